This design comes from an exercise in tuning for small area, a short achievable clock period and few clock cycles per item on the open sky130 flow, not from production work. RTL that was checked went through simulation tests only; none was proved equivalent to the original. Runs are listed by start time; runs that overlapped did not see each other's results, and the first one shown may already differ from the original design. Not every run is shown, and edits may drop behaviour that the tests do not exercise. No functional check of the RTL was part of runs 4 to 7, 13, 18, 22, 26 and 29.

--- flow/config.mk ---
export PLATFORM = sky130hd
export DESIGN_NAME = multiplierIEEE754_verilog
export DESIGN_NICKNAME = multiplierIEEE754_verilog
export VERILOG_FILES = /design/flow/design.v
export SDC_FILE = /design/flow/constraint.sdc
export NUM_CORES = 4
export LEC_CHECK = 0
export CAP_MARGIN = 20
export CORE_MARGIN = 2
export CORE_UTILIZATION = 40
export SLEW_MARGIN = 20
--- flow/design.v ---
`timescale 1ns / 1ps
module multiplierIEEE754_verilog(
    op1,
    op2,
    in_rdy,
    res,
    res_rdy,
    clk,
    rst
    );
    input  wire [31:0] op1, op2;
    input  wire clk, in_rdy, rst;
    output reg  [31:0] res;
    output reg  res_rdy;
    wire [7:0]  e1 = op1[30:23];
    wire [7:0]  e2 = op2[30:23];
    wire [22:0] f1 = op1[22:0];
    wire [22:0] f2 = op2[22:0];
    wire        s1 = op1[31];
    wire        s2 = op2[31];
    wire        s  = s1 ^ s2;
    wire e1_max = &e1, e2_max = &e2;
    wire e1_0 = ~|e1, e2_0 = ~|e2;
    wire f1_0 = ~|f1, f2_0 = ~|f2;
    wire nan1 = e1_max & ~f1_0;
    wire nan2 = e2_max & ~f2_0;
    wire inf1 = e1_max & f1_0;
    wire inf2 = e2_max & f2_0;
    wire zer1 = e1_0 & f1_0;
    wire zer2 = e2_0 & f2_0;
    wire        swap = e2_0;
    wire [23:0] ma = swap ? {1'b0, f2} : {~e1_0, f1};
    wire [23:0] mb = swap ? {~e1_0, f1} : {1'b1, f2};
    reg  [4:0]  za;
    integer i;
    always @(*) begin
        za = 5'd0;
        for (i = 0; i < 24; i = i + 1)
            if (ma[i]) za = 5'd23 - i[4:0];
    end
    wire [23:0] man = ma << za;
    wire [47:0] p   = man * mb;
    wire        p47 = p[47];
    wire [10:0] x0 = {3'b0, e1} + {3'b0, e2} - 11'd127 - {6'b0, za};
    wire        xneg = x0[10];
    wire [10:0] nx0  = -x0;
    wire        big  = |nx0[10:5] | (nx0[4:0] > 5'd25);
    wire [25:0] v  = p[47:22];
    wire [25:0] q  = xneg ? (big ? 26'd0 : (v >> nx0[4:0])) : (p47 ? (v >> 1) : v);
    wire [24:0] mr = {1'b0, q[24:1]} + {24'd0, q[0]};
    wire [7:0]  t  = xneg ? 8'd0 : (x0[7:0] + {7'd0, p47});
    wire [7:0]  te = t + {7'd0, mr[24]};
    reg [31:0] r;
    always @(*) begin
        if (nan1)
            r = {s1, 8'hFF, 1'b1, f1[21:0]};
        else if (nan2)
            r = {s2, 8'hFF, 1'b1, f2[21:0]};
        else if ((inf1 & zer2) | (zer1 & inf2))
            r = 32'hFFC00000;
        else if (inf1 | inf2)
            r = {s, 8'hFF, 23'd0};
        else if (zer1 | zer2 | (e1_0 & e2_0))
            r = {s, 31'd0};
        else
            r = {s, te, mr[22:0]};
    end
    always @(posedge clk)
        res <= r;
    always @(posedge clk, posedge rst)
        if (rst)
            res_rdy <= 1'b0;
        else
            res_rdy <= in_rdy;
endmodule
--- flow/constraint.sdc ---
create_clock -name core_clock -period 12.0 [get_ports {clk}]
set_input_delay 2.4000 -clock core_clock [delete_from_list [all_inputs] [get_ports {clk}]]
set_output_delay 2.4000 -clock core_clock [all_outputs]
set_load 0.01 [all_outputs]
--- flow/run.sh ---
#!/bin/bash
# synth_recipe.tcl (not shown) runs the flow's synth.tcl, then flattens the netlist and writes it again
# the make line also repeats each setting of config.mk as NAME=value (left out here)
make -C /OpenROAD-flow-scripts/flow DESIGN_CONFIG=/design/flow/config.mk WORK_HOME=/design/flow/orfs CLKGATE_MAP_FILE= SYNTH_SCRIPT=/design/flow/synth_recipe.tcl finish
==> qor.yml, run 1 <==
status:
  status: "failed layout checks"
  check.faults: "negative setup slack"
drt:
  drtIter0Drc: 2679
  wire_per_inst_um: 22.0
  num_vias: 31169
  drc: 0
  dr.pass1.iters: 5
  wirelength_um: 123000
  via_per_inst: 5.56
  postRouteAntennaNets: 0
timing:
  setup_slack_ns: -2.53
  final-max-slew-violation-count: 0
  worst_pin_slew_ns: 1.11
  min_period_ns: 14.53
  min_period_over_period: 1.21
  setup_viol: 31
  hold_viol: 0
  rsz0062_at_grt: "yes"
  fmax_ghz: 0.0688
  slew_headroom: 0.258
yosys:
  async_reset_ff_frac: 0.0303
  synth_compound_area_frac: 0.156
  yosys.area_share.simple: 0.230
  yosysWarnings: 1
  synthXorXnorAreaFrac: 0.0201
  synthMuxAreaShare: 0.0299
  synth_edf_count: 0
  ys_ff_latch: 33
  synth_fa_ha_area_frac: 0.431
  synth_ff_type: "dfxtp_1"
  postSynthAreaPerCell_um2: 7.56
  yosysSeqAreaShare: 0.0236
  synth_top_family_by_area: "adder cells"
  ys_types: 113
  syn_area_mm2: 0.0282
  synth_cells: 3729
grt:
  gr-usage-all-layers: 0.330
  grt_max_degree: 49
  gr-total-overflow: 0
  grt_pass1_vias: 31158
  grt_pass1_wl_um: 187000
  antenna_found_initial: 1
clock_tree:
  clkSinkCount: 33
  cts_made_buffers: 5
  cts_root_buffer: "clkbuf_16"
  cts_tree: "built"
  hold_buffers: 0
  htree_levels: 2
  cts_buffer_depth: 2
  clk_pin_slew_worst_paths_ns: 0.06
final_layout:
  multi_input_area_mm2: 0.0270
  fill_cells: 6336
  seqCellArea_um2: 666
  final_common_cell: "buf_4"
  fin_util: 0.589
  nNetsFinal: 5410
  final_cell_area_mm2: 0.0412
  layout_common_cells: "buf_4, inv_1, nand2_1"
  syn_to_final_growth_pct: 46.1
  diodes: 0
  final_cells: 5602
  drive_gt1_frac: 0.335
placed_design:
  place_hpwl_um: 104000
  place_ws_ns: -3.46
  place_area_mm2: 0.0377
  portBuffers: 99
  dp_cells: 5461
  globalplace.congestion: 0.994
critical_path:
  critPathCaptureType: "flop"
  startpoint_type: "input port"
  cp_max_fo: 6
  required_ns: 12.17
  max_stage_delay_ns: 0.57
  cpLargestDelayFamily: "adder cells"
  critPathArrivalTime_ns: 14.71
  critical_path_buf_inv_count: 21
  path_class: "in2reg"
  crit_slowest_cell: "fa_1"
die:
  start_util: 0.403
  die_w_um: 270
  core_mm2: 0.0699
  die-area_mm2: 0.0726
  rows: 97
  ios: 100
  fp.dieH_um: 270
job:
  drv_cap: 0
hold_path:
  min_path_type: "in2async"
area by class of cell:
cell class	count	share of cell area
timing repair inverter	1	0.000152
inverter	594	0.0546
clock inverter	3	0.000425
timing repair buffer	1142	0.243
tap	940	0.0286
clock buffer	5	0.00304
sequential	33	0.0162
multi-input combinational	2884	0.654
metal layers:
metal	wire length, um	global-route usage
met5	10	0
met3	8760	0.0316
met1	51000	0.449
met4	7030	0.154
met2	56400	0.531
cell usage after synthesis (26+ instances only):
| library cell | n | share of area |
|---|---|---|
| a211oi_1 | 29 | 0.0077 |
| a21oi_1 | 127 | 0.023 |
| a31oi_1 | 36 | 0.0080 |
| and2_1 | 29 | 0.0064 |
| and3_1 | 40 | 0.0089 |
| clkbuf_1 | 186 | 0.025 |
| dfxtp_1 | 32 | 0.023 |
| fa_1 | 483 | 0.34 |
| ha_1 | 199 | 0.088 |
| inv_1 | 590 | 0.079 |
| mux2i_1 | 63 | 0.022 |
| nand2_1 | 586 | 0.078 |
| nand2b_1 | 27 | 0.0060 |
| nand3_1 | 49 | 0.0087 |
| nand4_1 | 55 | 0.012 |
| nor2_1 | 455 | 0.061 |
| nor3_1 | 72 | 0.013 |
| nor4_1 | 31 | 0.0069 |
| o21ai_0 | 95 | 0.017 |
| o21ai_1 | 26 | 0.0046 |
| xnor2_1 | 35 | 0.011 |
| xor2_1 | 28 | 0.0087 |
per-stage QoR:
step           hold slack [ns]  setup TNS (ns)
6_report                  2.25          -64.25
3_5_place_dp              2.55          -89.76
2_1_floorplan             2.13          -38.30
5_1_grt                   2.27          -76.09
4_1_cts                   2.25          -56.96
3_3_place_gp              2.54          -87.33
timing repair:
item,4_1_cts,5_1_grt
gates resized for setup,324,265
buffers inserted,76,63
cloned,4,1
hold endpoints to repair,0,0
pin swaps,123,128
endpoints found under the setup margin,31,31
cell families (layout without fill, tap and decap cells):
kind of cell,Yosys count,in the layout
simple gates,1438,1438
buf+inv,812,1745
fa+ha+maj,682,682
compound gates,621,621
mux,79,79
xor+xnor,64,64
flops,33,33
sequential cells by signal, summed over array words and instances, names as in the netlist:
name and cells:
res 32, res_rdy 1
worst max-delay path by stage:
stage | start | to | slack (ns) | cells past startpoint
finish | op2[15] | res[22] | -2.53 | 61
global route | op2[28] | res[29] | -2.95 | 62
CTS | op2[24] | res[30] | -2.29 | 63
detailed placement | op2[28] | res[30] | -3.46 | 56
global placement | op2[28] | res[30] | -3.39 | 57
floorplan | op2[28] | res[30] | -1.96 | 60
Testbench counts, summed over its fixed seeds: cycles 6,392, items 3,200.
Power of run 1 is not shown: default switching activity piles up to over one toggle a cycle in this logic, so the estimate is an artifact.
==> inputs of run 2 (changes only) <==
==> flow/design.v (replaced) <==
`timescale 1ns / 1ps
module multiplierIEEE754_verilog(
    op1,
    op2,
    in_rdy,
    res,
    res_rdy,
    clk,
    rst
    );
    input  wire [31:0] op1, op2;
    input  wire clk, in_rdy, rst;
    output reg  [31:0] res;
    output reg  res_rdy;
    wire [7:0]  e1 = op1[30:23];
    wire [7:0]  e2 = op2[30:23];
    wire [22:0] f1 = op1[22:0];
    wire [22:0] f2 = op2[22:0];
    wire        s1 = op1[31];
    wire        s2 = op2[31];
    wire        s  = s1 ^ s2;
    wire e1_max = &e1, e2_max = &e2;
    wire e1_0 = ~|e1, e2_0 = ~|e2;
    wire f1_0 = ~|f1, f2_0 = ~|f2;
    wire nan1 = e1_max & ~f1_0;
    wire nan2 = e2_max & ~f2_0;
    wire inf1 = e1_max & f1_0;
    wire inf2 = e2_max & f2_0;
    wire zer1 = e1_0 & f1_0;
    wire zer2 = e2_0 & f2_0;
    wire [47:0] p;
    mul24 u_mul(.a({~e1_0, f1}), .b({~e2_0, f2}), .p(p));
    wire p47 = p[47];
    wire [8:0]  sum   = {1'b0, e1} + {1'b0, e2};
    wire [8:0]  t0    = sum - 9'd127;              
    wire        under = (sum < 9'd127);
    wire [6:0]  d     = 7'd127 - sum[6:0];         
    wire        dn    = e1_0 | e2_0;               
    wire        rare  = under | dn;
    wire [22:0] fd = e1_0 ? f1 : f2;
    reg  [4:0]  lz;
    integer i;
    always @(*) begin
        lz = 5'd23;
        for (i = 0; i < 23; i = i + 1)
            if (fd[i]) lz = 5'd22 - i[4:0];
    end
    wire        extra = ({4'b0, lz} < t0);
    wire [4:0]  k1    = extra ? lz : t0[4:0];
    wire [5:0]  rsh   = under ? (6'd22 + {1'b0, d[4:0]}) : (6'd22 - {1'b0, k1});
    wire        flush = under & ((d[6:5] != 2'b00) | (d[4:0] >= 5'd26));
    wire [48:0] pv    = {p, 1'b0};
    wire [48:0] ysh   = pv >> rsh;
    wire [25:0] y     = flush ? 26'd0 : ysh[25:0];
    wire        late  = ~under & extra & ~y[25];
    wire [24:0] qr    = late ? y[24:0] : y[25:1];
    wire [7:0]  tr    = under ? 8'd0 : (t0[7:0] - {3'b0, k1} - {7'd0, late});
    wire [24:0] qn = p47 ? p[47:23] : p[46:22];
    wire [7:0]  tn = t0[7:0] + {7'd0, p47};
    wire [24:0] q  = rare ? qr : qn;
    wire [7:0]  t  = rare ? tr : tn;
    wire [24:0] mr = {1'b0, q[24:1]} + {24'd0, q[0]};
    wire [7:0]  te = t + {7'd0, mr[24]};
    reg [31:0] r;
    always @(*) begin
        if (nan1)
            r = {s1, 8'hFF, 1'b1, f1[21:0]};
        else if (nan2)
            r = {s2, 8'hFF, 1'b1, f2[21:0]};
        else if ((inf1 & zer2) | (zer1 & inf2))
            r = 32'hFFC00000;
        else if (inf1 | inf2)
            r = {s, 8'hFF, 23'd0};
        else if (zer1 | zer2 | (e1_0 & e2_0))
            r = {s, 31'd0};
        else
            r = {s, te, mr[22:0]};
    end
    always @(posedge clk)
        res <= r;
    always @(posedge clk, posedge rst)
        if (rst)
            res_rdy <= 1'b0;
        else
            res_rdy <= in_rdy;
endmodule
module mul24(a, b, p);
    input  wire [23:0] a;
    input  wire [23:0] b;
    output wire [47:0] p;
    wire pp0_0 = a[0] & b[0];
    wire pp0_1 = a[0] & b[1];
    wire pp0_2 = a[0] & b[2];
    wire pp0_3 = a[0] & b[3];
    wire pp0_4 = a[0] & b[4];
    wire pp0_5 = a[0] & b[5];
    wire pp0_6 = a[0] & b[6];
    wire pp0_7 = a[0] & b[7];
    wire pp0_8 = a[0] & b[8];
    wire pp0_9 = a[0] & b[9];
    wire pp0_10 = a[0] & b[10];
    wire pp0_11 = a[0] & b[11];
    wire pp0_12 = a[0] & b[12];
    wire pp0_13 = a[0] & b[13];
    wire pp0_14 = a[0] & b[14];
    wire pp0_15 = a[0] & b[15];
    wire pp0_16 = a[0] & b[16];
    wire pp0_17 = a[0] & b[17];
    wire pp0_18 = a[0] & b[18];
    wire pp0_19 = a[0] & b[19];
    wire pp0_20 = a[0] & b[20];
    wire pp0_21 = a[0] & b[21];
    wire pp0_22 = a[0] & b[22];
    wire pp0_23 = a[0] & b[23];
    wire pp1_0 = a[1] & b[0];
    wire pp1_1 = a[1] & b[1];
    wire pp1_2 = a[1] & b[2];
    wire pp1_3 = a[1] & b[3];
    wire pp1_4 = a[1] & b[4];
    wire pp1_5 = a[1] & b[5];
    wire pp1_6 = a[1] & b[6];
    wire pp1_7 = a[1] & b[7];
    wire pp1_8 = a[1] & b[8];
    wire pp1_9 = a[1] & b[9];
    wire pp1_10 = a[1] & b[10];
    wire pp1_11 = a[1] & b[11];
    wire pp1_12 = a[1] & b[12];
    wire pp1_13 = a[1] & b[13];
    wire pp1_14 = a[1] & b[14];
    wire pp1_15 = a[1] & b[15];
    wire pp1_16 = a[1] & b[16];
    wire pp1_17 = a[1] & b[17];
    wire pp1_18 = a[1] & b[18];
    wire pp1_19 = a[1] & b[19];
    wire pp1_20 = a[1] & b[20];
    wire pp1_21 = a[1] & b[21];
    wire pp1_22 = a[1] & b[22];
    wire pp1_23 = a[1] & b[23];
    wire pp2_0 = a[2] & b[0];
    wire pp2_1 = a[2] & b[1];
    wire pp2_2 = a[2] & b[2];
    wire pp2_3 = a[2] & b[3];
    wire pp2_4 = a[2] & b[4];
    wire pp2_5 = a[2] & b[5];
    wire pp2_6 = a[2] & b[6];
    wire pp2_7 = a[2] & b[7];
    wire pp2_8 = a[2] & b[8];
    wire pp2_9 = a[2] & b[9];
    wire pp2_10 = a[2] & b[10];
    wire pp2_11 = a[2] & b[11];
    wire pp2_12 = a[2] & b[12];
    wire pp2_13 = a[2] & b[13];
    wire pp2_14 = a[2] & b[14];
    wire pp2_15 = a[2] & b[15];
    wire pp2_16 = a[2] & b[16];
    wire pp2_17 = a[2] & b[17];
    wire pp2_18 = a[2] & b[18];
    wire pp2_19 = a[2] & b[19];
    wire pp2_20 = a[2] & b[20];
    wire pp2_21 = a[2] & b[21];
    wire pp2_22 = a[2] & b[22];
    wire pp2_23 = a[2] & b[23];
    wire pp3_0 = a[3] & b[0];
    wire pp3_1 = a[3] & b[1];
    wire pp3_2 = a[3] & b[2];
    wire pp3_3 = a[3] & b[3];
    wire pp3_4 = a[3] & b[4];
    wire pp3_5 = a[3] & b[5];
    wire pp3_6 = a[3] & b[6];
    wire pp3_7 = a[3] & b[7];
    wire pp3_8 = a[3] & b[8];
    wire pp3_9 = a[3] & b[9];
    wire pp3_10 = a[3] & b[10];
    wire pp3_11 = a[3] & b[11];
    wire pp3_12 = a[3] & b[12];
    wire pp3_13 = a[3] & b[13];
    wire pp3_14 = a[3] & b[14];
    wire pp3_15 = a[3] & b[15];
    wire pp3_16 = a[3] & b[16];
    wire pp3_17 = a[3] & b[17];
    wire pp3_18 = a[3] & b[18];
    wire pp3_19 = a[3] & b[19];
    wire pp3_20 = a[3] & b[20];
    wire pp3_21 = a[3] & b[21];
    wire pp3_22 = a[3] & b[22];
    wire pp3_23 = a[3] & b[23];
    wire pp4_0 = a[4] & b[0];
    wire pp4_1 = a[4] & b[1];
    wire pp4_2 = a[4] & b[2];
    wire pp4_3 = a[4] & b[3];
    wire pp4_4 = a[4] & b[4];
    wire pp4_5 = a[4] & b[5];
    wire pp4_6 = a[4] & b[6];
    wire pp4_7 = a[4] & b[7];
    wire pp4_8 = a[4] & b[8];
    wire pp4_9 = a[4] & b[9];
    wire pp4_10 = a[4] & b[10];
    wire pp4_11 = a[4] & b[11];
    wire pp4_12 = a[4] & b[12];
    wire pp4_13 = a[4] & b[13];
    wire pp4_14 = a[4] & b[14];
    wire pp4_15 = a[4] & b[15];
    wire pp4_16 = a[4] & b[16];
    wire pp4_17 = a[4] & b[17];
    wire pp4_18 = a[4] & b[18];
    wire pp4_19 = a[4] & b[19];
    wire pp4_20 = a[4] & b[20];
    wire pp4_21 = a[4] & b[21];
    wire pp4_22 = a[4] & b[22];
    wire pp4_23 = a[4] & b[23];
    wire pp5_0 = a[5] & b[0];
    wire pp5_1 = a[5] & b[1];
    wire pp5_2 = a[5] & b[2];
    wire pp5_3 = a[5] & b[3];
    wire pp5_4 = a[5] & b[4];
    wire pp5_5 = a[5] & b[5];
    wire pp5_6 = a[5] & b[6];
    wire pp5_7 = a[5] & b[7];
    wire pp5_8 = a[5] & b[8];
    wire pp5_9 = a[5] & b[9];
    wire pp5_10 = a[5] & b[10];
    wire pp5_11 = a[5] & b[11];
    wire pp5_12 = a[5] & b[12];
    wire pp5_13 = a[5] & b[13];
    wire pp5_14 = a[5] & b[14];
    wire pp5_15 = a[5] & b[15];
    wire pp5_16 = a[5] & b[16];
    wire pp5_17 = a[5] & b[17];
    wire pp5_18 = a[5] & b[18];
    wire pp5_19 = a[5] & b[19];
    wire pp5_20 = a[5] & b[20];
    wire pp5_21 = a[5] & b[21];
    wire pp5_22 = a[5] & b[22];
    wire pp5_23 = a[5] & b[23];
    wire pp6_0 = a[6] & b[0];
    wire pp6_1 = a[6] & b[1];
    wire pp6_2 = a[6] & b[2];
    wire pp6_3 = a[6] & b[3];
    wire pp6_4 = a[6] & b[4];
    wire pp6_5 = a[6] & b[5];
    wire pp6_6 = a[6] & b[6];
    wire pp6_7 = a[6] & b[7];
    wire pp6_8 = a[6] & b[8];
    wire pp6_9 = a[6] & b[9];
    wire pp6_10 = a[6] & b[10];
    wire pp6_11 = a[6] & b[11];
    wire pp6_12 = a[6] & b[12];
    wire pp6_13 = a[6] & b[13];
    wire pp6_14 = a[6] & b[14];
    wire pp6_15 = a[6] & b[15];
    wire pp6_16 = a[6] & b[16];
    wire pp6_17 = a[6] & b[17];
    wire pp6_18 = a[6] & b[18];
    wire pp6_19 = a[6] & b[19];
    wire pp6_20 = a[6] & b[20];
    wire pp6_21 = a[6] & b[21];
    wire pp6_22 = a[6] & b[22];
    wire pp6_23 = a[6] & b[23];
    wire pp7_0 = a[7] & b[0];
    wire pp7_1 = a[7] & b[1];
    wire pp7_2 = a[7] & b[2];
    wire pp7_3 = a[7] & b[3];
    wire pp7_4 = a[7] & b[4];
    wire pp7_5 = a[7] & b[5];
    wire pp7_6 = a[7] & b[6];
    wire pp7_7 = a[7] & b[7];
    wire pp7_8 = a[7] & b[8];
    wire pp7_9 = a[7] & b[9];
    wire pp7_10 = a[7] & b[10];
    wire pp7_11 = a[7] & b[11];
    wire pp7_12 = a[7] & b[12];
    wire pp7_13 = a[7] & b[13];
    wire pp7_14 = a[7] & b[14];
    wire pp7_15 = a[7] & b[15];
    wire pp7_16 = a[7] & b[16];
    wire pp7_17 = a[7] & b[17];
    wire pp7_18 = a[7] & b[18];
    wire pp7_19 = a[7] & b[19];
    wire pp7_20 = a[7] & b[20];
    wire pp7_21 = a[7] & b[21];
    wire pp7_22 = a[7] & b[22];
    wire pp7_23 = a[7] & b[23];
    wire pp8_0 = a[8] & b[0];
    wire pp8_1 = a[8] & b[1];
    wire pp8_2 = a[8] & b[2];
    wire pp8_3 = a[8] & b[3];
    wire pp8_4 = a[8] & b[4];
    wire pp8_5 = a[8] & b[5];
    wire pp8_6 = a[8] & b[6];
    wire pp8_7 = a[8] & b[7];
    wire pp8_8 = a[8] & b[8];
    wire pp8_9 = a[8] & b[9];
    wire pp8_10 = a[8] & b[10];
    wire pp8_11 = a[8] & b[11];
    wire pp8_12 = a[8] & b[12];
    wire pp8_13 = a[8] & b[13];
    wire pp8_14 = a[8] & b[14];
    wire pp8_15 = a[8] & b[15];
    wire pp8_16 = a[8] & b[16];
    wire pp8_17 = a[8] & b[17];
    wire pp8_18 = a[8] & b[18];
    wire pp8_19 = a[8] & b[19];
    wire pp8_20 = a[8] & b[20];
    wire pp8_21 = a[8] & b[21];
    wire pp8_22 = a[8] & b[22];
    wire pp8_23 = a[8] & b[23];
    wire pp9_0 = a[9] & b[0];
    wire pp9_1 = a[9] & b[1];
    wire pp9_2 = a[9] & b[2];
    wire pp9_3 = a[9] & b[3];
    wire pp9_4 = a[9] & b[4];
    wire pp9_5 = a[9] & b[5];
    wire pp9_6 = a[9] & b[6];
    wire pp9_7 = a[9] & b[7];
    wire pp9_8 = a[9] & b[8];
    wire pp9_9 = a[9] & b[9];
    wire pp9_10 = a[9] & b[10];
    wire pp9_11 = a[9] & b[11];
    wire pp9_12 = a[9] & b[12];
    wire pp9_13 = a[9] & b[13];
    wire pp9_14 = a[9] & b[14];
    wire pp9_15 = a[9] & b[15];
    wire pp9_16 = a[9] & b[16];
    wire pp9_17 = a[9] & b[17];
    wire pp9_18 = a[9] & b[18];
    wire pp9_19 = a[9] & b[19];
    wire pp9_20 = a[9] & b[20];
    wire pp9_21 = a[9] & b[21];
    wire pp9_22 = a[9] & b[22];
    wire pp9_23 = a[9] & b[23];
    wire pp10_0 = a[10] & b[0];
    wire pp10_1 = a[10] & b[1];
    wire pp10_2 = a[10] & b[2];
    wire pp10_3 = a[10] & b[3];
    wire pp10_4 = a[10] & b[4];
    wire pp10_5 = a[10] & b[5];
    wire pp10_6 = a[10] & b[6];
    wire pp10_7 = a[10] & b[7];
    wire pp10_8 = a[10] & b[8];
    wire pp10_9 = a[10] & b[9];
    wire pp10_10 = a[10] & b[10];
    wire pp10_11 = a[10] & b[11];
    wire pp10_12 = a[10] & b[12];
    wire pp10_13 = a[10] & b[13];
    wire pp10_14 = a[10] & b[14];
    wire pp10_15 = a[10] & b[15];
    wire pp10_16 = a[10] & b[16];
    wire pp10_17 = a[10] & b[17];
    wire pp10_18 = a[10] & b[18];
    wire pp10_19 = a[10] & b[19];
    wire pp10_20 = a[10] & b[20];
    wire pp10_21 = a[10] & b[21];
    wire pp10_22 = a[10] & b[22];
    wire pp10_23 = a[10] & b[23];
    wire pp11_0 = a[11] & b[0];
    wire pp11_1 = a[11] & b[1];
    wire pp11_2 = a[11] & b[2];
    wire pp11_3 = a[11] & b[3];
    wire pp11_4 = a[11] & b[4];
    wire pp11_5 = a[11] & b[5];
    wire pp11_6 = a[11] & b[6];
    wire pp11_7 = a[11] & b[7];
    wire pp11_8 = a[11] & b[8];
    wire pp11_9 = a[11] & b[9];
    wire pp11_10 = a[11] & b[10];
    wire pp11_11 = a[11] & b[11];
    wire pp11_12 = a[11] & b[12];
    wire pp11_13 = a[11] & b[13];
    wire pp11_14 = a[11] & b[14];
    wire pp11_15 = a[11] & b[15];
    wire pp11_16 = a[11] & b[16];
    wire pp11_17 = a[11] & b[17];
    wire pp11_18 = a[11] & b[18];
    wire pp11_19 = a[11] & b[19];
    wire pp11_20 = a[11] & b[20];
    wire pp11_21 = a[11] & b[21];
    wire pp11_22 = a[11] & b[22];
    wire pp11_23 = a[11] & b[23];
    wire pp12_0 = a[12] & b[0];
    wire pp12_1 = a[12] & b[1];
    wire pp12_2 = a[12] & b[2];
    wire pp12_3 = a[12] & b[3];
    wire pp12_4 = a[12] & b[4];
    wire pp12_5 = a[12] & b[5];
    wire pp12_6 = a[12] & b[6];
    wire pp12_7 = a[12] & b[7];
    wire pp12_8 = a[12] & b[8];
    wire pp12_9 = a[12] & b[9];
    wire pp12_10 = a[12] & b[10];
    wire pp12_11 = a[12] & b[11];
    wire pp12_12 = a[12] & b[12];
    wire pp12_13 = a[12] & b[13];
    wire pp12_14 = a[12] & b[14];
    wire pp12_15 = a[12] & b[15];
    wire pp12_16 = a[12] & b[16];
    wire pp12_17 = a[12] & b[17];
    wire pp12_18 = a[12] & b[18];
    wire pp12_19 = a[12] & b[19];
    wire pp12_20 = a[12] & b[20];
    wire pp12_21 = a[12] & b[21];
    wire pp12_22 = a[12] & b[22];
    wire pp12_23 = a[12] & b[23];
    wire pp13_0 = a[13] & b[0];
    wire pp13_1 = a[13] & b[1];
    wire pp13_2 = a[13] & b[2];
    wire pp13_3 = a[13] & b[3];
    wire pp13_4 = a[13] & b[4];
    wire pp13_5 = a[13] & b[5];
    wire pp13_6 = a[13] & b[6];
    wire pp13_7 = a[13] & b[7];
    wire pp13_8 = a[13] & b[8];
    wire pp13_9 = a[13] & b[9];
    wire pp13_10 = a[13] & b[10];
    wire pp13_11 = a[13] & b[11];
    wire pp13_12 = a[13] & b[12];
    wire pp13_13 = a[13] & b[13];
    wire pp13_14 = a[13] & b[14];
    wire pp13_15 = a[13] & b[15];
    wire pp13_16 = a[13] & b[16];
    wire pp13_17 = a[13] & b[17];
    wire pp13_18 = a[13] & b[18];
    wire pp13_19 = a[13] & b[19];
    wire pp13_20 = a[13] & b[20];
    wire pp13_21 = a[13] & b[21];
    wire pp13_22 = a[13] & b[22];
    wire pp13_23 = a[13] & b[23];
    wire pp14_0 = a[14] & b[0];
    wire pp14_1 = a[14] & b[1];
    wire pp14_2 = a[14] & b[2];
    wire pp14_3 = a[14] & b[3];
    wire pp14_4 = a[14] & b[4];
    wire pp14_5 = a[14] & b[5];
    wire pp14_6 = a[14] & b[6];
    wire pp14_7 = a[14] & b[7];
    wire pp14_8 = a[14] & b[8];
    wire pp14_9 = a[14] & b[9];
    wire pp14_10 = a[14] & b[10];
    wire pp14_11 = a[14] & b[11];
    wire pp14_12 = a[14] & b[12];
    wire pp14_13 = a[14] & b[13];
    wire pp14_14 = a[14] & b[14];
    wire pp14_15 = a[14] & b[15];
    wire pp14_16 = a[14] & b[16];
    wire pp14_17 = a[14] & b[17];
    wire pp14_18 = a[14] & b[18];
    wire pp14_19 = a[14] & b[19];
    wire pp14_20 = a[14] & b[20];
    wire pp14_21 = a[14] & b[21];
    wire pp14_22 = a[14] & b[22];
    wire pp14_23 = a[14] & b[23];
    wire pp15_0 = a[15] & b[0];
    wire pp15_1 = a[15] & b[1];
    wire pp15_2 = a[15] & b[2];
    wire pp15_3 = a[15] & b[3];
    wire pp15_4 = a[15] & b[4];
    wire pp15_5 = a[15] & b[5];
    wire pp15_6 = a[15] & b[6];
    wire pp15_7 = a[15] & b[7];
    wire pp15_8 = a[15] & b[8];
    wire pp15_9 = a[15] & b[9];
    wire pp15_10 = a[15] & b[10];
    wire pp15_11 = a[15] & b[11];
    wire pp15_12 = a[15] & b[12];
    wire pp15_13 = a[15] & b[13];
    wire pp15_14 = a[15] & b[14];
    wire pp15_15 = a[15] & b[15];
    wire pp15_16 = a[15] & b[16];
    wire pp15_17 = a[15] & b[17];
    wire pp15_18 = a[15] & b[18];
    wire pp15_19 = a[15] & b[19];
    wire pp15_20 = a[15] & b[20];
    wire pp15_21 = a[15] & b[21];
    wire pp15_22 = a[15] & b[22];
    wire pp15_23 = a[15] & b[23];
    wire pp16_0 = a[16] & b[0];
    wire pp16_1 = a[16] & b[1];
    wire pp16_2 = a[16] & b[2];
    wire pp16_3 = a[16] & b[3];
    wire pp16_4 = a[16] & b[4];
    wire pp16_5 = a[16] & b[5];
    wire pp16_6 = a[16] & b[6];
    wire pp16_7 = a[16] & b[7];
    wire pp16_8 = a[16] & b[8];
    wire pp16_9 = a[16] & b[9];
    wire pp16_10 = a[16] & b[10];
    wire pp16_11 = a[16] & b[11];
    wire pp16_12 = a[16] & b[12];
    wire pp16_13 = a[16] & b[13];
    wire pp16_14 = a[16] & b[14];
    wire pp16_15 = a[16] & b[15];
    wire pp16_16 = a[16] & b[16];
    wire pp16_17 = a[16] & b[17];
    wire pp16_18 = a[16] & b[18];
    wire pp16_19 = a[16] & b[19];
    wire pp16_20 = a[16] & b[20];
    wire pp16_21 = a[16] & b[21];
    wire pp16_22 = a[16] & b[22];
    wire pp16_23 = a[16] & b[23];
    wire pp17_0 = a[17] & b[0];
    wire pp17_1 = a[17] & b[1];
    wire pp17_2 = a[17] & b[2];
    wire pp17_3 = a[17] & b[3];
    wire pp17_4 = a[17] & b[4];
    wire pp17_5 = a[17] & b[5];
    wire pp17_6 = a[17] & b[6];
    wire pp17_7 = a[17] & b[7];
    wire pp17_8 = a[17] & b[8];
    wire pp17_9 = a[17] & b[9];
    wire pp17_10 = a[17] & b[10];
    wire pp17_11 = a[17] & b[11];
    wire pp17_12 = a[17] & b[12];
    wire pp17_13 = a[17] & b[13];
    wire pp17_14 = a[17] & b[14];
    wire pp17_15 = a[17] & b[15];
    wire pp17_16 = a[17] & b[16];
    wire pp17_17 = a[17] & b[17];
    wire pp17_18 = a[17] & b[18];
    wire pp17_19 = a[17] & b[19];
    wire pp17_20 = a[17] & b[20];
    wire pp17_21 = a[17] & b[21];
    wire pp17_22 = a[17] & b[22];
    wire pp17_23 = a[17] & b[23];
    wire pp18_0 = a[18] & b[0];
    wire pp18_1 = a[18] & b[1];
    wire pp18_2 = a[18] & b[2];
    wire pp18_3 = a[18] & b[3];
    wire pp18_4 = a[18] & b[4];
    wire pp18_5 = a[18] & b[5];
    wire pp18_6 = a[18] & b[6];
    wire pp18_7 = a[18] & b[7];
    wire pp18_8 = a[18] & b[8];
    wire pp18_9 = a[18] & b[9];
    wire pp18_10 = a[18] & b[10];
    wire pp18_11 = a[18] & b[11];
    wire pp18_12 = a[18] & b[12];
    wire pp18_13 = a[18] & b[13];
    wire pp18_14 = a[18] & b[14];
    wire pp18_15 = a[18] & b[15];
    wire pp18_16 = a[18] & b[16];
    wire pp18_17 = a[18] & b[17];
    wire pp18_18 = a[18] & b[18];
    wire pp18_19 = a[18] & b[19];
    wire pp18_20 = a[18] & b[20];
    wire pp18_21 = a[18] & b[21];
    wire pp18_22 = a[18] & b[22];
    wire pp18_23 = a[18] & b[23];
    wire pp19_0 = a[19] & b[0];
    wire pp19_1 = a[19] & b[1];
    wire pp19_2 = a[19] & b[2];
    wire pp19_3 = a[19] & b[3];
    wire pp19_4 = a[19] & b[4];
    wire pp19_5 = a[19] & b[5];
    wire pp19_6 = a[19] & b[6];
    wire pp19_7 = a[19] & b[7];
    wire pp19_8 = a[19] & b[8];
    wire pp19_9 = a[19] & b[9];
    wire pp19_10 = a[19] & b[10];
    wire pp19_11 = a[19] & b[11];
    wire pp19_12 = a[19] & b[12];
    wire pp19_13 = a[19] & b[13];
    wire pp19_14 = a[19] & b[14];
    wire pp19_15 = a[19] & b[15];
    wire pp19_16 = a[19] & b[16];
    wire pp19_17 = a[19] & b[17];
    wire pp19_18 = a[19] & b[18];
    wire pp19_19 = a[19] & b[19];
    wire pp19_20 = a[19] & b[20];
    wire pp19_21 = a[19] & b[21];
    wire pp19_22 = a[19] & b[22];
    wire pp19_23 = a[19] & b[23];
    wire pp20_0 = a[20] & b[0];
    wire pp20_1 = a[20] & b[1];
    wire pp20_2 = a[20] & b[2];
    wire pp20_3 = a[20] & b[3];
    wire pp20_4 = a[20] & b[4];
    wire pp20_5 = a[20] & b[5];
    wire pp20_6 = a[20] & b[6];
    wire pp20_7 = a[20] & b[7];
    wire pp20_8 = a[20] & b[8];
    wire pp20_9 = a[20] & b[9];
    wire pp20_10 = a[20] & b[10];
    wire pp20_11 = a[20] & b[11];
    wire pp20_12 = a[20] & b[12];
    wire pp20_13 = a[20] & b[13];
    wire pp20_14 = a[20] & b[14];
    wire pp20_15 = a[20] & b[15];
    wire pp20_16 = a[20] & b[16];
    wire pp20_17 = a[20] & b[17];
    wire pp20_18 = a[20] & b[18];
    wire pp20_19 = a[20] & b[19];
    wire pp20_20 = a[20] & b[20];
    wire pp20_21 = a[20] & b[21];
    wire pp20_22 = a[20] & b[22];
    wire pp20_23 = a[20] & b[23];
    wire pp21_0 = a[21] & b[0];
    wire pp21_1 = a[21] & b[1];
    wire pp21_2 = a[21] & b[2];
    wire pp21_3 = a[21] & b[3];
    wire pp21_4 = a[21] & b[4];
    wire pp21_5 = a[21] & b[5];
    wire pp21_6 = a[21] & b[6];
    wire pp21_7 = a[21] & b[7];
    wire pp21_8 = a[21] & b[8];
    wire pp21_9 = a[21] & b[9];
    wire pp21_10 = a[21] & b[10];
    wire pp21_11 = a[21] & b[11];
    wire pp21_12 = a[21] & b[12];
    wire pp21_13 = a[21] & b[13];
    wire pp21_14 = a[21] & b[14];
    wire pp21_15 = a[21] & b[15];
    wire pp21_16 = a[21] & b[16];
    wire pp21_17 = a[21] & b[17];
    wire pp21_18 = a[21] & b[18];
    wire pp21_19 = a[21] & b[19];
    wire pp21_20 = a[21] & b[20];
    wire pp21_21 = a[21] & b[21];
    wire pp21_22 = a[21] & b[22];
    wire pp21_23 = a[21] & b[23];
    wire pp22_0 = a[22] & b[0];
    wire pp22_1 = a[22] & b[1];
    wire pp22_2 = a[22] & b[2];
    wire pp22_3 = a[22] & b[3];
    wire pp22_4 = a[22] & b[4];
    wire pp22_5 = a[22] & b[5];
    wire pp22_6 = a[22] & b[6];
    wire pp22_7 = a[22] & b[7];
    wire pp22_8 = a[22] & b[8];
    wire pp22_9 = a[22] & b[9];
    wire pp22_10 = a[22] & b[10];
    wire pp22_11 = a[22] & b[11];
    wire pp22_12 = a[22] & b[12];
    wire pp22_13 = a[22] & b[13];
    wire pp22_14 = a[22] & b[14];
    wire pp22_15 = a[22] & b[15];
    wire pp22_16 = a[22] & b[16];
    wire pp22_17 = a[22] & b[17];
    wire pp22_18 = a[22] & b[18];
    wire pp22_19 = a[22] & b[19];
    wire pp22_20 = a[22] & b[20];
    wire pp22_21 = a[22] & b[21];
    wire pp22_22 = a[22] & b[22];
    wire pp22_23 = a[22] & b[23];
    wire pp23_0 = a[23] & b[0];
    wire pp23_1 = a[23] & b[1];
    wire pp23_2 = a[23] & b[2];
    wire pp23_3 = a[23] & b[3];
    wire pp23_4 = a[23] & b[4];
    wire pp23_5 = a[23] & b[5];
    wire pp23_6 = a[23] & b[6];
    wire pp23_7 = a[23] & b[7];
    wire pp23_8 = a[23] & b[8];
    wire pp23_9 = a[23] & b[9];
    wire pp23_10 = a[23] & b[10];
    wire pp23_11 = a[23] & b[11];
    wire pp23_12 = a[23] & b[12];
    wire pp23_13 = a[23] & b[13];
    wire pp23_14 = a[23] & b[14];
    wire pp23_15 = a[23] & b[15];
    wire pp23_16 = a[23] & b[16];
    wire pp23_17 = a[23] & b[17];
    wire pp23_18 = a[23] & b[18];
    wire pp23_19 = a[23] & b[19];
    wire pp23_20 = a[23] & b[20];
    wire pp23_21 = a[23] & b[21];
    wire pp23_22 = a[23] & b[22];
    wire pp23_23 = a[23] & b[23];
    wire t1, t2;
    ha u_t1 (.a(pp0_19), .b(pp1_18), .s(t1), .co(t2));
    wire t3, t4;
    fa u_t3 (.a(pp0_20), .b(pp1_19), .c(pp2_18), .s(t3), .co(t4));
    wire t5, t6;
    ha u_t5 (.a(pp3_17), .b(pp4_16), .s(t5), .co(t6));
    wire t7, t8;
    fa u_t7 (.a(pp0_21), .b(pp1_20), .c(pp2_19), .s(t7), .co(t8));
    wire t9, t10;
    fa u_t9 (.a(pp3_18), .b(pp4_17), .c(pp5_16), .s(t9), .co(t10));
    wire t11, t12;
    ha u_t11 (.a(pp6_15), .b(pp7_14), .s(t11), .co(t12));
    wire t13, t14;
    fa u_t13 (.a(pp0_22), .b(pp1_21), .c(pp2_20), .s(t13), .co(t14));
    wire t15, t16;
    fa u_t15 (.a(pp3_19), .b(pp4_18), .c(pp5_17), .s(t15), .co(t16));
    wire t17, t18;
    fa u_t17 (.a(pp6_16), .b(pp7_15), .c(pp8_14), .s(t17), .co(t18));
    wire t19, t20;
    ha u_t19 (.a(pp9_13), .b(pp10_12), .s(t19), .co(t20));
    wire t21, t22;
    fa u_t21 (.a(pp0_23), .b(pp1_22), .c(pp2_21), .s(t21), .co(t22));
    wire t23, t24;
    fa u_t23 (.a(pp3_20), .b(pp4_19), .c(pp5_18), .s(t23), .co(t24));
    wire t25, t26;
    fa u_t25 (.a(pp6_17), .b(pp7_16), .c(pp8_15), .s(t25), .co(t26));
    wire t27, t28;
    fa u_t27 (.a(pp9_14), .b(pp10_13), .c(pp11_12), .s(t27), .co(t28));
    wire t29, t30;
    ha u_t29 (.a(pp12_11), .b(pp13_10), .s(t29), .co(t30));
    wire t31, t32;
    fa u_t31 (.a(pp1_23), .b(pp2_22), .c(pp3_21), .s(t31), .co(t32));
    wire t33, t34;
    fa u_t33 (.a(pp4_20), .b(pp5_19), .c(pp6_18), .s(t33), .co(t34));
    wire t35, t36;
    fa u_t35 (.a(pp7_17), .b(pp8_16), .c(pp9_15), .s(t35), .co(t36));
    wire t37, t38;
    fa u_t37 (.a(pp10_14), .b(pp11_13), .c(pp12_12), .s(t37), .co(t38));
    wire t39, t40;
    ha u_t39 (.a(pp13_11), .b(pp14_10), .s(t39), .co(t40));
    wire t41, t42;
    fa u_t41 (.a(pp2_23), .b(pp3_22), .c(pp4_21), .s(t41), .co(t42));
    wire t43, t44;
    fa u_t43 (.a(pp5_20), .b(pp6_19), .c(pp7_18), .s(t43), .co(t44));
    wire t45, t46;
    fa u_t45 (.a(pp8_17), .b(pp9_16), .c(pp10_15), .s(t45), .co(t46));
    wire t47, t48;
    fa u_t47 (.a(pp11_14), .b(pp12_13), .c(pp13_12), .s(t47), .co(t48));
    wire t49, t50;
    fa u_t49 (.a(pp3_23), .b(pp4_22), .c(pp5_21), .s(t49), .co(t50));
    wire t51, t52;
    fa u_t51 (.a(pp6_20), .b(pp7_19), .c(pp8_18), .s(t51), .co(t52));
    wire t53, t54;
    fa u_t53 (.a(pp9_17), .b(pp10_16), .c(pp11_15), .s(t53), .co(t54));
    wire t55, t56;
    fa u_t55 (.a(pp4_23), .b(pp5_22), .c(pp6_21), .s(t55), .co(t56));
    wire t57, t58;
    fa u_t57 (.a(pp7_20), .b(pp8_19), .c(pp9_18), .s(t57), .co(t58));
    wire t59, t60;
    fa u_t59 (.a(pp5_23), .b(pp6_22), .c(pp7_21), .s(t59), .co(t60));
    wire t61, t62;
    ha u_t61 (.a(pp0_13), .b(pp1_12), .s(t61), .co(t62));
    wire t63, t64;
    fa u_t63 (.a(pp0_14), .b(pp1_13), .c(pp2_12), .s(t63), .co(t64));
    wire t65, t66;
    ha u_t65 (.a(pp3_11), .b(pp4_10), .s(t65), .co(t66));
    wire t67, t68;
    fa u_t67 (.a(pp0_15), .b(pp1_14), .c(pp2_13), .s(t67), .co(t68));
    wire t69, t70;
    fa u_t69 (.a(pp3_12), .b(pp4_11), .c(pp5_10), .s(t69), .co(t70));
    wire t71, t72;
    ha u_t71 (.a(pp6_9), .b(pp7_8), .s(t71), .co(t72));
    wire t73, t74;
    fa u_t73 (.a(pp0_16), .b(pp1_15), .c(pp2_14), .s(t73), .co(t74));
    wire t75, t76;
    fa u_t75 (.a(pp3_13), .b(pp4_12), .c(pp5_11), .s(t75), .co(t76));
    wire t77, t78;
    fa u_t77 (.a(pp6_10), .b(pp7_9), .c(pp8_8), .s(t77), .co(t78));
    wire t79, t80;
    ha u_t79 (.a(pp9_7), .b(pp10_6), .s(t79), .co(t80));
    wire t81, t82;
    fa u_t81 (.a(pp0_17), .b(pp1_16), .c(pp2_15), .s(t81), .co(t82));
    wire t83, t84;
    fa u_t83 (.a(pp3_14), .b(pp4_13), .c(pp5_12), .s(t83), .co(t84));
    wire t85, t86;
    fa u_t85 (.a(pp6_11), .b(pp7_10), .c(pp8_9), .s(t85), .co(t86));
    wire t87, t88;
    fa u_t87 (.a(pp9_8), .b(pp10_7), .c(pp11_6), .s(t87), .co(t88));
    wire t89, t90;
    ha u_t89 (.a(pp12_5), .b(pp13_4), .s(t89), .co(t90));
    wire t91, t92;
    fa u_t91 (.a(pp0_18), .b(pp1_17), .c(pp2_16), .s(t91), .co(t92));
    wire t93, t94;
    fa u_t93 (.a(pp3_15), .b(pp4_14), .c(pp5_13), .s(t93), .co(t94));
    wire t95, t96;
    fa u_t95 (.a(pp6_12), .b(pp7_11), .c(pp8_10), .s(t95), .co(t96));
    wire t97, t98;
    fa u_t97 (.a(pp9_9), .b(pp10_8), .c(pp11_7), .s(t97), .co(t98));
    wire t99, t100;
    fa u_t99 (.a(pp12_6), .b(pp13_5), .c(pp14_4), .s(t99), .co(t100));
    wire t101, t102;
    ha u_t101 (.a(pp15_3), .b(pp16_2), .s(t101), .co(t102));
    wire t103, t104;
    fa u_t103 (.a(t1), .b(pp2_17), .c(pp3_16), .s(t103), .co(t104));
    wire t105, t106;
    fa u_t105 (.a(pp4_15), .b(pp5_14), .c(pp6_13), .s(t105), .co(t106));
    wire t107, t108;
    fa u_t107 (.a(pp7_12), .b(pp8_11), .c(pp9_10), .s(t107), .co(t108));
    wire t109, t110;
    fa u_t109 (.a(pp10_9), .b(pp11_8), .c(pp12_7), .s(t109), .co(t110));
    wire t111, t112;
    fa u_t111 (.a(pp13_6), .b(pp14_5), .c(pp15_4), .s(t111), .co(t112));
    wire t113, t114;
    fa u_t113 (.a(pp16_3), .b(pp17_2), .c(pp18_1), .s(t113), .co(t114));
    wire t115, t116;
    fa u_t115 (.a(t2), .b(t3), .c(t5), .s(t115), .co(t116));
    wire t117, t118;
    fa u_t117 (.a(pp5_15), .b(pp6_14), .c(pp7_13), .s(t117), .co(t118));
    wire t119, t120;
    fa u_t119 (.a(pp8_12), .b(pp9_11), .c(pp10_10), .s(t119), .co(t120));
    wire t121, t122;
    fa u_t121 (.a(pp11_9), .b(pp12_8), .c(pp13_7), .s(t121), .co(t122));
    wire t123, t124;
    fa u_t123 (.a(pp14_6), .b(pp15_5), .c(pp16_4), .s(t123), .co(t124));
    wire t125, t126;
    fa u_t125 (.a(pp17_3), .b(pp18_2), .c(pp19_1), .s(t125), .co(t126));
    wire t127, t128;
    fa u_t127 (.a(t4), .b(t6), .c(t7), .s(t127), .co(t128));
    wire t129, t130;
    fa u_t129 (.a(t9), .b(t11), .c(pp8_13), .s(t129), .co(t130));
    wire t131, t132;
    fa u_t131 (.a(pp9_12), .b(pp10_11), .c(pp11_10), .s(t131), .co(t132));
    wire t133, t134;
    fa u_t133 (.a(pp12_9), .b(pp13_8), .c(pp14_7), .s(t133), .co(t134));
    wire t135, t136;
    fa u_t135 (.a(pp15_6), .b(pp16_5), .c(pp17_4), .s(t135), .co(t136));
    wire t137, t138;
    fa u_t137 (.a(pp18_3), .b(pp19_2), .c(pp20_1), .s(t137), .co(t138));
    wire t139, t140;
    fa u_t139 (.a(t8), .b(t10), .c(t12), .s(t139), .co(t140));
    wire t141, t142;
    fa u_t141 (.a(t13), .b(t15), .c(t17), .s(t141), .co(t142));
    wire t143, t144;
    fa u_t143 (.a(t19), .b(pp11_11), .c(pp12_10), .s(t143), .co(t144));
    wire t145, t146;
    fa u_t145 (.a(pp13_9), .b(pp14_8), .c(pp15_7), .s(t145), .co(t146));
    wire t147, t148;
    fa u_t147 (.a(pp16_6), .b(pp17_5), .c(pp18_4), .s(t147), .co(t148));
    wire t149, t150;
    fa u_t149 (.a(pp19_3), .b(pp20_2), .c(pp21_1), .s(t149), .co(t150));
    wire t151, t152;
    fa u_t151 (.a(t14), .b(t16), .c(t18), .s(t151), .co(t152));
    wire t153, t154;
    fa u_t153 (.a(t20), .b(t21), .c(t23), .s(t153), .co(t154));
    wire t155, t156;
    fa u_t155 (.a(t25), .b(t27), .c(t29), .s(t155), .co(t156));
    wire t157, t158;
    fa u_t157 (.a(pp14_9), .b(pp15_8), .c(pp16_7), .s(t157), .co(t158));
    wire t159, t160;
    fa u_t159 (.a(pp17_6), .b(pp18_5), .c(pp19_4), .s(t159), .co(t160));
    wire t161, t162;
    fa u_t161 (.a(pp20_3), .b(pp21_2), .c(pp22_1), .s(t161), .co(t162));
    wire t163, t164;
    fa u_t163 (.a(t22), .b(t24), .c(t26), .s(t163), .co(t164));
    wire t165, t166;
    fa u_t165 (.a(t28), .b(t30), .c(t31), .s(t165), .co(t166));
    wire t167, t168;
    fa u_t167 (.a(t33), .b(t35), .c(t37), .s(t167), .co(t168));
    wire t169, t170;
    fa u_t169 (.a(t39), .b(pp15_9), .c(pp16_8), .s(t169), .co(t170));
    wire t171, t172;
    fa u_t171 (.a(pp17_7), .b(pp18_6), .c(pp19_5), .s(t171), .co(t172));
    wire t173, t174;
    fa u_t173 (.a(pp20_4), .b(pp21_3), .c(pp22_2), .s(t173), .co(t174));
    wire t175, t176;
    fa u_t175 (.a(t32), .b(t34), .c(t36), .s(t175), .co(t176));
    wire t177, t178;
    fa u_t177 (.a(t38), .b(t40), .c(t41), .s(t177), .co(t178));
    wire t179, t180;
    fa u_t179 (.a(t43), .b(t45), .c(t47), .s(t179), .co(t180));
    wire t181, t182;
    fa u_t181 (.a(pp14_11), .b(pp15_10), .c(pp16_9), .s(t181), .co(t182));
    wire t183, t184;
    fa u_t183 (.a(pp17_8), .b(pp18_7), .c(pp19_6), .s(t183), .co(t184));
    wire t185, t186;
    fa u_t185 (.a(pp20_5), .b(pp21_4), .c(pp22_3), .s(t185), .co(t186));
    wire t187, t188;
    fa u_t187 (.a(t42), .b(t44), .c(t46), .s(t187), .co(t188));
    wire t189, t190;
    fa u_t189 (.a(t48), .b(t49), .c(t51), .s(t189), .co(t190));
    wire t191, t192;
    fa u_t191 (.a(t53), .b(pp12_14), .c(pp13_13), .s(t191), .co(t192));
    wire t193, t194;
    fa u_t193 (.a(pp14_12), .b(pp15_11), .c(pp16_10), .s(t193), .co(t194));
    wire t195, t196;
    fa u_t195 (.a(pp17_9), .b(pp18_8), .c(pp19_7), .s(t195), .co(t196));
    wire t197, t198;
    fa u_t197 (.a(pp20_6), .b(pp21_5), .c(pp22_4), .s(t197), .co(t198));
    wire t199, t200;
    fa u_t199 (.a(t50), .b(t52), .c(t54), .s(t199), .co(t200));
    wire t201, t202;
    fa u_t201 (.a(t55), .b(t57), .c(pp10_17), .s(t201), .co(t202));
    wire t203, t204;
    fa u_t203 (.a(pp11_16), .b(pp12_15), .c(pp13_14), .s(t203), .co(t204));
    wire t205, t206;
    fa u_t205 (.a(pp14_13), .b(pp15_12), .c(pp16_11), .s(t205), .co(t206));
    wire t207, t208;
    fa u_t207 (.a(pp17_10), .b(pp18_9), .c(pp19_8), .s(t207), .co(t208));
    wire t209, t210;
    fa u_t209 (.a(pp20_7), .b(pp21_6), .c(pp22_5), .s(t209), .co(t210));
    wire t211, t212;
    fa u_t211 (.a(t56), .b(t58), .c(t59), .s(t211), .co(t212));
    wire t213, t214;
    fa u_t213 (.a(pp8_20), .b(pp9_19), .c(pp10_18), .s(t213), .co(t214));
    wire t215, t216;
    fa u_t215 (.a(pp11_17), .b(pp12_16), .c(pp13_15), .s(t215), .co(t216));
    wire t217, t218;
    fa u_t217 (.a(pp14_14), .b(pp15_13), .c(pp16_12), .s(t217), .co(t218));
    wire t219, t220;
    fa u_t219 (.a(pp17_11), .b(pp18_10), .c(pp19_9), .s(t219), .co(t220));
    wire t221, t222;
    fa u_t221 (.a(pp20_8), .b(pp21_7), .c(pp22_6), .s(t221), .co(t222));
    wire t223, t224;
    fa u_t223 (.a(t60), .b(pp6_23), .c(pp7_22), .s(t223), .co(t224));
    wire t225, t226;
    fa u_t225 (.a(pp8_21), .b(pp9_20), .c(pp10_19), .s(t225), .co(t226));
    wire t227, t228;
    fa u_t227 (.a(pp11_18), .b(pp12_17), .c(pp13_16), .s(t227), .co(t228));
    wire t229, t230;
    fa u_t229 (.a(pp14_15), .b(pp15_14), .c(pp16_13), .s(t229), .co(t230));
    wire t231, t232;
    fa u_t231 (.a(pp17_12), .b(pp18_11), .c(pp19_10), .s(t231), .co(t232));
    wire t233, t234;
    fa u_t233 (.a(pp20_9), .b(pp21_8), .c(pp22_7), .s(t233), .co(t234));
    wire t235, t236;
    fa u_t235 (.a(pp7_23), .b(pp8_22), .c(pp9_21), .s(t235), .co(t236));
    wire t237, t238;
    fa u_t237 (.a(pp10_20), .b(pp11_19), .c(pp12_18), .s(t237), .co(t238));
    wire t239, t240;
    fa u_t239 (.a(pp13_17), .b(pp14_16), .c(pp15_15), .s(t239), .co(t240));
    wire t241, t242;
    fa u_t241 (.a(pp16_14), .b(pp17_13), .c(pp18_12), .s(t241), .co(t242));
    wire t243, t244;
    fa u_t243 (.a(pp19_11), .b(pp20_10), .c(pp21_9), .s(t243), .co(t244));
    wire t245, t246;
    fa u_t245 (.a(pp8_23), .b(pp9_22), .c(pp10_21), .s(t245), .co(t246));
    wire t247, t248;
    fa u_t247 (.a(pp11_20), .b(pp12_19), .c(pp13_18), .s(t247), .co(t248));
    wire t249, t250;
    fa u_t249 (.a(pp14_17), .b(pp15_16), .c(pp16_15), .s(t249), .co(t250));
    wire t251, t252;
    fa u_t251 (.a(pp17_14), .b(pp18_13), .c(pp19_12), .s(t251), .co(t252));
    wire t253, t254;
    fa u_t253 (.a(pp9_23), .b(pp10_22), .c(pp11_21), .s(t253), .co(t254));
    wire t255, t256;
    fa u_t255 (.a(pp12_20), .b(pp13_19), .c(pp14_18), .s(t255), .co(t256));
    wire t257, t258;
    fa u_t257 (.a(pp15_17), .b(pp16_16), .c(pp17_15), .s(t257), .co(t258));
    wire t259, t260;
    fa u_t259 (.a(pp10_23), .b(pp11_22), .c(pp12_21), .s(t259), .co(t260));
    wire t261, t262;
    fa u_t261 (.a(pp13_20), .b(pp14_19), .c(pp15_18), .s(t261), .co(t262));
    wire t263, t264;
    fa u_t263 (.a(pp11_23), .b(pp12_22), .c(pp13_21), .s(t263), .co(t264));
    wire t265, t266;
    ha u_t265 (.a(pp0_9), .b(pp1_8), .s(t265), .co(t266));
    wire t267, t268;
    fa u_t267 (.a(pp0_10), .b(pp1_9), .c(pp2_8), .s(t267), .co(t268));
    wire t269, t270;
    ha u_t269 (.a(pp3_7), .b(pp4_6), .s(t269), .co(t270));
    wire t271, t272;
    fa u_t271 (.a(pp0_11), .b(pp1_10), .c(pp2_9), .s(t271), .co(t272));
    wire t273, t274;
    fa u_t273 (.a(pp3_8), .b(pp4_7), .c(pp5_6), .s(t273), .co(t274));
    wire t275, t276;
    ha u_t275 (.a(pp6_5), .b(pp7_4), .s(t275), .co(t276));
    wire t277, t278;
    fa u_t277 (.a(pp0_12), .b(pp1_11), .c(pp2_10), .s(t277), .co(t278));
    wire t279, t280;
    fa u_t279 (.a(pp3_9), .b(pp4_8), .c(pp5_7), .s(t279), .co(t280));
    wire t281, t282;
    fa u_t281 (.a(pp6_6), .b(pp7_5), .c(pp8_4), .s(t281), .co(t282));
    wire t283, t284;
    ha u_t283 (.a(pp9_3), .b(pp10_2), .s(t283), .co(t284));
    wire t285, t286;
    fa u_t285 (.a(t61), .b(pp2_11), .c(pp3_10), .s(t285), .co(t286));
    wire t287, t288;
    fa u_t287 (.a(pp4_9), .b(pp5_8), .c(pp6_7), .s(t287), .co(t288));
    wire t289, t290;
    fa u_t289 (.a(pp7_6), .b(pp8_5), .c(pp9_4), .s(t289), .co(t290));
    wire t291, t292;
    fa u_t291 (.a(pp10_3), .b(pp11_2), .c(pp12_1), .s(t291), .co(t292));
    wire t293, t294;
    fa u_t293 (.a(t62), .b(t63), .c(t65), .s(t293), .co(t294));
    wire t295, t296;
    fa u_t295 (.a(pp5_9), .b(pp6_8), .c(pp7_7), .s(t295), .co(t296));
    wire t297, t298;
    fa u_t297 (.a(pp8_6), .b(pp9_5), .c(pp10_4), .s(t297), .co(t298));
    wire t299, t300;
    fa u_t299 (.a(pp11_3), .b(pp12_2), .c(pp13_1), .s(t299), .co(t300));
    wire t301, t302;
    fa u_t301 (.a(t64), .b(t66), .c(t67), .s(t301), .co(t302));
    wire t303, t304;
    fa u_t303 (.a(t69), .b(t71), .c(pp8_7), .s(t303), .co(t304));
    wire t305, t306;
    fa u_t305 (.a(pp9_6), .b(pp10_5), .c(pp11_4), .s(t305), .co(t306));
    wire t307, t308;
    fa u_t307 (.a(pp12_3), .b(pp13_2), .c(pp14_1), .s(t307), .co(t308));
    wire t309, t310;
    fa u_t309 (.a(t68), .b(t70), .c(t72), .s(t309), .co(t310));
    wire t311, t312;
    fa u_t311 (.a(t73), .b(t75), .c(t77), .s(t311), .co(t312));
    wire t313, t314;
    fa u_t313 (.a(t79), .b(pp11_5), .c(pp12_4), .s(t313), .co(t314));
    wire t315, t316;
    fa u_t315 (.a(pp13_3), .b(pp14_2), .c(pp15_1), .s(t315), .co(t316));
    wire t317, t318;
    fa u_t317 (.a(t74), .b(t76), .c(t78), .s(t317), .co(t318));
    wire t319, t320;
    fa u_t319 (.a(t80), .b(t81), .c(t83), .s(t319), .co(t320));
    wire t321, t322;
    fa u_t321 (.a(t85), .b(t87), .c(t89), .s(t321), .co(t322));
    wire t323, t324;
    fa u_t323 (.a(pp14_3), .b(pp15_2), .c(pp16_1), .s(t323), .co(t324));
    wire t325, t326;
    fa u_t325 (.a(t82), .b(t84), .c(t86), .s(t325), .co(t326));
    wire t327, t328;
    fa u_t327 (.a(t88), .b(t90), .c(t91), .s(t327), .co(t328));
    wire t329, t330;
    fa u_t329 (.a(t93), .b(t95), .c(t97), .s(t329), .co(t330));
    wire t331, t332;
    fa u_t331 (.a(t99), .b(t101), .c(pp17_1), .s(t331), .co(t332));
    wire t333, t334;
    fa u_t333 (.a(t92), .b(t94), .c(t96), .s(t333), .co(t334));
    wire t335, t336;
    fa u_t335 (.a(t98), .b(t100), .c(t102), .s(t335), .co(t336));
    wire t337, t338;
    fa u_t337 (.a(t103), .b(t105), .c(t107), .s(t337), .co(t338));
    wire t339, t340;
    fa u_t339 (.a(t109), .b(t111), .c(t113), .s(t339), .co(t340));
    wire t341, t342;
    fa u_t341 (.a(t104), .b(t106), .c(t108), .s(t341), .co(t342));
    wire t343, t344;
    fa u_t343 (.a(t110), .b(t112), .c(t114), .s(t343), .co(t344));
    wire t345, t346;
    fa u_t345 (.a(t115), .b(t117), .c(t119), .s(t345), .co(t346));
    wire t347, t348;
    fa u_t347 (.a(t121), .b(t123), .c(t125), .s(t347), .co(t348));
    wire t349, t350;
    fa u_t349 (.a(t116), .b(t118), .c(t120), .s(t349), .co(t350));
    wire t351, t352;
    fa u_t351 (.a(t122), .b(t124), .c(t126), .s(t351), .co(t352));
    wire t353, t354;
    fa u_t353 (.a(t127), .b(t129), .c(t131), .s(t353), .co(t354));
    wire t355, t356;
    fa u_t355 (.a(t133), .b(t135), .c(t137), .s(t355), .co(t356));
    wire t357, t358;
    fa u_t357 (.a(t128), .b(t130), .c(t132), .s(t357), .co(t358));
    wire t359, t360;
    fa u_t359 (.a(t134), .b(t136), .c(t138), .s(t359), .co(t360));
    wire t361, t362;
    fa u_t361 (.a(t139), .b(t141), .c(t143), .s(t361), .co(t362));
    wire t363, t364;
    fa u_t363 (.a(t145), .b(t147), .c(t149), .s(t363), .co(t364));
    wire t365, t366;
    fa u_t365 (.a(t140), .b(t142), .c(t144), .s(t365), .co(t366));
    wire t367, t368;
    fa u_t367 (.a(t146), .b(t148), .c(t150), .s(t367), .co(t368));
    wire t369, t370;
    fa u_t369 (.a(t151), .b(t153), .c(t155), .s(t369), .co(t370));
    wire t371, t372;
    fa u_t371 (.a(t157), .b(t159), .c(t161), .s(t371), .co(t372));
    wire t373, t374;
    fa u_t373 (.a(t152), .b(t154), .c(t156), .s(t373), .co(t374));
    wire t375, t376;
    fa u_t375 (.a(t158), .b(t160), .c(t162), .s(t375), .co(t376));
    wire t377, t378;
    fa u_t377 (.a(t163), .b(t165), .c(t167), .s(t377), .co(t378));
    wire t379, t380;
    fa u_t379 (.a(t169), .b(t171), .c(t173), .s(t379), .co(t380));
    wire t381, t382;
    fa u_t381 (.a(t164), .b(t166), .c(t168), .s(t381), .co(t382));
    wire t383, t384;
    fa u_t383 (.a(t170), .b(t172), .c(t174), .s(t383), .co(t384));
    wire t385, t386;
    fa u_t385 (.a(t175), .b(t177), .c(t179), .s(t385), .co(t386));
    wire t387, t388;
    fa u_t387 (.a(t181), .b(t183), .c(t185), .s(t387), .co(t388));
    wire t389, t390;
    fa u_t389 (.a(t176), .b(t178), .c(t180), .s(t389), .co(t390));
    wire t391, t392;
    fa u_t391 (.a(t182), .b(t184), .c(t186), .s(t391), .co(t392));
    wire t393, t394;
    fa u_t393 (.a(t187), .b(t189), .c(t191), .s(t393), .co(t394));
    wire t395, t396;
    fa u_t395 (.a(t193), .b(t195), .c(t197), .s(t395), .co(t396));
    wire t397, t398;
    fa u_t397 (.a(t188), .b(t190), .c(t192), .s(t397), .co(t398));
    wire t399, t400;
    fa u_t399 (.a(t194), .b(t196), .c(t198), .s(t399), .co(t400));
    wire t401, t402;
    fa u_t401 (.a(t199), .b(t201), .c(t203), .s(t401), .co(t402));
    wire t403, t404;
    fa u_t403 (.a(t205), .b(t207), .c(t209), .s(t403), .co(t404));
    wire t405, t406;
    fa u_t405 (.a(t200), .b(t202), .c(t204), .s(t405), .co(t406));
    wire t407, t408;
    fa u_t407 (.a(t206), .b(t208), .c(t210), .s(t407), .co(t408));
    wire t409, t410;
    fa u_t409 (.a(t211), .b(t213), .c(t215), .s(t409), .co(t410));
    wire t411, t412;
    fa u_t411 (.a(t217), .b(t219), .c(t221), .s(t411), .co(t412));
    wire t413, t414;
    fa u_t413 (.a(t212), .b(t214), .c(t216), .s(t413), .co(t414));
    wire t415, t416;
    fa u_t415 (.a(t218), .b(t220), .c(t222), .s(t415), .co(t416));
    wire t417, t418;
    fa u_t417 (.a(t223), .b(t225), .c(t227), .s(t417), .co(t418));
    wire t419, t420;
    fa u_t419 (.a(t229), .b(t231), .c(t233), .s(t419), .co(t420));
    wire t421, t422;
    fa u_t421 (.a(t224), .b(t226), .c(t228), .s(t421), .co(t422));
    wire t423, t424;
    fa u_t423 (.a(t230), .b(t232), .c(t234), .s(t423), .co(t424));
    wire t425, t426;
    fa u_t425 (.a(t235), .b(t237), .c(t239), .s(t425), .co(t426));
    wire t427, t428;
    fa u_t427 (.a(t241), .b(t243), .c(pp22_8), .s(t427), .co(t428));
    wire t429, t430;
    fa u_t429 (.a(t236), .b(t238), .c(t240), .s(t429), .co(t430));
    wire t431, t432;
    fa u_t431 (.a(t242), .b(t244), .c(t245), .s(t431), .co(t432));
    wire t433, t434;
    fa u_t433 (.a(t247), .b(t249), .c(t251), .s(t433), .co(t434));
    wire t435, t436;
    fa u_t435 (.a(pp20_11), .b(pp21_10), .c(pp22_9), .s(t435), .co(t436));
    wire t437, t438;
    fa u_t437 (.a(t246), .b(t248), .c(t250), .s(t437), .co(t438));
    wire t439, t440;
    fa u_t439 (.a(t252), .b(t253), .c(t255), .s(t439), .co(t440));
    wire t441, t442;
    fa u_t441 (.a(t257), .b(pp18_14), .c(pp19_13), .s(t441), .co(t442));
    wire t443, t444;
    fa u_t443 (.a(pp20_12), .b(pp21_11), .c(pp22_10), .s(t443), .co(t444));
    wire t445, t446;
    fa u_t445 (.a(t254), .b(t256), .c(t258), .s(t445), .co(t446));
    wire t447, t448;
    fa u_t447 (.a(t259), .b(t261), .c(pp16_17), .s(t447), .co(t448));
    wire t449, t450;
    fa u_t449 (.a(pp17_16), .b(pp18_15), .c(pp19_14), .s(t449), .co(t450));
    wire t451, t452;
    fa u_t451 (.a(pp20_13), .b(pp21_12), .c(pp22_11), .s(t451), .co(t452));
    wire t453, t454;
    fa u_t453 (.a(t260), .b(t262), .c(t263), .s(t453), .co(t454));
    wire t455, t456;
    fa u_t455 (.a(pp14_20), .b(pp15_19), .c(pp16_18), .s(t455), .co(t456));
    wire t457, t458;
    fa u_t457 (.a(pp17_17), .b(pp18_16), .c(pp19_15), .s(t457), .co(t458));
    wire t459, t460;
    fa u_t459 (.a(pp20_14), .b(pp21_13), .c(pp22_12), .s(t459), .co(t460));
    wire t461, t462;
    fa u_t461 (.a(t264), .b(pp12_23), .c(pp13_22), .s(t461), .co(t462));
    wire t463, t464;
    fa u_t463 (.a(pp14_21), .b(pp15_20), .c(pp16_19), .s(t463), .co(t464));
    wire t465, t466;
    fa u_t465 (.a(pp17_18), .b(pp18_17), .c(pp19_16), .s(t465), .co(t466));
    wire t467, t468;
    fa u_t467 (.a(pp20_15), .b(pp21_14), .c(pp22_13), .s(t467), .co(t468));
    wire t469, t470;
    fa u_t469 (.a(pp13_23), .b(pp14_22), .c(pp15_21), .s(t469), .co(t470));
    wire t471, t472;
    fa u_t471 (.a(pp16_20), .b(pp17_19), .c(pp18_18), .s(t471), .co(t472));
    wire t473, t474;
    fa u_t473 (.a(pp19_17), .b(pp20_16), .c(pp21_15), .s(t473), .co(t474));
    wire t475, t476;
    fa u_t475 (.a(pp14_23), .b(pp15_22), .c(pp16_21), .s(t475), .co(t476));
    wire t477, t478;
    fa u_t477 (.a(pp17_20), .b(pp18_19), .c(pp19_18), .s(t477), .co(t478));
    wire t479, t480;
    fa u_t479 (.a(pp15_23), .b(pp16_22), .c(pp17_21), .s(t479), .co(t480));
    wire t481, t482;
    ha u_t481 (.a(pp0_6), .b(pp1_5), .s(t481), .co(t482));
    wire t483, t484;
    fa u_t483 (.a(pp0_7), .b(pp1_6), .c(pp2_5), .s(t483), .co(t484));
    wire t485, t486;
    ha u_t485 (.a(pp3_4), .b(pp4_3), .s(t485), .co(t486));
    wire t487, t488;
    fa u_t487 (.a(pp0_8), .b(pp1_7), .c(pp2_6), .s(t487), .co(t488));
    wire t489, t490;
    fa u_t489 (.a(pp3_5), .b(pp4_4), .c(pp5_3), .s(t489), .co(t490));
    wire t491, t492;
    ha u_t491 (.a(pp6_2), .b(pp7_1), .s(t491), .co(t492));
    wire t493, t494;
    fa u_t493 (.a(t265), .b(pp2_7), .c(pp3_6), .s(t493), .co(t494));
    wire t495, t496;
    fa u_t495 (.a(pp4_5), .b(pp5_4), .c(pp6_3), .s(t495), .co(t496));
    wire t497, t498;
    fa u_t497 (.a(pp7_2), .b(pp8_1), .c(pp9_0), .s(t497), .co(t498));
    wire t499, t500;
    fa u_t499 (.a(t266), .b(t267), .c(t269), .s(t499), .co(t500));
    wire t501, t502;
    fa u_t501 (.a(pp5_5), .b(pp6_4), .c(pp7_3), .s(t501), .co(t502));
    wire t503, t504;
    fa u_t503 (.a(pp8_2), .b(pp9_1), .c(pp10_0), .s(t503), .co(t504));
    wire t505, t506;
    fa u_t505 (.a(t268), .b(t270), .c(t271), .s(t505), .co(t506));
    wire t507, t508;
    fa u_t507 (.a(t273), .b(t275), .c(pp8_3), .s(t507), .co(t508));
    wire t509, t510;
    fa u_t509 (.a(pp9_2), .b(pp10_1), .c(pp11_0), .s(t509), .co(t510));
    wire t511, t512;
    fa u_t511 (.a(t272), .b(t274), .c(t276), .s(t511), .co(t512));
    wire t513, t514;
    fa u_t513 (.a(t277), .b(t279), .c(t281), .s(t513), .co(t514));
    wire t515, t516;
    fa u_t515 (.a(t283), .b(pp11_1), .c(pp12_0), .s(t515), .co(t516));
    wire t517, t518;
    fa u_t517 (.a(t278), .b(t280), .c(t282), .s(t517), .co(t518));
    wire t519, t520;
    fa u_t519 (.a(t284), .b(t285), .c(t287), .s(t519), .co(t520));
    wire t521, t522;
    fa u_t521 (.a(t289), .b(t291), .c(pp13_0), .s(t521), .co(t522));
    wire t523, t524;
    fa u_t523 (.a(t286), .b(t288), .c(t290), .s(t523), .co(t524));
    wire t525, t526;
    fa u_t525 (.a(t292), .b(t293), .c(t295), .s(t525), .co(t526));
    wire t527, t528;
    fa u_t527 (.a(t297), .b(t299), .c(pp14_0), .s(t527), .co(t528));
    wire t529, t530;
    fa u_t529 (.a(t294), .b(t296), .c(t298), .s(t529), .co(t530));
    wire t531, t532;
    fa u_t531 (.a(t300), .b(t301), .c(t303), .s(t531), .co(t532));
    wire t533, t534;
    fa u_t533 (.a(t305), .b(t307), .c(pp15_0), .s(t533), .co(t534));
    wire t535, t536;
    fa u_t535 (.a(t302), .b(t304), .c(t306), .s(t535), .co(t536));
    wire t537, t538;
    fa u_t537 (.a(t308), .b(t309), .c(t311), .s(t537), .co(t538));
    wire t539, t540;
    fa u_t539 (.a(t313), .b(t315), .c(pp16_0), .s(t539), .co(t540));
    wire t541, t542;
    fa u_t541 (.a(t310), .b(t312), .c(t314), .s(t541), .co(t542));
    wire t543, t544;
    fa u_t543 (.a(t316), .b(t317), .c(t319), .s(t543), .co(t544));
    wire t545, t546;
    fa u_t545 (.a(t321), .b(t323), .c(pp17_0), .s(t545), .co(t546));
    wire t547, t548;
    fa u_t547 (.a(t318), .b(t320), .c(t322), .s(t547), .co(t548));
    wire t549, t550;
    fa u_t549 (.a(t324), .b(t325), .c(t327), .s(t549), .co(t550));
    wire t551, t552;
    fa u_t551 (.a(t329), .b(t331), .c(pp18_0), .s(t551), .co(t552));
    wire t553, t554;
    fa u_t553 (.a(t326), .b(t328), .c(t330), .s(t553), .co(t554));
    wire t555, t556;
    fa u_t555 (.a(t332), .b(t333), .c(t335), .s(t555), .co(t556));
    wire t557, t558;
    fa u_t557 (.a(t337), .b(t339), .c(pp19_0), .s(t557), .co(t558));
    wire t559, t560;
    fa u_t559 (.a(t334), .b(t336), .c(t338), .s(t559), .co(t560));
    wire t561, t562;
    fa u_t561 (.a(t340), .b(t341), .c(t343), .s(t561), .co(t562));
    wire t563, t564;
    fa u_t563 (.a(t345), .b(t347), .c(pp20_0), .s(t563), .co(t564));
    wire t565, t566;
    fa u_t565 (.a(t342), .b(t344), .c(t346), .s(t565), .co(t566));
    wire t567, t568;
    fa u_t567 (.a(t348), .b(t349), .c(t351), .s(t567), .co(t568));
    wire t569, t570;
    fa u_t569 (.a(t353), .b(t355), .c(pp21_0), .s(t569), .co(t570));
    wire t571, t572;
    fa u_t571 (.a(t350), .b(t352), .c(t354), .s(t571), .co(t572));
    wire t573, t574;
    fa u_t573 (.a(t356), .b(t357), .c(t359), .s(t573), .co(t574));
    wire t575, t576;
    fa u_t575 (.a(t361), .b(t363), .c(pp22_0), .s(t575), .co(t576));
    wire t577, t578;
    fa u_t577 (.a(t358), .b(t360), .c(t362), .s(t577), .co(t578));
    wire t579, t580;
    fa u_t579 (.a(t364), .b(t365), .c(t367), .s(t579), .co(t580));
    wire t581, t582;
    fa u_t581 (.a(t369), .b(t371), .c(pp23_0), .s(t581), .co(t582));
    wire t583, t584;
    fa u_t583 (.a(t366), .b(t368), .c(t370), .s(t583), .co(t584));
    wire t585, t586;
    fa u_t585 (.a(t372), .b(t373), .c(t375), .s(t585), .co(t586));
    wire t587, t588;
    fa u_t587 (.a(t377), .b(t379), .c(pp23_1), .s(t587), .co(t588));
    wire t589, t590;
    fa u_t589 (.a(t374), .b(t376), .c(t378), .s(t589), .co(t590));
    wire t591, t592;
    fa u_t591 (.a(t380), .b(t381), .c(t383), .s(t591), .co(t592));
    wire t593, t594;
    fa u_t593 (.a(t385), .b(t387), .c(pp23_2), .s(t593), .co(t594));
    wire t595, t596;
    fa u_t595 (.a(t382), .b(t384), .c(t386), .s(t595), .co(t596));
    wire t597, t598;
    fa u_t597 (.a(t388), .b(t389), .c(t391), .s(t597), .co(t598));
    wire t599, t600;
    fa u_t599 (.a(t393), .b(t395), .c(pp23_3), .s(t599), .co(t600));
    wire t601, t602;
    fa u_t601 (.a(t390), .b(t392), .c(t394), .s(t601), .co(t602));
    wire t603, t604;
    fa u_t603 (.a(t396), .b(t397), .c(t399), .s(t603), .co(t604));
    wire t605, t606;
    fa u_t605 (.a(t401), .b(t403), .c(pp23_4), .s(t605), .co(t606));
    wire t607, t608;
    fa u_t607 (.a(t398), .b(t400), .c(t402), .s(t607), .co(t608));
    wire t609, t610;
    fa u_t609 (.a(t404), .b(t405), .c(t407), .s(t609), .co(t610));
    wire t611, t612;
    fa u_t611 (.a(t409), .b(t411), .c(pp23_5), .s(t611), .co(t612));
    wire t613, t614;
    fa u_t613 (.a(t406), .b(t408), .c(t410), .s(t613), .co(t614));
    wire t615, t616;
    fa u_t615 (.a(t412), .b(t413), .c(t415), .s(t615), .co(t616));
    wire t617, t618;
    fa u_t617 (.a(t417), .b(t419), .c(pp23_6), .s(t617), .co(t618));
    wire t619, t620;
    fa u_t619 (.a(t414), .b(t416), .c(t418), .s(t619), .co(t620));
    wire t621, t622;
    fa u_t621 (.a(t420), .b(t421), .c(t423), .s(t621), .co(t622));
    wire t623, t624;
    fa u_t623 (.a(t425), .b(t427), .c(pp23_7), .s(t623), .co(t624));
    wire t625, t626;
    fa u_t625 (.a(t422), .b(t424), .c(t426), .s(t625), .co(t626));
    wire t627, t628;
    fa u_t627 (.a(t428), .b(t429), .c(t431), .s(t627), .co(t628));
    wire t629, t630;
    fa u_t629 (.a(t433), .b(t435), .c(pp23_8), .s(t629), .co(t630));
    wire t631, t632;
    fa u_t631 (.a(t430), .b(t432), .c(t434), .s(t631), .co(t632));
    wire t633, t634;
    fa u_t633 (.a(t436), .b(t437), .c(t439), .s(t633), .co(t634));
    wire t635, t636;
    fa u_t635 (.a(t441), .b(t443), .c(pp23_9), .s(t635), .co(t636));
    wire t637, t638;
    fa u_t637 (.a(t438), .b(t440), .c(t442), .s(t637), .co(t638));
    wire t639, t640;
    fa u_t639 (.a(t444), .b(t445), .c(t447), .s(t639), .co(t640));
    wire t641, t642;
    fa u_t641 (.a(t449), .b(t451), .c(pp23_10), .s(t641), .co(t642));
    wire t643, t644;
    fa u_t643 (.a(t446), .b(t448), .c(t450), .s(t643), .co(t644));
    wire t645, t646;
    fa u_t645 (.a(t452), .b(t453), .c(t455), .s(t645), .co(t646));
    wire t647, t648;
    fa u_t647 (.a(t457), .b(t459), .c(pp23_11), .s(t647), .co(t648));
    wire t649, t650;
    fa u_t649 (.a(t454), .b(t456), .c(t458), .s(t649), .co(t650));
    wire t651, t652;
    fa u_t651 (.a(t460), .b(t461), .c(t463), .s(t651), .co(t652));
    wire t653, t654;
    fa u_t653 (.a(t465), .b(t467), .c(pp23_12), .s(t653), .co(t654));
    wire t655, t656;
    fa u_t655 (.a(t462), .b(t464), .c(t466), .s(t655), .co(t656));
    wire t657, t658;
    fa u_t657 (.a(t468), .b(t469), .c(t471), .s(t657), .co(t658));
    wire t659, t660;
    fa u_t659 (.a(t473), .b(pp22_14), .c(pp23_13), .s(t659), .co(t660));
    wire t661, t662;
    fa u_t661 (.a(t470), .b(t472), .c(t474), .s(t661), .co(t662));
    wire t663, t664;
    fa u_t663 (.a(t475), .b(t477), .c(pp20_17), .s(t663), .co(t664));
    wire t665, t666;
    fa u_t665 (.a(pp21_16), .b(pp22_15), .c(pp23_14), .s(t665), .co(t666));
    wire t667, t668;
    fa u_t667 (.a(t476), .b(t478), .c(t479), .s(t667), .co(t668));
    wire t669, t670;
    fa u_t669 (.a(pp18_20), .b(pp19_19), .c(pp20_18), .s(t669), .co(t670));
    wire t671, t672;
    fa u_t671 (.a(pp21_17), .b(pp22_16), .c(pp23_15), .s(t671), .co(t672));
    wire t673, t674;
    fa u_t673 (.a(t480), .b(pp16_23), .c(pp17_22), .s(t673), .co(t674));
    wire t675, t676;
    fa u_t675 (.a(pp18_21), .b(pp19_20), .c(pp20_19), .s(t675), .co(t676));
    wire t677, t678;
    fa u_t677 (.a(pp21_18), .b(pp22_17), .c(pp23_16), .s(t677), .co(t678));
    wire t679, t680;
    fa u_t679 (.a(pp17_23), .b(pp18_22), .c(pp19_21), .s(t679), .co(t680));
    wire t681, t682;
    fa u_t681 (.a(pp20_20), .b(pp21_19), .c(pp22_18), .s(t681), .co(t682));
    wire t683, t684;
    fa u_t683 (.a(pp18_23), .b(pp19_22), .c(pp20_21), .s(t683), .co(t684));
    wire t685, t686;
    ha u_t685 (.a(pp0_4), .b(pp1_3), .s(t685), .co(t686));
    wire t687, t688;
    fa u_t687 (.a(pp0_5), .b(pp1_4), .c(pp2_3), .s(t687), .co(t688));
    wire t689, t690;
    ha u_t689 (.a(pp3_2), .b(pp4_1), .s(t689), .co(t690));
    wire t691, t692;
    fa u_t691 (.a(t481), .b(pp2_4), .c(pp3_3), .s(t691), .co(t692));
    wire t693, t694;
    fa u_t693 (.a(pp4_2), .b(pp5_1), .c(pp6_0), .s(t693), .co(t694));
    wire t695, t696;
    fa u_t695 (.a(t482), .b(t483), .c(t485), .s(t695), .co(t696));
    wire t697, t698;
    fa u_t697 (.a(pp5_2), .b(pp6_1), .c(pp7_0), .s(t697), .co(t698));
    wire t699, t700;
    fa u_t699 (.a(t484), .b(t486), .c(t487), .s(t699), .co(t700));
    wire t701, t702;
    fa u_t701 (.a(t489), .b(t491), .c(pp8_0), .s(t701), .co(t702));
    wire t703, t704;
    fa u_t703 (.a(t488), .b(t490), .c(t492), .s(t703), .co(t704));
    wire t705, t706;
    fa u_t705 (.a(t493), .b(t495), .c(t497), .s(t705), .co(t706));
    wire t707, t708;
    fa u_t707 (.a(t494), .b(t496), .c(t498), .s(t707), .co(t708));
    wire t709, t710;
    fa u_t709 (.a(t499), .b(t501), .c(t503), .s(t709), .co(t710));
    wire t711, t712;
    fa u_t711 (.a(t500), .b(t502), .c(t504), .s(t711), .co(t712));
    wire t713, t714;
    fa u_t713 (.a(t505), .b(t507), .c(t509), .s(t713), .co(t714));
    wire t715, t716;
    fa u_t715 (.a(t506), .b(t508), .c(t510), .s(t715), .co(t716));
    wire t717, t718;
    fa u_t717 (.a(t511), .b(t513), .c(t515), .s(t717), .co(t718));
    wire t719, t720;
    fa u_t719 (.a(t512), .b(t514), .c(t516), .s(t719), .co(t720));
    wire t721, t722;
    fa u_t721 (.a(t517), .b(t519), .c(t521), .s(t721), .co(t722));
    wire t723, t724;
    fa u_t723 (.a(t518), .b(t520), .c(t522), .s(t723), .co(t724));
    wire t725, t726;
    fa u_t725 (.a(t523), .b(t525), .c(t527), .s(t725), .co(t726));
    wire t727, t728;
    fa u_t727 (.a(t524), .b(t526), .c(t528), .s(t727), .co(t728));
    wire t729, t730;
    fa u_t729 (.a(t529), .b(t531), .c(t533), .s(t729), .co(t730));
    wire t731, t732;
    fa u_t731 (.a(t530), .b(t532), .c(t534), .s(t731), .co(t732));
    wire t733, t734;
    fa u_t733 (.a(t535), .b(t537), .c(t539), .s(t733), .co(t734));
    wire t735, t736;
    fa u_t735 (.a(t536), .b(t538), .c(t540), .s(t735), .co(t736));
    wire t737, t738;
    fa u_t737 (.a(t541), .b(t543), .c(t545), .s(t737), .co(t738));
    wire t739, t740;
    fa u_t739 (.a(t542), .b(t544), .c(t546), .s(t739), .co(t740));
    wire t741, t742;
    fa u_t741 (.a(t547), .b(t549), .c(t551), .s(t741), .co(t742));
    wire t743, t744;
    fa u_t743 (.a(t548), .b(t550), .c(t552), .s(t743), .co(t744));
    wire t745, t746;
    fa u_t745 (.a(t553), .b(t555), .c(t557), .s(t745), .co(t746));
    wire t747, t748;
    fa u_t747 (.a(t554), .b(t556), .c(t558), .s(t747), .co(t748));
    wire t749, t750;
    fa u_t749 (.a(t559), .b(t561), .c(t563), .s(t749), .co(t750));
    wire t751, t752;
    fa u_t751 (.a(t560), .b(t562), .c(t564), .s(t751), .co(t752));
    wire t753, t754;
    fa u_t753 (.a(t565), .b(t567), .c(t569), .s(t753), .co(t754));
    wire t755, t756;
    fa u_t755 (.a(t566), .b(t568), .c(t570), .s(t755), .co(t756));
    wire t757, t758;
    fa u_t757 (.a(t571), .b(t573), .c(t575), .s(t757), .co(t758));
    wire t759, t760;
    fa u_t759 (.a(t572), .b(t574), .c(t576), .s(t759), .co(t760));
    wire t761, t762;
    fa u_t761 (.a(t577), .b(t579), .c(t581), .s(t761), .co(t762));
    wire t763, t764;
    fa u_t763 (.a(t578), .b(t580), .c(t582), .s(t763), .co(t764));
    wire t765, t766;
    fa u_t765 (.a(t583), .b(t585), .c(t587), .s(t765), .co(t766));
    wire t767, t768;
    fa u_t767 (.a(t584), .b(t586), .c(t588), .s(t767), .co(t768));
    wire t769, t770;
    fa u_t769 (.a(t589), .b(t591), .c(t593), .s(t769), .co(t770));
    wire t771, t772;
    fa u_t771 (.a(t590), .b(t592), .c(t594), .s(t771), .co(t772));
    wire t773, t774;
    fa u_t773 (.a(t595), .b(t597), .c(t599), .s(t773), .co(t774));
    wire t775, t776;
    fa u_t775 (.a(t596), .b(t598), .c(t600), .s(t775), .co(t776));
    wire t777, t778;
    fa u_t777 (.a(t601), .b(t603), .c(t605), .s(t777), .co(t778));
    wire t779, t780;
    fa u_t779 (.a(t602), .b(t604), .c(t606), .s(t779), .co(t780));
    wire t781, t782;
    fa u_t781 (.a(t607), .b(t609), .c(t611), .s(t781), .co(t782));
    wire t783, t784;
    fa u_t783 (.a(t608), .b(t610), .c(t612), .s(t783), .co(t784));
    wire t785, t786;
    fa u_t785 (.a(t613), .b(t615), .c(t617), .s(t785), .co(t786));
    wire t787, t788;
    fa u_t787 (.a(t614), .b(t616), .c(t618), .s(t787), .co(t788));
    wire t789, t790;
    fa u_t789 (.a(t619), .b(t621), .c(t623), .s(t789), .co(t790));
    wire t791, t792;
    fa u_t791 (.a(t620), .b(t622), .c(t624), .s(t791), .co(t792));
    wire t793, t794;
    fa u_t793 (.a(t625), .b(t627), .c(t629), .s(t793), .co(t794));
    wire t795, t796;
    fa u_t795 (.a(t626), .b(t628), .c(t630), .s(t795), .co(t796));
    wire t797, t798;
    fa u_t797 (.a(t631), .b(t633), .c(t635), .s(t797), .co(t798));
    wire t799, t800;
    fa u_t799 (.a(t632), .b(t634), .c(t636), .s(t799), .co(t800));
    wire t801, t802;
    fa u_t801 (.a(t637), .b(t639), .c(t641), .s(t801), .co(t802));
    wire t803, t804;
    fa u_t803 (.a(t638), .b(t640), .c(t642), .s(t803), .co(t804));
    wire t805, t806;
    fa u_t805 (.a(t643), .b(t645), .c(t647), .s(t805), .co(t806));
    wire t807, t808;
    fa u_t807 (.a(t644), .b(t646), .c(t648), .s(t807), .co(t808));
    wire t809, t810;
    fa u_t809 (.a(t649), .b(t651), .c(t653), .s(t809), .co(t810));
    wire t811, t812;
    fa u_t811 (.a(t650), .b(t652), .c(t654), .s(t811), .co(t812));
    wire t813, t814;
    fa u_t813 (.a(t655), .b(t657), .c(t659), .s(t813), .co(t814));
    wire t815, t816;
    fa u_t815 (.a(t656), .b(t658), .c(t660), .s(t815), .co(t816));
    wire t817, t818;
    fa u_t817 (.a(t661), .b(t663), .c(t665), .s(t817), .co(t818));
    wire t819, t820;
    fa u_t819 (.a(t662), .b(t664), .c(t666), .s(t819), .co(t820));
    wire t821, t822;
    fa u_t821 (.a(t667), .b(t669), .c(t671), .s(t821), .co(t822));
    wire t823, t824;
    fa u_t823 (.a(t668), .b(t670), .c(t672), .s(t823), .co(t824));
    wire t825, t826;
    fa u_t825 (.a(t673), .b(t675), .c(t677), .s(t825), .co(t826));
    wire t827, t828;
    fa u_t827 (.a(t674), .b(t676), .c(t678), .s(t827), .co(t828));
    wire t829, t830;
    fa u_t829 (.a(t679), .b(t681), .c(pp23_17), .s(t829), .co(t830));
    wire t831, t832;
    fa u_t831 (.a(t680), .b(t682), .c(t683), .s(t831), .co(t832));
    wire t833, t834;
    fa u_t833 (.a(pp21_20), .b(pp22_19), .c(pp23_18), .s(t833), .co(t834));
    wire t835, t836;
    fa u_t835 (.a(t684), .b(pp19_23), .c(pp20_22), .s(t835), .co(t836));
    wire t837, t838;
    fa u_t837 (.a(pp21_21), .b(pp22_20), .c(pp23_19), .s(t837), .co(t838));
    wire t839, t840;
    fa u_t839 (.a(pp20_23), .b(pp21_22), .c(pp22_21), .s(t839), .co(t840));
    wire t841, t842;
    ha u_t841 (.a(pp0_3), .b(pp1_2), .s(t841), .co(t842));
    wire t843, t844;
    fa u_t843 (.a(t685), .b(pp2_2), .c(pp3_1), .s(t843), .co(t844));
    wire t845, t846;
    fa u_t845 (.a(t686), .b(t687), .c(t689), .s(t845), .co(t846));
    wire t847, t848;
    fa u_t847 (.a(t688), .b(t690), .c(t691), .s(t847), .co(t848));
    wire t849, t850;
    fa u_t849 (.a(t692), .b(t694), .c(t695), .s(t849), .co(t850));
    wire t851, t852;
    fa u_t851 (.a(t696), .b(t698), .c(t699), .s(t851), .co(t852));
    wire t853, t854;
    fa u_t853 (.a(t700), .b(t702), .c(t703), .s(t853), .co(t854));
    wire t855, t856;
    fa u_t855 (.a(t704), .b(t706), .c(t707), .s(t855), .co(t856));
    wire t857, t858;
    fa u_t857 (.a(t708), .b(t710), .c(t711), .s(t857), .co(t858));
    wire t859, t860;
    fa u_t859 (.a(t712), .b(t714), .c(t715), .s(t859), .co(t860));
    wire t861, t862;
    fa u_t861 (.a(t716), .b(t718), .c(t719), .s(t861), .co(t862));
    wire t863, t864;
    fa u_t863 (.a(t720), .b(t722), .c(t723), .s(t863), .co(t864));
    wire t865, t866;
    fa u_t865 (.a(t724), .b(t726), .c(t727), .s(t865), .co(t866));
    wire t867, t868;
    fa u_t867 (.a(t728), .b(t730), .c(t731), .s(t867), .co(t868));
    wire t869, t870;
    fa u_t869 (.a(t732), .b(t734), .c(t735), .s(t869), .co(t870));
    wire t871, t872;
    fa u_t871 (.a(t736), .b(t738), .c(t739), .s(t871), .co(t872));
    wire t873, t874;
    fa u_t873 (.a(t740), .b(t742), .c(t743), .s(t873), .co(t874));
    wire t875, t876;
    fa u_t875 (.a(t744), .b(t746), .c(t747), .s(t875), .co(t876));
    wire t877, t878;
    fa u_t877 (.a(t748), .b(t750), .c(t751), .s(t877), .co(t878));
    wire t879, t880;
    fa u_t879 (.a(t752), .b(t754), .c(t755), .s(t879), .co(t880));
    wire t881, t882;
    fa u_t881 (.a(t756), .b(t758), .c(t759), .s(t881), .co(t882));
    wire t883, t884;
    fa u_t883 (.a(t760), .b(t762), .c(t763), .s(t883), .co(t884));
    wire t885, t886;
    fa u_t885 (.a(t764), .b(t766), .c(t767), .s(t885), .co(t886));
    wire t887, t888;
    fa u_t887 (.a(t768), .b(t770), .c(t771), .s(t887), .co(t888));
    wire t889, t890;
    fa u_t889 (.a(t772), .b(t774), .c(t775), .s(t889), .co(t890));
    wire t891, t892;
    fa u_t891 (.a(t776), .b(t778), .c(t779), .s(t891), .co(t892));
    wire t893, t894;
    fa u_t893 (.a(t780), .b(t782), .c(t783), .s(t893), .co(t894));
    wire t895, t896;
    fa u_t895 (.a(t784), .b(t786), .c(t787), .s(t895), .co(t896));
    wire t897, t898;
    fa u_t897 (.a(t788), .b(t790), .c(t791), .s(t897), .co(t898));
    wire t899, t900;
    fa u_t899 (.a(t792), .b(t794), .c(t795), .s(t899), .co(t900));
    wire t901, t902;
    fa u_t901 (.a(t796), .b(t798), .c(t799), .s(t901), .co(t902));
    wire t903, t904;
    fa u_t903 (.a(t800), .b(t802), .c(t803), .s(t903), .co(t904));
    wire t905, t906;
    fa u_t905 (.a(t804), .b(t806), .c(t807), .s(t905), .co(t906));
    wire t907, t908;
    fa u_t907 (.a(t808), .b(t810), .c(t811), .s(t907), .co(t908));
    wire t909, t910;
    fa u_t909 (.a(t812), .b(t814), .c(t815), .s(t909), .co(t910));
    wire t911, t912;
    fa u_t911 (.a(t816), .b(t818), .c(t819), .s(t911), .co(t912));
    wire t913, t914;
    fa u_t913 (.a(t820), .b(t822), .c(t823), .s(t913), .co(t914));
    wire t915, t916;
    fa u_t915 (.a(t824), .b(t826), .c(t827), .s(t915), .co(t916));
    wire t917, t918;
    fa u_t917 (.a(t828), .b(t830), .c(t831), .s(t917), .co(t918));
    wire t919, t920;
    fa u_t919 (.a(t832), .b(t834), .c(t835), .s(t919), .co(t920));
    wire t921, t922;
    fa u_t921 (.a(t836), .b(t838), .c(t839), .s(t921), .co(t922));
    wire t923, t924;
    fa u_t923 (.a(t840), .b(pp21_23), .c(pp22_22), .s(t923), .co(t924));
    wire t925, t926;
    ha u_t925 (.a(pp0_2), .b(pp1_1), .s(t925), .co(t926));
    wire t927, t928;
    fa u_t927 (.a(t841), .b(pp2_1), .c(pp3_0), .s(t927), .co(t928));
    wire t929, t930;
    fa u_t929 (.a(t842), .b(t843), .c(pp4_0), .s(t929), .co(t930));
    wire t931, t932;
    fa u_t931 (.a(t844), .b(t845), .c(pp5_0), .s(t931), .co(t932));
    wire t933, t934;
    fa u_t933 (.a(t846), .b(t847), .c(t693), .s(t933), .co(t934));
    wire t935, t936;
    fa u_t935 (.a(t848), .b(t849), .c(t697), .s(t935), .co(t936));
    wire t937, t938;
    fa u_t937 (.a(t850), .b(t851), .c(t701), .s(t937), .co(t938));
    wire t939, t940;
    fa u_t939 (.a(t852), .b(t853), .c(t705), .s(t939), .co(t940));
    wire t941, t942;
    fa u_t941 (.a(t854), .b(t855), .c(t709), .s(t941), .co(t942));
    wire t943, t944;
    fa u_t943 (.a(t856), .b(t857), .c(t713), .s(t943), .co(t944));
    wire t945, t946;
    fa u_t945 (.a(t858), .b(t859), .c(t717), .s(t945), .co(t946));
    wire t947, t948;
    fa u_t947 (.a(t860), .b(t861), .c(t721), .s(t947), .co(t948));
    wire t949, t950;
    fa u_t949 (.a(t862), .b(t863), .c(t725), .s(t949), .co(t950));
    wire t951, t952;
    fa u_t951 (.a(t864), .b(t865), .c(t729), .s(t951), .co(t952));
    wire t953, t954;
    fa u_t953 (.a(t866), .b(t867), .c(t733), .s(t953), .co(t954));
    wire t955, t956;
    fa u_t955 (.a(t868), .b(t869), .c(t737), .s(t955), .co(t956));
    wire t957, t958;
    fa u_t957 (.a(t870), .b(t871), .c(t741), .s(t957), .co(t958));
    wire t959, t960;
    fa u_t959 (.a(t872), .b(t873), .c(t745), .s(t959), .co(t960));
    wire t961, t962;
    fa u_t961 (.a(t874), .b(t875), .c(t749), .s(t961), .co(t962));
    wire t963, t964;
    fa u_t963 (.a(t876), .b(t877), .c(t753), .s(t963), .co(t964));
    wire t965, t966;
    fa u_t965 (.a(t878), .b(t879), .c(t757), .s(t965), .co(t966));
    wire t967, t968;
    fa u_t967 (.a(t880), .b(t881), .c(t761), .s(t967), .co(t968));
    wire t969, t970;
    fa u_t969 (.a(t882), .b(t883), .c(t765), .s(t969), .co(t970));
    wire t971, t972;
    fa u_t971 (.a(t884), .b(t885), .c(t769), .s(t971), .co(t972));
    wire t973, t974;
    fa u_t973 (.a(t886), .b(t887), .c(t773), .s(t973), .co(t974));
    wire t975, t976;
    fa u_t975 (.a(t888), .b(t889), .c(t777), .s(t975), .co(t976));
    wire t977, t978;
    fa u_t977 (.a(t890), .b(t891), .c(t781), .s(t977), .co(t978));
    wire t979, t980;
    fa u_t979 (.a(t892), .b(t893), .c(t785), .s(t979), .co(t980));
    wire t981, t982;
    fa u_t981 (.a(t894), .b(t895), .c(t789), .s(t981), .co(t982));
    wire t983, t984;
    fa u_t983 (.a(t896), .b(t897), .c(t793), .s(t983), .co(t984));
    wire t985, t986;
    fa u_t985 (.a(t898), .b(t899), .c(t797), .s(t985), .co(t986));
    wire t987, t988;
    fa u_t987 (.a(t900), .b(t901), .c(t801), .s(t987), .co(t988));
    wire t989, t990;
    fa u_t989 (.a(t902), .b(t903), .c(t805), .s(t989), .co(t990));
    wire t991, t992;
    fa u_t991 (.a(t904), .b(t905), .c(t809), .s(t991), .co(t992));
    wire t993, t994;
    fa u_t993 (.a(t906), .b(t907), .c(t813), .s(t993), .co(t994));
    wire t995, t996;
    fa u_t995 (.a(t908), .b(t909), .c(t817), .s(t995), .co(t996));
    wire t997, t998;
    fa u_t997 (.a(t910), .b(t911), .c(t821), .s(t997), .co(t998));
    wire t999, t1000;
    fa u_t999 (.a(t912), .b(t913), .c(t825), .s(t999), .co(t1000));
    wire t1001, t1002;
    fa u_t1001 (.a(t914), .b(t915), .c(t829), .s(t1001), .co(t1002));
    wire t1003, t1004;
    fa u_t1003 (.a(t916), .b(t917), .c(t833), .s(t1003), .co(t1004));
    wire t1005, t1006;
    fa u_t1005 (.a(t918), .b(t919), .c(t837), .s(t1005), .co(t1006));
    wire t1007, t1008;
    fa u_t1007 (.a(t920), .b(t921), .c(pp23_20), .s(t1007), .co(t1008));
    wire t1009, t1010;
    fa u_t1009 (.a(t922), .b(t923), .c(pp23_21), .s(t1009), .co(t1010));
    wire t1011, t1012;
    fa u_t1011 (.a(t924), .b(pp22_23), .c(pp23_22), .s(t1011), .co(t1012));
    wire [47:0] r0 = {1'b0, t1012, t1010, t1008, t1006, t1004, t1002, t1000, t998, t996, t994, t992, t990, t988, t986, t984, t982, t980, t978, t976, t974, t972, t970, t968, t966, t964, t962, t960, t958, t956, t954, t952, t950, t948, t946, t944, t942, t940, t938, t936, t934, t932, t930, t928, t926, t925, pp0_1, pp0_0};
    wire [47:0] r1 = {1'b0, pp23_23, t1011, t1009, t1007, t1005, t1003, t1001, t999, t997, t995, t993, t991, t989, t987, t985, t983, t981, t979, t977, t975, t973, t971, t969, t967, t965, t963, t961, t959, t957, t955, t953, t951, t949, t947, t945, t943, t941, t939, t937, t935, t933, t931, t929, t927, pp2_0, pp1_0, 1'b0};
    assign p = r0 + r1;
endmodule
module fa(a, b, c, s, co);
    input  wire a, b, c;
    output wire s, co;
    assign s  = a ^ b ^ c;
    assign co = (a & b) | (a & c) | (b & c);
endmodule
module ha(a, b, s, co);
    input  wire a, b;
    output wire s, co;
    assign s  = a ^ b;
    assign co = a & b;
endmodule
--- a/flow/config.mk
+++ b/flow/config.mk
@@ -5,7 +5,9 @@
 export SDC_FILE = /design/flow/constraint.sdc
 export NUM_CORES = 4
 export LEC_CHECK = 0
+export ABC_AREA = 1
 export CAP_MARGIN = 20
 export CORE_MARGIN = 2
 export CORE_UTILIZATION = 40
 export SLEW_MARGIN = 20
+export SYNTH_HIERARCHICAL = 1
==> qor.yml, run 2 <==
final_layout:
  fill_cells: 6895  # +8.8%
  reg.largest.list: "res: 32 flops, res_rdy: 1 flops"
  multi_input_area_mm2: 0.0230  # -15%
  largest_register_ffs: 32  # unchanged
  regMostFlops: "res"
  diodes: 0  # unchanged
  layout_common_cells: "nand2_1, inv_1, fa_1"
  syn_to_final_growth_pct: 17.4
  nNetsFinal: 5101  # -5.7%
  final_cells: 5322  # -5.0%
  drive_gt1_frac: 0.147  # -0.188
  seqCellArea_um2: 666  # unchanged
  final_common_cell: "nand2_1"
  fin_util: 0.476  # -0.114
yosys:
  synthDominantAreaCellType: "fa_1"
  yosysSeqAreaShare: 0.0244  # +0.000816
  synth.most_common_cell: "nand2_1"
  yosysWarnings: 7  # +6
  ys_types: 65  # -42%
  synth_top_area_frac: 0.358  # +0.0148
  ys_ff_latch: 33  # unchanged
  synth_cells: 4190  # +12%
  synthTopCellsByCount: "nand2_1, inv_1, fa_1"
  synth_ff_type: "dfxtp_1"
  synth_edf_count: 0  # unchanged
  syn_area_mm2: 0.0273  # -3.3%
  netlist_top_cells_area: "fa_1, nand2_1, inv_1"
  async_reset_ff_frac: 0.0303  # unchanged
  postSynthAreaPerCell_um2: 6.51  # -14%
critical_path:
  crit_slowest_cell: "fa_1"
  critPathCaptureType: "flop"
  critPathArrivalTime_ns: 11.75  # -2.96 ns
  required_ns: 12.16  # about the same
  max_stage_delay_ns: 0.56  # about the same
  cpLargestDelayFamily: "adder cells"
  crit_top_cell: "nand2_1"
  cp_max_fo: 6  # unchanged
  startpoint_type: "input port"
  critical_path_buf_inv_count: 6  # -71%
  path_class: "in2reg"
drt:
  dr.pass1.iters: 6  # +1
  postRouteAntennaNets: 0  # unchanged
  wirelength_um: 92700  # -25%
  drtIter0Drc: 2006  # -25%
  via_per_inst: 4.99  # -10%
  wire_per_inst_um: 17.4  # -21%
  drc: 0  # unchanged
  num_vias: 26575  # -15%
clock_tree:
  htree_levels: 2  # unchanged
  cts_buffer_depth: 2  # unchanged
  cts_tree: "built"
  clk_pin_slew_worst_paths_ns: 0.05  # about the same
  cts_root_buffer: "clkbuf_16"
  cts_made_buffers: 5  # unchanged
  hold_buffers: 0  # unchanged
  clkSinkCount: 33  # unchanged
status:
  status: "complete, no violations"
placed_design:
  dp_cells: 5301  # -2.9%
  place_hpwl_um: 76000  # -27%
  globalplace.congestion: 0.935  # -6.0%
  place_ws_ns: -0.112  # +3.35 ns
  portBuffers: 99  # unchanged
timing:
  setup_viol: 0  # -100%
  tns_ns: 0  # +64.25 ns
  min_period_ns: 11.59  # -2.94 ns
  hold_viol: 0  # unchanged
  fmax_ghz: 0.0863  # +25%
  setup_slack_ns: 0.408  # +2.94 ns
  slew_headroom: 0.404  # +0.146
  worst_pin_slew_ns: 0.891  # -0.218 ns
  final-max-slew-violation-count: 0  # unchanged
  min_period_over_period: 0.966  # -0.245
grt:
  gr-total-overflow: 0  # unchanged
  gr-usage-all-layers: 0.262  # -0.0683
  antenna_found_initial: 1  # unchanged
  grt_pass1_wl_um: 146000  # -22%
  grt_max_degree: 53  # +8.2%
  grt_pass1_vias: 26554  # -15%
die:
  fp.dieH_um: 265  # -1.7%
  die_w_um: 265  # -1.7%
  core_mm2: 0.0673  # -3.8%
  ios: 100  # unchanged
  start_util: 0.405  # +0.00177
  rows: 95  # -2.1%
  die-area_mm2: 0.0703  # -3.3%
hold_path:
  min_path_type: "in2async"
job:
  drv_cap: 0  # unchanged
-- run 2: changes by cell type after synthesis, sizes merged, moves of 65 or more --
cell | previous run | this run
clkbuf | 187 | 114
nor3 | 77 | 12
nor2 | 457 | 224
nand3 | 50 | 354
inv | 592 | 925
ha | 199 | 99
nand2 | 587 | 1550
-- run 2: through the flow --
stage	instance area, um^2	hold WS, ns
6_report	32000	2.26
5_1_grt	32000	2.26
4_1_cts	31100	2.25
3_5_place_dp	30900	2.55
3_3_place_gp	30900	2.54
2_1_floorplan	27300	2.13
-- run 2: final timing paths --
kind / slack [ns] / cells past startpoint / from / endpoint
setup / recovery: 0.41 / 52 / op2[29] / res[30]
hold / removal: 2.26 / 2 / rst / res_rdy
max in group asynchronous: 9.65 / 2 / rst / res_rdy
min in group core_clock: 2.56 / 1 / in_rdy / res_rdy
-- run 2: cells by family after synthesis --
logic type,after synthesis,share of synthesized area
AOI/OAI and AO/OA,220,0.0482
xor gates and xnor gates,42,0.0138
adders and majority gates,586,0.403
buffers and inverters,1098,0.161
DFF,33,0.0244
muxes,8,0.00294
and+or+nand+nor,2203,0.347
-- run 2: final cells by class --
| type | count | area share |
|---|---|---|
| clock buffer | 6 | 0.00434 |
| clock inverter | 2 | 0.00117 |
| inverter | 927 | 0.109 |
| multi-input combinational | 3059 | 0.718 |
| sequential | 33 | 0.0208 |
| tap | 873 | 0.0341 |
| timing repair buffer | 422 | 0.113 |
-- run 2: repair_timing --
action | CTS | global route
setup endpoints to repair | 0 | 7
buffers inserted | 0 | 12
endpoints found under the hold margin | 0 | 0
resized for setup | 0 | 206
-- run 2: metal layers --
layer / wire length (um) / vias up / track usage / share of wire
met3: 4680 / 100 / 0.0167 / 0.051
li1: - / 12892 / - / -
met4: 1870 / 0 / 0.0510 / 0.020
met5: 0 / - / 0 / 0
met1: 41300 / 12795 / 0.360 / 0.44
met2: 44900 / 788 / 0.457 / 0.48
-- run 2: modules after synthesis, one instance, submodules excluded --
module | times used | cell area, um^2 | flops+latches
mul24 | 1 | 8750 | 0
multiplierIEEE754_verilog | 1 | 8560 | 33
ha | 23 | 12.5 | 0
fa | 483 | 20.0 | 0
Testbench counts for the RTL of run 2, summed over its fixed seeds: cycles 6,392, items 3,200.
Power of run 2 is left out for the same reason.
## Run 3: large edit since run 2, in outline
flow/design.v: 1694 -> 1836 lines; modules unchanged: 1
  multiplierIEEE754_verilog: edited, 85 -> 91 lines
  mul24: edited, 1596 -> 1596 lines, shown in part
  mul24_add: new, 136 lines
  hai: new, 6 lines
  removed: ha
==> module multiplierIEEE754_verilog as of run 3 <==
module multiplierIEEE754_verilog(
    op1,
    op2,
    in_rdy,
    res,
    res_rdy,
    clk,
    rst
    );
    input  wire [31:0] op1, op2;
    input  wire clk, in_rdy, rst;
    output reg  [31:0] res;
    output reg  res_rdy;
    wire [7:0]  e1 = op1[30:23];
    wire [7:0]  e2 = op2[30:23];
    wire [22:0] f1 = op1[22:0];
    wire [22:0] f2 = op2[22:0];
    wire        s1 = op1[31];
    wire        s2 = op2[31];
    wire        s  = s1 ^ s2;
    wire e1_max = &e1, e2_max = &e2;
    wire e1_0 = ~|e1, e2_0 = ~|e2;
    wire f1_0 = ~|f1, f2_0 = ~|f2;
    wire nan1 = e1_max & ~f1_0;
    wire nan2 = e2_max & ~f2_0;
    wire inf1 = e1_max & f1_0;
    wire inf2 = e2_max & f2_0;
    wire zer1 = e1_0 & f1_0;
    wire zer2 = e2_0 & f2_0;
    wire [47:0] np;
    mul24 u_mul(.a({~e1_0, f1}), .b({~e2_0, f2}), .p(np));
    wire [47:0] p = ~np;
    wire p47 = p[47];
    wire [8:0]  sum   = {1'b0, e1} + {1'b0, e2};
    wire [8:0]  t0    = sum - 9'd127;              
    wire        under = (sum < 9'd127);
    wire        dn    = e1_0 | e2_0;               
    wire        rare  = under | dn;
    wire [22:0] fd = e1_0 ? f1 : f2;
    reg  [4:0]  lead;
    integer i;
    always @(*) begin
        lead = 5'd0;
        for (i = 0; i < 23; i = i + 1)
            if (fd[i]) lead = i[4:0];
    end
    wire [4:0]  a     = dn ? lead : 5'd0;
    wire [9:0]  b     = 10'd149 - {1'b0, sum};    
    wire        extra = b[9] | ({4'd0, a} > b[8:0]);
    wire [5:0]  rsh   = extra ? {1'b0, a} : b[5:0];
    wire        flush = ~extra & (b[8:0] >= 9'd48);
    wire [48:0] pv  = {p, 1'b0};
    wire [56:0] sh5 = rsh[5] ? {32'd0, pv[48:32]} : {8'd0, pv};
    wire [40:0] sh4 = rsh[4] ? sh5[56:16] : sh5[40:0];
    wire [32:0] sh3 = rsh[3] ? sh4[40:8]  : sh4[32:0];
    wire [28:0] sh2 = rsh[2] ? sh3[32:4]  : sh3[28:0];
    wire [26:0] sh1 = rsh[1] ? sh2[28:2]  : sh2[26:0];
    wire [25:0] sh0 = rsh[0] ? sh1[26:1]  : sh1[25:0];
    wire [25:0] y   = flush ? 26'd0 : sh0;
    wire        late  = extra & ~y[25];
    wire [24:0] qr    = late ? y[24:0] : y[25:1];
    wire [7:0]  tr    = extra ? ({3'd0, a} - b[7:0] - {7'd0, late}) : 8'd0;
    wire [24:0] qn = p47 ? p[47:23] : p[46:22];
    wire [7:0]  tn = t0[7:0] + {7'd0, p47};
    wire [24:0] q  = rare ? qr : qn;
    wire [7:0]  t  = rare ? tr : tn;
    wire [24:0] mr = {1'b0, q[24:1]} + {24'd0, q[0]};
    wire [7:0]  te = t + {7'd0, mr[24]};
    reg [31:0] r;
    always @(*) begin
        if (nan1)
            r = {s1, 8'hFF, 1'b1, f1[21:0]};
        else if (nan2)
            r = {s2, 8'hFF, 1'b1, f2[21:0]};
        else if ((inf1 & zer2) | (zer1 & inf2))
            r = 32'hFFC00000;
        else if (inf1 | inf2)
            r = {s, 8'hFF, 23'd0};
        else if (zer1 | zer2 | (e1_0 & e2_0))
            r = {s, 31'd0};
        else
            r = {s, te, mr[22:0]};
    end
    always @(posedge clk)
        res <= r;
    always @(posedge clk, posedge rst)
        if (rst)
            res_rdy <= 1'b0;
        else
            res_rdy <= in_rdy;
endmodule
==> module mul24 as of run 3, first 53 of 1596 lines <==
module mul24(a, b, p);
    input  wire [23:0] a;
    input  wire [23:0] b;
    output wire [47:0] p;
    wire pp0_0 = ~(a[0] & b[0]);
    wire pp0_1 = ~(a[0] & b[1]);
    wire pp0_2 = ~(a[0] & b[2]);
    wire pp0_3 = ~(a[0] & b[3]);
    wire pp0_4 = ~(a[0] & b[4]);
    wire pp0_5 = ~(a[0] & b[5]);
    wire pp0_6 = ~(a[0] & b[6]);
    wire pp0_7 = ~(a[0] & b[7]);
    wire pp0_8 = ~(a[0] & b[8]);
    wire pp0_9 = ~(a[0] & b[9]);
    wire pp0_10 = ~(a[0] & b[10]);
    wire pp0_11 = ~(a[0] & b[11]);
    wire pp0_12 = ~(a[0] & b[12]);
    wire pp0_13 = ~(a[0] & b[13]);
    wire pp0_14 = ~(a[0] & b[14]);
    wire pp0_15 = ~(a[0] & b[15]);
    wire pp0_16 = ~(a[0] & b[16]);
    wire pp0_17 = ~(a[0] & b[17]);
    wire pp0_18 = ~(a[0] & b[18]);
    wire pp0_19 = ~(a[0] & b[19]);
    wire pp0_20 = ~(a[0] & b[20]);
    wire pp0_21 = ~(a[0] & b[21]);
    wire pp0_22 = ~(a[0] & b[22]);
    wire pp0_23 = ~(a[0] & b[23]);
    wire pp1_0 = ~(a[1] & b[0]);
    wire pp1_1 = ~(a[1] & b[1]);
    wire pp1_2 = ~(a[1] & b[2]);
    wire pp1_3 = ~(a[1] & b[3]);
    wire pp1_4 = ~(a[1] & b[4]);
    wire pp1_5 = ~(a[1] & b[5]);
    wire pp1_6 = ~(a[1] & b[6]);
    wire pp1_7 = ~(a[1] & b[7]);
    wire pp1_8 = ~(a[1] & b[8]);
    wire pp1_9 = ~(a[1] & b[9]);
    wire pp1_10 = ~(a[1] & b[10]);
    wire pp1_11 = ~(a[1] & b[11]);
    wire pp1_12 = ~(a[1] & b[12]);
    wire pp1_13 = ~(a[1] & b[13]);
    wire pp1_14 = ~(a[1] & b[14]);
    wire pp1_15 = ~(a[1] & b[15]);
    wire pp1_16 = ~(a[1] & b[16]);
    wire pp1_17 = ~(a[1] & b[17]);
    wire pp1_18 = ~(a[1] & b[18]);
    wire pp1_19 = ~(a[1] & b[19]);
    wire pp1_20 = ~(a[1] & b[20]);
    wire pp1_21 = ~(a[1] & b[21]);
    wire pp1_22 = ~(a[1] & b[22]);
    wire pp1_23 = ~(a[1] & b[23]);
    wire pp2_0 = ~(a[2] & b[0]);
==> module mul24_add as of run 3 <==
module mul24_add(a, b, s);
    input  wire [47:0] a, b;
    output wire [47:0] s;
    wire [47:0] p = a ^ b;
    wire [47:0] g0 = {a[47:1] & b[47:1], a[0] | b[0]};
    wire G1 = g0[1] | (p[1] & g0[0]);
    wire G2 = g0[3] | (p[3] & g0[2]);
    wire P2 = p[3] & p[2];
    wire G3 = g0[5] | (p[5] & g0[4]);
    wire P3 = p[5] & p[4];
    wire G4 = g0[7] | (p[7] & g0[6]);
    wire P4 = p[7] & p[6];
    wire G5 = g0[9] | (p[9] & g0[8]);
    wire P5 = p[9] & p[8];
    wire G6 = g0[11] | (p[11] & g0[10]);
    wire P6 = p[11] & p[10];
    wire G7 = g0[13] | (p[13] & g0[12]);
    wire P7 = p[13] & p[12];
    wire G8 = g0[15] | (p[15] & g0[14]);
    wire P8 = p[15] & p[14];
    wire G9 = g0[17] | (p[17] & g0[16]);
    wire P9 = p[17] & p[16];
    wire G10 = g0[19] | (p[19] & g0[18]);
    wire P10 = p[19] & p[18];
    wire G11 = g0[21] | (p[21] & g0[20]);
    wire P11 = p[21] & p[20];
    wire G12 = g0[23] | (p[23] & g0[22]);
    wire P12 = p[23] & p[22];
    wire G13 = g0[25] | (p[25] & g0[24]);
    wire P13 = p[25] & p[24];
    wire G14 = g0[27] | (p[27] & g0[26]);
    wire P14 = p[27] & p[26];
    wire G15 = g0[29] | (p[29] & g0[28]);
    wire P15 = p[29] & p[28];
    wire G16 = g0[31] | (p[31] & g0[30]);
    wire P16 = p[31] & p[30];
    wire G17 = g0[33] | (p[33] & g0[32]);
    wire P17 = p[33] & p[32];
    wire G18 = g0[35] | (p[35] & g0[34]);
    wire P18 = p[35] & p[34];
    wire G19 = g0[37] | (p[37] & g0[36]);
    wire P19 = p[37] & p[36];
    wire G20 = g0[39] | (p[39] & g0[38]);
    wire P20 = p[39] & p[38];
    wire G21 = g0[41] | (p[41] & g0[40]);
    wire P21 = p[41] & p[40];
    wire G22 = g0[43] | (p[43] & g0[42]);
    wire P22 = p[43] & p[42];
    wire G23 = g0[45] | (p[45] & g0[44]);
    wire P23 = p[45] & p[44];
    wire G24 = g0[47] | (p[47] & g0[46]);
    wire P24 = p[47] & p[46];
    wire G25 = G2 | (P2 & G1);
    wire G26 = G4 | (P4 & G3);
    wire P26 = P4 & P3;
    wire G27 = G6 | (P6 & G5);
    wire P27 = P6 & P5;
    wire G28 = G8 | (P8 & G7);
    wire P28 = P8 & P7;
    wire G29 = G10 | (P10 & G9);
    wire P29 = P10 & P9;
    wire G30 = G12 | (P12 & G11);
    wire P30 = P12 & P11;
    wire G31 = G14 | (P14 & G13);
    wire P31 = P14 & P13;
    wire G32 = G16 | (P16 & G15);
    wire P32 = P16 & P15;
    wire G33 = G18 | (P18 & G17);
    wire P33 = P18 & P17;
    wire G34 = G20 | (P20 & G19);
    wire P34 = P20 & P19;
    wire G35 = G22 | (P22 & G21);
    wire P35 = P22 & P21;
    wire G36 = G24 | (P24 & G23);
    wire P36 = P24 & P23;
    wire G37 = G26 | (P26 & G25);
    wire G38 = G28 | (P28 & G27);
    wire P38 = P28 & P27;
    wire G39 = G30 | (P30 & G29);
    wire P39 = P30 & P29;
    wire G40 = G32 | (P32 & G31);
    wire P40 = P32 & P31;
    wire G41 = G34 | (P34 & G33);
    wire P41 = P34 & P33;
    wire G42 = G36 | (P36 & G35);
    wire P42 = P36 & P35;
    wire G43 = G38 | (P38 & G37);
    wire G44 = G40 | (P40 & G39);
    wire P44 = P40 & P39;
    wire G45 = G42 | (P42 & G41);
    wire P45 = P42 & P41;
    wire G46 = G44 | (P44 & G43);
    wire G47 = G45 | (P45 & G46);
    wire G48 = G39 | (P39 & G43);
    wire G49 = G41 | (P41 & G46);
    wire G50 = G27 | (P27 & G37);
    wire G51 = G29 | (P29 & G43);
    wire G52 = G31 | (P31 & G48);
    wire G53 = G33 | (P33 & G46);
    wire G54 = G35 | (P35 & G49);
    wire G55 = G3 | (P3 & G25);
    wire G56 = G5 | (P5 & G37);
    wire G57 = G7 | (P7 & G50);
    wire G58 = G9 | (P9 & G43);
    wire G59 = G11 | (P11 & G51);
    wire G60 = G13 | (P13 & G48);
    wire G61 = G15 | (P15 & G52);
    wire G62 = G17 | (P17 & G46);
    wire G63 = G19 | (P19 & G53);
    wire G64 = G21 | (P21 & G49);
    wire G65 = G23 | (P23 & G54);
    wire G66 = g0[2] | (p[2] & G1);
    wire G67 = g0[4] | (p[4] & G25);
    wire G68 = g0[6] | (p[6] & G55);
    wire G69 = g0[8] | (p[8] & G37);
    wire G70 = g0[10] | (p[10] & G56);
    wire G71 = g0[12] | (p[12] & G50);
    wire G72 = g0[14] | (p[14] & G57);
    wire G73 = g0[16] | (p[16] & G43);
    wire G74 = g0[18] | (p[18] & G58);
    wire G75 = g0[20] | (p[20] & G51);
    wire G76 = g0[22] | (p[22] & G59);
    wire G77 = g0[24] | (p[24] & G48);
    wire G78 = g0[26] | (p[26] & G60);
    wire G79 = g0[28] | (p[28] & G52);
    wire G80 = g0[30] | (p[30] & G61);
    wire G81 = g0[32] | (p[32] & G46);
    wire G82 = g0[34] | (p[34] & G62);
    wire G83 = g0[36] | (p[36] & G53);
    wire G84 = g0[38] | (p[38] & G63);
    wire G85 = g0[40] | (p[40] & G49);
    wire G86 = g0[42] | (p[42] & G64);
    wire G87 = g0[44] | (p[44] & G54);
    wire G88 = g0[46] | (p[46] & G65);
    assign s = {p[47] ^ G88, p[46] ^ G65, p[45] ^ G87, p[44] ^ G54, p[43] ^ G86, p[42] ^ G64, p[41] ^ G85, p[40] ^ G49, p[39] ^ G84, p[38] ^ G63, p[37] ^ G83, p[36] ^ G53, p[35] ^ G82, p[34] ^ G62, p[33] ^ G81, p[32] ^ G46, p[31] ^ G80, p[30] ^ G61, p[29] ^ G79, p[28] ^ G52, p[27] ^ G78, p[26] ^ G60, p[25] ^ G77, p[24] ^ G48, p[23] ^ G76, p[22] ^ G59, p[21] ^ G75, p[20] ^ G51, p[19] ^ G74, p[18] ^ G58, p[17] ^ G73, p[16] ^ G43, p[15] ^ G72, p[14] ^ G57, p[13] ^ G71, p[12] ^ G50, p[11] ^ G70, p[10] ^ G56, p[9] ^ G69, p[8] ^ G37, p[7] ^ G68, p[6] ^ G55, p[5] ^ G67, p[4] ^ G25, p[3] ^ G66, p[2] ^ G1, p[1] ^ g0[0], ~p[0]};
endmodule
==> module hai as of run 3 <==
module hai(a, b, s, co);
    input  wire a, b;
    output wire s, co;
    assign s  = ~(a ^ b);
    assign co = a | b;
endmodule
==> qor.yml, run 3 <==
status:
  status: "complete, no violations"
yosys:
  synth.most_common_cell: "nand2_1"
  postSynthAreaPerCell_um2: 7.85  # +21%
  async_reset_ff_frac: 0.0303  # unchanged
  ys_ff_latch: 33  # unchanged
  ys_types: 65  # unchanged
  yosysSeqAreaShare: 0.0287  # +0.00430
  netlist_top_cells_area: "fa_1, nand2_1, ha_1"
  synthTopCellsByCount: "nand2_1, fa_1, inv_1"
  synth_ff_type: "dfxtp_1"
  syn_area_mm2: 0.0232  # -15%
  synth_cells: 2954  # -29%
  synth_top_area_frac: 0.440  # +0.0829
  synthDominantAreaCellType: "fa_1"
  yosysWarnings: 7  # unchanged
  synth_edf_count: 0  # unchanged
grt:
  antenna_found_initial: 1  # unchanged
  gr-total-overflow: 0  # unchanged
  grt_pass1_vias: 23148  # -13%
  grt_pass1_wl_um: 130000  # -11%
  gr-usage-all-layers: 0.279  # +0.0170
  grt_max_degree: 43  # -19%
drt:
  drtIter0Drc: 2278  # +14%
  postRouteAntennaNets: 0  # unchanged
  wirelength_um: 83900  # -9.5%
  drc: 0  # unchanged
  dr.pass1.iters: 9  # +3
  wire_per_inst_um: 20.8  # +19%
  via_per_inst: 5.42  # +8.6%
  num_vias: 21910  # -18%
critical_path:
  cp_max_fo: 7  # +1
  crit_top_cell: "nand2_1"
  critical_path_buf_inv_count: 10  # +4
  critPathCaptureType: "flop"
  critPathArrivalTime_ns: 11.78  # +0.03 ns
  crit_slowest_cell: "fa_1"
  cpLargestDelayFamily: "adder cells"
  required_ns: 12.14  # -0.02 ns
  startpoint_type: "input port"
  path_class: "in2reg"
  max_stage_delay_ns: 0.59  # +0.03 ns
  path_depth: 55  # +5.8%
die:
  ios: 100  # unchanged
  die_w_um: 245  # -7.7%
  die-area_mm2: 0.0599  # -15%
  fp.dieH_um: 245  # -7.7%
  rows: 88  # -7.4%
  core_mm2: 0.0575  # -15%
  start_util: 0.403  # -0.00193
clock_tree:
  htree_levels: 2  # unchanged
  cts_root_buffer: "clkbuf_16"
  cts_made_buffers: 5  # unchanged
  cts_buffer_depth: 2  # unchanged
  clkSinkCount: 33  # unchanged
  clk_pin_slew_worst_paths_ns: 0.06  # about the same
  cts_tree: "built"
timing:
  min_period_over_period: 0.970  # +0.00367
  setup_viol: 0  # unchanged
  fmax_ghz: 0.0859  # -0.38%
  min_period_ns: 11.64  # +0.0441 ns
  slew_headroom: 0.335  # -0.0696
  hold_viol: 0  # unchanged
  fin_hold_ws_ns: 2.25  # -0.00761 ns
  worst_pin_slew_ns: 0.995  # +0.105 ns
  final-max-slew-violation-count: 0  # unchanged
final_layout:
  largest_register_ffs: 32  # unchanged
  reg.largest.list: "res: 32 flops, res_rdy: 1 flops"
  drive_gt1_frac: 0.202  # +0.0552
  syn_to_final_growth_pct: 20.0
  diodes: 0  # unchanged
  layout_common_cells: "nand2_1, fa_1, buf_4"
  final_common_cell: "nand2_1"
  nNetsFinal: 3952  # -23%
  fin_util: 0.484  # +0.00847
  regMostFlops: "res"
hold_path:
  min_path_type: "in2async"
job:
  drv_cap: 0  # unchanged
placed_design:
  portBuffers: 99  # unchanged
  globalplace.congestion: 0.955  # +2.2%
  place_hpwl_um: 67200  # -12%
run 3: repair_timing:
action	4_1_cts	5_1_grt
cloned	0	1
gates resized for setup	68	209
endpoints found under the setup margin	4	16
pin swaps	48	109
buffers inserted	8	14
hold buffers	0	0
run 3: cell type report:
cell class | instances | area, um^2
Sequential cell | 33 | 666
Fill cell | 5619 | 29700
Clock inverter | 1 | 30.0
Multi-Input combinational cell | 2445 | 20500
Inverter | 318 | 1200
Timing Repair Buffer | 471 | 4300
Tap cell | 765 | 957
Clock buffer | 7 | 143
run 3: per-stage QoR:
stage | setup TNS (ns) | setup WS (ns) | cell area (um^2) | cells
after floorplan | 0 | 0.236 | 23200 | 2956
after global placement | -1.70 | -0.604 | 26600 | 4009
after detailed placement | -2.54 | -0.694 | 26600 | 4009
after CTS | 0 | 0.00307 | 27100 | 4025
after global routing | -0.203 | -0.177 | 27800 | 4040
final | 0 | 0.364 | 27800 | 4040
run 3: path summary, 6_finish.rpt:
path                       startpoint  endpoint  slack (ns)
min in group core_clock        in_rdy   res_rdy        2.56
worst max-delay path          op2[25]   res[29]        0.36
max in group asynchronous         rst   res_rdy        9.66
worst min-delay path              rst   res_rdy        2.25
run 3: Yosys stat by module, one instance, submodules excluded:
module | cell area, um^2 | flip-flops and latches | copies in the design
fa | 20.0 | 0 | 483
hai | 27.5 | 0 | 23
mul24 | 3250 | 0 | 1
mul24_add | 2050 | 0 | 1
multiplierIEEE754_verilog | 7580 | 33 | 1
run 3: cells by family after synthesis:
kind of cell,share of synthesized area
simple gates,0.281
fa+ha+maj,0.495
buf+inv,0.117
compound gates,0.0607
xor+xnor,0.0151
flops,0.0287
mux,0.00216
other cells,0.000162
run 3: per-layer routing:
metal,GRT usage,up-vias,share of wire
met5,0,-,0
met4,0.0881,0,0.030
met3,0.0343,168,0.075
met2,0.472,1103,0.48
met1,0.372,10887,0.42
li1,-,9752,-
Testbench counts for the RTL of run 3, summed over its fixed seeds: cycles 6,392, items 3,200.
Power of run 3 is left out for the same reason.
==> inputs of run 4 (changes only) <==
--- a/flow/design.v
+++ b/flow/design.v
@@ -60,16 +60,43 @@
     wire [25:0] y   = flush ? 26'd0 : sh0;
     wire        late  = extra & ~y[25];
     wire [24:0] qr    = late ? y[24:0] : y[25:1];
-    wire [7:0]  tr    = extra ? ({3'd0, a} - b[7:0] - {7'd0, late}) : 8'd0;
+    reg         pend;
+    reg  [24:0] qr_r;
+    reg  [7:0]  eb_r;
+    reg         s_r;
+    wire [7:0]  eb_p = eb_r + 8'd1;
     wire [24:0] qn = p47 ? p[47:23] : p[46:22];
-    wire [7:0]  tn = t0[7:0] + {7'd0, p47};
-    wire [24:0] q  = rare ? qr : qn;
-    wire [7:0]  t  = rare ? tr : tn;
-    wire [24:0] mr = {1'b0, q[24:1]} + {24'd0, q[0]};
-    wire [7:0]  te = t + {7'd0, mr[24]};
+    wire [24:0] q = pend ? qr_r : qn;
+    wire [24:0] c1, c2, c3, c4, c5;
+    genvar k;
+    generate
+        for (k = 0; k < 25; k = k + 1) begin : g_pre
+            assign c1[k] = (k % 2  >= 1) ? (q[k]  & q[k - k % 2 + 0]  ) : q[k];
+        end
+        for (k = 0; k < 25; k = k + 1) begin : g_pre2
+            assign c2[k] = (k % 4  >= 2) ? (c1[k] & c1[k - k % 4 + 1] ) : c1[k];
+            assign c3[k] = (k % 8  >= 4) ? (c2[k] & c2[k - k % 8 + 3] ) : c2[k];
+            assign c4[k] = (k % 16 >= 8) ? (c3[k] & c3[k - k % 16 + 7]) : c3[k];
+            assign c5[k] = (k % 32 >= 16) ? (c4[k] & c4[k - k % 32 + 15]) : c4[k];
+        end
+    endgenerate
+    wire [22:0] mr  = q[23:1] ^ c5[22:0];
+    wire        ovf = c5[24];
+    wire [7:0]  tx0  = t0[7:0];
+    wire [7:0]  tx1 = t0[7:0] + 8'd1;
+    wire [7:0]  tx2 = t0[7:0] + 8'd2;
+    wire [7:0]  ab  = {3'd0, a} - b[7:0];
+    wire [7:0]  abm = ab - 8'd1;
+    wire [7:0]  en  = (p47 & ovf) ? tx2 : ((p47 | ovf) ? tx1 : tx0);
+    wire [7:0]  eb  = ~extra ? 8'd0 : (late ? abm : ab);
+    wire [7:0]  te  = pend ? (ovf ? eb_p : eb_r) : en;
+    wire special = nan1 | nan2 | inf1 | inf2 | zer1 | zer2 | (e1_0 & e2_0);
+    wire slow    = rare & ~special;
     reg [31:0] r;
     always @(*) begin
-        if (nan1)
+        if (pend | ~special)
+            r = {pend ? s_r : s, te, mr};
+        else if (nan1)
             r = {s1, 8'hFF, 1'b1, f1[21:0]};
         else if (nan2)
             r = {s2, 8'hFF, 1'b1, f2[21:0]};
@@ -77,18 +104,23 @@
             r = 32'hFFC00000;
         else if (inf1 | inf2)
             r = {s, 8'hFF, 23'd0};
-        else if (zer1 | zer2 | (e1_0 & e2_0))
-            r = {s, 31'd0};
         else
-            r = {s, te, mr[22:0]};
+            r = {s, 31'd0};
+    end
+    always @(posedge clk) begin
+        res  <= r;
+        qr_r <= qr;
+        eb_r <= eb;
+        s_r  <= s;
     end
-    always @(posedge clk)
-        res <= r;
     always @(posedge clk, posedge rst)
-        if (rst)
+        if (rst) begin
+            pend    <= 1'b0;
             res_rdy <= 1'b0;
-        else
-            res_rdy <= in_rdy;
+        end else begin
+            pend    <= in_rdy & slow;
+            res_rdy <= (in_rdy & ~slow) | pend;
+        end
 endmodule
 module mul24(a, b, p);
     input  wire [23:0] a;
--- a/flow/config.mk
+++ b/flow/config.mk
@@ -9,5 +9,6 @@
 export CAP_MARGIN = 20
 export CORE_MARGIN = 2
 export CORE_UTILIZATION = 40
+export GPL_TIMING_DRIVEN = 0
 export SLEW_MARGIN = 20
 export SYNTH_HIERARCHICAL = 1
==> qor.yml, run 4 <==
status:
  status: "complete, no violations"
timing:
  hold_viol: 0  # unchanged
  worst_pin_slew_ns: 0.948  # -0.0472 ns
  final-max-slew-violation-count: 0  # unchanged
  min_period_ns: 11.64  # +0.00646 ns
  fmax_ghz: 0.0859  # about the same
  setup_viol: 0  # unchanged
  slew_headroom: 0.368  # +0.0329
  fin_hold_ws_ns: 0.523  # -1.73 ns
  finClkSkew_ns: 0.0160
  min_period_over_period: 0.970  # about the same
job:
  drv_cap: 0  # unchanged
critical_path:
  startpoint_type: "input port"
  critical_path_buf_inv_count: 8  # -2
  cp_max_fo: 18  # +11
  path_class: "in2reg"
  critPathArrivalTime_ns: 11.88  # +0.10 ns
  cpLargestDelayFamily: "adder cells"
  critPathCaptureType: "flop"
  r2r_slack_ns: 7.62
  max_stage_delay_ns: 0.82  # +0.23 ns
  crit_top_cell: "fa_1"
  required_ns: 12.24  # +0.10 ns
  crit_slowest_cell: "dlygate4sd2_1"
final_layout:
  syn_to_final_growth_pct: 10.8
  regMostFlops: "res"
  nNetsFinal: 3753  # -5.0%
  layout_common_cells: "nand2_1, fa_1, inv_1"
  largest_register_ffs: 32  # unchanged
  fill_cells: 5910  # +5.2%
  final_common_cell: "nand2_1"
  drive_gt1_frac: 0.0822  # -0.120
  reg.largest.list: "res: 32 flops, qr_r: 25 flops, eb_r: 8 flops"
  diodes: 0  # unchanged
grt:
  grt_pass1_wl_um: 131000  # +0.77%
  grt_max_degree: 19  # -56%
  antenna_found_initial: 2  # +1
  gr-total-overflow: 0  # unchanged
  gr-usage-all-layers: 0.285  # +0.00605
  gr-usage-met3: 0.0569  # +0.0225
  grtUsageMet1: 0.373  # +0.000597
  use_met2: 0.471  # about the same
  grt_pass1_vias: 22555  # -2.6%
  busiest_layer: "met2"
die:
  start_util: 0.403  # about the same
  die-area_mm2: 0.0612  # +2.2%
  die_w_um: 247  # +1.1%
  fp.dieH_um: 247  # +1.1%
  ios: 100  # unchanged
  core_mm2: 0.0588  # +2.3%
  rows: 89  # +1.1%
placed_design:
  globalplace.congestion: 0.981  # +2.7%
  portBuffers: 99  # unchanged
  place_hpwl_um: 70600  # +5.1%
clock_tree:
  insertion_delay_ns: 0.36
  cts_root_buffer: "clkbuf_16"
  htree_levels: 3  # +1
  cts_made_buffers: 9  # +4
  cts_buffer_depth: 2  # unchanged
  clkSinkCount: 68  # +110%
  clk_pin_slew_worst_paths_ns: 0.07  # about the same
  cts_tree: "built"
yosys:
  synthTopCellsByCount: "nand2_1, fa_1, inv_1"
  synth_cells: 2968  # +0.47%
  synth_top_area_frac: 0.430  # -0.0103
  postSynthAreaPerCell_um2: 7.98  # +1.7%
  yosysWarnings: 7  # unchanged
  async_reset_ff_frac: 0.0294  # -0.000891
  synth_edf_count: 0  # unchanged
  netlist_top_cells_area: "fa_1, nand2_1, dfxtp_1"
  synth_ff_type: "dfxtp_1"
  yosysSeqAreaShare: 0.0579  # +0.0292
  syn_area_mm2: 0.0237  # +2.2%
  ys_ff_latch: 68  # +110%
  synth.most_common_cell: "nand2_1"
  synthDominantAreaCellType: "fa_1"
  ys_types: 66  # +1.5%
drt:
  via_per_inst: 5.51  # +1.6%
  num_vias: 21283  # -2.9%
  drc: 0  # unchanged
  drtIter0Drc: 1692  # -26%
  postRouteAntennaNets: 0  # unchanged
  dr.pass1.iters: 6  # -3
  wirelength_um: 85700  # +2.1%
  wire_per_inst_um: 22.2  # +6.8%
hold_path:
  min_path_type: "reg2reg"
-- run 4: layer usage --
layer  vias up  routed length (um)
li1       9476                   -
met1     10738               35300
met3       158                6740
met5         -                  86
met4         4                3000
met2       907               40500
-- run 4: cells by family (layout without fill, tap and decap cells) --
family,after synthesis,in the layout,synth area share
compound gates,257,257,0.0657
fa+ha+maj,601,601,0.479
mux,2,2,0.000845
other cells,1,3,0.000158
simple gates,1526,1526,0.265
xor+xnor,57,57,0.0241
buf+inv,456,576,0.107
flops,68,68,0.0579
-- run 4: final timing paths --
check,start,to,cells past startpoint
max,op1[7],res[28],45
min,s_r,res[31],1
max reg2reg,pend,res[28],24
min reg2reg,s_r,res[31],1
max in group asynchronous,rst,pend,2
min in group asynchronous,rst,res_rdy,2
-- run 4: area by class of cell --
class                      instances  area, um^2  area share
multi-input combinational       2446       19900       0.760
buffer                           163        1460      0.0556
sequential                        68        1370      0.0522
inverter                         292        1100      0.0419
timing repair buffer             105        1080      0.0413
tap                              773         967      0.0368
clock buffer                       9         225     0.00858
clock inverter                     7         105     0.00400
-- run 4: repair_timing --
item,CTS,global route
pin swaps,1,14
resized for setup,24,56
hold buffers,0,0
setup endpoints to repair,36,16
setup buffers,3,3
-- run 4: Yosys stat by module (local to each module, per instance) --
module	area [um^2]	flip-flops and latches	times used
hai	27.5	0	23
multiplierIEEE754_verilog	8090	68	1
mul24	3250	0	1
fa	20.0	0	483
mul24_add	2050	0	1
-- run 4: per-stage QoR --
stage	instance area (um^2)	TNS, ns	instances	util	setup WS, ns
detailed placement	25700	-42.42	3842	0.436	-1.73
finish	26300	0	3863	0.446	0.357
global route	26300	-0.0577	3863	0.446	-0.0577
CTS	26000	0	3860	0.443	0.0117
global placement	25700	-35.54	3842	0.436	-1.62
floorplan	23700	0	2970	-	1.20
Power of run 4 is left out for the same reason.
==> inputs of run 5 (changes only) <==
--- a/flow/config.mk
+++ b/flow/config.mk
@@ -9,6 +9,5 @@
 export CAP_MARGIN = 20
 export CORE_MARGIN = 2
 export CORE_UTILIZATION = 40
-export GPL_TIMING_DRIVEN = 0
 export SLEW_MARGIN = 20
 export SYNTH_HIERARCHICAL = 1
==> qor.yml, run 5 <==
hold_path:
  hold_start: "s_r"
  whs_endpoint: "res[31]"
  min_path_type: "reg2reg"
  hold_depth: 1  # unchanged
yosys:
  synthTopCellsByCount: "nand2_1, fa_1, inv_1"
  synth_top_area_frac: 0.430  # unchanged
  synth_edf_count: 0  # unchanged
  syn_area_mm2: 0.0237  # unchanged
  async_reset_ff_frac: 0.0294  # unchanged
  ys_ff_latch: 68  # unchanged
  synth.most_common_cell: "nand2_1"
  yosysWarnings: 7  # unchanged
  postSynthAreaPerCell_um2: 7.98  # unchanged
  synthDominantAreaCellType: "fa_1"
  ys_types: 66  # unchanged
  netlist_top_cells_area: "fa_1, nand2_1, dfxtp_1"
  synth_ff_type: "dfxtp_1"
  synth_cells: 2968  # unchanged
  yosysSeqAreaShare: 0.0579  # unchanged
drt:
  dr.pass1.iters: 6  # unchanged
  via_per_inst: 5.53  # +0.32%
  num_vias: 21074  # -0.98%
  wire_per_inst_um: 20.9  # -5.8%
  postRouteAntennaNets: 0  # unchanged
  drc: 0  # unchanged
  drtIter0Drc: 2009  # +19%
  wirelength_um: 79700  # -7.0%
grt:
  grt_pass1_wl_um: 127000  # -3.3%
  grt_pass1_vias: 22618  # +0.28%
  grt_max_degree: 61  # +42
  busiest_layer: "met2"
  gr-usage-all-layers: 0.269  # -0.0157
  antenna_found_initial: 2  # unchanged
  grtUsageMet1: 0.362  # -0.0105
  use_met2: 0.443  # -0.0285
  gr-usage-met3: 0.0453  # -0.0116
  gr-total-overflow: 0  # unchanged
status:
  status: "complete, no violations"
critical_path:
  r2r_slack_ns: 8.60  # +0.98 ns
  ff2ff_path_depth: 20  # -17%
  cp_max_fo: 17  # -1
  startpoint_type: "input port"
  critPathArrivalTime_ns: 11.47  # -0.41 ns
  critPathCaptureType: "flop"
  timing.rr.end: "res[21]"
  required_ns: 12.25  # about the same
  path_class: "in2reg"
  crit_slowest_cell: "clkdlybuf4s50_1"
  max_stage_delay_ns: 0.84  # +0.02 ns
  worst_r2r_startpoint: "pend"
timing:
  hold_viol: 0  # unchanged
  fmax_ghz: 0.0891  # +3.7%
  finClkSkew_ns: 0.0139  # -0.00216 ns
  final-max-slew-violation-count: 0  # unchanged
  setup_viol: 0  # unchanged
  min_period_ns: 11.22  # -0.419 ns
  min_period_over_period: 0.935  # -0.0349
  rsz0062_at_grt: "no"
  worst_pin_slew_ns: 1.11  # +0.163 ns
  tns_ns: 0  # unchanged
  slew_headroom: 0.257  # -0.111
clock_tree:
  insertion_delay_ns: 0.37  # about the same
  htree_levels: 3  # unchanged
  clkSinkCount: 68  # unchanged
  cts_buffer_depth: 2  # unchanged
  cts_made_buffers: 9  # unchanged
  cts_root_buffer: "clkbuf_16"
  clk_pin_slew_worst_paths_ns: 0.07  # about the same
  cts_tree: "built"
die:
  rows: 89  # unchanged
  ios: 100  # unchanged
  core_mm2: 0.0588  # unchanged
  fp.dieH_um: 247  # unchanged
  start_util: 0.403  # unchanged
  die_w_um: 247  # unchanged
  die-area_mm2: 0.0612  # unchanged
final_layout:
  diodes: 0  # unchanged
  regMostFlops: "res"
  multi_input_area_mm2: 0.0198  # -0.58%
  largest_register_ffs: 32  # unchanged
  final_cell_area_mm2: 0.0254  # -3.1%
  nNetsFinal: 3703  # -1.3%
  syn_to_final_growth_pct: 7.43
  seqCellArea_mm2: 0.00137  # unchanged
  fill_cells: 5942  # +0.54%
  reg.largest.list: "res: 32 flops, qr_r: 25 flops, eb_r: 8 flops"
  layout_common_cells: "nand2_1, fa_1, inv_1"
  drive_gt1_frac: 0.0684  # -0.0138
  final_common_cell: "nand2_1"
job:
  drv_cap: 0  # unchanged
placed_design:
  place_area_mm2: 0.0251  # -2.0%
  globalplace.congestion: 0.947  # -3.4%
  portBuffers: 99  # unchanged
  place_hpwl_um: 63100  # -11%
[run 5: cells by family after synthesis]
family / count (synthesis) / share of synthesized area
adder cells (fa/ha/maj): 601 / 0.479
other: 1 / 0.000158
XOR/XNOR: 57 / 0.0241
buffers and inverters: 456 / 0.107
AND/OR/NAND/NOR: 1526 / 0.265
AO/OA/AOI/OAI: 257 / 0.0657
flip-flops: 68 / 0.0579
multiplexers: 2 / 0.000845
[run 5: what timing repair did]
action | CTS | global route
setup endpoints to repair | 0 | 5
buffers inserted | 0 | 0
hold buffers | 0 | 0
gates resized for setup | 0 | 7
[run 5: worst max-delay path, delay by kind of cell]
kind	cells	cell delay [ns]
XOR/XNOR	1	0.25
adder cells (fa/ha/maj)	9	3.80
buffers and inverters	8	2.02
AND/OR/NAND/NOR	18	2.04
AO/OA/AOI/OAI	6	0.95
[run 5: worst max-delay path by stage]
stage          slack [ns]    start  endpoint
2_1_floorplan        1.20  op2[23]   res[28]
3_3_place_gp         0.38  op2[27]   res[28]
3_5_place_dp         0.29  op2[27]   res[28]
4_1_cts              0.65  op2[27]   res[28]
5_1_grt              0.03  op2[23]   res[28]
6_report             0.78   op1[9]   res[29]
[run 5: routing by layer]
metal	vias to the layer above	wire, um
met5	-	11
met4	2	2460
met3	170	6440
met2	1036	37700
met1	10532	33100
li1	9334	-
[run 5: modules after synthesis (local to each module, per instance)]
| module | area (um^2) | times used | flops+latches | cells |
|---|---|---|---|---|
| multiplierIEEE754_verilog | 8090 | 1 | 68 | 1431 |
| mul24 | 3250 | 1 | 0 | 673 |
| mul24_add | 2050 | 1 | 0 | 266 |
| hai | 27.5 | 23 | 0 | 5 |
| fa | 20.0 | 483 | 0 | 1 |
[run 5: layout make-up]
cell class / count / share of cell area
flip-flops and latches: 68 / 0.0539
multi-input cells: 2446 / 0.779
inverters: 292 / 0.0432
clock buffers: 9 / 0.00885
clock inverters: 7 / 0.00206
repair buffers: 218 / 0.0752
well taps: 773 / 0.0380
[run 5: stage by stage]
stage                     hold WS [ns]  utilization  setup WS, ns  cells
after floorplan                  0.438            -          1.20   2970
after global placement           0.525        0.427         0.379   3796
after detailed placement         0.521        0.427         0.291   3796
after CTS                        0.547        0.432         0.653   3812
after global routing             0.579        0.433        0.0270   3813
final                            0.546        0.433         0.776   3813
Power of run 5 is left out for the same reason.
==> inputs of run 6 (changes only) <==
--- a/flow/config.mk
+++ b/flow/config.mk
@@ -9,5 +9,6 @@
 export CAP_MARGIN = 20
 export CORE_MARGIN = 2
 export CORE_UTILIZATION = 40
+export SETUP_SLACK_MARGIN = 2
 export SLEW_MARGIN = 20
 export SYNTH_HIERARCHICAL = 1
==> qor.yml, run 6 <==
yosys:
  postSynthAreaPerCell_um2: 7.98  # unchanged
  ys_ff_latch: 68  # unchanged
  syn_area_mm2: 0.0237  # unchanged
  yosysSeqAreaShare: 0.0579  # unchanged
  async_reset_ff_frac: 0.0294  # unchanged
  synth_cells: 2968  # unchanged
  synth.most_common_cell: "nand2_1"
  synth_edf_count: 0  # unchanged
  synthTopCellsByCount: "nand2_1, fa_1, inv_1"
  synth_top_area_frac: 0.430  # unchanged
  ys_types: 66  # unchanged
  yosysWarnings: 7  # unchanged
  synthDominantAreaCellType: "fa_1"
  netlist_top_cells_area: "fa_1, nand2_1, dfxtp_1"
  synth_ff_type: "dfxtp_1"
grt:
  gr-total-overflow: 0  # unchanged
  antenna_found_initial: 3  # +1
  grt_max_degree: 61  # unchanged
  grt_pass1_vias: 23143  # +2.3%
  gr-usage-all-layers: 0.274  # +0.00525
  grt_pass1_wl_um: 129000  # +1.7%
die:
  core_mm2: 0.0588  # unchanged
  die-area_mm2: 0.0612  # unchanged
  ios: 100  # unchanged
  start_util: 0.403  # unchanged
  die_w_um: 247  # unchanged
  fp.dieH_um: 247  # unchanged
  rows: 89  # unchanged
final_layout:
  final_common_cell: "nand2_1"
  nNetsFinal: 3774  # +1.9%
  largest_register_ffs: 32  # unchanged
  multi_input_area_mm2: 0.0206  # +4.0%
  layout_common_cells: "nand2_1, fa_1, inv_1"
  diodes: 0  # unchanged
  fill_cells: 5845  # -1.6%
  syn_to_final_growth_pct: 13.5
  drive_gt1_frac: 0.156  # +0.0872
  final_cells: 3884  # +1.9%
  reg.largest.list: "res: 32 flops, qr_r: 25 flops, eb_r: 8 flops"
  seqCellArea_mm2: 0.00137  # about the same
  regMostFlops: "res"
clock_tree:
  cts_made_buffers: 9  # unchanged
  clk_pin_slew_worst_paths_ns: 0.07  # about the same
  insertion_delay_ns: 0.37  # about the same
  htree_levels: 3  # unchanged
  clkSinkCount: 68  # unchanged
  cts_tree: "built"
  cts_root_buffer: "clkbuf_16"
  cts_buffer_depth: 2  # unchanged
timing:
  final-max-slew-violation-count: 0  # unchanged
  worst_pin_slew_ns: 1.05  # -0.0619 ns
  min_period_ns: 10.50  # -0.720 ns
  min_period_over_period: 0.875  # -0.0600
  finClkSkew_ns: 0.0116  # -0.00231 ns
  slew_headroom: 0.298  # +0.0416
  rsz0062_at_grt: "yes"
  tns_ns: 0  # unchanged
  fmax_ghz: 0.0952  # +6.9%
  setup_viol: 0  # unchanged
  hold_viol: 0  # unchanged
critical_path:
  cp_max_fo: 7  # -10
  path_class: "in2reg"
  crit_start: "op2[25]"
  startpoint_type: "input port"
  critical_path_buf_inv_count: 7  # -1
  max_stage_delay_ns: 0.58  # -0.26 ns
  crit_end: "res[28]"
  ff2ff_path_depth: 23  # +15%
  required_ns: 12.24  # about the same
  cpLargestDelayFamily: "adder cells"
  critPathCaptureType: "flop"
  crit_slowest_cell: "fa_1"
  r2r_slack_ns: 8.41  # -0.19 ns
  critPathArrivalTime_ns: 10.74  # -0.73 ns
  worst_r2r_startpoint: "pend"
  crit_top_cell: "nand2_2"
  path_depth: 46  # +9.5%
  timing.rr.end: "res[19]"
placed_design:
  globalplace.congestion: 0.973  # +2.7%
  dp_cells: 3785  # -0.29%
  portBuffers: 99  # unchanged
  place_hpwl_um: 64700  # +2.5%
status:
  status: "complete, no violations"
drt:
  drtIter0Drc: 1993  # -0.80%
  wirelength_um: 83500  # +4.8%
  wire_per_inst_um: 21.5  # +2.9%
  drc: 0  # unchanged
  via_per_inst: 5.62  # +1.7%
  dr.pass1.iters: 6  # unchanged
  num_vias: 21827  # +3.6%
  postRouteAntennaNets: 0  # unchanged
hold_path:
  min_path_type: "reg2reg"
job:
  drv_cap: 0  # unchanged
run 6: cell counts after synthesis:
Identical to the previous run, type by type.
run 6: cell families (layout without fill, tap and decap cells):
logic type                 after synthesis  count (layout)  share of synthesized area
and+or+nand+nor                       1526            1528                      0.265
adders and majority gates              601             601                      0.479
buffers and inverters                  456             594                      0.107
AOI/OAI and AO/OA                      257             257                     0.0657
DFF                                     68              68                     0.0579
xor gates and xnor gates                57              58                     0.0241
muxes                                    2               2                   0.000845
other                                    1               3                   0.000158
run 6: per-module statistics from Yosys, one instance, submodules excluded:
| module | cells inside | copies in the design | flops+latches |
|---|---|---|---|
| fa | 1 | 483 | 0 |
| hai | 5 | 23 | 0 |
| mul24 | 673 | 1 | 0 |
| mul24_add | 266 | 1 | 0 |
| multiplierIEEE754_verilog | 1431 | 1 | 68 |
run 6: cell type report:
class	count	area share
Inverter	292	0.0413
Sequential cell	68	0.0511
Tap cell	773	0.0360
Timing Repair Buffer	286	0.0936
Clock buffer	10	0.00852
Multi-Input combinational cell	2449	0.767
Clock inverter	6	0.00270
run 6: routing by layer:
metal,track usage,vias up,wire (um)
li1,-,9492,-
met1,0.372,10984,34100
met2,0.444,1148,39000
met3,0.0440,203,7310
met4,0.100,0,3080
met5,0,-,0
run 6: worst min-delay path by stage:
stage / from / endpoint / slack (ns) / cells past startpoint
6_report: s_r / res[31] / 0.57 / 1
5_1_grt: s_r / res[31] / 0.55 / 1
4_1_cts: s_r / res[31] / 0.54 / 1
3_5_place_dp: s_r / res[31] / 0.54 / 1
3_3_place_gp: s_r / res[31] / 0.53 / 1
2_1_floorplan: s_r / res[31] / 0.44 / 1
run 6: metrics by stage:
step | hold slack [ns] | worst slack [ns] | utilization | instance area, um^2
floorplan | 0.438 | 1.71 | - | 23900
global placement | 0.534 | 0.234 | 0.429 | 25200
detailed placement | 0.537 | 0.0572 | 0.429 | 25200
CTS | 0.543 | 1.60 | 0.445 | 26200
global route | 0.553 | 1.23 | 0.457 | 26900
finish | 0.567 | 1.50 | 0.457 | 26900
run 6: worst register-to-register path, cell delays in order (launching register included):
cell      delay [ns]
dfrtp_2         0.35
buf_4           0.48
clkinv_1        0.24
buf_4           0.28
o211ai_1        0.12
o21ai_0         0.16
nand3b_1        0.22
inv_2           0.09
nand3_4         0.08
nor2_4          0.11
nand2_2         0.09
inv_2           0.08
nand2_4         0.06
buf_6           0.12
nor2_4          0.08
nand2_2         0.08
nor2_2          0.11
inv_2           0.06
buf_4           0.13
buf_4           0.13
buf_4           0.13
nand2_1         0.06
nand3_1         0.13
nand2_2         0.14
run 6: what timing repair did:
action / CTS / global route
gates resized for setup: 194 / 159
pin swaps: 66 / 41
setup endpoints to repair: 63 / 61
hold endpoints to repair: 0 / 0
hold buffers: 0 / 0
cloned: 2 / 2
setup buffers: 46 / 32
Power of run 6 is left out for the same reason.
==> inputs of run 7 (changes only) <==
--- a/flow/config.mk
+++ b/flow/config.mk
@@ -9,6 +9,6 @@
 export CAP_MARGIN = 20
 export CORE_MARGIN = 2
 export CORE_UTILIZATION = 40
-export SETUP_SLACK_MARGIN = 2
+export SETUP_SLACK_MARGIN = 1
 export SLEW_MARGIN = 20
 export SYNTH_HIERARCHICAL = 1
==> qor.yml, run 7 <==
status:
  status: "complete, no violations"
yosys:
  ys_types: 66  # unchanged
  synthDominantAreaCellType: "fa_1"
  synth_cells: 2968  # unchanged
  postSynthAreaPerCell_um2: 7.98  # unchanged
  syn_area_mm2: 0.0237  # unchanged
  synthTopCellsByCount: "nand2_1, fa_1, inv_1"
  synth.most_common_cell: "nand2_1"
  ys_ff_latch: 68  # unchanged
  async_reset_ff_frac: 0.0294  # unchanged
  yosysSeqAreaShare: 0.0579  # unchanged
  synth_top_area_frac: 0.430  # unchanged
  synth_edf_count: 0  # unchanged
  netlist_top_cells_area: "fa_1, nand2_1, dfxtp_1"
  synth_ff_type: "dfxtp_1"
  yosysWarnings: 7  # unchanged
critical_path:
  timing.rr.end: "res[5]"
  worst_r2r_startpoint: "pend"
  max_stage_delay_ns: 0.59  # about the same
  crit_end: "res[29]"
  path_class: "in2reg"
  cp_max_fo: 10  # +3
  r2r_slack_ns: 8.57  # +0.16 ns
  required_ns: 12.25  # about the same
  critical_path_buf_inv_count: 7  # unchanged
  path_depth: 42  # -8.7%
  ff2ff_path_depth: 7  # -70%
  startpoint_type: "input port"
  critPathArrivalTime_ns: 10.96  # +0.22 ns
  cpLargestDelayFamily: "adder cells"
  crit_start: "op1[5]"
  critPathCaptureType: "flop"
  crit_slowest_cell: "fa_1"
grt:
  gr-usage-all-layers: 0.269  # -0.00496
  grt_pass1_wl_um: 127000  # -1.7%
  grt_max_degree: 61  # unchanged
  grt_pass1_vias: 22595  # -2.4%
  gr-total-overflow: 0  # unchanged
  antenna_found_initial: 3  # unchanged
die:
  fp.dieH_um: 247  # unchanged
  die_w_um: 247  # unchanged
  die-area_mm2: 0.0612  # unchanged
  ios: 100  # unchanged
  core_mm2: 0.0588  # unchanged
  start_util: 0.403  # unchanged
  rows: 89  # unchanged
placed_design:
  place_area_mm2: 0.0251  # -0.29%
  globalplace.congestion: 0.947  # -2.7%
  portBuffers: 99  # unchanged
  place_hpwl_um: 63100  # -2.4%
hold_path:
  hold_start: "s_r"
  min_path_type: "reg2reg"
final_layout:
  largest_register_ffs: 32  # unchanged
  reg.largest.list: "res: 32 flops, qr_r: 25 flops, eb_r: 8 flops"
  final_common_cell: "nand2_1"
  fin_util: 0.442  # -0.0148
  layout_common_cells: "nand2_1, fa_1, inv_1"
  regMostFlops: "res"
  final_cell_area_mm2: 0.0260  # -3.2%
  nNetsFinal: 3725  # -1.3%
  drive_gt1_frac: 0.0999  # -0.0556
  syn_to_final_growth_pct: 9.81
timing:
  fmax_ghz: 0.0934  # -1.9%
  setup_viol: 0  # unchanged
  tns_ns: 0  # unchanged
  finClkSkew_ns: 0.0156  # +0.00405 ns
  rsz0062_at_grt: "yes"
  worst_pin_slew_ns: 1.10  # +0.0478 ns
  min_period_over_period: 0.892  # +0.0171
  min_period_ns: 10.71  # +0.205 ns
  hold_viol: 0  # unchanged
  final-max-slew-violation-count: 0  # unchanged
  slew_headroom: 0.267  # -0.0311
drt:
  wire_per_inst_um: 21.0  # -2.1%
  num_vias: 21258  # -2.6%
  drc: 0  # unchanged
  postRouteAntennaNets: 0  # unchanged
  drtIter0Drc: 2020  # +1.4%
  via_per_inst: 5.54  # -1.4%
  dr.pass1.iters: 5  # -1
  wirelength_um: 80700  # -3.3%
clock_tree:
  clk_pin_slew_worst_paths_ns: 0.07  # about the same
  cts_made_buffers: 9  # unchanged
  htree_levels: 3  # unchanged
  cts_buffer_depth: 2  # unchanged
  cts_root_buffer: "clkbuf_16"
  insertion_delay_ns: 0.37  # about the same
  clkSinkCount: 68  # unchanged
  cts_tree: "built"
job:
  drv_cap: 0  # unchanged
==> run 7: final cells by class <==
cell class                      count  area (um^2)
Tap cell                          773          967
Clock inverter                      7         52.6
Timing Repair Buffer              239         2180
Antenna cell                        1         2.50
Multi-Input combinational cell   2447        20100
Inverter                          292         1100
Sequential cell                    68         1370
Clock buffer                        9          225
Fill cell                        5901        32800
==> run 7: worst min path at each step <==
stage / to / slack [ns] / cells past startpoint
after floorplan: res[31] / 0.44 / 1
after global placement: res[31] / 0.53 / 1
after detailed placement: res[31] / 0.52 / 1
after CTS: res[31] / 0.55 / 1
after global routing: res[31] / 0.58 / 1
final: res[31] / 0.55 / 1
==> run 7: what timing repair did <==
action,CTS,global route
endpoints found under the setup margin,12,34
buffers inserted,2,18
hold endpoints to repair,0,0
pin swaps,21,73
gates resized for setup,34,145
hold buffers,0,0
gates cloned,1,1
==> run 7: cells by family (layout without fill, tap and decap cells) <==
family | Yosys count | in the layout | synth area share
AO/OA/AOI/OAI | 257 | 257 | 0.0657
XOR/XNOR | 57 | 58 | 0.0241
adder cells (fa/ha/maj) | 601 | 601 | 0.479
buffers and inverters | 456 | 547 | 0.107
flip-flops | 68 | 68 | 0.0579
multiplexers | 2 | 2 | 0.000845
other | 1 | 4 | 0.000158
AND/OR/NAND/NOR | 1526 | 1526 | 0.265
==> run 7: per-layer routing <==
layer	vias up	part of all wire	track usage
met5	-	0.00017	0
met4	2	0.033	0.0845
met3	177	0.079	0.0439
met2	1075	0.47	0.443
met1	10619	0.42	0.364
li1	9385	-	-
==> run 7: per-stage QoR <==
step / setup slack (ns) / instances / hold slack, ns
2_1_floorplan: 1.20 / 2970 / 0.438
3_3_place_gp: 0.379 / 3796 / 0.525
3_5_place_dp: 0.291 / 3796 / 0.521
4_1_cts: 1.00 / 3815 / 0.547
5_1_grt: 0.911 / 3835 / 0.579
6_report: 1.29 / 3836 / 0.546
==> run 7: Yosys stat by module (local to each module, per instance) <==
module	cells	flip-flops and latches	area [um^2]
fa	1	0	20.0
hai	5	0	27.5
mul24_add	266	0	2050
multiplierIEEE754_verilog	1431	68	8090
mul24	673	0	3250
Power of run 7 is left out for the same reason.
==> inputs of run 8 (changes only) <==
--- a/flow/design.v
+++ b/flow/design.v
@@ -28,15 +28,15 @@
     wire inf2 = e2_max & f2_0;
     wire zer1 = e1_0 & f1_0;
     wire zer2 = e2_0 & f2_0;
-    wire [47:0] np;
-    mul24 u_mul(.a({~e1_0, f1}), .b({~e2_0, f2}), .p(np));
-    wire [47:0] p = ~np;
-    wire p47 = p[47];
     wire [8:0]  sum   = {1'b0, e1} + {1'b0, e2};
     wire [8:0]  t0    = sum - 9'd127;              
     wire        under = (sum < 9'd127);
     wire        dn    = e1_0 | e2_0;               
     wire        rare  = under | dn;
+    wire [47:0] np;
+    mul24 u_mul(.a({~e1_0, f1}), .b({~e2_0, f2}), .rn(rare), .p(np));
+    wire [47:0] p = ~np;
+    wire p47 = p[47];
     wire [22:0] fd = e1_0 ? f1 : f2;
     reg  [4:0]  lead;
     integer i;
@@ -65,29 +65,30 @@
     reg  [7:0]  eb_r;
     reg         s_r;
     wire [7:0]  eb_p = eb_r + 8'd1;
-    wire [24:0] qn = p47 ? p[47:23] : p[46:22];
-    wire [24:0] q = pend ? qr_r : qn;
+    wire [23:0] x  = pend ? qr_r[24:1] : p[47:24];
+    wire        xc = pend ? qr_r[0] : (p[23] & p[22]);
+    wire [24:0] q = {x, xc};
     wire [24:0] c1, c2, c3, c4, c5;
     genvar k;
     generate
         for (k = 0; k < 25; k = k + 1) begin : g_pre
             assign c1[k] = (k % 2  >= 1) ? (q[k]  & q[k - k % 2 + 0]  ) : q[k];
-        end
-        for (k = 0; k < 25; k = k + 1) begin : g_pre2
             assign c2[k] = (k % 4  >= 2) ? (c1[k] & c1[k - k % 4 + 1] ) : c1[k];
             assign c3[k] = (k % 8  >= 4) ? (c2[k] & c2[k - k % 8 + 3] ) : c2[k];
             assign c4[k] = (k % 16 >= 8) ? (c3[k] & c3[k - k % 16 + 7]) : c3[k];
             assign c5[k] = (k % 32 >= 16) ? (c4[k] & c4[k - k % 32 + 15]) : c4[k];
         end
     endgenerate
-    wire [22:0] mr  = q[23:1] ^ c5[22:0];
+    wire [22:0] mr  = x[22:0] ^ c5[22:0];
     wire        ovf = c5[24];
-    wire [7:0]  tx0  = t0[7:0];
+    wire        sh  = pend | p47;
+    wire [22:0] mm  = sh ? mr : p[45:23];
+    wire [7:0]  tx0 = t0[7:0];
     wire [7:0]  tx1 = t0[7:0] + 8'd1;
     wire [7:0]  tx2 = t0[7:0] + 8'd2;
     wire [7:0]  ab  = {3'd0, a} - b[7:0];
     wire [7:0]  abm = ab - 8'd1;
-    wire [7:0]  en  = (p47 & ovf) ? tx2 : ((p47 | ovf) ? tx1 : tx0);
+    wire [7:0]  en  = p47 ? (ovf ? tx2 : tx1) : tx0;
     wire [7:0]  eb  = ~extra ? 8'd0 : (late ? abm : ab);
     wire [7:0]  te  = pend ? (ovf ? eb_p : eb_r) : en;
     wire special = nan1 | nan2 | inf1 | inf2 | zer1 | zer2 | (e1_0 & e2_0);
@@ -95,7 +96,7 @@
     reg [31:0] r;
     always @(*) begin
         if (pend | ~special)
-            r = {pend ? s_r : s, te, mr};
+            r = {pend ? s_r : s, te, mm};
         else if (nan1)
             r = {s1, 8'hFF, 1'b1, f1[21:0]};
         else if (nan2)
@@ -122,9 +123,10 @@
             res_rdy <= (in_rdy & ~slow) | pend;
         end
 endmodule
-module mul24(a, b, p);
+module mul24(a, b, rn, p);
     input  wire [23:0] a;
     input  wire [23:0] b;
+    input  wire rn;        
     output wire [47:0] p;
     wire pp0_0 = ~(a[0] & b[0]);
     wire pp0_1 = ~(a[0] & b[1]);
@@ -721,7 +723,7 @@
     wire t17, t18;
     fa u_t17 (.a(pp6_16), .b(pp7_15), .c(pp8_14), .s(t17), .co(t18));
     wire t19, t20;
-    hai u_t19 (.a(pp9_13), .b(pp10_12), .s(t19), .co(t20));
+    fa u_t19 (.a(pp9_13), .b(pp10_12), .c(pp11_11), .s(t19), .co(t20));
     wire t21, t22;
     fa u_t21 (.a(pp0_23), .b(pp1_22), .c(pp2_21), .s(t21), .co(t22));
     wire t23, t24;
@@ -845,13 +847,13 @@
     wire t141, t142;
     fa u_t141 (.a(t13), .b(t15), .c(t17), .s(t141), .co(t142));
     wire t143, t144;
-    fa u_t143 (.a(t19), .b(pp11_11), .c(pp12_10), .s(t143), .co(t144));
+    fa u_t143 (.a(t19), .b(pp12_10), .c(pp13_9), .s(t143), .co(t144));
     wire t145, t146;
-    fa u_t145 (.a(pp13_9), .b(pp14_8), .c(pp15_7), .s(t145), .co(t146));
+    fa u_t145 (.a(pp14_8), .b(pp15_7), .c(pp16_6), .s(t145), .co(t146));
     wire t147, t148;
-    fa u_t147 (.a(pp16_6), .b(pp17_5), .c(pp18_4), .s(t147), .co(t148));
+    fa u_t147 (.a(pp17_5), .b(pp18_4), .c(pp19_3), .s(t147), .co(t148));
     wire t149, t150;
-    fa u_t149 (.a(pp19_3), .b(pp20_2), .c(pp21_1), .s(t149), .co(t150));
+    fa u_t149 (.a(pp20_2), .b(pp21_1), .c(pp22_0), .s(t149), .co(t150));
     wire t151, t152;
     fa u_t151 (.a(t14), .b(t16), .c(t18), .s(t151), .co(t152));
     wire t153, t154;
@@ -1277,7 +1279,7 @@
     wire t573, t574;
     fa u_t573 (.a(t356), .b(t357), .c(t359), .s(t573), .co(t574));
     wire t575, t576;
-    fa u_t575 (.a(t361), .b(t363), .c(pp22_0), .s(t575), .co(t576));
+    fa u_t575 (.a(t361), .b(t363), .c(rn), .s(t575), .co(t576));
     wire t577, t578;
     fa u_t577 (.a(t358), .b(t360), .c(t362), .s(t577), .co(t578));
     wire t579, t580;
@@ -1860,6 +1862,12 @@
     assign s  = a ^ b ^ c;
     assign co = (a & b) | (a & c) | (b & c);
 endmodule
+module ha(a, b, s, co);
+    input  wire a, b;
+    output wire s, co;
+    assign s  = a ^ b;
+    assign co = a & b;
+endmodule
 module hai(a, b, s, co);
     input  wire a, b;
     output wire s, co;
==> qor.yml, run 8 <==
yosys:
  synthTopCellsByCount: "nand2_1, fa_1, inv_1"
  synth_cells: 2969  # +0.034%
  netlist_top_cells_area: "fa_1, nand2_1, dfxtp_1"
  yosysWarnings: 7  # unchanged
  synth_top_area_frac: 0.431  # +0.00126
  synthDominantAreaCellType: "fa_1"
  ys_types: 63  # -4.5%
  postSynthAreaPerCell_um2: 7.97  # -0.13%
  synth.most_common_cell: "nand2_1"
  syn_area_mm2: 0.0237  # about the same
  synth_ff_type: "dfxtp_1"
  yosysSeqAreaShare: 0.0579  # about the same
  async_reset_ff_frac: 0.0294  # unchanged
  synth_edf_count: 0  # unchanged
  ys_ff_latch: 68  # unchanged
placed_design:
  place_area_mm2: 0.0250  # -0.53%
  place_ws_ns: 0.520  # +0.229 ns
  globalplace.congestion: 0.945  # -0.22%
  portBuffers: 99  # unchanged
  place_hpwl_um: 63800  # +1.2%
die:
  ios: 100  # unchanged
  die_w_um: 247  # about the same
  rows: 89  # unchanged
  core_mm2: 0.0588  # unchanged
  die-area_mm2: 0.0611  # about the same
  start_util: 0.403  # about the same
  fp.dieH_um: 247  # about the same
clock_tree:
  htree_levels: 3  # unchanged
  clkSinkCount: 68  # unchanged
  insertion_delay_ns: 0.37  # about the same
  cts_root_buffer: "clkbuf_16"
  cts_buffer_depth: 2  # unchanged
  clk_pin_slew_worst_paths_ns: 0.06  # about the same
  cts_tree: "built"
  cts_made_buffers: 9  # unchanged
critical_path:
  required_ns: 12.25  # about the same
  max_stage_delay_ns: 1.10  # +0.51 ns
  path_class: "in2reg"
  startpoint_type: "input port"
  critPathArrivalTime_ns: 10.85  # -0.11 ns
  cp_max_fo: 13  # +3
  crit_slowest_cell: "clkdlybuf4s50_1"
  critPathCaptureType: "flop"
  crit_top_cell: "nand2_1"
timing:
  fmax_ghz: 0.0943  # +1.0%
  setup_viol: 0  # unchanged
  rsz0062_at_grt: "no"
  finClkSkew_ns: 0.0101  # -0.00548 ns
  setup_slack_ns: 1.40  # +0.109 ns
  tns_ns: 0  # unchanged
  slew_headroom: 0.335  # +0.0674
  hold_viol: 0  # unchanged
  fin_hold_ws_ns: 0.516  # -0.0307 ns
  min_period_over_period: 0.883  # -0.00907
  final-max-slew-violation-count: 0  # unchanged
  worst_pin_slew_ns: 0.996  # -0.101 ns
  min_period_ns: 10.60  # -0.109 ns
grt:
  gr-total-overflow: 0  # unchanged
  antenna_found_initial: 3  # unchanged
  grt_pass1_vias: 22191  # -1.8%
  gr-usage-all-layers: 0.274  # +0.00419
  grt_max_degree: 56  # -8.2%
  grt_pass1_wl_um: 127000  # +0.50%
drt:
  num_vias: 21269  # +0.052%
  dr.pass1.iters: 6  # +1
  postRouteAntennaNets: 0  # unchanged
  wirelength_um: 82000  # +1.5%
  wire_per_inst_um: 21.5  # +2.0%
  drc: 0  # unchanged
  drtIter0Drc: 2093  # +3.6%
  via_per_inst: 5.57  # +0.52%
final_layout:
  layout_common_cells: "nand2_1, fa_1, inv_1"
  regMostFlops: "res"
  final_cell_area_mm2: 0.0256  # -1.5%
  nNetsFinal: 3708  # -0.46%
  drive_gt1_frac: 0.0877  # -0.0122
  syn_to_final_growth_pct: 8.31
  final_common_cell: "nand2_1"
  reg.largest.list: "res: 32 flops, qr_r: 25 flops, eb_r: 8 flops"
  largest_register_ffs: 32  # unchanged
  diodes: 0  # -1
job:
  drv_cap: 0  # unchanged
hold_path:
  min_path_type: "reg2reg"
status:
  status: "complete, no violations"
-- run 8: cell count changes in the layout (fill, tap and decap cells not counted), moves of 8 or more --
cell,change
o21ai_0,+9
nand2_1,+20
buf_4,-8
nand3_1,+13
nor3_1,+8
a21oi_1,-8
-- run 8: Yosys stat by module, one instance, submodules excluded --
module / times used / cells / flip-flops and latches
mul24: 1 / 673 / 0
multiplierIEEE754_verilog: 1 / 1436 / 68
fa: 484 / 1 / 0
hai: 22 / 5 / 0
mul24_add: 1 / 266 / 0
-- run 8: worst max-delay path: cells and delay by family --
family | cells | cell delay (ns)
buffers and inverters | 7 | 1.49
AO/OA/AOI/OAI | 6 | 0.83
AND/OR/NAND/NOR | 19 | 2.27
XOR/XNOR | 1 | 0.13
adder cells (fa/ha/maj) | 8 | 3.72
-- run 8: cell families after synthesis --
logic type / after synthesis / synth area share
AO/OA/AOI/OAI: 247 / 0.0634
adder cells (fa/ha/maj): 601 / 0.480
flip-flops: 68 / 0.0579
buffers and inverters: 459 / 0.110
multiplexers: 1 / 0.000423
XOR/XNOR: 53 / 0.0209
other: 1 / 0.000158
AND/OR/NAND/NOR: 1539 / 0.268
-- run 8: what timing repair did --
item,in CTS,in global routing
hold endpoints to repair,0,0
pin swaps,1,35
setup endpoints to repair,4,39
hold buffers,0,0
setup buffers,1,9
resized for setup,12,125
-- run 8: final cells by class --
cell class / instances / area, um^2
fill: 5961 / 33200
timing repair buffer: 224 / 2010
clock inverter: 4 / 47.5
clock buffer: 12 / 256
inverter: 293 / 1100
tap: 773 / 967
multi-input combinational: 2444 / 19900
sequential: 68 / 1370
-- run 8: worst paths after layout --
check | slack (ns) | startpoint | depth (start not counted) | end
max | 1.40 | op1[22] | 41 | res[29]
min | 0.52 | s_r | 1 | res[31]
max reg2reg | 7.96 | pend | 26 | res[29]
min reg2reg | 0.52 | s_r | 1 | res[31]
max in group asynchronous | 9.69 | rst | 2 | pend
min in group asynchronous | 2.20 | rst | 2 | res_rdy
-- run 8: metal layers --
metal  up-vias  global-route usage  part of all wire
li1       9326                   -                 -
met4         4               0.107             0.040
met5         -             0.00408           0.00051
met3       214              0.0563             0.090
met2      1056               0.435              0.46
met1     10669               0.366              0.41
-- run 8: metrics by stage --
stage / instances / utilization
2_1_floorplan: 2971 / -
3_3_place_gp: 3791 / 0.425
3_5_place_dp: 3791 / 0.425
4_1_cts: 3808 / 0.431
5_1_grt: 3818 / 0.436
6_report: 3818 / 0.436
Testbench counts for the RTL of run 8, summed over its fixed seeds: cycles 6,488, items 3,200.
Power of run 8 is left out for the same reason.
==> inputs of run 9 (changes only) <==
--- a/flow/config.mk
+++ b/flow/config.mk
@@ -9,6 +9,6 @@
 export CAP_MARGIN = 20
 export CORE_MARGIN = 2
 export CORE_UTILIZATION = 40
-export SETUP_SLACK_MARGIN = 1
+export SETUP_SLACK_MARGIN = 0.5
 export SLEW_MARGIN = 20
 export SYNTH_HIERARCHICAL = 1
==> qor.yml, run 9 <==
status:
  status: "complete, no violations"
yosys:
  synth.most_common_cell: "nand2_1"
  synth_edf_count: 0  # unchanged
  netlist_top_cells_area: "fa_1, nand2_1, dfxtp_1"
  async_reset_ff_frac: 0.0294  # unchanged
  synth_cells: 2969  # unchanged
  yosysSeqAreaShare: 0.0579  # unchanged
  postSynthAreaPerCell_um2: 7.97  # unchanged
  ys_types: 63  # unchanged
  synthDominantAreaCellType: "fa_1"
  synth_top_area_frac: 0.431  # unchanged
  syn_area_mm2: 0.0237  # unchanged
  synthTopCellsByCount: "nand2_1, fa_1, inv_1"
  ys_ff_latch: 68  # unchanged
  yosysWarnings: 7  # unchanged
  synth_ff_type: "dfxtp_1"
grt:
  gr-total-overflow: 0  # unchanged
  gr-usage-met3: 0.0558  # -0.000543
  gr-usage-all-layers: 0.274  # about the same
  busiest_layer: "met2"
  antenna_found_initial: 3  # unchanged
  grt_max_degree: 56  # unchanged
  use_met2: 0.435  # unchanged
  grt_pass1_wl_um: 127000  # about the same
  grt_pass1_vias: 22189  # -0.0090%
  grtUsageMet1: 0.366  # about the same
clock_tree:
  clk_pin_slew_worst_paths_ns: 0.06  # about the same
  cts_buffer_depth: 2  # unchanged
  clkSinkCount: 68  # unchanged
  cts_root_buffer: "clkbuf_16"
  cts_made_buffers: 9  # unchanged
  insertion_delay_ns: 0.37  # about the same
  cts_tree: "built"
  htree_levels: 3  # unchanged
  hold_buffers: 0  # unchanged
die:
  fp.dieH_um: 247  # unchanged
  core_mm2: 0.0588  # unchanged
  ios: 100  # unchanged
  rows: 89  # unchanged
  die-area_mm2: 0.0611  # unchanged
  start_util: 0.403  # unchanged
  die_w_um: 247  # unchanged
drt:
  wirelength_um: 81700  # -0.35%
  num_vias: 21303  # +0.16%
  wire_per_inst_um: 21.4  # -0.14%
  drc: 0  # unchanged
  dr.pass1.iters: 7  # +1
  postRouteAntennaNets: 0  # unchanged
  via_per_inst: 5.59  # +0.37%
  drtIter0Drc: 1999  # -4.5%
final_layout:
  regMostFlops: "res"
  syn_to_final_growth_pct: 7.51
  layout_common_cells: "nand2_1, fa_1, inv_1"
  drive_gt1_frac: 0.0718  # -0.0159
  final_common_cell: "nand2_1"
  nNetsFinal: 3700  # -0.22%
  reg.largest.list: "res: 32 flops, qr_r: 25 flops, eb_r: 8 flops"
  fin_util: 0.433  # -0.00324
  diodes: 0  # unchanged
  largest_register_ffs: 32  # unchanged
  fill_cells: 5987  # +0.44%
critical_path:
  path_class: "in2reg"
  cpLargestDelayFamily: "adder cells"
  startpoint_type: "input port"
  critical_path_buf_inv_count: 8  # +1
  cp_max_fo: 7  # -6
  max_stage_delay_ns: 0.79  # -0.31 ns
  crit_top_cell: "nand2_1"
  critPathCaptureType: "flop"
  required_ns: 12.25  # about the same
  crit_slowest_cell: "clkdlybuf4s50_1"
  critPathArrivalTime_ns: 11.26  # +0.41 ns
placed_design:
  globalplace.congestion: 0.945  # unchanged
  place_hpwl_um: 63800  # unchanged
  portBuffers: 99  # unchanged
timing:
  final-max-slew-violation-count: 0  # unchanged
  hold_viol: 0  # unchanged
  slew_headroom: 0.292  # -0.0428
  min_period_ns: 11.01  # +0.407 ns
  tns_ns: 0  # unchanged
  worst_pin_slew_ns: 1.06  # +0.0641 ns
  min_period_over_period: 0.917  # +0.0339
  fmax_ghz: 0.0909  # -3.7%
  rsz0062_at_grt: "no"
  setup_viol: 0  # unchanged
  finClkSkew_ns: 0.0111  # +0.000921 ns
  fin_hold_ws_ns: 0.517  # +0.00102 ns
job:
  drv_cap: 0  # unchanged
hold_path:
  min_path_type: "reg2reg"
[run 9: cell count changes in the layout (fill, tap and decap cells not counted), moves of 7 or more]
| cell | delta |
|---|---|
| o21ai_0 | +7 |
| fa_1 | +16 |
| dlymetal6s2s_1 | -18 |
| clkbuf_2 | -13 |
| fa_2 | -16 |
| clkdlybuf4s50_1 | +32 |
| buf_6 | -9 |
[run 9: layout make-up]
class / count / area, um^2 / share of cell area
clock buffers: 12 / 256 / 0.0101
clock inverters: 4 / 47.5 / 0.00187
inverters: 293 / 1100 / 0.0433
multi-input cells: 2444 / 19800 / 0.777
flip-flops and latches: 68 / 1370 / 0.0539
well taps: 773 / 967 / 0.0380
repair buffers: 216 / 1930 / 0.0757
[run 9: worst paths after layout]
kind                         start      end  slack [ns]  cells past startpoint
min in group asynchronous      rst  res_rdy        2.21                      2
max in group asynchronous      rst     pend        9.69                      2
max reg2reg                   pend  res[29]        7.92                     26
min reg2reg                    s_r  res[31]        0.52                      1
max                        op2[22]  res[29]        0.99                     43
min                            s_r  res[31]        0.52                      1
[run 9: routing by layer]
layer	share of wire	vias up	wire, um
li1	-	9312	-
met1	0.41	10658	33700
met2	0.46	1110	37200
met3	0.090	219	7370
met4	0.042	4	3430
met5	0.00051	-	42
[run 9: cells by family after synthesis]
logic type | share of synthesized area
XOR/XNOR | 0.0209
adder cells (fa/ha/maj) | 0.480
AND/OR/NAND/NOR | 0.268
AO/OA/AOI/OAI | 0.0634
buffers and inverters | 0.110
other | 0.000158
multiplexers | 0.000423
flip-flops | 0.0579
[run 9: modules after synthesis, one instance, submodules excluded]
module | cells | flip-flops and latches
fa | 1 | 0
hai | 5 | 0
mul24 | 673 | 0
mul24_add | 266 | 0
multiplierIEEE754_verilog | 1436 | 68
[run 9: per-stage QoR]
step | cells | setup slack, ns | cell area (um^2)
2_1_floorplan | 2971 | 1.90 | 23700
3_3_place_gp | 3791 | 0.511 | 25000
3_5_place_dp | 3791 | 0.520 | 25000
4_1_cts | 3807 | 0.869 | 25300
5_1_grt | 3810 | 0.462 | 25400
6_report | 3810 | 0.993 | 25400
[run 9: what timing repair did]
| action | 4_1_cts | 5_1_grt |
|---|---|---|
| endpoints found under the setup margin | 0 | 7 |
| gates resized for setup | 0 | 33 |
| setup buffers | 0 | 2 |
Power of run 9 is left out for the same reason.
==> inputs of run 10 (changes only) <==
--- a/flow/config.mk
+++ b/flow/config.mk
@@ -9,6 +9,6 @@
 export CAP_MARGIN = 20
 export CORE_MARGIN = 2
 export CORE_UTILIZATION = 40
-export SETUP_SLACK_MARGIN = 0.5
+export SETUP_SLACK_MARGIN = 1.5
 export SLEW_MARGIN = 20
 export SYNTH_HIERARCHICAL = 1
==> qor.yml, run 10 <==
status:
  status: "complete, no violations"
yosys:
  async_reset_ff_frac: 0.0294  # unchanged
  synth_top_area_frac: 0.431  # unchanged
  synthTopCellsByCount: "nand2_1, fa_1, inv_1"
  synth_edf_count: 0  # unchanged
  netlist_top_cells_area: "fa_1, nand2_1, dfxtp_1"
  synth.most_common_cell: "nand2_1"
  yosysSeqAreaShare: 0.0579  # unchanged
  synth_ff_type: "dfxtp_1"
  postSynthAreaPerCell_um2: 7.97  # unchanged
  synthDominantAreaCellType: "fa_1"
  synth_cells: 2969  # unchanged
  ys_ff_latch: 68  # unchanged
  syn_area_mm2: 0.0237  # unchanged
  yosysWarnings: 7  # unchanged
  ys_types: 63  # unchanged
timing:
  hold_viol: 0  # unchanged
  tns_ns: 0  # unchanged
  fmax_ghz: 0.0970  # +6.8%
  rsz0062_at_grt: "yes"
  min_period_over_period: 0.859  # -0.0586
  final-max-slew-violation-count: 0  # unchanged
  finClkSkew_ns: 0.0105  # -0.000605 ns
  setup_viol: 0  # unchanged
  min_period_ns: 10.30  # -0.703 ns
  worst_pin_slew_ns: 0.940  # -0.121 ns
  slew_headroom: 0.373  # +0.0815
  setup_slack_ns: 1.70  # +0.703 ns
  fin_hold_ws_ns: 0.522  # +0.00505 ns
final_layout:
  reg.largest.list: "res: 32 flops, qr_r: 25 flops, eb_r: 8 flops"
  diodes: 0  # unchanged
  nNetsFinal: 3728  # +0.76%
  layout_common_cells: "nand2_1, fa_1, inv_1"
  largest_register_ffs: 32  # unchanged
  regMostFlops: "res"
  final_common_cell: "nand2_1"
  drive_gt1_frac: 0.118  # +0.0463
  syn_to_final_growth_pct: 10.1
  final_cell_area_mm2: 0.0260  # +2.4%
drt:
  dr.pass1.iters: 6  # -1
  via_per_inst: 5.61  # +0.40%
  postRouteAntennaNets: 0  # unchanged
  drc: 0  # unchanged
  wire_per_inst_um: 21.8  # +1.5%
  num_vias: 21545  # +1.1%
  drtIter0Drc: 2096  # +4.9%
  wirelength_um: 83500  # +2.3%
grt:
  gr-total-overflow: 0  # unchanged
  grt_pass1_wl_um: 128000  # +0.57%
  grt_pass1_vias: 22387  # +0.89%
  grt_max_degree: 56  # unchanged
  gr-usage-all-layers: 0.275  # +0.00154
  antenna_found_initial: 4  # +1
clock_tree:
  insertion_delay_ns: 0.37  # about the same
  htree_levels: 3  # unchanged
  cts_tree: "built"
  cts_buffer_depth: 2  # unchanged
  cts_made_buffers: 9  # unchanged
  clk_pin_slew_worst_paths_ns: 0.06  # about the same
  cts_root_buffer: "clkbuf_16"
  clkSinkCount: 68  # unchanged
placed_design:
  place_hpwl_um: 63800  # unchanged
  place_area_mm2: 0.0250  # unchanged
  portBuffers: 99  # unchanged
  globalplace.congestion: 0.945  # unchanged
  place_ws_ns: 0.520  # unchanged
critical_path:
  crit_top_cell: "nand2_1"
  path_class: "in2reg"
  path_depth: 49  # +14%
  cp_max_fo: 6  # -1
  critPathArrivalTime_ns: 10.56  # -0.70 ns
  timing.rr.end: "res[29]"
  max_stage_delay_ns: 0.58  # -0.21 ns
  critical_path_buf_inv_count: 10  # +2
  required_ns: 12.25  # about the same
  startpoint_type: "input port"
  critPathCaptureType: "flop"
  r2r_slack_ns: 8.00  # +0.08 ns
  crit_slowest_cell: "fa_1"
  ff2ff_path_depth: 26  # unchanged
  worst_r2r_startpoint: "pend"
  cpLargestDelayFamily: "adder cells"
die:
  die_w_um: 247  # unchanged
  fp.dieH_um: 247  # unchanged
  ios: 100  # unchanged
  start_util: 0.403  # unchanged
  die-area_mm2: 0.0611  # unchanged
  core_mm2: 0.0588  # unchanged
  rows: 89  # unchanged
hold_path:
  min_path_type: "reg2reg"
  hold_depth: 1  # unchanged
  hold_start: "s_r"
  whs_endpoint: "res[31]"
job:
  drv_cap: 0  # unchanged
## run 10: cell counts after synthesis
No cell type changed its count.
## run 10: timing repair
item,CTS,global route
setup buffers,12,15
gates cloned,0,3
hold buffers,0,0
pin swaps,33,65
resized for setup,118,220
endpoints found under the setup margin,46,52
endpoints found under the hold margin,0,0
## run 10: modules after synthesis, one instance, submodules excluded
module | flip-flops and latches | cells inside | area, um^2 | copies in the design
fa | 0 | 1 | 20.0 | 484
hai | 0 | 5 | 27.5 | 22
multiplierIEEE754_verilog | 68 | 1436 | 8070 | 1
mul24 | 0 | 673 | 3250 | 1
mul24_add | 0 | 266 | 2050 | 1
## run 10: final cells by class
cell class | instances | area [um^2]
fillers | 5923 | 32800
repair buffers | 244 | 2190
flip-flops and latches | 68 | 1370
inverters | 293 | 1110
clock inverters | 4 | 47.5
multi-input cells | 2444 | 20100
well taps | 773 | 967
clock buffers | 12 | 256
## run 10: logic make-up after synthesis
family | after synthesis | share of synthesized area
compound gates | 247 | 0.0634
xor+xnor | 53 | 0.0209
fa+ha+maj | 601 | 0.480
buf+inv | 459 | 0.110
flops | 68 | 0.0579
mux | 1 | 0.000423
other cells | 1 | 0.000158
simple gates | 1539 | 0.268
## run 10: metal layers
metal / vias up / routed length, um / GRT usage
met5: - / 43 / 0.00408
met4: 4 / 3460 / 0.108
met3: 227 / 7710 / 0.0565
met2: 1164 / 38300 / 0.439
met1: 10776 / 34000 / 0.366
li1: 9374 / - / -
## run 10: worst max-delay path by stage
stage                  from       to  slack (ns)
floorplan           op2[23]  res[29]        1.90
global placement    op2[24]  res[29]        0.51
detailed placement  op2[27]  res[29]        0.52
CTS                  op2[6]  res[29]        1.50
global route        op2[30]  res[29]        1.31
finish              op2[30]  res[29]        1.70
## run 10: metrics by stage
stage               instances   util
floorplan                2971      -
global placement         3791  0.425
detailed placement       3791  0.425
CTS                      3819  0.435
global route             3838  0.443
finish                   3838  0.443
Power of run 10 is left out for the same reason.
==> inputs of run 11 (changes only) <==
==> flow/flow/run.sh (new file) <==
#!/bin/bash
# The standard layout (standard.sh, all of ORFS from synthesis to
# finish), except that the input and output ports are buffered with buf_4
# cells instead of the cell buffer_ports picks by itself.
set -euo pipefail
bash standard.sh "BUFFER_PORTS_ARGS=-buffer_cell sky130_fd_sc_hd__buf_4" finish > standard_flow.log 2>&1
==> flow/standard.sh (new file) <==
#!/bin/bash
# synth_recipe.tcl (not shown) runs the flow's synth.tcl, then flattens the netlist and writes it again
# the make line also repeats each setting of config.mk as NAME=value (left out here)
make -C /OpenROAD-flow-scripts/flow DESIGN_CONFIG=/design/flow/config.mk WORK_HOME=/design/flow/orfs CLKGATE_MAP_FILE= SYNTH_SCRIPT=/design/flow/synth_recipe.tcl "${@:-finish}"
--- a/flow/config.mk
+++ b/flow/config.mk
@@ -9,6 +9,6 @@
 export CAP_MARGIN = 20
 export CORE_MARGIN = 2
 export CORE_UTILIZATION = 40
-export SETUP_SLACK_MARGIN = 1.5
+export SETUP_SLACK_MARGIN = 1
 export SLEW_MARGIN = 20
 export SYNTH_HIERARCHICAL = 1
removed: flow/run.sh
==> qor.yml, run 11 <==
timing:
  setup_viol: 0  # unchanged
  min_period_ns: 10.43  # +0.125 ns
  tns_ns: 0  # unchanged
  fmax_ghz: 0.0959  # -1.2%
  finClkSkew_ns: 0.0160  # +0.00552 ns
  fin_hold_ws_ns: 0.557  # +0.0355 ns
  slew_headroom: 0.303  # -0.0707
  final-max-slew-violation-count: 0  # unchanged
  rsz0062_at_grt: "no"
  worst_pin_slew_ns: 1.04  # +0.103 ns
  min_period_over_period: 0.869  # +0.0104
  hold_viol: 0  # unchanged
placed_design:
  globalplace.congestion: 0.920  # -2.6%
  portBuffers: 99  # unchanged
  place_hpwl_um: 57000  # -11%
  place_area_mm2: 0.0241  # -3.5%
  dp_cells: 3707  # -2.2%
drt:
  num_vias: 20534  # -4.7%
  dr.pass1.iters: 5  # -1
  wirelength_um: 78900  # -5.6%
  postRouteAntennaNets: 0  # unchanged
  drc: 0  # unchanged
  wire_per_inst_um: 21.1  # -3.0%
  drtIter0Drc: 1954  # -6.8%
  via_per_inst: 5.50  # -2.1%
die:
  die_w_um: 247  # unchanged
  ios: 100  # unchanged
  rows: 89  # unchanged
  start_util: 0.403  # unchanged
  fp.dieH_um: 247  # unchanged
  core_mm2: 0.0588  # unchanged
  die-area_mm2: 0.0611  # unchanged
grt:
  gr-total-overflow: 0  # unchanged
  grt_pass1_vias: 20953  # -6.4%
  antenna_found_initial: 3  # -1
  gr-usage-all-layers: 0.266  # -0.00902
  grt_max_degree: 56  # unchanged
  grt_pass1_wl_um: 124000  # -3.5%
clock_tree:
  cts_tree: "built"
  cts_made_buffers: 9  # unchanged
  hold_buffers: 0  # unchanged
  insertion_delay_ns: 0.37  # about the same
  cts_buffer_depth: 2  # unchanged
  clk_pin_slew_worst_paths_ns: 0.07  # about the same
  clkSinkCount: 68  # unchanged
  cts_root_buffer: "clkbuf_16"
  htree_levels: 3  # unchanged
critical_path:
  cpLargestDelayFamily: "adder cells"
  required_ns: 12.25  # about the same
  max_stage_delay_ns: 0.57  # about the same
  crit_slowest_cell: "fa_1"
  timing.rr.end: "res[29]"
  ff2ff_path_depth: 26  # unchanged
  r2r_slack_ns: 7.94  # -0.06 ns
  cp_max_fo: 11  # +5
  critPathCaptureType: "flop"
  worst_r2r_startpoint: "pend"
  critical_path_buf_inv_count: 9  # -1
  critPathArrivalTime_ns: 10.68  # +0.12 ns
  startpoint_type: "input port"
  path_class: "in2reg"
final_layout:
  regMostFlops: "res"
  nNetsFinal: 3625  # -2.8%
  largest_register_ffs: 32  # unchanged
  drive_gt1_frac: 0.0834  # -0.0347
  syn_to_final_growth_pct: 4.56
  final_cells: 3736  # -2.7%
  layout_common_cells: "nand2_1, fa_1, inv_1"
  reg.largest.list: "res: 32 flops, qr_r: 25 flops, eb_r: 8 flops"
  final_cell_area_mm2: 0.0247  # -5.0%
  final_common_cell: "nand2_1"
yosys:
  ys_ff_latch: 68  # unchanged
  synth.most_common_cell: "nand2_1"
  synthTopCellsByCount: "nand2_1, fa_1, inv_1"
  yosysSeqAreaShare: 0.0579  # unchanged
  syn_area_mm2: 0.0237  # unchanged
  ys_types: 63  # unchanged
  netlist_top_cells_area: "fa_1, nand2_1, dfxtp_1"
  synth_ff_type: "dfxtp_1"
  yosysWarnings: 7  # unchanged
  synthDominantAreaCellType: "fa_1"
  synth_top_area_frac: 0.431  # unchanged
  async_reset_ff_frac: 0.0294  # unchanged
  postSynthAreaPerCell_um2: 7.97  # unchanged
  synth_edf_count: 0  # unchanged
  synth_cells: 2969  # unchanged
job:
  drv_cap: 0  # unchanged
hold_path:
  hold_start: "s_r"
  min_path_type: "reg2reg"
  hold_depth: 1  # unchanged
  whs_endpoint: "res[31]"
status:
  status: "complete, no violations"
-- run 11: worst max-delay path by stage --
stage | from | to | slack [ns] | cells after the start
after global routing | op2[23] | res[29] | 0.89 | 47
after CTS | op2[27] | res[30] | 1.11 | 44
after detailed placement | op2[27] | res[30] | 0.73 | 44
final | op2[23] | res[29] | 1.57 | 47
after global placement | op2[24] | res[30] | 0.78 | 44
after floorplan | op2[23] | res[29] | 1.90 | 45
-- run 11: modules after synthesis (local to each module, per instance) --
| module | cell area, um^2 | cells | copies in the design | flops+latches |
|---|---|---|---|---|
| multiplierIEEE754_verilog | 8070 | 1436 | 1 | 68 |
| mul24 | 3250 | 673 | 1 | 0 |
| mul24_add | 2050 | 266 | 1 | 0 |
| hai | 27.5 | 5 | 22 | 0 |
| fa | 20.0 | 1 | 484 | 0 |
-- run 11: cell type report --
| type | count | area (um^2) |
|---|---|---|
| tap | 773 | 967 |
| fill | 6058 | 34100 |
| clock inverter | 7 | 98.8 |
| sequential | 68 | 1370 |
| multi-input combinational | 2444 | 19800 |
| clock buffer | 9 | 225 |
| timing repair buffer | 141 | 1150 |
| antenna | 1 | 2.50 |
| inverter | 293 | 1100 |
-- run 11: cell families (layout without fill, tap and decap cells) --
kind of cell	count (synthesis)	in the layout	share of synthesized area
AO/OA/AOI/OAI	247	247	0.0634
XOR/XNOR	53	53	0.0209
adder cells (fa/ha/maj)	601	601	0.480
buffers and inverters	459	450	0.110
flip-flops	68	68	0.0579
multiplexers	1	1	0.000423
other	1	4	0.000158
AND/OR/NAND/NOR	1539	1539	0.268
-- run 11: per-stage QoR --
stage           util  setup WS, ns
6_report       0.421          1.57
3_3_place_gp   0.410         0.776
5_1_grt        0.421         0.893
2_1_floorplan      -          1.90
3_5_place_dp   0.410         0.727
4_1_cts        0.416          1.11
-- run 11: layer usage --
metal  global-route usage  vias to the layer above  share of wire  wire length [um]
met5                    0                        -        0.00016                13
met1                0.372                    10161           0.43             33700
li1                     -                     9172              -                 -
met3               0.0512                      158          0.094              7380
met4               0.0743                        2          0.030              2400
met2                0.420                     1041           0.45             35400
-- run 11: timing repair --
action	CTS	global route
setup endpoints to repair	0	19
gates resized for setup	0	50
buffers inserted	0	11
Power of run 11 is left out for the same reason.
==> inputs of run 12 (changes only) <==
--- a/flow/design.v
+++ b/flow/design.v
@@ -68,19 +68,140 @@
     wire [23:0] x  = pend ? qr_r[24:1] : p[47:24];
     wire        xc = pend ? qr_r[0] : (p[23] & p[22]);
     wire [24:0] q = {x, xc};
-    wire [24:0] c1, c2, c3, c4, c5;
-    genvar k;
-    generate
-        for (k = 0; k < 25; k = k + 1) begin : g_pre
-            assign c1[k] = (k % 2  >= 1) ? (q[k]  & q[k - k % 2 + 0]  ) : q[k];
-            assign c2[k] = (k % 4  >= 2) ? (c1[k] & c1[k - k % 4 + 1] ) : c1[k];
-            assign c3[k] = (k % 8  >= 4) ? (c2[k] & c2[k - k % 8 + 3] ) : c2[k];
-            assign c4[k] = (k % 16 >= 8) ? (c3[k] & c3[k - k % 16 + 7]) : c3[k];
-            assign c5[k] = (k % 32 >= 16) ? (c4[k] & c4[k - k % 32 + 15]) : c4[k];
-        end
-    endgenerate
-    wire [22:0] mr  = x[22:0] ^ c5[22:0];
-    wire        ovf = c5[24];
+    wire [22:0] mr;
+    wire        ovf;
+    wire pc1;
+    pnd u_pc1 (.a(q[1]), .b(q[0]), .y(pc1));
+    wire pc2;
+    pnd u_pc2 (.a(q[3]), .b(q[2]), .y(pc2));
+    wire pc3;
+    pnd u_pc3 (.a(q[5]), .b(q[4]), .y(pc3));
+    wire pc4;
+    pnd u_pc4 (.a(q[7]), .b(q[6]), .y(pc4));
+    wire pc5;
+    pnd u_pc5 (.a(q[9]), .b(q[8]), .y(pc5));
+    wire pc6;
+    pnd u_pc6 (.a(q[11]), .b(q[10]), .y(pc6));
+    wire pc7;
+    pnd u_pc7 (.a(q[13]), .b(q[12]), .y(pc7));
+    wire pc8;
+    pnd u_pc8 (.a(q[15]), .b(q[14]), .y(pc8));
+    wire pc9;
+    pnd u_pc9 (.a(q[17]), .b(q[16]), .y(pc9));
+    wire pc10;
+    pnd u_pc10 (.a(q[19]), .b(q[18]), .y(pc10));
+    wire pc11;
+    pnd u_pc11 (.a(q[21]), .b(q[20]), .y(pc11));
+    wire pc12;
+    pnd u_pc12 (.a(q[23]), .b(q[22]), .y(pc12));
+    wire pc13;
+    pan u_pc13 (.an(pc1), .b(q[2]), .y(pc13));
+    wire pc14;
+    pnr u_pc14 (.a(pc2), .b(pc1), .y(pc14));
+    wire pc15;
+    pan u_pc15 (.an(pc3), .b(q[6]), .y(pc15));
+    wire pc16;
+    pnr u_pc16 (.a(pc4), .b(pc3), .y(pc16));
+    wire pc17;
+    pan u_pc17 (.an(pc5), .b(q[10]), .y(pc17));
+    wire pc18;
+    pnr u_pc18 (.a(pc6), .b(pc5), .y(pc18));
+    wire pc19;
+    pan u_pc19 (.an(pc7), .b(q[14]), .y(pc19));
+    wire pc20;
+    pnr u_pc20 (.a(pc8), .b(pc7), .y(pc20));
+    wire pc21;
+    pan u_pc21 (.an(pc9), .b(q[18]), .y(pc21));
+    wire pc22;
+    pnr u_pc22 (.a(pc10), .b(pc9), .y(pc22));
+    wire pc23;
+    pan u_pc23 (.an(pc11), .b(q[22]), .y(pc23));
+    wire pc24;
+    pnr u_pc24 (.a(pc12), .b(pc11), .y(pc24));
+    wire pc25;
+    pnd u_pc25 (.a(q[4]), .b(pc14), .y(pc25));
+    wire pc26;
+    pan u_pc26 (.an(pc3), .b(pc14), .y(pc26));
+    wire pc27;
+    pnd u_pc27 (.a(pc15), .b(pc14), .y(pc27));
+    wire pc28;
+    pnd u_pc28 (.a(pc16), .b(pc14), .y(pc28));
+    wire pc29;
+    pnd u_pc29 (.a(q[12]), .b(pc18), .y(pc29));
+    wire pc30;
+    pan u_pc30 (.an(pc7), .b(pc18), .y(pc30));
+    wire pc31;
+    pnd u_pc31 (.a(pc19), .b(pc18), .y(pc31));
+    wire pc32;
+    pnd u_pc32 (.a(pc20), .b(pc18), .y(pc32));
+    wire pc33;
+    pnd u_pc33 (.a(q[20]), .b(pc22), .y(pc33));
+    wire pc34;
+    pan u_pc34 (.an(pc11), .b(pc22), .y(pc34));
+    wire pc35;
+    pnd u_pc35 (.a(pc23), .b(pc22), .y(pc35));
+    wire pc36;
+    pnd u_pc36 (.a(pc24), .b(pc22), .y(pc36));
+    wire pc37;
+    pan u_pc37 (.an(pc28), .b(q[8]), .y(pc37));
+    wire pc38;
+    pnr u_pc38 (.a(pc5), .b(pc28), .y(pc38));
+    wire pc39;
+    pan u_pc39 (.an(pc28), .b(pc17), .y(pc39));
+    wire pc40;
+    pan u_pc40 (.an(pc28), .b(pc18), .y(pc40));
+    wire pc41;
+    pnr u_pc41 (.a(pc29), .b(pc28), .y(pc41));
+    wire pc42;
+    pan u_pc42 (.an(pc28), .b(pc30), .y(pc42));
+    wire pc43;
+    pnr u_pc43 (.a(pc31), .b(pc28), .y(pc43));
+    wire pc44;
+    pnr u_pc44 (.a(pc32), .b(pc28), .y(pc44));
+    wire pc45;
+    pan u_pc45 (.an(pc36), .b(q[24]), .y(pc45));
+    wire pc46;
+    pnd u_pc46 (.a(q[16]), .b(pc44), .y(pc46));
+    wire pc47;
+    pan u_pc47 (.an(pc9), .b(pc44), .y(pc47));
+    wire pc48;
+    pnd u_pc48 (.a(pc21), .b(pc44), .y(pc48));
+    wire pc49;
+    pnd u_pc49 (.a(pc22), .b(pc44), .y(pc49));
+    wire pc50;
+    pan u_pc50 (.an(pc33), .b(pc44), .y(pc50));
+    wire pc51;
+    pnd u_pc51 (.a(pc34), .b(pc44), .y(pc51));
+    wire pc52;
+    pan u_pc52 (.an(pc35), .b(pc44), .y(pc52));
+    wire pc53;
+    pan u_pc53 (.an(pc36), .b(pc44), .y(pc53));
+    wire pc54;
+    pnd u_pc54 (.a(pc45), .b(pc44), .y(pc54));
+    assign mr[0] = x[0] ^ q[0];
+    assign mr[1] = ~(x[1] ^ pc1);
+    assign mr[2] = x[2] ^ pc13;
+    assign mr[3] = x[3] ^ pc14;
+    assign mr[4] = ~(x[4] ^ pc25);
+    assign mr[5] = x[5] ^ pc26;
+    assign mr[6] = ~(x[6] ^ pc27);
+    assign mr[7] = ~(x[7] ^ pc28);
+    assign mr[8] = x[8] ^ pc37;
+    assign mr[9] = x[9] ^ pc38;
+    assign mr[10] = x[10] ^ pc39;
+    assign mr[11] = x[11] ^ pc40;
+    assign mr[12] = x[12] ^ pc41;
+    assign mr[13] = x[13] ^ pc42;
+    assign mr[14] = x[14] ^ pc43;
+    assign mr[15] = x[15] ^ pc44;
+    assign mr[16] = ~(x[16] ^ pc46);
+    assign mr[17] = x[17] ^ pc47;
+    assign mr[18] = ~(x[18] ^ pc48);
+    assign mr[19] = ~(x[19] ^ pc49);
+    assign mr[20] = x[20] ^ pc50;
+    assign mr[21] = ~(x[21] ^ pc51);
+    assign mr[22] = x[22] ^ pc52;
+    assign ovf = ~pc54;
     wire        sh  = pend | p47;
     wire [22:0] mm  = sh ? mr : p[45:23];
     wire [7:0]  tx0 = t0[7:0];
@@ -88,9 +209,10 @@
     wire [7:0]  tx2 = t0[7:0] + 8'd2;
     wire [7:0]  ab  = {3'd0, a} - b[7:0];
     wire [7:0]  abm = ab - 8'd1;
-    wire [7:0]  en  = p47 ? (ovf ? tx2 : tx1) : tx0;
     wire [7:0]  eb  = ~extra ? 8'd0 : (late ? abm : ab);
-    wire [7:0]  te  = pend ? (ovf ? eb_p : eb_r) : en;
+    wire [7:0]  te0 = pend ? eb_r : (p47 ? tx1 : tx0);
+    wire [7:0]  te1 = pend ? eb_p : tx2;
+    wire [7:0]  te  = ovf ? te1 : te0;
     wire special = nan1 | nan2 | inf1 | inf2 | zer1 | zer2 | (e1_0 & e2_0);
     wire slow    = rare & ~special;
     reg [31:0] r;
@@ -123,6 +245,21 @@
             res_rdy <= (in_rdy & ~slow) | pend;
         end
 endmodule
+module pnd(a, b, y);
+    input  wire a, b;
+    output wire y;
+    assign y = ~(a & b);
+endmodule
+module pnr(a, b, y);
+    input  wire a, b;
+    output wire y;
+    assign y = ~(a | b);
+endmodule
+module pan(an, b, y);
+    input  wire an, b;
+    output wire y;
+    assign y = ~an & b;
+endmodule
 module mul24(a, b, rn, p);
     input  wire [23:0] a;
     input  wire [23:0] b;
==> flow/flow/run.sh (replaced) <==
#!/bin/bash
# The standard layout (standard.sh, all of ORFS from synthesis to
# finish), except that the input and output ports are buffered with buf_2
# cells instead of the cell buffer_ports picks by itself.
set -euo pipefail
bash standard.sh "BUFFER_PORTS_ARGS=-buffer_cell sky130_fd_sc_hd__buf_2" finish > standard_flow.log 2>&1
==> qor.yml, run 12 <==
status:
  status: "complete, no violations"
final_layout:
  drive_gt1_frac: 0.0908  # +0.00737
  layout_common_cells: "nand2_1, fa_1, inv_1"
  nNetsFinal: 3622  # -0.083%
  largest_register_ffs: 32  # unchanged
  regMostFlops: "res"
  syn_to_final_growth_pct: 3.36
  final_common_cell: "nand2_1"
  multi_input_area_mm2: 0.0199  # +0.34%
  seqCellArea_mm2: 0.00137  # about the same
  fill_cells: 6078  # +0.33%
  reg.largest.list: "res: 32 flops, qr_r: 25 flops, eb_r: 8 flops"
  diodes: 0  # -1
die:
  rows: 89  # unchanged
  start_util: 0.404  # +0.00102
  core_mm2: 0.0588  # unchanged
  ios: 100  # unchanged
  fp.dieH_um: 248  # +0.13%
  die-area_mm2: 0.0613  # +0.25%
  die_w_um: 248  # +0.13%
drt:
  dr.pass1.iters: 6  # +1
  top_layer_used: "met5"
  drtIter0Drc: 1772  # -9.3%
  wire_per_inst_um: 21.3  # +1.1%
  wirelength_um: 79700  # +1.1%
  wl_met2_um: 36600  # +3.6%
  via_per_inst: 5.53  # +0.59%
  m1WireLength_um: 33400  # -0.84%
  drc: 0  # unchanged
  postRouteAntennaNets: 0  # unchanged
  wl_met3_um: 7450  # +1.0%
  num_vias: 20660  # +0.61%
job:
  drv_cap: 0  # unchanged
hold_path:
  min_path_type: "reg2reg"
yosys:
  synth_ff_type: "dfxtp_1"
  synthMuxAreaShare: 0.00211  # +0.00169
  synth_compound_area_frac: 0.0676  # +0.00416
  synth_edf_count: 0  # unchanged
  postSynthAreaPerCell_um2: 8.04  # +0.83%
  syn_area_mm2: 0.0237  # +0.25%
  synth_top_family_by_area: "adder cells"
  yosysWarnings: 7  # unchanged
  synthTopCellsByCount: "nand2_1, fa_1, inv_1"
  synthXorXnorAreaFrac: 0.0301  # +0.00918
  synth_cells: 2952  # -0.57%
  ys_types: 61  # -3.2%
  synth_fa_ha_area_frac: 0.476  # -0.00385
  synth_top_area_frac: 0.430  # -0.00109
  yosysSeqAreaShare: 0.0578  # -0.000147
  yosys.area_share.simple: 0.262  # -0.00595
  ys_ff_latch: 68  # unchanged
  synthDominantAreaCellType: "fa_1"
  synth.most_common_cell: "nand2_1"
  async_reset_ff_frac: 0.0294  # unchanged
  netlist_top_cells_area: "fa_1, nand2_1, dfxtp_1"
grt:
  grt_pass1_vias: 21674  # +3.4%
  grt_pass1_wl_um: 126000  # +1.7%
  gr-total-overflow: 0  # unchanged
  grt_max_degree: 64  # +14%
  antenna_found_initial: 1  # -2
  gr-usage-all-layers: 0.269  # +0.00250
clock_tree:
  hold_buffers: 0  # unchanged
  clkSinkCount: 68  # unchanged
  cts_root_buffer: "clkbuf_16"
  insertion_delay_ns: 0.36  # about the same
  htree_levels: 3  # unchanged
  clk_pin_slew_worst_paths_ns: 0.07  # about the same
  cts_buffer_depth: 2  # unchanged
  cts_tree: "built"
  cts_made_buffers: 9  # unchanged
critical_path:
  max_stage_delay_ns: 0.58  # about the same
  critPathArrivalTime_ns: 10.76  # +0.08 ns
  critical_path_buf_inv_count: 3  # -6
  cpLargestDelayFamily: "adder cells"
  path_class: "in2reg"
  crit_slowest_cell: "fa_1"
  cp_max_fo: 11  # unchanged
  startpoint_type: "input port"
  required_ns: 12.29  # +0.04 ns
  critPathCaptureType: "flop"
timing:
  slew_headroom: 0.345  # +0.0420
  fin_hold_ws_ns: 0.613  # +0.0551 ns
  setup_viol: 0  # unchanged
  worst_pin_slew_ns: 0.981  # -0.0624 ns
  fmax_ghz: 0.0956  # -0.34%
  rsz0062_at_grt: "yes"
  final-max-slew-violation-count: 0  # unchanged
  setup_slack_ns: 1.53  # -0.0361 ns
  finClkSkew_ns: 0.0125  # -0.00343 ns
  hold_viol: 0  # unchanged
  min_period_over_period: 0.872  # +0.00301
  min_period_ns: 10.47  # +0.0361 ns
  tns_ns: 0  # unchanged
placed_design:
  place_hpwl_um: 60200  # +5.5%
  portBuffers: 99  # unchanged
  globalplace.congestion: 0.916  # -0.48%
  place_ws_ns: 0.987  # +0.260 ns
run 12: cell types whose count changed after synthesis, moves of 10 or more:
cell,change
xor2_1,+13
a21oi_1,-20
buf_4,-10
nor2_2,+15
nand3_1,-34
o211ai_1,+23
inv_1,-22
run 12: metrics by stage:
step	instance area, um^2	instances	util
6_report	24500	3737	0.417
5_1_grt	24500	3737	0.417
4_1_cts	24500	3737	0.417
3_5_place_dp	24200	3721	0.412
3_3_place_gp	24200	3721	0.412
2_1_floorplan	23700	2954	-
run 12: final timing paths:
path,startpoint,endpoint,slack [ns],cells after the start
worst min register to register,s_r,res[31],0.61,2
worst min-delay path,s_r,res[31],0.61,2
max in group asynchronous,rst,pend,10.00,2
worst max register to register,pend,res[25],8.39,16
worst max-delay path,op2[24],res[25],1.53,32
min in group asynchronous,rst,res_rdy,1.88,2
run 12: routing by layer:
metal / vias to the layer above / global-route usage
met2: 1075 / 0.432
met1: 10283 / 0.369
met3: 157 / 0.0523
li1: 9143 / -
met4: 2 / 0.0756
met5: - / 0
run 12: timing repair:
item / 4_1_cts / 5_1_grt
resized for setup: 0 / 3
buffers inserted: 0 / 0
endpoints found under the setup margin: 0 / 33
run 12: kinds of logic after synthesis:
kind of cell	Yosys count
simple gates	1513
fa+ha+maj	596
buf+inv	436
compound gates	258
xor+xnor	75
flops	68
mux	5
other cells	1
run 12: area by class of cell:
type	instances	area share
repair buffers	162	0.0395
inverters	268	0.0412
clock inverters	7	0.00337
multi-input cells	2450	0.811
well taps	773	0.0394
flip-flops and latches	68	0.0560
clock buffers	9	0.00918
run 12: per-module statistics from Yosys (local to each module, per instance):
module / area (um^2) / copies in the design / cells inside / flip-flops and latches
fa: 20.0 / 484 / 1 / 0
hai: 27.5 / 22 / 5 / 0
mul24: 3250 / 1 / 673 / 0
mul24_add: 2050 / 1 / 266 / 0
multiplierIEEE754_verilog: 7830 / 1 / 1349 / 68
pan: 10.0 / 17 / 2 / 0
pnd: 3.75 / 26 / 1 / 0
pnr: 3.75 / 10 / 1 / 0
run 12: worst register-to-register path: stages, from the launching register on:
cell,delay (ns)
dfrtp_2,0.34
buf_4,0.51
inv_1,0.10
buf_4,0.24
nand2_1,0.08
o21ai_0,0.13
inv_1,0.10
nand2_1,0.11
nor2_1,0.33
nand2_1,0.19
nor2_2,0.39
nand2_1,0.34
inv_1,0.25
o21ai_0,0.11
o21ai_0,0.17
nand2_1,0.07
nand2_1,0.08
Testbench counts for the RTL of run 12, summed over its fixed seeds: cycles 6,488, items 3,200.
Power of run 12 is left out for the same reason.
--- run 13: outline of the changes from run 12 ---
flow/design.v: 2013 -> 2013 lines; modules unchanged: 8
  mul24: edited, 1597 -> 1597 lines, shown in part
==> module mul24, changes in run 13, first 34 of 1374 lines <==
@@ -600,45 +600,45 @@
     wire t19, t20;
     fa u_t19 (.a(pp9_13), .b(pp10_12), .c(pp11_11), .s(t19), .co(t20));
     wire t21, t22;
-    fa u_t21 (.a(pp0_23), .b(pp1_22), .c(pp2_21), .s(t21), .co(t22));
+    fa u_t21 (.a(pp1_22), .b(pp2_21), .c(pp3_20), .s(t21), .co(t22));
     wire t23, t24;
-    fa u_t23 (.a(pp3_20), .b(pp4_19), .c(pp5_18), .s(t23), .co(t24));
+    fa u_t23 (.a(pp4_19), .b(pp5_18), .c(pp6_17), .s(t23), .co(t24));
     wire t25, t26;
-    fa u_t25 (.a(pp6_17), .b(pp7_16), .c(pp8_15), .s(t25), .co(t26));
+    fa u_t25 (.a(pp7_16), .b(pp8_15), .c(pp9_14), .s(t25), .co(t26));
     wire t27, t28;
-    fa u_t27 (.a(pp9_14), .b(pp10_13), .c(pp11_12), .s(t27), .co(t28));
+    fa u_t27 (.a(pp10_13), .b(pp11_12), .c(pp12_11), .s(t27), .co(t28));
     wire t29, t30;
-    hai u_t29 (.a(pp12_11), .b(pp13_10), .s(t29), .co(t30));
+    hai u_t29 (.a(pp13_10), .b(pp14_9), .s(t29), .co(t30));
     wire t31, t32;
-    fa u_t31 (.a(pp1_23), .b(pp2_22), .c(pp3_21), .s(t31), .co(t32));
+    fa u_t31 (.a(pp2_22), .b(pp3_21), .c(pp4_20), .s(t31), .co(t32));
     wire t33, t34;
-    fa u_t33 (.a(pp4_20), .b(pp5_19), .c(pp6_18), .s(t33), .co(t34));
+    fa u_t33 (.a(pp5_19), .b(pp6_18), .c(pp7_17), .s(t33), .co(t34));
     wire t35, t36;
-    fa u_t35 (.a(pp7_17), .b(pp8_16), .c(pp9_15), .s(t35), .co(t36));
+    fa u_t35 (.a(pp8_16), .b(pp9_15), .c(pp10_14), .s(t35), .co(t36));
     wire t37, t38;
-    fa u_t37 (.a(pp10_14), .b(pp11_13), .c(pp12_12), .s(t37), .co(t38));
+    fa u_t37 (.a(pp11_13), .b(pp12_12), .c(pp13_11), .s(t37), .co(t38));
     wire t39, t40;
-    hai u_t39 (.a(pp13_11), .b(pp14_10), .s(t39), .co(t40));
+    hai u_t39 (.a(pp14_10), .b(pp15_9), .s(t39), .co(t40));
     wire t41, t42;
==> flow/flow/run.sh (replaced) <==
#!/bin/bash
# The standard layout (standard.sh, all of ORFS from synthesis to
# finish), except that the input and output ports are buffered with buf_4
# cells instead of the cell buffer_ports picks by itself.
set -euo pipefail
bash standard.sh "BUFFER_PORTS_ARGS=-buffer_cell sky130_fd_sc_hd__buf_4" finish > standard_flow.log 2>&1
==> qor.yml, run 13 <==
status:
  status: "complete, no violations"
final_layout:
  fin_util: 0.415  # -0.00204
  drive_gt1_frac: 0.0754  # -0.0153
  largest_register_ffs: 32  # unchanged
  nNetsFinal: 3574  # -1.3%
  final_common_cell: "nand2_1"
  reg.largest.list: "res: 32 flops, qr_r: 25 flops, eb_r: 8 flops"
  regMostFlops: "res"
  syn_to_final_growth_pct: 2.85
  diodes: 0  # unchanged
  layout_common_cells: "nand2_1, fa_1, inv_1"
yosys:
  ys_types: 61  # unchanged
  synth_cells: 2952  # unchanged
  synth_top_area_frac: 0.430  # unchanged
  synthTopCellsByCount: "nand2_1, fa_1, inv_1"
  netlist_top_cells_area: "fa_1, nand2_1, dfxtp_1"
  yosysWarnings: 7  # unchanged
  synth_edf_count: 0  # unchanged
  synthDominantAreaCellType: "fa_1"
  ys_ff_latch: 68  # unchanged
  postSynthAreaPerCell_um2: 8.04  # unchanged
  synth.most_common_cell: "nand2_1"
  yosysSeqAreaShare: 0.0578  # unchanged
  async_reset_ff_frac: 0.0294  # unchanged
  syn_area_mm2: 0.0237  # unchanged
  synth_ff_type: "dfxtp_1"
critical_path:
  worst_r2r_startpoint: "pend"
  ff2ff_path_depth: 14  # -2
  timing.rr.end: "res[25]"
  cp_max_fo: 11  # unchanged
  critical_path_buf_inv_count: 4  # +1
  startpoint_type: "input port"
  r2r_slack_ns: 8.47  # +0.08 ns
  crit_slowest_cell: "fa_1"
  critPathCaptureType: "flop"
  max_stage_delay_ns: 0.61  # +0.03 ns
  required_ns: 12.30  # about the same
  critPathArrivalTime_ns: 10.74  # -0.02 ns
  path_class: "in2reg"
  cpLargestDelayFamily: "adder cells"
  crit_top_cell: "nand2_1"
drt:
  dr.pass1.iters: 6  # unchanged
  via_per_inst: 5.54  # +0.22%
  wire_per_inst_um: 21.6  # +1.0%
  wirelength_um: 79500  # -0.28%
  num_vias: 20439  # -1.1%
  drtIter0Drc: 2120  # +20%
  postRouteAntennaNets: 0  # unchanged
  drc: 0  # unchanged
clock_tree:
  cts_made_buffers: 9  # unchanged
  clk_pin_slew_worst_paths_ns: 0.06  # about the same
  insertion_delay_ns: 0.37  # about the same
  cts_buffer_depth: 2  # unchanged
  hold_buffers: 0  # unchanged
  cts_root_buffer: "clkbuf_16"
  post_cts_buffers: 0  # unchanged
  htree_levels: 3  # unchanged
  cts_tree: "built"
  clkSinkCount: 68  # unchanged
placed_design:
  place_hpwl_um: 56300  # -6.4%
  globalplace.congestion: 0.929  # +1.4%
  portBuffers: 99  # unchanged
  place_ws_ns: 1.17  # +0.187 ns
timing:
  slew_headroom: 0.423  # +0.0782
  rsz0062_at_grt: "no"
  fin_hold_ws_ns: 0.513  # -0.100 ns
  setup_viol: 0  # unchanged
  min_period_ns: 10.44  # -0.0258 ns
  fmax_ghz: 0.0958  # +0.25%
  finClkSkew_ns: 0.0193  # +0.00679 ns
  tns_ns: 0  # unchanged
  hold_viol: 0  # unchanged
  final-max-slew-violation-count: 0  # unchanged
  min_period_over_period: 0.870  # -0.00215
  setup_slack_ns: 1.56  # +0.0257 ns
  worst_pin_slew_ns: 0.858  # -0.123 ns
die:
  start_util: 0.404  # unchanged
  die-area_mm2: 0.0613  # unchanged
  ios: 100  # unchanged
  die_w_um: 248  # unchanged
  core_mm2: 0.0588  # unchanged
  rows: 89  # unchanged
  fp.dieH_um: 248  # unchanged
job:
  drv_cap: 0  # unchanged
hold_path:
  min_path_type: "reg2reg"
  whs_endpoint: "res[31]"
  hold_start: "s_r"
  hold_depth: 2  # unchanged
grt:
  gr-usage-all-layers: 0.267  # -0.00110
  antenna_found_initial: 1  # unchanged
  grt_pass1_vias: 21339  # -1.5%
  gr-total-overflow: 0  # unchanged
  grt_pass1_wl_um: 125000  # -0.95%
  grt_max_degree: 63  # -1.6%
run 13: metrics by stage:
stage / cell area (um^2) / std cells
6_report: 24400 / 3689
5_1_grt: 24400 / 3689
4_1_cts: 24400 / 3689
3_5_place_dp: 24100 / 3673
3_3_place_gp: 24100 / 3673
2_1_floorplan: 23700 / 2954
run 13: cell type report:
class | instances | area (um^2)
repair buffers | 114 | 856
multi-input cells | 2450 | 19900
clock buffers | 9 | 225
fillers | 6067 | 34400
well taps | 773 | 967
clock inverters | 7 | 82.6
flip-flops and latches | 68 | 1370
inverters | 268 | 1010
run 13: cell families (layout without fill, tap and decap cells):
| group | after synthesis | in the layout | synth area share |
|---|---|---|---|
| AND/OR/NAND/NOR | 1513 | 1513 | 0.262 |
| adder cells (fa/ha/maj) | 596 | 596 | 0.476 |
| buffers and inverters | 436 | 398 | 0.105 |
| AO/OA/AOI/OAI | 258 | 258 | 0.0676 |
| XOR/XNOR | 75 | 75 | 0.0301 |
| flip-flops | 68 | 68 | 0.0578 |
| multiplexers | 5 | 5 | 0.00211 |
| other | 1 | 3 | 0.000158 |
run 13: worst reg2reg max path, cell delays in order (launching register included):
cell	delay, ns
dfrtp_2	0.35
buf_4	0.53
nand2_1	0.24
o31ai_1	0.18
nand2_1	0.19
nor2_1	0.32
nand2_1	0.33
nor2_1	0.18
buf_4	0.19
nand2_1	0.29
inv_1	0.26
o21ai_0	0.11
o21ai_0	0.17
nand2_1	0.07
nand2_1	0.08
run 13: modules after synthesis, one instance, submodules excluded:
module | copies in the design | cells inside | cell area (um^2) | flops+latches
multiplierIEEE754_verilog | 1 | 1349 | 7830 | 68
mul24 | 1 | 673 | 3250 | 0
mul24_add | 1 | 266 | 2050 | 0
hai | 22 | 5 | 27.5 | 0
fa | 484 | 1 | 20.0 | 0
pan | 17 | 2 | 10.0 | 0
pnd | 26 | 1 | 3.75 | 0
pnr | 10 | 1 | 3.75 | 0
run 13: how the worst max path moves through the flow:
stage,endpoint,depth (start not counted),startpoint,slack [ns]
finish,res[25],39,op1[23],1.56
global route,res[25],38,op1[23],1.01
CTS,res[25],39,op1[23],1.55
detailed placement,res[25],39,op1[23],1.17
global placement,res[27],36,op1[23],1.30
floorplan,res[30],37,op1[23],2.23
run 13: metal layers:
layer,up-vias,GRT usage,wire (um)
met5,-,0,0
met1,10129,0.367,33400
li1,9050,-,-
met3,174,0.0480,7260
met4,0,0.100,3120
met2,1086,0.423,35800
run 13: repair_timing:
action	in CTS	in global routing
endpoints found under the hold margin	0	0
setup endpoints to repair	0	24
gates resized for setup	0	2
Power of run 13 is left out for the same reason.
==> inputs of run 14 (changes only) <==
==> flow/design.v: back to that of run 12 <==
==> qor.yml, run 14 <==
status:
  status: "complete, no violations"
die:
  ios: 100  # unchanged
  fp.dieH_um: 248  # unchanged
  die_w_um: 248  # unchanged
  core_mm2: 0.0588  # unchanged
  die-area_mm2: 0.0613  # unchanged
  rows: 89  # unchanged
  start_util: 0.404  # unchanged
critical_path:
  crit_slowest_cell: "fa_1"
  max_stage_delay_ns: 0.58  # -0.03 ns
  critPathCaptureType: "flop"
  startpoint_type: "input port"
  critPathArrivalTime_ns: 10.63  # -0.11 ns
  crit_top_cell: "fa_1"
  required_ns: 12.29  # about the same
  path_class: "in2reg"
  cp_max_fo: 11  # unchanged
timing:
  fin_hold_ws_ns: 0.612  # +0.0997 ns
  min_period_ns: 10.34  # -0.0957 ns
  min_period_over_period: 0.862  # -0.00797
  worst_pin_slew_ns: 0.910  # +0.0518 ns
  hold_viol: 0  # unchanged
  slew_headroom: 0.392  # -0.0307
  final-max-slew-violation-count: 0  # unchanged
  setup_viol: 0  # unchanged
  rsz0062_at_grt: "no"
  finClkSkew_ns: 0.0107  # -0.00861 ns
  tns_ns: 0  # unchanged
  fmax_ghz: 0.0967  # +0.92%
clock_tree:
  post_cts_buffers: 0  # unchanged
  clkSinkCount: 68  # unchanged
  cts_buffer_depth: 2  # unchanged
  htree_levels: 3  # unchanged
  cts_root_buffer: "clkbuf_16"
  hold_buffers: 0  # unchanged
  clk_pin_slew_worst_paths_ns: 0.06  # about the same
  cts_made_buffers: 9  # unchanged
  cts.repair.resized: 0  # unchanged
  insertion_delay_ns: 0.35  # -0.02 ns
  cts_tree: "built"
drt:
  postRouteAntennaNets: 0  # unchanged
  via_per_inst: 5.54  # about the same
  num_vias: 20495  # +0.27%
  drc: 0  # unchanged
  wire_per_inst_um: 21.4  # -0.82%
  drtIter0Drc: 1758  # -17%
  dr.pass1.iters: 6  # unchanged
  wirelength_um: 79100  # -0.47%
grt:
  busiest_layer: "met2"
  gr-usage-met3: 0.0403  # -0.00768
  antenna_found_initial: 0  # -1
  grt_pass1_wl_um: 124000  # -0.78%
  grtUsageMet1: 0.368  # +0.00138
  gr-usage-all-layers: 0.263  # -0.00416
  gr-total-overflow: 0  # unchanged
  grt_pass1_vias: 21125  # -1.0%
  use_met2: 0.429  # +0.00592
  grt_max_degree: 64  # +1.6%
placed_design:
  portBuffers: 99  # unchanged
  dp_cells: 3686  # +0.35%
  globalplace.congestion: 0.920  # -0.97%
  place_hpwl_um: 56600  # +0.48%
final_layout:
  nNetsFinal: 3587  # +0.36%
  drive_gt1_frac: 0.0795  # +0.00410
  layout_common_cells: "nand2_1, fa_1, inv_1"
  diodes: 0  # unchanged
  fin_util: 0.417  # +0.00202
  reg.largest.list: "res: 32 flops, qr_r: 25 flops, eb_r: 8 flops"
  regMostFlops: "res"
  syn_to_final_growth_pct: 3.35
  final_cells: 3702  # +0.35%
  final_common_cell: "nand2_1"
  largest_register_ffs: 32  # unchanged
yosys:
  postSynthAreaPerCell_um2: 8.04  # unchanged
  netlist_top_cells_area: "fa_1, nand2_1, dfxtp_1"
  ys_ff_latch: 68  # unchanged
  synth.most_common_cell: "nand2_1"
  synth_edf_count: 0  # unchanged
  synth_ff_type: "dfxtp_1"
  yosysWarnings: 7  # unchanged
  synthDominantAreaCellType: "fa_1"
  yosysSeqAreaShare: 0.0578  # unchanged
  synth_cells: 2952  # unchanged
  synth_top_area_frac: 0.430  # unchanged
  ys_types: 61  # unchanged
  syn_area_mm2: 0.0237  # unchanged
  async_reset_ff_frac: 0.0294  # unchanged
  synthTopCellsByCount: "nand2_1, fa_1, inv_1"
job:
  drv_cap: 0  # unchanged
hold_path:
  min_path_type: "reg2reg"
[run 14: cell counts after synthesis]
Identical to the previous run, type by type.
[run 14: kinds of logic (layout without fill, tap and decap cells)]
logic type	count (synthesis)	after routing	synth area share
adder cells (fa/ha/maj)	596	596	0.476
XOR/XNOR	75	75	0.0301
other	1	3	0.000158
AO/OA/AOI/OAI	258	258	0.0676
AND/OR/NAND/NOR	1513	1513	0.262
flip-flops	68	68	0.0578
buffers and inverters	436	411	0.105
multiplexers	5	5	0.00211
[run 14: per-layer routing]
| metal | share of wire | vias up |
|---|---|---|
| met4 | 0.024 | 0 |
| met5 | 0 | - |
| met3 | 0.088 | 137 |
| li1 | - | 9070 |
| met2 | 0.46 | 1030 |
| met1 | 0.43 | 10258 |
[run 14: area by class of cell]
cell class	count	area, um^2
repair buffers	127	953
clock inverters	6	95.1
inverters	268	1010
multi-input cells	2450	19900
clock buffers	10	239
well taps	773	967
flip-flops and latches	68	1370
fillers	5992	34300
[run 14: worst paths after layout]
check                        start      end  slack (ns)  cells after the start
max                        op2[27]  res[25]        1.66                     32
min                            s_r  res[31]        0.61                      2
max reg2reg                   pend  res[25]        8.34                     16
min reg2reg                    s_r  res[31]        0.61                      2
max in group asynchronous      rst     pend        9.99                      2
min in group asynchronous      rst     pend        1.89                      2
[run 14: critical path: cells and delay by family]
| kind | cells | cell delay, ns |
|---|---|---|
| simple gates | 16 | 2.82 |
| fa+ha+maj | 9 | 4.23 |
| buf+inv | 4 | 0.53 |
| compound gates | 3 | 0.60 |
[run 14: modules after synthesis, one instance, submodules excluded]
module,cells,area [um^2]
mul24_add,266,2050
mul24,673,3250
pan,2,10.0
fa,1,20.0
pnr,1,3.75
multiplierIEEE754_verilog,1349,7830
hai,5,27.5
pnd,1,3.75
[run 14: through the flow]
| step | worst slack, ns | area (um^2) |
|---|---|---|
| floorplan | 2.31 | 23700 |
| global placement | 1.02 | 24200 |
| detailed placement | 1.00 | 24200 |
| CTS | 1.33 | 24500 |
| global route | 1.06 | 24500 |
| finish | 1.66 | 24500 |
Testbench counts for the RTL of run 14, summed over its fixed seeds: cycles 6,488, items 3,200.
Power of run 14 is left out for the same reason.
==> run 15: too many edits to list; what changed since run 14 <==
flow/design.v: 2013 -> 2013 lines; modules unchanged: 8
  mul24: edited, 1597 -> 1597 lines, shown in part
==> module mul24, changes in run 15, first 34 of 1372 lines <==
@@ -600,45 +600,45 @@
     wire t19, t20;
     fa u_t19 (.a(pp9_13), .b(pp10_12), .c(pp11_11), .s(t19), .co(t20));
     wire t21, t22;
-    fa u_t21 (.a(pp0_23), .b(pp1_22), .c(pp2_21), .s(t21), .co(t22));
+    fa u_t21 (.a(pp1_22), .b(pp2_21), .c(pp3_20), .s(t21), .co(t22));
     wire t23, t24;
-    fa u_t23 (.a(pp3_20), .b(pp4_19), .c(pp5_18), .s(t23), .co(t24));
+    fa u_t23 (.a(pp4_19), .b(pp5_18), .c(pp6_17), .s(t23), .co(t24));
     wire t25, t26;
-    fa u_t25 (.a(pp6_17), .b(pp7_16), .c(pp8_15), .s(t25), .co(t26));
+    fa u_t25 (.a(pp7_16), .b(pp8_15), .c(pp9_14), .s(t25), .co(t26));
     wire t27, t28;
-    fa u_t27 (.a(pp9_14), .b(pp10_13), .c(pp11_12), .s(t27), .co(t28));
+    fa u_t27 (.a(pp10_13), .b(pp11_12), .c(pp12_11), .s(t27), .co(t28));
     wire t29, t30;
-    hai u_t29 (.a(pp12_11), .b(pp13_10), .s(t29), .co(t30));
+    hai u_t29 (.a(pp13_10), .b(pp14_9), .s(t29), .co(t30));
     wire t31, t32;
-    fa u_t31 (.a(pp1_23), .b(pp2_22), .c(pp3_21), .s(t31), .co(t32));
+    fa u_t31 (.a(pp2_22), .b(pp3_21), .c(pp4_20), .s(t31), .co(t32));
     wire t33, t34;
-    fa u_t33 (.a(pp4_20), .b(pp5_19), .c(pp6_18), .s(t33), .co(t34));
+    fa u_t33 (.a(pp5_19), .b(pp6_18), .c(pp7_17), .s(t33), .co(t34));
     wire t35, t36;
-    fa u_t35 (.a(pp7_17), .b(pp8_16), .c(pp9_15), .s(t35), .co(t36));
+    fa u_t35 (.a(pp8_16), .b(pp9_15), .c(pp10_14), .s(t35), .co(t36));
     wire t37, t38;
-    fa u_t37 (.a(pp10_14), .b(pp11_13), .c(pp12_12), .s(t37), .co(t38));
+    fa u_t37 (.a(pp11_13), .b(pp12_12), .c(pp13_11), .s(t37), .co(t38));
     wire t39, t40;
-    hai u_t39 (.a(pp13_11), .b(pp14_10), .s(t39), .co(t40));
+    hai u_t39 (.a(pp14_10), .b(pp15_9), .s(t39), .co(t40));
     wire t41, t42;
==> qor.yml, run 15 <==
critical_path:
  critPathArrivalTime_ns: 10.61  # -0.02 ns
  required_ns: 12.30  # about the same
  max_stage_delay_ns: 0.61  # +0.03 ns
  critical_path_buf_inv_count: 4  # unchanged
  cp_max_fo: 11  # unchanged
  path_class: "in2reg"
  startpoint_type: "input port"
  crit_slowest_cell: "xor2_1"
  cpLargestDelayFamily: "adder cells"
  crit_top_cell: "nand2_1"
  r2r_slack_ns: 7.98  # -0.36 ns
  critPathCaptureType: "flop"
grt:
  grt_max_degree: 64  # unchanged
  grt_pass1_vias: 21092  # -0.16%
  antenna_found_initial: 0  # unchanged
  gr-total-overflow: 0  # unchanged
  grt_pass1_wl_um: 123000  # -0.39%
  gr-usage-all-layers: 0.264  # +0.000563
yosys:
  synthDominantAreaCellType: "fa_1"
  yosysSeqAreaShare: 0.0578  # unchanged
  yosysWarnings: 7  # unchanged
  synth_ff_type: "dfxtp_1"
  async_reset_ff_frac: 0.0294  # unchanged
  ys_types: 61  # unchanged
  syn_area_mm2: 0.0237  # unchanged
  postSynthAreaPerCell_um2: 8.04  # unchanged
  synth_top_area_frac: 0.430  # unchanged
  synth_cells: 2952  # unchanged
  ys_ff_latch: 68  # unchanged
  synth.most_common_cell: "nand2_1"
  synthTopCellsByCount: "nand2_1, fa_1, inv_1"
  netlist_top_cells_area: "fa_1, nand2_1, dfxtp_1"
  synth_edf_count: 0  # unchanged
die:
  core_mm2: 0.0588  # unchanged
  die-area_mm2: 0.0613  # unchanged
  ios: 100  # unchanged
  fp.dieH_um: 248  # unchanged
  die_w_um: 248  # unchanged
  rows: 89  # unchanged
  start_util: 0.404  # unchanged
final_layout:
  nNetsFinal: 3575  # -0.33%
  regMostFlops: "res"
  largest_register_ffs: 32  # unchanged
  final_common_cell: "nand2_1"
  layout_common_cells: "nand2_1, fa_1, inv_1"
  reg.largest.list: "res: 32 flops, qr_r: 25 flops, eb_r: 8 flops"
  multi_input_area_mm2: 0.0199  # about the same
  diodes: 0  # unchanged
  drive_gt1_frac: 0.0754  # -0.00413
  fill_cells: 6028  # +0.60%
  syn_to_final_growth_pct: 2.86
  seqCellArea_mm2: 0.00137  # unchanged
hold_path:
  min_path_type: "reg2reg"
status:
  status: "complete, no violations"
timing:
  hold_viol: 0  # unchanged
  min_period_ns: 10.31  # -0.0383 ns
  setup_viol: 0  # unchanged
  finClkSkew_ns: 0.0135  # +0.00278 ns
  min_period_over_period: 0.859  # -0.00319
  worst_pin_slew_ns: 0.875  # -0.0345 ns
  fmax_ghz: 0.0970  # +0.37%
  final-max-slew-violation-count: 0  # unchanged
  slew_headroom: 0.415  # +0.0230
  tns_ns: 0  # unchanged
  rsz0062_at_grt: "no"
clock_tree:
  cts_made_buffers: 9  # unchanged
  post_cts_buffers: 0  # unchanged
  clkSinkCount: 68  # unchanged
  cts_tree: "built"
  cts.repair.resized: 0  # unchanged
  htree_levels: 3  # unchanged
  cts_root_buffer: "clkbuf_16"
  insertion_delay_ns: 0.37  # +0.02 ns
  clk_pin_slew_worst_paths_ns: 0.07  # about the same
  hold_buffers: 0  # unchanged
  cts_buffer_depth: 2  # unchanged
drt:
  postRouteAntennaNets: 0  # unchanged
  wire_per_inst_um: 21.3  # -0.47%
  via_per_inst: 5.49  # -0.84%
  drtIter0Drc: 1713  # -2.6%
  num_vias: 20256  # -1.2%
  drc: 0  # unchanged
  dr.pass1.iters: 6  # unchanged
  wirelength_um: 78500  # -0.79%
job:
  drv_cap: 0  # unchanged
placed_design:
  globalplace.congestion: 0.898  # -2.4%
  portBuffers: 99  # unchanged
  place_hpwl_um: 56200  # -0.70%
## run 15: layout make-up
type / count / area share
multi-input combinational: 2450 / 0.815
inverter: 268 / 0.0414
timing repair buffer: 115 / 0.0354
sequential: 68 / 0.0562
clock inverter: 7 / 0.00344
tap: 773 / 0.0396
clock buffer: 9 / 0.00923
## run 15: final timing paths
check / startpoint / end / depth (start not counted)
worst max-delay path: op1[23] / res[27] / 36
worst min-delay path: s_r / res[31] / 2
worst max register to register: pend / res[25] / 16
worst min register to register: s_r / res[31] / 2
max in group asynchronous: rst / pend / 2
min in group asynchronous: rst / res_rdy / 2
## run 15: routing by layer
layer	part of all wire	up-vias	global-route usage	wire (um)
met5	0.00068	-	0.00636	53
met4	0.028	2	0.0743	2180
met3	0.096	145	0.0590	7540
met2	0.46	1035	0.427	35800
met1	0.42	10024	0.355	32900
li1	-	9050	-	-
## run 15: cells by family (layout without fill, tap and decap cells)
logic type / count (synthesis) / after routing / share of synthesized area
AOI/OAI and AO/OA: 258 / 258 / 0.0676
xor gates and xnor gates: 75 / 75 / 0.0301
adders and majority gates: 596 / 596 / 0.476
buffers and inverters: 436 / 399 / 0.105
DFF: 68 / 68 / 0.0578
muxes: 5 / 5 / 0.00211
other: 1 / 3 / 0.000158
and+or+nand+nor: 1513 / 1513 / 0.262
## run 15: worst register-to-register path, delay by kind of cell (launching register included)
family	cells	cell delay [ns]
simple gates	8	1.55
buf+inv	5	1.63
flops	1	0.34
compound gates	3	0.43
## run 15: modules after synthesis, one instance, submodules excluded
module	cell area [um^2]	cells inside	copies in the design
multiplierIEEE754_verilog	7830	1349	1
mul24_add	2050	266	1
fa	20.0	1	484
hai	27.5	5	22
pnd	3.75	1	26
pan	10.0	2	17
pnr	3.75	1	10
mul24	3250	673	1
## run 15: through the flow
step | hold slack (ns) | instances | area (um^2) | util | worst slack, ns
2_1_floorplan | 0.433 | 2954 | 23700 | - | 2.74
3_3_place_gp | 0.530 | 3674 | 24100 | 0.410 | 1.54
3_5_place_dp | 0.485 | 3674 | 24100 | 0.410 | 1.49
4_1_cts | 0.511 | 3690 | 24400 | 0.415 | 1.86
5_1_grt | 0.559 | 3690 | 24400 | 0.415 | 1.21
6_report | 0.503 | 3690 | 24400 | 0.415 | 1.69
Testbench counts for the RTL of run 15, summed over its fixed seeds: cycles 6,488, items 3,200.
Power of run 15 is left out for the same reason.
==> inputs of run 16 (changes only) <==
--- a/flow/config.mk
+++ b/flow/config.mk
@@ -9,6 +9,6 @@
 export CAP_MARGIN = 20
 export CORE_MARGIN = 2
 export CORE_UTILIZATION = 40
-export SETUP_SLACK_MARGIN = 1
+export SETUP_SLACK_MARGIN = 1.5
 export SLEW_MARGIN = 20
 export SYNTH_HIERARCHICAL = 1
==> qor.yml, run 16 <==
die:
  rows: 89  # unchanged
  die-area_mm2: 0.0613  # unchanged
  fp.dieH_um: 248  # unchanged
  die_w_um: 248  # unchanged
  ios: 100  # unchanged
  core_mm2: 0.0588  # unchanged
  start_util: 0.404  # unchanged
grt:
  grt_max_degree: 64  # unchanged
  gr-usage-all-layers: 0.264  # unchanged
  gr-total-overflow: 0  # unchanged
  grt_pass1_vias: 21092  # unchanged
  antenna_found_initial: 0  # unchanged
  grt_pass1_wl_um: 123000  # unchanged
final_layout:
  final_common_cell: "nand2_1"
  layout_common_cells: "nand2_1, fa_1, inv_1"
  drive_gt1_frac: 0.0768  # +0.00137
  largest_register_ffs: 32  # unchanged
  syn_to_final_growth_pct: 2.94  # about the same
  fill_cells: 6025  # -0.050%
  regMostFlops: "res"
  reg.largest.list: "res: 32 flops, qr_r: 25 flops, eb_r: 8 flops"
  nNetsFinal: 3575  # unchanged
  diodes: 0  # unchanged
critical_path:
  cp_max_fo: 30  # +19
  path_class: "in2reg"
  critical_path_buf_inv_count: 4  # unchanged
  ff2ff_path_depth: 17  # +1
  required_ns: 12.30  # about the same
  critPathArrivalTime_ns: 10.22  # -0.39 ns
  crit_slowest_cell: "fa_1"
  critPathCaptureType: "flop"
  cpLargestDelayFamily: "adder cells"
  max_stage_delay_ns: 0.54  # -0.07 ns
  path_depth: 33  # -8.3%
  startpoint_type: "input port"
drt:
  wire_per_inst_um: 21.3  # about the same
  num_vias: 20209  # -0.23%
  drc: 0  # unchanged
  via_per_inst: 5.48  # -0.23%
  postRouteAntennaNets: 0  # unchanged
  wirelength_um: 78600  # about the same
  drtIter0Drc: 1703  # -0.58%
  dr.pass1.iters: 6  # unchanged
clock_tree:
  insertion_delay_ns: 0.37  # about the same
  cts_root_buffer: "clkbuf_16"
  htree_levels: 3  # unchanged
  clkSinkCount: 68  # unchanged
  cts_made_buffers: 9  # unchanged
  clk_pin_slew_worst_paths_ns: 0.07  # about the same
  cts.repair.resized: 0  # unchanged
  hold_buffers: 0  # unchanged
  cts_tree: "built"
  cts_buffer_depth: 2  # unchanged
  post_cts_buffers: 0  # unchanged
yosys:
  synth_ff_type: "dfxtp_1"
  postSynthAreaPerCell_um2: 8.04  # unchanged
  yosysWarnings: 7  # unchanged
  synthTopCellsByCount: "nand2_1, fa_1, inv_1"
  async_reset_ff_frac: 0.0294  # unchanged
  syn_area_mm2: 0.0237  # unchanged
  synth_top_area_frac: 0.430  # unchanged
  ys_ff_latch: 68  # unchanged
  synth.most_common_cell: "nand2_1"
  ys_types: 61  # unchanged
  synth_cells: 2952  # unchanged
  yosysSeqAreaShare: 0.0578  # unchanged
  netlist_top_cells_area: "fa_1, nand2_1, dfxtp_1"
  synth_edf_count: 0  # unchanged
  synthDominantAreaCellType: "fa_1"
timing:
  slew_headroom: 0.420  # +0.00540
  worst_pin_slew_ns: 0.867  # -0.00808 ns
  final-max-slew-violation-count: 0  # unchanged
  fmax_ghz: 0.101  # +3.9%
  finClkSkew_ns: 0.0124  # -0.00107 ns
  hold_viol: 0  # unchanged
  min_period_over_period: 0.826  # -0.0325
  rsz0062_at_grt: "no"
  min_period_ns: 9.92  # -0.390 ns
  setup_viol: 0  # unchanged
  tns_ns: 0  # unchanged
placed_design:
  globalplace.congestion: 0.898  # unchanged
  place_hpwl_um: 56200  # unchanged
  portBuffers: 99  # unchanged
hold_path:
  min_path_type: "reg2reg"
  hold_depth: 2  # unchanged
job:
  drv_cap: 0  # unchanged
status:
  status: "complete, no violations"
-- run 16: cell counts after synthesis --
Identical to the previous run, type by type.
-- run 16: metal layers --
metal  up-vias  wire length (um)  track usage
li1       9050                 -            -
met1     10042             33200        0.355
met2       978             36000        0.427
met3       137              7260       0.0590
met4         2              2070       0.0743
met5         -                53      0.00636
-- run 16: metrics by stage --
step / instance area [um^2] / setup WS, ns / instances / hold WS [ns] / utilization
2_1_floorplan: 23700 / 2.74 / 2954 / 0.433 / -
3_3_place_gp: 24100 / 1.54 / 3674 / 0.530 / 0.410
3_5_place_dp: 24100 / 1.49 / 3674 / 0.485 / 0.410
4_1_cts: 24400 / 1.86 / 3690 / 0.511 / 0.415
5_1_grt: 24400 / 1.63 / 3690 / 0.559 / 0.415
6_report: 24400 / 2.08 / 3690 / 0.503 / 0.415
-- run 16: cells by family after synthesis --
kind of cell,after synthesis,synth area share
adder cells (fa/ha/maj),596,0.476
multiplexers,5,0.00211
AND/OR/NAND/NOR,1513,0.262
other,1,0.000158
AO/OA/AOI/OAI,258,0.0676
buffers and inverters,436,0.105
XOR/XNOR,75,0.0301
flip-flops,68,0.0578
-- run 16: worst register-to-register path: stages (launching register included) --
cell	delay (ns)
dfrtp_2	0.34
buf_4	0.48
inv_1	0.57
nand2_1	0.16
o21ai_0	0.15
inv_1	0.13
nand2_1	0.12
nor2_1	0.34
nand2_2	0.24
nor2_1	0.15
buf_4	0.18
nand2_2	0.19
inv_1	0.22
a21oi_1	0.07
o21ai_0	0.11
nand2_1	0.07
nand2_1	0.06
nand2_1	0.06
-- run 16: layout make-up --
cell class,instances,area [um^2],share of cell area
Clock inverter,7,83.8,0.00343
Tap cell,773,967,0.0396
Inverter,268,1010,0.0414
Timing Repair Buffer,115,863,0.0353
Sequential cell,68,1370,0.0562
Clock buffer,9,225,0.00922
Multi-Input combinational cell,2450,19900,0.815
-- run 16: worst paths after layout --
| path | startpoint | to | slack [ns] |
|---|---|---|---|
| min in group asynchronous | rst | res_rdy | 1.88 |
| worst max register to register | pend | res[27] | 8.24 |
| max in group asynchronous | rst | pend | 10.00 |
| worst max-delay path | op1[10] | res[23] | 2.08 |
| worst min-delay path | s_r | res[31] | 0.50 |
| worst min register to register | s_r | res[31] | 0.50 |
-- run 16: modules after synthesis (local to each module, per instance) --
module,flip-flops and latches,copies in the design
hai,0,22
fa,0,484
mul24,0,1
pan,0,17
pnr,0,10
mul24_add,0,1
pnd,0,26
multiplierIEEE754_verilog,68,1
Power of run 16 is left out for the same reason.
==> inputs of run 17 (changes only) <==
--- a/flow/config.mk
+++ b/flow/config.mk
@@ -9,6 +9,6 @@
 export CAP_MARGIN = 20
 export CORE_MARGIN = 2
 export CORE_UTILIZATION = 40
-export SETUP_SLACK_MARGIN = 1.5
+export SETUP_SLACK_MARGIN = 2
 export SLEW_MARGIN = 20
 export SYNTH_HIERARCHICAL = 1
==> qor.yml, run 17 <==
clock_tree:
  insertion_delay_ns: 0.37  # about the same
  cts_root_buffer: "clkbuf_16"
  cts_buffer_depth: 2  # unchanged
  clk_pin_slew_worst_paths_ns: 0.06  # about the same
  cts_made_buffers: 9  # unchanged
  htree_levels: 3  # unchanged
  cts_tree: "built"
  clkSinkCount: 68  # unchanged
final_layout:
  largest_register_ffs: 32  # unchanged
  syn_to_final_growth_pct: 3.61
  nNetsFinal: 3585  # +0.28%
  regMostFlops: "res"
  layout_common_cells: "nand2_1, fa_1, inv_1"
  fill_cells: 6019  # -0.10%
  reg.largest.list: "res: 32 flops, qr_r: 25 flops, eb_r: 8 flops"
  diodes: 0  # unchanged
  drive_gt1_frac: 0.0830  # +0.00623
  final_common_cell: "nand2_1"
die:
  start_util: 0.404  # unchanged
  ios: 100  # unchanged
  fp.dieH_um: 248  # unchanged
  rows: 89  # unchanged
  core_mm2: 0.0588  # unchanged
  die-area_mm2: 0.0613  # unchanged
  die_w_um: 248  # unchanged
grt:
  grt_max_degree: 64  # unchanged
  grt_pass1_vias: 21109  # +0.081%
  antenna_found_initial: 0  # unchanged
  gr-total-overflow: 0  # unchanged
  grt_pass1_wl_um: 123000  # about the same
  gr-usage-all-layers: 0.264  # about the same
timing:
  hold_viol: 0  # unchanged
  slew_headroom: 0.416  # -0.00446
  setup_viol: 0  # unchanged
  final-max-slew-violation-count: 0  # unchanged
  finClkSkew_ns: 0.0124  # -0.0000616 ns
  tns_ns: 0  # unchanged
  min_period_ns: 9.62  # -0.295 ns
  rsz0062_at_grt: "yes"
  worst_pin_slew_ns: 0.874  # +0.00668 ns
  min_period_over_period: 0.802  # -0.0246
  fmax_ghz: 0.104  # +3.1%
drt:
  via_per_inst: 5.51  # +0.68%
  m1WireLength_um: 33100  # -0.27%
  top_layer_used: "met5"
  postRouteAntennaNets: 0  # unchanged
  wl_met3_um: 7460  # +2.8%
  drc: 0  # unchanged
  drtIter0Drc: 1633  # -4.1%
  wirelength_um: 78700  # +0.19%
  dr.pass1.iters: 5  # -1
  wire_per_inst_um: 21.3  # about the same
  wl_met2_um: 35900  # -0.29%
  num_vias: 20402  # +0.96%
yosys:
  synth_top_area_frac: 0.430  # unchanged
  ys_types: 61  # unchanged
  syn_area_mm2: 0.0237  # unchanged
  postSynthAreaPerCell_um2: 8.04  # unchanged
  synth_cells: 2952  # unchanged
  synthTopCellsByCount: "nand2_1, fa_1, inv_1"
  synthDominantAreaCellType: "fa_1"
  synth_ff_type: "dfxtp_1"
  netlist_top_cells_area: "fa_1, nand2_1, dfxtp_1"
  yosysSeqAreaShare: 0.0578  # unchanged
  synth_edf_count: 0  # unchanged
  async_reset_ff_frac: 0.0294  # unchanged
  yosysWarnings: 7  # unchanged
  ys_ff_latch: 68  # unchanged
  synth.most_common_cell: "nand2_1"
critical_path:
  cp_max_fo: 27  # -10%
  crit_start: "op2[18]"
  timing.rr.end: "res[27]"
  required_ns: 12.26  # -0.04 ns
  ff2ff_path_depth: 17  # unchanged
  crit_slowest_cell: "fa_1"
  r2r_slack_ns: 8.39  # +0.15 ns
  worst_r2r_startpoint: "pend"
  critPathCaptureType: "flop"
  startpoint_type: "input port"
  max_stage_delay_ns: 0.53  # about the same
  path_class: "in2reg"
  critPathArrivalTime_ns: 9.88  # -0.34 ns
hold_path:
  hold_depth: 2  # unchanged
  whs_endpoint: "res[31]"
  hold_start: "s_r"
  min_path_type: "reg2reg"
placed_design:
  globalplace.congestion: 0.898  # unchanged
  portBuffers: 99  # unchanged
  place_hpwl_um: 56200  # unchanged
status:
  status: "complete, no violations"
job:
  drv_cap: 0  # unchanged
-- run 17: cell counts after synthesis --
No cell type changed its count.
-- run 17: kinds of logic after synthesis --
| family | count (synthesis) | synth area share |
|---|---|---|
| other | 1 | 0.000158 |
| multiplexers | 5 | 0.00211 |
| AO/OA/AOI/OAI | 258 | 0.0676 |
| flip-flops | 68 | 0.0578 |
| adder cells (fa/ha/maj) | 596 | 0.476 |
| AND/OR/NAND/NOR | 1513 | 0.262 |
| buffers and inverters | 436 | 0.105 |
| XOR/XNOR | 75 | 0.0301 |
-- run 17: layout make-up --
| cell class | instances | area (um^2) | share of cell area |
|---|---|---|---|
| inverters | 268 | 1010 | 0.0411 |
| flip-flops and latches | 68 | 1370 | 0.0558 |
| repair buffers | 124 | 968 | 0.0394 |
| multi-input cells | 2451 | 20000 | 0.812 |
| clock inverters | 7 | 83.8 | 0.00341 |
| clock buffers | 9 | 225 | 0.00916 |
| well taps | 773 | 967 | 0.0393 |
-- run 17: worst max-delay path by stage --
stage	endpoint	slack, ns	cells after the start
final	qr_r[22]	2.38	30
after global routing	res[25]	1.98	37
after CTS	res[25]	2.07	35
after detailed placement	res[27]	1.49	36
after global placement	res[26]	1.54	35
after floorplan	res[30]	2.74	36
-- run 17: metrics by stage --
step / utilization / std cells / setup WS, ns / hold slack (ns) / area (um^2)
6_report: 0.418 / 3700 / 2.38 / 0.502 / 24600
5_1_grt: 0.418 / 3700 / 1.98 / 0.559 / 24600
4_1_cts: 0.415 / 3690 / 2.07 / 0.511 / 24400
3_5_place_dp: 0.410 / 3674 / 1.49 / 0.485 / 24100
3_3_place_gp: 0.410 / 3674 / 1.54 / 0.530 / 24100
2_1_floorplan: - / 2954 / 2.74 / 0.433 / 23700
-- run 17: critical path, delay by kind of cell --
kind / cells / cell delay (ns)
xor+xnor: 1 / 0.40
fa+ha+maj: 9 / 4.11
simple gates: 16 / 2.22
compound gates: 1 / 0.13
buf+inv: 3 / 0.59
-- run 17: routing by layer --
metal | vias to the layer above | GRT usage
met3 | 145 | 0.0588
met4 | 2 | 0.0745
met2 | 1007 | 0.427
li1 | 9072 | -
met1 | 10176 | 0.355
met5 | - | 0.00636
-- run 17: what timing repair did --
item,CTS,global route
setup buffers,0,9
endpoints found under the setup margin,4,52
cloned,0,1
pin swaps,0,3
hold buffers,0,0
resized for setup,6,29
-- run 17: modules after synthesis (local to each module, per instance) --
module / times used / area (um^2) / cells
multiplierIEEE754_verilog: 1 / 7830 / 1349
mul24: 1 / 3250 / 673
mul24_add: 1 / 2050 / 266
hai: 22 / 27.5 / 5
fa: 484 / 20.0 / 1
pan: 17 / 10.0 / 2
pnd: 26 / 3.75 / 1
pnr: 10 / 3.75 / 1
Power of run 17 is left out for the same reason.
==> inputs of run 18 (changes only) <==
--- a/flow/design.v
+++ b/flow/design.v
@@ -1909,89 +1909,169 @@
     wire P23 = p[45] & p[44];
     wire G24 = g0[47] | (p[47] & g0[46]);
     wire P24 = p[47] & p[46];
-    wire G25 = G2 | (P2 & G1);
-    wire G26 = G4 | (P4 & G3);
-    wire P26 = P4 & P3;
-    wire G27 = G6 | (P6 & G5);
-    wire P27 = P6 & P5;
-    wire G28 = G8 | (P8 & G7);
-    wire P28 = P8 & P7;
-    wire G29 = G10 | (P10 & G9);
-    wire P29 = P10 & P9;
-    wire G30 = G12 | (P12 & G11);
-    wire P30 = P12 & P11;
-    wire G31 = G14 | (P14 & G13);
-    wire P31 = P14 & P13;
-    wire G32 = G16 | (P16 & G15);
-    wire P32 = P16 & P15;
-    wire G33 = G18 | (P18 & G17);
-    wire P33 = P18 & P17;
-    wire G34 = G20 | (P20 & G19);
-    wire P34 = P20 & P19;
-    wire G35 = G22 | (P22 & G21);
-    wire P35 = P22 & P21;
-    wire G36 = G24 | (P24 & G23);
-    wire P36 = P24 & P23;
-    wire G37 = G26 | (P26 & G25);
-    wire G38 = G28 | (P28 & G27);
-    wire P38 = P28 & P27;
-    wire G39 = G30 | (P30 & G29);
-    wire P39 = P30 & P29;
-    wire G40 = G32 | (P32 & G31);
-    wire P40 = P32 & P31;
-    wire G41 = G34 | (P34 & G33);
-    wire P41 = P34 & P33;
-    wire G42 = G36 | (P36 & G35);
-    wire P42 = P36 & P35;
-    wire G43 = G38 | (P38 & G37);
-    wire G44 = G40 | (P40 & G39);
-    wire P44 = P40 & P39;
-    wire G45 = G42 | (P42 & G41);
-    wire P45 = P42 & P41;
-    wire G46 = G44 | (P44 & G43);
-    wire G47 = G45 | (P45 & G46);
-    wire G48 = G39 | (P39 & G43);
-    wire G49 = G41 | (P41 & G46);
-    wire G50 = G27 | (P27 & G37);
-    wire G51 = G29 | (P29 & G43);
-    wire G52 = G31 | (P31 & G48);
-    wire G53 = G33 | (P33 & G46);
-    wire G54 = G35 | (P35 & G49);
-    wire G55 = G3 | (P3 & G25);
-    wire G56 = G5 | (P5 & G37);
-    wire G57 = G7 | (P7 & G50);
-    wire G58 = G9 | (P9 & G43);
-    wire G59 = G11 | (P11 & G51);
-    wire G60 = G13 | (P13 & G48);
-    wire G61 = G15 | (P15 & G52);
-    wire G62 = G17 | (P17 & G46);
-    wire G63 = G19 | (P19 & G53);
-    wire G64 = G21 | (P21 & G49);
-    wire G65 = G23 | (P23 & G54);
-    wire G66 = g0[2] | (p[2] & G1);
-    wire G67 = g0[4] | (p[4] & G25);
-    wire G68 = g0[6] | (p[6] & G55);
-    wire G69 = g0[8] | (p[8] & G37);
-    wire G70 = g0[10] | (p[10] & G56);
-    wire G71 = g0[12] | (p[12] & G50);
-    wire G72 = g0[14] | (p[14] & G57);
-    wire G73 = g0[16] | (p[16] & G43);
-    wire G74 = g0[18] | (p[18] & G58);
-    wire G75 = g0[20] | (p[20] & G51);
-    wire G76 = g0[22] | (p[22] & G59);
-    wire G77 = g0[24] | (p[24] & G48);
-    wire G78 = g0[26] | (p[26] & G60);
-    wire G79 = g0[28] | (p[28] & G52);
-    wire G80 = g0[30] | (p[30] & G61);
-    wire G81 = g0[32] | (p[32] & G46);
-    wire G82 = g0[34] | (p[34] & G62);
-    wire G83 = g0[36] | (p[36] & G53);
-    wire G84 = g0[38] | (p[38] & G63);
-    wire G85 = g0[40] | (p[40] & G49);
-    wire G86 = g0[42] | (p[42] & G64);
-    wire G87 = g0[44] | (p[44] & G54);
-    wire G88 = g0[46] | (p[46] & G65);
-    assign s = {p[47] ^ G88, p[46] ^ G65, p[45] ^ G87, p[44] ^ G54, p[43] ^ G86, p[42] ^ G64, p[41] ^ G85, p[40] ^ G49, p[39] ^ G84, p[38] ^ G63, p[37] ^ G83, p[36] ^ G53, p[35] ^ G82, p[34] ^ G62, p[33] ^ G81, p[32] ^ G46, p[31] ^ G80, p[30] ^ G61, p[29] ^ G79, p[28] ^ G52, p[27] ^ G78, p[26] ^ G60, p[25] ^ G77, p[24] ^ G48, p[23] ^ G76, p[22] ^ G59, p[21] ^ G75, p[20] ^ G51, p[19] ^ G74, p[18] ^ G58, p[17] ^ G73, p[16] ^ G43, p[15] ^ G72, p[14] ^ G57, p[13] ^ G71, p[12] ^ G50, p[11] ^ G70, p[10] ^ G56, p[9] ^ G69, p[8] ^ G37, p[7] ^ G68, p[6] ^ G55, p[5] ^ G67, p[4] ^ G25, p[3] ^ G66, p[2] ^ G1, p[1] ^ g0[0], ~p[0]};
+    wire G25 = g0[2] | (p[2] & G1);
+    wire G26 = G2 | (P2 & G1);
+    wire G27 = g0[6] | (p[6] & G3);
+    wire P27 = p[6] & P3;
+    wire G28 = G4 | (P4 & G3);
+    wire P28 = P4 & P3;
+    wire G29 = g0[10] | (p[10] & G5);
+    wire P29 = p[10] & P5;
+    wire G30 = G6 | (P6 & G5);
+    wire P30 = P6 & P5;
+    wire G31 = g0[14] | (p[14] & G7);
+    wire P31 = p[14] & P7;
+    wire G32 = G8 | (P8 & G7);
+    wire P32 = P8 & P7;
+    wire G33 = g0[18] | (p[18] & G9);
+    wire P33 = p[18] & P9;
+    wire G34 = G10 | (P10 & G9);
+    wire P34 = P10 & P9;
+    wire G35 = g0[22] | (p[22] & G11);
+    wire P35 = p[22] & P11;
+    wire G36 = G12 | (P12 & G11);
+    wire P36 = P12 & P11;
+    wire G37 = g0[26] | (p[26] & G13);
+    wire P37 = p[26] & P13;
+    wire G38 = G14 | (P14 & G13);
+    wire P38 = P14 & P13;
+    wire G39 = g0[30] | (p[30] & G15);
+    wire P39 = p[30] & P15;
+    wire G40 = G16 | (P16 & G15);
+    wire P40 = P16 & P15;
+    wire G41 = g0[34] | (p[34] & G17);
+    wire P41 = p[34] & P17;
+    wire G42 = G18 | (P18 & G17);
+    wire P42 = P18 & P17;
+    wire G43 = g0[38] | (p[38] & G19);
+    wire P43 = p[38] & P19;
+    wire G44 = G20 | (P20 & G19);
+    wire P44 = P20 & P19;
+    wire G45 = g0[42] | (p[42] & G21);
+    wire P45 = p[42] & P21;
+    wire G46 = G22 | (P22 & G21);
+    wire P46 = P22 & P21;
+    wire G47 = g0[46] | (p[46] & G23);
+    wire P47 = p[46] & P23;
+    wire G48 = G24 | (P24 & G23);
+    wire P48 = P24 & P23;
+    wire G49 = g0[4] | (p[4] & G26);
+    wire G50 = G3 | (P3 & G26);
+    wire G51 = G27 | (P27 & G26);
+    wire G52 = G28 | (P28 & G26);
+    wire G53 = g0[12] | (p[12] & G30);
+    wire P53 = p[12] & P30;
+    wire G54 = G7 | (P7 & G30);
+    wire P54 = P7 & P30;
+    wire G55 = G31 | (P31 & G30);
+    wire P55 = P31 & P30;
+    wire G56 = G32 | (P32 & G30);
+    wire P56 = P32 & P30;
+    wire G57 = g0[20] | (p[20] & G34);
+    wire P57 = p[20] & P34;
+    wire G58 = G11 | (P11 & G34);
+    wire P58 = P11 & P34;
+    wire G59 = G35 | (P35 & G34);
+    wire P59 = P35 & P34;
+    wire G60 = G36 | (P36 & G34);
+    wire P60 = P36 & P34;
+    wire G61 = g0[28] | (p[28] & G38);
+    wire P61 = p[28] & P38;
+    wire G62 = G15 | (P15 & G38);
+    wire P62 = P15 & P38;
+    wire G63 = G39 | (P39 & G38);
+    wire P63 = P39 & P38;
+    wire G64 = G40 | (P40 & G38);
+    wire P64 = P40 & P38;
+    wire G65 = g0[36] | (p[36] & G42);
+    wire P65 = p[36] & P42;
+    wire G66 = G19 | (P19 & G42);
+    wire P66 = P19 & P42;
+    wire G67 = G43 | (P43 & G42);
+    wire P67 = P43 & P42;
+    wire G68 = G44 | (P44 & G42);
+    wire P68 = P44 & P42;
+    wire G69 = g0[44] | (p[44] & G46);
+    wire P69 = p[44] & P46;
+    wire G70 = G23 | (P23 & G46);
+    wire P70 = P23 & P46;
+    wire G71 = G47 | (P47 & G46);
+    wire P71 = P47 & P46;
+    wire G72 = G48 | (P48 & G46);
+    wire P72 = P48 & P46;
+    wire G73 = g0[8] | (p[8] & G52);
+    wire G74 = G5 | (P5 & G52);
+    wire G75 = G29 | (P29 & G52);
+    wire G76 = G30 | (P30 & G52);
+    wire G77 = G53 | (P53 & G52);
+    wire G78 = G54 | (P54 & G52);
+    wire G79 = G55 | (P55 & G52);
+    wire G80 = G56 | (P56 & G52);
+    wire G81 = g0[24] | (p[24] & G60);
+    wire P81 = p[24] & P60;
+    wire G82 = G13 | (P13 & G60);
+    wire P82 = P13 & P60;
+    wire G83 = G37 | (P37 & G60);
+    wire P83 = P37 & P60;
+    wire G84 = G38 | (P38 & G60);
+    wire P84 = P38 & P60;
+    wire G85 = G61 | (P61 & G60);
+    wire P85 = P61 & P60;
+    wire G86 = G62 | (P62 & G60);
+    wire P86 = P62 & P60;
+    wire G87 = G63 | (P63 & G60);
+    wire P87 = P63 & P60;
+    wire G88 = G64 | (P64 & G60);
+    wire P88 = P64 & P60;
+    wire G89 = g0[40] | (p[40] & G68);
+    wire P89 = p[40] & P68;
+    wire G90 = G21 | (P21 & G68);
+    wire P90 = P21 & P68;
+    wire G91 = G45 | (P45 & G68);
+    wire P91 = P45 & P68;
+    wire G92 = G46 | (P46 & G68);
+    wire P92 = P46 & P68;
+    wire G93 = G69 | (P69 & G68);
+    wire P93 = P69 & P68;
+    wire G94 = G70 | (P70 & G68);
+    wire P94 = P70 & P68;
+    wire G95 = G71 | (P71 & G68);
+    wire P95 = P71 & P68;
+    wire G96 = G72 | (P72 & G68);
+    wire P96 = P72 & P68;
+    wire G97 = g0[16] | (p[16] & G80);
+    wire G98 = G9 | (P9 & G80);
+    wire G99 = G33 | (P33 & G80);
+    wire G100 = G34 | (P34 & G80);
+    wire G101 = G57 | (P57 & G80);
+    wire G102 = G58 | (P58 & G80);
+    wire G103 = G59 | (P59 & G80);
+    wire G104 = G60 | (P60 & G80);
+    wire G105 = G81 | (P81 & G80);
+    wire G106 = G82 | (P82 & G80);
+    wire G107 = G83 | (P83 & G80);
+    wire G108 = G84 | (P84 & G80);
+    wire G109 = G85 | (P85 & G80);
+    wire G110 = G86 | (P86 & G80);
+    wire G111 = G87 | (P87 & G80);
+    wire G112 = G88 | (P88 & G80);
+    wire G113 = g0[32] | (p[32] & G112);
+    wire G114 = G17 | (P17 & G112);
+    wire G115 = G41 | (P41 & G112);
+    wire G116 = G42 | (P42 & G112);
+    wire G117 = G65 | (P65 & G112);
+    wire G118 = G66 | (P66 & G112);
+    wire G119 = G67 | (P67 & G112);
+    wire G120 = G68 | (P68 & G112);
+    wire G121 = G89 | (P89 & G112);
+    wire G122 = G90 | (P90 & G112);
+    wire G123 = G91 | (P91 & G112);
+    wire G124 = G92 | (P92 & G112);
+    wire G125 = G93 | (P93 & G112);
+    wire G126 = G94 | (P94 & G112);
+    wire G127 = G95 | (P95 & G112);
+    wire G128 = G96 | (P96 & G112);
+    assign s = {p[47] ^ G127, p[46] ^ G126, p[45] ^ G125, p[44] ^ G124, p[43] ^ G123, p[42] ^ G122, p[41] ^ G121, p[40] ^ G120, p[39] ^ G119, p[38] ^ G118, p[37] ^ G117, p[36] ^ G116, p[35] ^ G115, p[34] ^ G114, p[33] ^ G113, p[32] ^ G112, p[31] ^ G111, p[30] ^ G110, p[29] ^ G109, p[28] ^ G108, p[27] ^ G107, p[26] ^ G106, p[25] ^ G105, p[24] ^ G104, p[23] ^ G103, p[22] ^ G102, p[21] ^ G101, p[20] ^ G100, p[19] ^ G99, p[18] ^ G98, p[17] ^ G97, p[16] ^ G80, p[15] ^ G79, p[14] ^ G78, p[13] ^ G77, p[12] ^ G76, p[11] ^ G75, p[10] ^ G74, p[9] ^ G73, p[8] ^ G52, p[7] ^ G51, p[6] ^ G50, p[5] ^ G49, p[4] ^ G26, p[3] ^ G25, p[2] ^ G1, p[1] ^ g0[0], ~p[0]};
 endmodule
 module fa(a, b, c, s, co);
     input  wire a, b, c;
==> qor.yml, run 18 <==
status:
  status: "complete, no violations"
critical_path:
  startpoint_type: "input port"
  crit_top_cell: "fa_1"
  max_stage_delay_ns: 0.57  # +0.04 ns
  required_ns: 12.30  # +0.04 ns
  cpLargestDelayFamily: "adder cells"
  crit_start: "op1[9]"
  path_class: "in2reg"
  critical_path_buf_inv_count: 3  # unchanged
  worst_r2r_startpoint: "pend"
  crit_slowest_cell: "fa_1"
  critPathCaptureType: "flop"
  critPathArrivalTime_ns: 9.90  # +0.02 ns
  cp_max_fo: 26  # -3.7%
die:
  ios: 100  # unchanged
  die_w_um: 250  # +1.1%
  rows: 90  # +1.1%
  die-area_mm2: 0.0626  # +2.1%
  fp.dieH_um: 250  # +1.1%
  start_util: 0.403  # -0.000478
  core_mm2: 0.0601  # +2.3%
clock_tree:
  cts_tree: "built"
  cts_buffer_depth: 2  # unchanged
  clk_pin_slew_worst_paths_ns: 0.07  # about the same
  cts_made_buffers: 9  # unchanged
  clkSinkCount: 68  # unchanged
  hold_buffers: 0  # unchanged
  htree_levels: 3  # unchanged
  cts_root_buffer: "clkbuf_16"
  insertion_delay_ns: 0.36  # about the same
final_layout:
  largest_register_ffs: 32  # unchanged
  final_cells: 3889  # +5.1%
  regMostFlops: "res"
  syn_to_final_growth_pct: 3.26
  fill_cells: 6252  # +3.9%
  layout_common_cells: "nand2_1, fa_1, inv_1"
  final_common_cell: "nand2_1"
  nNetsFinal: 3748  # +4.5%
  diodes: 0  # unchanged
  multi_input_area_mm2: 0.0203  # +1.7%
  reg.largest.list: "res: 32 flops, qr_r: 25 flops, eb_r: 8 flops"
  seqCellArea_mm2: 0.00137  # unchanged
  drive_gt1_frac: 0.0795  # -0.00352
yosys:
  ys_ff_latch: 68  # unchanged
  synth.most_common_cell: "nand2_1"
  synth_ff_type: "dfxtp_1"
  synth_cells: 3138  # +6.3%
  netlist_top_cells_area: "fa_1, nand2_1, dfxtp_1"
  yosysWarnings: 7  # unchanged
  syn_area_mm2: 0.0242  # +2.2%
  async_reset_ff_frac: 0.0294  # unchanged
  synth_edf_count: 0  # unchanged
  yosysSeqAreaShare: 0.0566  # -0.00122
  synthDominantAreaCellType: "fa_1"
  synthTopCellsByCount: "nand2_1, fa_1, inv_1"
  ys_types: 62  # +1.6%
  synth_top_area_frac: 0.406  # -0.0239
  postSynthAreaPerCell_um2: 7.72  # -3.9%
grt:
  antenna_found_initial: 2  # +2
  grt_pass1_wl_um: 129000  # +4.6%
  grt_max_degree: 63  # -1.6%
  grt_pass1_vias: 21857  # +3.5%
  gr-usage-all-layers: 0.268  # +0.00367
  gr-total-overflow: 0  # unchanged
placed_design:
  globalplace.congestion: 0.912  # +1.5%
  portBuffers: 99  # unchanged
  dp_cells: 3864  # +5.2%
  place_hpwl_um: 57400  # +2.1%
  place_ws_ns: 1.57  # +0.0757 ns
timing:
  rsz0062_at_grt: "no"
  setup_viol: 0  # unchanged
  final-max-slew-violation-count: 0  # unchanged
  tns_ns: 0  # unchanged
  hold_viol: 0  # unchanged
  setup_slack_ns: 2.40  # +0.0179 ns
  min_period_over_period: 0.800  # -0.00149
  min_period_ns: 9.60  # -0.0179 ns
  finClkSkew_ns: 0.0117  # -0.000622 ns
  slew_headroom: 0.433  # +0.0173
  fmax_ghz: 0.104  # +0.19%
  fin_hold_ws_ns: 0.482  # -0.0200 ns
  worst_pin_slew_ns: 0.848  # -0.0259 ns
drt:
  wirelength_um: 82600  # +4.9%
  drtIter0Drc: 1990  # +22%
  via_per_inst: 5.54  # +0.49%
  postRouteAntennaNets: 0  # unchanged
  num_vias: 21550  # +5.6%
  dr.pass1.iters: 6  # +1
  drc: 0  # unchanged
  wire_per_inst_um: 21.2  # -0.19%
job:
  drv_cap: 0  # unchanged
hold_path:
  hold_start: "s_r"
  min_path_type: "reg2reg"
## run 18: cell types whose count changed in the layout (fill, tap and decap cells not counted), sizes merged, moves of 18 or more
cell,previous run,this run
a21oi,41,63
nand3,172,191
inv,269,299
nand2,1156,1254
fa,510,492
nor2,131,159
## run 18: path summary, 6_finish.rpt
| kind | endpoint | slack (ns) | cells after the start |
|---|---|---|---|
| max in group asynchronous | pend | 9.99 | 2 |
| max reg2reg | res[25] | 8.79 | 13 |
| min | res[31] | 0.48 | 2 |
| min in group asynchronous | res_rdy | 1.88 | 2 |
| min reg2reg | res[31] | 0.48 | 2 |
| max | res[25] | 2.40 | 29 |
## run 18: modules after synthesis (local to each module, per instance)
module | area, um^2 | cells inside | times used
pnd | 3.75 | 1 | 26
hai | 27.5 | 5 | 22
pan | 10.0 | 2 | 17
mul24_add | 2560 | 452 | 1
pnr | 3.75 | 1 | 10
fa | 20.0 | 1 | 484
multiplierIEEE754_verilog | 7830 | 1349 | 1
mul24 | 3250 | 673 | 1
## run 18: worst register-to-register path, cell delays in order (launching register included)
cell and delay, ns:
dfrtp_2 0.41, buf_4 0.32, o31ai_1 0.54, nand2_1 0.22
nor2_2 0.28, nand2_2 0.21, nor2_1 0.16, buf_4 0.19
nand2_2 0.18, inv_1 0.20, o21ai_0 0.11, o21ai_0 0.17
nand2_1 0.07, nand2_1 0.07
## run 18: layout make-up
| type | instances | share of cell area |
|---|---|---|
| multi-input combinational | 2604 | 0.811 |
| sequential | 68 | 0.0548 |
| inverter | 300 | 0.0455 |
| tap | 782 | 0.0391 |
| timing repair buffer | 119 | 0.0362 |
| clock buffer | 10 | 0.00955 |
| clock inverter | 6 | 0.00380 |
## run 18: logic make-up (layout without fill, tap and decap cells)
| kind of cell | after synthesis | count (layout) | share of synthesized area |
|---|---|---|---|
| adder cells (fa/ha/maj) | 579 | 579 | 0.451 |
| XOR/XNOR | 70 | 70 | 0.0276 |
| other | 1 | 3 | 0.000155 |
| buffers and inverters | 470 | 435 | 0.109 |
| flip-flops | 68 | 68 | 0.0566 |
| AO/OA/AOI/OAI | 281 | 281 | 0.0703 |
| multiplexers | 5 | 5 | 0.00207 |
| AND/OR/NAND/NOR | 1664 | 1666 | 0.283 |
## run 18: per-stage QoR
| step | instance area [um^2] | utilization |
|---|---|---|
| final | 25000 | 0.416 |
| after global routing | 25000 | 0.416 |
| after CTS | 25000 | 0.415 |
| after detailed placement | 24600 | 0.408 |
| after global placement | 24600 | 0.408 |
| after floorplan | 24200 | - |
## run 18: repair_timing
action	in CTS	in global routing
cloned	0	2
pin swaps	0	3
resized for setup	2	13
setup buffers	4	3
endpoints found under the setup margin	3	49
## run 18: layer usage
metal	global-route usage	part of all wire	vias up
met1	0.376	0.43	10645
met2	0.421	0.45	1124
met5	0	0	-
met4	0.0710	0.026	0
li1	-	-	9638
met3	0.0549	0.10	143
Power of run 18 is left out for the same reason.
==> inputs of run 19 (changes only) <==
==> flow/design.v: back to that of run 15 <==
--- a/flow/config.mk
+++ b/flow/config.mk
@@ -9,6 +9,6 @@
 export CAP_MARGIN = 20
 export CORE_MARGIN = 2
 export CORE_UTILIZATION = 40
-export SETUP_SLACK_MARGIN = 2
+export SETUP_SLACK_MARGIN = 3
 export SLEW_MARGIN = 20
 export SYNTH_HIERARCHICAL = 1
==> qor.yml, run 19 <==
status:
  status: "complete, no violations"
timing:
  fin_hold_ws_ns: 0.492  # +0.0102 ns
  finClkSkew_ns: 0.0160  # +0.00423 ns
  worst_pin_slew_ns: 1.29  # +0.442 ns
  min_period_ns: 9.09  # -0.515 ns
  slew_headroom: 0.138  # -0.295
  fmax_ghz: 0.110  # +5.7%
  final-max-slew-violation-count: 0  # unchanged
  hold_viol: 0  # unchanged
  min_period_over_period: 0.757  # -0.0430
  tns_ns: 0  # unchanged
  setup_viol: 0  # unchanged
  rsz0062_at_grt: "yes"
yosys:
  synth_edf_count: 0  # unchanged
  synth_ff_type: "dfxtp_1"
  ys_types: 61  # -1.6%
  synthTopCellsByCount: "nand2_1, fa_1, inv_1"
  netlist_top_cells_area: "fa_1, nand2_1, dfxtp_1"
  synth_top_area_frac: 0.430  # +0.0239
  ys_ff_latch: 68  # unchanged
  yosysWarnings: 7  # unchanged
  yosysSeqAreaShare: 0.0578  # +0.00122
  async_reset_ff_frac: 0.0294  # unchanged
  synth.most_common_cell: "nand2_1"
  syn_area_mm2: 0.0237  # -2.1%
  postSynthAreaPerCell_um2: 8.04  # +4.1%
  synthDominantAreaCellType: "fa_1"
  synth_cells: 2952  # -5.9%
placed_design:
  place_area_mm2: 0.0241  # -1.7%
  dp_cells: 3678  # -4.8%
  globalplace.congestion: 0.912  # about the same
  place_hpwl_um: 59700  # +4.0%
  portBuffers: 99  # unchanged
clock_tree:
  clkSinkCount: 68  # unchanged
  insertion_delay_ns: 0.37  # about the same
  cts_made_buffers: 9  # unchanged
  cts_root_buffer: "clkbuf_16"
  cts_tree: "built"
  htree_levels: 3  # unchanged
  hold_buffers: 0  # unchanged
  clk_pin_slew_worst_paths_ns: 0.07  # about the same
  cts_buffer_depth: 2  # unchanged
critical_path:
  required_ns: 12.30  # about the same
  startpoint_type: "input port"
  path_class: "in2reg"
  r2r_slack_ns: 8.41  # -0.38 ns
  worst_r2r_startpoint: "pend"
  ff2ff_path_depth: 17  # +4
  critPathArrivalTime_ns: 9.39  # -0.51 ns
  crit_slowest_cell: "fa_2"
  cp_max_fo: 12  # -54%
  critPathCaptureType: "flop"
  timing.rr.end: "res[27]"
  max_stage_delay_ns: 0.67  # +0.10 ns
grt:
  grt_pass1_vias: 22684  # +3.8%
  busiest_layer: "met2"
  gr-total-overflow: 0  # unchanged
  gr-usage-all-layers: 0.289  # +0.0212
  grtUsageMet1: 0.370  # -0.00636
  use_met2: 0.465  # +0.0445
  gr-usage-met3: 0.0692  # +0.0143
  antenna_found_initial: 3  # +1
  grt_max_degree: 64  # +1.6%
  grt_pass1_wl_um: 133000  # +3.2%
final_layout:
  syn_to_final_growth_pct: 16.4
  final_cells: 3811  # -2.0%
  drive_gt1_frac: 0.175  # +0.0957
  regMostFlops: "res"
  final_common_cell: "nand2_1"
  final_cell_area_mm2: 0.0276  # +10%
  reg.largest.list: "res: 32 flops, qr_r: 25 flops, eb_r: 8 flops"
  layout_common_cells: "nand2_1, fa_1, inv_1"
  nNetsFinal: 3696  # -1.4%
  largest_register_ffs: 32  # unchanged
drt:
  num_vias: 22198  # +3.0%
  dr.pass1.iters: 6  # unchanged
  wirelength_um: 91300  # +11%
  drtIter0Drc: 2348  # +18%
  drc: 0  # unchanged
  via_per_inst: 5.82  # +5.1%
  postRouteAntennaNets: 0  # unchanged
  wire_per_inst_um: 24.0  # +13%
job:
  drv_cap: 0  # unchanged
hold_path:
  hold_start: "s_r"
  hold_depth: 2  # unchanged
  whs_endpoint: "res[31]"
  min_path_type: "reg2reg"
die:
  fp.dieH_um: 248  # -1.0%
  die-area_mm2: 0.0613  # -2.1%
  core_mm2: 0.0588  # -2.2%
  rows: 89  # -1.1%
  start_util: 0.404  # +0.000478
  die_w_um: 248  # -1.0%
  ios: 100  # unchanged
run 19: cell families (layout without fill, tap and decap cells):
group                    Yosys count  after routing  share of synthesized area
other                              1              4                   0.000158
adder cells (fa/ha/maj)          596            596                      0.476
multiplexers                       5              5                    0.00211
XOR/XNOR                          75             75                     0.0301
buffers and inverters            436            516                      0.105
flip-flops                        68             68                     0.0578
AO/OA/AOI/OAI                    258            258                     0.0676
AND/OR/NAND/NOR                 1513           1516                      0.262
run 19: per-stage QoR:
stage	utilization	worst slack, ns
6_report	0.470	2.91
4_1_cts	0.441	3.00
3_5_place_dp	0.411	1.39
2_1_floorplan	-	3.01
5_1_grt	0.470	2.75
3_3_place_gp	0.411	1.54
run 19: critical path: cells and delay by family:
kind | cells | cell delay, ns
compound gates | 2 | 0.25
buf+inv | 6 | 0.65
fa+ha+maj | 9 | 4.59
simple gates | 15 | 1.48
run 19: modules after synthesis, one instance, submodules excluded:
module                     cells inside  flip-flops and latches  times used
multiplierIEEE754_verilog          1349                      68           1
mul24                               673                       0           1
mul24_add                           266                       0           1
hai                                   5                       0          22
fa                                    1                       0         484
pan                                   2                       0          17
pnd                                   1                       0          26
pnr                                   1                       0          10
run 19: area by class of cell:
class | count | area [um^2]
multi-input cells | 2453 | 20900
clock buffers | 9 | 225
repair inverters | 2 | 22.5
well taps | 773 | 967
inverters | 268 | 1030
repair buffers | 231 | 3090
flip-flops and latches | 68 | 1370
clock inverters | 6 | 41.3
fillers | 5679 | 31200
diodes | 1 | 2.50
run 19: how the worst max path moves through the flow:
stage,slack [ns],endpoint,start
after floorplan,3.01,res[30],op1[3]
after global placement,1.54,qr_r[0],op1[11]
after detailed placement,1.39,res[25],op2[14]
after CTS,3.00,qr_r[10],op2[15]
after global routing,2.75,eb_r[7],op2[20]
final,2.91,qr_r[12],op2[20]
run 19: routing by layer:
layer | vias to the layer above | part of all wire | wire length (um)
met5 | - | 0.00030 | 27
met4 | 4 | 0.050 | 4610
met3 | 303 | 0.11 | 10300
met2 | 1448 | 0.46 | 41700
met1 | 11100 | 0.38 | 34600
li1 | 9343 | - | -
run 19: timing repair:
action / CTS / global route
setup buffers: 29 / 56
resized for setup: 210 / 240
setup endpoints to repair: 64 / 64
hold endpoints to repair: 0 / 0
gates cloned: 15 / 17
pin swaps: 26 / 94
Testbench counts for the RTL of run 19, summed over its fixed seeds: cycles 6,488, items 3,200.
Power of run 19 is left out for the same reason.
==> inputs of run 20 (changes only) <==
--- a/flow/config.mk
+++ b/flow/config.mk
@@ -9,6 +9,6 @@
 export CAP_MARGIN = 20
 export CORE_MARGIN = 2
 export CORE_UTILIZATION = 40
-export SETUP_SLACK_MARGIN = 3
+export SETUP_SLACK_MARGIN = 2.5
 export SLEW_MARGIN = 20
 export SYNTH_HIERARCHICAL = 1
==> qor.yml, run 20 <==
drt:
  drc: 0  # unchanged
  postRouteAntennaNets: 0  # unchanged
  wirelength_um: 78900  # -14%
  via_per_inst: 5.48  # -5.8%
  dr.pass1.iters: 8  # +2
  num_vias: 20293  # -8.6%
  wire_per_inst_um: 21.3  # -11%
  drtIter0Drc: 1680  # -28%
status:
  status: "complete, no violations"
timing:
  slew_headroom: 0.390  # +0.252
  fmax_ghz: 0.108  # -1.5%
  tns_ns: 0  # unchanged
  finClkSkew_ns: 0.0117  # -0.00429 ns
  rsz0062_at_grt: "yes"
  worst_pin_slew_ns: 0.913  # -0.377 ns
  final-max-slew-violation-count: 0  # unchanged
  min_period_ns: 9.23  # +0.140 ns
  setup_viol: 0  # unchanged
  hold_viol: 0  # unchanged
  min_period_over_period: 0.769  # +0.0116
critical_path:
  startpoint_type: "input port"
  crit_slowest_cell: "fa_1"
  path_depth: 31  # -3.1%
  critPathArrivalTime_ns: 9.48  # +0.09 ns
  critPathCaptureType: "flop"
  path_class: "in2reg"
  crit_top_cell: "fa_1"
  critical_path_buf_inv_count: 4  # -2
  cp_max_fo: 27  # +15
  cpLargestDelayFamily: "adder cells"
  ff2ff_path_depth: 12  # -5
  max_stage_delay_ns: 0.53  # -0.14 ns
  required_ns: 12.25  # -0.05 ns
final_layout:
  reg.largest.list: "res: 32 flops, qr_r: 25 flops, eb_r: 8 flops"
  nNetsFinal: 3585  # -3.0%
  final_common_cell: "nand2_1"
  regMostFlops: "res"
  drive_gt1_frac: 0.0919  # -0.0833
  diodes: 0  # -1
  layout_common_cells: "nand2_1, fa_1, inv_1"
  largest_register_ffs: 32  # unchanged
  syn_to_final_growth_pct: 5.76
grt:
  gr-usage-met3: 0.0609  # -0.00833
  grt_max_degree: 64  # unchanged
  grt_pass1_wl_um: 124000  # -7.1%
  grt_pass1_vias: 21173  # -6.7%
  gr-total-overflow: 0  # unchanged
  antenna_found_initial: 0  # -3
  gr-usage-all-layers: 0.265  # -0.0241
  busiest_layer: "met2"
  grtUsageMet1: 0.355  # -0.0146
  use_met2: 0.428  # -0.0379
yosys:
  async_reset_ff_frac: 0.0294  # unchanged
  netlist_top_cells_area: "fa_1, nand2_1, dfxtp_1"
  synthDominantAreaCellType: "fa_1"
  syn_area_mm2: 0.0237  # unchanged
  ys_types: 61  # unchanged
  ys_ff_latch: 68  # unchanged
  synth_edf_count: 0  # unchanged
  postSynthAreaPerCell_um2: 8.04  # unchanged
  synth_ff_type: "dfxtp_1"
  yosysSeqAreaShare: 0.0578  # unchanged
  synth_top_area_frac: 0.430  # unchanged
  synthTopCellsByCount: "nand2_1, fa_1, inv_1"
  yosysWarnings: 7  # unchanged
  synth.most_common_cell: "nand2_1"
  synth_cells: 2952  # unchanged
die:
  rows: 89  # unchanged
  die-area_mm2: 0.0613  # unchanged
  ios: 100  # unchanged
  fp.dieH_um: 248  # unchanged
  core_mm2: 0.0588  # unchanged
  die_w_um: 248  # unchanged
  start_util: 0.404  # unchanged
hold_path:
  hold_depth: 2  # unchanged
  min_path_type: "reg2reg"
clock_tree:
  cts_root_buffer: "clkbuf_16"
  insertion_delay_ns: 0.37  # about the same
  cts_made_buffers: 9  # unchanged
  cts_tree: "built"
  htree_levels: 3  # unchanged
  clkSinkCount: 68  # unchanged
  cts_buffer_depth: 2  # unchanged
  clk_pin_slew_worst_paths_ns: 0.06  # about the same
placed_design:
  portBuffers: 99  # unchanged
  globalplace.congestion: 0.898  # -1.6%
  place_hpwl_um: 56200  # -5.8%
job:
  drv_cap: 0  # unchanged
## run 20: metrics by stage
step / hold WS [ns] / std cells / util / setup slack, ns / instance area [um^2]
floorplan: 0.433 / 2954 / - / 2.74 / 23700
global placement: 0.530 / 3674 / 0.410 / 1.54 / 24100
detailed placement: 0.485 / 3674 / 0.410 / 1.49 / 24100
CTS: 0.511 / 3695 / 0.418 / 2.50 / 24600
global route: 0.559 / 3700 / 0.427 / 2.47 / 25100
finish: 0.502 / 3700 / 0.427 / 2.77 / 25100
## run 20: per-module statistics from Yosys (local to each module, per instance)
module                     cells  area (um^2)  times used  flops+latches
mul24                        673         3250           1              0
pan                            2         10.0          17              0
hai                            5         27.5          22              0
mul24_add                    266         2050           1              0
pnd                            1         3.75          26              0
pnr                            1         3.75          10              0
multiplierIEEE754_verilog   1349         7830           1             68
fa                             1         20.0         484              0
## run 20: area by class of cell
class                      instances  area (um^2)
multi-input combinational       2452        20100
tap                              773          967
inverter                         268         1020
clock inverter                     7         83.8
clock buffer                       9          225
timing repair buffer             123         1290
sequential                        68         1370
fill                            5955        33700
## run 20: tightest hold or removal path: stages, from the launching register on
cell	delay [ns]
dfxtp_1	0.31
nand2_1	0.05
o311ai_0	0.11
## run 20: logic make-up (layout without fill, tap and decap cells)
| logic type | after synthesis | in the layout | share of synthesized area |
|---|---|---|---|
| AND/OR/NAND/NOR | 1513 | 1515 | 0.262 |
| adder cells (fa/ha/maj) | 596 | 596 | 0.476 |
| buffers and inverters | 436 | 407 | 0.105 |
| AO/OA/AOI/OAI | 258 | 258 | 0.0676 |
| XOR/XNOR | 75 | 75 | 0.0301 |
| flip-flops | 68 | 68 | 0.0578 |
| multiplexers | 5 | 5 | 0.00211 |
| other | 1 | 3 | 0.000158 |
## run 20: worst paths after layout
kind | from | endpoint | slack (ns)
worst min register to register | s_r | res[31] | 0.50
max in group asynchronous | rst | pend | 9.99
min in group asynchronous | rst | res_rdy | 1.88
worst min-delay path | s_r | res[31] | 0.50
worst max register to register | pend | res[15] | 8.42
worst max-delay path | op2[19] | qr_r[23] | 2.77
## run 20: routing by layer
metal	vias up	wire length (um)
met4	2	2100
met2	911	36300
li1	9069	-
met5	-	53
met1	10175	33300
met3	136	7120
## run 20: what timing repair did
| item | 4_1_cts | 5_1_grt |
|---|---|---|
| cloned | 1 | 1 |
| setup buffers | 4 | 3 |
| setup endpoints to repair | 57 | 64 |
| hold buffers | 0 | 0 |
| gates resized for setup | 44 | 113 |
| pin swaps | 3 | 4 |
Power of run 20 is left out for the same reason.
==> inputs of run 21 (changes only) <==
--- a/flow/config.mk
+++ b/flow/config.mk
@@ -8,7 +8,7 @@
 export ABC_AREA = 1
 export CAP_MARGIN = 20
 export CORE_MARGIN = 2
-export CORE_UTILIZATION = 40
+export CORE_UTILIZATION = 55
 export SETUP_SLACK_MARGIN = 2.5
 export SLEW_MARGIN = 20
 export SYNTH_HIERARCHICAL = 1
==> qor.yml, run 21 <==
drt:
  wire_per_inst_um: 23.7  # +11%
  drtIter0Drc: 1845  # +9.8%
  dr.pass1.iters: 5  # -3
  num_vias: 21044  # +3.7%
  via_per_inst: 6.01  # +9.7%
  wirelength_um: 83000  # +5.1%
  postRouteAntennaNets: 0  # unchanged
  drc: 0  # unchanged
die:
  fp.dieH_um: 212  # -14%
  start_util: 0.554  # +0.151
  ios: 100  # unchanged
  die-area_mm2: 0.0448  # -27%
  die_w_um: 212  # -14%
  core_mm2: 0.0428  # -27%
  rows: 76  # -15%
yosys:
  netlist_top_cells_area: "fa_1, nand2_1, dfxtp_1"
  synth_ff_type: "dfxtp_1"
  synth_cells: 2952  # unchanged
  syn_area_mm2: 0.0237  # unchanged
  yosysWarnings: 7  # unchanged
  synthTopCellsByCount: "nand2_1, fa_1, inv_1"
  yosysSeqAreaShare: 0.0578  # unchanged
  ys_ff_latch: 68  # unchanged
  synth_edf_count: 0  # unchanged
  postSynthAreaPerCell_um2: 8.04  # unchanged
  synth.most_common_cell: "nand2_1"
  synthDominantAreaCellType: "fa_1"
  async_reset_ff_frac: 0.0294  # unchanged
  ys_types: 61  # unchanged
  synth_top_area_frac: 0.430  # unchanged
clock_tree:
  clkSinkCount: 68  # unchanged
  insertion_delay_ns: 0.36  # about the same
  htree_levels: 3  # unchanged
  clk_pin_slew_worst_paths_ns: 0.06  # about the same
  cts_made_buffers: 9  # unchanged
  cts_tree: "built"
  cts_root_buffer: "clkbuf_16"
  hold_buffers: 0  # unchanged
  cts_buffer_depth: 2  # unchanged
timing:
  finClkSkew_ns: 0.0206  # +0.00893 ns
  fmax_ghz: 0.107  # -0.89%
  min_period_over_period: 0.776  # +0.00690
  min_period_ns: 9.31  # +0.0828 ns
  setup_viol: 0  # unchanged
  worst_pin_slew_ns: 0.855  # -0.0573 ns
  tns_ns: 0  # unchanged
  rsz0062_at_grt: "yes"
  final-max-slew-violation-count: 0  # unchanged
  hold_viol: 0  # unchanged
  slew_headroom: 0.424  # +0.0344
final_layout:
  layout_common_cells: "nand2_1, fa_1, inv_1"
  final_common_cell: "nand2_1"
  syn_to_final_growth_pct: 6.31
  final_cell_area_mm2: 0.0252  # +0.51%
  drive_gt1_frac: 0.109  # +0.0171
  nNetsFinal: 3611  # +0.73%
  regMostFlops: "res"
  diodes: 0  # unchanged
  reg.largest.list: "res: 32 flops, qr_r: 25 flops, eb_r: 8 flops"
  largest_register_ffs: 32  # unchanged
placed_design:
  place_hpwl_um: 58200  # +3.5%
  globalplace.congestion: 0.932  # +3.8%
  portBuffers: 99  # unchanged
  place_area_mm2: 0.0238  # -1.1%
critical_path:
  critPathArrivalTime_ns: 9.55  # +0.07 ns
  path_class: "in2reg"
  startpoint_type: "input port"
  crit_slowest_cell: "fa_1"
  crit_top_cell: "fa_1"
  cp_max_fo: 10  # -63%
  crit_start: "op1[23]"
  critPathCaptureType: "flop"
  worst_r2r_startpoint: "pend"
  required_ns: 12.24  # about the same
  max_stage_delay_ns: 0.52  # about the same
grt:
  gr-total-overflow: 0  # unchanged
  grt_pass1_vias: 22012  # +4.0%
  grt_pass1_wl_um: 128000  # +3.7%
  grt_max_degree: 64  # unchanged
  antenna_found_initial: 0  # unchanged
  gr-usage-all-layers: 0.382  # +0.117
job:
  drv_cap: 0  # unchanged
status:
  status: "complete, no violations"
hold_path:
  hold_start: "s_r"
  min_path_type: "reg2reg"
[run 21: cell counts after synthesis]
Identical to the previous run, type by type.
[run 21: cell families (layout without fill, tap and decap cells)]
kind of cell / count (synthesis) / in the layout / synth area share
mux: 5 / 5 / 0.00211
simple gates: 1513 / 1518 / 0.262
flops: 68 / 68 / 0.0578
other cells: 1 / 3 / 0.000158
fa+ha+maj: 596 / 596 / 0.476
compound gates: 258 / 258 / 0.0676
xor+xnor: 75 / 75 / 0.0301
buf+inv: 436 / 430 / 0.105
[run 21: cell type report]
class / instances / area [um^2]
timing repair inverter: 2 / 17.5
clock inverter: 4 / 72.6
timing repair buffer: 144 / 1480
tap: 546 / 683
inverter: 268 / 1030
sequential: 68 / 1370
multi-input combinational: 2455 / 20300
clock buffer: 12 / 246
fill: 3963 / 17600
[run 21: stage by stage]
stage | setup slack, ns | hold slack, ns | util | cells
after floorplan | 2.74 | 0.433 | - | 2954
after global placement | 1.05 | 0.557 | 0.557 | 3449
after detailed placement | 0.863 | 0.563 | 0.557 | 3449
after CTS | 2.50 | 0.578 | 0.573 | 3475
after global routing | 2.47 | 0.579 | 0.589 | 3499
final | 2.69 | 0.579 | 0.589 | 3499
[run 21: modules after synthesis (local to each module, per instance)]
module | times used | cell area, um^2 | cells | flops+latches
pnd | 26 | 3.75 | 1 | 0
pan | 17 | 10.0 | 2 | 0
multiplierIEEE754_verilog | 1 | 7830 | 1349 | 68
pnr | 10 | 3.75 | 1 | 0
mul24_add | 1 | 2050 | 266 | 0
mul24 | 1 | 3250 | 673 | 0
fa | 484 | 20.0 | 1 | 0
hai | 22 | 27.5 | 5 | 0
[run 21: worst max-delay path: cells and delay by family]
family                   cells  cell delay (ns)
buffers and inverters        7             0.86
AO/OA/AOI/OAI                4             0.53
AND/OR/NAND/NOR             14             1.85
adder cells (fa/ha/maj)      9             3.53
XOR/XNOR                     2             0.36
[run 21: worst paths after layout]
path	to	slack, ns	cells past startpoint
setup reg to reg	res[22]	8.81	16
max in group asynchronous	pend	9.96	2
min in group asynchronous	pend	1.91	2
hold / removal	res[31]	0.58	2
setup / recovery	res[22]	2.69	36
hold reg to reg	res[31]	0.58	2
[run 21: routing by layer]
| layer | vias up | global-route usage | share of wire |
|---|---|---|---|
| li1 | 9148 | - | - |
| met3 | 212 | 0.0860 | 0.10 |
| met1 | 10528 | 0.520 | 0.41 |
| met4 | 0 | 0.144 | 0.042 |
| met5 | - | 0 | 0 |
| met2 | 1156 | 0.599 | 0.45 |
[run 21: repair_timing]
item                                    4_1_cts  5_1_grt
endpoints found under the setup margin       64       56
gates cloned                                  2        5
resized for setup                            78      139
pin swaps                                     4       20
buffers inserted                              8       19
Power of run 21 is left out for the same reason.
==> inputs of run 22 (changes only) <==
--- a/flow/design.v
+++ b/flow/design.v
@@ -53,18 +53,20 @@
     wire [48:0] pv  = {p, 1'b0};
     wire [56:0] sh5 = rsh[5] ? {32'd0, pv[48:32]} : {8'd0, pv};
     wire [40:0] sh4 = rsh[4] ? sh5[56:16] : sh5[40:0];
-    wire [32:0] sh3 = rsh[3] ? sh4[40:8]  : sh4[32:0];
-    wire [28:0] sh2 = rsh[2] ? sh3[32:4]  : sh3[28:0];
-    wire [26:0] sh1 = rsh[1] ? sh2[28:2]  : sh2[26:0];
-    wire [25:0] sh0 = rsh[0] ? sh1[26:1]  : sh1[25:0];
-    wire [25:0] y   = flush ? 26'd0 : sh0;
-    wire        late  = extra & ~y[25];
-    wire [24:0] qr    = late ? y[24:0] : y[25:1];
+    wire [32:0] sh3 = flush ? 33'd0 : (rsh[3] ? sh4[40:8] : sh4[32:0]);
     reg         pend;
-    reg  [24:0] qr_r;
-    reg  [7:0]  eb_r;
+    reg  [32:0] sh3_r;
+    reg  [2:0]  rsh_r;
+    reg         extra_r;
+    reg  [7:0]  ab_r;
     reg         s_r;
-    wire [7:0]  eb_p = eb_r + 8'd1;
+    wire [28:0] sh2 = rsh_r[2] ? sh3_r[32:4] : sh3_r[28:0];
+    wire [26:0] sh1 = rsh_r[1] ? sh2[28:2]   : sh2[26:0];
+    wire [25:0] y   = rsh_r[0] ? sh1[26:1]   : sh1[25:0];
+    wire        late = extra_r & ~y[25];
+    wire [24:0] qr_r = late ? y[24:0] : y[25:1];
+    wire [7:0]  eb_r = ~extra_r ? 8'd0 : (late ? ab_r - 8'd1 : ab_r);
+    wire [7:0]  eb_p = ~extra_r ? 8'd1 : (late ? ab_r : ab_r + 8'd1);
     wire [23:0] x  = pend ? qr_r[24:1] : p[47:24];
     wire        xc = pend ? qr_r[0] : (p[23] & p[22]);
     wire [24:0] q = {x, xc};
@@ -207,9 +209,7 @@
     wire [7:0]  tx0 = t0[7:0];
     wire [7:0]  tx1 = t0[7:0] + 8'd1;
     wire [7:0]  tx2 = t0[7:0] + 8'd2;
-    wire [7:0]  ab  = {3'd0, a} - b[7:0];
-    wire [7:0]  abm = ab - 8'd1;
-    wire [7:0]  eb  = ~extra ? 8'd0 : (late ? abm : ab);
+    wire [7:0]  ab  = {3'd0, a} - b[7:0];      
     wire [7:0]  te0 = pend ? eb_r : (p47 ? tx1 : tx0);
     wire [7:0]  te1 = pend ? eb_p : tx2;
     wire [7:0]  te  = ovf ? te1 : te0;
@@ -232,9 +232,11 @@
     end
     always @(posedge clk) begin
         res  <= r;
-        qr_r <= qr;
-        eb_r <= eb;
-        s_r  <= s;
+        sh3_r   <= sh3;
+        rsh_r   <= rsh[2:0];
+        extra_r <= extra;
+        ab_r    <= ab;
+        s_r     <= s;
     end
     always @(posedge clk, posedge rst)
         if (rst) begin
--- a/flow/config.mk
+++ b/flow/config.mk
@@ -8,7 +8,7 @@
 export ABC_AREA = 1
 export CAP_MARGIN = 20
 export CORE_MARGIN = 2
-export CORE_UTILIZATION = 55
+export CORE_UTILIZATION = 40
 export SETUP_SLACK_MARGIN = 2.5
 export SLEW_MARGIN = 20
 export SYNTH_HIERARCHICAL = 1
==> qor.yml, run 22 <==
status:
  status: "complete, no violations"
drt:
  dr.pass1.iters: 6  # +1
  via_per_inst: 5.74  # -4.6%
  drtIter0Drc: 2696  # +46%
  wirelength_um: 88000  # +6.0%
  postRouteAntennaNets: 0  # unchanged
  num_vias: 21400  # +1.7%
  wire_per_inst_um: 23.6  # -0.49%
  drc: 0  # unchanged
yosys:
  postSynthAreaPerCell_um2: 8.06  # +0.24%
  synth_cells: 2917  # -1.2%
  ys_types: 56  # -8.2%
  syn_area_mm2: 0.0235  # -0.95%
  synth_edf_count: 0  # unchanged
  async_reset_ff_frac: 0.0250  # -0.00441
  synth_ff_type: "dfxtp_1"
  yosysWarnings: 7  # unchanged
  synthDominantAreaCellType: "fa_1"
  synth_top_area_frac: 0.434  # +0.00412
  ys_ff_latch: 80  # +18%
  synthTopCellsByCount: "nand2_1, fa_1, inv_1"
  netlist_top_cells_area: "fa_1, nand2_1, dfxtp_1"
  synth.most_common_cell: "nand2_1"
  yosysSeqAreaShare: 0.0686  # +0.0108
clock_tree:
  insertion_delay_ns: 0.35  # about the same
  cts_tree: "built"
  cts_root_buffer: "clkbuf_16"
  cts_buffer_depth: 2  # unchanged
  htree_levels: 3  # unchanged
  hold_buffers: 0  # unchanged
  cts_made_buffers: 9  # unchanged
  clk_pin_slew_worst_paths_ns: 0.06  # about the same
  clkSinkCount: 80  # +18%
grt:
  antenna_found_initial: 4  # +4
  gr-usage-all-layers: 0.273  # -0.108
  grt_pass1_wl_um: 127000  # -1.3%
  grt_max_degree: 48  # -25%
  gr-total-overflow: 0  # unchanged
  grt_pass1_vias: 21711  # -1.4%
placed_design:
  portBuffers: 99  # unchanged
  place_hpwl_um: 58900  # +1.2%
  globalplace.congestion: 0.952  # +2.2%
timing:
  rsz0062_at_grt: "yes"
  min_period_over_period: 0.774  # -0.00229
  worst_pin_slew_ns: 1.19  # +0.332 ns
  hold_viol: 0  # unchanged
  tns_ns: 0  # unchanged
  final-max-slew-violation-count: 0  # unchanged
  slew_headroom: 0.204  # -0.221
  min_period_ns: 9.28  # -0.0274 ns
  finClkSkew_ns: 0.0106  # -0.00997 ns
  fmax_ghz: 0.108  # +0.30%
  setup_viol: 0  # unchanged
hold_path:
  min_path_type: "reg2reg"
  hold_depth: 2  # unchanged
critical_path:
  ff2ff_path_depth: 27  # +11
  max_stage_delay_ns: 0.63  # +0.11 ns
  cp_max_fo: 27  # +17
  required_ns: 12.26  # +0.02 ns
  critPathArrivalTime_ns: 9.54  # about the same
  crit_top_cell: "nand2_1"
  path_class: "in2reg"
  startpoint_type: "input port"
  critPathCaptureType: "flop"
  crit_slowest_cell: "fa_2"
final_layout:
  multi_input_area_mm2: 0.0199  # -2.2%
  fill_cells: 5675  # +43%
  nNetsFinal: 3621  # +0.28%
  reg.largest.list: "sh3_r: 33 flops, res: 32 flops, ab_r: 8 flops"
  drive_gt1_frac: 0.127  # +0.0182
  final_common_cell: "nand2_1"
  regMostFlops: "sh3_r"
  syn_to_final_growth_pct: 12.5
  seqCellArea_mm2: 0.00161  # +17%
  diodes: 0  # unchanged
  layout_common_cells: "nand2_1, fa_1, inv_1"
  largest_register_ffs: 33  # +3.1%
die:
  core_mm2: 0.0579  # +35%
  ios: 100  # unchanged
  rows: 88  # +16%
  fp.dieH_um: 246  # +16%
  start_util: 0.406  # -0.149
  die-area_mm2: 0.0607  # +35%
  die_w_um: 246  # +16%
job:
  drv_cap: 0  # unchanged
run 22: through the flow:
stage / setup slack, ns / instances / utilization / cell area [um^2] / hold slack [ns]
finish: 2.72 / 3728 / 0.457 / 26400 / 0.472
global route: 2.43 / 3728 / 0.457 / 26400 / 0.502
CTS: 2.50 / 3681 / 0.429 / 24900 / 0.482
detailed placement: 1.19 / 3635 / 0.414 / 24000 / 0.466
global placement: 1.28 / 3635 / 0.414 / 24000 / 0.443
floorplan: 2.62 / 2919 / - / 23500 / 0.433
run 22: path summary, 6_finish.rpt:
| check | startpoint | end | slack (ns) |
|---|---|---|---|
| min | s_r | res[31] | 0.47 |
| max reg2reg | rsh_r[2] | res[30] | 7.34 |
| max in group asynchronous | rst | pend | 10.00 |
| min reg2reg | s_r | res[31] | 0.47 |
| max | op2[5] | res[30] | 2.72 |
| min in group asynchronous | rst | res_rdy | 1.89 |
run 22: worst max-delay path: cells and delay by family:
| kind | cells | cell delay [ns] |
|---|---|---|
| and+or+nand+nor | 14 | 1.17 |
| xor gates and xnor gates | 1 | 0.24 |
| AOI/OAI and AO/OA | 8 | 1.28 |
| adders and majority gates | 8 | 3.85 |
| buffers and inverters | 4 | 0.57 |
run 22: modules after synthesis, one instance, submodules excluded:
| module | cells inside | copies in the design | area [um^2] | flops+latches |
|---|---|---|---|---|
| fa | 1 | 484 | 20.0 | 0 |
| hai | 5 | 22 | 27.5 | 0 |
| mul24 | 673 | 1 | 3250 | 0 |
| mul24_add | 266 | 1 | 2050 | 0 |
| multiplierIEEE754_verilog | 1314 | 1 | 7600 | 80 |
| pan | 2 | 17 | 10.0 | 0 |
| pnd | 1 | 26 | 3.75 | 0 |
| pnr | 1 | 10 | 3.75 | 0 |
run 22: timing repair:
action | CTS | global route
gates resized for setup | 92 | 176
pin swaps | 19 | 43
cloned | 0 | 22
endpoints found under the hold margin | 0 | 0
endpoints found under the setup margin | 21 | 24
setup buffers | 30 | 25
run 22: cell type report:
type / count / share of cell area
clock buffers: 10 / 0.00866
flip-flops and latches: 80 / 0.0610
well taps: 765 / 0.0362
clock inverters: 6 / 0.00350
repair buffers: 194 / 0.0936
inverters: 320 / 0.0458
multi-input cells: 2353 / 0.751
run 22: cell families (layout without fill, tap and decap cells):
logic type / Yosys count / in the layout / share of synthesized area
AND/OR/NAND/NOR: 1320 / 1320 / 0.225
XOR/XNOR: 54 / 54 / 0.0212
flip-flops: 80 / 80 / 0.0686
other: 1 / 3 / 0.000160
buffers and inverters: 486 / 530 / 0.110
AO/OA/AOI/OAI: 380 / 380 / 0.0945
adder cells (fa/ha/maj): 596 / 596 / 0.480
run 22: routing by layer:
layer  GRT usage  part of all wire
met1       0.379              0.40
met2       0.441              0.46
met3      0.0497              0.11
met4      0.0716             0.032
met5           0                 0
Power of run 22 is left out for the same reason.
==> inputs of run 23 (changes only) <==
--- a/flow/design.v
+++ b/flow/design.v
@@ -53,20 +53,18 @@
     wire [48:0] pv  = {p, 1'b0};
     wire [56:0] sh5 = rsh[5] ? {32'd0, pv[48:32]} : {8'd0, pv};
     wire [40:0] sh4 = rsh[4] ? sh5[56:16] : sh5[40:0];
-    wire [32:0] sh3 = flush ? 33'd0 : (rsh[3] ? sh4[40:8] : sh4[32:0]);
+    wire [32:0] sh3 = rsh[3] ? sh4[40:8]  : sh4[32:0];
+    wire [28:0] sh2 = rsh[2] ? sh3[32:4]  : sh3[28:0];
+    wire [26:0] sh1 = rsh[1] ? sh2[28:2]  : sh2[26:0];
+    wire [25:0] sh0 = rsh[0] ? sh1[26:1]  : sh1[25:0];
+    wire [25:0] y   = flush ? 26'd0 : sh0;
+    wire        late  = extra & ~y[25];
+    wire [24:0] qr    = late ? y[24:0] : y[25:1];
     reg         pend;
-    reg  [32:0] sh3_r;
-    reg  [2:0]  rsh_r;
-    reg         extra_r;
-    reg  [7:0]  ab_r;
+    reg  [24:0] qr_r;
+    reg  [7:0]  eb_r;
     reg         s_r;
-    wire [28:0] sh2 = rsh_r[2] ? sh3_r[32:4] : sh3_r[28:0];
-    wire [26:0] sh1 = rsh_r[1] ? sh2[28:2]   : sh2[26:0];
-    wire [25:0] y   = rsh_r[0] ? sh1[26:1]   : sh1[25:0];
-    wire        late = extra_r & ~y[25];
-    wire [24:0] qr_r = late ? y[24:0] : y[25:1];
-    wire [7:0]  eb_r = ~extra_r ? 8'd0 : (late ? ab_r - 8'd1 : ab_r);
-    wire [7:0]  eb_p = ~extra_r ? 8'd1 : (late ? ab_r : ab_r + 8'd1);
+    wire [7:0]  eb_p = eb_r + 8'd1;
     wire [23:0] x  = pend ? qr_r[24:1] : p[47:24];
     wire        xc = pend ? qr_r[0] : (p[23] & p[22]);
     wire [24:0] q = {x, xc};
@@ -209,7 +207,9 @@
     wire [7:0]  tx0 = t0[7:0];
     wire [7:0]  tx1 = t0[7:0] + 8'd1;
     wire [7:0]  tx2 = t0[7:0] + 8'd2;
-    wire [7:0]  ab  = {3'd0, a} - b[7:0];      
+    wire [7:0]  ab  = {3'd0, a} - b[7:0];
+    wire [7:0]  abm = ab - 8'd1;
+    wire [7:0]  eb  = ~extra ? 8'd0 : (late ? abm : ab);
     wire [7:0]  te0 = pend ? eb_r : (p47 ? tx1 : tx0);
     wire [7:0]  te1 = pend ? eb_p : tx2;
     wire [7:0]  te  = ovf ? te1 : te0;
@@ -232,11 +232,9 @@
     end
     always @(posedge clk) begin
         res  <= r;
-        sh3_r   <= sh3;
-        rsh_r   <= rsh[2:0];
-        extra_r <= extra;
-        ab_r    <= ab;
-        s_r     <= s;
+        qr_r <= qr;
+        eb_r <= eb;
+        s_r  <= s;
     end
     always @(posedge clk, posedge rst)
         if (rst) begin
--- a/flow/config.mk
+++ b/flow/config.mk
@@ -5,7 +5,6 @@
 export SDC_FILE = /design/flow/constraint.sdc
 export NUM_CORES = 4
 export LEC_CHECK = 0
-export ABC_AREA = 1
 export CAP_MARGIN = 20
 export CORE_MARGIN = 2
 export CORE_UTILIZATION = 40
==> qor.yml, run 23 <==
timing:
  worst_pin_slew_ns: 1.09  # -0.0934 ns
  min_period_ns: 10.0  # +0.716 ns
  tns_ns: 0  # unchanged
  setup_viol: 0  # unchanged
  slew_headroom: 0.268  # +0.0643
  fmax_ghz: 0.100  # -7.2%
  finClkSkew_ns: 0.00628  # -0.00436 ns
  min_period_over_period: 0.833  # +0.0597
  final-max-slew-violation-count: 0  # unchanged
  hold_viol: 0  # unchanged
  rsz0062_at_grt: "yes"
drt:
  drtIter0Drc: 2179  # -19%
  postRouteAntennaNets: 0  # unchanged
  drc: 0  # unchanged
  dr.pass1.iters: 5  # -1
  wirelength_um: 89700  # +2.0%
  num_vias: 21057  # -1.6%
  wire_per_inst_um: 26.3  # +12%
  via_per_inst: 6.18  # +7.7%
critical_path:
  critPathCaptureType: "flop"
  startpoint_type: "input port"
  required_ns: 12.18  # -0.08 ns
  worst_r2r_startpoint: "pend"
  max_stage_delay_ns: 0.56  # -0.07 ns
  path_class: "in2reg"
  crit_start: "op1[23]"
  crit_slowest_cell: "fa_1"
  cp_max_fo: 7  # -74%
  critPathArrivalTime_ns: 10.18  # +0.64 ns
grt:
  gr-total-overflow: 0  # unchanged
  gr-usage-all-layers: 0.296  # +0.0226
  antenna_found_initial: 0  # -4
  grt_pass1_wl_um: 136000  # +7.1%
  grt_max_degree: 49  # +2.1%
  grt_pass1_vias: 22211  # +2.3%
die:
  core_mm2: 0.0579  # unchanged
  die-area_mm2: 0.0608  # +0.15%
  rows: 88  # unchanged
  start_util: 0.406  # +0.000626
  ios: 100  # unchanged
  die_w_um: 247  # about the same
  fp.dieH_um: 247  # about the same
final_layout:
  drive_gt1_frac: 0.186  # +0.0583
  nNetsFinal: 3299  # -8.9%
  syn_to_final_growth_pct: 16.2
  final_common_cell: "nand2_1"
  reg.largest.list: "res: 32 flops, qr_r: 25 flops, eb_r: 8 flops"
  regMostFlops: "res"
  multi_input_area_mm2: 0.0213  # +7.2%
  layout_common_cells: "nand2_1, fa_1, buf_4"
  diodes: 0  # unchanged
  fill_cells: 5416  # -4.6%
  largest_register_ffs: 32  # -3.0%
  seqCellArea_mm2: 0.00137  # -15%
yosys:
  yosysSeqAreaShare: 0.0583  # -0.0103
  async_reset_ff_frac: 0.0294  # +0.00441
  synthDominantAreaCellType: "fa_1"
  synth_ff_type: "dfxtp_1"
  syn_area_mm2: 0.0235  # +0.15%
  postSynthAreaPerCell_um2: 9.19  # +14%
  synthTopCellsByCount: "nand2_1, fa_1, inv_1"
  synth.most_common_cell: "nand2_1"
  synth_cells: 2562  # -12%
  ys_types: 97  # +73%
  synth_edf_count: 0  # unchanged
  netlist_top_cells_area: "fa_1, nand2_1, dfxtp_1"
  synth_top_area_frac: 0.434  # -0.000670
  ys_ff_latch: 68  # -15%
  yosysWarnings: 7  # unchanged
clock_tree:
  insertion_delay_ns: 0.34  # about the same
  cts_made_buffers: 9  # unchanged
  clk_pin_slew_worst_paths_ns: 0.06  # about the same
  hold_buffers: 0  # unchanged
  cts_buffer_depth: 2  # unchanged
  cts_tree: "built"
  cts_root_buffer: "clkbuf_16"
  clkSinkCount: 68  # -15%
  htree_levels: 3  # unchanged
job:
  drv_cap: 0  # unchanged
hold_path:
  hold_start: "s_r"
  min_path_type: "reg2reg"
status:
  status: "complete, no violations"
placed_design:
  place_hpwl_um: 57900  # -1.7%
  globalplace.congestion: 0.945  # -0.72%
  portBuffers: 99  # unchanged
run 23: cell count changes in the layout (fill, tap and decap cells not counted), sizes merged, moves of 23 or more:
cell	delta
a21oi	-35
a221oi	+25
buf	+23
bufbuf	+23
inv	-174
mux2i	+68
nand2	-326
nand3	-91
nor2b	+32
nor3	+31
o21ai	-53
o22ai	+42
xnor2	+27
run 23: worst max-delay path: cells and delay by family:
kind	cells	cell delay, ns
simple gates	7	0.92
fa+ha+maj	8	2.98
buf+inv	5	0.78
compound gates	13	2.18
xor+xnor	1	0.26
mux	3	0.63
run 23: cell families (layout without fill, tap and decap cells):
| logic type | count (synthesis) | count (layout) | synth area share |
|---|---|---|---|
| xor+xnor | 85 | 85 | 0.0316 |
| flops | 68 | 68 | 0.0583 |
| mux | 88 | 88 | 0.0405 |
| simple gates | 999 | 1002 | 0.186 |
| other cells | 1 | 3 | 0.000159 |
| fa+ha+maj | 596 | 596 | 0.479 |
| buf+inv | 303 | 377 | 0.0817 |
| compound gates | 422 | 422 | 0.122 |
run 23: stage by stage:
stage | std cells | instance area, um^2 | hold slack [ns] | utilization | setup WS, ns
6_report | 3406 | 27400 | 0.459 | 0.472 | 2.00
5_1_grt | 3406 | 27400 | 0.484 | 0.472 | 1.83
4_1_cts | 3365 | 26600 | 0.471 | 0.459 | 2.07
3_5_place_dp | 3288 | 24200 | 0.458 | 0.418 | 0.707
3_3_place_gp | 3288 | 24200 | 0.441 | 0.418 | 0.883
2_1_floorplan | 2564 | 23700 | 0.418 | - | 2.48
run 23: final cells by class:
cell class,instances,share of cell area
inverters,142,0.0196
well taps,765,0.0350
flip-flops and latches,68,0.0502
multi-input cells,2196,0.778
clock inverters,5,0.00197
clock buffers,11,0.00851
repair buffers,219,0.106
run 23: per-layer routing:
metal / track usage / part of all wire / vias up
li1: - / - / 8656
met5: 0 / 0 / -
met3: 0.0691 / 0.11 / 293
met2: 0.474 / 0.46 / 1360
met1: 0.391 / 0.39 / 10748
met4: 0.107 / 0.044 / 0
run 23: path summary, 6_finish.rpt:
check                           endpoint  slack [ns]  cells after the start
worst max-delay path            qr_r[21]        2.00                     37
worst min-delay path             res[31]        0.46                      2
worst max register to register   res[30]        8.94                     14
worst min register to register   res[31]        0.46                      2
max in group asynchronous           pend        9.97                      2
min in group asynchronous        res_rdy        1.91                      2
run 23: what timing repair did:
action / CTS / global route
pin swaps: 45 / 33
endpoints found under the setup margin: 64 / 64
resized for setup: 225 / 99
setup buffers: 35 / 41
gates cloned: 26 / 0
run 23: modules after synthesis, one instance, submodules excluded, a selection:
module,flip-flops and latches,area [um^2],times used,cells
pnd,0,3.75,26,1
mul24,0,3250,1,673
hai,0,27.5,22,5
fa,0,20.0,484,1
multiplierIEEE754_verilog,68,7620,1,1016
mul24_add,0,2000,1,226
pnr,0,3.75,10,1
Testbench counts for the RTL of run 23, summed over its fixed seeds: cycles 6,488, items 3,200.
Power of run 23 is left out for the same reason.
==> inputs of run 24 (changes only) <==
--- a/flow/config.mk
+++ b/flow/config.mk
@@ -5,9 +5,11 @@
 export SDC_FILE = /design/flow/constraint.sdc
 export NUM_CORES = 4
 export LEC_CHECK = 0
+export ABC_AREA = 1
 export CAP_MARGIN = 20
 export CORE_MARGIN = 2
 export CORE_UTILIZATION = 40
+export CTS_BUF_LIST = sky130_fd_sc_hd__clkbuf_4 sky130_fd_sc_hd__clkbuf_8
 export SETUP_SLACK_MARGIN = 2.5
 export SLEW_MARGIN = 20
 export SYNTH_HIERARCHICAL = 1
==> qor.yml, run 24 <==
status:
  status: "complete, no violations"
critical_path:
  required_ns: 12.31  # +0.13 ns
  cp_max_fo: 27  # +20
  critPathArrivalTime_ns: 9.52  # -0.66 ns
  crit_slowest_cell: "fa_1"
  critPathCaptureType: "flop"
  crit_top_cell: "fa_1"
  path_class: "in2reg"
  max_stage_delay_ns: 0.53  # -0.03 ns
  startpoint_type: "input port"
  cpLargestDelayFamily: "adder cells"
  critical_path_buf_inv_count: 4  # -1
timing:
  min_period_over_period: 0.768  # -0.0656
  slew_headroom: 0.386  # +0.118
  hold_viol: 0  # unchanged
  rsz0062_at_grt: "no"
  worst_pin_slew_ns: 0.918  # -0.175 ns
  min_period_ns: 9.21  # -0.787 ns
  final-max-slew-violation-count: 0  # unchanged
  fmax_ghz: 0.109  # +8.5%
  tns_ns: 0  # unchanged
  finClkSkew_ns: 0.0181  # +0.0118 ns
  setup_viol: 0  # unchanged
yosys:
  yosysWarnings: 7  # unchanged
  yosysSeqAreaShare: 0.0578  # -0.000464
  ys_types: 61  # -37%
  synth.most_common_cell: "nand2_1"
  syn_area_mm2: 0.0237  # +0.80%
  synth_top_family_by_area: "adder cells"
  netlist_top_cells_area: "fa_1, nand2_1, dfxtp_1"
  yosys.area_share.simple: 0.262  # +0.0758
  synthTopCellsByCount: "nand2_1, fa_1, inv_1"
  synthMuxAreaShare: 0.00211  # -0.0383
  synth_edf_count: 0  # unchanged
  synth_fa_ha_area_frac: 0.476  # -0.00382
  ys_ff_latch: 68  # unchanged
  synth_cells: 2952  # +15%
  synthDominantAreaCellType: "fa_1"
  postSynthAreaPerCell_um2: 8.04  # -13%
  synth_compound_area_frac: 0.0676  # -0.0549
  synth_ff_type: "dfxtp_1"
  async_reset_ff_frac: 0.0294  # unchanged
  synth_top_area_frac: 0.430  # -0.00345
  synthXorXnorAreaFrac: 0.0301  # -0.00157
placed_design:
  place_hpwl_um: 56200  # -2.9%
  globalplace.congestion: 0.898  # -5.1%
  portBuffers: 99  # unchanged
grt:
  grt_pass1_wl_um: 123000  # -8.9%
  grt_max_degree: 64  # +31%
  gr-usage-all-layers: 0.264  # -0.0315
  antenna_found_initial: 0  # unchanged
  gr-total-overflow: 0  # unchanged
  grt_pass1_vias: 21121  # -4.9%
clock_tree:
  hold_buffers: 0  # unchanged
  htree_levels: 3  # unchanged
  cts_made_buffers: 9  # unchanged
  cts_buffer_depth: 2  # unchanged
  clk_pin_slew_worst_paths_ns: 0.09  # +0.03 ns
  insertion_delay_ns: 0.42  # +0.08 ns
  cts_root_buffer: "clkbuf_8"
  clkSinkCount: 68  # unchanged
  cts_tree: "built"
final_layout:
  syn_to_final_growth_pct: 4.99
  regMostFlops: "res"
  fill_cells: 5978  # +10%
  reg.largest.list: "res: 32 flops, qr_r: 25 flops, eb_r: 8 flops"
  final_common_cell: "nand2_1"
  drive_gt1_frac: 0.0915  # -0.0940
  layout_common_cells: "nand2_1, fa_1, inv_1"
  largest_register_ffs: 32  # unchanged
  nNetsFinal: 3586  # +8.7%
  diodes: 0  # unchanged
die:
  fp.dieH_um: 248  # +0.40%
  die_w_um: 248  # +0.40%
  rows: 89  # +1.1%
  ios: 100  # unchanged
  die-area_mm2: 0.0613  # +0.79%
  start_util: 0.404  # -0.00288
  core_mm2: 0.0588  # +1.5%
drt:
  dr.pass1.iters: 8  # +3
  num_vias: 20403  # -3.1%
  wire_per_inst_um: 21.3  # -19%
  wirelength_um: 78900  # -12%
  drtIter0Drc: 1756  # -19%
  via_per_inst: 5.51  # -11%
  postRouteAntennaNets: 0  # unchanged
  drc: 0  # unchanged
hold_path:
  min_path_type: "reg2reg"
job:
  drv_cap: 0  # unchanged
run 24: changes by cell type after synthesis, moves of 23 or more:
cell | before | now
a21oi_1 | 102 | 34
a221oi_1 | 24 | 1
inv_1 | 141 | 257
mux2i_1 | 67 | 5
nand2_1 | 693 | 1136
nand3_1 | 28 | 165
nor3_1 | 38 | 5
o211ai_1 | 9 | 32
o22ai_1 | 41 | 2
run 24: Yosys stat by module (local to each module, per instance):
module                     area (um^2)  cells  times used  flip-flops and latches
pnd                               3.75      1          26                       0
hai                               27.5      5          22                       0
mul24                             3250    673           1                       0
fa                                20.0      1         484                       0
pan                               10.0      2          17                       0
multiplierIEEE754_verilog         7830   1349           1                      68
mul24_add                         2050    266           1                       0
pnr                               3.75      1          10                       0
run 24: worst paths after layout:
kind / start / end / slack, ns / cells after the start
setup / recovery: op1[6] / qr_r[23] / 2.79 / 31
hold / removal: s_r / res[31] / 0.51 / 2
setup reg to reg: pend / res[15] / 8.42 / 12
hold reg to reg: s_r / res[31] / 0.51 / 2
max in group asynchronous: rst / pend / 10.05 / 2
min in group asynchronous: rst / res_rdy / 1.83 / 2
run 24: logic make-up after synthesis:
group	after synthesis
AOI/OAI and AO/OA	258
xor gates and xnor gates	75
adders and majority gates	596
buffers and inverters	436
DFF	68
muxes	5
other	1
and+or+nand+nor	1513
run 24: final cells by class:
class | count | area, um^2 | share of cell area
sequential | 68 | 1370 | 0.0551
tap | 773 | 967 | 0.0388
timing repair buffer | 125 | 1240 | 0.0497
multi-input combinational | 2451 | 20100 | 0.807
clock inverter | 7 | 83.8 | 0.00337
inverter | 268 | 1020 | 0.0409
clock buffer | 9 | 124 | 0.00497
run 24: stage by stage:
step                hold slack (ns)   util  area (um^2)  worst slack (ns)  std cells
global placement              0.530  0.410        24100              1.54       3674
floorplan                     0.433      -        23700              2.74       2954
finish                        0.506  0.424        24900              2.79       3701
CTS                           0.518  0.416        24400              2.50       3695
global route                  0.566  0.424        24900              2.47       3701
detailed placement            0.485  0.410        24100              1.49       3674
run 24: timing repair:
item,CTS,global route
gates resized for setup,34,105
cloned,1,0
pin swaps,2,4
setup endpoints to repair,53,64
buffers inserted,4,5
run 24: per-layer routing:
metal | up-vias | GRT usage | share of wire
met3 | 136 | 0.0649 | 0.10
li1 | 9075 | - | -
met4 | 0 | 0.0719 | 0.026
met5 | - | 0.00636 | 0
met2 | 1036 | 0.426 | 0.46
met1 | 10156 | 0.354 | 0.42
run 24: tightest hold or removal path, stage by stage, from the launching register on:
cell      delay, ns
dfxtp_1        0.32
nand2_1        0.05
o311ai_0       0.11
Power of run 24 is left out for the same reason.
==> inputs of run 25 (changes only) <==
--- a/flow/config.mk
+++ b/flow/config.mk
@@ -9,7 +9,6 @@
 export CAP_MARGIN = 20
 export CORE_MARGIN = 2
 export CORE_UTILIZATION = 40
-export CTS_BUF_LIST = sky130_fd_sc_hd__clkbuf_4 sky130_fd_sc_hd__clkbuf_8
-export SETUP_SLACK_MARGIN = 2.5
+export SETUP_SLACK_MARGIN = 2.75
 export SLEW_MARGIN = 20
 export SYNTH_HIERARCHICAL = 1
==> qor.yml, run 25 <==
status:
  status: "complete, no violations"
yosys:
  synthMuxAreaShare: 0.00211  # unchanged
  netlist_top_cells_area: "fa_1, nand2_1, dfxtp_1"
  synthTopCellsByCount: "nand2_1, fa_1, inv_1"
  synth_compound_area_frac: 0.0676  # unchanged
  synth_cells: 2952  # unchanged
  async_reset_ff_frac: 0.0294  # unchanged
  ys_types: 61  # unchanged
  synthDominantAreaCellType: "fa_1"
  synth_fa_ha_area_frac: 0.476  # unchanged
  ys_ff_latch: 68  # unchanged
  synth_ff_type: "dfxtp_1"
  yosysSeqAreaShare: 0.0578  # unchanged
  synth_edf_count: 0  # unchanged
  syn_area_mm2: 0.0237  # unchanged
  synth_top_area_frac: 0.430  # unchanged
  yosys.area_share.simple: 0.262  # unchanged
  postSynthAreaPerCell_um2: 8.04  # unchanged
  yosysWarnings: 7  # unchanged
  synthXorXnorAreaFrac: 0.0301  # unchanged
  synth.most_common_cell: "nand2_1"
  synth_top_family_by_area: "adder cells"
timing:
  worst_pin_slew_ns: 1.04  # +0.123 ns
  slew_headroom: 0.304  # -0.0819
  setup_viol: 0  # unchanged
  min_period_ns: 9.11  # -0.101 ns
  final-max-slew-violation-count: 0  # unchanged
  finClkSkew_ns: 0.0249  # +0.00683 ns
  min_period_over_period: 0.759  # -0.00841
  rsz0062_at_grt: "yes"
  hold_viol: 0  # unchanged
  fmax_ghz: 0.110  # +1.1%
  tns_ns: 0  # unchanged
critical_path:
  crit_top_cell: "fa_1"
  required_ns: 12.27  # -0.04 ns
  cp_max_fo: 14  # -48%
  critical_path_buf_inv_count: 4  # unchanged
  crit_slowest_cell: "fa_2"
  cpLargestDelayFamily: "adder cells"
  worst_r2r_startpoint: "pend"
  crit_start: "op2[13]"
  max_stage_delay_ns: 0.61  # +0.08 ns
  critPathArrivalTime_ns: 9.38  # -0.14 ns
  critPathCaptureType: "flop"
  startpoint_type: "input port"
  path_class: "in2reg"
drt:
  wirelength_um: 86000  # +9.0%
  num_vias: 21065  # +3.2%
  via_per_inst: 5.61  # +1.8%
  postRouteAntennaNets: 0  # unchanged
  dr.pass1.iters: 6  # -2
  wire_per_inst_um: 22.9  # +7.4%
  drtIter0Drc: 2244  # +28%
  drc: 0  # unchanged
clock_tree:
  cts_buffer_depth: 2  # unchanged
  insertion_delay_ns: 0.38  # -0.04 ns
  clkSinkCount: 68  # unchanged
  clk_pin_slew_worst_paths_ns: 0.07  # -0.02 ns
  cts_tree: "built"
  hold_buffers: 0  # unchanged
  cts_made_buffers: 9  # unchanged
  htree_levels: 3  # unchanged
  cts_root_buffer: "clkbuf_16"
grt:
  grt_pass1_wl_um: 123000  # -0.20%
  grt_max_degree: 64  # unchanged
  gr-usage-all-layers: 0.265  # about the same
  grt_pass1_vias: 21147  # +0.12%
  gr-total-overflow: 0  # unchanged
  antenna_found_initial: 0  # unchanged
die:
  die_w_um: 248  # unchanged
  ios: 100  # unchanged
  fp.dieH_um: 248  # unchanged
  core_mm2: 0.0588  # unchanged
  rows: 89  # unchanged
  start_util: 0.404  # unchanged
  die-area_mm2: 0.0613  # unchanged
final_layout:
  drive_gt1_frac: 0.128  # +0.0369
  reg.largest.list: "res: 32 flops, qr_r: 25 flops, eb_r: 8 flops"
  final_cells: 3755  # +1.5%
  layout_common_cells: "nand2_1, fa_1, inv_1"
  regMostFlops: "res"
  multi_input_area_mm2: 0.0204  # +1.5%
  nNetsFinal: 3640  # +1.5%
  final_common_cell: "nand2_1"
  seqCellArea_mm2: 0.00137  # unchanged
  fill_cells: 5846  # -2.2%
  syn_to_final_growth_pct: 11.5
  diodes: 0  # unchanged
  largest_register_ffs: 32  # unchanged
hold_path:
  min_path_type: "reg2reg"
  hold_start: "s_r"
placed_design:
  globalplace.congestion: 0.893  # -0.56%
  dp_cells: 3672  # -0.054%
  portBuffers: 99  # unchanged
  place_hpwl_um: 55800  # -0.72%
job:
  drv_cap: 0  # unchanged
## run 25: cells by family (layout without fill, tap and decap cells)
family                   count (synthesis)  count (layout)
buffers and inverters                  436             462
adder cells (fa/ha/maj)                596             596
AND/OR/NAND/NOR                       1513            1515
AO/OA/AOI/OAI                          258             258
other                                    1               3
flip-flops                              68              68
XOR/XNOR                                75              75
multiplexers                             5               5
## run 25: worst paths after layout
path                           end  slack (ns)  depth (start not counted)
setup / recovery           res[20]        2.89                         29
hold / removal             res[31]        0.52                          2
setup reg to reg           res[13]        8.33                         11
hold reg to reg            res[31]        0.52                          2
max in group asynchronous     pend       10.01                          2
min in group asynchronous     pend        1.87                          2
## run 25: area by class of cell
cell class,count,share of cell area
Multi-Input combinational cell,2452,0.771
Timing Repair inverter,1,0.000331
Clock buffer,9,0.00851
Inverter,268,0.0390
Tap cell,773,0.0366
Clock inverter,7,0.00317
Sequential cell,68,0.0519
Timing Repair Buffer,177,0.0894
## run 25: tightest hold or removal path: cells and delay by family, from the launching register on
kind	cells	cell delay, ns
simple gates	1	0.04
compound gates	1	0.12
flops	1	0.31
## run 25: what timing repair did
item,4_1_cts,5_1_grt
pin swaps,4,30
resized for setup,109,169
cloned,1,26
setup buffers,4,36
setup endpoints to repair,64,64
## run 25: routing by layer
layer  global-route usage  share of wire  vias up
li1                     -              -     9200
met2                0.428           0.45     1213
met1                0.360           0.39    10440
met4               0.0717          0.037        0
met3               0.0570           0.12      212
met5                    0              0        -
## run 25: modules after synthesis, one instance, submodules excluded
module,cells,flip-flops and latches
fa,1,0
hai,5,0
mul24,673,0
mul24_add,266,0
multiplierIEEE754_verilog,1349,68
pan,2,0
pnd,1,0
pnr,1,0
## run 25: through the flow
stage / instance area (um^2) / util / worst slack (ns) / hold slack [ns]
final: 26500 / 0.450 / 2.89 / 0.523
after global routing: 26500 / 0.450 / 2.64 / 0.571
after CTS: 24800 / 0.422 / 2.74 / 0.510
after detailed placement: 24100 / 0.410 / 1.38 / 0.484
after global placement: 24100 / 0.410 / 1.41 / 0.496
after floorplan: 23700 / - / 2.84 / 0.433
Power of run 25 is left out for the same reason.
==> inputs of run 26 (changes only) <==
--- a/flow/design.v
+++ b/flow/design.v
@@ -842,17 +842,17 @@
     wire pp23_22 = ~(a[23] & b[22]);
     wire pp23_23 = ~(a[23] & b[23]);
     wire t1, t2;
-    hai u_t1 (.a(pp0_19), .b(pp1_18), .s(t1), .co(t2));
+    fa u_t1 (.a(pp0_19), .b(pp1_18), .c(1'b1), .s(t1), .co(t2));
     wire t3, t4;
     fa u_t3 (.a(pp0_20), .b(pp1_19), .c(pp2_18), .s(t3), .co(t4));
     wire t5, t6;
-    hai u_t5 (.a(pp3_17), .b(pp4_16), .s(t5), .co(t6));
+    fa u_t5 (.a(pp3_17), .b(pp4_16), .c(1'b1), .s(t5), .co(t6));
     wire t7, t8;
     fa u_t7 (.a(pp0_21), .b(pp1_20), .c(pp2_19), .s(t7), .co(t8));
     wire t9, t10;
     fa u_t9 (.a(pp3_18), .b(pp4_17), .c(pp5_16), .s(t9), .co(t10));
     wire t11, t12;
-    hai u_t11 (.a(pp6_15), .b(pp7_14), .s(t11), .co(t12));
+    fa u_t11 (.a(pp6_15), .b(pp7_14), .c(1'b1), .s(t11), .co(t12));
     wire t13, t14;
     fa u_t13 (.a(pp0_22), .b(pp1_21), .c(pp2_20), .s(t13), .co(t14));
     wire t15, t16;
@@ -870,7 +870,7 @@
     wire t27, t28;
     fa u_t27 (.a(pp10_13), .b(pp11_12), .c(pp12_11), .s(t27), .co(t28));
     wire t29, t30;
-    hai u_t29 (.a(pp13_10), .b(pp14_9), .s(t29), .co(t30));
+    fa u_t29 (.a(pp13_10), .b(pp14_9), .c(1'b1), .s(t29), .co(t30));
     wire t31, t32;
     fa u_t31 (.a(pp2_22), .b(pp3_21), .c(pp4_20), .s(t31), .co(t32));
     wire t33, t34;
@@ -880,7 +880,7 @@
     wire t37, t38;
     fa u_t37 (.a(pp11_13), .b(pp12_12), .c(pp13_11), .s(t37), .co(t38));
     wire t39, t40;
-    hai u_t39 (.a(pp14_10), .b(pp15_9), .s(t39), .co(t40));
+    fa u_t39 (.a(pp14_10), .b(pp15_9), .c(1'b1), .s(t39), .co(t40));
     wire t41, t42;
     fa u_t41 (.a(pp3_22), .b(pp4_21), .c(pp5_20), .s(t41), .co(t42));
     wire t43, t44;
@@ -902,17 +902,17 @@
     wire t59, t60;
     fa u_t59 (.a(pp6_22), .b(pp7_21), .c(pp8_20), .s(t59), .co(t60));
     wire t61, t62;
-    hai u_t61 (.a(pp0_13), .b(pp1_12), .s(t61), .co(t62));
+    fa u_t61 (.a(pp0_13), .b(pp1_12), .c(1'b1), .s(t61), .co(t62));
     wire t63, t64;
     fa u_t63 (.a(pp0_14), .b(pp1_13), .c(pp2_12), .s(t63), .co(t64));
     wire t65, t66;
-    hai u_t65 (.a(pp3_11), .b(pp4_10), .s(t65), .co(t66));
+    fa u_t65 (.a(pp3_11), .b(pp4_10), .c(1'b1), .s(t65), .co(t66));
     wire t67, t68;
     fa u_t67 (.a(pp0_15), .b(pp1_14), .c(pp2_13), .s(t67), .co(t68));
     wire t69, t70;
     fa u_t69 (.a(pp3_12), .b(pp4_11), .c(pp5_10), .s(t69), .co(t70));
     wire t71, t72;
-    hai u_t71 (.a(pp6_9), .b(pp7_8), .s(t71), .co(t72));
+    fa u_t71 (.a(pp6_9), .b(pp7_8), .c(1'b1), .s(t71), .co(t72));
     wire t73, t74;
     fa u_t73 (.a(pp0_16), .b(pp1_15), .c(pp2_14), .s(t73), .co(t74));
     wire t75, t76;
@@ -920,7 +920,7 @@
     wire t77, t78;
     fa u_t77 (.a(pp6_10), .b(pp7_9), .c(pp8_8), .s(t77), .co(t78));
     wire t79, t80;
-    hai u_t79 (.a(pp9_7), .b(pp10_6), .s(t79), .co(t80));
+    fa u_t79 (.a(pp9_7), .b(pp10_6), .c(1'b1), .s(t79), .co(t80));
     wire t81, t82;
     fa u_t81 (.a(pp0_17), .b(pp1_16), .c(pp2_15), .s(t81), .co(t82));
     wire t83, t84;
@@ -930,7 +930,7 @@
     wire t87, t88;
     fa u_t87 (.a(pp9_8), .b(pp10_7), .c(pp11_6), .s(t87), .co(t88));
     wire t89, t90;
-    hai u_t89 (.a(pp12_5), .b(pp13_4), .s(t89), .co(t90));
+    fa u_t89 (.a(pp12_5), .b(pp13_4), .c(1'b1), .s(t89), .co(t90));
     wire t91, t92;
     fa u_t91 (.a(pp0_18), .b(pp1_17), .c(pp2_16), .s(t91), .co(t92));
     wire t93, t94;
@@ -942,7 +942,7 @@
     wire t99, t100;
     fa u_t99 (.a(pp12_6), .b(pp13_5), .c(pp14_4), .s(t99), .co(t100));
     wire t101, t102;
-    hai u_t101 (.a(pp15_3), .b(pp16_2), .s(t101), .co(t102));
+    fa u_t101 (.a(pp15_3), .b(pp16_2), .c(1'b1), .s(t101), .co(t102));
     wire t103, t104;
     fa u_t103 (.a(pp2_17), .b(pp3_16), .c(pp4_15), .s(t103), .co(t104));
     wire t105, t106;
@@ -1106,17 +1106,17 @@
     wire t263, t264;
     fa u_t263 (.a(pp12_22), .b(pp13_21), .c(pp14_20), .s(t263), .co(t264));
     wire t265, t266;
-    hai u_t265 (.a(pp0_9), .b(pp1_8), .s(t265), .co(t266));
+    fa u_t265 (.a(pp0_9), .b(pp1_8), .c(1'b1), .s(t265), .co(t266));
     wire t267, t268;
     fa u_t267 (.a(pp0_10), .b(pp1_9), .c(pp2_8), .s(t267), .co(t268));
     wire t269, t270;
-    hai u_t269 (.a(pp3_7), .b(pp4_6), .s(t269), .co(t270));
+    fa u_t269 (.a(pp3_7), .b(pp4_6), .c(1'b1), .s(t269), .co(t270));
     wire t271, t272;
     fa u_t271 (.a(pp0_11), .b(pp1_10), .c(pp2_9), .s(t271), .co(t272));
     wire t273, t274;
     fa u_t273 (.a(pp3_8), .b(pp4_7), .c(pp5_6), .s(t273), .co(t274));
     wire t275, t276;
-    hai u_t275 (.a(pp6_5), .b(pp7_4), .s(t275), .co(t276));
+    fa u_t275 (.a(pp6_5), .b(pp7_4), .c(1'b1), .s(t275), .co(t276));
     wire t277, t278;
     fa u_t277 (.a(pp0_12), .b(pp1_11), .c(pp2_10), .s(t277), .co(t278));
     wire t279, t280;
@@ -1124,7 +1124,7 @@
     wire t281, t282;
     fa u_t281 (.a(pp6_6), .b(pp7_5), .c(pp8_4), .s(t281), .co(t282));
     wire t283, t284;
-    hai u_t283 (.a(pp9_3), .b(pp10_2), .s(t283), .co(t284));
+    fa u_t283 (.a(pp9_3), .b(pp10_2), .c(1'b1), .s(t283), .co(t284));
     wire t285, t286;
     fa u_t285 (.a(pp2_11), .b(pp3_10), .c(pp4_9), .s(t285), .co(t286));
     wire t287, t288;
@@ -1322,17 +1322,17 @@
     wire t479, t480;
     fa u_t479 (.a(pp16_22), .b(pp17_21), .c(pp18_20), .s(t479), .co(t480));
     wire t481, t482;
-    hai u_t481 (.a(pp0_6), .b(pp1_5), .s(t481), .co(t482));
+    fa u_t481 (.a(pp0_6), .b(pp1_5), .c(1'b1), .s(t481), .co(t482));
     wire t483, t484;
     fa u_t483 (.a(pp0_7), .b(pp1_6), .c(pp2_5), .s(t483), .co(t484));
     wire t485, t486;
-    hai u_t485 (.a(pp3_4), .b(pp4_3), .s(t485), .co(t486));
+    fa u_t485 (.a(pp3_4), .b(pp4_3), .c(1'b1), .s(t485), .co(t486));
     wire t487, t488;
     fa u_t487 (.a(pp0_8), .b(pp1_7), .c(pp2_6), .s(t487), .co(t488));
     wire t489, t490;
     fa u_t489 (.a(pp3_5), .b(pp4_4), .c(pp5_3), .s(t489), .co(t490));
     wire t491, t492;
-    hai u_t491 (.a(pp6_2), .b(pp7_1), .s(t491), .co(t492));
+    fa u_t491 (.a(pp6_2), .b(pp7_1), .c(1'b1), .s(t491), .co(t492));
     wire t493, t494;
     fa u_t493 (.a(pp2_7), .b(pp3_6), .c(pp4_5), .s(t493), .co(t494));
     wire t495, t496;
@@ -1526,11 +1526,11 @@
     wire t683, t684;
     fa u_t683 (.a(pp19_22), .b(pp20_21), .c(pp21_20), .s(t683), .co(t684));
     wire t685, t686;
-    hai u_t685 (.a(pp0_4), .b(pp1_3), .s(t685), .co(t686));
+    fa u_t685 (.a(pp0_4), .b(pp1_3), .c(1'b1), .s(t685), .co(t686));
     wire t687, t688;
     fa u_t687 (.a(pp0_5), .b(pp1_4), .c(pp2_3), .s(t687), .co(t688));
     wire t689, t690;
-    hai u_t689 (.a(pp3_2), .b(pp4_1), .s(t689), .co(t690));
+    fa u_t689 (.a(pp3_2), .b(pp4_1), .c(1'b1), .s(t689), .co(t690));
     wire t691, t692;
     fa u_t691 (.a(pp2_4), .b(pp3_3), .c(pp4_2), .s(t691), .co(t692));
     wire t693, t694;
@@ -1682,7 +1682,7 @@
     wire t839, t840;
     fa u_t839 (.a(pp21_22), .b(pp22_21), .c(pp20_23), .s(t839), .co(t840));
     wire t841, t842;
-    hai u_t841 (.a(pp0_3), .b(pp1_2), .s(t841), .co(t842));
+    fa u_t841 (.a(pp0_3), .b(pp1_2), .c(1'b1), .s(t841), .co(t842));
     wire t843, t844;
     fa u_t843 (.a(pp2_2), .b(pp3_1), .c(pp4_0), .s(t843), .co(t844));
     wire t845, t846;
@@ -1766,7 +1766,7 @@
     wire t923, t924;
     fa u_t923 (.a(pp22_22), .b(pp21_23), .c(pp23_21), .s(t923), .co(t924));
     wire t925, t926;
-    hai u_t925 (.a(pp0_2), .b(pp1_1), .s(t925), .co(t926));
+    fa u_t925 (.a(pp0_2), .b(pp1_1), .c(1'b1), .s(t925), .co(t926));
     wire t927, t928;
     fa u_t927 (.a(pp2_1), .b(pp3_0), .c(t841), .s(t927), .co(t928));
     wire t929, t930;
--- a/flow/config.mk
+++ b/flow/config.mk
@@ -9,6 +9,7 @@
 export CAP_MARGIN = 20
 export CORE_MARGIN = 2
 export CORE_UTILIZATION = 40
-export SETUP_SLACK_MARGIN = 2.75
+export CTS_BUF_LIST = sky130_fd_sc_hd__clkbuf_4 sky130_fd_sc_hd__clkbuf_8
+export SETUP_SLACK_MARGIN = 2.5
 export SLEW_MARGIN = 20
 export SYNTH_HIERARCHICAL = 1
==> qor.yml, run 26 <==
yosys:
  yosysWarnings: 7  # unchanged
  synth_edf_count: 0  # unchanged
  synth_top_area_frac: 0.452  # +0.0217
  yosysSeqAreaShare: 0.0582  # +0.000405
  netlist_top_cells_area: "fa_1, nand2_1, dfxtp_1"
  synth_fa_ha_area_frac: 0.486  # +0.0103
  synthTopCellsByCount: "nand2_1, fa_1, inv_1"
  synth_compound_area_frac: 0.0680  # +0.000474
  synthDominantAreaCellType: "fa_1"
  yosys.area_share.simple: 0.264  # +0.00183
  postSynthAreaPerCell_um2: 8.23  # +2.4%
  synthXorXnorAreaFrac: 0.0303  # +0.000211
  synthMuxAreaShare: 0.00212  # +0.0000148
  synth_cells: 2864  # -3.0%
  synth_ff_type: "dfxtp_1"
  syn_area_mm2: 0.0236  # -0.70%
  synth_top_family_by_area: "adder cells"
  async_reset_ff_frac: 0.0294  # unchanged
  ys_types: 61  # unchanged
  synth.most_common_cell: "nand2_1"
  ys_ff_latch: 68  # unchanged
die:
  start_util: 0.407  # +0.00329
  die-area_mm2: 0.0609  # -0.69%
  core_mm2: 0.0579  # -1.5%
  die_w_um: 247  # -0.34%
  fp.dieH_um: 247  # -0.34%
  ios: 100  # unchanged
  rows: 88  # -1.1%
drt:
  via_per_inst: 5.71  # +1.7%
  num_vias: 20744  # -1.5%
  wire_per_inst_um: 22.2  # -3.2%
  wirelength_um: 80600  # -6.3%
  drtIter0Drc: 2189  # -2.5%
  drc: 0  # unchanged
  postRouteAntennaNets: 0  # unchanged
  dr.pass1.iters: 5  # -1
timing:
  setup_slack_ns: 2.69  # -0.199 ns
  final-max-slew-violation-count: 0  # unchanged
  worst_pin_slew_ns: 0.952  # -0.0889 ns
  min_period_ns: 9.31  # +0.199 ns
  hold_viol: 0  # unchanged
  slew_headroom: 0.364  # +0.0594
  finClkSkew_ns: 0.0238  # -0.00113 ns
  fmax_ghz: 0.107  # -2.1%
  setup_viol: 0  # unchanged
  tns_ns: 0  # unchanged
  rsz0062_at_grt: "yes"
  min_period_over_period: 0.776  # +0.0166
  fin_hold_ws_ns: 0.670  # +0.147 ns
final_layout:
  reg.largest.list: "res: 32 flops, qr_r: 25 flops, eb_r: 8 flops"
  syn_to_final_growth_pct: 5.91
  layout_common_cells: "nand2_1, fa_1, inv_1"
  largest_register_ffs: 32  # unchanged
  fin_util: 0.431  # -0.0192
  regMostFlops: "res"
  nNetsFinal: 3528  # -3.1%
  drive_gt1_frac: 0.0962  # -0.0323
  diodes: 0  # unchanged
  final_common_cell: "nand2_1"
critical_path:
  crit_top_cell: "nand2_1"
  max_stage_delay_ns: 0.60  # about the same
  timing.rr.end: "res[25]"
  path_class: "in2reg"
  cp_max_fo: 26  # +12
  r2r_slack_ns: 8.34  # about the same
  crit_slowest_cell: "fa_1"
  critPathArrivalTime_ns: 9.66  # +0.28 ns
  worst_r2r_startpoint: "pend"
  cpLargestDelayFamily: "adder cells"
  startpoint_type: "input port"
  required_ns: 12.35  # +0.08 ns
  critical_path_buf_inv_count: 3  # -1
  ff2ff_path_depth: 16  # +5
  critPathCaptureType: "flop"
placed_design:
  globalplace.congestion: 0.931  # +4.3%
  place_ws_ns: 1.34  # -0.0373 ns
  portBuffers: 99  # unchanged
  place_hpwl_um: 57600  # +3.2%
grt:
  grt_max_degree: 64  # unchanged
  antenna_found_initial: 0  # unchanged
  gr-usage-all-layers: 0.271  # +0.00604
  gr-total-overflow: 0  # unchanged
  grt_pass1_vias: 21892  # +3.5%
  grt_pass1_wl_um: 125000  # +1.8%
hold_path:
  whs_endpoint: "res[31]"
  min_path_type: "reg2reg"
  hold_start: "s_r"
  hold_depth: 2  # unchanged
clock_tree:
  cts_tree: "built"
  cts_made_buffers: 9  # unchanged
  clkSinkCount: 68  # unchanged
  hold_buffers: 0  # unchanged
  cts_root_buffer: "clkbuf_8"
  clk_pin_slew_worst_paths_ns: 0.11  # +0.04 ns
  htree_levels: 3  # unchanged
  insertion_delay_ns: 0.41  # +0.03 ns
  cts_buffer_depth: 2  # unchanged
status:
  status: "complete, no violations"
job:
  drv_cap: 0  # unchanged
## run 26: cells by family after synthesis
kind of cell,Yosys count
simple gates,1513
fa+ha+maj,596
buf+inv,348
compound gates,258
xor+xnor,75
flops,68
mux,5
other cells,1
## run 26: worst min-delay path, cell delays in order (launching register included)
cell and delay, ns:
dfxtp_1 0.33, nand2_1 0.05, o311ai_0 0.21
## run 26: worst max-delay path by stage
| stage | from | to | cells after the start |
|---|---|---|---|
| CTS | op1[2] | qr_r[8] | 32 |
| finish | op1[9] | res[25] | 32 |
| global route | op1[23] | res[27] | 38 |
| floorplan | op1[23] | res[30] | 36 |
| detailed placement | op1[23] | res[25] | 37 |
| global placement | op1[23] | res[26] | 35 |
## run 26: Yosys stat by module (local to each module, per instance)
module | cells | flops+latches | copies in the design | area (um^2)
fa | 1 | 0 | 506 | 20.0
multiplierIEEE754_verilog | 1349 | 68 | 1 | 7830
pan | 2 | 0 | 17 | 10.0
mul24 | 673 | 0 | 1 | 3250
pnd | 1 | 0 | 26 | 3.75
pnr | 1 | 0 | 10 | 3.75
mul24_add | 266 | 0 | 1 | 2050
## run 26: area by class of cell
type                       instances  area, um^2
clock buffer                       9         124
clock inverter                     7        82.6
fill                            5777       33000
inverter                         180         691
multi-input combinational       2474       20400
sequential                        68        1370
tap                              765         957
timing repair buffer             132        1360
## run 26: routing by layer
layer	part of all wire	GRT usage	wire [um]	vias to the layer above
met5	0	0	0	-
met4	0.035	0.0928	2800	0
met3	0.10	0.0483	8030	192
met2	0.46	0.441	37100	1263
met1	0.40	0.363	32600	10380
li1	-	-	-	8909
## run 26: per-stage QoR
stage | instance area (um^2) | std cells
global route | 25000 | 3635
finish | 25000 | 3635
CTS | 24500 | 3624
detailed placement | 24000 | 3603
global placement | 24000 | 3603
floorplan | 23700 | 2888
## run 26: what timing repair did
| action | 4_1_cts | 5_1_grt |
|---|---|---|
| cloned | 1 | 1 |
| buffers inserted | 4 | 10 |
| endpoints found under the setup margin | 54 | 59 |
| pin swaps | 2 | 7 |
| gates resized for setup | 61 | 107 |
Power of run 26 is left out for the same reason.
==> inputs of run 27 (changes only) <==
==> flow/design.v: back to that of run 15 <==
--- a/flow/config.mk
+++ b/flow/config.mk
@@ -10,6 +10,7 @@
 export CORE_MARGIN = 2
 export CORE_UTILIZATION = 40
 export CTS_BUF_LIST = sky130_fd_sc_hd__clkbuf_4 sky130_fd_sc_hd__clkbuf_8
+export PLACE_DENSITY = 0.7
 export SETUP_SLACK_MARGIN = 2.5
 export SLEW_MARGIN = 20
 export SYNTH_HIERARCHICAL = 1
==> qor.yml, run 27 <==
die:
  ios: 100  # unchanged
  die_w_um: 248  # +0.34%
  die-area_mm2: 0.0613  # +0.69%
  core_mm2: 0.0588  # +1.5%
  fp.dieH_um: 248  # +0.34%
  rows: 89  # +1.1%
  start_util: 0.404  # -0.00329
job:
  drv_cap: 0  # unchanged
critical_path:
  cp_max_fo: 27  # +3.8%
  ff2ff_path_depth: 11  # -5
  max_stage_delay_ns: 0.72  # +0.12 ns
  path_class: "in2reg"
  critical_path_buf_inv_count: 3  # unchanged
  critPathArrivalTime_ns: 9.44  # -0.22 ns
  required_ns: 12.30  # -0.05 ns
  worst_r2r_startpoint: "pend"
  crit_slowest_cell: "fa_1"
  critPathCaptureType: "flop"
  startpoint_type: "input port"
  path_depth: 31  # -3.1%
  crit_top_cell: "fa_1"
  r2r_slack_ns: 8.92  # +0.58 ns
  cpLargestDelayFamily: "adder cells"
  timing.rr.end: "res[12]"
final_layout:
  regMostFlops: "res"
  diodes: 0  # unchanged
  layout_common_cells: "nand2_1, fa_1, inv_1"
  drive_gt1_frac: 0.0887  # -0.00743
  nNetsFinal: 3588  # +1.7%
  largest_register_ffs: 32  # unchanged
  fin_util: 0.424  # -0.00716
  reg.largest.list: "res: 32 flops, qr_r: 25 flops, eb_r: 8 flops"
  final_common_cell: "nand2_1"
  fill_cells: 5898  # +2.1%
  syn_to_final_growth_pct: 5.00
placed_design:
  portBuffers: 99  # unchanged
  place_hpwl_um: 54200  # -5.9%
  globalplace.congestion: 0.935  # +0.43%
yosys:
  synth_edf_count: 0  # unchanged
  netlist_top_cells_area: "fa_1, nand2_1, dfxtp_1"
  synth.most_common_cell: "nand2_1"
  synth_top_area_frac: 0.430  # -0.0217
  postSynthAreaPerCell_um2: 8.04  # -2.3%
  syn_area_mm2: 0.0237  # +0.70%
  synthTopCellsByCount: "nand2_1, fa_1, inv_1"
  synthDominantAreaCellType: "fa_1"
  ys_ff_latch: 68  # unchanged
  ys_types: 61  # unchanged
  async_reset_ff_frac: 0.0294  # unchanged
  synth_ff_type: "dfxtp_1"
  synth_cells: 2952  # +3.1%
  yosysSeqAreaShare: 0.0578  # -0.000405
  yosysWarnings: 7  # unchanged
drt:
  drtIter0Drc: 2077  # -5.1%
  wire_per_inst_um: 20.4  # -8.2%
  dr.pass1.iters: 6  # +1
  drc: 0  # unchanged
  postRouteAntennaNets: 0  # unchanged
  wirelength_um: 75400  # -6.5%
  num_vias: 20746  # +0.0096%
  via_per_inst: 5.60  # -1.8%
clock_tree:
  hold_buffers: 0  # unchanged
  clkSinkCount: 68  # unchanged
  clk_pin_slew_worst_paths_ns: 0.09  # -0.02 ns
  htree_levels: 3  # unchanged
  cts_buffer_depth: 2  # unchanged
  cts_root_buffer: "clkbuf_8"
  cts_tree: "built"
  insertion_delay_ns: 0.41  # about the same
  cts_made_buffers: 9  # unchanged
hold_path:
  hold_depth: 4  # +2
  whs_endpoint: "res[30]"
  min_path_type: "reg2reg"
  hold_start: "eb_r[7]"
timing:
  slew_headroom: 0.352  # -0.0119
  hold_viol: 0  # unchanged
  fmax_ghz: 0.109  # +1.9%
  min_period_over_period: 0.762  # -0.0143
  tns_ns: 0  # unchanged
  rsz0062_at_grt: "no"
  min_period_ns: 9.14  # -0.171 ns
  setup_viol: 0  # unchanged
  final-max-slew-violation-count: 0  # unchanged
  finClkSkew_ns: 0.0240  # +0.000230 ns
  worst_pin_slew_ns: 0.960  # +0.00801 ns
grt:
  gr-total-overflow: 0  # unchanged
  grt_max_degree: 64  # unchanged
  grt_pass1_vias: 21183  # -3.2%
  grt_pass1_wl_um: 119000  # -5.3%
  gr-usage-all-layers: 0.252  # -0.0188
  antenna_found_initial: 0  # unchanged
status:
  status: "complete, no violations"
## run 27: cell types whose count changed after synthesis, sizes merged
| cell | delta |
|---|---|
| fa | -22 |
| ha | +22 |
| inv | +88 |
## run 27: tightest hold or removal path: stages, from the launching register on
cell and delay (ns):
dfxtp_1 0.38, o211ai_1 0.09, nand2_1 0.06, nand2_1 0.04, nand2_1 0.04
## run 27: kinds of logic after synthesis
logic type	after synthesis	synth area share
AO/OA/AOI/OAI	258	0.0676
XOR/XNOR	75	0.0301
adder cells (fa/ha/maj)	596	0.476
buffers and inverters	436	0.105
flip-flops	68	0.0578
multiplexers	5	0.00211
other	1	0.000158
AND/OR/NAND/NOR	1513	0.262
## run 27: modules after synthesis (local to each module, per instance), excerpt
module  copies in the design  area (um^2)
mul24                      1         3250
hai                       22         27.5
fa                       484         20.0
pan                       17         10.0
pnr                       10         3.75
pnd                       26         3.75
## run 27: final cells by class
type	instances	area, um^2	share of cell area
repair buffers	127	1310	0.0524
inverters	268	1020	0.0409
well taps	773	967	0.0388
flip-flops and latches	68	1370	0.0551
clock inverters	7	83.8	0.00336
clock buffers	9	124	0.00497
multi-input cells	2451	20000	0.804
## run 27: how the worst max path moves through the flow
stage / startpoint / end / slack, ns
floorplan: op1[23] / res[30] / 2.74
global placement: op1[23] / res[26] / 1.74
detailed placement: op1[23] / res[25] / 1.75
CTS: op1[0] / qr_r[11] / 2.54
global route: op1[11] / qr_r[4] / 2.49
finish: op2[20] / qr_r[9] / 2.86
## run 27: what timing repair did
item / 4_1_cts / 5_1_grt
gates cloned: 1 / 0
pin swaps: 1 / 7
setup endpoints to repair: 36 / 64
setup buffers: 0 / 10
resized for setup: 24 / 117
## run 27: per-stage QoR
step | instance area, um^2 | worst slack, ns | hold slack, ns | cells
floorplan | 23700 | 2.74 | 0.433 | 2954
global placement | 24100 | 1.74 | 0.628 | 3675
detailed placement | 24100 | 1.75 | 0.611 | 3675
CTS | 24400 | 2.54 | 0.646 | 3692
global route | 24900 | 2.49 | 0.686 | 3703
finish | 24900 | 2.86 | 0.645 | 3703
## run 27: routing by layer
| layer | vias up | GRT usage | wire, um |
|---|---|---|---|
| met5 | - | 0 | 0 |
| met3 | 239 | 0.0639 | 8180 |
| met2 | 1268 | 0.399 | 34200 |
| li1 | 9086 | - | - |
| met4 | 0 | 0.0921 | 3000 |
| met1 | 10153 | 0.333 | 30000 |
Testbench counts for the RTL of run 27, summed over its fixed seeds: cycles 6,488, items 3,200.
Power of run 27 is left out for the same reason.
==> inputs of run 28 (changes only) <==
--- a/flow/config.mk
+++ b/flow/config.mk
@@ -10,7 +10,7 @@
 export CORE_MARGIN = 2
 export CORE_UTILIZATION = 40
 export CTS_BUF_LIST = sky130_fd_sc_hd__clkbuf_4 sky130_fd_sc_hd__clkbuf_8
-export PLACE_DENSITY = 0.7
+export PLACE_DENSITY = 0.85
 export SETUP_SLACK_MARGIN = 2.5
 export SLEW_MARGIN = 20
 export SYNTH_HIERARCHICAL = 1
==> qor.yml, run 28 <==
status:
  status: "complete, no violations"
critical_path:
  crit_top_cell: "fa_1"
  r2r_slack_ns: 8.80  # -0.12 ns
  startpoint_type: "input port"
  required_ns: 12.28  # -0.02 ns
  path_class: "in2reg"
  critPathCaptureType: "flop"
  crit_slowest_cell: "fa_1"
  max_stage_delay_ns: 0.59  # -0.13 ns
  critPathArrivalTime_ns: 9.57  # +0.13 ns
  cp_max_fo: 27  # unchanged
yosys:
  yosysSeqAreaShare: 0.0578  # unchanged
  synth_cells: 2952  # unchanged
  async_reset_ff_frac: 0.0294  # unchanged
  synthDominantAreaCellType: "fa_1"
  synth.most_common_cell: "nand2_1"
  synth_edf_count: 0  # unchanged
  synth_top_area_frac: 0.430  # unchanged
  synthTopCellsByCount: "nand2_1, fa_1, inv_1"
  syn_area_mm2: 0.0237  # unchanged
  netlist_top_cells_area: "fa_1, nand2_1, dfxtp_1"
  ys_ff_latch: 68  # unchanged
  yosysWarnings: 7  # unchanged
  postSynthAreaPerCell_um2: 8.04  # unchanged
  synth_ff_type: "dfxtp_1"
  ys_types: 61  # unchanged
final_layout:
  largest_register_ffs: 32  # unchanged
  layout_common_cells: "nand2_1, fa_1, inv_1"
  final_common_cell: "nand2_1"
  final_cell_area_mm2: 0.0249  # about the same
  reg.largest.list: "res: 32 flops, qr_r: 25 flops, eb_r: 8 flops"
  drive_gt1_frac: 0.0891  # +0.000372
  final_cells: 3702  # -0.027%
  diodes: 0  # unchanged
  fill_cells: 5662  # -4.0%
  syn_to_final_growth_pct: 4.94  # about the same
  nNetsFinal: 3587  # -0.028%
  seqCellArea_mm2: 0.00137  # unchanged
  multi_input_area_mm2: 0.0201  # +0.13%
  fin_util: 0.423  # about the same
  regMostFlops: "res"
grt:
  grt_pass1_wl_um: 119000  # +0.39%
  grt_pass1_vias: 22249  # +5.0%
  grt_max_degree: 64  # unchanged
  gr-usage-all-layers: 0.249  # -0.00260
  antenna_found_initial: 3  # +3
  gr-total-overflow: 0  # unchanged
clock_tree:
  clk_pin_slew_worst_paths_ns: 0.09  # about the same
  cts_root_buffer: "clkbuf_8"
  cts_buffer_depth: 2  # unchanged
  insertion_delay_ns: 0.39  # -0.02 ns
  htree_levels: 3  # unchanged
  clkSinkCount: 68  # unchanged
  cts_made_buffers: 9  # unchanged
  cts_tree: "built"
die:
  die_w_um: 248  # unchanged
  ios: 100  # unchanged
  start_util: 0.404  # unchanged
  fp.dieH_um: 248  # unchanged
  rows: 89  # unchanged
  die-area_mm2: 0.0613  # unchanged
  core_mm2: 0.0588  # unchanged
timing:
  hold_viol: 0  # unchanged
  tns_ns: 0  # unchanged
  min_period_over_period: 0.774  # +0.0127
  setup_viol: 0  # unchanged
  min_period_ns: 9.29  # +0.153 ns
  slew_headroom: 0.370  # +0.0181
  fmax_ghz: 0.108  # -1.6%
  worst_pin_slew_ns: 0.943  # -0.0173 ns
  finClkSkew_ns: 0.0184  # -0.00568 ns
  rsz0062_at_grt: "no"
  final-max-slew-violation-count: 0  # unchanged
drt:
  postRouteAntennaNets: 0  # unchanged
  dr.pass1.iters: 8  # +2
  drtIter0Drc: 2858  # +38%
  drc: 0  # unchanged
  wirelength_um: 76100  # +0.93%
  num_vias: 21595  # +4.1%
  via_per_inst: 5.83  # +4.1%
  wire_per_inst_um: 20.6  # +0.96%
placed_design:
  place_hpwl_um: 53500  # -1.4%
  place_area_mm2: 0.0241  # unchanged
  dp_cells: 3675  # unchanged
  portBuffers: 99  # unchanged
  globalplace.congestion: 0.989  # +5.7%
hold_path:
  min_path_type: "reg2reg"
job:
  drv_cap: 0  # unchanged
[run 28: worst paths after layout]
kind,end,depth (start not counted),startpoint
max in group asynchronous,pend,2,rst
hold reg to reg,res[31],2,s_r
min in group asynchronous,res_rdy,2,rst
setup / recovery,res[24],31,op1[5]
setup reg to reg,res[22],16,pend
hold / removal,res[31],2,s_r
[run 28: cell families (layout without fill, tap and decap cells)]
family,count (synthesis),in the layout,share of synthesized area
adders and majority gates,596,596,0.476
AOI/OAI and AO/OA,258,258,0.0676
other,1,3,0.000158
DFF,68,68,0.0578
and+or+nand+nor,1513,1514,0.262
xor gates and xnor gates,75,75,0.0301
muxes,5,5,0.00211
buffers and inverters,436,410,0.105
[run 28: through the flow]
step / hold slack [ns] / setup WS [ns]
final: 0.475 / 2.71
after global routing: 0.481 / 2.48
after CTS: 0.475 / 2.51
after global placement: 0.452 / 1.80
after floorplan: 0.433 / 2.74
after detailed placement: 0.462 / 1.70
[run 28: final cells by class]
cell class                 instances  area share
clock buffer                      10     0.00528
inverter                         268      0.0409
clock inverter                     6     0.00256
timing repair buffer             126      0.0513
tap                              773      0.0388
multi-input combinational       2451       0.806
sequential                        68      0.0551
[run 28: per-module statistics from Yosys, one instance, submodules excluded]
module	cells inside	copies in the design
hai	5	22
pan	2	17
mul24_add	266	1
pnd	1	26
fa	1	484
mul24	673	1
multiplierIEEE754_verilog	1349	1
pnr	1	10
[run 28: worst max-delay path: cells and delay by family]
| kind | cells | cell delay (ns) |
|---|---|---|
| fa+ha+maj | 9 | 4.19 |
| simple gates | 15 | 1.64 |
| compound gates | 3 | 0.67 |
| buf+inv | 3 | 0.47 |
| xor+xnor | 1 | 0.16 |
[run 28: layer usage]
| layer | share of wire | global-route usage | vias up |
|---|---|---|---|
| met4 | 0.054 | 0.117 | 4 |
| met2 | 0.45 | 0.390 | 1761 |
| met1 | 0.36 | 0.319 | 10371 |
| met3 | 0.14 | 0.0712 | 386 |
| li1 | - | - | 9073 |
| met5 | 0.00032 | 0 | - |
[run 28: repair_timing]
item / CTS / global route
hold buffers: 0 / 0
resized for setup: 31 / 118
setup endpoints to repair: 44 / 64
cloned: 1 / 0
buffers inserted: 0 / 10
pin swaps: 1 / 5
Power of run 28 is left out for the same reason.
==> inputs of run 29 (changes only) <==
--- a/flow/design.v
+++ b/flow/design.v
@@ -58,13 +58,15 @@
     wire [26:0] sh1 = rsh[1] ? sh2[28:2]  : sh2[26:0];
     wire [25:0] sh0 = rsh[0] ? sh1[26:1]  : sh1[25:0];
     wire [25:0] y   = flush ? 26'd0 : sh0;
-    wire        late  = extra & ~y[25];
-    wire [24:0] qr    = late ? y[24:0] : y[25:1];
     reg         pend;
-    reg  [24:0] qr_r;
-    reg  [7:0]  eb_r;
+    reg  [25:0] y_r;
+    reg         extra_r;
+    reg  [7:0]  ab_r;
     reg         s_r;
-    wire [7:0]  eb_p = eb_r + 8'd1;
+    wire        late = extra_r & ~y_r[25];
+    wire [24:0] qr_r = late ? y_r[24:0] : y_r[25:1];
+    wire [7:0]  eb_r = ~extra_r ? 8'd0 : (late ? ab_r - 8'd1 : ab_r);
+    wire [7:0]  eb_p = ~extra_r ? 8'd1 : (late ? ab_r : ab_r + 8'd1);
     wire [23:0] x  = pend ? qr_r[24:1] : p[47:24];
     wire        xc = pend ? qr_r[0] : (p[23] & p[22]);
     wire [24:0] q = {x, xc};
@@ -208,8 +210,6 @@
     wire [7:0]  tx1 = t0[7:0] + 8'd1;
     wire [7:0]  tx2 = t0[7:0] + 8'd2;
     wire [7:0]  ab  = {3'd0, a} - b[7:0];
-    wire [7:0]  abm = ab - 8'd1;
-    wire [7:0]  eb  = ~extra ? 8'd0 : (late ? abm : ab);
     wire [7:0]  te0 = pend ? eb_r : (p47 ? tx1 : tx0);
     wire [7:0]  te1 = pend ? eb_p : tx2;
     wire [7:0]  te  = ovf ? te1 : te0;
@@ -232,9 +232,10 @@
     end
     always @(posedge clk) begin
         res  <= r;
-        qr_r <= qr;
-        eb_r <= eb;
-        s_r  <= s;
+        y_r     <= y;
+        extra_r <= extra;
+        ab_r    <= ab;
+        s_r     <= s;
     end
     always @(posedge clk, posedge rst)
         if (rst) begin
--- a/flow/config.mk
+++ b/flow/config.mk
@@ -10,7 +10,7 @@
 export CORE_MARGIN = 2
 export CORE_UTILIZATION = 40
 export CTS_BUF_LIST = sky130_fd_sc_hd__clkbuf_4 sky130_fd_sc_hd__clkbuf_8
-export PLACE_DENSITY = 0.85
+export PLACE_DENSITY = 0.7
 export SETUP_SLACK_MARGIN = 2.5
 export SLEW_MARGIN = 20
 export SYNTH_HIERARCHICAL = 1
==> qor.yml, run 29 <==
status:
  status: "complete, no violations"
yosys:
  synthTopCellsByCount: "nand2_1, fa_1, inv_1"
  ys_ff_latch: 70  # +2.9%
  ys_types: 56  # -8.2%
  synth_top_area_frac: 0.432  # +0.00207
  synthDominantAreaCellType: "fa_1"
  async_reset_ff_frac: 0.0286  # -0.000840
  yosysSeqAreaShare: 0.0599  # +0.00209
  synth_edf_count: 0  # unchanged
  syn_area_mm2: 0.0236  # -0.68%
  synth_cells: 2960  # +0.27%
  synth.most_common_cell: "nand2_1"
  netlist_top_cells_area: "fa_1, nand2_1, dfxtp_1"
  synth_ff_type: "dfxtp_1"
  yosysWarnings: 7  # unchanged
  postSynthAreaPerCell_um2: 7.96  # -0.94%
placed_design:
  dp_cells: 3671  # -0.11%
  portBuffers: 99  # unchanged
  globalplace.congestion: 0.975  # -1.4%
  place_hpwl_um: 55600  # +4.1%
final_layout:
  drive_gt1_frac: 0.0892  # about the same
  nNetsFinal: 3606  # +0.53%
  multi_input_area_mm2: 0.0198  # -1.3%
  diodes: 0  # unchanged
  final_common_cell: "nand2_1"
  fill_cells: 5784  # +2.2%
  seqCellArea_mm2: 0.00141  # +2.8%
  regMostFlops: "res"
  reg.largest.list: "res: 32 flops, y_r: 26 flops, ab_r: 8 flops"
  syn_to_final_growth_pct: 4.83
  largest_register_ffs: 32  # unchanged
  layout_common_cells: "nand2_1, fa_1, inv_1"
  final_cells: 3714  # +0.32%
die:
  die-area_mm2: 0.0609  # -0.67%
  start_util: 0.406  # +0.00260
  fp.dieH_um: 247  # -0.33%
  rows: 88  # -1.1%
  core_mm2: 0.0580  # -1.3%
  ios: 100  # unchanged
  die_w_um: 247  # -0.33%
timing:
  worst_pin_slew_ns: 1.01  # +0.0712 ns
  hold_viol: 0  # unchanged
  tns_ns: 0  # unchanged
  finClkSkew_ns: 0.0218  # +0.00343 ns
  fmax_ghz: 0.108  # about the same
  slew_headroom: 0.320  # -0.0501
  rsz0062_at_grt: "yes"
  min_period_ns: 9.29  # +0.000440 ns
  setup_viol: 0  # unchanged
  final-max-slew-violation-count: 0  # unchanged
  min_period_over_period: 0.774  # about the same
clock_tree:
  cts_made_buffers: 9  # unchanged
  cts_buffer_depth: 2  # unchanged
  cts_root_buffer: "clkbuf_8"
  insertion_delay_ns: 0.39  # about the same
  clkSinkCount: 70  # +2.9%
  hold_buffers: 0  # unchanged
  clk_pin_slew_worst_paths_ns: 0.08  # about the same
  htree_levels: 3  # unchanged
  cts_tree: "built"
grt:
  grt_pass1_vias: 21632  # -2.8%
  antenna_found_initial: 0  # -3
  use_met2: 0.408  # +0.0183
  grt_pass1_wl_um: 124000  # +3.7%
  gr-usage-all-layers: 0.264  # +0.0147
  grtUsageMet1: 0.364  # +0.0442
  busiest_layer: "met2"
  grt_max_degree: 62  # -3.1%
  gr-total-overflow: 0  # unchanged
  gr-usage-met3: 0.0594  # -0.0118
critical_path:
  crit_end: "res[26]"
  critical_path_buf_inv_count: 6  # +3
  path_class: "in2reg"
  crit_start: "op1[24]"
  critPathCaptureType: "flop"
  cp_max_fo: 28  # +3.7%
  cpLargestDelayFamily: "adder cells"
  crit_slowest_cell: "fa_1"
  max_stage_delay_ns: 0.51  # -0.08 ns
  startpoint_type: "input port"
  crit_top_cell: "fa_1"
  path_depth: 33  # +6.5%
  worst_r2r_startpoint: "y_r[25]"
  required_ns: 12.24  # -0.04 ns
  timing.rr.end: "res[26]"
  ff2ff_path_depth: 17  # +1
  critPathArrivalTime_ns: 9.53  # -0.04 ns
  r2r_slack_ns: 8.43  # -0.37 ns
drt:
  wirelength_um: 79000  # +3.8%
  drc: 0  # unchanged
  wire_per_inst_um: 21.3  # +3.5%
  num_vias: 21336  # -1.2%
  postRouteAntennaNets: 0  # unchanged
  dr.pass1.iters: 6  # -2
  via_per_inst: 5.74  # -1.5%
  drtIter0Drc: 2437  # -15%
job:
  drv_cap: 0  # unchanged
hold_path:
  hold_depth: 1  # -1
  min_path_type: "reg2reg"
==> run 29: cell count changes after synthesis, moves of 9 or more <==
cell      change
nand4_1      +17
nor2_1       +46
a21oi_1       +9
o21ai_0      +15
o22ai_1      +32
o211ai_1     -28
inv_1        +36
a22oi_1      -20
nand3_1      +77
nand2_1     -139
==> run 29: worst min path at each step <==
stage	slack, ns	start	to
finish	0.56	s_r	res[31]
CTS	0.56	s_r	res[31]
detailed placement	0.53	s_r	res[31]
global placement	0.54	s_r	res[31]
global route	0.59	s_r	res[31]
floorplan	0.44	s_r	res[31]
==> run 29: per-layer routing <==
metal / wire (um) / up-vias
met4: 2910 / 0
met1: 31700 / 10514
met2: 34700 / 1442
li1: - / 9183
met5: 0 / -
met3: 9680 / 197
==> run 29: stage by stage <==
| step | worst slack [ns] | utilization | area [um^2] | hold WS (ns) |
|---|---|---|---|---|
| 2_1_floorplan | 2.61 | - | 23600 | 0.437 |
| 3_3_place_gp | 1.41 | 0.412 | 23900 | 0.540 |
| 3_5_place_dp | 1.26 | 0.412 | 23900 | 0.531 |
| 4_1_cts | 2.56 | 0.419 | 24300 | 0.562 |
| 5_1_grt | 2.43 | 0.426 | 24700 | 0.592 |
| 6_report | 2.71 | 0.426 | 24700 | 0.558 |
==> run 29: logic make-up after synthesis <==
group,Yosys count,synth area share
mux,1,0.000425
xor+xnor,61,0.0230
buf+inv,470,0.110
other cells,1,0.000159
fa+ha+maj,595,0.478
simple gates,1499,0.263
flops,70,0.0599
compound gates,263,0.0655
==> run 29: repair_timing <==
item / in CTS / in global routing
setup buffers: 1 / 23
pin swaps: 2 / 14
cloned: 2 / 1
resized for setup: 46 / 53
endpoints found under the setup margin: 46 / 40
==> run 29: layout make-up <==
cell class / instances / share of cell area
Multi-Input combinational cell: 2423 / 0.802
Sequential cell: 70 / 0.0571
Timing Repair Buffer: 137 / 0.0486
Inverter: 302 / 0.0463
Tap cell: 765 / 0.0387
Clock buffer: 10 / 0.00532
Clock inverter: 6 / 0.00187
Timing Repair inverter: 1 / 0.000304
==> run 29: Yosys stat by module, one instance, submodules excluded <==
module,flip-flops and latches,copies in the design,area (um^2),cells
multiplierIEEE754_verilog,70,1,7670,1357
mul24,0,1,3250,673
mul24_add,0,1,2050,266
hai,0,22,27.5,5
fa,0,484,20.0,1
pan,0,17,10.0,2
pnd,0,26,3.75,1
pnr,0,10,3.75,1
Power of run 29 is left out for the same reason.
==> inputs of run 30 (changes only) <==
--- a/flow/design.v
+++ b/flow/design.v
@@ -58,15 +58,13 @@
     wire [26:0] sh1 = rsh[1] ? sh2[28:2]  : sh2[26:0];
     wire [25:0] sh0 = rsh[0] ? sh1[26:1]  : sh1[25:0];
     wire [25:0] y   = flush ? 26'd0 : sh0;
+    wire        late  = extra & ~y[25];
+    wire [24:0] qr    = late ? y[24:0] : y[25:1];
     reg         pend;
-    reg  [25:0] y_r;
-    reg         extra_r;
-    reg  [7:0]  ab_r;
+    reg  [24:0] qr_r;
+    reg  [7:0]  eb_r;
     reg         s_r;
-    wire        late = extra_r & ~y_r[25];
-    wire [24:0] qr_r = late ? y_r[24:0] : y_r[25:1];
-    wire [7:0]  eb_r = ~extra_r ? 8'd0 : (late ? ab_r - 8'd1 : ab_r);
-    wire [7:0]  eb_p = ~extra_r ? 8'd1 : (late ? ab_r : ab_r + 8'd1);
+    wire [7:0]  eb_p = eb_r + 8'd1;
     wire [23:0] x  = pend ? qr_r[24:1] : p[47:24];
     wire        xc = pend ? qr_r[0] : (p[23] & p[22]);
     wire [24:0] q = {x, xc};
@@ -210,6 +208,8 @@
     wire [7:0]  tx1 = t0[7:0] + 8'd1;
     wire [7:0]  tx2 = t0[7:0] + 8'd2;
     wire [7:0]  ab  = {3'd0, a} - b[7:0];
+    wire [7:0]  abm = ab - 8'd1;
+    wire [7:0]  eb  = ~extra ? 8'd0 : (late ? abm : ab);
     wire [7:0]  te0 = pend ? eb_r : (p47 ? tx1 : tx0);
     wire [7:0]  te1 = pend ? eb_p : tx2;
     wire [7:0]  te  = ovf ? te1 : te0;
@@ -232,10 +232,9 @@
     end
     always @(posedge clk) begin
         res  <= r;
-        y_r     <= y;
-        extra_r <= extra;
-        ab_r    <= ab;
-        s_r     <= s;
+        qr_r <= qr;
+        eb_r <= eb;
+        s_r  <= s;
     end
     always @(posedge clk, posedge rst)
         if (rst) begin
--- a/flow/config.mk
+++ b/flow/config.mk
@@ -11,6 +11,6 @@
 export CORE_UTILIZATION = 40
 export CTS_BUF_LIST = sky130_fd_sc_hd__clkbuf_4 sky130_fd_sc_hd__clkbuf_8
 export PLACE_DENSITY = 0.7
-export SETUP_SLACK_MARGIN = 2.5
+export SETUP_SLACK_MARGIN = 2.25
 export SLEW_MARGIN = 20
 export SYNTH_HIERARCHICAL = 1
==> qor.yml, run 30 <==
status:
  status: "complete, no violations"
grt:
  gr-usage-all-layers: 0.252  # -0.0125
  grt_pass1_wl_um: 119000  # -4.0%
  antenna_found_initial: 0  # unchanged
  grt_pass1_vias: 21167  # -2.1%
  gr-total-overflow: 0  # unchanged
  grt_max_degree: 64  # +3.2%
final_layout:
  largest_register_ffs: 32  # unchanged
  final_common_cell: "nand2_1"
  regMostFlops: "res"
  syn_to_final_growth_pct: 3.63
  reg.largest.list: "res: 32 flops, qr_r: 25 flops, eb_r: 8 flops"
  nNetsFinal: 3584  # -0.61%
  drive_gt1_frac: 0.0848  # -0.00443
  layout_common_cells: "nand2_1, fa_1, inv_1"
job:
  drv_cap: 0  # unchanged
timing:
  worst_pin_slew_ns: 1.09  # +0.0752 ns
  min_period_ns: 9.46  # +0.173 ns
  finClkSkew_ns: 0.0233  # +0.00153 ns
  setup_viol: 0  # unchanged
  slew_headroom: 0.265  # -0.0552
  rsz0062_at_grt: "yes"
  hold_viol: 0  # unchanged
  final-max-slew-violation-count: 0  # unchanged
  min_period_over_period: 0.789  # +0.0144
  tns_ns: 0  # unchanged
  fmax_ghz: 0.106  # -1.8%
critical_path:
  max_stage_delay_ns: 0.52  # about the same
  path_class: "in2reg"
  critPathCaptureType: "flop"
  critPathArrivalTime_ns: 9.73  # +0.20 ns
  crit_slowest_cell: "fa_1"
  startpoint_type: "input port"
  required_ns: 12.26  # +0.02 ns
  crit_start: "op1[13]"
  cp_max_fo: 38  # +36%
  worst_r2r_startpoint: "pend"
clock_tree:
  cts_buffer_depth: 2  # unchanged
  clkSinkCount: 68  # -2.9%
  insertion_delay_ns: 0.41  # +0.02 ns
  hold_buffers: 0  # unchanged
  clk_pin_slew_worst_paths_ns: 0.10  # +0.02 ns
  cts_root_buffer: "clkbuf_8"
  cts_tree: "built"
  htree_levels: 3  # unchanged
  cts_made_buffers: 9  # unchanged
drt:
  wire_per_inst_um: 20.3  # -4.4%
  drtIter0Drc: 1975  # -19%
  postRouteAntennaNets: 0  # unchanged
  via_per_inst: 5.56  # -3.2%
  dr.pass1.iters: 6  # unchanged
  wirelength_um: 75200  # -4.8%
  drc: 0  # unchanged
  num_vias: 20565  # -3.6%
yosys:
  synth_ff_type: "dfxtp_1"
  synth_top_area_frac: 0.430  # -0.00207
  synth.most_common_cell: "nand2_1"
  postSynthAreaPerCell_um2: 8.04  # +0.95%
  synthTopCellsByCount: "nand2_1, fa_1, inv_1"
  ys_types: 61  # +8.9%
  netlist_top_cells_area: "fa_1, nand2_1, dfxtp_1"
  syn_area_mm2: 0.0237  # +0.68%
  synth_edf_count: 0  # unchanged
  synth_cells: 2952  # -0.27%
  yosysWarnings: 7  # unchanged
  ys_ff_latch: 68  # -2.9%
  async_reset_ff_frac: 0.0294  # +0.000840
  yosysSeqAreaShare: 0.0578  # -0.00209
  synthDominantAreaCellType: "fa_1"
die:
  core_mm2: 0.0588  # +1.3%
  die_w_um: 248  # +0.33%
  die-area_mm2: 0.0613  # +0.67%
  ios: 100  # unchanged
  start_util: 0.404  # -0.00260
  fp.dieH_um: 248  # +0.33%
  rows: 89  # +1.1%
hold_path:
  hold_start: "eb_r[7]"
  min_path_type: "reg2reg"
placed_design:
  place_hpwl_um: 54200  # -2.6%
  globalplace.congestion: 0.935  # -4.1%
  portBuffers: 99  # unchanged
[run 30: layout make-up]
cell class	instances	area, um^2
multi-input combinational	2451	20000
fill	5949	34200
timing repair buffer	123	1040
antenna	1	2.50
tap	773	967
sequential	68	1370
clock buffer	9	124
clock inverter	7	83.8
inverter	268	1020
[run 30: repair_timing]
item                                    CTS  global route
cloned                                    0             1
endpoints found under the setup margin    3            63
setup buffers                             0             6
gates resized for setup                   3            69
pin swaps                                 0             2
[run 30: critical path: cells and delay by family]
family | cells | cell delay [ns]
AO/OA/AOI/OAI | 2 | 0.77
XOR/XNOR | 1 | 0.28
adder cells (fa/ha/maj) | 9 | 3.81
buffers and inverters | 3 | 0.98
AND/OR/NAND/NOR | 14 | 1.43
[run 30: final timing paths]
| kind | slack (ns) | cells past startpoint | to |
|---|---|---|---|
| setup / recovery | 2.54 | 29 | res[1] |
| hold / removal | 0.64 | 4 | res[30] |
| setup reg to reg | 8.86 | 15 | res[23] |
| hold reg to reg | 0.64 | 4 | res[30] |
| max in group asynchronous | 10.02 | 2 | pend |
| min in group asynchronous | 1.85 | 2 | res_rdy |
[run 30: logic make-up (layout without fill, tap and decap cells)]
| logic type | count (synthesis) | in the layout | share of synthesized area |
|---|---|---|---|
| AOI/OAI and AO/OA | 258 | 258 | 0.0676 |
| buffers and inverters | 436 | 407 | 0.105 |
| DFF | 68 | 68 | 0.0578 |
| other | 1 | 4 | 0.000158 |
| and+or+nand+nor | 1513 | 1514 | 0.262 |
| xor gates and xnor gates | 75 | 75 | 0.0301 |
| muxes | 5 | 5 | 0.00211 |
| adders and majority gates | 596 | 596 | 0.476 |
[run 30: through the flow]
step	util	setup WS (ns)	std cells	hold WS [ns]	instance area, um^2
after global routing	0.418	2.23	3699	0.686	24600
final	0.418	2.54	3700	0.644	24600
after detailed placement	0.410	1.75	3675	0.611	24100
after CTS	0.413	2.27	3691	0.646	24300
after global placement	0.410	1.74	3675	0.628	24100
after floorplan	-	2.74	2954	0.433	23700
[run 30: Yosys stat by module, one instance, submodules excluded]
module	flops+latches	times used	cells inside	area [um^2]
hai	0	22	5	27.5
mul24_add	0	1	266	2050
mul24	0	1	673	3250
fa	0	484	1	20.0
multiplierIEEE754_verilog	68	1	1349	7830
pnd	0	26	1	3.75
pnr	0	10	1	3.75
pan	0	17	2	10.0
[run 30: per-layer routing]
layer,track usage,up-vias,part of all wire
li1,-,9077,-
met1,0.333,10098,0.40
met2,0.399,1189,0.45
met3,0.0633,201,0.11
met4,0.0926,0,0.038
met5,0,-,0
Testbench counts for the RTL of run 30, summed over its fixed seeds: cycles 6,488, items 3,200.
Power of run 30 is left out for the same reason.
==> inputs of run 31 (changes only) <==
--- a/flow/config.mk
+++ b/flow/config.mk
@@ -11,6 +11,7 @@
 export CORE_UTILIZATION = 40
 export CTS_BUF_LIST = sky130_fd_sc_hd__clkbuf_4 sky130_fd_sc_hd__clkbuf_8
 export PLACE_DENSITY = 0.7
-export SETUP_SLACK_MARGIN = 2.25
+export SETUP_SLACK_MARGIN = 2.5
 export SLEW_MARGIN = 20
 export SYNTH_HIERARCHICAL = 1
+export TNS_END_PERCENT = 10
==> qor.yml, run 31 <==
yosys:
  async_reset_ff_frac: 0.0294  # unchanged
  syn_area_mm2: 0.0237  # unchanged
  ys_types: 61  # unchanged
  synth_ff_type: "dfxtp_1"
  ys_ff_latch: 68  # unchanged
  yosysSeqAreaShare: 0.0578  # unchanged
  yosysWarnings: 7  # unchanged
  synth_top_area_frac: 0.430  # unchanged
  netlist_top_cells_area: "fa_1, nand2_1, dfxtp_1"
  synth_edf_count: 0  # unchanged
  synth_cells: 2952  # unchanged
  postSynthAreaPerCell_um2: 8.04  # unchanged
  synthTopCellsByCount: "nand2_1, fa_1, inv_1"
  synthDominantAreaCellType: "fa_1"
  synth.most_common_cell: "nand2_1"
clock_tree:
  cts_tree: "built"
  insertion_delay_ns: 0.41  # about the same
  cts_root_buffer: "clkbuf_8"
  cts_buffer_depth: 2  # unchanged
  clkSinkCount: 68  # unchanged
  cts_made_buffers: 9  # unchanged
  clk_pin_slew_worst_paths_ns: 0.09  # about the same
  htree_levels: 3  # unchanged
drt:
  drtIter0Drc: 1975  # unchanged
  drc: 0  # unchanged
  dr.pass1.iters: 8  # +2
  num_vias: 20762  # +0.96%
  via_per_inst: 5.61  # +0.85%
  wirelength_um: 75300  # +0.18%
  postRouteAntennaNets: 0  # unchanged
  wire_per_inst_um: 20.3  # about the same
timing:
  worst_pin_slew_ns: 1.00  # -0.0873 ns
  rsz0062_at_grt: "no"
  fmax_ghz: 0.109  # +3.3%
  setup_viol: 0  # unchanged
  slew_headroom: 0.324  # +0.0590
  hold_viol: 0  # unchanged
  min_period_ns: 9.16  # -0.303 ns
  finClkSkew_ns: 0.0251  # +0.00174 ns
  tns_ns: 0  # unchanged
  setup_slack_ns: 2.84  # +0.303 ns
  final-max-slew-violation-count: 0  # unchanged
  min_period_over_period: 0.763  # -0.0252
hold_path:
  min_path_type: "reg2reg"
final_layout:
  reg.largest.list: "res: 32 flops, qr_r: 25 flops, eb_r: 8 flops"
  final_common_cell: "nand2_1"
  largest_register_ffs: 32  # unchanged
  regMostFlops: "res"
  syn_to_final_growth_pct: 5.03
  drive_gt1_frac: 0.0894  # +0.00463
  layout_common_cells: "nand2_1, fa_1, inv_1"
  final_cells: 3704  # +0.11%
  nNetsFinal: 3589  # +0.14%
  fill_cells: 5897  # -0.87%
  final_cell_area_mm2: 0.0249  # +1.4%
  diodes: 0  # -1
die:
  fp.dieH_um: 248  # unchanged
  die-area_mm2: 0.0613  # unchanged
  rows: 89  # unchanged
  start_util: 0.404  # unchanged
  die_w_um: 248  # unchanged
  core_mm2: 0.0588  # unchanged
  ios: 100  # unchanged
critical_path:
  required_ns: 12.30  # +0.04 ns
  crit_top_cell: "nand2_1"
  critPathCaptureType: "flop"
  critPathArrivalTime_ns: 9.46  # -0.27 ns
  max_stage_delay_ns: 0.54  # +0.02 ns
  crit_slowest_cell: "fa_1"
  path_class: "in2reg"
  startpoint_type: "input port"
  cp_max_fo: 26  # -32%
placed_design:
  place_ws_ns: 1.75  # unchanged
  portBuffers: 99  # unchanged
  dp_cells: 3675  # unchanged
  place_area_mm2: 0.0241  # unchanged
  place_hpwl_um: 54200  # unchanged
  globalplace.congestion: 0.935  # unchanged
grt:
  grt_pass1_vias: 21186  # +0.090%
  antenna_found_initial: 0  # unchanged
  grt_pass1_wl_um: 119000  # about the same
  use_met2: 0.399  # about the same
  gr-usage-all-layers: 0.252  # +0.000351
  gr-usage-met3: 0.0639  # +0.000649
  busiest_layer: "met2"
  gr-total-overflow: 0  # unchanged
  grtUsageMet1: 0.333  # +0.000626
  grt_max_degree: 64  # unchanged
status:
  status: "complete, no violations"
job:
  drv_cap: 0  # unchanged
-- run 31: cell counts after synthesis --
Identical to the previous run, type by type.
-- run 31: logic make-up (layout without fill, tap and decap cells) --
logic type | Yosys count | count (layout) | synth area share
AO/OA/AOI/OAI | 258 | 258 | 0.0676
AND/OR/NAND/NOR | 1513 | 1514 | 0.262
XOR/XNOR | 75 | 75 | 0.0301
other | 1 | 3 | 0.000158
flip-flops | 68 | 68 | 0.0578
multiplexers | 5 | 5 | 0.00211
adder cells (fa/ha/maj) | 596 | 596 | 0.476
buffers and inverters | 436 | 412 | 0.105
-- run 31: repair_timing --
item                       CTS  global route
setup endpoints to repair   36            64
pin swaps                    1             8
hold buffers                 0             0
resized for setup           23           121
gates cloned                 1             0
buffers inserted             0            11
-- run 31: per-module statistics from Yosys, one instance, submodules excluded --
module                     cells  times used  cell area, um^2  flip-flops and latches
pnd                            1          26             3.75                       0
pan                            2          17             10.0                       0
mul24                        673           1             3250                       0
mul24_add                    266           1             2050                       0
hai                            5          22             27.5                       0
fa                             1         484             20.0                       0
multiplierIEEE754_verilog   1349           1             7830                      68
pnr                            1          10             3.75                       0
-- run 31: metrics by stage --
stage	hold slack [ns]	util
floorplan	0.433	-
global placement	0.628	0.410
detailed placement	0.611	0.410
CTS	0.646	0.415
global route	0.686	0.424
finish	0.642	0.424
-- run 31: critical path: cells and delay by family --
family / cells / cell delay, ns
fa+ha+maj: 9 / 4.07
buf+inv: 4 / 0.71
xor+xnor: 1 / 0.26
simple gates: 16 / 1.54
compound gates: 3 / 0.46
-- run 31: area by class of cell --
type,count,area (um^2),area share
multi-input combinational,2451,20000,0.804
tap,773,967,0.0388
clock inverter,7,83.8,0.00336
inverter,268,1020,0.0411
sequential,68,1370,0.0551
clock buffer,9,124,0.00497
timing repair buffer,128,1310,0.0524
-- run 31: per-layer routing --
metal | up-vias | share of wire | routed length (um)
met1 | 10175 | 0.40 | 30100
li1 | 9090 | - | -
met4 | 0 | 0.040 | 3030
met5 | - | 0 | 0
met3 | 230 | 0.11 | 8290
met2 | 1267 | 0.45 | 33900
-- run 31: path summary, 6_finish.rpt --
kind                            slack, ns  depth (start not counted)      end     from
worst max-delay path                 2.84                         33  qr_r[9]  op1[13]
worst min-delay path                 0.64                          4  res[30]  eb_r[7]
worst max register to register       8.92                         11  res[12]     pend
worst min register to register       0.64                          4  res[30]  eb_r[7]
max in group asynchronous           10.02                          2     pend      rst
min in group asynchronous            1.85                          2  res_rdy      rst
Power of run 31 is left out for the same reason.
==> inputs of run 32 (changes only) <==
--- a/flow/config.mk
+++ b/flow/config.mk
@@ -14,4 +14,4 @@
 export SETUP_SLACK_MARGIN = 2.5
 export SLEW_MARGIN = 20
 export SYNTH_HIERARCHICAL = 1
-export TNS_END_PERCENT = 10
+export TNS_END_PERCENT = 0
==> qor.yml, run 32 <==
status:
  status: "complete, no violations"
critical_path:
  startpoint_type: "input port"
  ff2ff_path_depth: 11  # unchanged
  cpLargestDelayFamily: "adder cells"
  required_ns: 12.30  # about the same
  critical_path_buf_inv_count: 3  # -1
  worst_r2r_startpoint: "pend"
  path_class: "in2reg"
  crit_start: "op1[6]"
  crit_top_cell: "nand2_1"
  timing.rr.end: "res[12]"
  cp_max_fo: 27  # +3.8%
  max_stage_delay_ns: 0.57  # +0.03 ns
  critPathCaptureType: "flop"
  critPathArrivalTime_ns: 9.53  # +0.07 ns
  r2r_slack_ns: 8.92  # about the same
  crit_slowest_cell: "fa_1"
final_layout:
  regMostFlops: "res"
  final_common_cell: "nand2_1"
  multi_input_area_mm2: 0.0200  # -0.15%
  final_cells: 3702  # -0.054%
  fill_cells: 5920  # +0.39%
  seqCellArea_mm2: 0.00137  # unchanged
  layout_common_cells: "nand2_1, fa_1, inv_1"
  reg.largest.list: "res: 32 flops, qr_r: 25 flops, eb_r: 8 flops"
  largest_register_ffs: 32  # unchanged
  nNetsFinal: 3587  # -0.056%
  drive_gt1_frac: 0.0874  # -0.00199
  diodes: 0  # unchanged
  syn_to_final_growth_pct: 4.48
timing:
  fin_hold_ws_ns: 0.642  # -0.000220 ns
  setup_viol: 0  # unchanged
  fmax_ghz: 0.108  # -0.78%
  final-max-slew-violation-count: 0  # unchanged
  finClkSkew_ns: 0.0252  # +0.000129 ns
  slew_headroom: 0.375  # +0.0514
  setup_slack_ns: 2.77  # -0.0717 ns
  hold_viol: 0  # unchanged
  rsz0062_at_grt: "yes"
  min_period_ns: 9.23  # +0.0717 ns
  worst_pin_slew_ns: 0.935  # -0.0666 ns
  min_period_over_period: 0.769  # +0.00597
  tns_ns: 0  # unchanged
clock_tree:
  cts_root_buffer: "clkbuf_8"
  cts_tree: "built"
  clkSinkCount: 68  # unchanged
  insertion_delay_ns: 0.41  # about the same
  cts_buffer_depth: 2  # unchanged
  cts_made_buffers: 9  # unchanged
  htree_levels: 3  # unchanged
  clk_pin_slew_worst_paths_ns: 0.09  # about the same
yosys:
  synth_edf_count: 0  # unchanged
  ys_ff_latch: 68  # unchanged
  synth.most_common_cell: "nand2_1"
  netlist_top_cells_area: "fa_1, nand2_1, dfxtp_1"
  ys_types: 61  # unchanged
  yosysSeqAreaShare: 0.0578  # unchanged
  synthTopCellsByCount: "nand2_1, fa_1, inv_1"
  synth_ff_type: "dfxtp_1"
  synth_top_area_frac: 0.430  # unchanged
  syn_area_mm2: 0.0237  # unchanged
  async_reset_ff_frac: 0.0294  # unchanged
  postSynthAreaPerCell_um2: 8.04  # unchanged
  yosysWarnings: 7  # unchanged
  synth_cells: 2952  # unchanged
  synthDominantAreaCellType: "fa_1"
job:
  drv_cap: 0  # unchanged
grt:
  gr-total-overflow: 0  # unchanged
  grt_max_degree: 64  # unchanged
  gr-usage-all-layers: 0.252  # unchanged
  grt_pass1_wl_um: 119000  # unchanged
  antenna_found_initial: 0  # unchanged
  grt_pass1_vias: 21186  # unchanged
placed_design:
  place_hpwl_um: 54200  # unchanged
  portBuffers: 99  # unchanged
  dp_cells: 3675  # unchanged
  globalplace.congestion: 0.935  # unchanged
  place_ws_ns: 1.75  # unchanged
die:
  rows: 89  # unchanged
  die_w_um: 248  # unchanged
  core_mm2: 0.0588  # unchanged
  fp.dieH_um: 248  # unchanged
  ios: 100  # unchanged
  die-area_mm2: 0.0613  # unchanged
  start_util: 0.404  # unchanged
hold_path:
  hold_start: "eb_r[7]"
  min_path_type: "reg2reg"
  hold_depth: 4  # unchanged
  whs_endpoint: "res[30]"
drt:
  wirelength_um: 75200  # -0.23%
  via_per_inst: 5.57  # -0.66%
  drtIter0Drc: 2004  # +1.5%
  postRouteAntennaNets: 0  # unchanged
  dr.pass1.iters: 6  # -2
  top_layer_used: "met4"
  num_vias: 20614  # -0.71%
  wl_met3_um: 7940  # -4.2%
  wl_met2_um: 34300  # +1.0%
  wire_per_inst_um: 20.3  # -0.18%
  m1WireLength_um: 30300  # +0.57%
  drc: 0  # unchanged
-- run 32: changes by cell type in the layout (fill, tap and decap cells not counted), sizes merged --
cell | previous run | this run
buf | 128 | 126
clkinv | 5 | 4
inv | 267 | 268
-- run 32: worst max-delay path by stage --
stage               slack (ns)  depth (start not counted)        to
floorplan                 2.74                         36   res[30]
global placement          1.74                         35   res[26]
detailed placement        1.75                         37   res[25]
CTS                       2.49                         33  qr_r[13]
global route              2.41                         41   qr_r[4]
finish                    2.77                         33   qr_r[9]
-- run 32: routing by layer --
metal / GRT usage / vias to the layer above
met3: 0.0639 / 191
met1: 0.333 / 10155
met5: 0 / -
met4: 0.0923 / 0
li1: - / 9089
met2: 0.399 / 1179
-- run 32: per-module statistics from Yosys (local to each module, per instance), a selection --
| module | copies in the design | flops+latches | cells | cell area [um^2] |
|---|---|---|---|---|
| pnr | 10 | 0 | 1 | 3.75 |
| fa | 484 | 0 | 1 | 20.0 |
| pnd | 26 | 0 | 1 | 3.75 |
| mul24_add | 1 | 0 | 266 | 2050 |
| mul24 | 1 | 0 | 673 | 3250 |
| hai | 22 | 0 | 5 | 27.5 |
-- run 32: logic make-up (layout without fill, tap and decap cells) --
logic type	after synthesis	after routing	share of synthesized area
and+or+nand+nor	1513	1514	0.262
adders and majority gates	596	596	0.476
buffers and inverters	436	410	0.105
AOI/OAI and AO/OA	258	258	0.0676
xor gates and xnor gates	75	75	0.0301
DFF	68	68	0.0578
muxes	5	5	0.00211
other	1	3	0.000158
-- run 32: per-stage QoR --
step	cell area (um^2)	util
2_1_floorplan	23700	-
3_3_place_gp	24100	0.410
3_5_place_dp	24100	0.410
4_1_cts	24400	0.415
5_1_grt	24800	0.422
6_report	24800	0.422
-- run 32: area by class of cell --
class	count	area share
multi-input cells	2451	0.807
flip-flops and latches	68	0.0554
repair buffers	126	0.0488
clock inverters	7	0.00338
inverters	268	0.0411
clock buffers	9	0.00500
well taps	773	0.0390
-- run 32: what timing repair did --
item                                   CTS  global route
endpoints found under the hold margin    0             0
hold buffers                             0             0
buffers inserted                         0             9
cloned                                   1             0
resized for setup                       23            94
pin swaps                                1             7
setup endpoints to repair               36            64
-- run 32: worst reg2reg max path, stage by stage (launching register included) --
cell      delay [ns]
dfrtp_2         0.35
buf_4           0.53
inv_1           0.22
o21ai_0         0.37
inv_1           0.10
nand2_1         0.20
nor2_4          0.08
nand2_2         0.20
nor2_1          0.09
xor2_1          0.16
o211ai_1        0.31
o21ai_0         0.29
Power of run 32 is left out for the same reason.
==> inputs of run 33 (changes only) <==
--- a/flow/config.mk
+++ b/flow/config.mk
@@ -11,7 +11,7 @@
 export CORE_UTILIZATION = 40
 export CTS_BUF_LIST = sky130_fd_sc_hd__clkbuf_4 sky130_fd_sc_hd__clkbuf_8
 export PLACE_DENSITY = 0.7
-export SETUP_SLACK_MARGIN = 2.5
+export SETUP_SLACK_MARGIN = 3
 export SLEW_MARGIN = 20
 export SYNTH_HIERARCHICAL = 1
 export TNS_END_PERCENT = 0
==> qor.yml, run 33 <==
drt:
  drtIter0Drc: 2853  # +42%
  via_per_inst: 5.85  # +5.0%
  dr.pass1.iters: 6  # unchanged
  num_vias: 21987  # +6.7%
  postRouteAntennaNets: 0  # unchanged
  wire_per_inst_um: 23.0  # +13%
  wirelength_um: 86300  # +15%
  drc: 0  # unchanged
placed_design:
  place_hpwl_um: 54300  # +0.11%
  globalplace.congestion: 0.964  # +3.1%
  portBuffers: 99  # unchanged
yosys:
  synthXorXnorAreaFrac: 0.0301  # unchanged
  synth_compound_area_frac: 0.0676  # unchanged
  syn_area_mm2: 0.0237  # unchanged
  synth_top_family_by_area: "adder cells"
  netlist_top_cells_area: "fa_1, nand2_1, dfxtp_1"
  synthMuxAreaShare: 0.00211  # unchanged
  ys_types: 61  # unchanged
  synth_edf_count: 0  # unchanged
  synth_cells: 2952  # unchanged
  yosysSeqAreaShare: 0.0578  # unchanged
  synth_ff_type: "dfxtp_1"
  ys_ff_latch: 68  # unchanged
  yosysWarnings: 7  # unchanged
  yosys.area_share.simple: 0.262  # unchanged
  synthDominantAreaCellType: "fa_1"
  synth_top_area_frac: 0.430  # unchanged
  async_reset_ff_frac: 0.0294  # unchanged
  synthTopCellsByCount: "nand2_1, fa_1, inv_1"
  postSynthAreaPerCell_um2: 8.04  # unchanged
  synth.most_common_cell: "nand2_1"
  synth_fa_ha_area_frac: 0.476  # unchanged
job:
  drv_cap: 0  # unchanged
grt:
  grt_pass1_wl_um: 126000  # +6.3%
  gr-usage-all-layers: 0.271  # +0.0193
  gr-total-overflow: 0  # unchanged
  grt_max_degree: 65  # +1.6%
  grt_pass1_vias: 22080  # +4.2%
  antenna_found_initial: 7  # +7
final_layout:
  nNetsFinal: 3641  # +1.5%
  regMostFlops: "res"
  multi_input_area_mm2: 0.0204  # +2.0%
  final_common_cell: "nand2_1"
  fin_util: 0.450  # +0.0287
  seqCellArea_mm2: 0.00137  # unchanged
  drive_gt1_frac: 0.130  # +0.0427
  largest_register_ffs: 32  # unchanged
  layout_common_cells: "nand2_1, fa_1, inv_1"
  fill_cells: 5653  # -4.5%
  syn_to_final_growth_pct: 11.6
  reg.largest.list: "res: 32 flops, qr_r: 25 flops, eb_r: 8 flops"
critical_path:
  required_ns: 12.19  # -0.11 ns
  critPathCaptureType: "flop"
  startpoint_type: "input port"
  critPathArrivalTime_ns: 9.23  # -0.30 ns
  cp_max_fo: 14  # -48%
  path_class: "in2reg"
  r2r_slack_ns: 8.94  # +0.02 ns
  timing.rr.end: "res[15]"
  ff2ff_path_depth: 12  # +1
  worst_r2r_startpoint: "pend"
clock_tree:
  clk_pin_slew_worst_paths_ns: 0.09  # about the same
  insertion_delay_ns: 0.41  # about the same
  cts_root_buffer: "clkbuf_8"
  hold_buffers: 0  # unchanged
  clkSinkCount: 68  # unchanged
  htree_levels: 3  # unchanged
  cts_made_buffers: 9  # unchanged
  cts_buffer_depth: 2  # unchanged
  cts_tree: "built"
die:
  fp.dieH_um: 248  # unchanged
  die_w_um: 248  # unchanged
  core_mm2: 0.0588  # unchanged
  start_util: 0.404  # unchanged
  ios: 100  # unchanged
  die-area_mm2: 0.0613  # unchanged
  rows: 89  # unchanged
timing:
  hold_viol: 0  # unchanged
  setup_viol: 0  # unchanged
  min_period_ns: 9.05  # -0.186 ns
  min_period_over_period: 0.754  # -0.0155
  finClkSkew_ns: 0.0251  # -0.000143 ns
  slew_headroom: 0.378  # +0.00337
  final-max-slew-violation-count: 0  # unchanged
  rsz0062_at_grt: "yes"
  tns_ns: 0  # unchanged
  fmax_ghz: 0.111  # +2.1%
  worst_pin_slew_ns: 0.930  # -0.00504 ns
hold_path:
  min_path_type: "reg2reg"
  hold_depth: 4  # unchanged
  whs_endpoint: "res[30]"
  hold_start: "eb_r[7]"
status:
  status: "complete, no violations"
## run 33: cell counts after synthesis
Identical to the previous run, type by type.
## run 33: worst max-delay path, cell delays in order
cell and delay, ns:
buf_16 0.13, nand2_1 0.09, fa_1 0.51, fa_1 0.61, fa_1 0.48, fa_1 0.49, fa_1 0.39, fa_1 0.51
fa_1 0.45, ha_4 0.31, nand2_1 0.09, nor2_2 0.17, nand2_1 0.12, nand2_4 0.13, a21oi_4 0.06, o21bai_4 0.14
nand3_1 0.11, nand2_2 0.10, fa_2 0.53, o21ai_2 0.22, nand2_1 0.09, nor2_2 0.16, nand2_4 0.12, nor2_4 0.13
buf_6 0.14, xor2_1 0.07, o211ai_1 0.18, o21ai_0 0.28
## run 33: metal layers
metal  vias to the layer above  GRT usage  wire (um)  share of wire
li1                       9217          -          -              -
met5                         -          0         61        0.00071
met3                       414     0.0851      13000           0.15
met4                        10      0.120       5820          0.067
met2                      1629      0.424      36800           0.43
met1                     10717      0.345      30600           0.35
## run 33: how the worst max path moves through the flow
stage / start / endpoint / slack, ns / cells after the start
after detailed placement: op1[24] / res[27] / 1.43 / 32
after global placement: op1[29] / qr_r[0] / 1.56 / 38
after floorplan: op1[3] / res[30] / 3.01 / 29
final: op2[17] / res[15] / 2.95 / 28
after CTS: op1[13] / res[27] / 3.03 / 34
after global routing: op1[23] / res[20] / 2.75 / 37
## run 33: logic make-up (layout without fill, tap and decap cells)
kind of cell | count (synthesis) | in the layout
compound gates | 258 | 258
other cells | 1 | 8
buf+inv | 436 | 461
fa+ha+maj | 596 | 596
simple gates | 1513 | 1517
flops | 68 | 68
mux | 5 | 5
xor+xnor | 75 | 75
## run 33: final cells by class
| cell class | instances | share of cell area |
|---|---|---|
| antenna | 5 | 0.000473 |
| tap | 773 | 0.0365 |
| inverter | 268 | 0.0387 |
| sequential | 68 | 0.0518 |
| clock inverter | 6 | 0.00359 |
| clock buffer | 10 | 0.00520 |
| timing repair buffer | 176 | 0.0925 |
| multi-input combinational | 2454 | 0.771 |
| timing repair inverter | 1 | 0.000189 |
## run 33: stage by stage
stage                     area [um^2]  setup WS [ns]  instances  hold WS (ns)
after detailed placement        24100           1.43       3671         0.616
after CTS                       25400           3.03       3719         0.643
after floorplan                 23800           3.01       2954         0.433
after global placement          24100           1.56       3671         0.613
final                           26500           2.95       3761         0.638
after global routing            26500           2.75       3757         0.689
## run 33: per-module statistics from Yosys (local to each module, per instance)
module / copies in the design / area, um^2 / cells inside
mul24: 1 / 3250 / 673
pan: 17 / 10.0 / 2
pnd: 26 / 3.75 / 1
hai: 22 / 27.5 / 5
pnr: 10 / 3.75 / 1
mul24_add: 1 / 2050 / 266
multiplierIEEE754_verilog: 1 / 7830 / 1349
fa: 484 / 20.0 / 1
## run 33: repair_timing
item	in CTS	in global routing
gates cloned	12	18
pin swaps	12	36
resized for setup	159	117
setup endpoints to repair	64	64
setup buffers	20	19
Power of run 33 is left out for the same reason.
==> inputs of run 34 (changes only) <==
--- a/flow/config.mk
+++ b/flow/config.mk
@@ -11,7 +11,7 @@
 export CORE_UTILIZATION = 40
 export CTS_BUF_LIST = sky130_fd_sc_hd__clkbuf_4 sky130_fd_sc_hd__clkbuf_8
 export PLACE_DENSITY = 0.7
-export SETUP_SLACK_MARGIN = 3
+export SETUP_SLACK_MARGIN = 2.75
 export SLEW_MARGIN = 20
 export SYNTH_HIERARCHICAL = 1
 export TNS_END_PERCENT = 0
==> qor.yml, run 34 <==
final_layout:
  layout_common_cells: "nand2_1, fa_1, inv_1"
  seqCellArea_mm2: 0.00137  # unchanged
  final_cells: 3729  # -0.85%
  final_cell_area_mm2: 0.0259  # -2.4%
  syn_to_final_growth_pct: 8.98
  reg.largest.list: "res: 32 flops, qr_r: 25 flops, eb_r: 8 flops"
  largest_register_ffs: 32  # unchanged
  multi_input_area_mm2: 0.0203  # -0.40%
  fill_cells: 5749  # +1.7%
  final_common_cell: "nand2_1"
  nNetsFinal: 3612  # -0.80%
  drive_gt1_frac: 0.115  # -0.0146
  regMostFlops: "res"
yosys:
  postSynthAreaPerCell_um2: 8.04  # unchanged
  synth_edf_count: 0  # unchanged
  synthDominantAreaCellType: "fa_1"
  syn_area_mm2: 0.0237  # unchanged
  synth.most_common_cell: "nand2_1"
  synthTopCellsByCount: "nand2_1, fa_1, inv_1"
  yosysWarnings: 7  # unchanged
  async_reset_ff_frac: 0.0294  # unchanged
  netlist_top_cells_area: "fa_1, nand2_1, dfxtp_1"
  yosysSeqAreaShare: 0.0578  # unchanged
  ys_ff_latch: 68  # unchanged
  synth_top_area_frac: 0.430  # unchanged
  synth_cells: 2952  # unchanged
  ys_types: 61  # unchanged
  synth_ff_type: "dfxtp_1"
critical_path:
  critical_path_buf_inv_count: 5  # +3
  critPathArrivalTime_ns: 9.41  # +0.18 ns
  cpLargestDelayFamily: "adder cells"
  max_stage_delay_ns: 0.60  # about the same
  required_ns: 12.30  # +0.11 ns
  startpoint_type: "input port"
  crit_top_cell: "nand2_1"
  cp_max_fo: 27  # +13
  crit_slowest_cell: "fa_1"
  critPathCaptureType: "flop"
  path_class: "in2reg"
  r2r_slack_ns: 8.64  # -0.30 ns
die:
  fp.dieH_um: 248  # unchanged
  rows: 89  # unchanged
  core_mm2: 0.0588  # unchanged
  die-area_mm2: 0.0613  # unchanged
  die_w_um: 248  # unchanged
  start_util: 0.404  # unchanged
  ios: 100  # unchanged
timing:
  slew_headroom: 0.270  # -0.108
  finClkSkew_ns: 0.0224  # -0.00262 ns
  min_period_over_period: 0.759  # +0.00490
  tns_ns: 0  # unchanged
  min_period_ns: 9.11  # +0.0588 ns
  final-max-slew-violation-count: 0  # unchanged
  hold_viol: 0  # unchanged
  worst_pin_slew_ns: 1.08  # +0.151 ns
  fmax_ghz: 0.110  # -0.65%
  fin_hold_ws_ns: 0.668  # +0.0295 ns
  rsz0062_at_grt: "yes"
  setup_viol: 0  # unchanged
clock_tree:
  htree_levels: 3  # unchanged
  insertion_delay_ns: 0.40  # about the same
  clkSinkCount: 68  # unchanged
  cts_buffer_depth: 2  # unchanged
  clk_pin_slew_worst_paths_ns: 0.09  # about the same
  cts_tree: "built"
  cts_made_buffers: 9  # unchanged
  cts_root_buffer: "clkbuf_8"
  hold_buffers: 0  # unchanged
grt:
  gr-usage-all-layers: 0.254  # -0.0176
  grt_max_degree: 64  # -1.5%
  grt_pass1_vias: 21537  # -2.5%
  grt_pass1_wl_um: 120000  # -5.1%
  gr-total-overflow: 0  # unchanged
  antenna_found_initial: 0  # -7
drt:
  drc: 0  # unchanged
  dr.pass1.iters: 6  # unchanged
  via_per_inst: 5.70  # -2.6%
  wirelength_um: 80500  # -6.8%
  num_vias: 21239  # -3.4%
  drtIter0Drc: 2201  # -23%
  wire_per_inst_um: 21.6  # -6.0%
  postRouteAntennaNets: 0  # unchanged
job:
  drv_cap: 0  # unchanged
placed_design:
  place_area_mm2: 0.0241  # about the same
  dp_cells: 3672  # +0.027%
  globalplace.congestion: 0.955  # -0.93%
  place_hpwl_um: 53800  # -0.80%
  portBuffers: 99  # unchanged
status:
  status: "complete, no violations"
hold_path:
  min_path_type: "reg2reg"
run 34: cell counts after synthesis:
Identical to the previous run, type by type.
run 34: area by class of cell:
cell class	instances	share of cell area
Inverter	268	0.0394
Multi-Input combinational cell	2452	0.786
Sequential cell	68	0.0531
Timing Repair Buffer	150	0.0755
Clock inverter	7	0.00319
Antenna cell	2	0.000194
Tap cell	773	0.0374
Clock buffer	9	0.00479
run 34: metrics by stage:
stage / util / worst slack (ns)
floorplan: - / 2.84
global placement: 0.410 / 1.71
detailed placement: 0.410 / 1.55
CTS: 0.419 / 2.74
global route: 0.440 / 2.68
finish: 0.440 / 2.89
run 34: modules after synthesis (local to each module, per instance):
module | cell area [um^2] | cells | copies in the design
hai | 27.5 | 5 | 22
multiplierIEEE754_verilog | 7830 | 1349 | 1
pan | 10.0 | 2 | 17
pnr | 3.75 | 1 | 10
fa | 20.0 | 1 | 484
mul24_add | 2050 | 266 | 1
pnd | 3.75 | 1 | 26
mul24 | 3250 | 673 | 1
run 34: per-layer routing:
metal | vias to the layer above | track usage | wire [um]
li1 | 9131 | - | -
met1 | 10446 | 0.332 | 31200
met2 | 1405 | 0.402 | 35500
met3 | 257 | 0.0699 | 10300
met4 | 0 | 0.0930 | 3450
met5 | - | 0 | 0
run 34: logic make-up after synthesis:
| family | Yosys count | share of synthesized area |
|---|---|---|
| AO/OA/AOI/OAI | 258 | 0.0676 |
| XOR/XNOR | 75 | 0.0301 |
| adder cells (fa/ha/maj) | 596 | 0.476 |
| buffers and inverters | 436 | 0.105 |
| flip-flops | 68 | 0.0578 |
| multiplexers | 5 | 0.00211 |
| other | 1 | 0.000158 |
| AND/OR/NAND/NOR | 1513 | 0.262 |
run 34: path summary, 6_finish.rpt:
kind,endpoint,cells past startpoint,from
worst max-delay path,qr_r[24],31,op2[19]
worst min register to register,res[30],4,eb_r[7]
worst max register to register,res[8],12,pend
min in group asynchronous,res_rdy,2,rst
max in group asynchronous,pend,2,rst
worst min-delay path,res[30],4,eb_r[7]
run 34: what timing repair did:
action / 4_1_cts / 5_1_grt
setup endpoints to repair: 64 / 64
resized for setup: 86 / 159
buffers inserted: 7 / 16
cloned: 1 / 15
pin swaps: 3 / 23
run 34: worst register-to-register path, delay by kind of cell (launching register included):
kind,cells,cell delay [ns]
flip-flops,1,0.35
AND/OR/NAND/NOR,4,0.59
XOR/XNOR,1,0.16
AO/OA/AOI/OAI,3,0.89
buffers and inverters,4,1.17
Power of run 34 is left out for the same reason.
==> inputs of run 35 (changes only) <==
==> flow/flow/run.sh (replaced) <==
#!/bin/bash
# The standard layout (standard.sh, all of ORFS from synthesis to
# finish), except that the input and output ports are buffered with buf_8
# cells instead of the cell buffer_ports picks by itself.
set -euo pipefail
bash standard.sh "BUFFER_PORTS_ARGS=-buffer_cell sky130_fd_sc_hd__buf_8" finish > standard_flow.log 2>&1
--- a/flow/config.mk
+++ b/flow/config.mk
@@ -11,7 +11,6 @@
 export CORE_UTILIZATION = 40
 export CTS_BUF_LIST = sky130_fd_sc_hd__clkbuf_4 sky130_fd_sc_hd__clkbuf_8
 export PLACE_DENSITY = 0.7
-export SETUP_SLACK_MARGIN = 2.75
+export SETUP_SLACK_MARGIN = 2.5
 export SLEW_MARGIN = 20
 export SYNTH_HIERARCHICAL = 1
-export TNS_END_PERCENT = 0
==> qor.yml, run 35 <==
status:
  status: "complete, no violations"
clock_tree:
  cts_tree: "built"
  clkSinkCount: 68  # unchanged
  cts_made_buffers: 9  # unchanged
  htree_levels: 3  # unchanged
  cts_root_buffer: "clkbuf_8"
  cts_buffer_depth: 2  # unchanged
  insertion_delay_ns: 0.42  # +0.02 ns
  clk_pin_slew_worst_paths_ns: 0.11  # +0.02 ns
hold_path:
  min_path_type: "reg2reg"
  hold_depth: 4  # unchanged
yosys:
  synth_compound_area_frac: 0.0676  # unchanged
  ys_types: 61  # unchanged
  synth_cells: 2952  # unchanged
  yosys.area_share.simple: 0.262  # unchanged
  synthTopCellsByCount: "nand2_1, fa_1, inv_1"
  synthXorXnorAreaFrac: 0.0301  # unchanged
  syn_area_mm2: 0.0237  # unchanged
  synthDominantAreaCellType: "fa_1"
  yosysWarnings: 7  # unchanged
  yosysSeqAreaShare: 0.0578  # unchanged
  async_reset_ff_frac: 0.0294  # unchanged
  netlist_top_cells_area: "fa_1, nand2_1, dfxtp_1"
  synth_ff_type: "dfxtp_1"
  synth_top_family_by_area: "adder cells"
  ys_ff_latch: 68  # unchanged
  postSynthAreaPerCell_um2: 8.04  # unchanged
  synth_fa_ha_area_frac: 0.476  # unchanged
  synth.most_common_cell: "nand2_1"
  synth_edf_count: 0  # unchanged
  synthMuxAreaShare: 0.00211  # unchanged
  synth_top_area_frac: 0.430  # unchanged
die:
  ios: 100  # unchanged
  fp.dieH_um: 248  # unchanged
  rows: 89  # unchanged
  start_util: 0.404  # unchanged
  core_mm2: 0.0588  # unchanged
  die-area_mm2: 0.0613  # unchanged
  die_w_um: 248  # unchanged
final_layout:
  seqCellArea_mm2: 0.00137  # unchanged
  fill_cells: 5917  # +2.9%
  layout_common_cells: "nand2_1, fa_1, inv_1"
  syn_to_final_growth_pct: 7.60
  drive_gt1_frac: 0.0936  # -0.0218
  reg.largest.list: "res: 32 flops, qr_r: 25 flops, eb_r: 8 flops"
  regMostFlops: "res"
  nNetsFinal: 3595  # -0.47%
  multi_input_area_mm2: 0.0201  # -1.2%
  diodes: 0  # -2
  largest_register_ffs: 32  # unchanged
  final_common_cell: "nand2_1"
timing:
  slew_headroom: 0.296  # +0.0256
  tns_ns: 0  # unchanged
  min_period_over_period: 0.779  # +0.0201
  final-max-slew-violation-count: 0  # unchanged
  worst_pin_slew_ns: 1.04  # -0.0380 ns
  finClkSkew_ns: 0.0264  # +0.00400 ns
  fmax_ghz: 0.107  # -2.6%
  min_period_ns: 9.35  # +0.241 ns
  setup_viol: 0  # unchanged
  rsz0062_at_grt: "no"
  hold_viol: 0  # unchanged
grt:
  busiest_layer: "met2"
  use_met2: 0.398  # -0.00460
  grt_pass1_vias: 21404  # -0.62%
  gr-usage-met3: 0.0584  # -0.0115
  grtUsageMet1: 0.342  # +0.0104
  gr-usage-all-layers: 0.255  # +0.00165
  grt_max_degree: 64  # unchanged
  gr-total-overflow: 0  # unchanged
  grt_pass1_wl_um: 120000  # +0.32%
  antenna_found_initial: 1  # +1
placed_design:
  portBuffers: 99  # unchanged
  globalplace.congestion: 0.944  # -1.2%
  place_hpwl_um: 54300  # +0.89%
drt:
  wire_per_inst_um: 20.6  # -4.4%
  via_per_inst: 5.62  # -1.3%
  drtIter0Drc: 2301  # +4.5%
  dr.pass1.iters: 8  # +2
  wirelength_um: 76500  # -4.9%
  drc: 0  # unchanged
  num_vias: 20864  # -1.8%
  postRouteAntennaNets: 0  # unchanged
critical_path:
  critPathArrivalTime_ns: 9.58  # +0.17 ns
  required_ns: 12.24  # -0.06 ns
  crit_top_cell: "fa_1"
  path_class: "in2reg"
  critPathCaptureType: "flop"
  cp_max_fo: 29  # +7.4%
  max_stage_delay_ns: 0.66  # +0.06 ns
  ff2ff_path_depth: 16  # +4
  startpoint_type: "input port"
  crit_slowest_cell: "fa_1"
job:
  drv_cap: 0  # unchanged
[run 35: changes by cell type in the layout (fill, tap and decap cells not counted), sizes merged]
cell	previous run	this run
clkbuf	23	9
buf	135	133
diode	2	0
clkdlybuf4s18	1	0
clkinv	2	3
nand3	173	172
[run 35: per-module statistics from Yosys (local to each module, per instance)]
module	flops+latches	cells inside	area [um^2]
multiplierIEEE754_verilog	68	1349	7830
mul24	0	673	3250
mul24_add	0	266	2050
hai	0	5	27.5
fa	0	1	20.0
pan	0	2	10.0
pnd	0	1	3.75
pnr	0	1	3.75
[run 35: logic make-up after synthesis]
group / count (synthesis)
other cells: 1
compound gates: 258
fa+ha+maj: 596
flops: 68
xor+xnor: 75
mux: 5
buf+inv: 436
simple gates: 1513
[run 35: area by class of cell]
type	instances	share of cell area
repair buffers	133	0.0730
multi-input cells	2451	0.787
well taps	773	0.0379
inverters	268	0.0401
clock inverters	7	0.00323
clock buffers	9	0.00485
flip-flops and latches	68	0.0538
repair inverters	1	0.000343
[run 35: worst max-delay path: cells and delay by family]
| family | cells | cell delay (ns) |
|---|---|---|
| AOI/OAI and AO/OA | 3 | 0.95 |
| xor gates and xnor gates | 1 | 0.24 |
| adders and majority gates | 9 | 4.14 |
| buffers and inverters | 5 | 0.83 |
| and+or+nand+nor | 12 | 0.98 |
[run 35: timing repair]
action	4_1_cts	5_1_grt
buffers inserted	0	18
pin swaps	1	8
hold buffers	0	0
gates resized for setup	13	79
cloned	1	1
setup endpoints to repair	40	64
[run 35: per-layer routing]
metal	vias up	wire length (um)	share of wire
met5	-	0	0
met4	0	3600	0.047
met3	256	8600	0.11
met2	1279	34000	0.44
met1	10233	30300	0.40
li1	9096	-	-
[run 35: path summary, 6_finish.rpt]
| check | start | end | slack, ns |
|---|---|---|---|
| setup / recovery | op2[21] | res[3] | 2.65 |
| hold / removal | eb_r[7] | res[30] | 0.69 |
| setup reg to reg | pend | res[25] | 8.79 |
| hold reg to reg | eb_r[7] | res[30] | 0.69 |
| max in group asynchronous | rst | pend | 10.05 |
| min in group asynchronous | rst | pend | 1.83 |
[run 35: stage by stage]
step                      instances  setup WS (ns)  cell area (um^2)  utilization  hold slack, ns
after floorplan                2954           2.74             23700            -           0.433
after global placement         3674           1.87             24800        0.422           0.654
after detailed placement       3674           1.68             24800        0.422           0.655
after CTS                      3691           2.51             25100        0.427           0.682
after global routing           3710           2.49             25500        0.434           0.747
final                          3710           2.65             25500        0.434           0.689
Power of run 35 is left out for the same reason.
==> inputs of run 36 (changes only) <==
==> flow/flow/run.sh (replaced) <==
#!/bin/bash
# The standard layout (standard.sh, all of ORFS from synthesis to
# finish), except that the input and output ports are buffered with buf_4
# cells instead of the cell buffer_ports picks by itself.
set -euo pipefail
bash standard.sh "BUFFER_PORTS_ARGS=-buffer_cell sky130_fd_sc_hd__buf_4" finish > standard_flow.log 2>&1
--- a/flow/config.mk
+++ b/flow/config.mk
@@ -10,6 +10,7 @@
 export CORE_MARGIN = 2
 export CORE_UTILIZATION = 40
 export CTS_BUF_LIST = sky130_fd_sc_hd__clkbuf_4 sky130_fd_sc_hd__clkbuf_8
+export GPL_ROUTABILITY_DRIVEN = 0
 export PLACE_DENSITY = 0.7
 export SETUP_SLACK_MARGIN = 2.5
 export SLEW_MARGIN = 20
==> qor.yml, run 36 <==
timing:
  setup_viol: 0  # unchanged
  slew_headroom: 0.319  # +0.0230
  fmax_ghz: 0.108  # +1.1%
  rsz0062_at_grt: "no"
  min_period_ns: 9.25  # -0.100 ns
  min_period_over_period: 0.771  # -0.00834
  finClkSkew_ns: 0.0235  # -0.00290 ns
  hold_viol: 0  # unchanged
  worst_pin_slew_ns: 1.01  # -0.0340 ns
  tns_ns: 0  # unchanged
  final-max-slew-violation-count: 0  # unchanged
yosys:
  synthXorXnorAreaFrac: 0.0301  # unchanged
  yosysWarnings: 7  # unchanged
  ys_ff_latch: 68  # unchanged
  yosys.area_share.simple: 0.262  # unchanged
  syn_area_mm2: 0.0237  # unchanged
  synth_cells: 2952  # unchanged
  ys_types: 61  # unchanged
  synth.most_common_cell: "nand2_1"
  synth_top_area_frac: 0.430  # unchanged
  synth_fa_ha_area_frac: 0.476  # unchanged
  synth_edf_count: 0  # unchanged
  synth_top_family_by_area: "adder cells"
  yosysSeqAreaShare: 0.0578  # unchanged
  synthDominantAreaCellType: "fa_1"
  netlist_top_cells_area: "fa_1, nand2_1, dfxtp_1"
  synth_compound_area_frac: 0.0676  # unchanged
  synth_ff_type: "dfxtp_1"
  postSynthAreaPerCell_um2: 8.04  # unchanged
  synthMuxAreaShare: 0.00211  # unchanged
  async_reset_ff_frac: 0.0294  # unchanged
  synthTopCellsByCount: "nand2_1, fa_1, inv_1"
drt:
  dr.pass1.iters: 8  # unchanged
  via_per_inst: 5.62  # -0.12%
  wirelength_um: 75900  # -0.84%
  postRouteAntennaNets: 0  # unchanged
  drtIter0Drc: 2321  # +0.87%
  num_vias: 20845  # -0.091%
  drc: 0  # unchanged
  wire_per_inst_um: 20.5  # -0.87%
grt:
  gr-total-overflow: 0  # unchanged
  grt_pass1_vias: 20973  # -2.0%
  grt_pass1_wl_um: 119000  # -0.76%
  gr-usage-all-layers: 0.252  # -0.00292
  grt_max_degree: 64  # unchanged
  antenna_found_initial: 3  # +2
final_layout:
  regMostFlops: "res"
  drive_gt1_frac: 0.0919  # -0.00173
  syn_to_final_growth_pct: 5.34
  diodes: 0  # unchanged
  fin_util: 0.425  # -0.00911
  final_common_cell: "nand2_1"
  largest_register_ffs: 32  # unchanged
  reg.largest.list: "res: 32 flops, qr_r: 25 flops, eb_r: 8 flops"
  nNetsFinal: 3596  # +0.028%
  final_cells: 3711  # +0.027%
  layout_common_cells: "nand2_1, fa_1, inv_1"
die:
  fp.dieH_um: 248  # unchanged
  rows: 89  # unchanged
  die_w_um: 248  # unchanged
  start_util: 0.404  # unchanged
  core_mm2: 0.0588  # unchanged
  die-area_mm2: 0.0613  # unchanged
  ios: 100  # unchanged
status:
  status: "complete, no violations"
critical_path:
  cp_max_fo: 27  # -6.9%
  required_ns: 12.30  # +0.06 ns
  max_stage_delay_ns: 0.56  # -0.10 ns
  critPathCaptureType: "flop"
  crit_slowest_cell: "fa_1"
  path_class: "in2reg"
  startpoint_type: "input port"
  critPathArrivalTime_ns: 9.54  # -0.04 ns
placed_design:
  dp_cells: 3676  # +0.054%
  place_hpwl_um: 53900  # -0.69%
  portBuffers: 99  # unchanged
clock_tree:
  cts_root_buffer: "clkbuf_8"
  clkSinkCount: 68  # unchanged
  htree_levels: 3  # unchanged
  cts_tree: "built"
  clk_pin_slew_worst_paths_ns: 0.09  # -0.02 ns
  insertion_delay_ns: 0.42  # about the same
  cts_buffer_depth: 2  # unchanged
  cts_made_buffers: 9  # unchanged
job:
  drv_cap: 0  # unchanged
hold_path:
  min_path_type: "reg2reg"
run 36: cell count changes in the layout (fill, tap and decap cells not counted), moves of 3 or more:
cell / delta
buf_4: +70
fa_2: -3
o21ai_0: +4
buf_8: -76
buf_6: +5
inv_6: -3
fa_1: +3
buf_12: +3
o21ai_2: -3
run 36: metrics by stage:
| stage | setup slack (ns) | hold slack, ns | area (um^2) |
|---|---|---|---|
| floorplan | 2.74 | 0.433 | 23700 |
| global placement | 1.69 | 0.621 | 24100 |
| global route | 2.46 | 0.714 | 25000 |
| CTS | 2.54 | 0.643 | 24500 |
| detailed placement | 1.61 | 0.610 | 24100 |
| finish | 2.75 | 0.618 | 25000 |
run 36: path summary, 6_finish.rpt:
kind,start,endpoint,slack [ns],cells after the start
max in group asynchronous,rst,pend,10.04,2
worst max-delay path,op1[5],eb_r[2],2.75,35
worst min-delay path,eb_r[7],res[30],0.62,4
worst max register to register,pend,res[14],8.98,12
worst min register to register,eb_r[7],res[30],0.62,4
min in group asynchronous,rst,res_rdy,1.84,2
run 36: final cells by class:
type	instances	area [um^2]
clock buffers	9	124
clock inverters	7	98.8
fillers	5906	33800
inverters	268	1020
multi-input cells	2452	20100
flip-flops and latches	68	1370
well taps	773	967
repair buffers	134	1340
run 36: Yosys stat by module, one instance, submodules excluded:
| module | cells | area, um^2 | flip-flops and latches |
|---|---|---|---|
| multiplierIEEE754_verilog | 1349 | 7830 | 68 |
| mul24 | 673 | 3250 | 0 |
| mul24_add | 266 | 2050 | 0 |
| hai | 5 | 27.5 | 0 |
| fa | 1 | 20.0 | 0 |
| pan | 2 | 10.0 | 0 |
| pnd | 1 | 3.75 | 0 |
| pnr | 1 | 3.75 | 0 |
run 36: repair_timing:
action	in CTS	in global routing
pin swaps	1	7
gates cloned	1	1
hold buffers	0	0
endpoints found under the setup margin	49	64
gates resized for setup	42	98
buffers inserted	3	14
run 36: kinds of logic after synthesis:
| family | Yosys count |
|---|---|
| AND/OR/NAND/NOR | 1513 |
| adder cells (fa/ha/maj) | 596 |
| buffers and inverters | 436 |
| AO/OA/AOI/OAI | 258 |
| XOR/XNOR | 75 |
| flip-flops | 68 |
| multiplexers | 5 |
| other | 1 |
run 36: worst max-delay path, delay by kind of cell:
kind / cells / cell delay (ns)
adder cells (fa/ha/maj): 9 / 4.18
AND/OR/NAND/NOR: 20 / 1.97
buffers and inverters: 5 / 0.80
AO/OA/AOI/OAI: 1 / 0.14
run 36: layer usage:
metal	track usage	share of wire
met1	0.353	0.40
met2	0.389	0.44
met3	0.0527	0.12
met4	0.0856	0.036
met5	0	0.00017
Power of run 36 is left out for the same reason.

-- static timing again, ports no longer ideal --
In the flow no input, the clock included, has a driving cell. The finished layouts below were timed again as built, in two steps. Step 1 assumes that a clkbuf_16 drives the clock port and a buf_2 every other input. Step 2 also shifts input and output timing later by t, the mid clock arrival at the registers, as if the neighbouring blocks saw the same clock. Slacks: no drivers / after step 1 / after step 2; pairs: no drivers / after step 1.
run	shift t [ns]	setup WS [ns]	clock arrival spread, ns	worst data-port slew with drivers (ns)
run 1	0.309	-2.534 / -2.537 / -2.846	0.006 / 0.006	0.09
run 2	0.306	0.408 / 0.413 / 0.106	0.005 / 0.005	0.15
run 3	0.318	0.364 / 0.366 / 0.048	0.008 / 0.009	0.04
run 4	0.392	0.357 / 0.380 / -0.012	0.016 / 0.016	0.05
run 5	0.404	0.776 / 0.793 / 0.389	0.015 / 0.016	0.08
run 6	0.400	1.496 / 1.498 / 1.098	0.012 / 0.012	0.06
run 7	0.404	1.291 / 1.289 / 0.885	0.018 / 0.018	0.06
run 8	0.404	1.400 / 1.416 / 1.011	0.010 / 0.011	0.06
run 9	0.404	0.993 / 1.008 / 0.604	0.011 / 0.011	0.07
run 10	0.406	1.696 / 1.695 / 1.289	0.010 / 0.010	0.06
run 11	0.403	1.571 / 1.583 / 1.180	0.016 / 0.016	0.07
run 12	0.384	1.535 / 1.547 / 1.163	0.015 / 0.015	0.08
run 13	0.398	1.560 / 1.572 / 1.174	0.019 / 0.020	0.04
run 14	0.380	1.656 / 1.659 / 1.279	0.012 / 0.013	0.04
run 15	0.402	1.694 / 1.709 / 1.306	0.014 / 0.013	0.06
run 16	0.402	2.085 / 2.097 / 1.695	0.012 / 0.012	0.06
run 17	0.400	2.380 / 2.395 / 1.995	0.012 / 0.012	0.06
run 18	0.398	2.397 / 2.409 / 2.011	0.013 / 0.013	0.05
run 19	0.396	2.913 / 2.705 / 2.309	0.016 / 0.016	0.28
run 20	0.401	2.773 / 2.746 / 2.345	0.012 / 0.012	0.07
run 21	0.396	2.690 / 2.668 / 2.272	0.021 / 0.021	0.09
run 22	0.390	2.718 / 2.584 / 2.194	0.011 / 0.010	0.26
run 23	0.374	2.001 / 1.921 / 1.547	0.007 / 0.007	0.22
run 24	0.442	2.788 / 2.747 / 2.305	0.019 / 0.018	0.07
run 25	0.405	2.889 / 2.698 / 2.293	0.027 / 0.027	0.29
run 26	0.436	2.690 / 2.656 / 2.220	0.024 / 0.024	0.08
run 27	0.437	2.862 / 2.829 / 2.392	0.024 / 0.024	0.08
run 28	0.418	2.709 / 2.692 / 2.274	0.019 / 0.018	0.10
run 29	0.412	2.708 / 2.697 / 2.285	0.022 / 0.022	0.08
run 30	0.438	2.536 / 2.538 / 2.101	0.023 / 0.023	0.06
run 31	0.435	2.839 / 2.825 / 2.389	0.025 / 0.025	0.08
run 32	0.436	2.767 / 2.731 / 2.294	0.025 / 0.025	0.08
run 33	0.430	2.953 / 2.724 / 2.294	0.026 / 0.026	0.28
run 34	0.415	2.895 / 2.737 / 2.321	0.029 / 0.029	0.29
run 35	0.436	2.653 / 2.632 / 2.196	0.027 / 0.026	0.09
run 36	0.438	2.753 / 2.723 / 2.286	0.027 / 0.027	0.08
With both steps, setup timing fails in run 4, where it was met with ideal ports. The setup slack of run 33, which loses most, moves by -0.229 ns with the drivers and by -0.659 ns with both steps.
